What follows belongs to an exercise in optimizing a design on an open flow for small area, a short achievable clock period and few clock cycles; a production flow would make more cautious choices.
At most, simulation tests tie the RTL to the original design; equivalence was not proved.
The runs stand in the order in which they began. Some may have run side by side, so a run need not build on the results above it, and the first need not be the original design.
The series may have gaps, and a smaller design here may also do less where the tests do not look.
Function not checked in runs 2, 4, 11, 19, 20 and 26: the RTL went through the layout flow alone.

<file path="flow/run.sh">
#!/bin/bash
# synth_recipe.tcl (not shown) runs the flow's synth.tcl, then flattens the netlist and writes it again
# the make line also repeats each setting of config.mk as NAME=value (left out here)
make -C /OpenROAD-flow-scripts/flow DESIGN_CONFIG=/design/flow/config.mk WORK_HOME=/design/flow/orfs CLKGATE_MAP_FILE= SYNTH_SCRIPT=/design/flow/synth_recipe.tcl finish
</file>
<file path="flow/config.mk">
export PLATFORM = sky130hd
export DESIGN_NAME = Mips_Top
export DESIGN_NICKNAME = Mips_Top
export VERILOG_FILES = /design/flow/design.v
export SDC_FILE = /design/flow/constraint.sdc
export NUM_CORES = 8
export LEC_CHECK = 0
export CAP_MARGIN = 20
export CORE_MARGIN = 2
export CORE_UTILIZATION = 40
export SLEW_MARGIN = 20
</file>
<file path="flow/constraint.sdc">
create_clock -name core_clock -period 24.0 [get_ports {CLK}]
set_input_delay 4.8000 -clock core_clock [delete_from_list [all_inputs] [get_ports {CLK}]]
set_output_delay 4.8000 -clock core_clock [all_outputs]
set_load 0.01 [all_outputs]
</file>
<file path="flow/design.v">
module MUX #(parameter WIDTH = 32) (
  input    wire    [WIDTH-1:0]    MUX_IN1,
  input    wire    [WIDTH-1:0]    MUX_IN2,
  input    wire                   MUX_SelectionBit,
  output   reg     [WIDTH-1:0]    MUX_OUT);
  always@(*)
  begin
    case(MUX_SelectionBit)
      1'b0    : begin
                 MUX_OUT = MUX_IN1;
                end
      1'b1    : begin
                 MUX_OUT = MUX_IN2;
                end
      default : begin
                 MUX_OUT = MUX_IN1;
                end
    endcase
  end
endmodule
module Adder #( parameter WIDTH = 32) (
  input    wire    [WIDTH-1:0]    Adder_IN1,
  input    wire    [WIDTH-1:0]    Adder_IN2,
  output   wire    [WIDTH-1:0]    Adder_OUT);
  assign Adder_OUT = Adder_IN1 + Adder_IN2;
endmodule
module Shift_LeftTwice #(parameter WIDTH =25)(
  input      wire     [WIDTH-1:0]                           SLT_in,
  output     wire     [((WIDTH+2)>32?32:(WIDTH+2))-1:0]     SLT_out);
  assign SLT_out = SLT_in<<2;
endmodule
module Sign_Extend (
  input      wire     [15:0]     SignExtend_in,
  output     wire     [31:0]     SignExtend_out);
  assign SignExtend_out = { {16{SignExtend_in[15]}} , SignExtend_in };
endmodule
module ProgramCounter (
  input    wire    [31:0]    PC_IN,
  input    wire              PC_RST,
  input    wire              PC_CLK,
  output   reg     [31:0]    PC_OUT);
  always@(posedge PC_CLK or negedge PC_RST)
  begin
    if(!PC_RST)
      begin
        PC_OUT <= 32'b0 ;
      end
    else
      begin
        PC_OUT <= PC_IN ;
      end
  end
endmodule
module Register_File #( parameter ADDR_Nbits =5 , parameter DEPTH = 100  ) (
  input    wire    [ADDR_Nbits-1:0]          RegisterFile_A1,
  input    wire    [ADDR_Nbits-1:0]          RegisterFile_A2,
  input    wire    [ADDR_Nbits-1:0]          RegisterFile_A3,
  input    wire    [2**(ADDR_Nbits)-1:0]     RegisterFile_WD3,
  input    wire                              RegisterFile_WE3,
  input    wire                              RegisterFile_CLK,
  input    wire                              RegisterFile_RST,
  output   wire    [2**(ADDR_Nbits)-1:0]     RegisterFile_RD1,
  output   wire    [2**(ADDR_Nbits)-1:0]     RegisterFile_RD2);
  reg    [2**(ADDR_Nbits)-1:0]    Rmem    [DEPTH-1:0];
  integer                       i;
  always@(posedge RegisterFile_CLK or negedge RegisterFile_RST)
  begin
    if(!RegisterFile_RST)
      begin
        for(i=0;i<DEPTH;i=i+1)
        begin
          Rmem[i] <= 'b0;
        end
      end
    else if(RegisterFile_WE3)
      Rmem[RegisterFile_A3] <= RegisterFile_WD3;
  end
  assign RegisterFile_RD1 = Rmem[RegisterFile_A1];
  assign RegisterFile_RD2 = Rmem[RegisterFile_A2];
endmodule
module ALU #( parameter WIDTH = 32)(
  input    wire    [WIDTH-1:0]    ALU_srca,
  input    wire    [WIDTH-1:0]    ALU_srcb,
  input    wire    [2:0]          Control,
  output   reg     [WIDTH-1:0]    ALU_out,
  output   wire                   ALU_Zero);
  always@(*)
  begin
    case(Control)
        3'b000: begin
                 ALU_out = ALU_srca & ALU_srcb;
                end
        3'b001: begin
                 ALU_out = ALU_srca | ALU_srcb;
                end
        3'b010: begin
                 ALU_out = ALU_srca + ALU_srcb;
                end
        3'b100: begin
                 ALU_out = ALU_srca - ALU_srcb;
                end
        3'b101: begin
                 ALU_out = ALU_srca * ALU_srcb;
                end
        3'b110: begin
                 if(ALU_srca < ALU_srcb)
                   begin
                     ALU_out = 'b1;
                   end
                 else
                     ALU_out = 'b0;
                end
        default: begin
                  ALU_out = 'b0;
                end
      endcase
  end
assign ALU_Zero = ~(|ALU_out);
endmodule
module Main_Decoder (
  input     wire     [5:0]     MainDecoder_Opcode,
  output    reg                MainDecoder_MemtoReg,
  output    reg                MainDecoder_MemWrite,
  output    reg                MainDecoder_Branch,
  output    reg                MainDecoder_ALUSrc,
  output    reg                MainDecoder_RegDst,
  output    reg                MainDecoder_RegWrite,
  output    reg                MainDecoder_Jump,
  output    reg      [1:0]     MainDecoder_ALUOp);
  always@(*)
  begin
    case(MainDecoder_Opcode)
      6'b100011 : begin 
                  MainDecoder_MemtoReg = 1'b1;
                  MainDecoder_MemWrite = 1'b0;
                  MainDecoder_Branch   = 1'b0;
                  MainDecoder_ALUSrc   = 1'b1;
                  MainDecoder_RegDst   = 1'b0;
                  MainDecoder_RegWrite = 1'b1;
                  MainDecoder_Jump     = 1'b0;
                  MainDecoder_ALUOp    = 2'b00;
                  end
      6'b101011 : begin 
                  MainDecoder_MemtoReg = 1'b1;
                  MainDecoder_MemWrite = 1'b1;
                  MainDecoder_Branch   = 1'b0;
                  MainDecoder_ALUSrc   = 1'b1;
                  MainDecoder_RegDst   = 1'b0;
                  MainDecoder_RegWrite = 1'b0;
                  MainDecoder_Jump     = 1'b0;
                  MainDecoder_ALUOp    = 2'b00;
                  end
      6'b000000 : begin 
                  MainDecoder_MemtoReg = 1'b0;
                  MainDecoder_MemWrite = 1'b0;
                  MainDecoder_Branch   = 1'b0;
                  MainDecoder_ALUSrc   = 1'b0;
                  MainDecoder_RegDst   = 1'b1;
                  MainDecoder_RegWrite = 1'b1;
                  MainDecoder_Jump     = 1'b0;
                  MainDecoder_ALUOp    = 2'b10;
                  end
      6'b001000 : begin 
                  MainDecoder_MemtoReg = 1'b0;
                  MainDecoder_MemWrite = 1'b0;
                  MainDecoder_Branch   = 1'b0;
                  MainDecoder_ALUSrc   = 1'b1;
                  MainDecoder_RegDst   = 1'b0;
                  MainDecoder_RegWrite = 1'b1;
                  MainDecoder_Jump     = 1'b0;
                  MainDecoder_ALUOp    = 2'b00;
                  end
      6'b000100 : begin 
                  MainDecoder_MemtoReg = 1'b0;
                  MainDecoder_MemWrite = 1'b0;
                  MainDecoder_Branch   = 1'b1;
                  MainDecoder_ALUSrc   = 1'b0;
                  MainDecoder_RegDst   = 1'b0;
                  MainDecoder_RegWrite = 1'b0;
                  MainDecoder_Jump     = 1'b0;
                  MainDecoder_ALUOp    = 2'b01;
                  end
      6'b000010 : begin 
                  MainDecoder_MemtoReg = 1'b0;
                  MainDecoder_MemWrite = 1'b0;
                  MainDecoder_Branch   = 1'b0;
                  MainDecoder_ALUSrc   = 1'b0;
                  MainDecoder_RegDst   = 1'b0;
                  MainDecoder_RegWrite = 1'b0;
                  MainDecoder_Jump     = 1'b1;
                  MainDecoder_ALUOp    = 2'b00;
                  end
      default   : begin
                  MainDecoder_MemtoReg = 1'b0;
                  MainDecoder_MemWrite = 1'b0;
                  MainDecoder_Branch   = 1'b0;
                  MainDecoder_ALUSrc   = 1'b0;
                  MainDecoder_RegDst   = 1'b0;
                  MainDecoder_RegWrite = 1'b0;
                  MainDecoder_Jump     = 1'b0;
                  MainDecoder_ALUOp    = 2'b00;
                  end
    endcase
  end
endmodule
module ALU_Decoder (
  input     wire     [1:0]     Decoder_ALUOp,
  input     wire     [5:0]     Decoder_Funct,
  output    reg      [2:0]     Decoder_Control);
  always@(*)
  begin
    case(Decoder_ALUOp)
      2'b00            : begin
                          Decoder_Control = 3'b010;
                         end
      2'b01            : begin
                          Decoder_Control = 3'b100;
                         end
      2'b10            : begin
                          case(Decoder_Funct)
                            6'b100000 : begin
                                         Decoder_Control = 3'b010;
                                        end
                            6'b100010 : begin
                                         Decoder_Control = 3'b100;
                                        end
                            6'b100100 : begin
                                         Decoder_Control = 3'b000;
                                        end
                            6'b100101 : begin
                                         Decoder_Control = 3'b001;
                                        end
                            6'b101010 : begin
                                         Decoder_Control = 3'b110;
                                        end
                            6'b011100 : begin
                                         Decoder_Control = 3'b101;
                                        end
                            default   : begin
                                         Decoder_Control = 3'b010;
                                        end
                          endcase
                         end
      default          : begin
                          Decoder_Control = 3'b010;
                         end
    endcase
  end
endmodule
module Control_Unit (
  input     wire     [5:0]      ControlUnit_Opcode,
  input     wire     [5:0]      ControlUnit_Funct,
  output    wire                ControlUnit_MemtoReg,
  output    wire                ControlUnit_MemWrite,
  output    wire                ControlUnit_Branch,
  output    wire                ControlUnit_ALUSrc,
  output    wire                ControlUnit_RegDst,
  output    wire                ControlUnit_RegWrite,
  output    wire                ControlUnit_Jump,
  output    wire     [2:0]      ControlUnit_ALUControl);
  wire    [1:0]    ALUOp;
  Main_Decoder U_Main_Decoder (
  .MainDecoder_Opcode(ControlUnit_Opcode),
  .MainDecoder_MemtoReg(ControlUnit_MemtoReg),
  .MainDecoder_MemWrite(ControlUnit_MemWrite),
  .MainDecoder_Branch(ControlUnit_Branch),
  .MainDecoder_ALUSrc(ControlUnit_ALUSrc),
  .MainDecoder_RegDst(ControlUnit_RegDst),
  .MainDecoder_RegWrite(ControlUnit_RegWrite),
  .MainDecoder_Jump(ControlUnit_Jump),
  .MainDecoder_ALUOp(ALUOp));
  ALU_Decoder U_ALU_Decoder (
  .Decoder_ALUOp(ALUOp),
  .Decoder_Funct(ControlUnit_Funct),
  .Decoder_Control(ControlUnit_ALUControl));
endmodule
module Data_Path (
  input    wire    [31:0]    DataPath_Instr,
  input    wire    [31:0]    DataPath_ReadData,
  input    wire    [2:0]     DataPath_ALUControl,
  input    wire              DataPath_MemtoReg,
  input    wire              DataPath_MemWrite,
  input    wire              DataPath_PCSrc,
  input    wire              DataPath_ALUSrc,
  input    wire              DataPath_RegDst,
  input    wire              DataPath_RegWrite,
  input    wire              DataPath_Jump,
  input    wire              DataPath_CLK,
  input    wire              DataPath_RST,
  output   wire    [31:0]    DataPath_ALUOUT,
  output   wire    [31:0]    DataPath_WriteData,
  output   wire              DataPath_Zero,
  output   wire    [31:0]    DataPath_PC);
  wire    [31:0]    srca;
  wire    [31:0]    srcb;
  wire    [31:0]    SignImm;
  wire    [31:0]    RESULT;
  wire    [31:0]    PCDASH;
  wire    [31:0]    PCDASH2;
  wire    [31:0]    PCPLUS4;
  wire    [31:0]    PCBRANCH;
  wire    [31:0]    SignImmSLT;
  wire    [27:0]    InstrSLT;
  wire    [4:0]     WriteReg;
  Register_File #(.ADDR_Nbits(5) , .DEPTH(32)) U0_Register_File ( 
  .RegisterFile_A1(DataPath_Instr[25:21]),
  .RegisterFile_A2(DataPath_Instr[20:16]),
  .RegisterFile_A3(WriteReg),
  .RegisterFile_WD3(RESULT),
  .RegisterFile_WE3(DataPath_RegWrite),
  .RegisterFile_CLK(DataPath_CLK),
  .RegisterFile_RST(DataPath_RST),
  .RegisterFile_RD1(srca),
  .RegisterFile_RD2(DataPath_WriteData));
  Sign_Extend U0_Sign_Extend (
  .SignExtend_in(DataPath_Instr[15:0]),
  .SignExtend_out(SignImm));
  ALU #(.WIDTH(32)) U0_ALU (
  .ALU_srca(srca),
  .ALU_srcb(srcb),
  .Control(DataPath_ALUControl),
  .ALU_out(DataPath_ALUOUT),
  .ALU_Zero(DataPath_Zero));
  ProgramCounter U0_ProgramCounter (
  .PC_IN(PCDASH),
  .PC_RST(DataPath_RST),
  .PC_CLK(DataPath_CLK),
  .PC_OUT(DataPath_PC));
  Adder #(.WIDTH(32)) U0_ADDER (
  .Adder_IN1(DataPath_PC),
  .Adder_IN2(32'd4),
  .Adder_OUT(PCPLUS4));
  Adder #(.WIDTH(32)) U1_ADDER (
  .Adder_IN1(SignImmSLT),
  .Adder_IN2(PCPLUS4),
  .Adder_OUT(PCBRANCH));
  MUX #(.WIDTH(32)) U0_MUX ( 
  .MUX_IN1(DataPath_WriteData),
  .MUX_IN2(SignImm),
  .MUX_SelectionBit(DataPath_ALUSrc),
  .MUX_OUT(srcb));
  MUX #(.WIDTH(5)) U1_MUX ( 
  .MUX_IN1(DataPath_Instr[20:16]),
  .MUX_IN2(DataPath_Instr[15:11]),
  .MUX_SelectionBit(DataPath_RegDst),
  .MUX_OUT(WriteReg));
  MUX #(.WIDTH(32)) U2_MUX ( 
  .MUX_IN1(DataPath_ALUOUT),
  .MUX_IN2(DataPath_ReadData),
  .MUX_SelectionBit(DataPath_MemtoReg),
  .MUX_OUT(RESULT));
  MUX #(.WIDTH(32)) U3_MUX ( 
  .MUX_IN1(PCPLUS4),
  .MUX_IN2(PCBRANCH),
  .MUX_SelectionBit(DataPath_PCSrc),
  .MUX_OUT(PCDASH2));
  MUX #(.WIDTH(32)) U4_MUX ( 
  .MUX_IN1(PCDASH2),
  .MUX_IN2({ PCPLUS4[31:28] , InstrSLT }),
  .MUX_SelectionBit(DataPath_Jump),
  .MUX_OUT(PCDASH));
  Shift_LeftTwice #(.WIDTH(32)) U0_Shift_LeftTwice (
  .SLT_in(SignImm),
  .SLT_out(SignImmSLT));
  Shift_LeftTwice #(.WIDTH(26)) U1_Shift_LeftTwice (
  .SLT_in(DataPath_Instr[25:0]),
  .SLT_out(InstrSLT));
endmodule
module Mips_Top (
  input     wire              CLK,
  input     wire              RST,
  output    wire    [31:0]    PC,
  input     wire    [31:0]    Instr,
  output    wire    [31:0]    DataAddr,
  output    wire    [31:0]    WriteData,
  output    wire              MemWrite,
  input     wire    [31:0]    ReadData);
  wire    [31:0]    ALUOUT;
  wire    [2:0]     ALUControl;
  wire              MemtoReg;
  wire              Branch;
  wire              ALUSrc;
  wire              RegDst;
  wire              RegWrite;
  wire              Jump;
  wire              Zero;
  Data_Path U0_Data_Path (
  .DataPath_Instr(Instr),
  .DataPath_ReadData(ReadData),
  .DataPath_ALUControl(ALUControl),
  .DataPath_MemtoReg(MemtoReg),
  .DataPath_MemWrite(MemWrite),
  .DataPath_PCSrc(Zero & Branch),
  .DataPath_ALUSrc(ALUSrc),
  .DataPath_RegDst(RegDst),
  .DataPath_RegWrite(RegWrite),
  .DataPath_Jump(Jump),
  .DataPath_CLK(CLK),
  .DataPath_RST(RST),
  .DataPath_ALUOUT(ALUOUT),
  .DataPath_WriteData(WriteData),
  .DataPath_Zero(Zero),
  .DataPath_PC(PC));
  Control_Unit U0_Control_Unit (
  .ControlUnit_Opcode(Instr[31:26]),
  .ControlUnit_Funct(Instr[5:0]),
  .ControlUnit_MemtoReg(MemtoReg),
  .ControlUnit_MemWrite(MemWrite),
  .ControlUnit_Branch(Branch),
  .ControlUnit_ALUSrc(ALUSrc),
  .ControlUnit_RegDst(RegDst),
  .ControlUnit_RegWrite(RegWrite),
  .ControlUnit_Jump(Jump),
  .ControlUnit_ALUControl(ALUControl));
  assign DataAddr = ALUOUT;
endmodule
</file>
==> run notes, run 1 <==
The flow ran to the end and the layout has no timing, DRC or antenna violations. The relative slew slack is 0.130. The minimum period implied by the final worst setup slack is roughly 23 ns. The final RePlAce weighted congestion came out at around 1.1. The number of antenna violations at the first check in global routing came to 33.

Together, buffers and inverters on the worst path number 9. The clock sink total is 1054. Counting every instance in the synthesized netlist gives between 8k and 9k. The class of the most critical setup path is in2out.

The warning count from the yosys run is 8. The number of buffers inserted to repair setup after CTS came out at 0. The share of synthesized area spent on multiplexers is 0.0146. The maximum clock insertion buffer count is 3. The share of Yosys cell area claimed by the top area cell type is 0.351. The vias after detailed routing is approximately 76k.

The final hold violation count is 0. The slowest cell on the critical path is sky130_fd_sc_hd__clkdlybuf4s50_1. Entering global routing, the biggest net connects roughly 120 pins.

The clock transition at the registers of the reported paths is ~0.060 ns. The count of nets left with antenna violations once routing finished came out at 0. The net count of the finished layout is 9451.

Detailed placement ended at an HPWL of between 200000 and 300000 um. The share of the clock period used by the worst path after layout came out at 0.948. The register-to-register setup slack came out at 9.98 ns.

The achievable clock frequency is roughly 44 MHz. The aggregate global routing overflow is 0. The number of cells traversed by the worst register-to-register path is 37.

The die covers roughly 0.19 mm2. The overall global routing resource usage is 0.421. After detailed routing, the number of remaining DRC violations is 0. The die height came out at 437 um.

The post-synthesis to final-layout area growth is 12.0%. The buffer cell driving the clock tree root is sky130_fd_sc_hd__clkbuf_16. Setup total negative slack on the finished layout was measured at 0 ns. The die span in x came out at between 400 and 500 um. The mean instance size in the synthesized netlist came out at about 8.5 um2.

After synthesis, the largest family of logic cells by area is simple AND/OR/NAND/NOR gates. The simple-gate share of the synthesized area came out at 0.197. The compound-gate portion of the synthesized area is 0.194. The number of cells on the worst hold path is 2. The final-report setup violation count is 0. The worst setup path is launched from an input port. The post-route clock skew came out at around 0.12 ns. The critical path crosses 36 cells after its start point. Across the run, the number of max-cap violations was 0. The dominant register cell in the synthesized netlist is sky130_fd_sc_hd__dfrtp_1. For this design the top-level I/O count stands at 163.

Among all cell types in the netlist, the one instantiated most often is sky130_fd_sc_hd__nand2_1. The most prevalent standard cell on the critical path is sky130_fd_sc_hd__fa_1. The number of synthesized register bits is approximately 1.1k. Data on the critical path is required at its endpoint by approximately 19 ns.

The length of the first detailed-routing pass in iterations is 8. The cell area after synthesis came out at roughly 0.075 mm2. The distinct cell type count after synthesis is between 100 and 150. On the critical path the largest part of the delay comes from adder cells. The commonest cells after synthesis are 1450 x sky130_fd_sc_hd__nand2_1, 1103 x sky130_fd_sc_hd__o21ai_0, 1054 x sky130_fd_sc_hd__dfrtp_1. The post-cts gate resize count came out at 0. At the worst endpoint, the arrival time is ~18 ns. The clock latency at the later pin of the worst-skew pair came out at 0.84 ns. The final max-slew violation count is 0. TritonCTS built the clock tree.

Of the total synthesized cell area, the portion taken by XOR and XNOR cells is 0.0167. The kind of path behind the tightest hold check is reg2reg. The transition at the pin with the smallest max-transition slack is approximately 1.3 ns. The starting density of the core came out at 0.401.

Summed over all instances, the cell type with the most area after synthesis is sky130_fd_sc_hd__dfrtp_1. The count of port buffers added during placement is 160. The number of CTS-inserted buffers is between 100 and 150.

The stage delay of the slowest cell on the critical path is around 1.1 ns. The number of H-tree levels came out at 3. The endpoint class of the critical path is an output port. The post-synthesis sequential area ratio came out at 0.351. The count of routing violations after the opening detailed-route iteration came out at between 10k and 15k. The number of filler instances in the final layout is ~18k. The number of enable flip-flop cells after synthesis is 0. After synthesis, the share of flip-flops with an asynchronous set or reset is 1.00.

After synthesis, the cell types taking the most area are sky130_fd_sc_hd__dfrtp_1 35%, sky130_fd_sc_hd__fa_1 11%, sky130_fd_sc_hd__o21ai_0 7.4%. Of the total synthesized cell area, the portion taken by full adders, half adders and majority gates is 0.151. The overall routed net length came out at between 400000 and 500000 um.

The first global-routing pass estimated 571000 um of wire. The worst hold margin is about 0.5 ns. After detailed routing, the average wire length per cell comes to roughly 36 um. The floorplan has ~160 rows. In the routed layout, each cell is associated on average with a via count of ~6.7.

The via count of the first global-routing pass is 72.6k. Setup repair after global routing left no endpoint under its margin. The ratio of cells with drive above 1 in the final layout came out at 0.0864. The core region area came out at roughly 0.19 mm2.

The maximum fanout along the worst path is 24. The hold-fix buffer count after cts is 0.
[routing by layer]
| metal | vias to the layer above | global-route usage | wire length, um |
|---|---|---|---|
| li1 | 30400 | - | - |
| met1 | 36800 | 0.531 | 151000 |
| met2 | 6360 | 0.583 | 163000 |
| met3 | 1951 | 0.165 | 57300 |
| met4 | 28 | 0.300 | 37400 |
| met5 | - | 0.00680 | 319 |
[logic make-up after synthesis]
logic type,count (synthesis)
XOR/XNOR,135
adder cells (fa/ha/maj),662
flip-flops,1054
other,1
buffers and inverters,1369
AO/OA/AOI/OAI,2309
AND/OR/NAND/NOR,3225
multiplexers,104
[worst min-delay path, stage by stage (launching register included)]
cell	delay (ns)
sky130_fd_sc_hd__dfrtp_1	0.36
sky130_fd_sc_hd__nand2_1	0.05
sky130_fd_sc_hd__o21ai_0	0.06
[registers in the layout, summed over array words and instances (netlist names)]
| name | count |
|---|---|
| U0_Data_Path.U0_ProgramCounter.PC_OUT | 30 |
| U0_Data_Path.U0_Register_File.Rmem | 1024 |
[placed cells by master, fill, tap and decap left out, types with 23 or more instances in the layout]
| master | count |
|---|---|
| sky130_fd_sc_hd__a2111oi_0 | 58 |
| sky130_fd_sc_hd__a21o_1 | 42 |
| sky130_fd_sc_hd__a21oi_1 | 185 |
| sky130_fd_sc_hd__a221oi_1 | 49 |
| sky130_fd_sc_hd__a22oi_1 | 559 |
| sky130_fd_sc_hd__a31oi_1 | 25 |
| sky130_fd_sc_hd__and3_1 | 214 |
| sky130_fd_sc_hd__buf_4 | 293 |
| sky130_fd_sc_hd__clkbuf_1 | 23 |
| sky130_fd_sc_hd__clkbuf_16 | 115 |
| sky130_fd_sc_hd__clkbuf_8 | 25 |
| sky130_fd_sc_hd__clkdlybuf4s50_1 | 154 |
| sky130_fd_sc_hd__dfrtp_1 | 1054 |
| sky130_fd_sc_hd__diode_2 | 34 |
| sky130_fd_sc_hd__fa_1 | 411 |
| sky130_fd_sc_hd__ha_1 | 251 |
| sky130_fd_sc_hd__inv_1 | 635 |
| sky130_fd_sc_hd__mux2_2 | 43 |
| sky130_fd_sc_hd__mux2i_1 | 33 |
| sky130_fd_sc_hd__nand2_1 | 1435 |
| sky130_fd_sc_hd__nand2b_1 | 42 |
| sky130_fd_sc_hd__nand3_1 | 464 |
| sky130_fd_sc_hd__nand4_1 | 193 |
| sky130_fd_sc_hd__nor2_1 | 510 |
| sky130_fd_sc_hd__nor2_4 | 24 |
| sky130_fd_sc_hd__nor2b_1 | 29 |
| sky130_fd_sc_hd__nor3_1 | 56 |
| sky130_fd_sc_hd__nor4_1 | 54 |
| sky130_fd_sc_hd__o21a_1 | 24 |
| sky130_fd_sc_hd__o21ai_0 | 1091 |
| sky130_fd_sc_hd__xnor2_1 | 98 |
| sky130_fd_sc_hd__xor2_1 | 32 |
[cell type report]
cell class                      instances  area [um2]  share of cell area
Antenna cell                           34        85.1             0.00101
Clock buffer                          163        3310              0.0394
Clock inverter                         51         808             0.00962
Inverter                              651        2440              0.0291
Multi-Input combinational cell       6437       43900               0.522
Sequential cell                      1054       26400               0.314
Tap cell                             2495        3120              0.0371
Timing Repair Buffer                  465        4010              0.0477
[path summary, 6_finish.rpt]
path                                                                  end                                       start
worst max register to register  U0_Data_Path.U0_ProgramCounter.PC_OUT[13]  U0_Data_Path.U0_Register_File.Rmem[14][13]
worst min-delay path            U0_Data_Path.U0_Register_File.Rmem[25][9]   U0_Data_Path.U0_Register_File.Rmem[25][9]
worst max-delay path                                         DataAddr[30]                                   Instr[21]
worst min register to register  U0_Data_Path.U0_Register_File.Rmem[25][9]   U0_Data_Path.U0_Register_File.Rmem[25][9]
max in group asynchronous       U0_Data_Path.U0_Register_File.Rmem[13][3]                                         RST
min in group asynchronous       U0_Data_Path.U0_Register_File.Rmem[0][24]                                         RST
[through the flow]
| step | cell area (um2) | worst slack [ns] | utilization | instances |
|---|---|---|---|---|
| 6_report | 84100 | 1.24 | 0.449 | 11400 |
| 5_1_grt | 84000 | 1.02 | 0.449 | 11300 |
| 4_1_cts | 83800 | 1.73 | 0.448 | 11300 |
| 3_5_place_dp | 79700 | 1.76 | 0.426 | 11100 |
| 3_3_place_gp | 79700 | 1.88 | 0.426 | 11100 |
| 2_1_floorplan | 75100 | 4.95 | - | 8860 |
Testbench counts, summed over its fixed seeds: cycles 33,680.
Power of run 1 is not shown: the default activity estimate is doubtful for this run.
==> inputs of run 2 (changes only) <==
--- a/flow/design.v
+++ b/flow/design.v
@@ -375,42 +375,147 @@
   output    wire    [31:0]    WriteData,
   output    wire              MemWrite,
   input     wire    [31:0]    ReadData);
-  wire    [31:0]    ALUOUT;
-  wire    [2:0]     ALUControl;
-  wire              MemtoReg;
-  wire              Branch;
-  wire              ALUSrc;
-  wire              RegDst;
-  wire              RegWrite;
-  wire              Jump;
-  wire              Zero;
-  Data_Path U0_Data_Path (
-  .DataPath_Instr(Instr),
-  .DataPath_ReadData(ReadData),
-  .DataPath_ALUControl(ALUControl),
-  .DataPath_MemtoReg(MemtoReg),
-  .DataPath_MemWrite(MemWrite),
-  .DataPath_PCSrc(Zero & Branch),
-  .DataPath_ALUSrc(ALUSrc),
-  .DataPath_RegDst(RegDst),
-  .DataPath_RegWrite(RegWrite),
-  .DataPath_Jump(Jump),
-  .DataPath_CLK(CLK),
-  .DataPath_RST(RST),
-  .DataPath_ALUOUT(ALUOUT),
-  .DataPath_WriteData(WriteData),
-  .DataPath_Zero(Zero),
-  .DataPath_PC(PC));
-  Control_Unit U0_Control_Unit (
-  .ControlUnit_Opcode(Instr[31:26]),
-  .ControlUnit_Funct(Instr[5:0]),
-  .ControlUnit_MemtoReg(MemtoReg),
-  .ControlUnit_MemWrite(MemWrite),
-  .ControlUnit_Branch(Branch),
-  .ControlUnit_ALUSrc(ALUSrc),
-  .ControlUnit_RegDst(RegDst),
-  .ControlUnit_RegWrite(RegWrite),
-  .ControlUnit_Jump(Jump),
-  .ControlUnit_ALUControl(ALUControl));
-  assign DataAddr = ALUOUT;
+  localparam [5:0] OP_R    = 6'b000000;
+  localparam [5:0] OP_ADDI = 6'b001000;
+  localparam [5:0] OP_LW   = 6'b100011;
+  localparam [5:0] OP_SW   = 6'b101011;
+  localparam [5:0] OP_BEQ  = 6'b000100;
+  localparam [5:0] OP_J    = 6'b000010;
+  localparam [2:0] ALU_ADD = 3'd0;
+  localparam [2:0] ALU_SUB = 3'd1;
+  localparam [2:0] ALU_AND = 3'd2;
+  localparam [2:0] ALU_OR  = 3'd3;
+  localparam [2:0] ALU_SLT = 3'd4;
+  localparam [2:0] ALU_MUL = 3'd5;
+  reg  [31:0] pc_q;
+  reg         e_valid;
+  reg         e_we, e_lw, e_sw, e_beq, e_mul, e_imm;
+  reg  [2:0]  e_op;
+  reg  [4:0]  e_rs, e_rt, e_dst;
+  reg  [15:0] e_immv;
+  reg  [29:0] e_pc;
+  reg  [31:0] e_A, e_B;
+  reg         e_av, e_bv;
+  reg         m_valid;
+  reg         m_we, m_lw, m_sw, m_mul;
+  reg  [4:0]  m_dst;
+  reg  [31:0] m_alu, m_B;
+  reg  [15:0] m_a16;
+  reg         w_valid;
+  reg  [4:0]  w_dst;
+  reg  [31:0] w_data;
+  reg  [31:0] rf [0:31];
+  reg  [31:0] rfv;
+  wire [5:0]  f_op  = Instr[31:26];
+  wire [4:0]  f_rs  = Instr[25:21];
+  wire [4:0]  f_rt  = Instr[20:16];
+  wire [4:0]  f_rd  = Instr[15:11];
+  wire [5:0]  f_fn  = Instr[5:0];
+  wire f_isr    = (f_op == OP_R);
+  wire f_isaddi = (f_op == OP_ADDI);
+  wire f_islw   = (f_op == OP_LW);
+  wire f_issw   = (f_op == OP_SW);
+  wire f_isbeq  = (f_op == OP_BEQ);
+  wire f_isj    = (f_op == OP_J);
+  wire f_use_rs = f_isr | f_isaddi | f_islw | f_issw | f_isbeq;
+  wire f_use_rt = f_isr | f_issw | f_isbeq;
+  reg  [2:0] f_aluop;
+  always @(*) begin
+    f_aluop = ALU_ADD;
+    if (f_isr) begin
+      case (f_fn)
+        6'b100010: f_aluop = ALU_SUB;
+        6'b100100: f_aluop = ALU_AND;
+        6'b100101: f_aluop = ALU_OR;
+        6'b101010: f_aluop = ALU_SLT;
+        6'b011100: f_aluop = ALU_MUL;
+        default:   f_aluop = ALU_ADD;
+      endcase
+    end
+  end
+  wire e_late  = e_valid & (e_lw | e_mul);
+  wire f_stall = e_late & ((f_use_rs & (f_rs == e_dst)) | (f_use_rt & (f_rt == e_dst)));
+  wire        m_fwd_ok = m_valid & m_we & ~m_lw & ~m_mul;
+  wire [31:0] e_Ar = e_av ? e_A : 32'd0;
+  wire [31:0] e_Br = e_bv ? e_B : 32'd0;
+  wire [31:0] srcA = (m_fwd_ok & (m_dst == e_rs)) ? m_alu :
+                     (w_valid  & (w_dst == e_rs)) ? w_data : e_Ar;
+  wire [31:0] rtv  = (m_fwd_ok & (m_dst == e_rt)) ? m_alu :
+                     (w_valid  & (w_dst == e_rt)) ? w_data : e_Br;
+  wire [31:0] sext = {{16{e_immv[15]}}, e_immv};
+  wire [31:0] srcB = e_imm ? sext : rtv;
+  wire        is_sub = (e_op == ALU_SUB) | (e_op == ALU_SLT);
+  wire [32:0] sum    = {1'b0, srcA} + {1'b0, is_sub ? ~srcB : srcB} + {32'd0, is_sub};
+  wire        ltu    = ~sum[32];
+  wire [31:0] p_lo   = srcA * {16'd0, srcB[15:0]};
+  reg  [31:0] alu;
+  always @(*) begin
+    case (e_op)
+      ALU_AND: alu = srcA & srcB;
+      ALU_OR:  alu = srcA | srcB;
+      ALU_SLT: alu = {31'd0, ltu};
+      ALU_MUL: alu = p_lo;
+      default: alu = sum[31:0];
+    endcase
+  end
+  wire        e_taken = e_valid & e_beq & (srcA == rtv);
+  wire [29:0] e_tgt   = e_pc + {{14{e_immv[15]}}, e_immv} + 30'd1;
+  wire [15:0] mul_hi = m_a16 * m_B[31:16];
+  wire [31:0] mulres = {m_alu[31:16] + mul_hi, m_alu[15:0]};
+  wire [31:0] m_res  = m_lw ? ReadData : (m_mul ? mulres : m_alu);
+  wire        m_wen  = m_valid & m_we;
+  assign PC        = pc_q;
+  assign DataAddr  = m_alu;
+  assign WriteData = m_B;
+  assign MemWrite  = m_valid & m_sw;
+  wire [31:0] pc4  = pc_q + 32'd4;
+  wire [31:0] pc_n = e_taken ? {e_tgt, 2'b00} :
+                     f_stall ? pc_q :
+                     f_isj   ? {pc4[31:28], Instr[25:0], 2'b00} : pc4;
+  always @(posedge CLK or negedge RST) begin
+    if (!RST) pc_q <= 32'd0;
+    else      pc_q <= pc_n;
+  end
+  always @(posedge CLK or negedge RST) begin
+    if (!RST) begin
+      e_valid <= 1'b0;
+      m_valid <= 1'b0;
+      w_valid <= 1'b0;
+      rfv     <= 32'd0;
+    end else begin
+      e_valid <= ~e_taken & ~f_stall & f_use_rs;
+      m_valid <= e_valid;
+      w_valid <= m_wen;
+      if (m_wen) rfv[m_dst] <= 1'b1;
+    end
+  end
+  always @(posedge CLK) begin
+    e_we   <= f_isr | f_isaddi | f_islw;
+    e_lw   <= f_islw;
+    e_sw   <= f_issw;
+    e_beq  <= f_isbeq;
+    e_mul  <= f_isr & (f_fn == 6'b011100);
+    e_imm  <= f_isaddi | f_islw | f_issw;
+    e_op   <= f_aluop;
+    e_rs   <= f_rs;
+    e_rt   <= f_rt;
+    e_dst  <= f_isr ? f_rd : f_rt;
+    e_immv <= Instr[15:0];
+    e_pc   <= pc_q[31:2];
+    e_A    <= rf[f_rs];
+    e_B    <= rf[f_rt];
+    e_av   <= rfv[f_rs];
+    e_bv   <= rfv[f_rt];
+    m_we   <= e_we;
+    m_lw   <= e_lw;
+    m_sw   <= e_sw;
+    m_mul  <= e_mul;
+    m_dst  <= e_dst;
+    m_alu  <= alu;
+    m_B    <= rtv;
+    m_a16  <= srcA[15:0];
+    w_dst  <= m_dst;
+    w_data <= m_res;
+    if (m_wen) rf[m_dst] <= m_res;
+  end
 endmodule
==> flow/flow/run.sh (new file) <==
#!/bin/bash
# Standard ORFS layout, run through standard.sh.
cd "$(dirname "$0")/.."
bash standard.sh > standard.log 2>&1
==> flow/standard.sh (new file) <==
#!/bin/bash
# synth_recipe.tcl (not shown) runs the flow's synth.tcl, then flattens the netlist and writes it again
# the make line also repeats each setting of config.mk as NAME=value (left out here)
make -C /OpenROAD-flow-scripts/flow DESIGN_CONFIG=/design/flow/config.mk WORK_HOME=/design/flow/orfs CLKGATE_MAP_FILE= SYNTH_SCRIPT=/design/flow/synth_recipe.tcl "${@:-finish}"
removed: flow/run.sh
==> run notes, run 2 <==
The register-to-register setup slack came out at 14.36 ns (+4.38 ns). The worst register-to-register path begins at m_lw. The maximum fanout along the worst path is 54 (+130%). The footprint of the multi-input gates is 0.0384 mm2 (-12%). The number of filler instances in the final layout is 17.3k (-5.7%). The most common cell in the synthesized netlist is sky130_fd_sc_hd__edfxtp_1.

The dominant register cell in the synthesized netlist is sky130_fd_sc_hd__edfxtp_1. The clock transition at the registers of the reported paths is 0.06 ns (about the same). The mean instance size in the synthesized netlist was 14.0 um2 (+65%). The post-synthesis to final-layout area growth came out at 12.6%. TritonCTS built the clock tree.

The overall global routing resource usage came out at 0.253 (-0.168). The ratio of cells with drive above 1 in the final layout is 0.207 (+0.121). The final RePlAce weighted congestion is 0.925 (-12%). The vias after detailed routing came out at 50.7k (-33%).

The number of max-cap violations is 0 (unchanged). The residual antenna-violating net count after detailed routing came out at 0 (unchanged). The minimum period implied by the final worst setup slack is 9.64 ns (-13.12 ns).

The launch point of the worst path is m_lw. Ranked by flip-flop count, first place goes to rf. The floorplan die area came out at 0.201 mm2 (+5.1%). Setup repair after global routing left no endpoint under its margin. The final max-slew violation count was 0 (unchanged). The maximum clock insertion buffer count is 3 (unchanged). The routed length per instance came to 29.8 um (-18%). The relative slew slack came out at 0.235 (+0.105). The global-route wire length before repair is 365000 um (-36%). The number of synthesized register bits is 1351 (+28%).

The count of port buffers added during placement is 160 (unchanged). The overall routed net length was 253000 um (-38%). The distinct cell type count after synthesis came out at 89 (-15%).

The end point of the most critical hold path is m_we. The count of routing violations after the opening detailed-route iteration was 6039 (-53%). The endpoint identified for the worst register-to-register timing path is m_alu[31]. The hold-fix buffer count after cts is 0 (unchanged). The hold path startpoint is e_we. The number of flip-flops in the largest register is 1024 (unchanged). The post-route clock skew came out at 0.0311 ns (-0.0844 ns). The clock latency at the later pin of the worst-skew pair came to 0.81 ns (-0.03 ns). The path class of the tightest hold or removal check is reg2reg. The maximum number of pins on one net before global-route repair was 121 (+2.5%). The largest individual stage delay along the critical path comes from the cell sky130_fd_sc_hd__mux2_2. The number of core rows is 163 (+2.5%). The critical path is of the reg2reg type.

The share of Yosys cell area claimed by the top area cell type came out at 0.389 (+0.0381). The half-perimeter wire length after detailed placement came to 162000 um (-41%). The endpoint required time on the critical path is 24.69 ns (+5.49 ns). The post-synthesis sequential area ratio came out at 0.476 (+0.125).

The top cell types in the final layout, fill and taps aside, are 1024 x sky130_fd_sc_hd__edfxtp_1, 660 x sky130_fd_sc_hd__mux4_2, 532 x sky130_fd_sc_hd__inv_1. Counting instances in the post-synthesis netlist gives the leading cell types as 1024 x sky130_fd_sc_hd__edfxtp_1, 660 x sky130_fd_sc_hd__mux4_2, 532 x sky130_fd_sc_hd__inv_1. The number of antenna violations at the first check in global routing is 14 (-58%). The boundary pin count is 163 (unchanged). The most common library cell in the layout ignoring fill and taps is sky130_fd_sc_hd__edfxtp_1. The average vias per placed instance came out at 5.96 (-10%). The post-cts gate resize count is 0 (unchanged). The endpoint class of the critical path is a flop.

The achievable clock frequency is 104 MHz (+140%). Yosys attributes the largest share of cell area to sky130_fd_sc_hd__edfxtp_1 39%, sky130_fd_sc_hd__mux4_2 19%, sky130_fd_sc_hd__fa_1 10%. The synthesized design spends more area on one cell type than any other, namely sky130_fd_sc_hd__edfxtp_1. The data arrival time of the worst path came to 10.34 ns (-7.62 ns). The cell area after synthesis is 0.0790 mm2 (+5.2%). The stage delay of the slowest cell on the critical path came to 0.65 ns (-0.48 ns). The number of cells traversed by the worst register-to-register path was 30 (-19%). The number of nets in the finished design is 6381 (-32%). The number of cells on the worst hold path came out at 0 (-2). The number of enable flip-flop cells after synthesis came out at 1024 (+1024). The number of buffers inserted to repair setup after CTS came out at 0 (unchanged). The number of H-tree levels is 4 (+1). The transition at the pin with the smallest max-transition slack came out at 1.15 ns (-0.153 ns). The number of CTS-inserted buffers is 144 (+26%). The starting density of the core came out at 0.401 (about the same). The share of the clock period used by the worst path after layout is 0.402 (-0.546). The die height came out at 448 um (+2.5%). The core region area came out at 0.197 mm2 (+5.1%). The final hold violation count came to 0 (unchanged). The warning count from the yosys run is 1 (-7). The length of the first detailed-routing pass in iterations is 5 (-3). The root buffer cell chosen for the clock tree is sky130_fd_sc_hd__clkbuf_16. The flow ran to the end and the layout has no timing, DRC or antenna violations. The async set or reset register ratio after synthesis came to 0.0481 (-0.952). The number of remaining DRC errors came out at 0 (unchanged). The summed negative setup slack over all endpoints is 0 ns (unchanged). The sort of element at the start of the critical path is a flop. The via count of the first global-routing pass came out at 51.6k (-29%). The clock sink total was 1351 (+28%).

The area used by sequential logic in the layout came out at 0.0376 mm2 (+43%). The post-synthesis instance total came out at 5632 (-36%). The final-report setup violation count came out at 0 (unchanged). The aggregate global routing overflow came out at 0 (unchanged). The die span in x was 448 um (+2.5%). The most numerous cell type found on the critical path is sky130_fd_sc_hd__fa_1.
-- run 2: cell count changes in the layout (fill, tap and decap cells not counted), moves of 388 or more --
cell,delta
sky130_fd_sc_hd__dfrtp_1,-989
sky130_fd_sc_hd__nand3_1,-388
sky130_fd_sc_hd__nand2_1,-918
sky130_fd_sc_hd__mux4_2,+660
sky130_fd_sc_hd__a22oi_1,-553
sky130_fd_sc_hd__o21ai_0,-989
sky130_fd_sc_hd__edfxtp_1,+1024
-- run 2: metrics by stage --
| step | setup slack, ns | cell area [um2] | util | hold slack [ns] | cells |
|---|---|---|---|---|---|
| floorplan | 15.85 | 79000 | - | 0.310 | 5633 |
| global placement | 14.53 | 83900 | 0.426 | 0.312 | 8226 |
| detailed placement | 14.36 | 83900 | 0.426 | 0.318 | 8227 |
| CTS | 14.36 | 88800 | 0.451 | 0.334 | 8495 |
| global route | 13.73 | 88900 | 0.452 | 0.338 | 8498 |
| finish | 14.36 | 88900 | 0.452 | 0.331 | 8505 |
-- run 2: kinds of logic (layout without fill, tap and decap cells) --
family	Yosys count	in the layout	synth area share
other	1	12	0.0000475
DFF	1351	1351	0.476
adders and majority gates	599	599	0.132
buffers and inverters	876	1098	0.0424
muxes	783	783	0.205
AOI/OAI and AO/OA	606	606	0.0503
and+or+nand+nor	1176	1176	0.0659
xor gates and xnor gates	240	240	0.0271
-- run 2: worst max path at each step --
stage / cells after the start / slack (ns) / end
finish: 30 / 14.36 / m_alu[31]
floorplan: 34 / 15.85 / m_alu[31]
detailed placement: 30 / 14.36 / m_alu[31]
global placement: 30 / 14.53 / m_alu[31]
CTS: 30 / 14.36 / m_alu[31]
global route: 30 / 13.73 / m_alu[31]
-- run 2: area by class of cell --
| class | instances | share of cell area |
|---|---|---|
| clock inverter | 73 | 0.0102 |
| clock buffer | 195 | 0.0449 |
| timing repair buffer | 288 | 0.0292 |
| sequential | 1351 | 0.423 |
| multi-input combinational | 3406 | 0.432 |
| inverter | 542 | 0.0229 |
| antenna | 10 | 0.000282 |
| tap | 2640 | 0.0372 |
-- run 2: layer usage --
layer | vias to the layer above | global-route usage | wire (um)
met1 | 26600 | 0.332 | 97800
met4 | 2 | 0.132 | 15400
met3 | 592 | 0.0396 | 20100
li1 | 20900 | - | -
met2 | 2609 | 0.406 | 120000
met5 | - | 0 | 13
-- run 2: critical path: cells and delay by family (launching register included) --
family                   cells  cell delay (ns)
AND/OR/NAND/NOR              8             1.41
AO/OA/AOI/OAI                8             2.86
flip-flops                   1             0.31
XOR/XNOR                     1             0.15
multiplexers                 1             0.65
buffers and inverters        5             1.26
adder cells (fa/ha/maj)      7             2.86
Power of run 2 is not shown: the default activity estimate is doubtful for this run.
==> inputs of run 3 (changes only) <==
--- a/flow/design.v
+++ b/flow/design.v
@@ -78,44 +78,1057 @@
   assign RegisterFile_RD1 = Rmem[RegisterFile_A1];
   assign RegisterFile_RD2 = Rmem[RegisterFile_A2];
 endmodule
-module ALU #( parameter WIDTH = 32)(
-  input    wire    [WIDTH-1:0]    ALU_srca,
-  input    wire    [WIDTH-1:0]    ALU_srcb,
-  input    wire    [2:0]          Control,
-  output   reg     [WIDTH-1:0]    ALU_out,
-  output   wire                   ALU_Zero);
-  always@(*)
-  begin
-    case(Control)
-        3'b000: begin
-                 ALU_out = ALU_srca & ALU_srcb;
-                end
-        3'b001: begin
-                 ALU_out = ALU_srca | ALU_srcb;
-                end
-        3'b010: begin
-                 ALU_out = ALU_srca + ALU_srcb;
-                end
-        3'b100: begin
-                 ALU_out = ALU_srca - ALU_srcb;
-                end
-        3'b101: begin
-                 ALU_out = ALU_srca * ALU_srcb;
-                end
-        3'b110: begin
-                 if(ALU_srca < ALU_srcb)
-                   begin
-                     ALU_out = 'b1;
-                   end
-                 else
-                     ALU_out = 'b0;
-                end
-        default: begin
-                  ALU_out = 'b0;
-                end
-      endcase
-  end
-assign ALU_Zero = ~(|ALU_out);
+module Mul_CSA (
+  input  wire [31:0] A,
+  input  wire [18:0] B,
+  output wire [31:0] S,
+  output wire [31:0] C);
+  wire [31:0] pp [0:18];
+  genvar j;
+  generate for (j = 0; j < 19; j = j + 1) begin : g_pp
+    assign pp[j] = A & {32{B[j]}};
+  end endgenerate
+  wire xs1 = pp[0][13] ^ pp[1][12];
+  wire xc2 = pp[0][13] & pp[1][12];
+  wire xs3 = pp[0][14] ^ pp[1][13] ^ pp[2][12];
+  wire xc4 = (pp[0][14] & pp[1][13]) | (pp[0][14] & pp[2][12]) | (pp[1][13] & pp[2][12]);
+  wire xs5 = pp[3][11] ^ pp[4][10];
+  wire xc6 = pp[3][11] & pp[4][10];
+  wire xs7 = pp[0][15] ^ pp[1][14] ^ pp[2][13];
+  wire xc8 = (pp[0][15] & pp[1][14]) | (pp[0][15] & pp[2][13]) | (pp[1][14] & pp[2][13]);
+  wire xs9 = pp[3][12] ^ pp[4][11] ^ pp[5][10];
+  wire xc10 = (pp[3][12] & pp[4][11]) | (pp[3][12] & pp[5][10]) | (pp[4][11] & pp[5][10]);
+  wire xs11 = pp[6][9] ^ pp[7][8];
+  wire xc12 = pp[6][9] & pp[7][8];
+  wire xs13 = pp[0][16] ^ pp[1][15] ^ pp[2][14];
+  wire xc14 = (pp[0][16] & pp[1][15]) | (pp[0][16] & pp[2][14]) | (pp[1][15] & pp[2][14]);
+  wire xs15 = pp[3][13] ^ pp[4][12] ^ pp[5][11];
+  wire xc16 = (pp[3][13] & pp[4][12]) | (pp[3][13] & pp[5][11]) | (pp[4][12] & pp[5][11]);
+  wire xs17 = pp[6][10] ^ pp[7][9] ^ pp[8][8];
+  wire xc18 = (pp[6][10] & pp[7][9]) | (pp[6][10] & pp[8][8]) | (pp[7][9] & pp[8][8]);
+  wire xs19 = pp[9][7] ^ pp[10][6];
+  wire xc20 = pp[9][7] & pp[10][6];
+  wire xs21 = pp[0][17] ^ pp[1][16] ^ pp[2][15];
+  wire xc22 = (pp[0][17] & pp[1][16]) | (pp[0][17] & pp[2][15]) | (pp[1][16] & pp[2][15]);
+  wire xs23 = pp[3][14] ^ pp[4][13] ^ pp[5][12];
+  wire xc24 = (pp[3][14] & pp[4][13]) | (pp[3][14] & pp[5][12]) | (pp[4][13] & pp[5][12]);
+  wire xs25 = pp[6][11] ^ pp[7][10] ^ pp[8][9];
+  wire xc26 = (pp[6][11] & pp[7][10]) | (pp[6][11] & pp[8][9]) | (pp[7][10] & pp[8][9]);
+  wire xs27 = pp[9][8] ^ pp[10][7] ^ pp[11][6];
+  wire xc28 = (pp[9][8] & pp[10][7]) | (pp[9][8] & pp[11][6]) | (pp[10][7] & pp[11][6]);
+  wire xs29 = pp[12][5] ^ pp[13][4];
+  wire xc30 = pp[12][5] & pp[13][4];
+  wire xs31 = pp[0][18] ^ pp[1][17] ^ pp[2][16];
+  wire xc32 = (pp[0][18] & pp[1][17]) | (pp[0][18] & pp[2][16]) | (pp[1][17] & pp[2][16]);
+  wire xs33 = pp[3][15] ^ pp[4][14] ^ pp[5][13];
+  wire xc34 = (pp[3][15] & pp[4][14]) | (pp[3][15] & pp[5][13]) | (pp[4][14] & pp[5][13]);
+  wire xs35 = pp[6][12] ^ pp[7][11] ^ pp[8][10];
+  wire xc36 = (pp[6][12] & pp[7][11]) | (pp[6][12] & pp[8][10]) | (pp[7][11] & pp[8][10]);
+  wire xs37 = pp[9][9] ^ pp[10][8] ^ pp[11][7];
+  wire xc38 = (pp[9][9] & pp[10][8]) | (pp[9][9] & pp[11][7]) | (pp[10][8] & pp[11][7]);
+  wire xs39 = pp[12][6] ^ pp[13][5] ^ pp[14][4];
+  wire xc40 = (pp[12][6] & pp[13][5]) | (pp[12][6] & pp[14][4]) | (pp[13][5] & pp[14][4]);
+  wire xs41 = pp[15][3] ^ pp[16][2];
+  wire xc42 = pp[15][3] & pp[16][2];
+  wire xs43 = pp[0][19] ^ pp[1][18] ^ pp[2][17];
+  wire xc44 = (pp[0][19] & pp[1][18]) | (pp[0][19] & pp[2][17]) | (pp[1][18] & pp[2][17]);
+  wire xs45 = pp[3][16] ^ pp[4][15] ^ pp[5][14];
+  wire xc46 = (pp[3][16] & pp[4][15]) | (pp[3][16] & pp[5][14]) | (pp[4][15] & pp[5][14]);
+  wire xs47 = pp[6][13] ^ pp[7][12] ^ pp[8][11];
+  wire xc48 = (pp[6][13] & pp[7][12]) | (pp[6][13] & pp[8][11]) | (pp[7][12] & pp[8][11]);
+  wire xs49 = pp[9][10] ^ pp[10][9] ^ pp[11][8];
+  wire xc50 = (pp[9][10] & pp[10][9]) | (pp[9][10] & pp[11][8]) | (pp[10][9] & pp[11][8]);
+  wire xs51 = pp[12][7] ^ pp[13][6] ^ pp[14][5];
+  wire xc52 = (pp[12][7] & pp[13][6]) | (pp[12][7] & pp[14][5]) | (pp[13][6] & pp[14][5]);
+  wire xs53 = pp[15][4] ^ pp[16][3] ^ pp[17][2];
+  wire xc54 = (pp[15][4] & pp[16][3]) | (pp[15][4] & pp[17][2]) | (pp[16][3] & pp[17][2]);
+  wire xs55 = pp[0][20] ^ pp[1][19] ^ pp[2][18];
+  wire xc56 = (pp[0][20] & pp[1][19]) | (pp[0][20] & pp[2][18]) | (pp[1][19] & pp[2][18]);
+  wire xs57 = pp[3][17] ^ pp[4][16] ^ pp[5][15];
+  wire xc58 = (pp[3][17] & pp[4][16]) | (pp[3][17] & pp[5][15]) | (pp[4][16] & pp[5][15]);
+  wire xs59 = pp[6][14] ^ pp[7][13] ^ pp[8][12];
+  wire xc60 = (pp[6][14] & pp[7][13]) | (pp[6][14] & pp[8][12]) | (pp[7][13] & pp[8][12]);
+  wire xs61 = pp[9][11] ^ pp[10][10] ^ pp[11][9];
+  wire xc62 = (pp[9][11] & pp[10][10]) | (pp[9][11] & pp[11][9]) | (pp[10][10] & pp[11][9]);
+  wire xs63 = pp[12][8] ^ pp[13][7] ^ pp[14][6];
+  wire xc64 = (pp[12][8] & pp[13][7]) | (pp[12][8] & pp[14][6]) | (pp[13][7] & pp[14][6]);
+  wire xs65 = pp[15][5] ^ pp[16][4] ^ pp[17][3];
+  wire xc66 = (pp[15][5] & pp[16][4]) | (pp[15][5] & pp[17][3]) | (pp[16][4] & pp[17][3]);
+  wire xs67 = pp[0][21] ^ pp[1][20] ^ pp[2][19];
+  wire xc68 = (pp[0][21] & pp[1][20]) | (pp[0][21] & pp[2][19]) | (pp[1][20] & pp[2][19]);
+  wire xs69 = pp[3][18] ^ pp[4][17] ^ pp[5][16];
+  wire xc70 = (pp[3][18] & pp[4][17]) | (pp[3][18] & pp[5][16]) | (pp[4][17] & pp[5][16]);
+  wire xs71 = pp[6][15] ^ pp[7][14] ^ pp[8][13];
+  wire xc72 = (pp[6][15] & pp[7][14]) | (pp[6][15] & pp[8][13]) | (pp[7][14] & pp[8][13]);
+  wire xs73 = pp[9][12] ^ pp[10][11] ^ pp[11][10];
+  wire xc74 = (pp[9][12] & pp[10][11]) | (pp[9][12] & pp[11][10]) | (pp[10][11] & pp[11][10]);
+  wire xs75 = pp[12][9] ^ pp[13][8] ^ pp[14][7];
+  wire xc76 = (pp[12][9] & pp[13][8]) | (pp[12][9] & pp[14][7]) | (pp[13][8] & pp[14][7]);
+  wire xs77 = pp[15][6] ^ pp[16][5] ^ pp[17][4];
+  wire xc78 = (pp[15][6] & pp[16][5]) | (pp[15][6] & pp[17][4]) | (pp[16][5] & pp[17][4]);
+  wire xs79 = pp[0][22] ^ pp[1][21] ^ pp[2][20];
+  wire xc80 = (pp[0][22] & pp[1][21]) | (pp[0][22] & pp[2][20]) | (pp[1][21] & pp[2][20]);
+  wire xs81 = pp[3][19] ^ pp[4][18] ^ pp[5][17];
+  wire xc82 = (pp[3][19] & pp[4][18]) | (pp[3][19] & pp[5][17]) | (pp[4][18] & pp[5][17]);
+  wire xs83 = pp[6][16] ^ pp[7][15] ^ pp[8][14];
+  wire xc84 = (pp[6][16] & pp[7][15]) | (pp[6][16] & pp[8][14]) | (pp[7][15] & pp[8][14]);
+  wire xs85 = pp[9][13] ^ pp[10][12] ^ pp[11][11];
+  wire xc86 = (pp[9][13] & pp[10][12]) | (pp[9][13] & pp[11][11]) | (pp[10][12] & pp[11][11]);
+  wire xs87 = pp[12][10] ^ pp[13][9] ^ pp[14][8];
+  wire xc88 = (pp[12][10] & pp[13][9]) | (pp[12][10] & pp[14][8]) | (pp[13][9] & pp[14][8]);
+  wire xs89 = pp[15][7] ^ pp[16][6] ^ pp[17][5];
+  wire xc90 = (pp[15][7] & pp[16][6]) | (pp[15][7] & pp[17][5]) | (pp[16][6] & pp[17][5]);
+  wire xs91 = pp[0][23] ^ pp[1][22] ^ pp[2][21];
+  wire xc92 = (pp[0][23] & pp[1][22]) | (pp[0][23] & pp[2][21]) | (pp[1][22] & pp[2][21]);
+  wire xs93 = pp[3][20] ^ pp[4][19] ^ pp[5][18];
+  wire xc94 = (pp[3][20] & pp[4][19]) | (pp[3][20] & pp[5][18]) | (pp[4][19] & pp[5][18]);
+  wire xs95 = pp[6][17] ^ pp[7][16] ^ pp[8][15];
+  wire xc96 = (pp[6][17] & pp[7][16]) | (pp[6][17] & pp[8][15]) | (pp[7][16] & pp[8][15]);
+  wire xs97 = pp[9][14] ^ pp[10][13] ^ pp[11][12];
+  wire xc98 = (pp[9][14] & pp[10][13]) | (pp[9][14] & pp[11][12]) | (pp[10][13] & pp[11][12]);
+  wire xs99 = pp[12][11] ^ pp[13][10] ^ pp[14][9];
+  wire xc100 = (pp[12][11] & pp[13][10]) | (pp[12][11] & pp[14][9]) | (pp[13][10] & pp[14][9]);
+  wire xs101 = pp[15][8] ^ pp[16][7] ^ pp[17][6];
+  wire xc102 = (pp[15][8] & pp[16][7]) | (pp[15][8] & pp[17][6]) | (pp[16][7] & pp[17][6]);
+  wire xs103 = pp[0][24] ^ pp[1][23] ^ pp[2][22];
+  wire xc104 = (pp[0][24] & pp[1][23]) | (pp[0][24] & pp[2][22]) | (pp[1][23] & pp[2][22]);
+  wire xs105 = pp[3][21] ^ pp[4][20] ^ pp[5][19];
+  wire xc106 = (pp[3][21] & pp[4][20]) | (pp[3][21] & pp[5][19]) | (pp[4][20] & pp[5][19]);
+  wire xs107 = pp[6][18] ^ pp[7][17] ^ pp[8][16];
+  wire xc108 = (pp[6][18] & pp[7][17]) | (pp[6][18] & pp[8][16]) | (pp[7][17] & pp[8][16]);
+  wire xs109 = pp[9][15] ^ pp[10][14] ^ pp[11][13];
+  wire xc110 = (pp[9][15] & pp[10][14]) | (pp[9][15] & pp[11][13]) | (pp[10][14] & pp[11][13]);
+  wire xs111 = pp[12][12] ^ pp[13][11] ^ pp[14][10];
+  wire xc112 = (pp[12][12] & pp[13][11]) | (pp[12][12] & pp[14][10]) | (pp[13][11] & pp[14][10]);
+  wire xs113 = pp[15][9] ^ pp[16][8] ^ pp[17][7];
+  wire xc114 = (pp[15][9] & pp[16][8]) | (pp[15][9] & pp[17][7]) | (pp[16][8] & pp[17][7]);
+  wire xs115 = pp[0][25] ^ pp[1][24] ^ pp[2][23];
+  wire xc116 = (pp[0][25] & pp[1][24]) | (pp[0][25] & pp[2][23]) | (pp[1][24] & pp[2][23]);
+  wire xs117 = pp[3][22] ^ pp[4][21] ^ pp[5][20];
+  wire xc118 = (pp[3][22] & pp[4][21]) | (pp[3][22] & pp[5][20]) | (pp[4][21] & pp[5][20]);
+  wire xs119 = pp[6][19] ^ pp[7][18] ^ pp[8][17];
+  wire xc120 = (pp[6][19] & pp[7][18]) | (pp[6][19] & pp[8][17]) | (pp[7][18] & pp[8][17]);
+  wire xs121 = pp[9][16] ^ pp[10][15] ^ pp[11][14];
+  wire xc122 = (pp[9][16] & pp[10][15]) | (pp[9][16] & pp[11][14]) | (pp[10][15] & pp[11][14]);
+  wire xs123 = pp[12][13] ^ pp[13][12] ^ pp[14][11];
+  wire xc124 = (pp[12][13] & pp[13][12]) | (pp[12][13] & pp[14][11]) | (pp[13][12] & pp[14][11]);
+  wire xs125 = pp[15][10] ^ pp[16][9] ^ pp[17][8];
+  wire xc126 = (pp[15][10] & pp[16][9]) | (pp[15][10] & pp[17][8]) | (pp[16][9] & pp[17][8]);
+  wire xs127 = pp[0][26] ^ pp[1][25] ^ pp[2][24];
+  wire xc128 = (pp[0][26] & pp[1][25]) | (pp[0][26] & pp[2][24]) | (pp[1][25] & pp[2][24]);
+  wire xs129 = pp[3][23] ^ pp[4][22] ^ pp[5][21];
+  wire xc130 = (pp[3][23] & pp[4][22]) | (pp[3][23] & pp[5][21]) | (pp[4][22] & pp[5][21]);
+  wire xs131 = pp[6][20] ^ pp[7][19] ^ pp[8][18];
+  wire xc132 = (pp[6][20] & pp[7][19]) | (pp[6][20] & pp[8][18]) | (pp[7][19] & pp[8][18]);
+  wire xs133 = pp[9][17] ^ pp[10][16] ^ pp[11][15];
+  wire xc134 = (pp[9][17] & pp[10][16]) | (pp[9][17] & pp[11][15]) | (pp[10][16] & pp[11][15]);
+  wire xs135 = pp[12][14] ^ pp[13][13] ^ pp[14][12];
+  wire xc136 = (pp[12][14] & pp[13][13]) | (pp[12][14] & pp[14][12]) | (pp[13][13] & pp[14][12]);
+  wire xs137 = pp[15][11] ^ pp[16][10] ^ pp[17][9];
+  wire xc138 = (pp[15][11] & pp[16][10]) | (pp[15][11] & pp[17][9]) | (pp[16][10] & pp[17][9]);
+  wire xs139 = pp[0][27] ^ pp[1][26] ^ pp[2][25];
+  wire xc140 = (pp[0][27] & pp[1][26]) | (pp[0][27] & pp[2][25]) | (pp[1][26] & pp[2][25]);
+  wire xs141 = pp[3][24] ^ pp[4][23] ^ pp[5][22];
+  wire xc142 = (pp[3][24] & pp[4][23]) | (pp[3][24] & pp[5][22]) | (pp[4][23] & pp[5][22]);
+  wire xs143 = pp[6][21] ^ pp[7][20] ^ pp[8][19];
+  wire xc144 = (pp[6][21] & pp[7][20]) | (pp[6][21] & pp[8][19]) | (pp[7][20] & pp[8][19]);
+  wire xs145 = pp[9][18] ^ pp[10][17] ^ pp[11][16];
+  wire xc146 = (pp[9][18] & pp[10][17]) | (pp[9][18] & pp[11][16]) | (pp[10][17] & pp[11][16]);
+  wire xs147 = pp[12][15] ^ pp[13][14] ^ pp[14][13];
+  wire xc148 = (pp[12][15] & pp[13][14]) | (pp[12][15] & pp[14][13]) | (pp[13][14] & pp[14][13]);
+  wire xs149 = pp[15][12] ^ pp[16][11] ^ pp[17][10];
+  wire xc150 = (pp[15][12] & pp[16][11]) | (pp[15][12] & pp[17][10]) | (pp[16][11] & pp[17][10]);
+  wire xs151 = pp[0][28] ^ pp[1][27] ^ pp[2][26];
+  wire xc152 = (pp[0][28] & pp[1][27]) | (pp[0][28] & pp[2][26]) | (pp[1][27] & pp[2][26]);
+  wire xs153 = pp[3][25] ^ pp[4][24] ^ pp[5][23];
+  wire xc154 = (pp[3][25] & pp[4][24]) | (pp[3][25] & pp[5][23]) | (pp[4][24] & pp[5][23]);
+  wire xs155 = pp[6][22] ^ pp[7][21] ^ pp[8][20];
+  wire xc156 = (pp[6][22] & pp[7][21]) | (pp[6][22] & pp[8][20]) | (pp[7][21] & pp[8][20]);
+  wire xs157 = pp[9][19] ^ pp[10][18] ^ pp[11][17];
+  wire xc158 = (pp[9][19] & pp[10][18]) | (pp[9][19] & pp[11][17]) | (pp[10][18] & pp[11][17]);
+  wire xs159 = pp[12][16] ^ pp[13][15] ^ pp[14][14];
+  wire xc160 = (pp[12][16] & pp[13][15]) | (pp[12][16] & pp[14][14]) | (pp[13][15] & pp[14][14]);
+  wire xs161 = pp[15][13] ^ pp[16][12] ^ pp[17][11];
+  wire xc162 = (pp[15][13] & pp[16][12]) | (pp[15][13] & pp[17][11]) | (pp[16][12] & pp[17][11]);
+  wire xs163 = pp[0][29] ^ pp[1][28] ^ pp[2][27];
+  wire xc164 = (pp[0][29] & pp[1][28]) | (pp[0][29] & pp[2][27]) | (pp[1][28] & pp[2][27]);
+  wire xs165 = pp[3][26] ^ pp[4][25] ^ pp[5][24];
+  wire xc166 = (pp[3][26] & pp[4][25]) | (pp[3][26] & pp[5][24]) | (pp[4][25] & pp[5][24]);
+  wire xs167 = pp[6][23] ^ pp[7][22] ^ pp[8][21];
+  wire xc168 = (pp[6][23] & pp[7][22]) | (pp[6][23] & pp[8][21]) | (pp[7][22] & pp[8][21]);
+  wire xs169 = pp[9][20] ^ pp[10][19] ^ pp[11][18];
+  wire xc170 = (pp[9][20] & pp[10][19]) | (pp[9][20] & pp[11][18]) | (pp[10][19] & pp[11][18]);
+  wire xs171 = pp[12][17] ^ pp[13][16] ^ pp[14][15];
+  wire xc172 = (pp[12][17] & pp[13][16]) | (pp[12][17] & pp[14][15]) | (pp[13][16] & pp[14][15]);
+  wire xs173 = pp[15][14] ^ pp[16][13] ^ pp[17][12];
+  wire xc174 = (pp[15][14] & pp[16][13]) | (pp[15][14] & pp[17][12]) | (pp[16][13] & pp[17][12]);
+  wire xs175 = pp[0][30] ^ pp[1][29] ^ pp[2][28];
+  wire xc176 = (pp[0][30] & pp[1][29]) | (pp[0][30] & pp[2][28]) | (pp[1][29] & pp[2][28]);
+  wire xs177 = pp[3][27] ^ pp[4][26] ^ pp[5][25];
+  wire xc178 = (pp[3][27] & pp[4][26]) | (pp[3][27] & pp[5][25]) | (pp[4][26] & pp[5][25]);
+  wire xs179 = pp[6][24] ^ pp[7][23] ^ pp[8][22];
+  wire xc180 = (pp[6][24] & pp[7][23]) | (pp[6][24] & pp[8][22]) | (pp[7][23] & pp[8][22]);
+  wire xs181 = pp[9][21] ^ pp[10][20] ^ pp[11][19];
+  wire xc182 = (pp[9][21] & pp[10][20]) | (pp[9][21] & pp[11][19]) | (pp[10][20] & pp[11][19]);
+  wire xs183 = pp[12][18] ^ pp[13][17] ^ pp[14][16];
+  wire xc184 = (pp[12][18] & pp[13][17]) | (pp[12][18] & pp[14][16]) | (pp[13][17] & pp[14][16]);
+  wire xs185 = pp[15][15] ^ pp[16][14] ^ pp[17][13];
+  wire xc186 = (pp[15][15] & pp[16][14]) | (pp[15][15] & pp[17][13]) | (pp[16][14] & pp[17][13]);
+  wire xs187 = pp[0][31] ^ pp[1][30] ^ pp[2][29];
+  wire xs188 = pp[3][28] ^ pp[4][27] ^ pp[5][26];
+  wire xs189 = pp[6][25] ^ pp[7][24] ^ pp[8][23];
+  wire xs190 = pp[9][22] ^ pp[10][21] ^ pp[11][20];
+  wire xs191 = pp[12][19] ^ pp[13][18] ^ pp[14][17];
+  wire xs192 = pp[15][16] ^ pp[16][15] ^ pp[17][14];
+  wire xs193 = pp[0][9] ^ pp[1][8];
+  wire xc194 = pp[0][9] & pp[1][8];
+  wire xs195 = pp[0][10] ^ pp[1][9] ^ pp[2][8];
+  wire xc196 = (pp[0][10] & pp[1][9]) | (pp[0][10] & pp[2][8]) | (pp[1][9] & pp[2][8]);
+  wire xs197 = pp[3][7] ^ pp[4][6];
+  wire xc198 = pp[3][7] & pp[4][6];
+  wire xs199 = pp[0][11] ^ pp[1][10] ^ pp[2][9];
+  wire xc200 = (pp[0][11] & pp[1][10]) | (pp[0][11] & pp[2][9]) | (pp[1][10] & pp[2][9]);
+  wire xs201 = pp[3][8] ^ pp[4][7] ^ pp[5][6];
+  wire xc202 = (pp[3][8] & pp[4][7]) | (pp[3][8] & pp[5][6]) | (pp[4][7] & pp[5][6]);
+  wire xs203 = pp[6][5] ^ pp[7][4];
+  wire xc204 = pp[6][5] & pp[7][4];
+  wire xs205 = pp[0][12] ^ pp[1][11] ^ pp[2][10];
+  wire xc206 = (pp[0][12] & pp[1][11]) | (pp[0][12] & pp[2][10]) | (pp[1][11] & pp[2][10]);
+  wire xs207 = pp[3][9] ^ pp[4][8] ^ pp[5][7];
+  wire xc208 = (pp[3][9] & pp[4][8]) | (pp[3][9] & pp[5][7]) | (pp[4][8] & pp[5][7]);
+  wire xs209 = pp[6][6] ^ pp[7][5] ^ pp[8][4];
+  wire xc210 = (pp[6][6] & pp[7][5]) | (pp[6][6] & pp[8][4]) | (pp[7][5] & pp[8][4]);
+  wire xs211 = pp[9][3] ^ pp[10][2];
+  wire xc212 = pp[9][3] & pp[10][2];
+  wire xs213 = xs1 ^ pp[2][11] ^ pp[3][10];
+  wire xc214 = (xs1 & pp[2][11]) | (xs1 & pp[3][10]) | (pp[2][11] & pp[3][10]);
+  wire xs215 = pp[4][9] ^ pp[5][8] ^ pp[6][7];
+  wire xc216 = (pp[4][9] & pp[5][8]) | (pp[4][9] & pp[6][7]) | (pp[5][8] & pp[6][7]);
+  wire xs217 = pp[7][6] ^ pp[8][5] ^ pp[9][4];
+  wire xc218 = (pp[7][6] & pp[8][5]) | (pp[7][6] & pp[9][4]) | (pp[8][5] & pp[9][4]);
+  wire xs219 = pp[10][3] ^ pp[11][2] ^ pp[12][1];
+  wire xc220 = (pp[10][3] & pp[11][2]) | (pp[10][3] & pp[12][1]) | (pp[11][2] & pp[12][1]);
+  wire xs221 = xc2 ^ xs3 ^ xs5;
+  wire xc222 = (xc2 & xs3) | (xc2 & xs5) | (xs3 & xs5);
+  wire xs223 = pp[5][9] ^ pp[6][8] ^ pp[7][7];
+  wire xc224 = (pp[5][9] & pp[6][8]) | (pp[5][9] & pp[7][7]) | (pp[6][8] & pp[7][7]);
+  wire xs225 = pp[8][6] ^ pp[9][5] ^ pp[10][4];
+  wire xc226 = (pp[8][6] & pp[9][5]) | (pp[8][6] & pp[10][4]) | (pp[9][5] & pp[10][4]);
+  wire xs227 = pp[11][3] ^ pp[12][2] ^ pp[13][1];
+  wire xc228 = (pp[11][3] & pp[12][2]) | (pp[11][3] & pp[13][1]) | (pp[12][2] & pp[13][1]);
+  wire xs229 = xc4 ^ xc6 ^ xs7;
+  wire xc230 = (xc4 & xc6) | (xc4 & xs7) | (xc6 & xs7);
+  wire xs231 = xs9 ^ xs11 ^ pp[8][7];
+  wire xc232 = (xs9 & xs11) | (xs9 & pp[8][7]) | (xs11 & pp[8][7]);
+  wire xs233 = pp[9][6] ^ pp[10][5] ^ pp[11][4];
+  wire xc234 = (pp[9][6] & pp[10][5]) | (pp[9][6] & pp[11][4]) | (pp[10][5] & pp[11][4]);
+  wire xs235 = pp[12][3] ^ pp[13][2] ^ pp[14][1];
+  wire xc236 = (pp[12][3] & pp[13][2]) | (pp[12][3] & pp[14][1]) | (pp[13][2] & pp[14][1]);
+  wire xs237 = xc8 ^ xc10 ^ xc12;
+  wire xc238 = (xc8 & xc10) | (xc8 & xc12) | (xc10 & xc12);
+  wire xs239 = xs13 ^ xs15 ^ xs17;
+  wire xc240 = (xs13 & xs15) | (xs13 & xs17) | (xs15 & xs17);
+  wire xs241 = xs19 ^ pp[11][5] ^ pp[12][4];
+  wire xc242 = (xs19 & pp[11][5]) | (xs19 & pp[12][4]) | (pp[11][5] & pp[12][4]);
+  wire xs243 = pp[13][3] ^ pp[14][2] ^ pp[15][1];
+  wire xc244 = (pp[13][3] & pp[14][2]) | (pp[13][3] & pp[15][1]) | (pp[14][2] & pp[15][1]);
+  wire xs245 = xc14 ^ xc16 ^ xc18;
+  wire xc246 = (xc14 & xc16) | (xc14 & xc18) | (xc16 & xc18);
+  wire xs247 = xc20 ^ xs21 ^ xs23;
+  wire xc248 = (xc20 & xs21) | (xc20 & xs23) | (xs21 & xs23);
+  wire xs249 = xs25 ^ xs27 ^ xs29;
+  wire xc250 = (xs25 & xs27) | (xs25 & xs29) | (xs27 & xs29);
+  wire xs251 = pp[14][3] ^ pp[15][2] ^ pp[16][1];
+  wire xc252 = (pp[14][3] & pp[15][2]) | (pp[14][3] & pp[16][1]) | (pp[15][2] & pp[16][1]);
+  wire xs253 = xc22 ^ xc24 ^ xc26;
+  wire xc254 = (xc22 & xc24) | (xc22 & xc26) | (xc24 & xc26);
+  wire xs255 = xc28 ^ xc30 ^ xs31;
+  wire xc256 = (xc28 & xc30) | (xc28 & xs31) | (xc30 & xs31);
+  wire xs257 = xs33 ^ xs35 ^ xs37;
+  wire xc258 = (xs33 & xs35) | (xs33 & xs37) | (xs35 & xs37);
+  wire xs259 = xs39 ^ xs41 ^ pp[17][1];
+  wire xc260 = (xs39 & xs41) | (xs39 & pp[17][1]) | (xs41 & pp[17][1]);
+  wire xs261 = xc32 ^ xc34 ^ xc36;
+  wire xc262 = (xc32 & xc34) | (xc32 & xc36) | (xc34 & xc36);
+  wire xs263 = xc38 ^ xc40 ^ xc42;
+  wire xc264 = (xc38 & xc40) | (xc38 & xc42) | (xc40 & xc42);
+  wire xs265 = xs43 ^ xs45 ^ xs47;
+  wire xc266 = (xs43 & xs45) | (xs43 & xs47) | (xs45 & xs47);
+  wire xs267 = xs49 ^ xs51 ^ xs53;
+  wire xc268 = (xs49 & xs51) | (xs49 & xs53) | (xs51 & xs53);
+  wire xs269 = xc44 ^ xc46 ^ xc48;
+  wire xc270 = (xc44 & xc46) | (xc44 & xc48) | (xc46 & xc48);
+  wire xs271 = xc50 ^ xc52 ^ xc54;
+  wire xc272 = (xc50 & xc52) | (xc50 & xc54) | (xc52 & xc54);
+  wire xs273 = xs55 ^ xs57 ^ xs59;
+  wire xc274 = (xs55 & xs57) | (xs55 & xs59) | (xs57 & xs59);
+  wire xs275 = xs61 ^ xs63 ^ xs65;
+  wire xc276 = (xs61 & xs63) | (xs61 & xs65) | (xs63 & xs65);
+  wire xs277 = xc56 ^ xc58 ^ xc60;
+  wire xc278 = (xc56 & xc58) | (xc56 & xc60) | (xc58 & xc60);
+  wire xs279 = xc62 ^ xc64 ^ xc66;
+  wire xc280 = (xc62 & xc64) | (xc62 & xc66) | (xc64 & xc66);
+  wire xs281 = xs67 ^ xs69 ^ xs71;
+  wire xc282 = (xs67 & xs69) | (xs67 & xs71) | (xs69 & xs71);
+  wire xs283 = xs73 ^ xs75 ^ xs77;
+  wire xc284 = (xs73 & xs75) | (xs73 & xs77) | (xs75 & xs77);
+  wire xs285 = xc68 ^ xc70 ^ xc72;
+  wire xc286 = (xc68 & xc70) | (xc68 & xc72) | (xc70 & xc72);
+  wire xs287 = xc74 ^ xc76 ^ xc78;
+  wire xc288 = (xc74 & xc76) | (xc74 & xc78) | (xc76 & xc78);
+  wire xs289 = xs79 ^ xs81 ^ xs83;
+  wire xc290 = (xs79 & xs81) | (xs79 & xs83) | (xs81 & xs83);
+  wire xs291 = xs85 ^ xs87 ^ xs89;
+  wire xc292 = (xs85 & xs87) | (xs85 & xs89) | (xs87 & xs89);
+  wire xs293 = xc80 ^ xc82 ^ xc84;
+  wire xc294 = (xc80 & xc82) | (xc80 & xc84) | (xc82 & xc84);
+  wire xs295 = xc86 ^ xc88 ^ xc90;
+  wire xc296 = (xc86 & xc88) | (xc86 & xc90) | (xc88 & xc90);
+  wire xs297 = xs91 ^ xs93 ^ xs95;
+  wire xc298 = (xs91 & xs93) | (xs91 & xs95) | (xs93 & xs95);
+  wire xs299 = xs97 ^ xs99 ^ xs101;
+  wire xc300 = (xs97 & xs99) | (xs97 & xs101) | (xs99 & xs101);
+  wire xs301 = xc92 ^ xc94 ^ xc96;
+  wire xc302 = (xc92 & xc94) | (xc92 & xc96) | (xc94 & xc96);
+  wire xs303 = xc98 ^ xc100 ^ xc102;
+  wire xc304 = (xc98 & xc100) | (xc98 & xc102) | (xc100 & xc102);
+  wire xs305 = xs103 ^ xs105 ^ xs107;
+  wire xc306 = (xs103 & xs105) | (xs103 & xs107) | (xs105 & xs107);
+  wire xs307 = xs109 ^ xs111 ^ xs113;
+  wire xc308 = (xs109 & xs111) | (xs109 & xs113) | (xs111 & xs113);
+  wire xs309 = xc104 ^ xc106 ^ xc108;
+  wire xc310 = (xc104 & xc106) | (xc104 & xc108) | (xc106 & xc108);
+  wire xs311 = xc110 ^ xc112 ^ xc114;
+  wire xc312 = (xc110 & xc112) | (xc110 & xc114) | (xc112 & xc114);
+  wire xs313 = xs115 ^ xs117 ^ xs119;
+  wire xc314 = (xs115 & xs117) | (xs115 & xs119) | (xs117 & xs119);
+  wire xs315 = xs121 ^ xs123 ^ xs125;
+  wire xc316 = (xs121 & xs123) | (xs121 & xs125) | (xs123 & xs125);
+  wire xs317 = xc116 ^ xc118 ^ xc120;
+  wire xc318 = (xc116 & xc118) | (xc116 & xc120) | (xc118 & xc120);
+  wire xs319 = xc122 ^ xc124 ^ xc126;
+  wire xc320 = (xc122 & xc124) | (xc122 & xc126) | (xc124 & xc126);
+  wire xs321 = xs127 ^ xs129 ^ xs131;
+  wire xc322 = (xs127 & xs129) | (xs127 & xs131) | (xs129 & xs131);
+  wire xs323 = xs133 ^ xs135 ^ xs137;
+  wire xc324 = (xs133 & xs135) | (xs133 & xs137) | (xs135 & xs137);
+  wire xs325 = xc128 ^ xc130 ^ xc132;
+  wire xc326 = (xc128 & xc130) | (xc128 & xc132) | (xc130 & xc132);
+  wire xs327 = xc134 ^ xc136 ^ xc138;
+  wire xc328 = (xc134 & xc136) | (xc134 & xc138) | (xc136 & xc138);
+  wire xs329 = xs139 ^ xs141 ^ xs143;
+  wire xc330 = (xs139 & xs141) | (xs139 & xs143) | (xs141 & xs143);
+  wire xs331 = xs145 ^ xs147 ^ xs149;
+  wire xc332 = (xs145 & xs147) | (xs145 & xs149) | (xs147 & xs149);
+  wire xs333 = xc140 ^ xc142 ^ xc144;
+  wire xc334 = (xc140 & xc142) | (xc140 & xc144) | (xc142 & xc144);
+  wire xs335 = xc146 ^ xc148 ^ xc150;
+  wire xc336 = (xc146 & xc148) | (xc146 & xc150) | (xc148 & xc150);
+  wire xs337 = xs151 ^ xs153 ^ xs155;
+  wire xc338 = (xs151 & xs153) | (xs151 & xs155) | (xs153 & xs155);
+  wire xs339 = xs157 ^ xs159 ^ xs161;
+  wire xc340 = (xs157 & xs159) | (xs157 & xs161) | (xs159 & xs161);
+  wire xs341 = xc152 ^ xc154 ^ xc156;
+  wire xc342 = (xc152 & xc154) | (xc152 & xc156) | (xc154 & xc156);
+  wire xs343 = xc158 ^ xc160 ^ xc162;
+  wire xc344 = (xc158 & xc160) | (xc158 & xc162) | (xc160 & xc162);
+  wire xs345 = xs163 ^ xs165 ^ xs167;
+  wire xc346 = (xs163 & xs165) | (xs163 & xs167) | (xs165 & xs167);
+  wire xs347 = xs169 ^ xs171 ^ xs173;
+  wire xc348 = (xs169 & xs171) | (xs169 & xs173) | (xs171 & xs173);
+  wire xs349 = xc164 ^ xc166 ^ xc168;
+  wire xc350 = (xc164 & xc166) | (xc164 & xc168) | (xc166 & xc168);
+  wire xs351 = xc170 ^ xc172 ^ xc174;
+  wire xc352 = (xc170 & xc172) | (xc170 & xc174) | (xc172 & xc174);
+  wire xs353 = xs175 ^ xs177 ^ xs179;
+  wire xc354 = (xs175 & xs177) | (xs175 & xs179) | (xs177 & xs179);
+  wire xs355 = xs181 ^ xs183 ^ xs185;
+  wire xc356 = (xs181 & xs183) | (xs181 & xs185) | (xs183 & xs185);
+  wire xs357 = xc176 ^ xc178 ^ xc180;
+  wire xs358 = xc182 ^ xc184 ^ xc186;
+  wire xs359 = xs187 ^ xs188 ^ xs189;
+  wire xs360 = xs190 ^ xs191 ^ xs192;
+  wire xs361 = pp[0][6] ^ pp[1][5];
+  wire xc362 = pp[0][6] & pp[1][5];
+  wire xs363 = pp[0][7] ^ pp[1][6] ^ pp[2][5];
+  wire xc364 = (pp[0][7] & pp[1][6]) | (pp[0][7] & pp[2][5]) | (pp[1][6] & pp[2][5]);
+  wire xs365 = pp[3][4] ^ pp[4][3];
+  wire xc366 = pp[3][4] & pp[4][3];
+  wire xs367 = pp[0][8] ^ pp[1][7] ^ pp[2][6];
+  wire xc368 = (pp[0][8] & pp[1][7]) | (pp[0][8] & pp[2][6]) | (pp[1][7] & pp[2][6]);
+  wire xs369 = pp[3][5] ^ pp[4][4] ^ pp[5][3];
+  wire xc370 = (pp[3][5] & pp[4][4]) | (pp[3][5] & pp[5][3]) | (pp[4][4] & pp[5][3]);
+  wire xs371 = pp[6][2] ^ pp[7][1];
+  wire xc372 = pp[6][2] & pp[7][1];
+  wire xs373 = xs193 ^ pp[2][7] ^ pp[3][6];
+  wire xc374 = (xs193 & pp[2][7]) | (xs193 & pp[3][6]) | (pp[2][7] & pp[3][6]);
+  wire xs375 = pp[4][5] ^ pp[5][4] ^ pp[6][3];
+  wire xc376 = (pp[4][5] & pp[5][4]) | (pp[4][5] & pp[6][3]) | (pp[5][4] & pp[6][3]);
+  wire xs377 = pp[7][2] ^ pp[8][1] ^ pp[9][0];
+  wire xc378 = (pp[7][2] & pp[8][1]) | (pp[7][2] & pp[9][0]) | (pp[8][1] & pp[9][0]);
+  wire xs379 = xc194 ^ xs195 ^ xs197;
+  wire xc380 = (xc194 & xs195) | (xc194 & xs197) | (xs195 & xs197);
+  wire xs381 = pp[5][5] ^ pp[6][4] ^ pp[7][3];
+  wire xc382 = (pp[5][5] & pp[6][4]) | (pp[5][5] & pp[7][3]) | (pp[6][4] & pp[7][3]);
+  wire xs383 = pp[8][2] ^ pp[9][1] ^ pp[10][0];
+  wire xc384 = (pp[8][2] & pp[9][1]) | (pp[8][2] & pp[10][0]) | (pp[9][1] & pp[10][0]);
+  wire xs385 = xc196 ^ xc198 ^ xs199;
+  wire xc386 = (xc196 & xc198) | (xc196 & xs199) | (xc198 & xs199);
+  wire xs387 = xs201 ^ xs203 ^ pp[8][3];
+  wire xc388 = (xs201 & xs203) | (xs201 & pp[8][3]) | (xs203 & pp[8][3]);
+  wire xs389 = pp[9][2] ^ pp[10][1] ^ pp[11][0];
+  wire xc390 = (pp[9][2] & pp[10][1]) | (pp[9][2] & pp[11][0]) | (pp[10][1] & pp[11][0]);
+  wire xs391 = xc200 ^ xc202 ^ xc204;
+  wire xc392 = (xc200 & xc202) | (xc200 & xc204) | (xc202 & xc204);
+  wire xs393 = xs205 ^ xs207 ^ xs209;
+  wire xc394 = (xs205 & xs207) | (xs205 & xs209) | (xs207 & xs209);
+  wire xs395 = xs211 ^ pp[11][1] ^ pp[12][0];
+  wire xc396 = (xs211 & pp[11][1]) | (xs211 & pp[12][0]) | (pp[11][1] & pp[12][0]);
+  wire xs397 = xc206 ^ xc208 ^ xc210;
+  wire xc398 = (xc206 & xc208) | (xc206 & xc210) | (xc208 & xc210);
+  wire xs399 = xc212 ^ xs213 ^ xs215;
+  wire xc400 = (xc212 & xs213) | (xc212 & xs215) | (xs213 & xs215);
+  wire xs401 = xs217 ^ xs219 ^ pp[13][0];
+  wire xc402 = (xs217 & xs219) | (xs217 & pp[13][0]) | (xs219 & pp[13][0]);
+  wire xs403 = xc214 ^ xc216 ^ xc218;
+  wire xc404 = (xc214 & xc216) | (xc214 & xc218) | (xc216 & xc218);
+  wire xs405 = xc220 ^ xs221 ^ xs223;
+  wire xc406 = (xc220 & xs221) | (xc220 & xs223) | (xs221 & xs223);
+  wire xs407 = xs225 ^ xs227 ^ pp[14][0];
+  wire xc408 = (xs225 & xs227) | (xs225 & pp[14][0]) | (xs227 & pp[14][0]);
+  wire xs409 = xc222 ^ xc224 ^ xc226;
+  wire xc410 = (xc222 & xc224) | (xc222 & xc226) | (xc224 & xc226);
+  wire xs411 = xc228 ^ xs229 ^ xs231;
+  wire xc412 = (xc228 & xs229) | (xc228 & xs231) | (xs229 & xs231);
+  wire xs413 = xs233 ^ xs235 ^ pp[15][0];
+  wire xc414 = (xs233 & xs235) | (xs233 & pp[15][0]) | (xs235 & pp[15][0]);
+  wire xs415 = xc230 ^ xc232 ^ xc234;
+  wire xc416 = (xc230 & xc232) | (xc230 & xc234) | (xc232 & xc234);
+  wire xs417 = xc236 ^ xs237 ^ xs239;
+  wire xc418 = (xc236 & xs237) | (xc236 & xs239) | (xs237 & xs239);
+  wire xs419 = xs241 ^ xs243 ^ pp[16][0];
+  wire xc420 = (xs241 & xs243) | (xs241 & pp[16][0]) | (xs243 & pp[16][0]);
+  wire xs421 = xc238 ^ xc240 ^ xc242;
+  wire xc422 = (xc238 & xc240) | (xc238 & xc242) | (xc240 & xc242);
+  wire xs423 = xc244 ^ xs245 ^ xs247;
+  wire xc424 = (xc244 & xs245) | (xc244 & xs247) | (xs245 & xs247);
+  wire xs425 = xs249 ^ xs251 ^ pp[17][0];
+  wire xc426 = (xs249 & xs251) | (xs249 & pp[17][0]) | (xs251 & pp[17][0]);
+  wire xs427 = xc246 ^ xc248 ^ xc250;
+  wire xc428 = (xc246 & xc248) | (xc246 & xc250) | (xc248 & xc250);
+  wire xs429 = xc252 ^ xs253 ^ xs255;
+  wire xc430 = (xc252 & xs253) | (xc252 & xs255) | (xs253 & xs255);
+  wire xs431 = xs257 ^ xs259 ^ pp[18][0];
+  wire xc432 = (xs257 & xs259) | (xs257 & pp[18][0]) | (xs259 & pp[18][0]);
+  wire xs433 = xc254 ^ xc256 ^ xc258;
+  wire xc434 = (xc254 & xc256) | (xc254 & xc258) | (xc256 & xc258);
+  wire xs435 = xc260 ^ xs261 ^ xs263;
+  wire xc436 = (xc260 & xs261) | (xc260 & xs263) | (xs261 & xs263);
+  wire xs437 = xs265 ^ xs267 ^ pp[18][1];
+  wire xc438 = (xs265 & xs267) | (xs265 & pp[18][1]) | (xs267 & pp[18][1]);
+  wire xs439 = xc262 ^ xc264 ^ xc266;
+  wire xc440 = (xc262 & xc264) | (xc262 & xc266) | (xc264 & xc266);
+  wire xs441 = xc268 ^ xs269 ^ xs271;
+  wire xc442 = (xc268 & xs269) | (xc268 & xs271) | (xs269 & xs271);
+  wire xs443 = xs273 ^ xs275 ^ pp[18][2];
+  wire xc444 = (xs273 & xs275) | (xs273 & pp[18][2]) | (xs275 & pp[18][2]);
+  wire xs445 = xc270 ^ xc272 ^ xc274;
+  wire xc446 = (xc270 & xc272) | (xc270 & xc274) | (xc272 & xc274);
+  wire xs447 = xc276 ^ xs277 ^ xs279;
+  wire xc448 = (xc276 & xs277) | (xc276 & xs279) | (xs277 & xs279);
+  wire xs449 = xs281 ^ xs283 ^ pp[18][3];
+  wire xc450 = (xs281 & xs283) | (xs281 & pp[18][3]) | (xs283 & pp[18][3]);
+  wire xs451 = xc278 ^ xc280 ^ xc282;
+  wire xc452 = (xc278 & xc280) | (xc278 & xc282) | (xc280 & xc282);
+  wire xs453 = xc284 ^ xs285 ^ xs287;
+  wire xc454 = (xc284 & xs285) | (xc284 & xs287) | (xs285 & xs287);
+  wire xs455 = xs289 ^ xs291 ^ pp[18][4];
+  wire xc456 = (xs289 & xs291) | (xs289 & pp[18][4]) | (xs291 & pp[18][4]);
+  wire xs457 = xc286 ^ xc288 ^ xc290;
+  wire xc458 = (xc286 & xc288) | (xc286 & xc290) | (xc288 & xc290);
+  wire xs459 = xc292 ^ xs293 ^ xs295;
+  wire xc460 = (xc292 & xs293) | (xc292 & xs295) | (xs293 & xs295);
+  wire xs461 = xs297 ^ xs299 ^ pp[18][5];
+  wire xc462 = (xs297 & xs299) | (xs297 & pp[18][5]) | (xs299 & pp[18][5]);
+  wire xs463 = xc294 ^ xc296 ^ xc298;
+  wire xc464 = (xc294 & xc296) | (xc294 & xc298) | (xc296 & xc298);
+  wire xs465 = xc300 ^ xs301 ^ xs303;
+  wire xc466 = (xc300 & xs301) | (xc300 & xs303) | (xs301 & xs303);
+  wire xs467 = xs305 ^ xs307 ^ pp[18][6];
+  wire xc468 = (xs305 & xs307) | (xs305 & pp[18][6]) | (xs307 & pp[18][6]);
+  wire xs469 = xc302 ^ xc304 ^ xc306;
+  wire xc470 = (xc302 & xc304) | (xc302 & xc306) | (xc304 & xc306);
+  wire xs471 = xc308 ^ xs309 ^ xs311;
+  wire xc472 = (xc308 & xs309) | (xc308 & xs311) | (xs309 & xs311);
+  wire xs473 = xs313 ^ xs315 ^ pp[18][7];
+  wire xc474 = (xs313 & xs315) | (xs313 & pp[18][7]) | (xs315 & pp[18][7]);
+  wire xs475 = xc310 ^ xc312 ^ xc314;
+  wire xc476 = (xc310 & xc312) | (xc310 & xc314) | (xc312 & xc314);
+  wire xs477 = xc316 ^ xs317 ^ xs319;
+  wire xc478 = (xc316 & xs317) | (xc316 & xs319) | (xs317 & xs319);
+  wire xs479 = xs321 ^ xs323 ^ pp[18][8];
+  wire xc480 = (xs321 & xs323) | (xs321 & pp[18][8]) | (xs323 & pp[18][8]);
+  wire xs481 = xc318 ^ xc320 ^ xc322;
+  wire xc482 = (xc318 & xc320) | (xc318 & xc322) | (xc320 & xc322);
+  wire xs483 = xc324 ^ xs325 ^ xs327;
+  wire xc484 = (xc324 & xs325) | (xc324 & xs327) | (xs325 & xs327);
+  wire xs485 = xs329 ^ xs331 ^ pp[18][9];
+  wire xc486 = (xs329 & xs331) | (xs329 & pp[18][9]) | (xs331 & pp[18][9]);
+  wire xs487 = xc326 ^ xc328 ^ xc330;
+  wire xc488 = (xc326 & xc328) | (xc326 & xc330) | (xc328 & xc330);
+  wire xs489 = xc332 ^ xs333 ^ xs335;
+  wire xc490 = (xc332 & xs333) | (xc332 & xs335) | (xs333 & xs335);
+  wire xs491 = xs337 ^ xs339 ^ pp[18][10];
+  wire xc492 = (xs337 & xs339) | (xs337 & pp[18][10]) | (xs339 & pp[18][10]);
+  wire xs493 = xc334 ^ xc336 ^ xc338;
+  wire xc494 = (xc334 & xc336) | (xc334 & xc338) | (xc336 & xc338);
+  wire xs495 = xc340 ^ xs341 ^ xs343;
+  wire xc496 = (xc340 & xs341) | (xc340 & xs343) | (xs341 & xs343);
+  wire xs497 = xs345 ^ xs347 ^ pp[18][11];
+  wire xc498 = (xs345 & xs347) | (xs345 & pp[18][11]) | (xs347 & pp[18][11]);
+  wire xs499 = xc342 ^ xc344 ^ xc346;
+  wire xc500 = (xc342 & xc344) | (xc342 & xc346) | (xc344 & xc346);
+  wire xs501 = xc348 ^ xs349 ^ xs351;
+  wire xc502 = (xc348 & xs349) | (xc348 & xs351) | (xs349 & xs351);
+  wire xs503 = xs353 ^ xs355 ^ pp[18][12];
+  wire xc504 = (xs353 & xs355) | (xs353 & pp[18][12]) | (xs355 & pp[18][12]);
+  wire xs505 = xc350 ^ xc352 ^ xc354;
+  wire xs506 = xc356 ^ xs357 ^ xs358;
+  wire xs507 = xs359 ^ xs360 ^ pp[18][13];
+  wire xs508 = pp[0][4] ^ pp[1][3];
+  wire xc509 = pp[0][4] & pp[1][3];
+  wire xs510 = pp[0][5] ^ pp[1][4] ^ pp[2][3];
+  wire xc511 = (pp[0][5] & pp[1][4]) | (pp[0][5] & pp[2][3]) | (pp[1][4] & pp[2][3]);
+  wire xs512 = pp[3][2] ^ pp[4][1];
+  wire xc513 = pp[3][2] & pp[4][1];
+  wire xs514 = xs361 ^ pp[2][4] ^ pp[3][3];
+  wire xc515 = (xs361 & pp[2][4]) | (xs361 & pp[3][3]) | (pp[2][4] & pp[3][3]);
+  wire xs516 = pp[4][2] ^ pp[5][1] ^ pp[6][0];
+  wire xc517 = (pp[4][2] & pp[5][1]) | (pp[4][2] & pp[6][0]) | (pp[5][1] & pp[6][0]);
+  wire xs518 = xc362 ^ xs363 ^ xs365;
+  wire xc519 = (xc362 & xs363) | (xc362 & xs365) | (xs363 & xs365);
+  wire xs520 = pp[5][2] ^ pp[6][1] ^ pp[7][0];
+  wire xc521 = (pp[5][2] & pp[6][1]) | (pp[5][2] & pp[7][0]) | (pp[6][1] & pp[7][0]);
+  wire xs522 = xc364 ^ xc366 ^ xs367;
+  wire xc523 = (xc364 & xc366) | (xc364 & xs367) | (xc366 & xs367);
+  wire xs524 = xs369 ^ xs371 ^ pp[8][0];
+  wire xc525 = (xs369 & xs371) | (xs369 & pp[8][0]) | (xs371 & pp[8][0]);
+  wire xs526 = xc368 ^ xc370 ^ xc372;
+  wire xc527 = (xc368 & xc370) | (xc368 & xc372) | (xc370 & xc372);
+  wire xs528 = xs373 ^ xs375 ^ xs377;
+  wire xc529 = (xs373 & xs375) | (xs373 & xs377) | (xs375 & xs377);
+  wire xs530 = xc374 ^ xc376 ^ xc378;
+  wire xc531 = (xc374 & xc376) | (xc374 & xc378) | (xc376 & xc378);
+  wire xs532 = xs379 ^ xs381 ^ xs383;
+  wire xc533 = (xs379 & xs381) | (xs379 & xs383) | (xs381 & xs383);
+  wire xs534 = xc380 ^ xc382 ^ xc384;
+  wire xc535 = (xc380 & xc382) | (xc380 & xc384) | (xc382 & xc384);
+  wire xs536 = xs385 ^ xs387 ^ xs389;
+  wire xc537 = (xs385 & xs387) | (xs385 & xs389) | (xs387 & xs389);
+  wire xs538 = xc386 ^ xc388 ^ xc390;
+  wire xc539 = (xc386 & xc388) | (xc386 & xc390) | (xc388 & xc390);
+  wire xs540 = xs391 ^ xs393 ^ xs395;
+  wire xc541 = (xs391 & xs393) | (xs391 & xs395) | (xs393 & xs395);
+  wire xs542 = xc392 ^ xc394 ^ xc396;
+  wire xc543 = (xc392 & xc394) | (xc392 & xc396) | (xc394 & xc396);
+  wire xs544 = xs397 ^ xs399 ^ xs401;
+  wire xc545 = (xs397 & xs399) | (xs397 & xs401) | (xs399 & xs401);
+  wire xs546 = xc398 ^ xc400 ^ xc402;
+  wire xc547 = (xc398 & xc400) | (xc398 & xc402) | (xc400 & xc402);
+  wire xs548 = xs403 ^ xs405 ^ xs407;
+  wire xc549 = (xs403 & xs405) | (xs403 & xs407) | (xs405 & xs407);
+  wire xs550 = xc404 ^ xc406 ^ xc408;
+  wire xc551 = (xc404 & xc406) | (xc404 & xc408) | (xc406 & xc408);
+  wire xs552 = xs409 ^ xs411 ^ xs413;
+  wire xc553 = (xs409 & xs411) | (xs409 & xs413) | (xs411 & xs413);
+  wire xs554 = xc410 ^ xc412 ^ xc414;
+  wire xc555 = (xc410 & xc412) | (xc410 & xc414) | (xc412 & xc414);
+  wire xs556 = xs415 ^ xs417 ^ xs419;
+  wire xc557 = (xs415 & xs417) | (xs415 & xs419) | (xs417 & xs419);
+  wire xs558 = xc416 ^ xc418 ^ xc420;
+  wire xc559 = (xc416 & xc418) | (xc416 & xc420) | (xc418 & xc420);
+  wire xs560 = xs421 ^ xs423 ^ xs425;
+  wire xc561 = (xs421 & xs423) | (xs421 & xs425) | (xs423 & xs425);
+  wire xs562 = xc422 ^ xc424 ^ xc426;
+  wire xc563 = (xc422 & xc424) | (xc422 & xc426) | (xc424 & xc426);
+  wire xs564 = xs427 ^ xs429 ^ xs431;
+  wire xc565 = (xs427 & xs429) | (xs427 & xs431) | (xs429 & xs431);
+  wire xs566 = xc428 ^ xc430 ^ xc432;
+  wire xc567 = (xc428 & xc430) | (xc428 & xc432) | (xc430 & xc432);
+  wire xs568 = xs433 ^ xs435 ^ xs437;
+  wire xc569 = (xs433 & xs435) | (xs433 & xs437) | (xs435 & xs437);
+  wire xs570 = xc434 ^ xc436 ^ xc438;
+  wire xc571 = (xc434 & xc436) | (xc434 & xc438) | (xc436 & xc438);
+  wire xs572 = xs439 ^ xs441 ^ xs443;
+  wire xc573 = (xs439 & xs441) | (xs439 & xs443) | (xs441 & xs443);
+  wire xs574 = xc440 ^ xc442 ^ xc444;
+  wire xc575 = (xc440 & xc442) | (xc440 & xc444) | (xc442 & xc444);
+  wire xs576 = xs445 ^ xs447 ^ xs449;
+  wire xc577 = (xs445 & xs447) | (xs445 & xs449) | (xs447 & xs449);
+  wire xs578 = xc446 ^ xc448 ^ xc450;
+  wire xc579 = (xc446 & xc448) | (xc446 & xc450) | (xc448 & xc450);
+  wire xs580 = xs451 ^ xs453 ^ xs455;
+  wire xc581 = (xs451 & xs453) | (xs451 & xs455) | (xs453 & xs455);
+  wire xs582 = xc452 ^ xc454 ^ xc456;
+  wire xc583 = (xc452 & xc454) | (xc452 & xc456) | (xc454 & xc456);
+  wire xs584 = xs457 ^ xs459 ^ xs461;
+  wire xc585 = (xs457 & xs459) | (xs457 & xs461) | (xs459 & xs461);
+  wire xs586 = xc458 ^ xc460 ^ xc462;
+  wire xc587 = (xc458 & xc460) | (xc458 & xc462) | (xc460 & xc462);
+  wire xs588 = xs463 ^ xs465 ^ xs467;
+  wire xc589 = (xs463 & xs465) | (xs463 & xs467) | (xs465 & xs467);
+  wire xs590 = xc464 ^ xc466 ^ xc468;
+  wire xc591 = (xc464 & xc466) | (xc464 & xc468) | (xc466 & xc468);
+  wire xs592 = xs469 ^ xs471 ^ xs473;
+  wire xc593 = (xs469 & xs471) | (xs469 & xs473) | (xs471 & xs473);
+  wire xs594 = xc470 ^ xc472 ^ xc474;
+  wire xc595 = (xc470 & xc472) | (xc470 & xc474) | (xc472 & xc474);
+  wire xs596 = xs475 ^ xs477 ^ xs479;
+  wire xc597 = (xs475 & xs477) | (xs475 & xs479) | (xs477 & xs479);
+  wire xs598 = xc476 ^ xc478 ^ xc480;
+  wire xc599 = (xc476 & xc478) | (xc476 & xc480) | (xc478 & xc480);
+  wire xs600 = xs481 ^ xs483 ^ xs485;
+  wire xc601 = (xs481 & xs483) | (xs481 & xs485) | (xs483 & xs485);
+  wire xs602 = xc482 ^ xc484 ^ xc486;
+  wire xc603 = (xc482 & xc484) | (xc482 & xc486) | (xc484 & xc486);
+  wire xs604 = xs487 ^ xs489 ^ xs491;
+  wire xc605 = (xs487 & xs489) | (xs487 & xs491) | (xs489 & xs491);
+  wire xs606 = xc488 ^ xc490 ^ xc492;
+  wire xc607 = (xc488 & xc490) | (xc488 & xc492) | (xc490 & xc492);
+  wire xs608 = xs493 ^ xs495 ^ xs497;
+  wire xc609 = (xs493 & xs495) | (xs493 & xs497) | (xs495 & xs497);
+  wire xs610 = xc494 ^ xc496 ^ xc498;
+  wire xc611 = (xc494 & xc496) | (xc494 & xc498) | (xc496 & xc498);
+  wire xs612 = xs499 ^ xs501 ^ xs503;
+  wire xc613 = (xs499 & xs501) | (xs499 & xs503) | (xs501 & xs503);
+  wire xs614 = xc500 ^ xc502 ^ xc504;
+  wire xs615 = xs505 ^ xs506 ^ xs507;
+  wire xs616 = pp[0][3] ^ pp[1][2];
+  wire xc617 = pp[0][3] & pp[1][2];
+  wire xs618 = xs508 ^ pp[2][2] ^ pp[3][1];
+  wire xc619 = (xs508 & pp[2][2]) | (xs508 & pp[3][1]) | (pp[2][2] & pp[3][1]);
+  wire xs620 = xc509 ^ xs510 ^ xs512;
+  wire xc621 = (xc509 & xs510) | (xc509 & xs512) | (xs510 & xs512);
+  wire xs622 = xc511 ^ xc513 ^ xs514;
+  wire xc623 = (xc511 & xc513) | (xc511 & xs514) | (xc513 & xs514);
+  wire xs624 = xc515 ^ xc517 ^ xs518;
+  wire xc625 = (xc515 & xc517) | (xc515 & xs518) | (xc517 & xs518);
+  wire xs626 = xc519 ^ xc521 ^ xs522;
+  wire xc627 = (xc519 & xc521) | (xc519 & xs522) | (xc521 & xs522);
+  wire xs628 = xc523 ^ xc525 ^ xs526;
+  wire xc629 = (xc523 & xc525) | (xc523 & xs526) | (xc525 & xs526);
+  wire xs630 = xc527 ^ xc529 ^ xs530;
+  wire xc631 = (xc527 & xc529) | (xc527 & xs530) | (xc529 & xs530);
+  wire xs632 = xc531 ^ xc533 ^ xs534;
+  wire xc633 = (xc531 & xc533) | (xc531 & xs534) | (xc533 & xs534);
+  wire xs634 = xc535 ^ xc537 ^ xs538;
+  wire xc635 = (xc535 & xc537) | (xc535 & xs538) | (xc537 & xs538);
+  wire xs636 = xc539 ^ xc541 ^ xs542;
+  wire xc637 = (xc539 & xc541) | (xc539 & xs542) | (xc541 & xs542);
+  wire xs638 = xc543 ^ xc545 ^ xs546;
+  wire xc639 = (xc543 & xc545) | (xc543 & xs546) | (xc545 & xs546);
+  wire xs640 = xc547 ^ xc549 ^ xs550;
+  wire xc641 = (xc547 & xc549) | (xc547 & xs550) | (xc549 & xs550);
+  wire xs642 = xc551 ^ xc553 ^ xs554;
+  wire xc643 = (xc551 & xc553) | (xc551 & xs554) | (xc553 & xs554);
+  wire xs644 = xc555 ^ xc557 ^ xs558;
+  wire xc645 = (xc555 & xc557) | (xc555 & xs558) | (xc557 & xs558);
+  wire xs646 = xc559 ^ xc561 ^ xs562;
+  wire xc647 = (xc559 & xc561) | (xc559 & xs562) | (xc561 & xs562);
+  wire xs648 = xc563 ^ xc565 ^ xs566;
+  wire xc649 = (xc563 & xc565) | (xc563 & xs566) | (xc565 & xs566);
+  wire xs650 = xc567 ^ xc569 ^ xs570;
+  wire xc651 = (xc567 & xc569) | (xc567 & xs570) | (xc569 & xs570);
+  wire xs652 = xc571 ^ xc573 ^ xs574;
+  wire xc653 = (xc571 & xc573) | (xc571 & xs574) | (xc573 & xs574);
+  wire xs654 = xc575 ^ xc577 ^ xs578;
+  wire xc655 = (xc575 & xc577) | (xc575 & xs578) | (xc577 & xs578);
+  wire xs656 = xc579 ^ xc581 ^ xs582;
+  wire xc657 = (xc579 & xc581) | (xc579 & xs582) | (xc581 & xs582);
+  wire xs658 = xc583 ^ xc585 ^ xs586;
+  wire xc659 = (xc583 & xc585) | (xc583 & xs586) | (xc585 & xs586);
+  wire xs660 = xc587 ^ xc589 ^ xs590;
+  wire xc661 = (xc587 & xc589) | (xc587 & xs590) | (xc589 & xs590);
+  wire xs662 = xc591 ^ xc593 ^ xs594;
+  wire xc663 = (xc591 & xc593) | (xc591 & xs594) | (xc593 & xs594);
+  wire xs664 = xc595 ^ xc597 ^ xs598;
+  wire xc665 = (xc595 & xc597) | (xc595 & xs598) | (xc597 & xs598);
+  wire xs666 = xc599 ^ xc601 ^ xs602;
+  wire xc667 = (xc599 & xc601) | (xc599 & xs602) | (xc601 & xs602);
+  wire xs668 = xc603 ^ xc605 ^ xs606;
+  wire xc669 = (xc603 & xc605) | (xc603 & xs606) | (xc605 & xs606);
+  wire xs670 = xc607 ^ xc609 ^ xs610;
+  wire xc671 = (xc607 & xc609) | (xc607 & xs610) | (xc609 & xs610);
+  wire xs672 = xc611 ^ xc613 ^ xs614;
+  wire xs673 = pp[0][2] ^ pp[1][1];
+  wire xc674 = pp[0][2] & pp[1][1];
+  wire xs675 = xs616 ^ pp[2][1] ^ pp[3][0];
+  wire xc676 = (xs616 & pp[2][1]) | (xs616 & pp[3][0]) | (pp[2][1] & pp[3][0]);
+  wire xs677 = xc617 ^ xs618 ^ pp[4][0];
+  wire xc678 = (xc617 & xs618) | (xc617 & pp[4][0]) | (xs618 & pp[4][0]);
+  wire xs679 = xc619 ^ xs620 ^ pp[5][0];
+  wire xc680 = (xc619 & xs620) | (xc619 & pp[5][0]) | (xs620 & pp[5][0]);
+  wire xs681 = xc621 ^ xs622 ^ xs516;
+  wire xc682 = (xc621 & xs622) | (xc621 & xs516) | (xs622 & xs516);
+  wire xs683 = xc623 ^ xs624 ^ xs520;
+  wire xc684 = (xc623 & xs624) | (xc623 & xs520) | (xs624 & xs520);
+  wire xs685 = xc625 ^ xs626 ^ xs524;
+  wire xc686 = (xc625 & xs626) | (xc625 & xs524) | (xs626 & xs524);
+  wire xs687 = xc627 ^ xs628 ^ xs528;
+  wire xc688 = (xc627 & xs628) | (xc627 & xs528) | (xs628 & xs528);
+  wire xs689 = xc629 ^ xs630 ^ xs532;
+  wire xc690 = (xc629 & xs630) | (xc629 & xs532) | (xs630 & xs532);
+  wire xs691 = xc631 ^ xs632 ^ xs536;
+  wire xc692 = (xc631 & xs632) | (xc631 & xs536) | (xs632 & xs536);
+  wire xs693 = xc633 ^ xs634 ^ xs540;
+  wire xc694 = (xc633 & xs634) | (xc633 & xs540) | (xs634 & xs540);
+  wire xs695 = xc635 ^ xs636 ^ xs544;
+  wire xc696 = (xc635 & xs636) | (xc635 & xs544) | (xs636 & xs544);
+  wire xs697 = xc637 ^ xs638 ^ xs548;
+  wire xc698 = (xc637 & xs638) | (xc637 & xs548) | (xs638 & xs548);
+  wire xs699 = xc639 ^ xs640 ^ xs552;
+  wire xc700 = (xc639 & xs640) | (xc639 & xs552) | (xs640 & xs552);
+  wire xs701 = xc641 ^ xs642 ^ xs556;
+  wire xc702 = (xc641 & xs642) | (xc641 & xs556) | (xs642 & xs556);
+  wire xs703 = xc643 ^ xs644 ^ xs560;
+  wire xc704 = (xc643 & xs644) | (xc643 & xs560) | (xs644 & xs560);
+  wire xs705 = xc645 ^ xs646 ^ xs564;
+  wire xc706 = (xc645 & xs646) | (xc645 & xs564) | (xs646 & xs564);
+  wire xs707 = xc647 ^ xs648 ^ xs568;
+  wire xc708 = (xc647 & xs648) | (xc647 & xs568) | (xs648 & xs568);
+  wire xs709 = xc649 ^ xs650 ^ xs572;
+  wire xc710 = (xc649 & xs650) | (xc649 & xs572) | (xs650 & xs572);
+  wire xs711 = xc651 ^ xs652 ^ xs576;
+  wire xc712 = (xc651 & xs652) | (xc651 & xs576) | (xs652 & xs576);
+  wire xs713 = xc653 ^ xs654 ^ xs580;
+  wire xc714 = (xc653 & xs654) | (xc653 & xs580) | (xs654 & xs580);
+  wire xs715 = xc655 ^ xs656 ^ xs584;
+  wire xc716 = (xc655 & xs656) | (xc655 & xs584) | (xs656 & xs584);
+  wire xs717 = xc657 ^ xs658 ^ xs588;
+  wire xc718 = (xc657 & xs658) | (xc657 & xs588) | (xs658 & xs588);
+  wire xs719 = xc659 ^ xs660 ^ xs592;
+  wire xc720 = (xc659 & xs660) | (xc659 & xs592) | (xs660 & xs592);
+  wire xs721 = xc661 ^ xs662 ^ xs596;
+  wire xc722 = (xc661 & xs662) | (xc661 & xs596) | (xs662 & xs596);
+  wire xs723 = xc663 ^ xs664 ^ xs600;
+  wire xc724 = (xc663 & xs664) | (xc663 & xs600) | (xs664 & xs600);
+  wire xs725 = xc665 ^ xs666 ^ xs604;
+  wire xc726 = (xc665 & xs666) | (xc665 & xs604) | (xs666 & xs604);
+  wire xs727 = xc667 ^ xs668 ^ xs608;
+  wire xc728 = (xc667 & xs668) | (xc667 & xs608) | (xs668 & xs608);
+  wire xs729 = xc669 ^ xs670 ^ xs612;
+  wire xc730 = (xc669 & xs670) | (xc669 & xs612) | (xs670 & xs612);
+  wire xs731 = xc671 ^ xs672 ^ xs615;
+  assign S[0] = pp[0][0];
+  assign C[0] = 1'b0;
+  assign S[1] = pp[0][1];
+  assign C[1] = pp[1][0];
+  assign S[2] = xs673;
+  assign C[2] = pp[2][0];
+  assign S[3] = xc674;
+  assign C[3] = xs675;
+  assign S[4] = xc676;
+  assign C[4] = xs677;
+  assign S[5] = xc678;
+  assign C[5] = xs679;
+  assign S[6] = xc680;
+  assign C[6] = xs681;
+  assign S[7] = xc682;
+  assign C[7] = xs683;
+  assign S[8] = xc684;
+  assign C[8] = xs685;
+  assign S[9] = xc686;
+  assign C[9] = xs687;
+  assign S[10] = xc688;
+  assign C[10] = xs689;
+  assign S[11] = xc690;
+  assign C[11] = xs691;
+  assign S[12] = xc692;
+  assign C[12] = xs693;
+  assign S[13] = xc694;
+  assign C[13] = xs695;
+  assign S[14] = xc696;
+  assign C[14] = xs697;
+  assign S[15] = xc698;
+  assign C[15] = xs699;
+  assign S[16] = xc700;
+  assign C[16] = xs701;
+  assign S[17] = xc702;
+  assign C[17] = xs703;
+  assign S[18] = xc704;
+  assign C[18] = xs705;
+  assign S[19] = xc706;
+  assign C[19] = xs707;
+  assign S[20] = xc708;
+  assign C[20] = xs709;
+  assign S[21] = xc710;
+  assign C[21] = xs711;
+  assign S[22] = xc712;
+  assign C[22] = xs713;
+  assign S[23] = xc714;
+  assign C[23] = xs715;
+  assign S[24] = xc716;
+  assign C[24] = xs717;
+  assign S[25] = xc718;
+  assign C[25] = xs719;
+  assign S[26] = xc720;
+  assign C[26] = xs721;
+  assign S[27] = xc722;
+  assign C[27] = xs723;
+  assign S[28] = xc724;
+  assign C[28] = xs725;
+  assign S[29] = xc726;
+  assign C[29] = xs727;
+  assign S[30] = xc728;
+  assign C[30] = xs729;
+  assign S[31] = xc730;
+  assign C[31] = xs731;
+endmodule
+module Mul_CSA2 (
+  input  wire [31:0] S,
+  input  wire [31:0] C,
+  input  wire [12:0] A,
+  input  wire [12:0] B,
+  output wire [31:0] S2,
+  output wire [31:0] C2);
+  wire [12:0] pp [0:12];
+  genvar j;
+  generate for (j = 0; j < 13; j = j + 1) begin : g_pp
+    assign pp[j] = A & {13{B[j]}};
+  end endgenerate
+  wire ys1 = S[30] ^ C[30];
+  wire yc2 = S[30] & C[30];
+  wire ys3 = S[31] ^ C[31] ^ pp[0][12];
+  wire ys4 = pp[1][11] ^ pp[2][10];
+  wire ys5 = S[26] ^ C[26];
+  wire yc6 = S[26] & C[26];
+  wire ys7 = S[27] ^ C[27] ^ pp[0][8];
+  wire yc8 = (S[27] & C[27]) | (S[27] & pp[0][8]) | (C[27] & pp[0][8]);
+  wire ys9 = pp[1][7] ^ pp[2][6];
+  wire yc10 = pp[1][7] & pp[2][6];
+  wire ys11 = S[28] ^ C[28] ^ pp[0][9];
+  wire yc12 = (S[28] & C[28]) | (S[28] & pp[0][9]) | (C[28] & pp[0][9]);
+  wire ys13 = pp[1][8] ^ pp[2][7] ^ pp[3][6];
+  wire yc14 = (pp[1][8] & pp[2][7]) | (pp[1][8] & pp[3][6]) | (pp[2][7] & pp[3][6]);
+  wire ys15 = pp[4][5] ^ pp[5][4];
+  wire yc16 = pp[4][5] & pp[5][4];
+  wire ys17 = S[29] ^ C[29] ^ pp[0][10];
+  wire yc18 = (S[29] & C[29]) | (S[29] & pp[0][10]) | (C[29] & pp[0][10]);
+  wire ys19 = pp[1][9] ^ pp[2][8] ^ pp[3][7];
+  wire yc20 = (pp[1][9] & pp[2][8]) | (pp[1][9] & pp[3][7]) | (pp[2][8] & pp[3][7]);
+  wire ys21 = pp[4][6] ^ pp[5][5] ^ pp[6][4];
+  wire yc22 = (pp[4][6] & pp[5][5]) | (pp[4][6] & pp[6][4]) | (pp[5][5] & pp[6][4]);
+  wire ys23 = pp[7][3] ^ pp[8][2];
+  wire yc24 = pp[7][3] & pp[8][2];
+  wire ys25 = ys1 ^ pp[0][11] ^ pp[1][10];
+  wire yc26 = (ys1 & pp[0][11]) | (ys1 & pp[1][10]) | (pp[0][11] & pp[1][10]);
+  wire ys27 = pp[2][9] ^ pp[3][8] ^ pp[4][7];
+  wire yc28 = (pp[2][9] & pp[3][8]) | (pp[2][9] & pp[4][7]) | (pp[3][8] & pp[4][7]);
+  wire ys29 = pp[5][6] ^ pp[6][5] ^ pp[7][4];
+  wire yc30 = (pp[5][6] & pp[6][5]) | (pp[5][6] & pp[7][4]) | (pp[6][5] & pp[7][4]);
+  wire ys31 = pp[8][3] ^ pp[9][2] ^ pp[10][1];
+  wire yc32 = (pp[8][3] & pp[9][2]) | (pp[8][3] & pp[10][1]) | (pp[9][2] & pp[10][1]);
+  wire ys33 = yc2 ^ ys3 ^ ys4;
+  wire ys34 = pp[3][9] ^ pp[4][8] ^ pp[5][7];
+  wire ys35 = pp[6][6] ^ pp[7][5] ^ pp[8][4];
+  wire ys36 = pp[9][3] ^ pp[10][2] ^ pp[11][1];
+  wire ys37 = S[23] ^ C[23];
+  wire yc38 = S[23] & C[23];
+  wire ys39 = S[24] ^ C[24] ^ pp[0][5];
+  wire yc40 = (S[24] & C[24]) | (S[24] & pp[0][5]) | (C[24] & pp[0][5]);
+  wire ys41 = pp[1][4] ^ pp[2][3];
+  wire yc42 = pp[1][4] & pp[2][3];
+  wire ys43 = S[25] ^ C[25] ^ pp[0][6];
+  wire yc44 = (S[25] & C[25]) | (S[25] & pp[0][6]) | (C[25] & pp[0][6]);
+  wire ys45 = pp[1][5] ^ pp[2][4] ^ pp[3][3];
+  wire yc46 = (pp[1][5] & pp[2][4]) | (pp[1][5] & pp[3][3]) | (pp[2][4] & pp[3][3]);
+  wire ys47 = pp[4][2] ^ pp[5][1];
+  wire yc48 = pp[4][2] & pp[5][1];
+  wire ys49 = ys5 ^ pp[0][7] ^ pp[1][6];
+  wire yc50 = (ys5 & pp[0][7]) | (ys5 & pp[1][6]) | (pp[0][7] & pp[1][6]);
+  wire ys51 = pp[2][5] ^ pp[3][4] ^ pp[4][3];
+  wire yc52 = (pp[2][5] & pp[3][4]) | (pp[2][5] & pp[4][3]) | (pp[3][4] & pp[4][3]);
+  wire ys53 = pp[5][2] ^ pp[6][1] ^ pp[7][0];
+  wire yc54 = (pp[5][2] & pp[6][1]) | (pp[5][2] & pp[7][0]) | (pp[6][1] & pp[7][0]);
+  wire ys55 = yc6 ^ ys7 ^ ys9;
+  wire yc56 = (yc6 & ys7) | (yc6 & ys9) | (ys7 & ys9);
+  wire ys57 = pp[3][5] ^ pp[4][4] ^ pp[5][3];
+  wire yc58 = (pp[3][5] & pp[4][4]) | (pp[3][5] & pp[5][3]) | (pp[4][4] & pp[5][3]);
+  wire ys59 = pp[6][2] ^ pp[7][1] ^ pp[8][0];
+  wire yc60 = (pp[6][2] & pp[7][1]) | (pp[6][2] & pp[8][0]) | (pp[7][1] & pp[8][0]);
+  wire ys61 = yc8 ^ yc10 ^ ys11;
+  wire yc62 = (yc8 & yc10) | (yc8 & ys11) | (yc10 & ys11);
+  wire ys63 = ys13 ^ ys15 ^ pp[6][3];
+  wire yc64 = (ys13 & ys15) | (ys13 & pp[6][3]) | (ys15 & pp[6][3]);
+  wire ys65 = pp[7][2] ^ pp[8][1] ^ pp[9][0];
+  wire yc66 = (pp[7][2] & pp[8][1]) | (pp[7][2] & pp[9][0]) | (pp[8][1] & pp[9][0]);
+  wire ys67 = yc12 ^ yc14 ^ yc16;
+  wire yc68 = (yc12 & yc14) | (yc12 & yc16) | (yc14 & yc16);
+  wire ys69 = ys17 ^ ys19 ^ ys21;
+  wire yc70 = (ys17 & ys19) | (ys17 & ys21) | (ys19 & ys21);
+  wire ys71 = ys23 ^ pp[9][1] ^ pp[10][0];
+  wire yc72 = (ys23 & pp[9][1]) | (ys23 & pp[10][0]) | (pp[9][1] & pp[10][0]);
+  wire ys73 = yc18 ^ yc20 ^ yc22;
+  wire yc74 = (yc18 & yc20) | (yc18 & yc22) | (yc20 & yc22);
+  wire ys75 = yc24 ^ ys25 ^ ys27;
+  wire yc76 = (yc24 & ys25) | (yc24 & ys27) | (ys25 & ys27);
+  wire ys77 = ys29 ^ ys31 ^ pp[11][0];
+  wire yc78 = (ys29 & ys31) | (ys29 & pp[11][0]) | (ys31 & pp[11][0]);
+  wire ys79 = yc26 ^ yc28 ^ yc30;
+  wire ys80 = yc32 ^ ys33 ^ ys34;
+  wire ys81 = ys35 ^ ys36 ^ pp[12][0];
+  wire ys82 = S[21] ^ C[21];
+  wire yc83 = S[21] & C[21];
+  wire ys84 = S[22] ^ C[22] ^ pp[0][3];
+  wire yc85 = (S[22] & C[22]) | (S[22] & pp[0][3]) | (C[22] & pp[0][3]);
+  wire ys86 = pp[1][2] ^ pp[2][1];
+  wire yc87 = pp[1][2] & pp[2][1];
+  wire ys88 = ys37 ^ pp[0][4] ^ pp[1][3];
+  wire yc89 = (ys37 & pp[0][4]) | (ys37 & pp[1][3]) | (pp[0][4] & pp[1][3]);
+  wire ys90 = pp[2][2] ^ pp[3][1] ^ pp[4][0];
+  wire yc91 = (pp[2][2] & pp[3][1]) | (pp[2][2] & pp[4][0]) | (pp[3][1] & pp[4][0]);
+  wire ys92 = yc38 ^ ys39 ^ ys41;
+  wire yc93 = (yc38 & ys39) | (yc38 & ys41) | (ys39 & ys41);
+  wire ys94 = pp[3][2] ^ pp[4][1] ^ pp[5][0];
+  wire yc95 = (pp[3][2] & pp[4][1]) | (pp[3][2] & pp[5][0]) | (pp[4][1] & pp[5][0]);
+  wire ys96 = yc40 ^ yc42 ^ ys43;
+  wire yc97 = (yc40 & yc42) | (yc40 & ys43) | (yc42 & ys43);
+  wire ys98 = ys45 ^ ys47 ^ pp[6][0];
+  wire yc99 = (ys45 & ys47) | (ys45 & pp[6][0]) | (ys47 & pp[6][0]);
+  wire ys100 = yc44 ^ yc46 ^ yc48;
+  wire yc101 = (yc44 & yc46) | (yc44 & yc48) | (yc46 & yc48);
+  wire ys102 = ys49 ^ ys51 ^ ys53;
+  wire yc103 = (ys49 & ys51) | (ys49 & ys53) | (ys51 & ys53);
+  wire ys104 = yc50 ^ yc52 ^ yc54;
+  wire yc105 = (yc50 & yc52) | (yc50 & yc54) | (yc52 & yc54);
+  wire ys106 = ys55 ^ ys57 ^ ys59;
+  wire yc107 = (ys55 & ys57) | (ys55 & ys59) | (ys57 & ys59);
+  wire ys108 = yc56 ^ yc58 ^ yc60;
+  wire yc109 = (yc56 & yc58) | (yc56 & yc60) | (yc58 & yc60);
+  wire ys110 = ys61 ^ ys63 ^ ys65;
+  wire yc111 = (ys61 & ys63) | (ys61 & ys65) | (ys63 & ys65);
+  wire ys112 = yc62 ^ yc64 ^ yc66;
+  wire yc113 = (yc62 & yc64) | (yc62 & yc66) | (yc64 & yc66);
+  wire ys114 = ys67 ^ ys69 ^ ys71;
+  wire yc115 = (ys67 & ys69) | (ys67 & ys71) | (ys69 & ys71);
+  wire ys116 = yc68 ^ yc70 ^ yc72;
+  wire yc117 = (yc68 & yc70) | (yc68 & yc72) | (yc70 & yc72);
+  wire ys118 = ys73 ^ ys75 ^ ys77;
+  wire yc119 = (ys73 & ys75) | (ys73 & ys77) | (ys75 & ys77);
+  wire ys120 = yc74 ^ yc76 ^ yc78;
+  wire ys121 = ys79 ^ ys80 ^ ys81;
+  wire ys122 = S[20] ^ C[20];
+  wire yc123 = S[20] & C[20];
+  wire ys124 = ys82 ^ pp[0][2] ^ pp[1][1];
+  wire yc125 = (ys82 & pp[0][2]) | (ys82 & pp[1][1]) | (pp[0][2] & pp[1][1]);
+  wire ys126 = yc83 ^ ys84 ^ ys86;
+  wire yc127 = (yc83 & ys84) | (yc83 & ys86) | (ys84 & ys86);
+  wire ys128 = yc85 ^ yc87 ^ ys88;
+  wire yc129 = (yc85 & yc87) | (yc85 & ys88) | (yc87 & ys88);
+  wire ys130 = yc89 ^ yc91 ^ ys92;
+  wire yc131 = (yc89 & yc91) | (yc89 & ys92) | (yc91 & ys92);
+  wire ys132 = yc93 ^ yc95 ^ ys96;
+  wire yc133 = (yc93 & yc95) | (yc93 & ys96) | (yc95 & ys96);
+  wire ys134 = yc97 ^ yc99 ^ ys100;
+  wire yc135 = (yc97 & yc99) | (yc97 & ys100) | (yc99 & ys100);
+  wire ys136 = yc101 ^ yc103 ^ ys104;
+  wire yc137 = (yc101 & yc103) | (yc101 & ys104) | (yc103 & ys104);
+  wire ys138 = yc105 ^ yc107 ^ ys108;
+  wire yc139 = (yc105 & yc107) | (yc105 & ys108) | (yc107 & ys108);
+  wire ys140 = yc109 ^ yc111 ^ ys112;
+  wire yc141 = (yc109 & yc111) | (yc109 & ys112) | (yc111 & ys112);
+  wire ys142 = yc113 ^ yc115 ^ ys116;
+  wire yc143 = (yc113 & yc115) | (yc113 & ys116) | (yc115 & ys116);
+  wire ys144 = yc117 ^ yc119 ^ ys120;
+  wire ys145 = S[19] ^ C[19];
+  wire yc146 = S[19] & C[19];
+  wire ys147 = ys122 ^ pp[0][1] ^ pp[1][0];
+  wire yc148 = (ys122 & pp[0][1]) | (ys122 & pp[1][0]) | (pp[0][1] & pp[1][0]);
+  wire ys149 = yc123 ^ ys124 ^ pp[2][0];
+  wire yc150 = (yc123 & ys124) | (yc123 & pp[2][0]) | (ys124 & pp[2][0]);
+  wire ys151 = yc125 ^ ys126 ^ pp[3][0];
+  wire yc152 = (yc125 & ys126) | (yc125 & pp[3][0]) | (ys126 & pp[3][0]);
+  wire ys153 = yc127 ^ ys128 ^ ys90;
+  wire yc154 = (yc127 & ys128) | (yc127 & ys90) | (ys128 & ys90);
+  wire ys155 = yc129 ^ ys130 ^ ys94;
+  wire yc156 = (yc129 & ys130) | (yc129 & ys94) | (ys130 & ys94);
+  wire ys157 = yc131 ^ ys132 ^ ys98;
+  wire yc158 = (yc131 & ys132) | (yc131 & ys98) | (ys132 & ys98);
+  wire ys159 = yc133 ^ ys134 ^ ys102;
+  wire yc160 = (yc133 & ys134) | (yc133 & ys102) | (ys134 & ys102);
+  wire ys161 = yc135 ^ ys136 ^ ys106;
+  wire yc162 = (yc135 & ys136) | (yc135 & ys106) | (ys136 & ys106);
+  wire ys163 = yc137 ^ ys138 ^ ys110;
+  wire yc164 = (yc137 & ys138) | (yc137 & ys110) | (ys138 & ys110);
+  wire ys165 = yc139 ^ ys140 ^ ys114;
+  wire yc166 = (yc139 & ys140) | (yc139 & ys114) | (ys140 & ys114);
+  wire ys167 = yc141 ^ ys142 ^ ys118;
+  wire yc168 = (yc141 & ys142) | (yc141 & ys118) | (ys142 & ys118);
+  wire ys169 = yc143 ^ ys144 ^ ys121;
+  assign S2[0] = S[0];
+  assign C2[0] = C[0];
+  assign S2[1] = S[1];
+  assign C2[1] = C[1];
+  assign S2[2] = S[2];
+  assign C2[2] = C[2];
+  assign S2[3] = S[3];
+  assign C2[3] = C[3];
+  assign S2[4] = S[4];
+  assign C2[4] = C[4];
+  assign S2[5] = S[5];
+  assign C2[5] = C[5];
+  assign S2[6] = S[6];
+  assign C2[6] = C[6];
+  assign S2[7] = S[7];
+  assign C2[7] = C[7];
+  assign S2[8] = S[8];
+  assign C2[8] = C[8];
+  assign S2[9] = S[9];
+  assign C2[9] = C[9];
+  assign S2[10] = S[10];
+  assign C2[10] = C[10];
+  assign S2[11] = S[11];
+  assign C2[11] = C[11];
+  assign S2[12] = S[12];
+  assign C2[12] = C[12];
+  assign S2[13] = S[13];
+  assign C2[13] = C[13];
+  assign S2[14] = S[14];
+  assign C2[14] = C[14];
+  assign S2[15] = S[15];
+  assign C2[15] = C[15];
+  assign S2[16] = S[16];
+  assign C2[16] = C[16];
+  assign S2[17] = S[17];
+  assign C2[17] = C[17];
+  assign S2[18] = S[18];
+  assign C2[18] = C[18];
+  assign S2[19] = ys145;
+  assign C2[19] = pp[0][0];
+  assign S2[20] = yc146;
+  assign C2[20] = ys147;
+  assign S2[21] = yc148;
+  assign C2[21] = ys149;
+  assign S2[22] = yc150;
+  assign C2[22] = ys151;
+  assign S2[23] = yc152;
+  assign C2[23] = ys153;
+  assign S2[24] = yc154;
+  assign C2[24] = ys155;
+  assign S2[25] = yc156;
+  assign C2[25] = ys157;
+  assign S2[26] = yc158;
+  assign C2[26] = ys159;
+  assign S2[27] = yc160;
+  assign C2[27] = ys161;
+  assign S2[28] = yc162;
+  assign C2[28] = ys163;
+  assign S2[29] = yc164;
+  assign C2[29] = ys165;
+  assign S2[30] = yc166;
+  assign C2[30] = ys167;
+  assign S2[31] = yc168;
+  assign C2[31] = ys169;
 endmodule
 module Main_Decoder (
   input     wire     [5:0]     MainDecoder_Opcode,
@@ -391,16 +1404,19 @@
   reg         e_valid;
   reg         e_we, e_lw, e_sw, e_beq, e_mul, e_imm;
   reg  [2:0]  e_op;
-  reg  [4:0]  e_rs, e_rt, e_dst;
+  reg  [4:0]  e_dst;
   reg  [15:0] e_immv;
   reg  [29:0] e_pc;
   reg  [31:0] e_A, e_B;
   reg         e_av, e_bv;
+  reg         e_fam, e_faw, e_fbm, e_fbw;    
   reg         m_valid;
-  reg         m_we, m_lw, m_sw, m_mul;
+  reg         m_we, m_lw, m_mul;
   reg  [4:0]  m_dst;
-  reg  [31:0] m_alu, m_B;
-  reg  [15:0] m_a16;
+  reg  [31:0] m_alu, m_c;
+  reg  [12:0] m_ah, m_bh;
+  reg  [31:0] da_q, wd_q;
+  reg         mw_q;
   reg         w_valid;
   reg  [4:0]  w_dst;
   reg  [31:0] w_data;
@@ -435,39 +1451,38 @@
   end
   wire e_late  = e_valid & (e_lw | e_mul);
   wire f_stall = e_late & ((f_use_rs & (f_rs == e_dst)) | (f_use_rt & (f_rt == e_dst)));
-  wire        m_fwd_ok = m_valid & m_we & ~m_lw & ~m_mul;
   wire [31:0] e_Ar = e_av ? e_A : 32'd0;
   wire [31:0] e_Br = e_bv ? e_B : 32'd0;
-  wire [31:0] srcA = (m_fwd_ok & (m_dst == e_rs)) ? m_alu :
-                     (w_valid  & (w_dst == e_rs)) ? w_data : e_Ar;
-  wire [31:0] rtv  = (m_fwd_ok & (m_dst == e_rt)) ? m_alu :
-                     (w_valid  & (w_dst == e_rt)) ? w_data : e_Br;
+  wire [31:0] srcA = e_fam ? m_alu : e_faw ? w_data : e_Ar;
+  wire [31:0] rtv  = e_fbm ? m_alu : e_fbw ? w_data : e_Br;
   wire [31:0] sext = {{16{e_immv[15]}}, e_immv};
   wire [31:0] srcB = e_imm ? sext : rtv;
   wire        is_sub = (e_op == ALU_SUB) | (e_op == ALU_SLT);
   wire [32:0] sum    = {1'b0, srcA} + {1'b0, is_sub ? ~srcB : srcB} + {32'd0, is_sub};
   wire        ltu    = ~sum[32];
-  wire [31:0] p_lo   = srcA * {16'd0, srcB[15:0]};
+  wire [31:0] mul_s, mul_c;
+  Mul_CSA U_Mul_CSA (.A(srcA), .B(rtv[18:0]), .S(mul_s), .C(mul_c));
   reg  [31:0] alu;
   always @(*) begin
     case (e_op)
       ALU_AND: alu = srcA & srcB;
       ALU_OR:  alu = srcA | srcB;
       ALU_SLT: alu = {31'd0, ltu};
-      ALU_MUL: alu = p_lo;
+      ALU_MUL: alu = mul_s;
       default: alu = sum[31:0];
     endcase
   end
   wire        e_taken = e_valid & e_beq & (srcA == rtv);
   wire [29:0] e_tgt   = e_pc + {{14{e_immv[15]}}, e_immv} + 30'd1;
-  wire [15:0] mul_hi = m_a16 * m_B[31:16];
-  wire [31:0] mulres = {m_alu[31:16] + mul_hi, m_alu[15:0]};
+  wire [31:0] mul_s2, mul_c2;
+  Mul_CSA2 U_Mul_CSA2 (.S(m_alu), .C(m_c), .A(m_ah), .B(m_bh), .S2(mul_s2), .C2(mul_c2));
+  wire [31:0] mulres = mul_s2 + mul_c2;
   wire [31:0] m_res  = m_lw ? ReadData : (m_mul ? mulres : m_alu);
   wire        m_wen  = m_valid & m_we;
   assign PC        = pc_q;
-  assign DataAddr  = m_alu;
-  assign WriteData = m_B;
-  assign MemWrite  = m_valid & m_sw;
+  assign DataAddr  = da_q;
+  assign WriteData = wd_q;
+  assign MemWrite  = mw_q;
   wire [31:0] pc4  = pc_q + 32'd4;
   wire [31:0] pc_n = e_taken ? {e_tgt, 2'b00} :
                      f_stall ? pc_q :
@@ -481,11 +1496,13 @@
       e_valid <= 1'b0;
       m_valid <= 1'b0;
       w_valid <= 1'b0;
+      mw_q    <= 1'b0;
       rfv     <= 32'd0;
     end else begin
       e_valid <= ~e_taken & ~f_stall & f_use_rs;
       m_valid <= e_valid;
       w_valid <= m_wen;
+      mw_q    <= e_valid & e_sw;
       if (m_wen) rfv[m_dst] <= 1'b1;
     end
   end
@@ -497,8 +1514,6 @@
     e_mul  <= f_isr & (f_fn == 6'b011100);
     e_imm  <= f_isaddi | f_islw | f_issw;
     e_op   <= f_aluop;
-    e_rs   <= f_rs;
-    e_rt   <= f_rt;
     e_dst  <= f_isr ? f_rd : f_rt;
     e_immv <= Instr[15:0];
     e_pc   <= pc_q[31:2];
@@ -506,14 +1521,20 @@
     e_B    <= rf[f_rt];
     e_av   <= rfv[f_rs];
     e_bv   <= rfv[f_rt];
+    e_fam  <= e_valid & e_we & ~e_lw & ~e_mul & (f_rs == e_dst);
+    e_fbm  <= e_valid & e_we & ~e_lw & ~e_mul & (f_rt == e_dst);
+    e_faw  <= m_wen & (f_rs == m_dst);
+    e_fbw  <= m_wen & (f_rt == m_dst);
     m_we   <= e_we;
     m_lw   <= e_lw;
-    m_sw   <= e_sw;
     m_mul  <= e_mul;
     m_dst  <= e_dst;
     m_alu  <= alu;
-    m_B    <= rtv;
-    m_a16  <= srcA[15:0];
+    m_c    <= mul_c;
+    m_ah   <= srcA[12:0];
+    m_bh   <= rtv[31:19];
+    da_q   <= sum[31:0];
+    wd_q   <= rtv;
     w_dst  <= m_dst;
     w_data <= m_res;
     if (m_wen) rf[m_dst] <= m_res;
==> flow/run.sh (new file) <==
#!/bin/bash
# synth_recipe.tcl (not shown) runs the flow's synth.tcl, then flattens the netlist and writes it again
# the make line also repeats each setting of config.mk as NAME=value (left out here)
make -C /OpenROAD-flow-scripts/flow DESIGN_CONFIG=/design/flow/config.mk WORK_HOME=/design/flow/orfs CLKGATE_MAP_FILE= SYNTH_SCRIPT=/design/flow/synth_recipe.tcl finish
removed: flow/flow/run.sh
removed: flow/standard.sh
==> run notes, run 3 <==
The final RePlAce weighted congestion is 1.01 (+9.5%). The number of CTS-inserted buffers is 153 (+6.3%). The number of buffers inserted to repair setup after CTS came out at 0 (unchanged).

The async set or reset register ratio after synthesis came out at 0.0465 (-0.00165). The clock latency at the later pin of the worst-skew pair came out at 0.83 ns (+0.02 ns). The average vias per placed instance is 6.09 (+2.1%).

TritonCTS built the clock tree. The cell sitting at the root of the clock tree is a sky130_fd_sc_hd__clkbuf_16. The post-synthesis to final-layout area growth is 13.7%.

The overall routed net length came to 270000 um (+6.7%). The final hold violation count is 0 (unchanged). The half-perimeter wire length after detailed placement came out at 170000 um (+4.6%). The mean instance size in the synthesized netlist is 14.4 um2 (+2.5%).

Setup repair after global routing left no endpoint under its margin. The setup path with the least slack is of type in2reg. The cell area after synthesis is 0.0788 mm2 (-0.25%). The number of H-tree levels was 4 (unchanged). The core region area is 0.195 mm2 (-0.72%). The library cell used most frequently in the layout, excluding fill and tap cells, is sky130_fd_sc_hd__edfxtp_1.

The count of port buffers added during placement came to 160 (unchanged). The post-cts gate resize count came out at 0 (unchanged). The final-report setup violation count came out at 0 (unchanged). The floorplan die area is 0.200 mm2 (-0.24%).

Ranked by flip-flop count, first place goes to rf. The length of the first detailed-routing pass in iterations came out at 5 (unchanged). The cell type with the highest aggregate area in the netlist is sky130_fd_sc_hd__edfxtp_1. The register-to-register setup slack is 16.23 ns (+1.87 ns).

The achievable clock frequency is 122 MHz (+18%). The post-synthesis sequential area ratio came out at 0.490 (+0.0134). STA classifies the critical path startpoint as an input port. The data arrival time of the worst path is 8.92 ns (-1.42 ns). The global-route wire length before repair was 383000 um (+4.9%). Sorting the synthesized cells by how often they occur yields 1024 x sky130_fd_sc_hd__edfxtp_1, 660 x sky130_fd_sc_hd__mux4_2, 435 x sky130_fd_sc_hd__nor2_1. The post-layout worst setup margin came out at 15.79 ns (+1.44 ns). By area the synthesized netlist is led by sky130_fd_sc_hd__edfxtp_1 39%, sky130_fd_sc_hd__mux4_2 19%, sky130_fd_sc_hd__fa_1 10%.

The number of enable flip-flop cells after synthesis is 1024 (unchanged). The final max-slew violation count came out at 0 (unchanged). The clock transition at the registers of the reported paths came to 0.06 ns (about the same). The number of filler instances in the final layout is 17.2k (-0.71%). The endpoint required time on the critical path came out at 24.71 ns (+0.02 ns). The flow ran to the end and the layout has no timing, DRC or antenna violations. The transition at the pin with the smallest max-transition slack came to 1.15 ns (-0.00121 ns). The dominant register cell in the synthesized netlist is sky130_fd_sc_hd__edfxtp_1. The library cells used most frequently in the layout, excluding fill and tap cells, are 1024 x sky130_fd_sc_hd__edfxtp_1, 660 x sky130_fd_sc_hd__mux4_2, 433 x sky130_fd_sc_hd__inv_1. The number of max-cap violations came out at 0 (unchanged). The number of flip-flops in the largest register is 1024 (unchanged).

The post-synthesis instance total is 5479 (-2.7%). The relative slew slack was 0.227 (-0.00727). The vias after detailed routing came out at 51.1k (+0.73%). The worst slack at placement is 14.96 ns (+0.600 ns). The number of core rows is 162 (-0.61%).

The number of remaining DRC errors is 0 (unchanged). The via count of the first global-routing pass is 51.4k (-0.33%). The worst hold margin came out at 0.360 ns (+0.0291 ns).

The routed length per instance is 32.2 um (+8.2%). The footprint of the multi-input gates came out at 0.0377 mm2 (-2.0%). The maximum fanout along the worst path came out at 65 (+20%). The area used by sequential logic in the layout came out at 0.0386 mm2 (+2.6%).

The distinct cell type count after synthesis came to 100 (+12%). The post-route clock skew is 0.0438 ns (+0.0127 ns). The boundary pin count is 163 (unchanged). The share of Yosys cell area claimed by the top area cell type is 0.390 (+0.000965).

The hold-fix buffer count after cts came out at 0 (unchanged). The most common cell in the synthesized netlist is sky130_fd_sc_hd__edfxtp_1. The post-detailed-placement cell area came out at 0.0839 mm2 (about the same). The minimum period implied by the final worst setup slack came out at 8.21 ns (-1.44 ns). The ratio of cells with drive above 1 in the final layout was 0.219 (+0.0119). The aggregate global routing overflow is 0 (unchanged). The residual antenna-violating net count after detailed routing came out at 0 (unchanged). The number of antenna violations at the first check in global routing is 9 (-5). The kind of path behind the tightest hold check is reg2reg. The share of the clock period used by the worst path after layout is 0.342 (-0.0599).

The number of nets in the finished design is 6231 (-2.4%). The maximum clock insertion buffer count came out at 3 (unchanged). The count of routing violations after the opening detailed-route iteration came out at 6228 (+3.1%). The maximum number of pins on one net before global-route repair is 135 (+12%).

The die span in x came out at 448 um (-0.12%). The endpoint class of the critical path is a flop. The warning count from the yosys run was 3 (+2). The starting density of the core came out at 0.403 (+0.00190). The summed negative setup slack over all endpoints is 0 ns (unchanged). The overall global routing resource usage is 0.270 (+0.0175). The clock sink total came out at 1399 (+3.6%).

The die height is 448 um (-0.12%). The number of synthesized register bits came out at 1399 (+3.6%). The final design instance area without fill is 0.0895 mm2 (+0.72%).
run 3: area by class of cell:
cell class / count / area share
well taps: 2624 / 0.0367
clock buffers: 196 / 0.0472
flip-flops and latches: 1399 / 0.431
inverters: 457 / 0.0192
clock inverters: 91 / 0.0142
diodes: 15 / 0.000419
repair buffers: 308 / 0.0308
multi-input cells: 3297 / 0.421
run 3: final timing paths:
check,cells after the start,from,endpoint
setup / recovery,7,Instr[17],e_B[23]
hold / removal,0,e_lw,m_lw
setup reg to reg,16,e_av,m_alu[26]
hold reg to reg,0,e_lw,m_lw
max in group asynchronous,2,RST,rfv[25]
min in group asynchronous,2,RST,pc_q[20]
run 3: cells by family after synthesis:
family | synth area share
AOI/OAI and AO/OA | 0.0565
muxes | 0.203
and+or+nand+nor | 0.0594
buffers and inverters | 0.0381
xor gates and xnor gates | 0.0237
adders and majority gates | 0.130
DFF | 0.490
other | 0.0000476
run 3: per-layer routing:
metal | GRT usage | share of wire | vias up
li1 | - | - | 20600
met1 | 0.348 | 0.37 | 26800
met2 | 0.421 | 0.47 | 2952
met3 | 0.0507 | 0.089 | 713
met4 | 0.173 | 0.073 | 0
met5 | 0 | 0 | -
run 3: worst max-delay path, stage by stage:
cell	delay, ns
sky130_fd_sc_hd__buf_8	0.35
sky130_fd_sc_hd__buf_4	0.61
sky130_fd_sc_hd__buf_4	0.90
sky130_fd_sc_hd__buf_4	0.88
sky130_fd_sc_hd__mux4_2	0.42
sky130_fd_sc_hd__mux4_2	0.49
sky130_fd_sc_hd__mux2_2	0.28
run 3: per-stage QoR:
step / instances / util
floorplan: 5480 / -
global placement: 8084 / 0.429
detailed placement: 8084 / 0.430
CTS: 8371 / 0.458
global route: 8385 / 0.458
finish: 8387 / 0.458
Testbench counts for the RTL of run 3, summed over its fixed seeds: cycles 36,835.
Power of run 3 is not shown: the default activity estimate is doubtful for this run.
==> inputs of run 4 (changes only) <==
--- a/flow/design.v
+++ b/flow/design.v
@@ -1,82 +1,45 @@
-module MUX #(parameter WIDTH = 32) (
-  input    wire    [WIDTH-1:0]    MUX_IN1,
-  input    wire    [WIDTH-1:0]    MUX_IN2,
-  input    wire                   MUX_SelectionBit,
-  output   reg     [WIDTH-1:0]    MUX_OUT);
-  always@(*)
-  begin
-    case(MUX_SelectionBit)
-      1'b0    : begin
-                 MUX_OUT = MUX_IN1;
-                end
-      1'b1    : begin
-                 MUX_OUT = MUX_IN2;
-                end
-      default : begin
-                 MUX_OUT = MUX_IN1;
-                end
-    endcase
-  end
-endmodule
-module Adder #( parameter WIDTH = 32) (
-  input    wire    [WIDTH-1:0]    Adder_IN1,
-  input    wire    [WIDTH-1:0]    Adder_IN2,
-  output   wire    [WIDTH-1:0]    Adder_OUT);
-  assign Adder_OUT = Adder_IN1 + Adder_IN2;
-endmodule
-module Shift_LeftTwice #(parameter WIDTH =25)(
-  input      wire     [WIDTH-1:0]                           SLT_in,
-  output     wire     [((WIDTH+2)>32?32:(WIDTH+2))-1:0]     SLT_out);
-  assign SLT_out = SLT_in<<2;
-endmodule
-module Sign_Extend (
-  input      wire     [15:0]     SignExtend_in,
-  output     wire     [31:0]     SignExtend_out);
-  assign SignExtend_out = { {16{SignExtend_in[15]}} , SignExtend_in };
-endmodule
-module ProgramCounter (
-  input    wire    [31:0]    PC_IN,
-  input    wire              PC_RST,
-  input    wire              PC_CLK,
-  output   reg     [31:0]    PC_OUT);
-  always@(posedge PC_CLK or negedge PC_RST)
-  begin
-    if(!PC_RST)
-      begin
-        PC_OUT <= 32'b0 ;
-      end
-    else
-      begin
-        PC_OUT <= PC_IN ;
-      end
+module Register_File (
+  input  wire        CLK,
+  input  wire        RST,
+  input  wire [4:0]  RA1,
+  input  wire [4:0]  RA2,
+  input  wire        WE,
+  input  wire [4:0]  WA,
+  input  wire [31:0] WD,
+  output wire [31:0] RD1,
+  output wire [31:0] RD2,
+  output wire        V1,
+  output wire        V2);
+  reg  [31:0] rf [0:31];
+  reg  [31:0] rfv;
+  wire [31:0] wsel;
+  wire [31:0] sel1, sel2;
+  reg  [31:0] rd1, rd2;
+  integer k;
+  genvar i;
+  generate for (i = 0; i < 32; i = i + 1) begin : g_r
+    assign wsel[i] = WE & (WA == i);
+    assign sel1[i] = (RA1 == i);
+    assign sel2[i] = (RA2 == i);
+    always @(posedge CLK)
+      rf[i] <= (rf[i] & ~{32{wsel[i]}}) | (WD & {32{wsel[i]}});
+  end endgenerate
+  always @(posedge CLK or negedge RST) begin
+    if (!RST) rfv <= 32'd0;
+    else      rfv <= rfv | wsel;
   end
-endmodule
-module Register_File #( parameter ADDR_Nbits =5 , parameter DEPTH = 100  ) (
-  input    wire    [ADDR_Nbits-1:0]          RegisterFile_A1,
-  input    wire    [ADDR_Nbits-1:0]          RegisterFile_A2,
-  input    wire    [ADDR_Nbits-1:0]          RegisterFile_A3,
-  input    wire    [2**(ADDR_Nbits)-1:0]     RegisterFile_WD3,
-  input    wire                              RegisterFile_WE3,
-  input    wire                              RegisterFile_CLK,
-  input    wire                              RegisterFile_RST,
-  output   wire    [2**(ADDR_Nbits)-1:0]     RegisterFile_RD1,
-  output   wire    [2**(ADDR_Nbits)-1:0]     RegisterFile_RD2);
-  reg    [2**(ADDR_Nbits)-1:0]    Rmem    [DEPTH-1:0];
-  integer                       i;
-  always@(posedge RegisterFile_CLK or negedge RegisterFile_RST)
-  begin
-    if(!RegisterFile_RST)
-      begin
-        for(i=0;i<DEPTH;i=i+1)
-        begin
-          Rmem[i] <= 'b0;
-        end
-      end
-    else if(RegisterFile_WE3)
-      Rmem[RegisterFile_A3] <= RegisterFile_WD3;
+  always @(*) begin
+    rd1 = 32'd0;
+    rd2 = 32'd0;
+    for (k = 0; k < 32; k = k + 1) begin
+      rd1 = rd1 | (rf[k] & {32{sel1[k]}});
+      rd2 = rd2 | (rf[k] & {32{sel2[k]}});
+    end
   end
-  assign RegisterFile_RD1 = Rmem[RegisterFile_A1];
-  assign RegisterFile_RD2 = Rmem[RegisterFile_A2];
+  assign RD1 = rd1;
+  assign RD2 = rd2;
+  assign V1  = |(rfv & sel1);
+  assign V2  = |(rfv & sel2);
 endmodule
 module Mul_CSA (
   input  wire [31:0] A,
@@ -1130,255 +1093,6 @@
   assign S2[31] = yc168;
   assign C2[31] = ys169;
 endmodule
-module Main_Decoder (
-  input     wire     [5:0]     MainDecoder_Opcode,
-  output    reg                MainDecoder_MemtoReg,
-  output    reg                MainDecoder_MemWrite,
-  output    reg                MainDecoder_Branch,
-  output    reg                MainDecoder_ALUSrc,
-  output    reg                MainDecoder_RegDst,
-  output    reg                MainDecoder_RegWrite,
-  output    reg                MainDecoder_Jump,
-  output    reg      [1:0]     MainDecoder_ALUOp);
-  always@(*)
-  begin
-    case(MainDecoder_Opcode)
-      6'b100011 : begin 
-                  MainDecoder_MemtoReg = 1'b1;
-                  MainDecoder_MemWrite = 1'b0;
-                  MainDecoder_Branch   = 1'b0;
-                  MainDecoder_ALUSrc   = 1'b1;
-                  MainDecoder_RegDst   = 1'b0;
-                  MainDecoder_RegWrite = 1'b1;
-                  MainDecoder_Jump     = 1'b0;
-                  MainDecoder_ALUOp    = 2'b00;
-                  end
-      6'b101011 : begin 
-                  MainDecoder_MemtoReg = 1'b1;
-                  MainDecoder_MemWrite = 1'b1;
-                  MainDecoder_Branch   = 1'b0;
-                  MainDecoder_ALUSrc   = 1'b1;
-                  MainDecoder_RegDst   = 1'b0;
-                  MainDecoder_RegWrite = 1'b0;
-                  MainDecoder_Jump     = 1'b0;
-                  MainDecoder_ALUOp    = 2'b00;
-                  end
-      6'b000000 : begin 
-                  MainDecoder_MemtoReg = 1'b0;
-                  MainDecoder_MemWrite = 1'b0;
-                  MainDecoder_Branch   = 1'b0;
-                  MainDecoder_ALUSrc   = 1'b0;
-                  MainDecoder_RegDst   = 1'b1;
-                  MainDecoder_RegWrite = 1'b1;
-                  MainDecoder_Jump     = 1'b0;
-                  MainDecoder_ALUOp    = 2'b10;
-                  end
-      6'b001000 : begin 
-                  MainDecoder_MemtoReg = 1'b0;
-                  MainDecoder_MemWrite = 1'b0;
-                  MainDecoder_Branch   = 1'b0;
-                  MainDecoder_ALUSrc   = 1'b1;
-                  MainDecoder_RegDst   = 1'b0;
-                  MainDecoder_RegWrite = 1'b1;
-                  MainDecoder_Jump     = 1'b0;
-                  MainDecoder_ALUOp    = 2'b00;
-                  end
-      6'b000100 : begin 
-                  MainDecoder_MemtoReg = 1'b0;
-                  MainDecoder_MemWrite = 1'b0;
-                  MainDecoder_Branch   = 1'b1;
-                  MainDecoder_ALUSrc   = 1'b0;
-                  MainDecoder_RegDst   = 1'b0;
-                  MainDecoder_RegWrite = 1'b0;
-                  MainDecoder_Jump     = 1'b0;
-                  MainDecoder_ALUOp    = 2'b01;
-                  end
-      6'b000010 : begin 
-                  MainDecoder_MemtoReg = 1'b0;
-                  MainDecoder_MemWrite = 1'b0;
-                  MainDecoder_Branch   = 1'b0;
-                  MainDecoder_ALUSrc   = 1'b0;
-                  MainDecoder_RegDst   = 1'b0;
-                  MainDecoder_RegWrite = 1'b0;
-                  MainDecoder_Jump     = 1'b1;
-                  MainDecoder_ALUOp    = 2'b00;
-                  end
-      default   : begin
-                  MainDecoder_MemtoReg = 1'b0;
-                  MainDecoder_MemWrite = 1'b0;
-                  MainDecoder_Branch   = 1'b0;
-                  MainDecoder_ALUSrc   = 1'b0;
-                  MainDecoder_RegDst   = 1'b0;
-                  MainDecoder_RegWrite = 1'b0;
-                  MainDecoder_Jump     = 1'b0;
-                  MainDecoder_ALUOp    = 2'b00;
-                  end
-    endcase
-  end
-endmodule
-module ALU_Decoder (
-  input     wire     [1:0]     Decoder_ALUOp,
-  input     wire     [5:0]     Decoder_Funct,
-  output    reg      [2:0]     Decoder_Control);
-  always@(*)
-  begin
-    case(Decoder_ALUOp)
-      2'b00            : begin
-                          Decoder_Control = 3'b010;
-                         end
-      2'b01            : begin
-                          Decoder_Control = 3'b100;
-                         end
-      2'b10            : begin
-                          case(Decoder_Funct)
-                            6'b100000 : begin
-                                         Decoder_Control = 3'b010;
-                                        end
-                            6'b100010 : begin
-                                         Decoder_Control = 3'b100;
-                                        end
-                            6'b100100 : begin
-                                         Decoder_Control = 3'b000;
-                                        end
-                            6'b100101 : begin
-                                         Decoder_Control = 3'b001;
-                                        end
-                            6'b101010 : begin
-                                         Decoder_Control = 3'b110;
-                                        end
-                            6'b011100 : begin
-                                         Decoder_Control = 3'b101;
-                                        end
-                            default   : begin
-                                         Decoder_Control = 3'b010;
-                                        end
-                          endcase
-                         end
-      default          : begin
-                          Decoder_Control = 3'b010;
-                         end
-    endcase
-  end
-endmodule
-module Control_Unit (
-  input     wire     [5:0]      ControlUnit_Opcode,
-  input     wire     [5:0]      ControlUnit_Funct,
-  output    wire                ControlUnit_MemtoReg,
-  output    wire                ControlUnit_MemWrite,
-  output    wire                ControlUnit_Branch,
-  output    wire                ControlUnit_ALUSrc,
-  output    wire                ControlUnit_RegDst,
-  output    wire                ControlUnit_RegWrite,
-  output    wire                ControlUnit_Jump,
-  output    wire     [2:0]      ControlUnit_ALUControl);
-  wire    [1:0]    ALUOp;
-  Main_Decoder U_Main_Decoder (
-  .MainDecoder_Opcode(ControlUnit_Opcode),
-  .MainDecoder_MemtoReg(ControlUnit_MemtoReg),
-  .MainDecoder_MemWrite(ControlUnit_MemWrite),
-  .MainDecoder_Branch(ControlUnit_Branch),
-  .MainDecoder_ALUSrc(ControlUnit_ALUSrc),
-  .MainDecoder_RegDst(ControlUnit_RegDst),
-  .MainDecoder_RegWrite(ControlUnit_RegWrite),
-  .MainDecoder_Jump(ControlUnit_Jump),
-  .MainDecoder_ALUOp(ALUOp));
-  ALU_Decoder U_ALU_Decoder (
-  .Decoder_ALUOp(ALUOp),
-  .Decoder_Funct(ControlUnit_Funct),
-  .Decoder_Control(ControlUnit_ALUControl));
-endmodule
-module Data_Path (
-  input    wire    [31:0]    DataPath_Instr,
-  input    wire    [31:0]    DataPath_ReadData,
-  input    wire    [2:0]     DataPath_ALUControl,
-  input    wire              DataPath_MemtoReg,
-  input    wire              DataPath_MemWrite,
-  input    wire              DataPath_PCSrc,
-  input    wire              DataPath_ALUSrc,
-  input    wire              DataPath_RegDst,
-  input    wire              DataPath_RegWrite,
-  input    wire              DataPath_Jump,
-  input    wire              DataPath_CLK,
-  input    wire              DataPath_RST,
-  output   wire    [31:0]    DataPath_ALUOUT,
-  output   wire    [31:0]    DataPath_WriteData,
-  output   wire              DataPath_Zero,
-  output   wire    [31:0]    DataPath_PC);
-  wire    [31:0]    srca;
-  wire    [31:0]    srcb;
-  wire    [31:0]    SignImm;
-  wire    [31:0]    RESULT;
-  wire    [31:0]    PCDASH;
-  wire    [31:0]    PCDASH2;
-  wire    [31:0]    PCPLUS4;
-  wire    [31:0]    PCBRANCH;
-  wire    [31:0]    SignImmSLT;
-  wire    [27:0]    InstrSLT;
-  wire    [4:0]     WriteReg;
-  Register_File #(.ADDR_Nbits(5) , .DEPTH(32)) U0_Register_File ( 
-  .RegisterFile_A1(DataPath_Instr[25:21]),
-  .RegisterFile_A2(DataPath_Instr[20:16]),
-  .RegisterFile_A3(WriteReg),
-  .RegisterFile_WD3(RESULT),
-  .RegisterFile_WE3(DataPath_RegWrite),
-  .RegisterFile_CLK(DataPath_CLK),
-  .RegisterFile_RST(DataPath_RST),
-  .RegisterFile_RD1(srca),
-  .RegisterFile_RD2(DataPath_WriteData));
-  Sign_Extend U0_Sign_Extend (
-  .SignExtend_in(DataPath_Instr[15:0]),
-  .SignExtend_out(SignImm));
-  ALU #(.WIDTH(32)) U0_ALU (
-  .ALU_srca(srca),
-  .ALU_srcb(srcb),
-  .Control(DataPath_ALUControl),
-  .ALU_out(DataPath_ALUOUT),
-  .ALU_Zero(DataPath_Zero));
-  ProgramCounter U0_ProgramCounter (
-  .PC_IN(PCDASH),
-  .PC_RST(DataPath_RST),
-  .PC_CLK(DataPath_CLK),
-  .PC_OUT(DataPath_PC));
-  Adder #(.WIDTH(32)) U0_ADDER (
-  .Adder_IN1(DataPath_PC),
-  .Adder_IN2(32'd4),
-  .Adder_OUT(PCPLUS4));
-  Adder #(.WIDTH(32)) U1_ADDER (
-  .Adder_IN1(SignImmSLT),
-  .Adder_IN2(PCPLUS4),
-  .Adder_OUT(PCBRANCH));
-  MUX #(.WIDTH(32)) U0_MUX ( 
-  .MUX_IN1(DataPath_WriteData),
-  .MUX_IN2(SignImm),
-  .MUX_SelectionBit(DataPath_ALUSrc),
-  .MUX_OUT(srcb));
-  MUX #(.WIDTH(5)) U1_MUX ( 
-  .MUX_IN1(DataPath_Instr[20:16]),
-  .MUX_IN2(DataPath_Instr[15:11]),
-  .MUX_SelectionBit(DataPath_RegDst),
-  .MUX_OUT(WriteReg));
-  MUX #(.WIDTH(32)) U2_MUX ( 
-  .MUX_IN1(DataPath_ALUOUT),
-  .MUX_IN2(DataPath_ReadData),
-  .MUX_SelectionBit(DataPath_MemtoReg),
-  .MUX_OUT(RESULT));
-  MUX #(.WIDTH(32)) U3_MUX ( 
-  .MUX_IN1(PCPLUS4),
-  .MUX_IN2(PCBRANCH),
-  .MUX_SelectionBit(DataPath_PCSrc),
-  .MUX_OUT(PCDASH2));
-  MUX #(.WIDTH(32)) U4_MUX ( 
-  .MUX_IN1(PCDASH2),
-  .MUX_IN2({ PCPLUS4[31:28] , InstrSLT }),
-  .MUX_SelectionBit(DataPath_Jump),
-  .MUX_OUT(PCDASH));
-  Shift_LeftTwice #(.WIDTH(32)) U0_Shift_LeftTwice (
-  .SLT_in(SignImm),
-  .SLT_out(SignImmSLT));
-  Shift_LeftTwice #(.WIDTH(26)) U1_Shift_LeftTwice (
-  .SLT_in(DataPath_Instr[25:0]),
-  .SLT_out(InstrSLT));
-endmodule
 module Mips_Top (
   input     wire              CLK,
   input     wire              RST,
@@ -1406,7 +1120,6 @@
   reg  [2:0]  e_op;
   reg  [4:0]  e_dst;
   reg  [15:0] e_immv;
-  reg  [29:0] e_pc;
   reg  [31:0] e_A, e_B;
   reg         e_av, e_bv;
   reg         e_fam, e_faw, e_fbm, e_fbw;    
@@ -1420,8 +1133,13 @@
   reg         w_valid;
   reg  [4:0]  w_dst;
   reg  [31:0] w_data;
-  reg  [31:0] rf [0:31];
-  reg  [31:0] rfv;
+  wire [31:0] rf_rd1, rf_rd2;
+  wire        rf_v1, rf_v2;
+  Register_File U_Register_File (
+    .CLK(CLK), .RST(RST),
+    .RA1(Instr[25:21]), .RA2(Instr[20:16]),
+    .WE(m_wen), .WA(m_dst), .WD(m_res),
+    .RD1(rf_rd1), .RD2(rf_rd2), .V1(rf_v1), .V2(rf_v2));
   wire [5:0]  f_op  = Instr[31:26];
   wire [4:0]  f_rs  = Instr[25:21];
   wire [4:0]  f_rt  = Instr[20:16];
@@ -1473,7 +1191,7 @@
     endcase
   end
   wire        e_taken = e_valid & e_beq & (srcA == rtv);
-  wire [29:0] e_tgt   = e_pc + {{14{e_immv[15]}}, e_immv} + 30'd1;
+  wire [29:0] e_tgt   = pc_q[31:2] + {{14{e_immv[15]}}, e_immv};
   wire [31:0] mul_s2, mul_c2;
   Mul_CSA2 U_Mul_CSA2 (.S(m_alu), .C(m_c), .A(m_ah), .B(m_bh), .S2(mul_s2), .C2(mul_c2));
   wire [31:0] mulres = mul_s2 + mul_c2;
@@ -1497,13 +1215,11 @@
       m_valid <= 1'b0;
       w_valid <= 1'b0;
       mw_q    <= 1'b0;
-      rfv     <= 32'd0;
     end else begin
       e_valid <= ~e_taken & ~f_stall & f_use_rs;
       m_valid <= e_valid;
       w_valid <= m_wen;
       mw_q    <= e_valid & e_sw;
-      if (m_wen) rfv[m_dst] <= 1'b1;
     end
   end
   always @(posedge CLK) begin
@@ -1516,11 +1232,10 @@
     e_op   <= f_aluop;
     e_dst  <= f_isr ? f_rd : f_rt;
     e_immv <= Instr[15:0];
-    e_pc   <= pc_q[31:2];
-    e_A    <= rf[f_rs];
-    e_B    <= rf[f_rt];
-    e_av   <= rfv[f_rs];
-    e_bv   <= rfv[f_rt];
+    e_A    <= rf_rd1;
+    e_B    <= rf_rd2;
+    e_av   <= rf_v1;
+    e_bv   <= rf_v2;
     e_fam  <= e_valid & e_we & ~e_lw & ~e_mul & (f_rs == e_dst);
     e_fbm  <= e_valid & e_we & ~e_lw & ~e_mul & (f_rt == e_dst);
     e_faw  <= m_wen & (f_rs == m_dst);
@@ -1537,6 +1252,5 @@
     wd_q   <= rtv;
     w_dst  <= m_dst;
     w_data <= m_res;
-    if (m_wen) rf[m_dst] <= m_res;
   end
 endmodule
==> flow/flow/run.sh (new file) <==
#!/bin/bash
# The standard ORFS layout, with repair_timing asked for setup slack
# margin: the design is laid out and signed off at the design's clock and
# constraints, and the repair steps aim at a shorter achieved period.
set -euo pipefail
bash standard.sh SETUP_SLACK_MARGIN=17.7 finish > standard.log 2>&1
==> flow/standard.sh (new file) <==
#!/bin/bash
# synth_recipe.tcl (not shown) runs the flow's synth.tcl, then flattens the netlist and writes it again
# the make line also repeats each setting of config.mk as NAME=value (left out here)
make -C /OpenROAD-flow-scripts/flow DESIGN_CONFIG=/design/flow/config.mk WORK_HOME=/design/flow/orfs CLKGATE_MAP_FILE= SYNTH_SCRIPT=/design/flow/synth_recipe.tcl "${@:-finish}"
removed: flow/run.sh
==> run notes, run 4 <==
CTS placed an instance of sky130_fd_sc_hd__clkbuf_16 at the clock tree root. The clock transition at the registers of the reported paths is 0.06 ns (about the same). The most used flip-flop cell after synthesis is sky130_fd_sc_hd__edfxtp_1.

The transition at the pin with the smallest max-transition slack is 1.23 ns (+0.0794 ns). The top register by number of flip-flops is U_Register_File.rf. The share of the clock period used by the worst path after layout came out at 0.265 (-0.0768).

The area used by sequential logic in the layout came out at 0.0381 mm2 (-1.4%). The maximum clock insertion buffer count came to 3 (unchanged). Setup repair after global routing could not meet its margin everywhere.

The routing usage on met3 came out at 0.137 (+0.0861). The number of H-tree levels came to 4 (unchanged). The aggregate global routing overflow came to 0 (unchanged).

The vias after detailed routing is 62.2k (+22%). The via count of the first global-routing pass is 60.3k (+17%). The half-perimeter wire length after detailed placement came out at 203000 um (+20%). Counting instances in the post-synthesis netlist gives the leading cell types as 1024 x sky130_fd_sc_hd__edfxtp_1, 726 x sky130_fd_sc_hd__a22oi_1, 560 x sky130_fd_sc_hd__nor2_1. The area growth from synthesis to layout is 17.8%. The number of standard cells in the final layout excluding fillers came to 9153 (+9.1%). The clock latency at the later pin of the worst-skew pair came out at 0.86 ns (+0.03 ns). The endpoint required time on the critical path came out at 24.79 ns (+0.08 ns).

For hold timing, the worst endpoint is m_we. The global-route wire length before repair came out at 483000 um (+26%). The number of CTS-inserted buffers came out at 150 (-2.0%).

The warning count from the yosys run came out at 5 (+2). The number of nets in the finished design is 7168 (+15%). The length of the first detailed-routing pass in iterations is 10 (+5). The number of placed instances, taps included came out at 8782 (+8.6%). The data arrival time of the worst path is 7.15 ns (-1.77 ns). The number of cells on the worst hold path is 0 (unchanged).

The met2 routing resource usage after global routing is 0.539 (+0.117). In this run the critical register-to-register path is captured at m_alu[28]. The sort of element at the start of the critical path is an input port.

Leaving out fill and tap cells, the most frequent cell in the layout is sky130_fd_sc_hd__edfxtp_1. sky130_fd_sc_hd__edfxtp_1 takes more of the synthesized area than any other cell. The number of flip-flops in the largest register came to 1024 (unchanged). The number of cells traversed by the worst register-to-register path is 18 (+2). The floorplan die area came out at 0.188 mm2 (-6.3%). The number of synthesized register bits came out at 1369 (-2.1%). The class of the most critical setup path is in2reg.

The die height came out at 433 um (-3.2%). The overall routed net length came out at 354000 um (+31%). The run finished with no timing, DRC or antenna violations. The core region area came out at 0.183 mm2 (-6.3%).

The post-synthesis instance total was 6336 (+16%). The async set or reset register ratio after synthesis came out at 0.0475 (+0.00102). The residual antenna-violating net count after detailed routing came out at 0 (unchanged). The mean instance size in the synthesized netlist is 11.6 um2 (-19%).

The worst slack at placement came out at 15.75 ns (+0.790 ns). The post-synthesis sequential area ratio is 0.515 (+0.0250). The maximum fanout along the worst path is 24 (-63%). The final hold violation count came out at 0 (unchanged). The tightest min-delay check is of the reg2reg type. The number of remaining DRC errors is 0 (unchanged).

The number of core rows came out at 157 (-3.1%). The number of max-cap violations is 0 (unchanged). The number of antenna violations at the first check in global routing is 17 (+8). The final RePlAce weighted congestion is 0.984 (-2.9%). The startpoint identified for the worst hold timing path is e_we. The stage delay of the slowest cell on the critical path is 0.53 ns (-0.37 ns). The worst setup path is captured at a flop. The share of Yosys cell area claimed by the top area cell type came out at 0.417 (+0.0264).

The post-layout worst setup margin was 17.64 ns (+1.84 ns). The final core utilization is 0.475 (+0.0166). In the layout the commonest cells are 1024 x sky130_fd_sc_hd__edfxtp_1, 633 x sky130_fd_sc_hd__a22oi_1, 544 x sky130_fd_sc_hd__inv_1. In this run the critical register-to-register path is launched from e_faw. The clock sink total came to 1369 (-2.1%). The global routing met1 resource utilization is 0.449 (+0.101). The relative slew slack came out at 0.182 (-0.0448).

The die span in x is 433 um (-3.2%). The summed negative setup slack over all endpoints is 0 ns (unchanged). The footprint of the multi-input gates is 0.0345 mm2 (-8.4%).

The achievable clock frequency came to 157 MHz (+29%). The number of filler instances in the final layout came out at 16.4k (-4.6%). The count of routing violations after the opening detailed-route iteration came to 11.1k (+79%). The count of port buffers added during placement came out at 160 (unchanged). The distinct cell type count after synthesis came out at 97 (-3.0%).

The maximum number of pins on one net before global-route repair came out at 66 (-51%). In this run the most used layer during global routing was met2. The most common cell in the synthesized netlist is sky130_fd_sc_hd__edfxtp_1. The minimum period implied by the final worst setup slack is 6.36 ns (-1.84 ns). The overall global routing resource usage came out at 0.371 (+0.101). The boundary pin count is 163 (unchanged).

The routed length per instance came to 38.7 um (+20%). The ratio of cells with drive above 1 in the final layout is 0.157 (-0.0616). The signal on the critical path passes through clkbuf_4, or3_4, nor2_4, buf_6, a22o_1, a221oi_1, nand4_1, or3_1. TritonCTS built the clock tree. The number of enable flip-flop cells after synthesis is 1024 (unchanged). The cell area after synthesis is 0.0738 mm2 (-6.3%). The register-to-register setup slack is 17.64 ns (+1.41 ns). The final-report setup violation count was 0 (unchanged).

The post-route clock skew is 0.0529 ns (+0.00904 ns). By area the synthesized netlist is led by sky130_fd_sc_hd__edfxtp_1 42%, sky130_fd_sc_hd__fa_1 11%, sky130_fd_sc_hd__dfxtp_1 7.6%. The starting density of the core is 0.403 (about the same). The largest individual stage delay along the critical path comes from the cell sky130_fd_sc_hd__nor2_4. The average vias per placed instance is 6.80 (+12%). The final max-slew violation count is 0 (unchanged).
## run 4: cell count changes after synthesis, moves of 36 or more
cell	before	now
sky130_fd_sc_hd__mux2_2	76	7
sky130_fd_sc_hd__clkbuf_1	232	320
sky130_fd_sc_hd__mux4_2	660	0
sky130_fd_sc_hd__nand2_1	390	301
sky130_fd_sc_hd__a221oi_1	10	196
sky130_fd_sc_hd__or2_2	4	40
sky130_fd_sc_hd__nand4_1	17	173
sky130_fd_sc_hd__nand3_1	47	106
sky130_fd_sc_hd__inv_1	433	549
sky130_fd_sc_hd__a22oi_1	59	726
sky130_fd_sc_hd__a22o_1	0	188
sky130_fd_sc_hd__or4_1	2	39
sky130_fd_sc_hd__nor2_1	435	560
## run 4: how the worst max path moves through the flow
stage	startpoint	endpoint	slack, ns	depth (start not counted)
5_1_grt	e_fbw	m_alu[28]	17.56	19
3_3_place_gp	Instr[23]	e_A[27]	15.81	8
2_1_floorplan	Instr[29]	pc_q[31]	17.24	11
3_5_place_dp	Instr[25]	e_av	15.75	8
4_1_cts	Instr[19]	e_B[26]	17.68	9
6_report	Instr[24]	e_A[26]	17.64	8
## run 4: through the flow
stage,hold slack (ns),area (um2)
floorplan,0.332,76700
global placement,0.346,80600
detailed placement,0.345,80700
CTS,0.356,86700
global route,0.364,86900
finish,0.358,86900
## run 4: metal layers
| metal | vias up | part of all wire |
|---|---|---|
| met3 | 1828 | 0.15 |
| met2 | 5722 | 0.42 |
| met4 | 14 | 0.096 |
| li1 | 24000 | - |
| met5 | - | 0.00084 |
| met1 | 30600 | 0.34 |
## run 4: cells by family (layout without fill, tap and decap cells)
group | count (synthesis) | after routing | synth area share
flops | 1369 | 1369 | 0.515
fa+ha+maj | 558 | 558 | 0.136
other cells | 1 | 10 | 0.0000508
simple gates | 1509 | 1509 | 0.0992
xor+xnor | 209 | 209 | 0.0248
buf+inv | 934 | 1278 | 0.0488
mux | 34 | 34 | 0.00473
compound gates | 1722 | 1722 | 0.172
## run 4: critical path, delay by kind of cell
family	cells	cell delay [ns]
simple gates	4	1.29
buf+inv	2	0.72
compound gates	2	0.28
## run 4: final cells by class
| class | count | share of cell area |
|---|---|---|
| Timing Repair Buffer | 445 | 0.0460 |
| Clock inverter | 87 | 0.0126 |
| Inverter | 557 | 0.0244 |
| Clock buffer | 189 | 0.0467 |
| Multi-Input combinational cell | 4034 | 0.397 |
| Tap cell | 2464 | 0.0355 |
| Antenna cell | 8 | 0.000230 |
| Sequential cell | 1369 | 0.438 |
## run 4: timing repair
| item | in CTS | in global routing |
|---|---|---|
| gates resized for setup | 327 | 55 |
| buffers inserted | 76 | 11 |
| pin swaps | 18 | 4 |
| hold buffers | 0 | 0 |
| endpoints found under the setup margin | 228 | 148 |
Power of run 4 is not shown: the default activity estimate is doubtful for this run.
==> inputs of run 5 (changes only) <==
--- a/flow/design.v
+++ b/flow/design.v
@@ -1151,8 +1151,10 @@
   wire f_issw   = (f_op == OP_SW);
   wire f_isbeq  = (f_op == OP_BEQ);
   wire f_isj    = (f_op == OP_J);
-  wire f_use_rs = f_isr | f_isaddi | f_islw | f_issw | f_isbeq;
-  wire f_use_rt = f_isr | f_issw | f_isbeq;
+  wire f_isbu   = f_isbeq & (f_rs == f_rt);
+  wire f_isbc   = f_isbeq & ~(f_rs == f_rt);
+  wire f_use_rs = f_isr | f_isaddi | f_islw | f_issw | f_isbc;
+  wire f_use_rt = f_isr | f_issw | f_isbc;
   reg  [2:0] f_aluop;
   always @(*) begin
     f_aluop = ALU_ADD;
@@ -1201,10 +1203,12 @@
   assign DataAddr  = da_q;
   assign WriteData = wd_q;
   assign MemWrite  = mw_q;
-  wire [31:0] pc4  = pc_q + 32'd4;
-  wire [31:0] pc_n = e_taken ? {e_tgt, 2'b00} :
-                     f_stall ? pc_q :
-                     f_isj   ? {pc4[31:28], Instr[25:0], 2'b00} : pc4;
+  wire [31:0] pc4   = pc_q + 32'd4;
+  wire [29:0] f_btg = pc4[31:2] + {{14{Instr[15]}}, Instr[15:0]};
+  wire [31:0] pc_n  = e_taken ? {e_tgt, 2'b00} :
+                      f_stall ? pc_q :
+                      f_isj   ? {pc4[31:28], Instr[25:0], 2'b00} :
+                      f_isbu  ? {f_btg, 2'b00} : pc4;
   always @(posedge CLK or negedge RST) begin
     if (!RST) pc_q <= 32'd0;
     else      pc_q <= pc_n;
@@ -1226,7 +1230,7 @@
     e_we   <= f_isr | f_isaddi | f_islw;
     e_lw   <= f_islw;
     e_sw   <= f_issw;
-    e_beq  <= f_isbeq;
+    e_beq  <= f_isbc;
     e_mul  <= f_isr & (f_fn == 6'b011100);
     e_imm  <= f_isaddi | f_islw | f_issw;
     e_op   <= f_aluop;
==> run notes, run 5 <==
The core region area is 0.187 mm2 (+2.3%). The post-synthesis instance total is 6554 (+3.4%). The maximum number of pins on one net before global-route repair came out at 66 (unchanged).

STA classifies the critical path endpoint as a flop. The average vias per placed instance came out at 6.84 (+0.60%). The async set or reset register ratio after synthesis came out at 0.0475 (unchanged). TritonCTS built the clock tree. The maximum clock insertion buffer count is 3 (unchanged). The number of synthesized register bits came to 1369 (unchanged).

The number of H-tree levels came out at 4 (unchanged). The ratio of cells with drive above 1 in the final layout is 0.183 (+0.0251). After synthesis, the largest family of logic cells by area is compound AO/OA/AOI/OAI gates. The number of remaining DRC errors is 0 (unchanged). The via count of the first global-routing pass came to 63.2k (+4.8%).

The register-to-register setup slack came out at 17.77 ns (+0.13 ns). The final max-slew violation count is 0 (unchanged). The final RePlAce weighted congestion came out at 0.993 (+0.98%). The startpoint identified for the worst register-to-register timing path is e_bv. The aggregate global routing overflow came out at 0 (unchanged). The count of routing violations after the opening detailed-route iteration is 10.8k (-2.5%). The post-route clock skew is 0.0686 ns (+0.0158 ns). The number of antenna violations at the first check in global routing is 19 (+2). The mean instance size in the synthesized netlist came to 11.5 um2 (-1.5%). In this run the worst setup path terminates at pc_q[28]. The overall global routing resource usage came out at 0.371 (-0.000500). In this run the critical register-to-register path is captured at m_alu[24]. By count the netlist is led by 1024 x sky130_fd_sc_hd__edfxtp_1, 761 x sky130_fd_sc_hd__a22oi_1, 585 x sky130_fd_sc_hd__nor2_1. The die span in x is 438 um (+0.94%). The number of core rows is 159 (+1.3%). The data arrival time of the worst path came out at 7.41 ns (+0.26 ns).

The relative slew slack is 0.170 (-0.0123). The final-report setup violation count is 0 (unchanged). The clock transition at the registers of the reported paths is 0.07 ns (about the same). The critical path starts at Instr[0]. The endpoint required time on the critical path came out at 24.68 ns (-0.11 ns). The residual antenna-violating net count after detailed routing is 0 (unchanged). The most common cell in the synthesized netlist is sky130_fd_sc_hd__edfxtp_1. Sorting the synthesized cells by area gives the leading types as sky130_fd_sc_hd__edfxtp_1 41%, sky130_fd_sc_hd__fa_1 11%, sky130_fd_sc_hd__a22oi_1 7.6%. The most common library cell in the layout ignoring fill and taps is sky130_fd_sc_hd__edfxtp_1. The share of synthesized area spent on multiplexers is 0.00434 (-0.000388). The post-synthesis sequential area ratio came out at 0.505 (-0.00959). The length of the first detailed-routing pass in iterations was 10 (unchanged). The overall routed net length is 363000 um (+2.7%). The global-route wire length before repair came to 497000 um (+2.9%). The die height is 438 um (+0.94%).

The hold path startpoint is e_lw. The boundary pin count is 163 (unchanged). Of all cell types, the one taking the most synthesized area is sky130_fd_sc_hd__edfxtp_1. The summed negative setup slack over all endpoints came out at 0 ns (unchanged). The post-synthesis to final-layout area growth came out at 19.8%. The achievable clock frequency came out at 149 MHz (-5.5%). The warning count from the yosys run is 5 (unchanged). The count of port buffers added during placement came out at 160 (unchanged). The cell area after synthesis is 0.0752 mm2 (+1.9%).

The clock sink total came out at 1369 (unchanged). The distinct cell type count after synthesis came to 94 (-3.1%). The minimum period implied by the final worst setup slack came out at 6.73 ns (+0.372 ns).

The share of the clock period used by the worst path after layout is 0.281 (+0.0155). The compound-gate portion of the synthesized area is 0.175 (+0.00369). The final hold violation count is 0 (unchanged). The routed length per instance came out at 38.3 um (-0.99%).

Setup repair after global routing could not meet its margin everywhere. The number of cells traversed by the worst register-to-register path is 18 (unchanged). The worst setup path is of the in2reg kind. The hold-fix buffer count after cts came out at 0 (unchanged). The flow ran to the end and the layout has no timing, DRC or antenna violations.

The top cell types in the final layout, fill and taps aside, are 1024 x sky130_fd_sc_hd__edfxtp_1, 659 x sky130_fd_sc_hd__a22oi_1, 554 x sky130_fd_sc_hd__inv_1. The maximum fanout along the worst path was 3 (-88%). The simple-gate share of the synthesized area is 0.0989 (-0.000283). The buffer cell driving the clock tree root is sky130_fd_sc_hd__clkbuf_16.

The sort of element at the start of the critical path is an input port. The half-perimeter wire length after detailed placement came to 207000 um (+2.2%). The transition at the pin with the smallest max-transition slack was 1.24 ns (+0.0102 ns). The share of synthesized cell area in full adder, half adder and majority cells is 0.138 (+0.00216). The xor/xnor share of the synthesized area is 0.0297 (+0.00490). The kind of path behind the tightest hold check is reg2reg. The number of CTS-inserted buffers came out at 148 (-1.3%). The share of Yosys cell area claimed by the top area cell type came out at 0.409 (-0.00776).

The floorplan die area was 0.191 mm2 (+1.9%). The vias after detailed routing is 64.9k (+4.3%). The number of flip-flops in the largest register came to 1024 (unchanged). The clock latency at the later pin of the worst-skew pair came out at 0.85 ns (about the same). The most used flip-flop cell after synthesis is sky130_fd_sc_hd__edfxtp_1. The number of enable flip-flop cells after synthesis is 1024 (unchanged).

The final core utilization is 0.481 (+0.00632). The starting density of the core was 0.402 (-0.00140). The number of max-cap violations came to 0 (unchanged). Ranked by flip-flop count, first place goes to U_Register_File.rf. The number of nets in the finished design is 7505 (+4.7%).
-- run 5: cell count changes after synthesis, moves of 15 or more --
cell,before,now
sky130_fd_sc_hd__a22oi_1,726,761
sky130_fd_sc_hd__ha_1,136,165
sky130_fd_sc_hd__nand3_1,106,124
sky130_fd_sc_hd__xnor2_1,138,195
sky130_fd_sc_hd__a21oi_1,172,205
sky130_fd_sc_hd__nand3b_1,23,8
sky130_fd_sc_hd__a21o_1,40,59
sky130_fd_sc_hd__nor2_1,560,585
-- run 5: per-stage QoR --
step / worst slack [ns] / hold WS [ns] / std cells / instance area, um2
after floorplan: 16.65 / 0.331 / 6555 / 78200
after global placement: 15.52 / 0.337 / 9024 / 82300
after detailed placement: 15.47 / 0.352 / 9024 / 82300
after CTS: 17.34 / 0.362 / 9449 / 89400
after global routing: 17.17 / 0.366 / 9483 / 90100
final: 17.27 / 0.358 / 9491 / 90100
-- run 5: cell families (layout without fill, tap and decap cells) --
family                   Yosys count  count (layout)
AO/OA/AOI/OAI                   1807            1807
XOR/XNOR                         255             255
adder cells (fa/ha/maj)          585             585
buffers and inverters            950            1382
flip-flops                      1369            1369
multiplexers                      32              32
other                              1              10
AND/OR/NAND/NOR                 1555            1556
-- run 5: routing by layer --
layer,share of wire,vias up,track usage
li1,-,24900,-
met1,0.33,31700,0.442
met2,0.41,6221,0.537
met3,0.15,2032,0.147
met4,0.10,20,0.280
met5,0.00057,-,0.00101
-- run 5: worst min path at each step --
| stage | to | slack (ns) | cells past startpoint |
|---|---|---|---|
| 3_3_place_gp | m_lw | 0.34 | 0 |
| 5_1_grt | m_lw | 0.37 | 0 |
| 2_1_floorplan | m_mul | 0.33 | 0 |
| 6_report | m_lw | 0.36 | 0 |
| 3_5_place_dp | m_lw | 0.35 | 0 |
| 4_1_cts | m_lw | 0.36 | 0 |
-- run 5: repair_timing --
| item | 4_1_cts | 5_1_grt |
|---|---|---|
| setup buffers | 142 | 32 |
| pin swaps | 71 | 41 |
| setup endpoints to repair | 196 | 93 |
| hold endpoints to repair | 0 | 0 |
| resized for setup | 561 | 108 |
| gates cloned | 9 | 1 |
-- run 5: critical path, stage by stage --
cell,delay [ns]
sky130_fd_sc_hd__buf_12,0.10
sky130_fd_sc_hd__ha_4,0.15
sky130_fd_sc_hd__fa_2,0.34
sky130_fd_sc_hd__a21oi_2,0.14
sky130_fd_sc_hd__nor2b_1,0.07
sky130_fd_sc_hd__a311o_1,0.33
sky130_fd_sc_hd__a31oi_4,0.24
sky130_fd_sc_hd__o21ai_2,0.12
sky130_fd_sc_hd__a41o_1,0.22
sky130_fd_sc_hd__a21o_1,0.17
sky130_fd_sc_hd__a211o_1,0.26
sky130_fd_sc_hd__a311o_1,0.31
sky130_fd_sc_hd__nand3_1,0.08
sky130_fd_sc_hd__o21ai_1,0.07
-- run 5: area by class of cell --
cell class | count | area, um2
fill | 16500 | 97100
clock buffer | 181 | 3970
inverter | 571 | 2180
multi-input combinational | 4237 | 36700
sequential | 1369 | 38100
antenna | 8 | 20.0
timing repair buffer | 537 | 4910
clock inverter | 93 | 1120
tap | 2495 | 3120
Testbench counts for the RTL of run 5, summed over its fixed seeds: cycles 35,865.
Power of run 5 is not shown: the default activity estimate is doubtful for this run.
==> inputs of run 6 (changes only) <==
--- a/flow/design.v
+++ b/flow/design.v
@@ -1151,8 +1151,9 @@
   wire f_issw   = (f_op == OP_SW);
   wire f_isbeq  = (f_op == OP_BEQ);
   wire f_isj    = (f_op == OP_J);
-  wire f_isbu   = f_isbeq & (f_rs == f_rt);
-  wire f_isbc   = f_isbeq & ~(f_rs == f_rt);
+  wire [5:0] f_blo = {1'b0, pc_q[6:2]} + 6'd1 + {1'b0, Instr[4:0]};
+  wire f_isbu   = f_isbeq & (f_rs == f_rt) & (Instr[15:5] == 11'd0) & ~f_blo[5];
+  wire f_isbc   = f_isbeq & ~f_isbu;
   wire f_use_rs = f_isr | f_isaddi | f_islw | f_issw | f_isbc;
   wire f_use_rt = f_isr | f_issw | f_isbc;
   reg  [2:0] f_aluop;
@@ -1170,7 +1171,8 @@
     end
   end
   wire e_late  = e_valid & (e_lw | e_mul);
-  wire f_stall = e_late & ((f_use_rs & (f_rs == e_dst)) | (f_use_rt & (f_rt == e_dst)));
+  wire f_may_rt = (f_op[5] & f_op[3]) | (~f_op[5] & ~f_op[3] & ~f_op[1]);
+  wire f_stall  = e_late & ((f_rs == e_dst) | (f_may_rt & (f_rt == e_dst)));
   wire [31:0] e_Ar = e_av ? e_A : 32'd0;
   wire [31:0] e_Br = e_bv ? e_B : 32'd0;
   wire [31:0] srcA = e_fam ? m_alu : e_faw ? w_data : e_Ar;
@@ -1204,11 +1206,17 @@
   assign WriteData = wd_q;
   assign MemWrite  = mw_q;
   wire [31:0] pc4   = pc_q + 32'd4;
-  wire [29:0] f_btg = pc4[31:2] + {{14{Instr[15]}}, Instr[15:0]};
-  wire [31:0] pc_n  = e_taken ? {e_tgt, 2'b00} :
-                      f_stall ? pc_q :
-                      f_isj   ? {pc4[31:28], Instr[25:0], 2'b00} :
-                      f_isbu  ? {f_btg, 2'b00} : pc4;
+  wire [29:0] f_btg   = {pc4[31:7], f_blo[4:0]};
+  wire        s_e  = e_taken;
+  wire        s_h  = ~e_taken & f_stall;
+  wire        s_j  = ~e_taken & ~f_stall & f_isj;
+  wire        s_b  = ~e_taken & ~f_stall & f_isbu;
+  wire        s_s  = ~e_taken & ~f_stall & ~f_isj & ~f_isbu;
+  wire [31:0] pc_n = ({32{s_e}} & {e_tgt, 2'b00}) |
+                     ({32{s_h}} & pc_q) |
+                     ({32{s_j}} & {pc4[31:28], Instr[25:0], 2'b00}) |
+                     ({32{s_b}} & {f_btg, 2'b00}) |
+                     ({32{s_s}} & pc4);
   always @(posedge CLK or negedge RST) begin
     if (!RST) pc_q <= 32'd0;
     else      pc_q <= pc_n;
==> run notes, run 6 <==
The run finished with no timing, DRC or antenna violations. The signal on the critical path passes through clkbuf_4, or2_4, buf_12, nor2_4, buf_6, a22o_1, a221oi_1, nand4_1, or3_1. The maximum clock insertion buffer count came out at 3 (unchanged).

The relative slew slack is 0.178 (+0.00807). The post-route clock skew came out at 0.0682 ns (-0.000410 ns). After synthesis, the most frequently instantiated cells are 1024 x sky130_fd_sc_hd__edfxtp_1, 698 x sky130_fd_sc_hd__a22oi_1, 560 x sky130_fd_sc_hd__inv_1.

The async set or reset register ratio after synthesis is 0.0489 (+0.00139). In this run the worst hold path is classified as reg2reg. The final core utilization came out at 0.474 (-0.00729). The warning count from the yosys run is 5 (unchanged). The sort of element at the start of the critical path is an input port. The buffer cell driving the clock tree root is sky130_fd_sc_hd__clkbuf_16. The transition at the pin with the smallest max-transition slack was 1.23 ns (-0.00380 ns). TritonCTS built the clock tree. The hold-fix buffer count after cts is 0 (unchanged). The clock sink total was 1371 (+0.15%). The number of filler instances in the final layout was 16.4k (-0.57%). The overall global routing resource usage came out at 0.367 (-0.00340). The post-synthesis sequential area ratio is 0.514 (+0.00895). The number of CTS-inserted buffers came out at 146 (-1.4%). The number of antenna violations at the first check in global routing was 30 (+11). The mean instance size in the synthesized netlist is 11.6 um2 (+1.0%). The number of remaining DRC errors is 0 (unchanged).

The worst setup path is captured at a flop. Setup repair after global routing left no endpoint under its margin. The clock transition at the registers of the reported paths came out at 0.06 ns (about the same). The share of synthesized area spent on multiplexers is 0.00558 (+0.00124). The stage delay of the slowest cell on the critical path came out at 0.40 ns (+0.06 ns). The setup path with the least slack is of type in2reg. The post-synthesis to final-layout area growth is 17.5%. The achievable clock frequency came to 158 MHz (+6.3%). The vias after detailed routing came out at 63.9k (-1.5%). The number of enable flip-flop cells after synthesis was 1024 (unchanged). The share of Yosys cell area claimed by the top area cell type came out at 0.416 (+0.00670).

The die height is 434 um (-0.80%). The share of the clock period used by the worst path after layout is 0.264 (-0.0167). The summed negative setup slack over all endpoints came out at 0 ns (unchanged). The largest total area in the synthesized netlist belongs to sky130_fd_sc_hd__edfxtp_1. The ratio of cells with drive above 1 in the final layout came to 0.151 (-0.0321). In the layout the commonest cells are 1024 x sky130_fd_sc_hd__edfxtp_1, 660 x sky130_fd_sc_hd__a22oi_1, 551 x sky130_fd_sc_hd__inv_1. The overall routed net length came out at 353000 um (-2.7%). The number of nets in the finished design is 7248 (-3.4%). The minimum period implied by the final worst setup slack came out at 6.33 ns (-0.400 ns). The maximum fanout along the worst path came out at 33 (+30).

The starting density of the core is 0.403 (+0.00156). Yosys attributes the largest share of cell area to sky130_fd_sc_hd__edfxtp_1 42%, sky130_fd_sc_hd__fa_1 11%, sky130_fd_sc_hd__dfxtp_1 7.6%. The final RePlAce weighted congestion came out at 1.01 (+2.0%).

The clock latency at the later pin of the worst-skew pair is 0.83 ns (-0.02 ns). After synthesis, the largest family of logic cells by area is compound AO/OA/AOI/OAI gates. The maximum number of pins on one net before global-route repair is 68 (+3.0%).

The worst hold margin is 0.360 ns (+0.00211 ns). The number of H-tree levels is 4 (unchanged). The count of routing violations after the opening detailed-route iteration came out at 12.3k (+13%). The xor/xnor share of the synthesized area is 0.0253 (-0.00437).

The routed length per instance came to 38.3 um (about the same). The simple-gate share of the synthesized area is 0.0984 (-0.000495). The number of max-cap violations was 0 (unchanged).

The post-synthesis instance total came out at 6383 (-2.6%). The compound-gate portion of the synthesized area is 0.172 (-0.00332). Grouping stages by cell kind, the critical path spends the most delay in simple AND/OR/NAND/NOR gates. The slowest stage of the critical path belongs to the cell sky130_fd_sc_hd__or3_1. Leaving out fill and tap cells, the most frequent cell in the layout is sky130_fd_sc_hd__edfxtp_1.

The global-route wire length before repair is 481000 um (-3.2%). The final max-slew violation count was 0 (unchanged). The number of buffer and inverter stages on the critical path came to 3 (+2). The number of synthesized register bits is 1371 (+0.15%).

The aggregate global routing overflow came out at 0 (unchanged). The data arrival time of the worst path is 7.01 ns (-0.40 ns). The distinct cell type count after synthesis is 86 (-8.5%).

The final hold violation count is 0 (unchanged). The number of core rows is 157 (-1.3%). The endpoint required time on the critical path came to 24.67 ns (about the same). The cell area after synthesis came out at 0.0740 mm2 (-1.6%). The boundary pin count came out at 163 (unchanged). Among all flip-flop cells after synthesis, the most frequent one is sky130_fd_sc_hd__edfxtp_1. The half-perimeter wire length after detailed placement came out at 201000 um (-2.9%).

The count of port buffers added during placement came out at 162 (+1.3%). The floorplan die area came out at 0.188 mm2 (-1.6%). The via count of the first global-routing pass is 60.7k (-4.0%).

The length of the first detailed-routing pass in iterations came out at 13 (+3). The residual antenna-violating net count after detailed routing came to 0 (unchanged). The share of synthesized cell area in full adder, half adder and majority cells is 0.136 (-0.00221). The die span in x came out at 434 um (-0.80%).

The final-report setup violation count is 0 (unchanged). The core region area is 0.183 mm2 (-2.0%). The average vias per placed instance came to 6.92 (+1.3%). The most common cell in the synthesized netlist is sky130_fd_sc_hd__edfxtp_1.
-- run 6: changes by cell type in the layout (fill, tap and decap cells not counted), sizes merged, moves of 22 or more --
cell,change
nor2,-43
a22o,+22
a21oi,-25
o21ai,+24
xnor2,-50
a22oi,-63
buf,-83
ha,-24
-- run 6: final cells by class --
type	count	area [um2]	share of cell area
diodes	16	40.0	0.000461
flip-flops and latches	1371	38100	0.438
repair buffers	475	4340	0.0499
multi-input cells	4068	34100	0.392
clock buffers	184	4000	0.0460
inverters	569	2170	0.0250
clock inverters	89	1070	0.0123
well taps	2464	3080	0.0355
-- run 6: per-stage QoR --
step	instances	area, um2	setup WS (ns)
after floorplan	6383	75600	17.39
after global placement	8831	80300	15.82
after detailed placement	8831	80300	15.80
after CTS	9196	86400	17.70
after global routing	9225	86900	17.65
final	9236	86900	17.67
-- run 6: cells by family after synthesis --
| kind of cell | Yosys count |
|---|---|
| AOI/OAI and AO/OA | 1737 |
| xor gates and xnor gates | 214 |
| adders and majority gates | 558 |
| buffers and inverters | 945 |
| DFF | 1371 |
| muxes | 40 |
| and+or+nand+nor | 1518 |
-- run 6: path summary, 6_finish.rpt --
path	cells past startpoint	slack, ns	endpoint	from
min in group asynchronous	1	4.11	U_Register_File.rfv[8]	RST
worst max register to register	17	17.74	m_alu[31]	e_av
worst min register to register	0	0.36	m_lw	e_lw
worst max-delay path	9	17.67	e_B[17]	Instr[16]
max in group asynchronous	1	19.13	pc_q[4]	RST
worst min-delay path	0	0.36	m_lw	e_lw
-- run 6: per-layer routing --
layer	share of wire	global-route usage	up-vias
met3	0.16	0.154	1928
met1	0.34	0.453	31300
met5	0.00084	0.000520	-
met2	0.40	0.521	6527
li1	-	-	24200
met4	0.090	0.250	26
-- run 6: what timing repair did --
action,in CTS,in global routing
pin swaps,18,10
gates cloned,2,2
setup buffers,90,20
setup endpoints to repair,204,136
resized for setup,404,82
Testbench counts for the RTL of run 6, summed over its fixed seeds: cycles 35,985.
Power of run 6 is not shown: the default activity estimate is doubtful for this run.
==> inputs of run 7 (changes only) <==
--- a/flow/config.mk
+++ b/flow/config.mk
@@ -8,4 +8,6 @@
 export CAP_MARGIN = 20
 export CORE_MARGIN = 2
 export CORE_UTILIZATION = 40
+export CTS_CLUSTER_DIAMETER = 100
+export CTS_CLUSTER_SIZE = 25
 export SLEW_MARGIN = 20
==> run notes, run 7 <==
The flow ran to the end and the layout has no timing, DRC or antenna violations. The distinct cell type count after synthesis came out at 86 (unchanged). The final-report setup violation count came out at 0 (unchanged). The post-synthesis instance total is 6383 (unchanged).

The data arrival time of the worst path came out at 7.03 ns (+0.02 ns). The biggest area contributor in the post-synthesis netlist is sky130_fd_sc_hd__edfxtp_1. The share of Yosys cell area claimed by the top area cell type is 0.416 (unchanged). The average vias per placed instance was 6.95 (+0.32%). The number of antenna violations at the first check in global routing is 29 (-3.3%).

The ratio of cells with drive above 1 in the final layout is 0.129 (-0.0217). The warning count from the yosys run is 5 (unchanged). The starting density of the core came to 0.403 (unchanged). The final hold violation count came out at 0 (unchanged). The residual antenna-violating net count after detailed routing is 0 (unchanged). The worst hold margin is 0.368 ns (+0.00862 ns). Ranked by instance count, the synthesized netlist is headed by 1024 x sky130_fd_sc_hd__edfxtp_1, 698 x sky130_fd_sc_hd__a22oi_1, 560 x sky130_fd_sc_hd__inv_1. The overall global routing resource usage came out at 0.364 (-0.00374). The length of the first detailed-routing pass in iterations came out at 11 (-2). The post-route clock skew came out at 0.0583 ns (-0.00990 ns). The area used by sequential logic in the layout came out at 0.0381 mm2 (about the same). The count of port buffers added during placement came out at 162 (unchanged). The number of nets in the finished design came out at 7175 (-1.0%). The maximum fanout along the worst path was 33 (unchanged).

The achievable clock frequency is 157 MHz (-0.70%). The summed negative setup slack over all endpoints was 0 ns (unchanged). The library cells used most frequently in the layout, excluding fill and tap cells, are 1024 x sky130_fd_sc_hd__edfxtp_1, 661 x sky130_fd_sc_hd__a22oi_1, 552 x sky130_fd_sc_hd__inv_1. The final RePlAce weighted congestion is 1.01 (unchanged).

The number of H-tree levels was 3 (-1). The relative slew slack is 0.196 (+0.0177). The number of synthesized register bits came to 1371 (unchanged).

The routed length per instance is 38.5 um (+0.56%). The clock latency at the later pin of the worst-skew pair is 0.77 ns (-0.06 ns). The die height is 434 um (unchanged). Leaving out fill and tap cells, the most frequent cell in the layout is sky130_fd_sc_hd__edfxtp_1. The final max-slew violation count is 0 (unchanged). The endpoint required time on the critical path was 24.65 ns (-0.02 ns). The maximum clock insertion buffer count is 3 (unchanged). The maximum number of pins on one net before global-route repair came out at 68 (unchanged). The sort of element at the start of the critical path is an input port. The boundary pin count came out at 163 (unchanged). After synthesis, the cell types taking the most area are sky130_fd_sc_hd__edfxtp_1 42%, sky130_fd_sc_hd__fa_1 11%, sky130_fd_sc_hd__dfxtp_1 7.6%.

The half-perimeter wire length after detailed placement was 201000 um (unchanged). The cell area after synthesis came out at 0.0740 mm2 (unchanged). The floorplan die area came out at 0.188 mm2 (unchanged).

The final core utilization is 0.459 (-0.0149). The critical path is of the in2reg type. The post-layout worst setup margin is 17.62 ns (-0.0448 ns). STA classifies the critical path endpoint as a flop. The share of the clock period used by the worst path after layout came out at 0.266 (+0.00187). The die span in x is 434 um (unchanged). The clock sink total is 1371 (unchanged).

The post-synthesis to final-layout area growth came out at 13.8%. The number of core rows came out at 157 (unchanged). The post-synthesis sequential area ratio was 0.514 (unchanged). The global-route wire length before repair is 476000 um (-0.91%). The worst slack at placement is 15.80 ns (unchanged).

The number of max-cap violations is 0 (unchanged). The CTS tree is yes. The dominant register cell in the synthesized netlist is sky130_fd_sc_hd__edfxtp_1.

The tightest min-delay check is of the reg2reg type. The aggregate global routing overflow is 0 (unchanged). The async set or reset register ratio after synthesis is 0.0489 (unchanged). The footprint of the multi-input gates was 0.0341 mm2 (about the same). The number of remaining DRC errors came out at 0 (unchanged).

The clock transition at the registers of the reported paths is 0.10 ns (+0.04 ns). The core region area came out at 0.183 mm2 (unchanged). The tree is rooted in a sky130_fd_sc_hd__clkbuf_16. The via count of the first global-routing pass is 59.8k (-1.4%). The number of CTS-inserted buffers came out at 70 (-52%). The number of enable flip-flop cells after synthesis came out at 1024 (unchanged). The overall routed net length came to 350000 um (-0.98%). The transition at the pin with the smallest max-transition slack was 1.21 ns (-0.0265 ns). The vias after detailed routing is 63.2k (-1.2%). Among all cell types in the netlist, the one instantiated most often is sky130_fd_sc_hd__edfxtp_1. Setup repair after global routing could not meet its margin everywhere. The number of filler instances in the final layout is 16.7k (+1.7%). The count of routing violations after the opening detailed-route iteration was 12.0k (-2.1%).

The minimum period implied by the final worst setup slack is 6.38 ns (+0.0448 ns). The mean instance size in the synthesized netlist was 11.6 um2 (unchanged).
run 7: cell types whose count changed in the layout (fill, tap and decap cells not counted), moves of 5 or more:
cell                              before  now
sky130_fd_sc_hd__clkbuf_16           151   71
sky130_fd_sc_hd__dlygate4sd2_1        55   81
sky130_fd_sc_hd__buf_2                25    2
sky130_fd_sc_hd__clkinv_2             23    3
sky130_fd_sc_hd__clkinv_1             21    3
sky130_fd_sc_hd__bufinv_16            14    0
sky130_fd_sc_hd__clkbuf_1             22   34
sky130_fd_sc_hd__clkbuf_8             12    0
sky130_fd_sc_hd__clkinvlp_4           19    8
sky130_fd_sc_hd__buf_4               232  241
sky130_fd_sc_hd__clkinv_4              9    1
sky130_fd_sc_hd__clkdlybuf4s15_1      12   19
sky130_fd_sc_hd__clkdlybuf4s15_2       9    4
sky130_fd_sc_hd__clkinv_8              1    6
run 7: layer usage:
| metal | wire length, um | GRT usage | vias up |
|---|---|---|---|
| met4 | 30800 | 0.244 | 24 |
| met5 | 292 | 0 | - |
| met3 | 56100 | 0.144 | 1807 |
| met1 | 121000 | 0.455 | 31200 |
| li1 | - | - | 24000 |
| met2 | 142000 | 0.516 | 6195 |
run 7: final cells by class:
cell class / count / area share
clock inverter: 22 / 0.00398
sequential: 1371 / 0.453
multi-input combinational: 4068 / 0.406
inverter: 569 / 0.0257
tap: 2464 / 0.0366
clock buffer: 105 / 0.0226
antenna: 18 / 0.000535
timing repair buffer: 478 / 0.0522
run 7: metrics by stage:
stage | std cells | cell area [um2]
final | 9095 | 84200
after floorplan | 6383 | 75600
after CTS | 9048 | 83600
after detailed placement | 8831 | 80300
after global placement | 8831 | 80300
after global routing | 9083 | 84200
run 7: logic make-up after synthesis:
family,synth area share
AOI/OAI and AO/OA,0.172
muxes,0.00558
DFF,0.514
xor gates and xnor gates,0.0253
adders and majority gates,0.136
and+or+nand+nor,0.0984
buffers and inverters,0.0485
run 7: path summary, 6_finish.rpt:
kind | depth (start not counted) | slack [ns] | start | end
worst min register to register | 0 | 0.37 | e_mul | m_mul
worst max register to register | 19 | 17.78 | e_faw | m_alu[19]
max in group asynchronous | 1 | 19.07 | RST | pc_q[14]
worst max-delay path | 8 | 17.62 | Instr[21] | e_A[6]
worst min-delay path | 0 | 0.37 | e_mul | m_mul
min in group asynchronous | 1 | 4.17 | RST | U_Register_File.rfv[8]
run 7: timing repair:
item	CTS	global route
pin swaps	19	14
gates resized for setup	346	83
setup buffers	88	27
cloned	2	1
hold buffers	0	0
endpoints found under the setup margin	204	118
run 7: critical path, stage by stage:
cell	delay, ns
sky130_fd_sc_hd__buf_4	0.18
sky130_fd_sc_hd__nand2b_4	0.29
sky130_fd_sc_hd__nor2_4	0.06
sky130_fd_sc_hd__buf_6	0.32
sky130_fd_sc_hd__a22o_1	0.35
sky130_fd_sc_hd__a221oi_1	0.32
sky130_fd_sc_hd__nand3_1	0.13
sky130_fd_sc_hd__or4_1	0.52
Power of run 7 is not shown: the default activity estimate is doubtful for this run.
==> inputs of run 8 (changes only) <==
--- a/flow/config.mk
+++ b/flow/config.mk
@@ -7,7 +7,7 @@
 export LEC_CHECK = 0
 export CAP_MARGIN = 20
 export CORE_MARGIN = 2
-export CORE_UTILIZATION = 40
+export CORE_UTILIZATION = 55
 export CTS_CLUSTER_DIAMETER = 100
 export CTS_CLUSTER_SIZE = 25
 export SLEW_MARGIN = 20
==> run notes, run 8 <==
The run finished with no timing, DRC or antenna violations. The count of port buffers added during placement was 162 (unchanged). The relative slew slack came out at 0.168 (-0.0275). The cell area after synthesis is 0.0740 mm2 (unchanged).

The die height is 371 um (-15%). The number of max-cap violations came out at 0 (unchanged). The endpoint class of the critical path is a flop. The count of routing violations after the opening detailed-route iteration was 12.0k (-0.24%). The minimum period implied by the final worst setup slack came out at 6.42 ns (+0.0459 ns). The share of synthesized area spent on multiplexers came out at 0.00558 (unchanged).

The overall global routing resource usage came to 0.482 (+0.119). The compound-gate portion of the synthesized area came out at 0.172 (unchanged). The number of H-tree levels was 3 (unchanged).

The number of nets in the finished design came to 7152 (-0.32%). The floorplan die area is 0.137 mm2 (-27%). The residual antenna-violating net count after detailed routing is 0 (unchanged).

The setup path with the least slack is of type in2reg. The transition at the pin with the smallest max-transition slack is 1.25 ns (+0.0413 ns). The distinct cell type count after synthesis came out at 86 (unchanged).

The stage delay of the slowest cell on the critical path is 0.67 ns (+0.15 ns). The number of core rows came out at 134 (-15%). The number of standard cells in the final layout excluding fillers is 8364 (-8.0%).

The summed negative setup slack over all endpoints came out at 0 ns (unchanged). The post-synthesis sequential area ratio is 0.514 (unchanged). The via count of the first global-routing pass is 59.3k (-0.86%). The endpoint required time on the critical path came out at 24.68 ns (+0.03 ns).

The post-synthesis instance total came out at 6383 (unchanged). The ratio of cells with drive above 1 in the final layout came to 0.124 (-0.00505). The maximum number of pins on one net before global-route repair is 68 (unchanged).

The number of placed instances, taps included was 8126 (-8.0%). The core region area came out at 0.133 mm2 (-27%). The final RePlAce weighted congestion is 0.997 (-1.5%). The most common library cell in the layout ignoring fill and taps is sky130_fd_sc_hd__edfxtp_1. In the layout the commonest cells are 1024 x sky130_fd_sc_hd__edfxtp_1, 662 x sky130_fd_sc_hd__a22oi_1, 551 x sky130_fd_sc_hd__inv_1. The gate family responsible for the most delay along the worst path is simple AND/OR/NAND/NOR gates. The data arrival time of the worst path came out at 7.10 ns (+0.07 ns). The number of antenna violations at the first check in global routing came out at 20 (-31%). The share of the clock period used by the worst path after layout came out at 0.268 (+0.00191). The xor/xnor share of the synthesized area is 0.0253 (unchanged). The routed length per instance is 40.0 um (+4.0%). The worst slack at placement was 15.69 ns (-0.110 ns).

The clock latency at the later pin of the worst-skew pair is 0.74 ns (-0.03 ns). The min-delay analysis places its worst path in the category reg2reg. The number of enable flip-flop cells after synthesis is 1024 (unchanged).

The warning count from the yosys run came out at 5 (unchanged). The final max-slew violation count was 0 (unchanged). The share of Yosys cell area claimed by the top area cell type came to 0.416 (unchanged). The post-route clock skew is 0.0357 ns (-0.0226 ns). The boundary pin count came out at 163 (unchanged). STA classifies the critical path startpoint as an input port.

Of all cell types, the one taking the most synthesized area is sky130_fd_sc_hd__edfxtp_1. The async set or reset register ratio after synthesis is 0.0489 (unchanged). The number of buffer and inverter stages on the critical path came to 2 (unchanged).

The overall routed net length was 335000 um (-4.3%). The global-route wire length before repair came out at 460000 um (-3.5%). The clock sink total is 1371 (unchanged). The mean instance size in the synthesized netlist came out at 11.6 um2 (unchanged). In the synthesized netlist the dominant register cell turns out to be sky130_fd_sc_hd__edfxtp_1. The simple-gate share of the synthesized area was 0.0984 (unchanged). The number of synthesized register bits is 1371 (unchanged).

Sorting the synthesized cells by area gives the leading types as sky130_fd_sc_hd__edfxtp_1 42%, sky130_fd_sc_hd__fa_1 11%, sky130_fd_sc_hd__dfxtp_1 7.6%. The slowest stage of the critical path is the sky130_fd_sc_hd__buf_4 cell. The vias after detailed routing came out at 62.4k (-1.3%). The number of CTS-inserted buffers is 69 (-1.4%). The starting density of the core came out at 0.554 (+0.151). The post-synthesis to final-layout area growth came out at 12.4%.

The post-layout worst setup margin came to 17.58 ns (-0.0459 ns). The critical path goes through clkbuf_4, nand3_4, nor2_4, buf_4, a22o_1, a221oi_1, nand4_1, or3_1. The aggregate global routing overflow came to 0 (unchanged). The length of the first detailed-routing pass in iterations came out at 11 (unchanged). The number of remaining DRC errors was 0 (unchanged). The half-perimeter wire length after detailed placement is 189000 um (-6.0%). Ranked by instance count, the synthesized netlist is headed by 1024 x sky130_fd_sc_hd__edfxtp_1, 698 x sky130_fd_sc_hd__a22oi_1, 560 x sky130_fd_sc_hd__inv_1.

The average vias per placed instance was 7.46 (+7.3%). The maximum fanout along the worst path was 23 (-30%). The die span in x came out at 371 um (-15%).

The share of synthesized cell area in full adder, half adder and majority cells came out at 0.136 (unchanged). The final-report setup violation count is 0 (unchanged). The clock transition at the registers of the reported paths was 0.10 ns (about the same).

TritonCTS built the clock tree. In the post-synthesis netlist, the cell with the most instances is sky130_fd_sc_hd__edfxtp_1. The root buffer cell chosen for the clock tree is sky130_fd_sc_hd__clkbuf_16.

Setup repair after global routing could not meet its margin everywhere. The achievable clock frequency came out at 156 MHz (-0.71%). After synthesis, the largest family of logic cells by area is compound AO/OA/AOI/OAI gates.

The final hold violation count is 0 (unchanged). The maximum clock insertion buffer count came out at 3 (unchanged).
==> run 8: cell counts after synthesis <==
No cell type changed its count.
==> run 8: what timing repair did <==
| action | CTS | global route |
|---|---|---|
| cloned | 2 | 3 |
| endpoints found under the setup margin | 211 | 89 |
| buffers inserted | 78 | 23 |
| hold buffers | 0 | 0 |
| pin swaps | 15 | 6 |
| gates resized for setup | 317 | 110 |
==> run 8: per-layer routing <==
| layer | global-route usage | part of all wire | wire, um | vias to the layer above |
|---|---|---|---|---|
| met5 | 0.00874 | 0.0015 | 489 | - |
| met1 | 0.616 | 0.34 | 113000 | 30200 |
| met2 | 0.688 | 0.41 | 137000 | 6222 |
| met4 | 0.306 | 0.092 | 30700 | 24 |
| li1 | - | - | - | 23900 |
| met3 | 0.184 | 0.16 | 54300 | 1939 |
==> run 8: through the flow <==
stage / util / area [um2] / hold slack [ns]
after floorplan: - / 75600 / 0.332
after global placement: 0.594 / 79300 / 0.363
after detailed placement: 0.594 / 79300 / 0.356
after CTS: 0.618 / 82500 / 0.374
after global routing: 0.623 / 83100 / 0.376
final: 0.623 / 83100 / 0.372
==> run 8: final timing paths <==
path                            from                      end  slack (ns)  depth (start not counted)
max                        Instr[24]                  e_A[10]       17.58                          8
min reg2reg                     e_lw                     m_lw        0.37                          0
min                             e_lw                     m_lw        0.37                          0
min in group asynchronous        RST  U_Register_File.rfv[27]        4.20                          1
max reg2reg                     e_bv                m_alu[22]       17.68                         18
max in group asynchronous        RST                 pc_q[13]       19.10                          1
==> run 8: cell type report <==
| cell class | instances | area, um2 |
|---|---|---|
| diodes | 4 | 10.0 |
| clock buffers | 109 | 1900 |
| clock inverters | 19 | 269 |
| fillers | 10800 | 50400 |
| inverters | 569 | 2170 |
| multi-input cells | 4069 | 34100 |
| flip-flops and latches | 1371 | 38100 |
| well taps | 1768 | 2210 |
| repair buffers | 455 | 4290 |
==> run 8: cell families after synthesis <==
kind of cell,after synthesis
flops,1371
xor+xnor,214
buf+inv,945
mux,40
compound gates,1737
fa+ha+maj,558
simple gates,1518
Power of run 8 is not shown: the default activity estimate is doubtful for this run.
==> inputs of run 9 (changes only) <==
==> flow/run.sh (new file) <==
#!/bin/bash
# synth_recipe.tcl (not shown) runs the flow's synth.tcl, then flattens the netlist and writes it again
# the make line also repeats each setting of config.mk as NAME=value (left out here)
make -C /OpenROAD-flow-scripts/flow DESIGN_CONFIG=/design/flow/config.mk WORK_HOME=/design/flow/orfs CLKGATE_MAP_FILE= SYNTH_SCRIPT=/design/flow/synth_recipe.tcl finish
--- a/flow/config.mk
+++ b/flow/config.mk
@@ -7,7 +7,7 @@
 export LEC_CHECK = 0
 export CAP_MARGIN = 20
 export CORE_MARGIN = 2
-export CORE_UTILIZATION = 55
+export CORE_UTILIZATION = 40
 export CTS_CLUSTER_DIAMETER = 100
 export CTS_CLUSTER_SIZE = 25
 export SLEW_MARGIN = 20
removed: flow/flow/run.sh
removed: flow/standard.sh
==> run notes, run 9 <==
The number of enable flip-flop cells after synthesis came out at 1024 (unchanged). The number of synthesized register bits came out at 1371 (unchanged). The count of routing violations after the opening detailed-route iteration is 12.8k (+6.6%).

The via count of the first global-routing pass is 59.9k (+1.1%). The number of standard cells in the final layout excluding fillers was 8969 (+7.2%). The flow ran to the end and the layout has no timing, DRC or antenna violations.

The cell type with the highest aggregate area in the netlist is sky130_fd_sc_hd__edfxtp_1. The post-synthesis sequential area ratio came out at 0.514 (unchanged). The number of H-tree levels came to 3 (unchanged).

The number of filler instances in the final layout is 16.8k (+56%). The routed length per instance is 38.8 um (-3.0%). The clock transition at the registers of the reported paths came out at 0.10 ns (about the same). The residual antenna-violating net count after detailed routing came to 0 (unchanged). The endpoint class of the critical path is a flop. The final hold violation count came out at 0 (unchanged). The number of core rows came out at 157 (+17%). The share of the clock period used by the worst path after layout came out at 0.330 (+0.0619). In this run the critical register-to-register path is launched from e_fbw. The number of nets in the finished design is 7054 (-1.4%). The length of the first detailed-routing pass in iterations came out at 13 (+2).

The number of remaining DRC errors came out at 0 (unchanged). The half-perimeter wire length after detailed placement is 207000 um (+9.3%). The maximum number of pins on one net before global-route repair is 68 (unchanged). The post-layout worst setup margin was 16.09 ns (-1.49 ns). The endpoint required time on the critical path was 24.70 ns (+0.02 ns). The maximum fanout along the worst path came out at 19 (-17%).

The boundary pin count is 163 (unchanged). The warning count from the yosys run is 5 (unchanged). The share of Yosys cell area claimed by the top area cell type is 0.416 (unchanged).

For this run, the leading register cell type out of synthesis is sky130_fd_sc_hd__edfxtp_1. The mean instance size in the synthesized netlist came out at 11.6 um2 (unchanged). Setup repair after global routing left no endpoint under its margin. The ratio of cells with drive above 1 in the final layout was 0.0791 (-0.0446).

The number of placed instances, taps included came out at 8827 (+8.6%). TritonCTS built the clock tree. The hold-fix buffer count after cts is 0 (unchanged). The aggregate global routing overflow is 0 (unchanged). The cell sitting at the root of the clock tree is a sky130_fd_sc_hd__clkbuf_16. The clock sink total came out at 1371 (unchanged). The number of buffers inserted to repair setup after CTS came out at 0 (-100%). The starting density of the core came out at 0.403 (-0.151). The relative slew slack is 0.126 (-0.0420). The floorplan die area came out at 0.188 mm2 (+37%). The vias after detailed routing is 62.2k (-0.24%). The post-cts gate resize count was 0 (-100%). The worst register-to-register path ends at m_alu[28]. The data arrival time of the worst path was 8.61 ns (+1.51 ns). The number of antenna violations at the first check in global routing is 25 (+25%). The async set or reset register ratio after synthesis came out at 0.0489 (unchanged). The overall routed net length is 348000 um (+4.0%).

The overall global routing resource usage came out at 0.363 (-0.119). The number of cells traversed by the worst register-to-register path came out at 18 (unchanged). The number of max-cap violations came out at 0 (unchanged).

In this run the worst setup path terminates at e_A[24]. The min-delay analysis places its worst path in the category reg2reg. The post-synthesis to final-layout area growth came out at 10.7%. The final-report setup violation count is 0 (unchanged).

The global-route wire length before repair came out at 474000 um (+3.2%). Ranked by instance count, the synthesized netlist is headed by 1024 x sky130_fd_sc_hd__edfxtp_1, 698 x sky130_fd_sc_hd__a22oi_1, 560 x sky130_fd_sc_hd__inv_1. The transition at the pin with the smallest max-transition slack is 1.31 ns (+0.0599 ns).

The number of CTS-inserted buffers came out at 72 (+4.3%). The final RePlAce weighted congestion came out at 1.02 (+2.6%). In the layout the commonest cells are 1024 x sky130_fd_sc_hd__edfxtp_1, 698 x sky130_fd_sc_hd__a22oi_1, 560 x sky130_fd_sc_hd__inv_1. The post-route clock skew was 0.107 ns (+0.0708 ns). The average vias per placed instance came out at 6.94 (-7.0%).

The worst slack at placement is 15.56 ns (-0.132 ns). The worst setup path is of the in2reg kind. The post-synthesis instance total came out at 6383 (unchanged). The core region area came out at 0.183 mm2 (+37%).

The summed negative setup slack over all endpoints is 0 ns (unchanged). The final max-slew violation count came to 0 (unchanged). The sort of element at the start of the critical path is an input port. The most common library cell in the layout ignoring fill and taps is sky130_fd_sc_hd__edfxtp_1. After synthesis, the cell types taking the most area are sky130_fd_sc_hd__edfxtp_1 42%, sky130_fd_sc_hd__fa_1 11%, sky130_fd_sc_hd__dfxtp_1 7.6%. The cell area after synthesis came out at 0.0740 mm2 (unchanged). The die height was 434 um (+17%). The maximum clock insertion buffer count came out at 3 (unchanged). The distinct cell type count after synthesis was 86 (unchanged). The most critical setup path has its startpoint at Instr[23]. The die span in x is 434 um (+17%). The register-to-register setup slack came out at 16.87 ns (-0.81 ns). The count of port buffers added during placement was 162 (unchanged). sky130_fd_sc_hd__edfxtp_1 is the most common cell in the netlist. The achievable clock frequency came out at 126 MHz (-19%).

The clock latency at the later pin of the worst-skew pair came out at 0.78 ns (+0.04 ns). The minimum period implied by the final worst setup slack is 7.91 ns (+1.49 ns).
[run 9: cell count changes in the layout (fill, tap and decap cells not counted), moves of 16 or more]
cell                              change
sky130_fd_sc_hd__a221oi_2            -66
sky130_fd_sc_hd__buf_6               -38
sky130_fd_sc_hd__clkdlybuf4s50_1    +122
sky130_fd_sc_hd__dfrtp_1             +26
sky130_fd_sc_hd__a221oi_1            +67
sky130_fd_sc_hd__a22oi_1             +36
sky130_fd_sc_hd__buf_8               -23
sky130_fd_sc_hd__dlygate4sd2_1       -99
sky130_fd_sc_hd__dfrtp_2             -26
sky130_fd_sc_hd__o21ai_0             +16
sky130_fd_sc_hd__a22oi_2             -36
sky130_fd_sc_hd__buf_4               -23
sky130_fd_sc_hd__buf_12              -20
[run 9: cell families after synthesis]
family | Yosys count | share of synthesized area
AOI/OAI and AO/OA | 1737 | 0.172
adders and majority gates | 558 | 0.136
xor gates and xnor gates | 214 | 0.0253
muxes | 40 | 0.00558
DFF | 1371 | 0.514
buffers and inverters | 945 | 0.0485
and+or+nand+nor | 1518 | 0.0984
[run 9: worst min path at each step]
stage	from	endpoint	slack, ns	cells after the start
finish	e_we	m_we	0.36	0
detailed placement	e_we	m_we	0.34	0
floorplan	e_we	m_we	0.33	0
global route	e_we	m_we	0.36	0
CTS	e_we	m_we	0.36	0
global placement	e_we	m_we	0.35	0
[run 9: area by class of cell]
class / instances / area (um2) / area share
sequential: 1371 / 38000 / 0.464
multi-input combinational: 4067 / 33300 / 0.406
tap: 2464 / 3080 / 0.0376
timing repair buffer: 356 / 3080 / 0.0375
inverter: 569 / 2140 / 0.0261
clock buffer: 108 / 1950 / 0.0238
clock inverter: 23 / 320 / 0.00391
antenna: 11 / 27.5 / 0.000336
[run 9: per-stage QoR]
step | cell area, um2 | hold WS [ns] | utilization
after global placement | 79600 | 0.348 | 0.434
after CTS | 81900 | 0.364 | 0.446
after detailed placement | 79600 | 0.344 | 0.434
after global routing | 81900 | 0.364 | 0.446
after floorplan | 74000 | 0.332 | -
final | 81900 | 0.363 | 0.446
[run 9: critical path, cell delays in order]
cell,delay (ns)
sky130_fd_sc_hd__clkdlybuf4s50_1,0.90
sky130_fd_sc_hd__or3_1,0.75
sky130_fd_sc_hd__nor2_4,0.81
sky130_fd_sc_hd__buf_4,0.67
sky130_fd_sc_hd__a22o_1,0.26
sky130_fd_sc_hd__a221oi_1,0.06
sky130_fd_sc_hd__nand3_1,0.13
sky130_fd_sc_hd__or4_1,0.14
[run 9: metal layers]
layer | wire length [um] | vias up | global-route usage
met5 | 153 | - | 0.00312
met4 | 30400 | 16 | 0.231
met3 | 55900 | 1851 | 0.146
met2 | 142000 | 6210 | 0.524
met1 | 120000 | 30400 | 0.449
li1 | - | 23700 | -
Power of run 9 is not shown: the default activity estimate is doubtful for this run.
==> inputs of run 10 (changes only) <==
==> flow/flow/run.sh (new file) <==
#!/bin/bash
# The standard ORFS layout, with repair_timing asked for setup slack
# margin: the design is laid out and signed off at the design's clock and
# constraints, and the repair steps aim at a shorter achieved period.
set -euo pipefail
bash standard.sh SETUP_SLACK_MARGIN=17.9 finish > standard.log 2>&1
==> flow/standard.sh (new file) <==
#!/bin/bash
# synth_recipe.tcl (not shown) runs the flow's synth.tcl, then flattens the netlist and writes it again
# the make line also repeats each setting of config.mk as NAME=value (left out here)
make -C /OpenROAD-flow-scripts/flow DESIGN_CONFIG=/design/flow/config.mk WORK_HOME=/design/flow/orfs CLKGATE_MAP_FILE= SYNTH_SCRIPT=/design/flow/synth_recipe.tcl "${@:-finish}"
removed: flow/run.sh
==> run notes, run 10 <==
The flow ran to the end and the layout has no timing, DRC or antenna violations. The clock transition at the registers of the reported paths is 0.10 ns (about the same). The global-route wire length before repair is 474000 um (about the same). The async set or reset register ratio after synthesis came to 0.0489 (unchanged). The clock latency at the later pin of the worst-skew pair is 0.76 ns (-0.02 ns). In this run the critical register-to-register path is launched from e_faw. Leaving out fill and tap cells, the most frequent cell in the layout is sky130_fd_sc_hd__edfxtp_1. The maximum number of pins on one net before global-route repair came out at 68 (unchanged). The achievable clock frequency came to 161 MHz (+28%). The hold-fix buffer count after cts is 0 (unchanged).

The path class of the tightest hold or removal check is reg2reg. The count of port buffers added during placement was 162 (unchanged). The register-to-register setup slack is 17.98 ns (+1.11 ns). The aggregate global routing overflow came out at 0 (unchanged). The residual antenna-violating net count after detailed routing came to 0 (unchanged). sky130_fd_sc_hd__edfxtp_1 is the most common cell in the netlist. The final-report setup violation count came out at 0 (unchanged). The share of Yosys cell area claimed by the top area cell type was 0.416 (unchanged).

The starting density of the core is 0.403 (unchanged). The cell area after synthesis was 0.0740 mm2 (unchanged). The warning count from the yosys run came out at 5 (unchanged).

TritonCTS built the clock tree. The ratio of cells with drive above 1 in the final layout is 0.160 (+0.0805). The core region area came out at 0.183 mm2 (unchanged). The worst setup path is of the in2reg kind. The minimum period implied by the final worst setup slack is 6.20 ns (-1.71 ns). The number of antenna violations at the first check in global routing was 24 (-4.0%). The maximum fanout along the worst path is 33 (+14). The length of the first detailed-routing pass in iterations came out at 11 (-2). The number of nets in the finished design came out at 7243 (+2.7%). The clock sink total is 1371 (unchanged). The distinct cell type count after synthesis is 86 (unchanged).

In this run the most critical hold path is launched from e_we. The final RePlAce weighted congestion came to 0.976 (-4.6%). The post-synthesis to final-layout area growth came out at 16.1%. The post-synthesis instance total came to 6383 (unchanged). The number of CTS-inserted buffers is 69 (-4.2%). In this run the critical register-to-register path is captured at m_alu[22].

The overall routed net length is 355000 um (+2.0%). The average vias per placed instance is 6.94 (about the same). The number of synthesized register bits came out at 1371 (unchanged). The number of cells traversed by the worst register-to-register path came to 17 (-1).

The overall global routing resource usage came out at 0.361 (-0.00190). Setup repair after global routing could not meet its margin everywhere. The die span in x came out at 434 um (unchanged). The data arrival time of the worst path came to 6.82 ns (-1.79 ns). The top cell types in the final layout, fill and taps aside, are 1024 x sky130_fd_sc_hd__edfxtp_1, 655 x sky130_fd_sc_hd__a22oi_1, 548 x sky130_fd_sc_hd__inv_1. The final hold violation count is 0 (unchanged). The cell type with the highest aggregate area in the netlist is sky130_fd_sc_hd__edfxtp_1. The routed length per instance came out at 38.8 um (-0.12%). The worst hold path terminates at m_we. The transition at the pin with the smallest max-transition slack is 1.27 ns (-0.0404 ns).

The post-synthesis sequential area ratio came out at 0.514 (unchanged). The floorplan die area is 0.188 mm2 (unchanged). The relative slew slack is 0.146 (+0.0201). The count of routing violations after the opening detailed-route iteration is 12.0k (-5.9%). The half-perimeter wire length after detailed placement is 198000 um (-4.1%). Counting instances in the post-synthesis netlist gives the leading cell types as 1024 x sky130_fd_sc_hd__edfxtp_1, 698 x sky130_fd_sc_hd__a22oi_1, 560 x sky130_fd_sc_hd__inv_1. By area the synthesized netlist is led by sky130_fd_sc_hd__edfxtp_1 42%, sky130_fd_sc_hd__fa_1 11%, sky130_fd_sc_hd__dfxtp_1 7.6%. The number of cells on the worst hold path came out at 0 (unchanged).

The summed negative setup slack over all endpoints was 0 ns (unchanged). The number of enable flip-flop cells after synthesis came out at 1024 (unchanged). The boundary pin count is 163 (unchanged). The number of max-cap violations came out at 0 (unchanged).

The sort of element at the start of the critical path is an input port. In the synthesized netlist the dominant register cell turns out to be sky130_fd_sc_hd__edfxtp_1. The vias after detailed routing is 63.6k (+2.2%). The endpoint required time on the critical path is 24.62 ns (-0.08 ns). The number of remaining DRC errors is 0 (unchanged). The via count of the first global-routing pass is 59.8k (-0.23%).

The number of H-tree levels is 3 (unchanged). The final max-slew violation count came out at 0 (unchanged). The buffer cell driving the clock tree root is sky130_fd_sc_hd__clkbuf_16. The share of the clock period used by the worst path after layout is 0.258 (-0.0711). The mean instance size in the synthesized netlist is 11.6 um2 (unchanged).

The number of core rows came out at 157 (unchanged). The post-route clock skew came to 0.0581 ns (-0.0485 ns). The maximum clock insertion buffer count is 3 (unchanged). The worst setup path is captured at a flop. The die height is 434 um (unchanged).
==> run 10: cell count changes in the layout (fill, tap and decap cells not counted), moves of 43 or more <==
cell                              delta
sky130_fd_sc_hd__buf_4              +64
sky130_fd_sc_hd__a221oi_2           +85
sky130_fd_sc_hd__a221oi_1           -86
sky130_fd_sc_hd__a22oi_1            -43
sky130_fd_sc_hd__a22oi_2            +43
sky130_fd_sc_hd__buf_12             +72
sky130_fd_sc_hd__clkdlybuf4s50_1   -127
sky130_fd_sc_hd__buf_6              +68
sky130_fd_sc_hd__buf_2              +52
==> run 10: how the worst max path moves through the flow <==
stage,startpoint,endpoint
2_1_floorplan,Instr[16],pc_q[31]
3_3_place_gp,Instr[17],e_B[7]
3_5_place_dp,Instr[17],e_B[11]
4_1_cts,pc_q[29],PC[29]
5_1_grt,Instr[31],pc_q[31]
6_report,Instr[18],e_B[9]
==> run 10: cell type report <==
cell class                 count  area, um2
clock buffer                 103       1860
timing repair buffer         548       5780
clock inverter                20        347
inverter                     569       2180
tap                         2464       3080
sequential                  1371      38100
multi-input combinational   4067      34400
antenna                       16       40.0
fill                       16600      97600
==> run 10: per-stage QoR <==
stage | utilization | cells | worst slack [ns] | hold slack [ns] | cell area (um2)
final | 0.468 | 9158 | 17.80 | 0.355 | 85900
after global routing | 0.468 | 9143 | 17.82 | 0.375 | 85800
after CTS | 0.458 | 9058 | 17.82 | 0.359 | 84000
after detailed placement | 0.437 | 8829 | 15.77 | 0.348 | 80200
after global placement | 0.437 | 8829 | 15.84 | 0.345 | 80200
after floorplan | - | 6383 | 17.39 | 0.332 | 75600
==> run 10: kinds of logic after synthesis <==
kind of cell	Yosys count	share of synthesized area
mux	40	0.00558
buf+inv	945	0.0485
xor+xnor	214	0.0253
compound gates	1737	0.172
fa+ha+maj	558	0.136
simple gates	1518	0.0984
flops	1371	0.514
==> run 10: repair_timing <==
item / in CTS / in global routing
setup buffers: 102 / 70
cloned: 4 / 14
endpoints found under the setup margin: 220 / 170
gates resized for setup: 774 / 209
pin swaps: 23 / 24
==> run 10: layer usage <==
layer  GRT usage  vias up  routed length [um]
met3       0.136     1953               57800
met1       0.449    31100              120000
met5    0.000781        -                 287
li1            -    24100                   -
met4       0.242       25               34000
met2       0.521     6303              143000
==> run 10: critical path: stages <==
cell,delay (ns)
sky130_fd_sc_hd__buf_8,0.14
sky130_fd_sc_hd__or3b_4,0.33
sky130_fd_sc_hd__nor2_4,0.06
sky130_fd_sc_hd__buf_12,0.21
sky130_fd_sc_hd__a22o_1,0.32
sky130_fd_sc_hd__a221oi_1,0.29
sky130_fd_sc_hd__nand4_1,0.17
sky130_fd_sc_hd__or3_1,0.38
Power of run 10 is not shown: the default activity estimate is doubtful for this run.
==> inputs of run 11 (changes only) <==
--- a/flow/design.v
+++ b/flow/design.v
@@ -7,12 +7,11 @@
   input  wire [4:0]  WA,
   input  wire [31:0] WD,
   output wire [31:0] RD1,
-  output wire [31:0] RD2,
-  output wire        V1,
-  output wire        V2);
+  output wire [31:0] RD2);
   reg  [31:0] rf [0:31];
-  reg  [31:0] rfv;
   wire [31:0] wsel;
+  wire [31:0] wen = wsel | {32{~RST}};    
+  wire [31:0] wd  = WD & {32{RST}};
   wire [31:0] sel1, sel2;
   reg  [31:0] rd1, rd2;
   integer k;
@@ -21,13 +20,10 @@
     assign wsel[i] = WE & (WA == i);
     assign sel1[i] = (RA1 == i);
     assign sel2[i] = (RA2 == i);
-    always @(posedge CLK)
-      rf[i] <= (rf[i] & ~{32{wsel[i]}}) | (WD & {32{wsel[i]}});
+    always @(posedge CLK) begin
+      if (wen[i]) rf[i] <= wd;
+    end
   end endgenerate
-  always @(posedge CLK or negedge RST) begin
-    if (!RST) rfv <= 32'd0;
-    else      rfv <= rfv | wsel;
-  end
   always @(*) begin
     rd1 = 32'd0;
     rd2 = 32'd0;
@@ -38,8 +34,6 @@
   end
   assign RD1 = rd1;
   assign RD2 = rd2;
-  assign V1  = |(rfv & sel1);
-  assign V2  = |(rfv & sel2);
 endmodule
 module Mul_CSA (
   input  wire [31:0] A,
@@ -1121,7 +1115,6 @@
   reg  [4:0]  e_dst;
   reg  [15:0] e_immv;
   reg  [31:0] e_A, e_B;
-  reg         e_av, e_bv;
   reg         e_fam, e_faw, e_fbm, e_fbw;    
   reg         m_valid;
   reg         m_we, m_lw, m_mul;
@@ -1134,12 +1127,11 @@
   reg  [4:0]  w_dst;
   reg  [31:0] w_data;
   wire [31:0] rf_rd1, rf_rd2;
-  wire        rf_v1, rf_v2;
   Register_File U_Register_File (
     .CLK(CLK), .RST(RST),
     .RA1(Instr[25:21]), .RA2(Instr[20:16]),
     .WE(m_wen), .WA(m_dst), .WD(m_res),
-    .RD1(rf_rd1), .RD2(rf_rd2), .V1(rf_v1), .V2(rf_v2));
+    .RD1(rf_rd1), .RD2(rf_rd2));
   wire [5:0]  f_op  = Instr[31:26];
   wire [4:0]  f_rs  = Instr[25:21];
   wire [4:0]  f_rt  = Instr[20:16];
@@ -1173,10 +1165,8 @@
   wire e_late  = e_valid & (e_lw | e_mul);
   wire f_may_rt = (f_op[5] & f_op[3]) | (~f_op[5] & ~f_op[3] & ~f_op[1]);
   wire f_stall  = e_late & ((f_rs == e_dst) | (f_may_rt & (f_rt == e_dst)));
-  wire [31:0] e_Ar = e_av ? e_A : 32'd0;
-  wire [31:0] e_Br = e_bv ? e_B : 32'd0;
-  wire [31:0] srcA = e_fam ? m_alu : e_faw ? w_data : e_Ar;
-  wire [31:0] rtv  = e_fbm ? m_alu : e_fbw ? w_data : e_Br;
+  wire [31:0] srcA = e_fam ? m_alu : e_faw ? w_data : e_A;
+  wire [31:0] rtv  = e_fbm ? m_alu : e_fbw ? w_data : e_B;
   wire [31:0] sext = {{16{e_immv[15]}}, e_immv};
   wire [31:0] srcB = e_imm ? sext : rtv;
   wire        is_sub = (e_op == ALU_SUB) | (e_op == ALU_SLT);
@@ -1246,8 +1236,6 @@
     e_immv <= Instr[15:0];
     e_A    <= rf_rd1;
     e_B    <= rf_rd2;
-    e_av   <= rf_v1;
-    e_bv   <= rf_v2;
     e_fam  <= e_valid & e_we & ~e_lw & ~e_mul & (f_rs == e_dst);
     e_fbm  <= e_valid & e_we & ~e_lw & ~e_mul & (f_rt == e_dst);
     e_faw  <= m_wen & (f_rs == m_dst);
==> run notes, run 11 <==
The most common library cell in the layout ignoring fill and taps is sky130_fd_sc_hd__edfxtp_1. The most common cell in the synthesized netlist is sky130_fd_sc_hd__edfxtp_1. The residual antenna-violating net count after detailed routing came out at 0 (unchanged). The floorplan die area came out at 0.187 mm2 (-0.87%).

The maximum clock insertion buffer count is 3 (unchanged). The hold-fix buffer count after cts is 0 (unchanged). The starting density of the core is 0.401 (-0.00181). The maximum fanout along the worst path is 2 (-94%). For this design, the slowest cell found on the critical path is sky130_fd_sc_hd__dfrtp_2.

The final RePlAce weighted congestion was 1.01 (+3.4%). The number of max-cap violations came to 0 (unchanged). The count of routing violations after the opening detailed-route iteration is 10.0k (-17%). The biggest area contributor in the post-synthesis netlist is sky130_fd_sc_hd__edfxtp_1. The dominant register cell in the synthesized netlist is sky130_fd_sc_hd__edfxtp_1. The average vias per placed instance is 6.87 (-1.0%). The number of nets in the finished design came out at 7091 (-2.1%). The die height came out at 432 um (-0.43%).

The number of synthesized register bits came to 1337 (-2.5%). The vias after detailed routing is 61.4k (-3.4%). The distinct cell type count after synthesis came to 87 (+1.2%). The number of CTS-inserted buffers is 72 (+4.3%). The maximum number of pins on one net before global-route repair is 68 (unchanged). Setup repair after global routing could not meet its margin everywhere. The overall routed net length came out at 351000 um (-1.2%). The post-synthesis to final-layout area growth is 16.1% (about the same). The post-synthesis sequential area ratio was 0.507 (-0.00693). Ranked by instance count, the synthesized netlist is headed by 1024 x sky130_fd_sc_hd__edfxtp_1, 612 x sky130_fd_sc_hd__a22oi_1, 560 x sky130_fd_sc_hd__inv_1.

The transition at the pin with the smallest max-transition slack is 1.17 ns (-0.0952 ns). The cell area after synthesis is 0.0733 mm2 (-0.87%). The core region area came out at 0.183 mm2 (-0.43%). The ratio of cells with drive above 1 in the final layout is 0.170 (+0.0106). The via count of the first global-routing pass is 58.3k (-2.5%). Yosys attributes the largest share of cell area to sky130_fd_sc_hd__edfxtp_1 42%, sky130_fd_sc_hd__fa_1 11%, sky130_fd_sc_hd__dfxtp_1 7.6%. The xor/xnor share of the synthesized area is 0.0270 (+0.00164). Walking the worst path, the cells encountered are buf_6.

The share of synthesized area spent on multiplexers came out at 0.0176 (+0.0120). The share of synthesized cell area in full adder, half adder and majority cells came out at 0.140 (+0.00461). The number of buffer and inverter stages on the critical path is 1 (-1). The final hold violation count is 0 (unchanged). The stage delay of the slowest cell on the critical path came out at 0.47 ns (+0.09 ns). The die span in x came out at 432 um (-0.43%). The achievable clock frequency is 162 MHz (+0.53%). TritonCTS built the clock tree.

The number of H-tree levels is 3 (unchanged). The number of enable flip-flop cells after synthesis came out at 1024 (unchanged). By area, the combinational part of the netlist is dominated by compound AO/OA/AOI/OAI gates. The mean instance size in the synthesized netlist came out at 11.7 um2 (+0.70%). The clock latency at the later pin of the worst-skew pair is 0.79 ns (+0.03 ns). The minimum period implied by the final worst setup slack is 6.17 ns (-0.0327 ns). The half-perimeter wire length after detailed placement came out at 201000 um (+1.3%). The overall global routing resource usage is 0.365 (+0.00369).

The post-synthesis instance total came out at 6283 (-1.6%). The worst setup path is captured at an output port. The final max-slew violation count came out at 0 (unchanged).

STA classifies the critical path startpoint as a flop. The clock transition at the registers of the reported paths is 0.10 ns (about the same). The warning count from the yosys run came out at 5 (unchanged).

The relative slew slack is 0.211 (+0.0642). Counting flops per register, the top entry is U_Register_File.rf. The global-route wire length before repair came out at 473000 um (-0.19%). The flow ran to the end and the layout has no timing, DRC or antenna violations.

The compound-gate portion of the synthesized area came out at 0.165 (-0.00746). The worst hold path belongs to the class reg2reg. The final core utilization is 0.466 (-0.00213).

The post-route clock skew is 0.0671 ns (+0.00905 ns). The count of port buffers added during placement was 162 (unchanged). The share of Yosys cell area claimed by the top area cell type came out at 0.419 (+0.00367). The simple-gate share of the synthesized area came out at 0.0938 (-0.00461). The routed length per instance came out at 39.3 um (+1.3%). The number of remaining DRC errors is 0 (unchanged). The number of filler instances in the final layout was 16.5k (-0.90%). The boundary pin count is 163 (unchanged). The class of the most critical setup path is reg2out. The endpoint required time on the critical path came out at 19.20 ns (-5.42 ns). The number of flip-flops in the largest register is between 1k and 1.5k. In the layout the commonest cells are 1024 x sky130_fd_sc_hd__edfxtp_1, 559 x sky130_fd_sc_hd__inv_1, 523 x sky130_fd_sc_hd__a22oi_1. The cell sitting at the root of the clock tree is a sky130_fd_sc_hd__clkbuf_16.

The final-report setup violation count came out at 0 (unchanged). The summed negative setup slack over all endpoints is 0 ns (unchanged). The share of the clock period used by the worst path after layout came to 0.257 (-0.00136). The length of the first detailed-routing pass in iterations came to 10 (-1). The async set or reset register ratio after synthesis came out at 0.0262 (-0.0227).

The aggregate global routing overflow came out at 0 (unchanged). The clock sink total is 1337 (-2.5%). The data arrival time of the worst path is 1.37 ns (-5.45 ns). The number of core rows is 157 (unchanged). The gate family responsible for the most delay along the worst path is flip-flops. The number of antenna violations at the first check in global routing is 25 (+4.2%).
-- run 11: changes by cell type in the layout (fill, tap and decap cells not counted), sizes merged, moves of 17 or more --
| cell | change |
|---|---|
| mux2 | +18 |
| dfrtp | -32 |
| maj3 | +25 |
| inv | +17 |
| or2 | -32 |
| o21ai | -29 |
| nand2 | -29 |
| a22oi | -87 |
| mux2i | +64 |
| buf | -67 |
| a21oi | -27 |
-- run 11: path summary, 6_finish.rpt --
kind | from | end | slack [ns] | depth (start not counted)
worst min register to register | e_we | m_we | 0.37 | 0
worst min-delay path | e_we | m_we | 0.37 | 0
max in group asynchronous | RST | pc_q[2] | 19.40 | 1
worst max register to register | e_fam | m_alu[22] | 17.97 | 18
worst max-delay path | pc_q[4] | PC[4] | 17.83 | 1
min in group asynchronous | RST | pc_q[30] | 4.07 | 1
-- run 11: logic make-up (layout without fill, tap and decap cells) --
group	count (synthesis)	in the layout
AO/OA/AOI/OAI	1632	1633
XOR/XNOR	225	225
adder cells (fa/ha/maj)	583	583
buffers and inverters	946	1193
flip-flops	1337	1337
multiplexers	122	122
other	0	18
AND/OR/NAND/NOR	1438	1438
-- run 11: cell type report --
type	instances	area, um2	share of cell area
sequential	1337	37300	0.438
multi-input combinational	4001	35400	0.416
timing repair buffer	494	4870	0.0572
tap	2385	2980	0.0351
inverter	568	2150	0.0252
clock buffer	106	1970	0.0232
clock inverter	25	375	0.00441
antenna	18	45.0	0.000529
-- run 11: stage by stage --
step | worst slack [ns] | cells | hold slack (ns) | instance area [um2]
floorplan | 17.32 | 6283 | 0.332 | 77000
global placement | 15.72 | 8621 | 0.357 | 80400
detailed placement | 15.60 | 8621 | 0.346 | 80400
CTS | 17.80 | 8865 | 0.373 | 84300
global route | 17.81 | 8925 | 0.375 | 85100
finish | 17.83 | 8934 | 0.373 | 85100
-- run 11: repair_timing --
item | 4_1_cts | 5_1_grt
resized for setup | 692 | 160
cloned | 3 | 9
pin swaps | 20 | 24
setup endpoints to repair | 1806 | 399
buffers inserted | 110 | 42
-- run 11: routing by layer --
layer / global-route usage / wire, um / vias to the layer above
met5: 0.00364 / 238 / -
met4: 0.233 / 31800 / 18
li1: - / - / 23700
met3: 0.140 / 52900 / 1673
met1: 0.449 / 120000 / 30300
met2: 0.534 / 146000 / 5698
Power of run 11 is not shown: the default activity estimate is doubtful for this run.
==> inputs of run 12 (changes only) <==
--- a/flow/design.v
+++ b/flow/design.v
@@ -11,7 +11,6 @@
   reg  [31:0] rf [0:31];
   wire [31:0] wsel;
   wire [31:0] wen = wsel | {32{~RST}};    
-  wire [31:0] wd  = WD & {32{RST}};
   wire [31:0] sel1, sel2;
   reg  [31:0] rd1, rd2;
   integer k;
@@ -21,7 +20,7 @@
     assign sel1[i] = (RA1 == i);
     assign sel2[i] = (RA2 == i);
     always @(posedge CLK) begin
-      if (wen[i]) rf[i] <= wd;
+      if (wen[i]) rf[i] <= WD;
     end
   end endgenerate
   always @(*) begin
@@ -1197,30 +1196,35 @@
   assign MemWrite  = mw_q;
   wire [31:0] pc4   = pc_q + 32'd4;
   wire [29:0] f_btg   = {pc4[31:7], f_blo[4:0]};
-  wire        s_e  = e_taken;
-  wire        s_h  = ~e_taken & f_stall;
-  wire        s_j  = ~e_taken & ~f_stall & f_isj;
-  wire        s_b  = ~e_taken & ~f_stall & f_isbu;
-  wire        s_s  = ~e_taken & ~f_stall & ~f_isj & ~f_isbu;
+  wire        s_e  = RST & e_taken;
+  wire        s_h  = RST & ~e_taken & f_stall;
+  wire        s_j  = RST & ~e_taken & ~f_stall & f_isj;
+  wire        s_b  = RST & ~e_taken & ~f_stall & f_isbu;
+  wire        s_s  = RST & ~e_taken & ~f_stall & ~f_isj & ~f_isbu;
   wire [31:0] pc_n = ({32{s_e}} & {e_tgt, 2'b00}) |
                      ({32{s_h}} & pc_q) |
                      ({32{s_j}} & {pc4[31:28], Instr[25:0], 2'b00}) |
                      ({32{s_b}} & {f_btg, 2'b00}) |
                      ({32{s_s}} & pc4);
-  always @(posedge CLK or negedge RST) begin
-    if (!RST) pc_q <= 32'd0;
-    else      pc_q <= pc_n;
+  always @(posedge CLK) begin
+    pc_q <= pc_n;
   end
   always @(posedge CLK or negedge RST) begin
     if (!RST) begin
       e_valid <= 1'b0;
       m_valid <= 1'b0;
       w_valid <= 1'b0;
+      m_lw    <= 1'b0;
+      m_mul   <= 1'b0;
+      m_alu   <= 32'd0;
       mw_q    <= 1'b0;
     end else begin
       e_valid <= ~e_taken & ~f_stall & f_use_rs;
       m_valid <= e_valid;
       w_valid <= m_wen;
+      m_lw    <= e_lw;
+      m_mul   <= e_mul;
+      m_alu   <= alu;
       mw_q    <= e_valid & e_sw;
     end
   end
@@ -1241,13 +1245,10 @@
     e_faw  <= m_wen & (f_rs == m_dst);
     e_fbw  <= m_wen & (f_rt == m_dst);
     m_we   <= e_we;
-    m_lw   <= e_lw;
-    m_mul  <= e_mul;
     m_dst  <= e_dst;
-    m_alu  <= alu;
     m_c    <= mul_c;
     m_ah   <= srcA[12:0];
-    m_bh   <= rtv[31:19];
+    m_bh   <= srcB[31:19];      
     da_q   <= sum[31:0];
     wd_q   <= rtv;
     w_dst  <= m_dst;
==> flow/flow/run.sh (replaced) <==
#!/bin/bash
# The standard ORFS layout, with repair_timing asked for setup slack
# margin: the design is laid out and signed off at the design's clock and
# constraints, and the repair steps aim at a shorter achieved period.
set -euo pipefail
bash standard.sh SETUP_SLACK_MARGIN=17.8 finish > standard.log 2>&1
==> run notes, run 12 <==
The post-route clock skew is 0.0660 ns (-0.00117 ns). Clock tree synthesis selected as its root buffer the cell sky130_fd_sc_hd__clkbuf_16. The endpoint required time on the critical path is 24.69 ns (+5.49 ns). The aggregate global routing overflow is 0 (unchanged).

The clock latency at the later pin of the worst-skew pair is 0.77 ns (-0.02 ns). The count of port buffers added during placement came out at 162 (unchanged). The share of the clock period used by the worst path after layout came to 0.262 (+0.00509). The clock transition at the registers of the reported paths came out at 0.11 ns (about the same). The wire length on met1 was 114000 um (-5.6%).

For this run, the leading register cell type out of synthesis is sky130_fd_sc_hd__edfxtp_1. The via count of the first global-routing pass came out at 58.3k (-0.024%). The hold-fix buffer count after cts came out at 0 (unchanged). The transition at the pin with the smallest max-transition slack is 1.17 ns (-0.00128 ns).

The summed negative setup slack over all endpoints is 0 ns (unchanged). The length of the first detailed-routing pass in iterations came to 12 (+2). The maximum fanout along the worst path is 23 (+21).

The min-delay analysis places its worst path in the category reg2reg. The half-perimeter wire length after detailed placement was 189000 um (-5.8%). The number of placed instances, taps included is 8629 (+0.093%). The floorplan die area is 0.186 mm2 (-0.14%). In the layout the commonest cells are 1024 x sky130_fd_sc_hd__edfxtp_1, 548 x sky130_fd_sc_hd__inv_1, 517 x sky130_fd_sc_hd__a22oi_1. The vias after detailed routing is 60.6k (-1.3%). The number of nets in the finished design is 7032 (-0.83%). The number of antenna violations at the first check in global routing came out at 14 (-44%). The async set or reset register ratio after synthesis is 0.0274 (+0.00123).

The minimum period implied by the final worst setup slack is 6.29 ns (+0.122 ns). The library cell used most frequently in the layout, excluding fill and tap cells, is sky130_fd_sc_hd__edfxtp_1. The wire length on met2 is 137000 um (-6.2%).

The global-route wire length before repair came out at 453000 um (-4.1%). The overall global routing resource usage is 0.347 (-0.0180). The maximum number of pins on one net before global-route repair is 67 (-1.5%).

The number of core rows is 157 (unchanged). The data arrival time of the worst path came out at 6.98 ns (+5.61 ns). The maximum clock insertion buffer count came out at 3 (unchanged). The post-synthesis instance total is 6267 (-0.25%).

The average vias per placed instance is 6.84 (-0.50%). Sorting the synthesized cells by area gives the leading types as sky130_fd_sc_hd__edfxtp_1 42%, sky130_fd_sc_hd__fa_1 11%, sky130_fd_sc_hd__dfxtp_1 7.9%. The residual antenna-violating net count after detailed routing is 0 (unchanged).

The number of H-tree levels is 3 (unchanged). The distinct cell type count after synthesis came out at 80 (-8.0%). The sort of element at the start of the critical path is an input port. The number of remaining DRC errors was 0 (unchanged). The cell type with the highest aggregate area in the netlist is sky130_fd_sc_hd__edfxtp_1. The warning count from the yosys run is 5 (unchanged).

The share of Yosys cell area claimed by the top area cell type is 0.420 (+0.000609). The clock sink total came out at 1350 (+0.97%). The post-synthesis sequential area ratio came out at 0.512 (+0.00443). The achievable clock frequency is 159 MHz (-1.9%). The cell area after synthesis came to 0.0732 mm2 (-0.15%). The number of standard cells in the final layout excluding fillers is 8865 (-0.77%). The starting density of the core came to 0.401 (about the same). The mean instance size in the synthesized netlist is 11.7 um2 (+0.11%). The die span in x was 432 um (about the same). The final max-slew violation count came out at 0 (unchanged).

The worst setup path is of the in2reg kind. The relative slew slack is 0.211 (+0.000863). Setup repair after global routing could not meet its margin everywhere.

The overall routed net length is 331000 um (-5.8%). The final RePlAce weighted congestion is 0.972 (-3.7%). Routed signal wires occupy layers up through met5. Counting instances in the post-synthesis netlist gives the leading cell types as 1024 x sky130_fd_sc_hd__edfxtp_1, 609 x sky130_fd_sc_hd__a22oi_1, 575 x sky130_fd_sc_hd__nor2_1.

The final-report setup violation count is 0 (unchanged). The number of flip-flops in the largest register is 1024 (unchanged). The number of CTS-inserted buffers is 68 (-5.6%). STA classifies the critical path endpoint as a flop. The number of enable flip-flop cells after synthesis was 1024 (unchanged). More flip-flops sit in one register than any other, and that register is U_Register_File.rf. The number of synthesized register bits came out at 1350 (+0.97%).

The final hold violation count is 0 (unchanged). By instance count, the leading cell after synthesis is sky130_fd_sc_hd__edfxtp_1. The core region area came to 0.182 mm2 (-0.11%). The count of routing violations after the opening detailed-route iteration is 10.5k (+5.2%). The number of max-cap violations is 0 (unchanged).

The run finished with no timing, DRC or antenna violations. The ratio of cells with drive above 1 in the final layout is 0.148 (-0.0225). The post-synthesis to final-layout area growth came out at 14.8%. The met3 routed wirelength came to 50500 um (-4.6%).

The routed length per instance is 37.3 um (-5.1%). TritonCTS built the clock tree. The boundary pin count came out at 163 (unchanged).

The die height is 432 um (about the same).
## run 12: changes by cell type in the layout (fill, tap and decap cells not counted), sizes merged, moves of 17 or more
| cell | previous run | this run |
|---|---|---|
| inv | 579 | 558 |
| a21oi | 158 | 179 |
| dlygate4sd2 | 7 | 50 |
| buf | 410 | 302 |
| mux2 | 28 | 10 |
| nor2 | 538 | 575 |
| and2 | 100 | 76 |
| clkdlybuf4s15 | 13 | 42 |
| clkbuf | 134 | 116 |
| o22ai | 6 | 23 |
## run 12: final cells by class
cell class / instances / area [um2]
Fill cell: 16400 / 98400
Sequential cell: 1350 / 37600
Multi-Input combinational cell: 3990 / 35000
Timing Repair Buffer: 450 / 4170
Tap cell: 2385 / 2980
Inverter: 555 / 2090
Clock buffer: 106 / 1890
Clock inverter: 19 / 337
Antenna cell: 10 / 25.0
## run 12: path summary, 6_finish.rpt
path | slack (ns) | startpoint | to | cells after the start
min in group asynchronous | 4.06 | RST | e_valid | 1
setup reg to reg | 17.93 | e_fbw | m_alu[18] | 17
max in group asynchronous | 18.93 | RST | m_lw | 2
hold / removal | 0.31 | e_we | m_we | 0
hold reg to reg | 0.31 | e_we | m_we | 0
setup / recovery | 17.71 | Instr[19] | e_B[29] | 9
## run 12: logic make-up (layout without fill, tap and decap cells)
group	after synthesis	count (layout)	synth area share
AOI/OAI and AO/OA	1660	1660	0.167
and+or+nand+nor	1441	1441	0.0934
DFF	1350	1350	0.512
buffers and inverters	927	1130	0.0488
adders and majority gates	582	582	0.140
xor gates and xnor gates	215	215	0.0257
muxes	92	92	0.0127
other	0	10	0
## run 12: timing repair
action | 4_1_cts | 5_1_grt
gates cloned | 2 | 0
endpoints found under the hold margin | 0 | 0
pin swaps | 27 | 10
buffers inserted | 79 | 20
resized for setup | 381 | 84
setup endpoints to repair | 1222 | 89
## run 12: through the flow
stage / instance area (um2) / utilization / hold slack (ns) / worst slack (ns)
floorplan: 76700 / - / 0.332 / 17.41
global placement: 80400 / 0.441 / 0.339 / 15.83
detailed placement: 80400 / 0.441 / 0.344 / 15.78
CTS: 83700 / 0.459 / 0.307 / 17.80
global route: 84100 / 0.461 / 0.318 / 17.76
finish: 84100 / 0.461 / 0.311 / 17.71
## run 12: metal layers
metal | track usage | up-vias
met1 | 0.429 | 29700
li1 | - | 23500
met5 | 0.00182 | -
met4 | 0.229 | 16
met2 | 0.502 | 5718
met3 | 0.134 | 1696
## run 12: critical path, cell delays in order
cell	delay, ns
sky130_fd_sc_hd__buf_4	0.18
sky130_fd_sc_hd__nand3b_1	0.18
sky130_fd_sc_hd__buf_4	0.18
sky130_fd_sc_hd__nor2_4	0.49
sky130_fd_sc_hd__buf_6	0.50
sky130_fd_sc_hd__a22o_1	0.24
sky130_fd_sc_hd__a221oi_1	0.05
sky130_fd_sc_hd__nand4_1	0.13
sky130_fd_sc_hd__or3_1	0.09
Testbench counts for the RTL of run 12, summed over its fixed seeds: cycles 35,985.
Power of run 12 is not shown: the default activity estimate is doubtful for this run.
==> inputs of run 13 (changes only) <==
==> flow/flow/run.sh (replaced) <==
#!/bin/bash
# The standard ORFS layout, with repair_timing asked for setup slack
# margin: the design is laid out and signed off at the design's clock and
# constraints, and the repair steps aim at a shorter achieved period.
set -euo pipefail
bash standard.sh SETUP_SLACK_MARGIN=17.9 finish > standard.log 2>&1
--- a/flow/config.mk
+++ b/flow/config.mk
@@ -9,5 +9,5 @@
 export CORE_MARGIN = 2
 export CORE_UTILIZATION = 40
 export CTS_CLUSTER_DIAMETER = 100
-export CTS_CLUSTER_SIZE = 25
+export CTS_CLUSTER_SIZE = 20
 export SLEW_MARGIN = 20
==> run notes, run 13 <==
The length of the first detailed-routing pass in iterations is 8 (-4). The top register by number of flip-flops is U_Register_File.rf. The number of nets in the finished design is 7091 (+0.84%). The number of flip-flops in the largest register came out at 1024 (unchanged). The number of cells traversed by the worst register-to-register path was 18 (+1). The number of core rows is 157 (unchanged).

STA classifies the critical path startpoint as an input port. The register-to-register setup slack is 18.01 ns (+0.08 ns). The maximum fanout along the worst path came out at 32 (+39%). The relative slew slack came out at 0.168 (-0.0435). The routed length per instance came to 38.3 um (+2.6%). The final-report setup violation count came out at 0 (unchanged). The data arrival time of the worst path is 6.79 ns (-0.19 ns).

The most common cell in the synthesized netlist is sky130_fd_sc_hd__edfxtp_1. The clock sink total is 1350 (unchanged). The ratio of cells with drive above 1 in the final layout came to 0.169 (+0.0211). The clock latency at the later pin of the worst-skew pair came to 0.81 ns (+0.04 ns). The launch point of the worst path is Instr[22].

The kind of path behind the tightest hold check is reg2reg. The capture instance of the worst register-to-register path is m_alu[17]. The warning count from the yosys run is 5 (unchanged). The final hold violation count came to 0 (unchanged). The starting density of the core was 0.401 (unchanged). The number of H-tree levels came out at 3 (unchanged). The minimum period implied by the final worst setup slack came to 6.18 ns (-0.108 ns). The library cell used most frequently in the layout, excluding fill and tap cells, is sky130_fd_sc_hd__edfxtp_1.

The number of enable flip-flop cells after synthesis is 1024 (unchanged). Ranked by total cell area, the synthesized netlist is headed by sky130_fd_sc_hd__edfxtp_1 42%, sky130_fd_sc_hd__fa_1 11%, sky130_fd_sc_hd__dfxtp_1 7.9%. The residual antenna-violating net count after detailed routing came to 0 (unchanged). The average vias per placed instance is 6.82 (-0.18%).

The summed negative setup slack over all endpoints came out at 0 ns (unchanged). The die height was 432 um (unchanged). The run finished with no timing, DRC or antenna violations. The vias after detailed routing is 60.9k (+0.54%). The count of routing violations after the opening detailed-route iteration was 10.1k (-3.9%).

The distinct cell type count after synthesis was 80 (unchanged). From synthesis to final layout, the design area changed by 16.3%. The buffer cell driving the clock tree root is sky130_fd_sc_hd__clkbuf_16. The number of antenna violations at the first check in global routing is 20 (+6). The share of the clock period used by the worst path after layout is 0.258 (-0.00449). The transition at the pin with the smallest max-transition slack came out at 1.24 ns (+0.0730 ns). The share of Yosys cell area claimed by the top area cell type was 0.420 (unchanged). The number of remaining DRC errors came to 0 (unchanged). The overall global routing resource usage was 0.356 (+0.00970). The half-perimeter wire length after detailed placement came to 192000 um (+1.7%). The post-synthesis sequential area ratio was 0.512 (unchanged). The global-route wire length before repair is 464000 um (+2.4%).

The clock transition at the registers of the reported paths is 0.09 ns (-0.02 ns). The via count of the first global-routing pass came out at 58.7k (+0.78%). The post-route clock skew is 0.0721 ns (+0.00609 ns). The launching point of the worst reg2reg path is e_fbw. The overall routed net length is 342000 um (+3.4%). The final max-slew violation count is 0 (unchanged). The count of port buffers added during placement came to 162 (unchanged). The final core utilization came out at 0.466 (+0.00576). By count the netlist is led by 1024 x sky130_fd_sc_hd__edfxtp_1, 609 x sky130_fd_sc_hd__a22oi_1, 575 x sky130_fd_sc_hd__nor2_1.

The maximum clock insertion buffer count is 3 (unchanged). The boundary pin count is 163 (unchanged). In the layout the commonest cells are 1024 x sky130_fd_sc_hd__edfxtp_1, 546 x sky130_fd_sc_hd__inv_1, 515 x sky130_fd_sc_hd__a22oi_1. The number of max-cap violations is 0 (unchanged). The endpoint required time on the critical path came out at 24.61 ns (-0.08 ns). The maximum number of pins on one net before global-route repair came to 65 (-3.0%). The post-synthesis instance total is 6267 (unchanged). The biggest area contributor in the post-synthesis netlist is sky130_fd_sc_hd__edfxtp_1. The number of synthesized register bits came to 1350 (unchanged). The final RePlAce weighted congestion came out at 1.00 (+2.8%).

The core region area came out at 0.182 mm2 (unchanged). The aggregate global routing overflow was 0 (unchanged). The endpoint class of the critical path is a flop.

Setup repair after global routing could not meet its margin everywhere. The cell area after synthesis came to 0.0732 mm2 (unchanged). The die span in x is 432 um (unchanged). The class of the most critical setup path is in2reg. The number of CTS-inserted buffers came out at 82 (+21%). Following the worst setup path forward leads to its endpoint at e_A[11]. The achievable clock frequency is 162 MHz (+1.7%). The mean instance size in the synthesized netlist is 11.7 um2 (unchanged).

The floorplan die area is 0.186 mm2 (unchanged). The most used flip-flop cell after synthesis is sky130_fd_sc_hd__edfxtp_1. The CTS tree is yes. The async set or reset register ratio after synthesis came out at 0.0274 (unchanged).
## run 13: cell type report
type / count / area, um2
clock buffers: 127 / 2240
flip-flops and latches: 1350 / 37600
repair inverters: 1 / 5.00
inverters: 555 / 2110
repair buffers: 494 / 4740
multi-input cells: 3990 / 35100
diodes: 10 / 25.0
well taps: 2385 / 2980
clock inverters: 17 / 302
fillers: 16300 / 97400
## run 13: kinds of logic (layout without fill, tap and decap cells)
group,Yosys count,in the layout,synth area share
buffers and inverters,927,1194,0.0488
multiplexers,92,92,0.0127
AND/OR/NAND/NOR,1441,1441,0.0934
XOR/XNOR,215,215,0.0257
other,0,10,0
adder cells (fa/ha/maj),582,582,0.140
AO/OA/AOI/OAI,1660,1660,0.167
flip-flops,1350,1350,0.512
## run 13: worst min path at each step
stage               start    to  slack [ns]  depth (start not counted)
finish               e_lw  m_lw        0.36                          0
global placement     e_lw  m_lw        0.35                          0
floorplan            e_we  m_we        0.33                          0
global route         e_lw  m_lw        0.38                          0
detailed placement   e_lw  m_lw        0.35                          0
CTS                  e_lw  m_lw        0.36                          0
## run 13: worst max-delay path, cell delays in order
cell,delay (ns)
sky130_fd_sc_hd__buf_6,0.15
sky130_fd_sc_hd__or2_4,0.22
sky130_fd_sc_hd__buf_12,0.15
sky130_fd_sc_hd__nor2_4,0.04
sky130_fd_sc_hd__buf_6,0.24
sky130_fd_sc_hd__a221oi_2,0.38
sky130_fd_sc_hd__nand3_1,0.11
sky130_fd_sc_hd__or4_1,0.54
## run 13: per-layer routing
layer	global-route usage	vias to the layer above	wire length [um]
met5	0.00130	-	414
met4	0.229	22	30100
li1	-	23600	-
met2	0.520	5469	142000
met3	0.136	1664	50500
met1	0.441	30200	118000
## run 13: repair_timing
action,CTS,global route
hold buffers,0,0
pin swaps,24,21
setup buffers,89,42
endpoints found under the setup margin,210,119
cloned,4,7
gates resized for setup,664,130
## run 13: through the flow
| step | hold WS (ns) | setup WS, ns | area, um2 | instances |
|---|---|---|---|---|
| 6_report | 0.360 | 17.82 | 85100 | 8929 |
| 5_1_grt | 0.381 | 17.86 | 85100 | 8924 |
| 2_1_floorplan | 0.332 | 17.41 | 76700 | 6267 |
| 4_1_cts | 0.362 | 17.90 | 84300 | 8870 |
| 3_3_place_gp | 0.351 | 15.88 | 80400 | 8631 |
| 3_5_place_dp | 0.349 | 15.86 | 80500 | 8633 |
Power of run 13 is not shown: the default activity estimate is doubtful for this run.
==> inputs of run 14 (changes only) <==
--- a/flow/config.mk
+++ b/flow/config.mk
@@ -9,5 +9,5 @@
 export CORE_MARGIN = 2
 export CORE_UTILIZATION = 40
 export CTS_CLUSTER_DIAMETER = 100
-export CTS_CLUSTER_SIZE = 20
+export CTS_CLUSTER_SIZE = 25
 export SLEW_MARGIN = 20
==> run notes, run 14 <==
The transition at the pin with the smallest max-transition slack came out at 1.18 ns (-0.0660 ns). After synthesis, the most frequently instantiated cells are 1024 x sky130_fd_sc_hd__edfxtp_1, 609 x sky130_fd_sc_hd__a22oi_1, 575 x sky130_fd_sc_hd__nor2_1. The run finished with no timing, DRC or antenna violations. The worst hold path begins at e_lw.

By area the synthesized netlist is led by sky130_fd_sc_hd__edfxtp_1 42%, sky130_fd_sc_hd__fa_1 11%, sky130_fd_sc_hd__dfxtp_1 7.9%. The share of synthesized cell area in full adder, half adder and majority cells came out at 0.140 (unchanged). The worst setup path is launched from an input port.

The count of routing violations after the opening detailed-route iteration came out at 9573 (-5.3%). The core region area is 0.182 mm2 (unchanged). The tree is rooted in a sky130_fd_sc_hd__clkbuf_16. The overall global routing resource usage is 0.356 (-0.000591). The maximum clock insertion buffer count came out at 3 (unchanged). The number of nets in the finished design is 7068 (-0.32%).

The final hold violation count came to 0 (unchanged). The maximum number of pins on one net before global-route repair is 65 (unchanged). The aggregate global routing overflow is 0 (unchanged).

The post-route clock skew was 0.0797 ns (+0.00762 ns). The global-route wire length before repair came out at 463000 um (-0.22%). The via count of the first global-routing pass came out at 58.7k (-0.027%).

The overall routed net length is 339000 um (-0.69%). The most used flip-flop cell after synthesis is sky130_fd_sc_hd__edfxtp_1. The final RePlAce weighted congestion was 1.00 (unchanged). TritonCTS built the clock tree. The biggest area contributor in the post-synthesis netlist is sky130_fd_sc_hd__edfxtp_1.

The number of synthesized register bits is 1350 (unchanged). The length of the first detailed-routing pass in iterations is 9 (+1). The starting density of the core is 0.401 (unchanged).

The async set or reset register ratio after synthesis is 0.0274 (unchanged). In the layout the commonest cells are 1024 x sky130_fd_sc_hd__edfxtp_1, 546 x sky130_fd_sc_hd__inv_1, 514 x sky130_fd_sc_hd__a22oi_1. The routed length per instance came out at 38.1 um (-0.38%). The final max-slew violation count came to 0 (unchanged).

The path class of the tightest hold or removal check is reg2reg. The minimum period implied by the final worst setup slack is 6.16 ns (-0.0223 ns). The share of synthesized area spent on multiplexers came to 0.0127 (unchanged). The achievable clock frequency is 162 MHz (+0.36%). The data arrival time of the worst path is 6.83 ns (+0.04 ns).

The ratio of cells with drive above 1 in the final layout is 0.167 (-0.00191). The share of the clock period used by the worst path after layout is 0.257 (-0.000929). The startpoint identified for the worst register-to-register timing path is e_fbw. The warning count from the yosys run is 5 (unchanged). The number of max-cap violations is 0 (unchanged). The number of core rows is 157 (unchanged). By instance count, the leading cell after synthesis is sky130_fd_sc_hd__edfxtp_1. The post-synthesis instance total came to 6267 (unchanged).

Counting flops per register, the top entry is U_Register_File.rf. The endpoint required time on the critical path is 24.67 ns (+0.06 ns). The number of H-tree levels came out at 3 (unchanged).

The share of Yosys cell area claimed by the top area cell type is 0.420 (unchanged). The hold-fix buffer count after cts came to 0 (unchanged). The post-synthesis sequential area ratio is 0.512 (unchanged). The register-to-register setup slack came out at 17.99 ns (-0.02 ns). The die height came out at 432 um (unchanged). The clock latency at the later pin of the worst-skew pair is 0.80 ns (about the same). The boundary pin count came to 163 (unchanged). The half-perimeter wire length after detailed placement is 192000 um (unchanged).

The number of antenna violations at the first check in global routing is 18 (-10%). The relative slew slack is 0.212 (+0.0442). The final-report setup violation count came to 0 (unchanged). The routing layer with the top usage in global route is met2. The residual antenna-violating net count after detailed routing is 0 (unchanged). The clock transition at the registers of the reported paths was 0.10 ns (about the same). The distinct cell type count after synthesis came out at 80 (unchanged). The cell area after synthesis is 0.0732 mm2 (unchanged). The die span in x is 432 um (unchanged). The mean instance size in the synthesized netlist is 11.7 um2 (unchanged). Compared with the post-synthesis result, the final layout area differs by 15.7%. By area, the combinational part of the netlist is dominated by compound AO/OA/AOI/OAI gates.

The clock sink total is 1350 (unchanged). The number of remaining DRC errors came to 0 (unchanged). The number of CTS-inserted buffers is 70 (-15%). The maximum fanout along the worst path is 32 (unchanged). The met2 routing resource usage after global routing came out at 0.517 (-0.00284). The routing usage on met3 is 0.134 (-0.00176). The average vias per placed instance came out at 6.83 (about the same).

The number of cells on the worst hold path came out at 0 (unchanged). The floorplan die area is 0.186 mm2 (unchanged). The worst setup path is captured at a flop. The xor/xnor share of the synthesized area is 0.0257 (unchanged). The number of enable flip-flop cells after synthesis is 1024 (unchanged). The compound-gate portion of the synthesized area came out at 0.167 (unchanged). The summed negative setup slack over all endpoints is 0 ns (unchanged). The global routing met1 resource utilization is 0.440 (-0.000841). The number of flip-flops in the largest register came to 1024 (unchanged).

The critical path is of the in2reg type. The vias after detailed routing came out at 60.8k (-0.29%). Leaving out fill and tap cells, the most frequent cell in the layout is sky130_fd_sc_hd__edfxtp_1. The count of port buffers added during placement came out at 162 (unchanged). Setup repair after global routing could not meet its margin everywhere. The worst register-to-register path ends at m_alu[22]. The worst hold path terminates at m_lw. The number of cells traversed by the worst register-to-register path came out at 19 (+1). The simple-gate share of the synthesized area came out at 0.0934 (unchanged).
run 14: cell counts after synthesis:
Identical to the previous run, type by type.
run 14: timing repair:
item / 4_1_cts / 5_1_grt
setup endpoints to repair: 216 / 117
pin swaps: 23 / 16
gates cloned: 4 / 2
buffers inserted: 106 / 18
resized for setup: 688 / 111
run 14: kinds of logic (layout without fill, tap and decap cells):
| group | count (synthesis) | after routing |
|---|---|---|
| xor+xnor | 215 | 215 |
| flops | 1350 | 1350 |
| other cells | 0 | 9 |
| buf+inv | 927 | 1167 |
| fa+ha+maj | 582 | 582 |
| mux | 92 | 92 |
| compound gates | 1660 | 1660 |
| simple gates | 1441 | 1441 |
run 14: worst max-delay path, stage by stage:
cell and delay [ns]:
sky130_fd_sc_hd__buf_6 0.15, sky130_fd_sc_hd__nand2b_4 0.21, sky130_fd_sc_hd__buf_4 0.14, sky130_fd_sc_hd__buf_4 0.11, sky130_fd_sc_hd__nor2_4 0.04, sky130_fd_sc_hd__buf_12 0.20
sky130_fd_sc_hd__a22o_1 0.33, sky130_fd_sc_hd__a221oi_2 0.19, sky130_fd_sc_hd__nand4_1 0.17, sky130_fd_sc_hd__or3_1 0.35
run 14: worst max path at each step:
stage | start | end | cells past startpoint
final | Instr[22] | e_A[30] | 10
after global routing | e_fbw | m_alu[19] | 19
after CTS | mw_q | MemWrite | 1
after detailed placement | Instr[17] | e_B[10] | 8
after global placement | Instr[17] | e_B[30] | 8
after floorplan | RST | U_Register_File.rf[0][0] | 3
run 14: per-layer routing:
metal / up-vias / part of all wire
met5: - / 0.0012
met4: 14 / 0.092
met3: 1738 / 0.15
met2: 5324 / 0.41
met1: 30100 / 0.35
li1: 23600 / -
run 14: cell type report:
cell class / count / area (um2)
fill: 16300 / 97800
clock buffer: 108 / 1930
sequential: 1350 / 37600
timing repair buffer: 484 / 4600
inverter: 555 / 2100
multi-input combinational: 3990 / 35100
antenna: 9 / 22.5
clock inverter: 20 / 332
tap: 2385 / 2980
run 14: through the flow:
stage                util  hold slack, ns  cell area (um2)  setup WS (ns)  instances
detailed placement  0.441           0.349            80500          15.86       8633
CTS                 0.461           0.364            84200          17.89       8871
floorplan               -           0.332            76700          17.41       6267
global route        0.464           0.384            84700          17.84       8897
finish              0.464           0.365            84700          17.84       8901
global placement    0.441           0.351            80400          15.88       8631
Power of run 14 is not shown: the default activity estimate is doubtful for this run.
==> inputs of run 15 (changes only) <==
--- a/flow/config.mk
+++ b/flow/config.mk
@@ -7,7 +7,7 @@
 export LEC_CHECK = 0
 export CAP_MARGIN = 20
 export CORE_MARGIN = 2
-export CORE_UTILIZATION = 40
+export CORE_UTILIZATION = 34
 export CTS_CLUSTER_DIAMETER = 100
 export CTS_CLUSTER_SIZE = 25
 export SLEW_MARGIN = 20
==> run notes, run 15 <==
The critical path goes through buf_6, nand2b_4, buf_12, buf_4, nor2_4, buf_8, a22o_1, a221oi_2, nand3_1, or4_1. The worst setup path is captured at a flop. The residual antenna-violating net count after detailed routing is 0 (unchanged).

The footprint of the multi-input gates came to 0.0352 mm2 (+0.18%). The warning count from the yosys run is 5 (unchanged). The length of the first detailed-routing pass in iterations came to 11 (+2). The count of port buffers added during placement is 162 (unchanged).

The die span in x came out at 468 um (+8.4%). The final hold violation count is 0 (unchanged). The number of core rows came out at 170 (+8.3%). The maximum number of pins on one net before global-route repair is 69 (+6.2%). The final max-slew violation count came out at 0 (unchanged). The clock sink total came out at 1350 (unchanged). The average vias per placed instance came out at 6.50 (-4.7%). The post-layout worst setup margin is 17.83 ns (-0.00570 ns). The number of H-tree levels is 3 (unchanged). Among all flip-flop cells after synthesis, the most frequent one is sky130_fd_sc_hd__edfxtp_1.

The core region area came out at 0.214 mm2 (+17%). The number of buffer and inverter stages on the critical path came out at 4 (unchanged). The post-route clock skew came out at 0.0726 ns (-0.00708 ns). The data arrival time of the worst path was 6.77 ns (-0.06 ns).

The number of max-cap violations came out at 0 (unchanged). The number of synthesized register bits is 1350 (unchanged). The maximum fanout along the worst path is 32 (unchanged). The boundary pin count is 163 (unchanged). The transition at the pin with the smallest max-transition slack is 1.15 ns (-0.0234 ns). The post-synthesis sequential area ratio is 0.512 (unchanged). The class of the most critical setup path is in2reg.

The aggregate global routing overflow came to 0 (unchanged). In this design, the largest share of critical-path delay is due to simple AND/OR/NAND/NOR gates. The half-perimeter wire length after detailed placement is 188000 um (-2.4%). The mean instance size in the synthesized netlist was 11.7 um2 (unchanged). The final core utilization came out at 0.399 (-0.0652). The most common library cell in the layout ignoring fill and taps is sky130_fd_sc_hd__edfxtp_1. The overall global routing resource usage is 0.294 (-0.0620). The cell area after synthesis is 0.0732 mm2 (unchanged). The endpoint required time on the critical path came to 24.61 ns (-0.06 ns). The biggest area contributor in the post-synthesis netlist is sky130_fd_sc_hd__edfxtp_1. The hold-fix buffer count after cts is 0 (unchanged).

The maximum clock insertion buffer count is 3 (unchanged). The number of enable flip-flop cells after synthesis came out at 1024 (unchanged). The number of flip-flops in the largest register is 1024 (unchanged). The number of CTS-inserted buffers came out at 68 (-2.9%). After synthesis, the cell types taking the most area are sky130_fd_sc_hd__edfxtp_1 42%, sky130_fd_sc_hd__fa_1 11%, sky130_fd_sc_hd__dfxtp_1 7.9%. The stage delay of the slowest cell on the critical path came out at 0.48 ns (+0.13 ns). The CTS tree is yes. The post-synthesis instance total came out at 6267 (unchanged). The worst hold path belongs to the class reg2reg. The clock transition at the registers of the reported paths came out at 0.09 ns (about the same). The share of the clock period used by the worst path after layout came to 0.257 (about the same). Sorting the synthesized cells by how often they occur yields 1024 x sky130_fd_sc_hd__edfxtp_1, 609 x sky130_fd_sc_hd__a22oi_1, 575 x sky130_fd_sc_hd__nor2_1.

Setup repair after global routing could not meet its margin everywhere. The number of remaining DRC errors is 0 (unchanged). The floorplan die area is 0.219 mm2 (+17%). The slowest cell on the critical path is sky130_fd_sc_hd__or4_1. CTS placed an instance of sky130_fd_sc_hd__clkbuf_16 at the clock tree root. The via count of the first global-routing pass came out at 58.4k (-0.53%). The vias after detailed routing is 61.0k (+0.35%). The register with the most flip-flops in the final layout is U_Register_File.rf. The flow ran to the end and the layout has no timing, DRC or antenna violations. The post-synthesis to final-layout area growth came out at 16.8%. The async set or reset register ratio after synthesis is 0.0274 (unchanged). The overall routed net length came out at 334000 um (-1.5%).

The distinct cell type count after synthesis is 80 (unchanged). The starting density of the core was 0.341 (-0.0597). The number of antenna violations at the first check in global routing is 15 (-3). The ratio of cells with drive above 1 in the final layout was 0.170 (+0.00350). In the post-synthesis netlist, the cell with the most instances is sky130_fd_sc_hd__edfxtp_1. The final-report setup violation count came out at 0 (unchanged).

The summed negative setup slack over all endpoints is 0 ns (unchanged). The relative slew slack came out at 0.228 (+0.0157). The die height came out at 468 um (+8.4%). The share of Yosys cell area claimed by the top area cell type is 0.420 (unchanged).

The minimum period implied by the final worst setup slack is 6.17 ns (+0.00570 ns). The final RePlAce weighted congestion is 0.964 (-3.6%). The worst slack at placement came out at 15.92 ns (+0.0624 ns). The number of filler instances in the final layout is 20.3k (+24%). The sort of element at the start of the critical path is an input port. The routed length per instance came out at 35.6 um (-6.5%).

The area used by sequential logic in the layout was 0.0376 mm2 (about the same). The global-route wire length before repair came out at 454000 um (-1.9%). In the layout the commonest cells are 1024 x sky130_fd_sc_hd__edfxtp_1, 547 x sky130_fd_sc_hd__inv_1, 514 x sky130_fd_sc_hd__a22oi_1.

The number of nets in the finished design came out at 7087 (+0.27%). The clock latency at the later pin of the worst-skew pair is 0.75 ns (-0.05 ns). The achievable clock frequency came out at 162 MHz (about the same). The count of routing violations after the opening detailed-route iteration came out at 11.1k (+16%).
-- run 15: kinds of logic (layout without fill, tap and decap cells) --
kind of cell	Yosys count	count (layout)	share of synthesized area
xor+xnor	215	215	0.0257
flops	1350	1350	0.512
fa+ha+maj	582	582	0.140
mux	92	92	0.0127
buf+inv	927	1186	0.0488
other cells	0	12	0
compound gates	1660	1660	0.167
simple gates	1441	1441	0.0934
-- run 15: metal layers --
layer	wire length, um	track usage
met2	138000	0.431
met5	487	0.00725
met1	114000	0.366
met3	54200	0.119
met4	27000	0.163
-- run 15: repair_timing --
action / CTS / global route
resized for setup: 641 / 186
gates cloned: 4 / 6
setup buffers: 85 / 62
endpoints found under the hold margin: 0 / 0
pin swaps: 20 / 22
setup endpoints to repair: 1233 / 295
-- run 15: worst paths after layout --
kind,startpoint,to,slack (ns),depth (start not counted)
min in group asynchronous,RST,m_alu[13],4.06,1
max in group asynchronous,RST,m_lw,19.42,1
hold reg to reg,e_we,m_we,0.36,0
setup / recovery,Instr[22],e_A[27],17.83,10
hold / removal,e_we,m_we,0.36,0
setup reg to reg,e_faw,m_alu[22],18.00,19
-- run 15: through the flow --
stage	instances	area, um2	hold slack, ns
5_1_grt	9365	85500	0.380
2_1_floorplan	6267	76700	0.332
3_5_place_dp	9081	81000	0.351
6_report	9376	85500	0.362
4_1_cts	9296	84500	0.364
3_3_place_gp	9080	81000	0.338
-- run 15: layout make-up --
type	count	area share
inverter	555	0.0246
timing repair buffer	505	0.0566
tap	2838	0.0415
clock inverter	17	0.00328
sequential	1350	0.440
clock buffer	109	0.0222
multi-input combinational	3990	0.411
antenna	12	0.000351
Power of run 15 is not shown: the default activity estimate is doubtful for this run.
==> inputs of run 16 (changes only) <==
--- a/flow/config.mk
+++ b/flow/config.mk
@@ -7,7 +7,7 @@
 export LEC_CHECK = 0
 export CAP_MARGIN = 20
 export CORE_MARGIN = 2
-export CORE_UTILIZATION = 34
+export CORE_UTILIZATION = 47
 export CTS_CLUSTER_DIAMETER = 100
 export CTS_CLUSTER_SIZE = 25
 export SLEW_MARGIN = 20
==> run notes, run 16 <==
The final-report setup violation count came to 0 (unchanged). After synthesis, the largest family of logic cells by area is compound AO/OA/AOI/OAI gates. The average vias per placed instance is 7.07 (+8.7%). The vias after detailed routing was 60.8k (-0.25%). The share of Yosys cell area claimed by the top area cell type is 0.420 (unchanged). The length of the first detailed-routing pass in iterations came to 8 (-3). The final max-slew violation count came out at 0 (unchanged). The number of synthesized register bits came out at 1350 (unchanged).

The xor/xnor share of the synthesized area is 0.0257 (unchanged). The distinct cell type count after synthesis is 80 (unchanged). For this design, the slowest cell found on the critical path is sky130_fd_sc_hd__a22o_1.

The number of core rows is 144 (-15%). The post-route clock skew came out at 0.0526 ns (-0.0201 ns). The aggregate global routing overflow was 0 (unchanged). The starting density of the core is 0.474 (+0.133). The number of remaining DRC errors is 0 (unchanged).

The register-to-register setup slack came out at 18.03 ns (+0.03 ns). The path class of the tightest hold or removal check is reg2reg. The top register by number of flip-flops is U_Register_File.rf. The global-route wire length before repair is 452000 um (-0.52%). The boundary pin count is 163 (unchanged). The simple-gate share of the synthesized area came out at 0.0934 (unchanged). The critical path in this run is classified as in2reg. The number of H-tree levels came to 3 (unchanged). The post-synthesis instance total came to 6267 (unchanged). The die height is 399 um (-15%).

The number of nets in the finished design came out at 7115 (+0.40%). The routed length per instance was 39.2 um (+10%). The most common cell in the synthesized netlist is sky130_fd_sc_hd__edfxtp_1. The transition at the pin with the smallest max-transition slack was 1.22 ns (+0.0611 ns).

The stage delay of the slowest cell on the critical path is 0.35 ns (-0.13 ns). The core region area was 0.154 mm2 (-28%). The residual antenna-violating net count after detailed routing came out at 0 (unchanged). Setup repair after global routing could not meet its margin everywhere. TritonCTS built the clock tree. The half-perimeter wire length after detailed placement came out at 186000 um (-0.74%). Tracing the worst setup path back leads to its startpoint at Instr[25]. The flow ran to the end and the layout has no timing, DRC or antenna violations. The number of flip-flops in the largest register is 1024 (unchanged). The compound-gate portion of the synthesized area is 0.167 (unchanged).

The number of cells on the worst hold path is 0 (unchanged). The maximum clock insertion buffer count is 3 (unchanged). The die span in x is 399 um (-15%). The share of synthesized area spent on multiplexers is 0.0127 (unchanged). The number of max-cap violations is 0 (unchanged).

The most prevalent standard cell on the critical path is sky130_fd_sc_hd__buf_6. The count of port buffers added during placement is 162 (unchanged). Sorting the synthesized cells by area gives the leading types as sky130_fd_sc_hd__edfxtp_1 42%, sky130_fd_sc_hd__fa_1 11%, sky130_fd_sc_hd__dfxtp_1 7.9%. The warning count from the yosys run came out at 5 (unchanged).

The mean instance size in the synthesized netlist is 11.7 um2 (unchanged). The final hold violation count is 0 (unchanged). The number of antenna violations at the first check in global routing is 15 (unchanged). The critical path ends at e_A[17]. STA classifies the critical path startpoint as an input port. The number of CTS-inserted buffers is 68 (unchanged). The number of cells traversed by the worst register-to-register path is 19 (unchanged). The maximum fanout along the worst path was 33 (+3.1%). The count of routing violations after the opening detailed-route iteration is 10.4k (-6.4%). The achievable clock frequency came out at 161 MHz (-0.57%). The overall routed net length came out at 337000 um (+0.96%). The launching point of the worst reg2reg path is e_faw. The number of enable flip-flop cells after synthesis came to 1024 (unchanged). The overall global routing resource usage is 0.409 (+0.115).

The post-synthesis to final-layout area growth came out at 16.0%. The async set or reset register ratio after synthesis is 0.0274 (unchanged). The commonest cells after synthesis are 1024 x sky130_fd_sc_hd__edfxtp_1, 609 x sky130_fd_sc_hd__a22oi_1, 575 x sky130_fd_sc_hd__nor2_1. The floorplan die area is 0.159 mm2 (-27%).

For this run, the leading register cell type out of synthesis is sky130_fd_sc_hd__edfxtp_1. Leaving out fill and tap cells, the most frequent cell in the layout is sky130_fd_sc_hd__edfxtp_1. The summed negative setup slack over all endpoints came out at 0 ns (unchanged). The clock latency at the later pin of the worst-skew pair came to 0.76 ns (about the same). The endpoint identified for the worst register-to-register timing path is m_alu[22]. The cell area after synthesis is 0.0732 mm2 (unchanged). Summed over all instances, the cell type with the most area after synthesis is sky130_fd_sc_hd__edfxtp_1. The post-synthesis sequential area ratio is 0.512 (unchanged). The data arrival time of the worst path is 6.82 ns (+0.05 ns).

The share of the clock period used by the worst path after layout came out at 0.258 (+0.00148). The minimum period implied by the final worst setup slack is 6.20 ns (+0.0354 ns). The final RePlAce weighted congestion is 0.985 (+2.2%). The worst setup path is captured at a flop.

The buffer cell driving the clock tree root is sky130_fd_sc_hd__clkbuf_16. The via count of the first global-routing pass is 57.7k (-1.2%). The endpoint required time on the critical path was 24.62 ns (about the same). The share of synthesized cell area in full adder, half adder and majority cells is 0.140 (unchanged). The ratio of cells with drive above 1 in the final layout is 0.173 (+0.00296). The clock sink total is 1350 (unchanged). The maximum number of pins on one net before global-route repair came out at 65 (-5.8%). The clock transition at the registers of the reported paths is 0.11 ns (+0.02 ns). The relative slew slack is 0.187 (-0.0409).

The number of filler instances in the final layout is 12.9k (-36%). The signal on the critical path passes through buf_6, or3_4, nor2_4, buf_6, a22o_1, a221oi_1, nand4_1, or3_1. The library cells used most frequently in the layout, excluding fill and tap cells, are 1024 x sky130_fd_sc_hd__edfxtp_1, 548 x sky130_fd_sc_hd__inv_1, 516 x sky130_fd_sc_hd__a22oi_1.
run 16: cell type report:
class	count	area, um2	area share
tap	2044	2560	0.0301
multi-input combinational	3990	35200	0.415
sequential	1350	37600	0.443
clock buffer	108	1890	0.0223
timing repair buffer	533	5270	0.0621
inverter	555	2100	0.0247
antenna	9	22.5	0.000265
clock inverter	17	263	0.00309
run 16: worst min path at each step:
stage,startpoint,to,slack [ns]
after detailed placement,e_mul,m_mul,0.35
after floorplan,e_we,m_we,0.33
after global routing,e_lw,m_lw,0.36
after global placement,e_lw,m_lw,0.35
final,e_lw,m_lw,0.36
after CTS,e_lw,m_lw,0.36
run 16: cell families after synthesis:
kind of cell	count (synthesis)
flip-flops	1350
XOR/XNOR	215
adder cells (fa/ha/maj)	582
AND/OR/NAND/NOR	1441
multiplexers	92
buffers and inverters	927
AO/OA/AOI/OAI	1660
run 16: through the flow:
step                hold slack (ns)  std cells  utilization  setup slack, ns  area, um2
floorplan                     0.332       6267            -            17.41      76700
global placement              0.354       8296        0.518            15.82      80100
detailed placement            0.352       8296        0.519            15.75      80100
CTS                           0.364       8530        0.543            17.87      83900
global route                  0.360       8598        0.550            17.85      84900
finish                        0.358       8606        0.550            17.80      84900
run 16: per-layer routing:
metal  vias to the layer above  track usage  wire length (um)
li1                      23700            -                 -
met1                     29800        0.522            117000
met2                      5646        0.597            139000
met3                      1647        0.142             51400
met4                        16        0.252             29900
met5                         -      0.00212               347
run 16: repair_timing:
item	in CTS	in global routing
hold buffers	0	0
gates resized for setup	680	155
setup buffers	107	56
endpoints found under the setup margin	200	104
pin swaps	29	31
gates cloned	2	11
run 16: critical path: cells and delay by family:
family / cells / cell delay, ns
buf+inv: 2 / 0.44
compound gates: 2 / 0.68
simple gates: 4 / 0.79
Power of run 16 is not shown: the default activity estimate is doubtful for this run.
==> inputs of run 17 (changes only) <==
==> flow/flow/run.sh (replaced) <==
#!/bin/bash
# The standard ORFS layout (standard.sh), in two calls:
#  1. synthesis and floorplan with no setup margin, so the floorplan's
#     timing repair (which sees no wires yet) leaves the netlist alone;
#  2. the rest, with repair_timing asked for a setup slack margin, so the
#     placed design is repaired towards a shorter achieved period.
# The design is laid out and signed off at the design's clock and
# constraints throughout.
set -euo pipefail
bash standard.sh SETUP_SLACK_MARGIN=0 floorplan > standard_floorplan.log 2>&1
bash standard.sh SETUP_SLACK_MARGIN=17.9 finish > standard.log 2>&1
--- a/flow/config.mk
+++ b/flow/config.mk
@@ -7,7 +7,7 @@
 export LEC_CHECK = 0
 export CAP_MARGIN = 20
 export CORE_MARGIN = 2
-export CORE_UTILIZATION = 47
+export CORE_UTILIZATION = 40
 export CTS_CLUSTER_DIAMETER = 100
 export CTS_CLUSTER_SIZE = 25
 export SLEW_MARGIN = 20
==> run notes, run 17 <==
The worst setup path is captured at a flop. The ratio of cells with drive above 1 in the final layout is 0.125 (-0.0485). The achievable clock frequency came out at 160 MHz (-0.96%).

The routed length per instance came out at 39.0 um (-0.54%). The detailed router used layers up to and including met5. The summed negative setup slack over all endpoints was 0 ns (unchanged). The data arrival time of the worst path is 6.91 ns (+0.09 ns). The aggregate global routing overflow came to 0 (unchanged). The number of enable flip-flop cells after synthesis came out at 1024 (unchanged). The number of CTS-inserted buffers is 70 (+2.9%). Traced cell by cell, the critical path runs through buf_6, nand3b_1, buf_12, nor2_4, buf_12, a22o_1, a221oi_1, nand3_1, or4_1. The share of synthesized cell area in full adder, half adder and majority cells came out at 0.140 (unchanged). The distinct cell type count after synthesis came out at 80 (unchanged). In this run the most critical hold path is launched from e_mul. The async set or reset register ratio after synthesis came to 0.0274 (unchanged). The boundary pin count came out at 163 (unchanged). The global-route wire length before repair came to 466000 um (+3.2%). The number of cells traversed by the worst register-to-register path is 18 (-1). The wire length on met2 is 142000 um (+2.6%). The final RePlAce weighted congestion came out at 0.983 (-0.17%). The residual antenna-violating net count after detailed routing came out at 0 (unchanged).

The flow ran to the end and the layout has no timing, DRC or antenna violations. The post-route clock skew came out at 0.0584 ns (+0.00582 ns). The simple-gate share of the synthesized area came to 0.0934 (unchanged).

The number of buffer and inverter stages on the critical path was 3 (+1). For this run, the leading register cell type out of synthesis is sky130_fd_sc_hd__edfxtp_1. The transition at the pin with the smallest max-transition slack came out at 1.17 ns (-0.0432 ns). The overall routed net length was 346000 um (+2.5%). The met3 routed wirelength is 53000 um (+3.0%). The kind of path behind the tightest hold check is reg2reg.

The maximum fanout along the worst path is 32 (-3.0%). By count the netlist is led by 1024 x sky130_fd_sc_hd__edfxtp_1, 609 x sky130_fd_sc_hd__a22oi_1, 575 x sky130_fd_sc_hd__nor2_1. The share of the clock period used by the worst path after layout came out at 0.261 (+0.00250). The total stage count of the critical path came out at 9 (+1). On the critical path, the stage with the largest delay is an instance of sky130_fd_sc_hd__or4_1. Setup repair after global routing could not meet its margin everywhere. The maximum number of pins on one net before global-route repair came out at 65 (unchanged). The largest total area in the synthesized netlist belongs to sky130_fd_sc_hd__edfxtp_1. The post-synthesis to final-layout area growth is 13.9%.

The class of the most critical setup path is in2reg. The mean instance size in the synthesized netlist came out at 11.7 um2 (unchanged). The sort of element at the start of the critical path is an input port. The clock transition at the registers of the reported paths is 0.11 ns (about the same). The die span in x is 432 um (+8.3%).

The number of synthesized register bits came out at 1350 (unchanged). The floorplan die area came out at 0.186 mm2 (+17%). The number of nets in the finished design is 7034 (-1.1%).

The via count of the first global-routing pass came out at 58.7k (+1.8%). The startpoint identified for the worst register-to-register timing path is e_faw. The starting density of the core came to 0.401 (-0.0730). The cell area after synthesis is 0.0732 mm2 (unchanged). The length of the first detailed-routing pass in iterations is 12 (+4).

The main combinational cell family by area after synthesis is compound AO/OA/AOI/OAI gates. TritonCTS built the clock tree. The clock sink total came out at 1350 (unchanged). The share of Yosys cell area claimed by the top area cell type is 0.420 (unchanged).

The post-synthesis instance total is 6267 (unchanged). The xor/xnor share of the synthesized area is 0.0257 (unchanged). The most common cell in the synthesized netlist is sky130_fd_sc_hd__edfxtp_1. The compound-gate portion of the synthesized area came to 0.167 (unchanged). By area the synthesized netlist is led by sky130_fd_sc_hd__edfxtp_1 42%, sky130_fd_sc_hd__fa_1 11%, sky130_fd_sc_hd__dfxtp_1 7.9%. The hold-fix buffer count after cts was 0 (unchanged). The clock latency at the later pin of the worst-skew pair is 0.76 ns (about the same). The minimum period implied by the final worst setup slack is 6.26 ns (+0.0601 ns).

The tree is rooted in a sky130_fd_sc_hd__clkbuf_16. The core region area came out at 0.182 mm2 (+18%). The number of cells on the worst hold path was 0 (unchanged). The most numerous cell type found on the critical path is sky130_fd_sc_hd__buf_12.

The share of synthesized area spent on multiplexers is 0.0127 (unchanged). The number of antenna violations at the first check in global routing was 16 (+1). The half-perimeter wire length after detailed placement came out at 196000 um (+5.0%).

The number of flip-flops in the largest register is 1024 (unchanged). The count of routing violations after the opening detailed-route iteration was 11.3k (+8.2%). The final hold violation count came to 0 (unchanged). The number of H-tree levels came out at 3 (unchanged). The endpoint required time on the critical path is 24.65 ns (+0.03 ns). The average vias per placed instance is 6.90 (-2.4%).

The die height is 432 um (+8.3%). The stage delay of the slowest cell on the critical path came to 0.52 ns (+0.17 ns). The wire length on met1 is 118000 um (+1.2%).

The count of port buffers added during placement came to 162 (unchanged). The number of standard cells in the final layout excluding fillers came to 8868 (+3.0%). The relative slew slack was 0.219 (+0.0318). The gate family responsible for the most delay along the worst path is simple AND/OR/NAND/NOR gates. The overall global routing resource usage came out at 0.358 (-0.0507).

The number of max-cap violations is 0 (unchanged). The maximum clock insertion buffer count came out at 3 (unchanged). The vias after detailed routing is 61.2k (+0.55%).

The final-report setup violation count is 0 (unchanged). The number of remaining DRC errors is 0 (unchanged). The final max-slew violation count is 0 (unchanged). The number of placed instances, taps included came out at 8633 (+4.1%). The post-synthesis sequential area ratio was 0.512 (unchanged). The launch point of the worst path is Instr[25].

The number of core rows is 157 (+9.0%). In the layout the commonest cells are 1024 x sky130_fd_sc_hd__edfxtp_1, 608 x sky130_fd_sc_hd__a22oi_1, 547 x sky130_fd_sc_hd__inv_1. Counting flops per register, the top entry is U_Register_File.rf. The library cell used most frequently in the layout, excluding fill and tap cells, is sky130_fd_sc_hd__edfxtp_1.

The warning count from the yosys run came out at 5 (unchanged).
-- run 17: worst register-to-register path: stages (launching register included) --
cell	delay (ns)
sky130_fd_sc_hd__dfxtp_2	0.36
sky130_fd_sc_hd__buf_12	0.23
sky130_fd_sc_hd__mux2i_1	0.19
sky130_fd_sc_hd__o21a_1	0.19
sky130_fd_sc_hd__buf_4	0.21
sky130_fd_sc_hd__inv_1	0.35
sky130_fd_sc_hd__nand2_1	0.14
sky130_fd_sc_hd__fa_1	0.57
sky130_fd_sc_hd__inv_1	0.06
sky130_fd_sc_hd__fa_1	0.52
sky130_fd_sc_hd__inv_1	0.07
sky130_fd_sc_hd__fa_1	0.44
sky130_fd_sc_hd__fa_1	0.49
sky130_fd_sc_hd__fa_1	0.53
sky130_fd_sc_hd__fa_1	0.44
sky130_fd_sc_hd__or3_1	0.40
sky130_fd_sc_hd__o21ai_0	0.09
sky130_fd_sc_hd__o21ai_0	0.13
sky130_fd_sc_hd__a21oi_2	0.39
-- run 17: kinds of logic (layout without fill, tap and decap cells) --
kind of cell / Yosys count / after routing
AOI/OAI and AO/OA: 1660 / 1660
xor gates and xnor gates: 215 / 215
adders and majority gates: 582 / 582
buffers and inverters: 927 / 1134
DFF: 1350 / 1350
muxes: 92 / 92
other: 0 / 9
and+or+nand+nor: 1441 / 1441
-- run 17: final timing paths --
| check | slack, ns | endpoint |
|---|---|---|
| worst min register to register | 0.37 | m_mul |
| worst max register to register | 18.04 | m_alu[19] |
| min in group asynchronous | 3.95 | m_alu[4] |
| max in group asynchronous | 19.07 | m_alu[22] |
| worst min-delay path | 0.37 | m_mul |
| worst max-delay path | 17.74 | e_A[26] |
-- run 17: cell type report --
class / count / area, um2
Fill cell: 16400 / 99100
Inverter: 555 / 2110
Multi-Input combinational cell: 3990 / 33800
Tap cell: 2385 / 2980
Antenna cell: 9 / 22.5
Timing Repair Buffer: 450 / 4540
Sequential cell: 1350 / 37600
Clock buffer: 112 / 1980
Clock inverter: 17 / 305
-- run 17: routing by layer --
metal  vias to the layer above  GRT usage
met1                     30100      0.442
met5                         -     0.0117
met2                      5804      0.522
li1                      23500          -
met3                      1736      0.138
met4                        18      0.233
-- run 17: what timing repair did --
action | in CTS | in global routing
resized for setup | 656 | 227
pin swaps | 13 | 22
cloned | 2 | 7
setup buffers | 61 | 27
endpoints found under the setup margin | 458 | 158
-- run 17: stage by stage --
step	setup WS (ns)	util	instance area [um2]	hold WS, ns
final	17.74	0.457	83400	0.374
after global routing	17.84	0.457	83400	0.384
after CTS	17.90	0.452	82400	0.375
after detailed placement	15.56	0.432	78900	0.355
after global placement	15.55	0.432	78900	0.347
after floorplan	16.92	-	73200	0.332
Power of run 17 is not shown: the default activity estimate is doubtful for this run.
==> inputs of run 18 (changes only) <==
--- a/flow/flow/run.sh
+++ b/flow/flow/run.sh
@@ -8,4 +8,4 @@
 # constraints throughout.
 set -euo pipefail
 bash standard.sh SETUP_SLACK_MARGIN=0 floorplan > standard_floorplan.log 2>&1
-bash standard.sh SETUP_SLACK_MARGIN=17.9 finish > standard.log 2>&1
+bash standard.sh SETUP_SLACK_MARGIN=18.0 finish > standard.log 2>&1
==> run notes, run 18 <==
The sort of element at the start of the critical path is an input port. The run finished with no timing, DRC or antenna violations. STA classifies the critical path endpoint as a flop. The count of port buffers added during placement came out at 162 (unchanged). The number of H-tree levels is 3 (unchanged).

The boundary pin count came out at 163 (unchanged). The number of max-cap violations is 0 (unchanged). Setup repair after global routing could not meet its margin everywhere. The average vias per placed instance came to 7.13 (+3.4%). The mean instance size in the synthesized netlist is 11.7 um2 (unchanged). The floorplan die area came out at 0.186 mm2 (unchanged). The number of nets in the finished design is 7182 (+2.1%).

The tree is rooted in a sky130_fd_sc_hd__clkbuf_16. The share of the clock period used by the worst path after layout came out at 0.259 (-0.00197). The post-synthesis instance total was 6267 (unchanged). The biggest area contributor in the post-synthesis netlist is sky130_fd_sc_hd__edfxtp_1. The signal on the critical path passes through buf_8, or3b_4, buf_6, nor2_4, clkbuf_16, buf_16, a22oi_1, nand4_1, or3_1. The critical path is of the in2reg type. The transition at the pin with the smallest max-transition slack is 1.22 ns (+0.0500 ns). The most common cell in the synthesized netlist is sky130_fd_sc_hd__edfxtp_1. The vias after detailed routing is 64.5k (+5.5%). The clock latency at the later pin of the worst-skew pair came out at 0.79 ns (+0.03 ns). The count of routing violations after the opening detailed-route iteration came out at 13.2k (+17%). The number of buffer and inverter stages on the critical path came out at 4 (+1).

The maximum clock insertion buffer count came out at 3 (unchanged). The number of CTS-inserted buffers is 70 (unchanged). The core region area came out at 0.182 mm2 (unchanged). The warning count from the yosys run is 5 (unchanged). The minimum period implied by the final worst setup slack is 6.22 ns (-0.0472 ns).

The overall global routing resource usage is 0.370 (+0.0113). The maximum fanout along the worst path came to 13 (-59%). The global-route wire length before repair came out at 479000 um (+2.7%). The number of remaining DRC errors is 0 (unchanged). Ranked by total cell area, the synthesized netlist is headed by sky130_fd_sc_hd__edfxtp_1 42%, sky130_fd_sc_hd__fa_1 11%, sky130_fd_sc_hd__dfxtp_1 7.9%. The most common library cell in the layout ignoring fill and taps is sky130_fd_sc_hd__edfxtp_1. The stage delay of the slowest cell on the critical path is 0.49 ns (-0.03 ns). The final hold violation count came out at 0 (unchanged).

The via count of the first global-routing pass was 59.5k (+1.4%). The share of Yosys cell area claimed by the top area cell type came out at 0.420 (unchanged). The post-route clock skew is 0.0677 ns (+0.00931 ns). The largest individual stage delay along the critical path comes from the cell sky130_fd_sc_hd__or3b_4. On the critical path the largest part of the delay comes from simple AND/OR/NAND/NOR gates. Counting instances in the post-synthesis netlist gives the leading cell types as 1024 x sky130_fd_sc_hd__edfxtp_1, 609 x sky130_fd_sc_hd__a22oi_1, 575 x sky130_fd_sc_hd__nor2_1. The maximum number of pins on one net before global-route repair came out at 65 (unchanged). The die height came out at 432 um (unchanged).

The achievable clock frequency came to 161 MHz (+0.76%). The relative slew slack was 0.178 (-0.0408). The ratio of cells with drive above 1 in the final layout is 0.159 (+0.0347). The final-report setup violation count is 0 (unchanged). The number of antenna violations at the first check in global routing came out at 39 (+23). The post-synthesis sequential area ratio came to 0.512 (unchanged). The endpoint required time on the critical path is 24.74 ns (+0.09 ns). The half-perimeter wire length after detailed placement is 196000 um (unchanged).

In the layout the commonest cells are 1024 x sky130_fd_sc_hd__edfxtp_1, 603 x sky130_fd_sc_hd__a22oi_1, 545 x sky130_fd_sc_hd__inv_1. The worst hold margin came out at 0.373 ns (-0.00109 ns). The starting density of the core came out at 0.401 (unchanged). The number of flip-flops in the largest register is 1024 (unchanged). The length of the first detailed-routing pass in iterations came out at 9 (-3). The hold-fix buffer count after cts came to 0 (unchanged). The clock transition at the registers of the reported paths came out at 0.11 ns (about the same). The final max-slew violation count came out at 0 (unchanged). From synthesis to final layout, the design area changed by 18.4%. The number of core rows came out at 157 (unchanged).

The final RePlAce weighted congestion came to 0.983 (unchanged). The worst hold path belongs to the class reg2reg. The summed negative setup slack over all endpoints came out at 0 ns (unchanged). The die span in x came to 432 um (unchanged).

The number of enable flip-flop cells after synthesis is 1024 (unchanged). The async set or reset register ratio after synthesis is 0.0274 (unchanged). The overall routed net length is 374000 um (+8.3%). The residual antenna-violating net count after detailed routing came to 0 (unchanged). The most used flip-flop cell after synthesis is sky130_fd_sc_hd__edfxtp_1. The cell area after synthesis was 0.0732 mm2 (unchanged). TritonCTS built the clock tree.

The final core utilization is 0.475 (+0.0183). The aggregate global routing overflow is 0 (unchanged). The routed length per instance is 41.4 um (+6.2%). The data arrival time of the worst path is 6.95 ns (+0.04 ns). The distinct cell type count after synthesis is 80 (unchanged).

The clock sink total came out at 1350 (unchanged). The number of synthesized register bits came out at 1350 (unchanged). The top register by number of flip-flops is U_Register_File.rf.
==> run 18: cell count changes in the layout (fill, tap and decap cells not counted), sizes merged <==
cell,delta
and4b,+1
buf,+134
bufbuf,+11
clkbuf,+21
clkdlybuf4s15,-16
clkdlybuf4s50,-4
clkinvlp,+1
diode,+28
inv,-1
o21ai,+1
==> run 18: final cells by class <==
class	count	area, um2
multi-input combinational	3992	34400
fill	16100	95800
inverter	555	2110
clock inverter	17	305
sequential	1350	37600
antenna	37	92.6
timing repair buffer	596	7250
tap	2385	2980
clock buffer	112	1980
==> run 18: worst paths after layout <==
kind / end / slack, ns / from / depth (start not counted)
max in group asynchronous: m_alu[22] / 19.06 / RST / 2
min reg2reg: m_mul / 0.37 / e_mul / 0
max: e_B[22] / 17.78 / Instr[19] / 9
max reg2reg: m_alu[19] / 18.02 / e_B[2] / 17
min in group asynchronous: m_alu[4] / 3.93 / RST / 1
min: m_mul / 0.37 / e_mul / 0
==> run 18: worst reg2reg max path: stages, from the launching register on <==
cell	delay, ns
sky130_fd_sc_hd__dfxtp_1	0.69
sky130_fd_sc_hd__mux2i_1	0.19
sky130_fd_sc_hd__o21a_1	0.21
sky130_fd_sc_hd__buf_4	0.24
sky130_fd_sc_hd__clkinv_4	0.26
sky130_fd_sc_hd__nand2_1	0.12
sky130_fd_sc_hd__fa_1	0.56
sky130_fd_sc_hd__inv_1	0.06
sky130_fd_sc_hd__fa_1	0.52
sky130_fd_sc_hd__inv_1	0.07
sky130_fd_sc_hd__fa_1	0.44
sky130_fd_sc_hd__fa_1	0.49
sky130_fd_sc_hd__fa_1	0.53
sky130_fd_sc_hd__fa_1	0.44
sky130_fd_sc_hd__or3_1	0.41
sky130_fd_sc_hd__o21ai_0	0.09
sky130_fd_sc_hd__o21ai_0	0.13
sky130_fd_sc_hd__a21oi_2	0.36
==> run 18: cells by family after synthesis <==
| family | count (synthesis) | share of synthesized area |
|---|---|---|
| compound gates | 1660 | 0.167 |
| simple gates | 1441 | 0.0934 |
| flops | 1350 | 0.512 |
| buf+inv | 927 | 0.0488 |
| fa+ha+maj | 582 | 0.140 |
| xor+xnor | 215 | 0.0257 |
| mux | 92 | 0.0127 |
==> run 18: what timing repair did <==
| item | in CTS | in global routing |
|---|---|---|
| gates resized for setup | 890 | 266 |
| setup endpoints to repair | 1246 | 213 |
| pin swaps | 22 | 63 |
| gates cloned | 17 | 39 |
| buffers inserted | 108 | 81 |
==> run 18: per-layer routing <==
layer	up-vias	global-route usage	share of wire
li1	23900	-	-
met3	2287	0.154	0.16
met1	31500	0.447	0.33
met2	6847	0.531	0.40
met5	-	0.00390	0.0032
met4	50	0.261	0.11
==> run 18: through the flow <==
stage               area [um2]  cells  setup slack (ns)
floorplan                73200   6267             16.92
global placement         78900   8631             15.55
detailed placement       78900   8633             15.56
CTS                      83800   8887             17.91
global route             86600   9009             17.87
finish                   86700   9044             17.78
Power of run 18 is not shown: the default activity estimate is doubtful for this run.
==> run 19: too many edits to list; what changed since run 18 <==
flow/design.v: 1257 -> 1176 lines; modules unchanged: 1
  Mul_CSA: edited, 806 -> 682 lines, shown in part
  Mul_CSA2: edited, 246 -> 288 lines
  Mips_Top: edited, 169 -> 170 lines
==> module Mul_CSA as of run 19, first 40 of 682 lines <==
module Mul_CSA (
  input  wire [31:0] A,
  input  wire [17:0] B,
  output wire [31:0] S,
  output wire [31:0] C);
  wire one0 = B[0] ^ 1'b0;
  wire two0 = (B[1] & ~B[0] & ~1'b0) | (~B[1] & B[0] & 1'b0);
  wire neg0 = B[1] & ~(B[0] & 1'b0);
  wire [31:0] x0 = A[31:0] ^ {32{neg0}};
  wire p0_0 = (one0 & x0[0]) | (two0 & neg0);
  wire p0_1 = (one0 & x0[1]) | (two0 & x0[0]);
  wire p0_2 = (one0 & x0[2]) | (two0 & x0[1]);
  wire p0_3 = (one0 & x0[3]) | (two0 & x0[2]);
  wire p0_4 = (one0 & x0[4]) | (two0 & x0[3]);
  wire p0_5 = (one0 & x0[5]) | (two0 & x0[4]);
  wire p0_6 = (one0 & x0[6]) | (two0 & x0[5]);
  wire p0_7 = (one0 & x0[7]) | (two0 & x0[6]);
  wire p0_8 = (one0 & x0[8]) | (two0 & x0[7]);
  wire p0_9 = (one0 & x0[9]) | (two0 & x0[8]);
  wire p0_10 = (one0 & x0[10]) | (two0 & x0[9]);
  wire p0_11 = (one0 & x0[11]) | (two0 & x0[10]);
  wire p0_12 = (one0 & x0[12]) | (two0 & x0[11]);
  wire p0_13 = (one0 & x0[13]) | (two0 & x0[12]);
  wire p0_14 = (one0 & x0[14]) | (two0 & x0[13]);
  wire p0_15 = (one0 & x0[15]) | (two0 & x0[14]);
  wire p0_16 = (one0 & x0[16]) | (two0 & x0[15]);
  wire p0_17 = (one0 & x0[17]) | (two0 & x0[16]);
  wire p0_18 = (one0 & x0[18]) | (two0 & x0[17]);
  wire p0_19 = (one0 & x0[19]) | (two0 & x0[18]);
  wire p0_20 = (one0 & x0[20]) | (two0 & x0[19]);
  wire p0_21 = (one0 & x0[21]) | (two0 & x0[20]);
  wire p0_22 = (one0 & x0[22]) | (two0 & x0[21]);
  wire p0_23 = (one0 & x0[23]) | (two0 & x0[22]);
  wire p0_24 = (one0 & x0[24]) | (two0 & x0[23]);
  wire p0_25 = (one0 & x0[25]) | (two0 & x0[24]);
  wire p0_26 = (one0 & x0[26]) | (two0 & x0[25]);
  wire p0_27 = (one0 & x0[27]) | (two0 & x0[26]);
  wire p0_28 = (one0 & x0[28]) | (two0 & x0[27]);
  wire p0_29 = (one0 & x0[29]) | (two0 & x0[28]);
  wire p0_30 = (one0 & x0[30]) | (two0 & x0[29]);
==> module Mul_CSA2 as of run 19 <==
module Mul_CSA2 (
  input  wire [31:0] S,
  input  wire [31:0] C,
  input  wire [13:0] A,
  input  wire [14:0] B,
  output wire [31:0] S2,
  output wire [31:0] C2);
  wire one9 = B[1] ^ B[0];
  wire two9 = (B[2] & ~B[1] & ~B[0]) | (~B[2] & B[1] & B[0]);
  wire neg9 = B[2] & ~(B[1] & B[0]);
  wire [13:0] x9 = A[13:0] ^ {14{neg9}};
  wire p9_0 = (one9 & x9[0]) | (two9 & neg9);
  wire p9_1 = (one9 & x9[1]) | (two9 & x9[0]);
  wire p9_2 = (one9 & x9[2]) | (two9 & x9[1]);
  wire p9_3 = (one9 & x9[3]) | (two9 & x9[2]);
  wire p9_4 = (one9 & x9[4]) | (two9 & x9[3]);
  wire p9_5 = (one9 & x9[5]) | (two9 & x9[4]);
  wire p9_6 = (one9 & x9[6]) | (two9 & x9[5]);
  wire p9_7 = (one9 & x9[7]) | (two9 & x9[6]);
  wire p9_8 = (one9 & x9[8]) | (two9 & x9[7]);
  wire p9_9 = (one9 & x9[9]) | (two9 & x9[8]);
  wire p9_10 = (one9 & x9[10]) | (two9 & x9[9]);
  wire p9_11 = (one9 & x9[11]) | (two9 & x9[10]);
  wire p9_12 = (one9 & x9[12]) | (two9 & x9[11]);
  wire p9_13 = (one9 & x9[13]) | (two9 & x9[12]);
  wire one10 = B[3] ^ B[2];
  wire two10 = (B[4] & ~B[3] & ~B[2]) | (~B[4] & B[3] & B[2]);
  wire neg10 = B[4] & ~(B[3] & B[2]);
  wire [11:0] x10 = A[11:0] ^ {12{neg10}};
  wire p10_0 = (one10 & x10[0]) | (two10 & neg10);
  wire p10_1 = (one10 & x10[1]) | (two10 & x10[0]);
  wire p10_2 = (one10 & x10[2]) | (two10 & x10[1]);
  wire p10_3 = (one10 & x10[3]) | (two10 & x10[2]);
  wire p10_4 = (one10 & x10[4]) | (two10 & x10[3]);
  wire p10_5 = (one10 & x10[5]) | (two10 & x10[4]);
  wire p10_6 = (one10 & x10[6]) | (two10 & x10[5]);
  wire p10_7 = (one10 & x10[7]) | (two10 & x10[6]);
  wire p10_8 = (one10 & x10[8]) | (two10 & x10[7]);
  wire p10_9 = (one10 & x10[9]) | (two10 & x10[8]);
  wire p10_10 = (one10 & x10[10]) | (two10 & x10[9]);
  wire p10_11 = (one10 & x10[11]) | (two10 & x10[10]);
  wire one11 = B[5] ^ B[4];
  wire two11 = (B[6] & ~B[5] & ~B[4]) | (~B[6] & B[5] & B[4]);
  wire neg11 = B[6] & ~(B[5] & B[4]);
  wire [9:0] x11 = A[9:0] ^ {10{neg11}};
  wire p11_0 = (one11 & x11[0]) | (two11 & neg11);
  wire p11_1 = (one11 & x11[1]) | (two11 & x11[0]);
  wire p11_2 = (one11 & x11[2]) | (two11 & x11[1]);
  wire p11_3 = (one11 & x11[3]) | (two11 & x11[2]);
  wire p11_4 = (one11 & x11[4]) | (two11 & x11[3]);
  wire p11_5 = (one11 & x11[5]) | (two11 & x11[4]);
  wire p11_6 = (one11 & x11[6]) | (two11 & x11[5]);
  wire p11_7 = (one11 & x11[7]) | (two11 & x11[6]);
  wire p11_8 = (one11 & x11[8]) | (two11 & x11[7]);
  wire p11_9 = (one11 & x11[9]) | (two11 & x11[8]);
  wire one12 = B[7] ^ B[6];
  wire two12 = (B[8] & ~B[7] & ~B[6]) | (~B[8] & B[7] & B[6]);
  wire neg12 = B[8] & ~(B[7] & B[6]);
  wire [7:0] x12 = A[7:0] ^ {8{neg12}};
  wire p12_0 = (one12 & x12[0]) | (two12 & neg12);
  wire p12_1 = (one12 & x12[1]) | (two12 & x12[0]);
  wire p12_2 = (one12 & x12[2]) | (two12 & x12[1]);
  wire p12_3 = (one12 & x12[3]) | (two12 & x12[2]);
  wire p12_4 = (one12 & x12[4]) | (two12 & x12[3]);
  wire p12_5 = (one12 & x12[5]) | (two12 & x12[4]);
  wire p12_6 = (one12 & x12[6]) | (two12 & x12[5]);
  wire p12_7 = (one12 & x12[7]) | (two12 & x12[6]);
  wire one13 = B[9] ^ B[8];
  wire two13 = (B[10] & ~B[9] & ~B[8]) | (~B[10] & B[9] & B[8]);
  wire neg13 = B[10] & ~(B[9] & B[8]);
  wire [5:0] x13 = A[5:0] ^ {6{neg13}};
  wire p13_0 = (one13 & x13[0]) | (two13 & neg13);
  wire p13_1 = (one13 & x13[1]) | (two13 & x13[0]);
  wire p13_2 = (one13 & x13[2]) | (two13 & x13[1]);
  wire p13_3 = (one13 & x13[3]) | (two13 & x13[2]);
  wire p13_4 = (one13 & x13[4]) | (two13 & x13[3]);
  wire p13_5 = (one13 & x13[5]) | (two13 & x13[4]);
  wire one14 = B[11] ^ B[10];
  wire two14 = (B[12] & ~B[11] & ~B[10]) | (~B[12] & B[11] & B[10]);
  wire neg14 = B[12] & ~(B[11] & B[10]);
  wire [3:0] x14 = A[3:0] ^ {4{neg14}};
  wire p14_0 = (one14 & x14[0]) | (two14 & neg14);
  wire p14_1 = (one14 & x14[1]) | (two14 & x14[0]);
  wire p14_2 = (one14 & x14[2]) | (two14 & x14[1]);
  wire p14_3 = (one14 & x14[3]) | (two14 & x14[2]);
  wire one15 = B[13] ^ B[12];
  wire two15 = (B[14] & ~B[13] & ~B[12]) | (~B[14] & B[13] & B[12]);
  wire neg15 = B[14] & ~(B[13] & B[12]);
  wire [1:0] x15 = A[1:0] ^ {2{neg15}};
  wire p15_0 = (one15 & x15[0]) | (two15 & neg15);
  wire p15_1 = (one15 & x15[1]) | (two15 & x15[0]);
  wire ys1 = S[30] ^ C[30];
  wire yc2 = S[30] & C[30];
  wire ys3 = S[31] ^ C[31];
  wire ys4 = S[24] ^ C[24];
  wire yc5 = S[24] & C[24];
  wire ys6 = S[25] ^ C[25];
  wire yc7 = S[25] & C[25];
  wire ys8 = S[26] ^ C[26] ^ p9_8;
  wire yc9 = (S[26] & C[26]) | (S[26] & p9_8) | (C[26] & p9_8);
  wire ys10 = p10_6 ^ p11_4;
  wire yc11 = p10_6 & p11_4;
  wire ys12 = S[27] ^ C[27] ^ p9_9;
  wire yc13 = (S[27] & C[27]) | (S[27] & p9_9) | (C[27] & p9_9);
  wire ys14 = p10_7 ^ p11_5;
  wire yc15 = p10_7 & p11_5;
  wire ys16 = S[28] ^ C[28] ^ p9_10;
  wire yc17 = (S[28] & C[28]) | (S[28] & p9_10) | (C[28] & p9_10);
  wire ys18 = p10_8 ^ p11_6 ^ p12_4;
  wire yc19 = (p10_8 & p11_6) | (p10_8 & p12_4) | (p11_6 & p12_4);
  wire ys20 = p13_2 ^ p14_0;
  wire yc21 = p13_2 & p14_0;
  wire ys22 = S[29] ^ C[29] ^ p9_11;
  wire yc23 = (S[29] & C[29]) | (S[29] & p9_11) | (C[29] & p9_11);
  wire ys24 = p10_9 ^ p11_7 ^ p12_5;
  wire yc25 = (p10_9 & p11_7) | (p10_9 & p12_5) | (p11_7 & p12_5);
  wire ys26 = p13_3 ^ p14_1;
  wire yc27 = p13_3 & p14_1;
  wire ys28 = ys1 ^ p9_12 ^ p10_10;
  wire yc29 = (ys1 & p9_12) | (ys1 & p10_10) | (p9_12 & p10_10);
  wire ys30 = p11_8 ^ p12_6 ^ p13_4;
  wire yc31 = (p11_8 & p12_6) | (p11_8 & p13_4) | (p12_6 & p13_4);
  wire ys32 = p14_2 ^ p15_0 ^ neg15;
  wire yc33 = (p14_2 & p15_0) | (p14_2 & neg15) | (p15_0 & neg15);
  wire ys34 = yc2 ^ ys3 ^ p9_13;
  wire ys35 = p10_11 ^ p11_9 ^ p12_7;
  wire ys36 = p13_5 ^ p14_3 ^ p15_1;
  wire ys37 = S[20] ^ C[20];
  wire yc38 = S[20] & C[20];
  wire ys39 = S[21] ^ C[21];
  wire yc40 = S[21] & C[21];
  wire ys41 = S[22] ^ C[22] ^ p9_4;
  wire yc42 = (S[22] & C[22]) | (S[22] & p9_4) | (C[22] & p9_4);
  wire ys43 = p10_2 ^ p11_0;
  wire yc44 = p10_2 & p11_0;
  wire ys45 = S[23] ^ C[23] ^ p9_5;
  wire yc46 = (S[23] & C[23]) | (S[23] & p9_5) | (C[23] & p9_5);
  wire ys47 = p10_3 ^ p11_1;
  wire yc48 = p10_3 & p11_1;
  wire ys49 = ys4 ^ p9_6 ^ p10_4;
  wire yc50 = (ys4 & p9_6) | (ys4 & p10_4) | (p9_6 & p10_4);
  wire ys51 = p11_2 ^ p12_0 ^ neg12;
  wire yc52 = (p11_2 & p12_0) | (p11_2 & neg12) | (p12_0 & neg12);
  wire ys53 = yc5 ^ ys6 ^ p9_7;
  wire yc54 = (yc5 & ys6) | (yc5 & p9_7) | (ys6 & p9_7);
  wire ys55 = p10_5 ^ p11_3 ^ p12_1;
  wire yc56 = (p10_5 & p11_3) | (p10_5 & p12_1) | (p11_3 & p12_1);
  wire ys57 = yc7 ^ ys8 ^ ys10;
  wire yc58 = (yc7 & ys8) | (yc7 & ys10) | (ys8 & ys10);
  wire ys59 = p12_2 ^ p13_0 ^ neg13;
  wire yc60 = (p12_2 & p13_0) | (p12_2 & neg13) | (p13_0 & neg13);
  wire ys61 = yc9 ^ yc11 ^ ys12;
  wire yc62 = (yc9 & yc11) | (yc9 & ys12) | (yc11 & ys12);
  wire ys63 = ys14 ^ p12_3 ^ p13_1;
  wire yc64 = (ys14 & p12_3) | (ys14 & p13_1) | (p12_3 & p13_1);
  wire ys65 = yc13 ^ yc15 ^ ys16;
  wire yc66 = (yc13 & yc15) | (yc13 & ys16) | (yc15 & ys16);
  wire ys67 = ys18 ^ ys20 ^ neg14;
  wire yc68 = (ys18 & ys20) | (ys18 & neg14) | (ys20 & neg14);
  wire ys69 = yc17 ^ yc19 ^ yc21;
  wire yc70 = (yc17 & yc19) | (yc17 & yc21) | (yc19 & yc21);
  wire ys71 = ys22 ^ ys24 ^ ys26;
  wire yc72 = (ys22 & ys24) | (ys22 & ys26) | (ys24 & ys26);
  wire ys73 = yc23 ^ yc25 ^ yc27;
  wire yc74 = (yc23 & yc25) | (yc23 & yc27) | (yc25 & yc27);
  wire ys75 = ys28 ^ ys30 ^ ys32;
  wire yc76 = (ys28 & ys30) | (ys28 & ys32) | (ys30 & ys32);
  wire ys77 = yc29 ^ yc31 ^ yc33;
  wire ys78 = ys34 ^ ys35 ^ ys36;
  wire ys79 = S[18] ^ C[18];
  wire yc80 = S[18] & C[18];
  wire ys81 = S[19] ^ C[19];
  wire yc82 = S[19] & C[19];
  wire ys83 = ys37 ^ p9_2 ^ p10_0;
  wire yc84 = (ys37 & p9_2) | (ys37 & p10_0) | (p9_2 & p10_0);
  wire ys85 = yc38 ^ ys39 ^ p9_3;
  wire yc86 = (yc38 & ys39) | (yc38 & p9_3) | (ys39 & p9_3);
  wire ys87 = yc40 ^ ys41 ^ ys43;
  wire yc88 = (yc40 & ys41) | (yc40 & ys43) | (ys41 & ys43);
  wire ys89 = yc42 ^ yc44 ^ ys45;
  wire yc90 = (yc42 & yc44) | (yc42 & ys45) | (yc44 & ys45);
  wire ys91 = yc46 ^ yc48 ^ ys49;
  wire yc92 = (yc46 & yc48) | (yc46 & ys49) | (yc48 & ys49);
  wire ys93 = yc50 ^ yc52 ^ ys53;
  wire yc94 = (yc50 & yc52) | (yc50 & ys53) | (yc52 & ys53);
  wire ys95 = yc54 ^ yc56 ^ ys57;
  wire yc96 = (yc54 & yc56) | (yc54 & ys57) | (yc56 & ys57);
  wire ys97 = yc58 ^ yc60 ^ ys61;
  wire yc98 = (yc58 & yc60) | (yc58 & ys61) | (yc60 & ys61);
  wire ys99 = yc62 ^ yc64 ^ ys65;
  wire yc100 = (yc62 & yc64) | (yc62 & ys65) | (yc64 & ys65);
  wire ys101 = yc66 ^ yc68 ^ ys69;
  wire yc102 = (yc66 & yc68) | (yc66 & ys69) | (yc68 & ys69);
  wire ys103 = yc70 ^ yc72 ^ ys73;
  wire yc104 = (yc70 & yc72) | (yc70 & ys73) | (yc72 & ys73);
  wire ys105 = yc74 ^ yc76 ^ ys77;
  wire ys106 = ys79 ^ p9_0;
  wire yc107 = ys79 & p9_0;
  wire ys108 = yc80 ^ ys81 ^ p9_1;
  wire yc109 = (yc80 & ys81) | (yc80 & p9_1) | (ys81 & p9_1);
  wire ys110 = yc82 ^ ys83 ^ neg10;
  wire yc111 = (yc82 & ys83) | (yc82 & neg10) | (ys83 & neg10);
  wire ys112 = yc84 ^ ys85 ^ p10_1;
  wire yc113 = (yc84 & ys85) | (yc84 & p10_1) | (ys85 & p10_1);
  wire ys114 = yc86 ^ ys87 ^ neg11;
  wire yc115 = (yc86 & ys87) | (yc86 & neg11) | (ys87 & neg11);
  wire ys116 = yc88 ^ ys89 ^ ys47;
  wire yc117 = (yc88 & ys89) | (yc88 & ys47) | (ys89 & ys47);
  wire ys118 = yc90 ^ ys91 ^ ys51;
  wire yc119 = (yc90 & ys91) | (yc90 & ys51) | (ys91 & ys51);
  wire ys120 = yc92 ^ ys93 ^ ys55;
  wire yc121 = (yc92 & ys93) | (yc92 & ys55) | (ys93 & ys55);
  wire ys122 = yc94 ^ ys95 ^ ys59;
  wire yc123 = (yc94 & ys95) | (yc94 & ys59) | (ys95 & ys59);
  wire ys124 = yc96 ^ ys97 ^ ys63;
  wire yc125 = (yc96 & ys97) | (yc96 & ys63) | (ys97 & ys63);
  wire ys126 = yc98 ^ ys99 ^ ys67;
  wire yc127 = (yc98 & ys99) | (yc98 & ys67) | (ys99 & ys67);
  wire ys128 = yc100 ^ ys101 ^ ys71;
  wire yc129 = (yc100 & ys101) | (yc100 & ys71) | (ys101 & ys71);
  wire ys130 = yc102 ^ ys103 ^ ys75;
  wire yc131 = (yc102 & ys103) | (yc102 & ys75) | (ys103 & ys75);
  wire ys132 = yc104 ^ ys105 ^ ys78;
  assign S2[0] = S[0];
  assign C2[0] = C[0];
  assign S2[1] = S[1];
  assign C2[1] = C[1];
  assign S2[2] = S[2];
  assign C2[2] = C[2];
  assign S2[3] = S[3];
  assign C2[3] = C[3];
  assign S2[4] = S[4];
  assign C2[4] = C[4];
  assign S2[5] = S[5];
  assign C2[5] = C[5];
  assign S2[6] = S[6];
  assign C2[6] = C[6];
  assign S2[7] = S[7];
  assign C2[7] = C[7];
  assign S2[8] = S[8];
  assign C2[8] = C[8];
  assign S2[9] = S[9];
  assign C2[9] = C[9];
  assign S2[10] = S[10];
  assign C2[10] = C[10];
  assign S2[11] = S[11];
  assign C2[11] = C[11];
  assign S2[12] = S[12];
  assign C2[12] = C[12];
  assign S2[13] = S[13];
  assign C2[13] = C[13];
  assign S2[14] = S[14];
  assign C2[14] = C[14];
  assign S2[15] = S[15];
  assign C2[15] = C[15];
  assign S2[16] = S[16];
  assign C2[16] = C[16];
  assign S2[17] = S[17];
  assign C2[17] = C[17];
  assign S2[18] = ys106;
  assign C2[18] = neg9;
  assign S2[19] = yc107;
  assign C2[19] = ys108;
  assign S2[20] = yc109;
  assign C2[20] = ys110;
  assign S2[21] = yc111;
  assign C2[21] = ys112;
  assign S2[22] = yc113;
  assign C2[22] = ys114;
  assign S2[23] = yc115;
  assign C2[23] = ys116;
  assign S2[24] = yc117;
  assign C2[24] = ys118;
  assign S2[25] = yc119;
  assign C2[25] = ys120;
  assign S2[26] = yc121;
  assign C2[26] = ys122;
  assign S2[27] = yc123;
  assign C2[27] = ys124;
  assign S2[28] = yc125;
  assign C2[28] = ys126;
  assign S2[29] = yc127;
  assign C2[29] = ys128;
  assign S2[30] = yc129;
  assign C2[30] = ys130;
  assign S2[31] = yc131;
  assign C2[31] = ys132;
endmodule
==> module Mips_Top, changes in run 19 <==
@@ -31,7 +31,8 @@
   reg         m_we, m_lw, m_mul;
   reg  [4:0]  m_dst;
   reg  [31:0] m_alu, m_c;
-  reg  [12:0] m_ah, m_bh;
+  reg  [13:0] m_ah;
+  reg  [14:0] m_bh;
   reg  [31:0] da_q, wd_q;
   reg         mw_q;
   reg         w_valid;
@@ -84,7 +85,7 @@
   wire [32:0] sum    = {1'b0, srcA} + {1'b0, is_sub ? ~srcB : srcB} + {32'd0, is_sub};
   wire        ltu    = ~sum[32];
   wire [31:0] mul_s, mul_c;
-  Mul_CSA U_Mul_CSA (.A(srcA), .B(rtv[18:0]), .S(mul_s), .C(mul_c));
+  Mul_CSA U_Mul_CSA (.A(srcA), .B(rtv[17:0]), .S(mul_s), .C(mul_c));
   reg  [31:0] alu;
   always @(*) begin
     case (e_op)
@@ -159,8 +160,8 @@
     m_we   <= e_we;
     m_dst  <= e_dst;
     m_c    <= mul_c;
-    m_ah   <= srcA[12:0];
-    m_bh   <= srcB[31:19];      
+    m_ah   <= srcA[13:0];
+    m_bh   <= srcB[31:17];      
     da_q   <= sum[31:0];
     wd_q   <= rtv;
     w_dst  <= m_dst;
--- a/flow/flow/run.sh
+++ b/flow/flow/run.sh
@@ -8,4 +8,4 @@
 # constraints throughout.
 set -euo pipefail
 bash standard.sh SETUP_SLACK_MARGIN=0 floorplan > standard_floorplan.log 2>&1
-bash standard.sh SETUP_SLACK_MARGIN=18.0 finish > standard.log 2>&1
+bash standard.sh SETUP_SLACK_MARGIN=17.9 finish > standard.log 2>&1
==> run notes, run 19 <==
After synthesis, the largest family of logic cells by area is compound AO/OA/AOI/OAI gates. The tree is rooted in a sky130_fd_sc_hd__clkbuf_16. The number of core rows came to 154 (-1.9%).

The average vias per placed instance came out at 7.23 (+1.3%). The die height is 425 um (-1.6%). The register-to-register setup slack came to 18.03 ns (about the same). The number of synthesized register bits is 1352 (+0.15%).

The overall routed net length came out at 344000 um (-8.0%). The residual antenna-violating net count after detailed routing came out at 0 (unchanged). The clock transition at the registers of the reported paths is 0.11 ns (about the same).

The simple-gate share of the synthesized area was 0.0695 (-0.0239). The run finished with no timing, DRC or antenna violations. The clock latency at the later pin of the worst-skew pair is 0.78 ns (about the same). The distinct cell type count after synthesis came out at 88 (+10%). The vias after detailed routing is 61.6k (-4.5%). The clock sink total was 1352 (+0.15%). In the post-synthesis netlist, the biggest area contributors are sky130_fd_sc_hd__edfxtp_1 43%, sky130_fd_sc_hd__dfxtp_1 8.2%, sky130_fd_sc_hd__a22oi_1 7.1%. The overall global routing resource usage is 0.358 (-0.0113). The number of antenna violations at the first check in global routing was 26 (-33%). The final hold violation count came out at 0 (unchanged). The starting density of the core came out at 0.402 (+0.00132).

STA classifies the critical path startpoint as an input port. The number of cells on the worst hold path is 0 (unchanged). The routed length per instance came out at 40.4 um (-2.5%).

The summed negative setup slack over all endpoints came out at 0 ns (unchanged). The count of routing violations after the opening detailed-route iteration was 11.9k (-9.6%). The post-synthesis instance total came out at 5886 (-6.1%). The maximum fanout along the worst path came out at 32 (+19). The post-synthesis sequential area ratio is 0.529 (+0.0174). The share of synthesized area spent on multiplexers came to 0.0198 (+0.00704). The final max-slew violation count came out at 0 (unchanged). The via count of the first global-routing pass came out at 56.7k (-4.7%). The number of nets in the finished design came out at 6518 (-9.2%). The number of H-tree levels is 3 (unchanged). The number of enable flip-flop cells after synthesis is 1024 (unchanged).

The CTS tree is yes. The top cell types in the final layout, fill and taps aside, are 1024 x sky130_fd_sc_hd__edfxtp_1, 670 x sky130_fd_sc_hd__a22oi_1, 361 x sky130_fd_sc_hd__xnor2_1. The share of synthesized cell area in full adder, half adder and majority cells is 0.0877 (-0.0528). The xor/xnor share of the synthesized area came to 0.0581 (+0.0324). The async set or reset register ratio after synthesis is 0.0274 (-0.0000405). The final RePlAce weighted congestion came out at 0.969 (-1.5%). The ratio of cells with drive above 1 in the final layout is 0.157 (-0.00266). The endpoint identified for the worst register-to-register timing path is m_alu[27].

The maximum clock insertion buffer count is 3 (unchanged). The kind of path behind the tightest hold check is reg2reg. The transition at the pin with the smallest max-transition slack came out at 1.12 ns (-0.0972 ns). After synthesis, the most frequently instantiated cells are 1024 x sky130_fd_sc_hd__edfxtp_1, 673 x sky130_fd_sc_hd__a22oi_1, 361 x sky130_fd_sc_hd__xnor2_1. The final-report setup violation count is 0 (unchanged). The cell area after synthesis is 0.0709 mm2 (-3.2%). The endpoint required time on the critical path is 24.63 ns (-0.11 ns). The achievable clock frequency is 160 MHz (-0.64%). The floorplan die area came to 0.181 mm2 (-3.2%).

Among all cell types in the netlist, the one instantiated most often is sky130_fd_sc_hd__edfxtp_1. The warning count from the yosys run is 3 (-2). The share of the clock period used by the worst path after layout is 0.261 (+0.00167). The half-perimeter wire length after detailed placement came out at 189000 um (-3.6%). The data arrival time of the worst path is 6.89 ns (-0.06 ns). The aggregate global routing overflow is 0 (unchanged).

The final core utilization came to 0.467 (-0.00854). The number of filler instances in the final layout came out at 15.8k (-1.5%). The startpoint identified for the worst register-to-register timing path is e_fbw. The length of the first detailed-routing pass in iterations is 9 (unchanged). The global-route wire length before repair came out at 452000 um (-5.5%). Summed over all instances, the cell type with the most area after synthesis is sky130_fd_sc_hd__edfxtp_1. The compound-gate portion of the synthesized area came out at 0.197 (+0.0293). The minimum period implied by the final worst setup slack came out at 6.26 ns (+0.0400 ns). The number of remaining DRC errors came to 0 (unchanged).

The critical path is of the in2reg type. The most used flip-flop cell after synthesis is sky130_fd_sc_hd__edfxtp_1. The top register by number of flip-flops is U_Register_File.rf.

The startpoint identified for the worst hold timing path is e_we. The number of max-cap violations is 0 (unchanged). The boundary pin count came out at 163 (unchanged). The count of port buffers added during placement is 162 (unchanged). The maximum number of pins on one net before global-route repair came out at 60 (-7.7%).

The number of flip-flops in the largest register came out at 1024 (unchanged). The mean instance size in the synthesized netlist came to 12.0 um2 (+3.1%). The library cell used most frequently in the layout, excluding fill and tap cells, is sky130_fd_sc_hd__edfxtp_1. Compared with the post-synthesis result, the final layout area differs by 15.9%. The die span in x is 425 um (-1.6%). The share of Yosys cell area claimed by the top area cell type is 0.434 (+0.0138). The endpoint class of the critical path is a flop. The number of CTS-inserted buffers is 71 (+1.4%).

The number of cells traversed by the worst register-to-register path is 16 (-1). The post-route clock skew was 0.0655 ns (-0.00222 ns). The worst hold path terminates at m_we. The core region area came to 0.176 mm2 (-3.5%). Setup repair after global routing could not meet its margin everywhere.

The relative slew slack was 0.250 (+0.0723).
-- run 19: repair_timing --
item                       in CTS  in global routing
hold buffers                    0                  0
buffers inserted               98                 62
pin swaps                      20                 34
resized for setup             733                168
gates cloned                    5                 16
setup endpoints to repair    1342                416
-- run 19: how the worst max path moves through the flow --
stage,start,to,slack (ns),cells past startpoint
after floorplan,Instr[22],pc_q[6],17.00,10
after global placement,Instr[18],pc_q[6],15.69,11
after detailed placement,Instr[20],pc_q[6],15.64,11
after CTS,e_fbw,m_alu[22],17.82,17
after global routing,Instr[13],pc_q[1],17.80,8
final,Instr[21],e_A[0],17.74,8
-- run 19: cell families after synthesis --
kind of cell    count (synthesis)
fa+ha+maj                     384
compound gates               1871
mux                           132
flops                        1352
simple gates                  956
buf+inv                       721
xor+xnor                      470
-- run 19: layer usage --
| metal | GRT usage | vias to the layer above | wire length (um) |
|---|---|---|---|
| li1 | - | 23400 | - |
| met2 | 0.516 | 6343 | 139000 |
| met1 | 0.438 | 29900 | 116000 |
| met4 | 0.243 | 20 | 33600 |
| met5 | 0.00582 | - | 339 |
| met3 | 0.146 | 2006 | 55700 |
-- run 19: final cells by class --
| class | count | area, um2 | area share |
|---|---|---|---|
| repair buffers | 537 | 5470 | 0.0666 |
| well taps | 2340 | 2930 | 0.0356 |
| inverters | 319 | 1200 | 0.0146 |
| diodes | 33 | 82.6 | 0.00100 |
| multi-input cells | 3818 | 32600 | 0.396 |
| clock inverters | 22 | 375 | 0.00457 |
| clock buffers | 106 | 1930 | 0.0235 |
| flip-flops and latches | 1352 | 37600 | 0.458 |
-- run 19: worst max-delay path, cell delays in order --
cell and delay [ns]:
sky130_fd_sc_hd__buf_6 0.15, sky130_fd_sc_hd__nand2b_4 0.26, sky130_fd_sc_hd__buf_4 0.16, sky130_fd_sc_hd__nor2_4 0.04, sky130_fd_sc_hd__buf_6 0.21, sky130_fd_sc_hd__a221oi_2 0.43
sky130_fd_sc_hd__nand3_1 0.09, sky130_fd_sc_hd__or4_1 0.50
-- run 19: per-stage QoR --
step	instance area [um2]	instances	hold slack, ns	setup slack, ns
4_1_cts	80600	8416	0.369	17.82
3_3_place_gp	76500	8185	0.347	15.69
6_report	82200	8527	0.372	17.74
2_1_floorplan	70900	5886	0.332	17.00
3_5_place_dp	76500	8185	0.352	15.64
5_1_grt	82100	8496	0.389	17.80
Power of run 19 is not shown: the default activity estimate is doubtful for this run.
==> inputs of run 20 (changes only) <==
==> flow/design.v (replaced) <==
module Register_File (
  input  wire        CLK,
  input  wire        RST,
  input  wire [4:0]  RA1,
  input  wire [4:0]  RA2,
  input  wire        WE,
  input  wire [4:0]  WA,
  input  wire [31:0] WD,
  output wire [31:0] RD1,
  output wire [31:0] RD2);
  reg  [31:0] rf [0:31];
  wire [31:0] wsel;
  wire [31:0] wen = wsel | {32{~RST}};    
  wire [31:0] sel1, sel2;
  reg  [31:0] rd1, rd2;
  integer k;
  genvar i;
  generate for (i = 0; i < 32; i = i + 1) begin : g_r
    assign wsel[i] = WE & (WA == i);
    assign sel1[i] = (RA1 == i);
    assign sel2[i] = (RA2 == i);
    always @(posedge CLK) begin
      if (wen[i]) rf[i] <= WD;
    end
  end endgenerate
  always @(*) begin
    rd1 = 32'd0;
    rd2 = 32'd0;
    for (k = 0; k < 32; k = k + 1) begin
      rd1 = rd1 | (rf[k] & {32{sel1[k]}});
      rd2 = rd2 | (rf[k] & {32{sel2[k]}});
    end
  end
  assign RD1 = rd1;
  assign RD2 = rd2;
endmodule
module Mul_CSA (
  input  wire [31:0] A,
  input  wire [15:0] B,
  output wire [31:0] S,
  output wire [31:0] C);
  wire one0 = B[0] ^ 1'b0;
  wire two0 = (B[1] & ~B[0] & ~1'b0) | (~B[1] & B[0] & 1'b0);
  wire neg0 = B[1] & ~(B[0] & 1'b0);
  wire [31:0] x0 = A[31:0] ^ {32{neg0}};
  wire p0_0 = (one0 & x0[0]) | (two0 & neg0);
  wire p0_1 = (one0 & x0[1]) | (two0 & x0[0]);
  wire p0_2 = (one0 & x0[2]) | (two0 & x0[1]);
  wire p0_3 = (one0 & x0[3]) | (two0 & x0[2]);
  wire p0_4 = (one0 & x0[4]) | (two0 & x0[3]);
  wire p0_5 = (one0 & x0[5]) | (two0 & x0[4]);
  wire p0_6 = (one0 & x0[6]) | (two0 & x0[5]);
  wire p0_7 = (one0 & x0[7]) | (two0 & x0[6]);
  wire p0_8 = (one0 & x0[8]) | (two0 & x0[7]);
  wire p0_9 = (one0 & x0[9]) | (two0 & x0[8]);
  wire p0_10 = (one0 & x0[10]) | (two0 & x0[9]);
  wire p0_11 = (one0 & x0[11]) | (two0 & x0[10]);
  wire p0_12 = (one0 & x0[12]) | (two0 & x0[11]);
  wire p0_13 = (one0 & x0[13]) | (two0 & x0[12]);
  wire p0_14 = (one0 & x0[14]) | (two0 & x0[13]);
  wire p0_15 = (one0 & x0[15]) | (two0 & x0[14]);
  wire p0_16 = (one0 & x0[16]) | (two0 & x0[15]);
  wire p0_17 = (one0 & x0[17]) | (two0 & x0[16]);
  wire p0_18 = (one0 & x0[18]) | (two0 & x0[17]);
  wire p0_19 = (one0 & x0[19]) | (two0 & x0[18]);
  wire p0_20 = (one0 & x0[20]) | (two0 & x0[19]);
  wire p0_21 = (one0 & x0[21]) | (two0 & x0[20]);
  wire p0_22 = (one0 & x0[22]) | (two0 & x0[21]);
  wire p0_23 = (one0 & x0[23]) | (two0 & x0[22]);
  wire p0_24 = (one0 & x0[24]) | (two0 & x0[23]);
  wire p0_25 = (one0 & x0[25]) | (two0 & x0[24]);
  wire p0_26 = (one0 & x0[26]) | (two0 & x0[25]);
  wire p0_27 = (one0 & x0[27]) | (two0 & x0[26]);
  wire p0_28 = (one0 & x0[28]) | (two0 & x0[27]);
  wire p0_29 = (one0 & x0[29]) | (two0 & x0[28]);
  wire p0_30 = (one0 & x0[30]) | (two0 & x0[29]);
  wire p0_31 = (one0 & x0[31]) | (two0 & x0[30]);
  wire one1 = B[2] ^ B[1];
  wire two1 = (B[3] & ~B[2] & ~B[1]) | (~B[3] & B[2] & B[1]);
  wire neg1 = B[3] & ~(B[2] & B[1]);
  wire [29:0] x1 = A[29:0] ^ {30{neg1}};
  wire p1_0 = (one1 & x1[0]) | (two1 & neg1);
  wire p1_1 = (one1 & x1[1]) | (two1 & x1[0]);
  wire p1_2 = (one1 & x1[2]) | (two1 & x1[1]);
  wire p1_3 = (one1 & x1[3]) | (two1 & x1[2]);
  wire p1_4 = (one1 & x1[4]) | (two1 & x1[3]);
  wire p1_5 = (one1 & x1[5]) | (two1 & x1[4]);
  wire p1_6 = (one1 & x1[6]) | (two1 & x1[5]);
  wire p1_7 = (one1 & x1[7]) | (two1 & x1[6]);
  wire p1_8 = (one1 & x1[8]) | (two1 & x1[7]);
  wire p1_9 = (one1 & x1[9]) | (two1 & x1[8]);
  wire p1_10 = (one1 & x1[10]) | (two1 & x1[9]);
  wire p1_11 = (one1 & x1[11]) | (two1 & x1[10]);
  wire p1_12 = (one1 & x1[12]) | (two1 & x1[11]);
  wire p1_13 = (one1 & x1[13]) | (two1 & x1[12]);
  wire p1_14 = (one1 & x1[14]) | (two1 & x1[13]);
  wire p1_15 = (one1 & x1[15]) | (two1 & x1[14]);
  wire p1_16 = (one1 & x1[16]) | (two1 & x1[15]);
  wire p1_17 = (one1 & x1[17]) | (two1 & x1[16]);
  wire p1_18 = (one1 & x1[18]) | (two1 & x1[17]);
  wire p1_19 = (one1 & x1[19]) | (two1 & x1[18]);
  wire p1_20 = (one1 & x1[20]) | (two1 & x1[19]);
  wire p1_21 = (one1 & x1[21]) | (two1 & x1[20]);
  wire p1_22 = (one1 & x1[22]) | (two1 & x1[21]);
  wire p1_23 = (one1 & x1[23]) | (two1 & x1[22]);
  wire p1_24 = (one1 & x1[24]) | (two1 & x1[23]);
  wire p1_25 = (one1 & x1[25]) | (two1 & x1[24]);
  wire p1_26 = (one1 & x1[26]) | (two1 & x1[25]);
  wire p1_27 = (one1 & x1[27]) | (two1 & x1[26]);
  wire p1_28 = (one1 & x1[28]) | (two1 & x1[27]);
  wire p1_29 = (one1 & x1[29]) | (two1 & x1[28]);
  wire one2 = B[4] ^ B[3];
  wire two2 = (B[5] & ~B[4] & ~B[3]) | (~B[5] & B[4] & B[3]);
  wire neg2 = B[5] & ~(B[4] & B[3]);
  wire [27:0] x2 = A[27:0] ^ {28{neg2}};
  wire p2_0 = (one2 & x2[0]) | (two2 & neg2);
  wire p2_1 = (one2 & x2[1]) | (two2 & x2[0]);
  wire p2_2 = (one2 & x2[2]) | (two2 & x2[1]);
  wire p2_3 = (one2 & x2[3]) | (two2 & x2[2]);
  wire p2_4 = (one2 & x2[4]) | (two2 & x2[3]);
  wire p2_5 = (one2 & x2[5]) | (two2 & x2[4]);
  wire p2_6 = (one2 & x2[6]) | (two2 & x2[5]);
  wire p2_7 = (one2 & x2[7]) | (two2 & x2[6]);
  wire p2_8 = (one2 & x2[8]) | (two2 & x2[7]);
  wire p2_9 = (one2 & x2[9]) | (two2 & x2[8]);
  wire p2_10 = (one2 & x2[10]) | (two2 & x2[9]);
  wire p2_11 = (one2 & x2[11]) | (two2 & x2[10]);
  wire p2_12 = (one2 & x2[12]) | (two2 & x2[11]);
  wire p2_13 = (one2 & x2[13]) | (two2 & x2[12]);
  wire p2_14 = (one2 & x2[14]) | (two2 & x2[13]);
  wire p2_15 = (one2 & x2[15]) | (two2 & x2[14]);
  wire p2_16 = (one2 & x2[16]) | (two2 & x2[15]);
  wire p2_17 = (one2 & x2[17]) | (two2 & x2[16]);
  wire p2_18 = (one2 & x2[18]) | (two2 & x2[17]);
  wire p2_19 = (one2 & x2[19]) | (two2 & x2[18]);
  wire p2_20 = (one2 & x2[20]) | (two2 & x2[19]);
  wire p2_21 = (one2 & x2[21]) | (two2 & x2[20]);
  wire p2_22 = (one2 & x2[22]) | (two2 & x2[21]);
  wire p2_23 = (one2 & x2[23]) | (two2 & x2[22]);
  wire p2_24 = (one2 & x2[24]) | (two2 & x2[23]);
  wire p2_25 = (one2 & x2[25]) | (two2 & x2[24]);
  wire p2_26 = (one2 & x2[26]) | (two2 & x2[25]);
  wire p2_27 = (one2 & x2[27]) | (two2 & x2[26]);
  wire one3 = B[6] ^ B[5];
  wire two3 = (B[7] & ~B[6] & ~B[5]) | (~B[7] & B[6] & B[5]);
  wire neg3 = B[7] & ~(B[6] & B[5]);
  wire [25:0] x3 = A[25:0] ^ {26{neg3}};
  wire p3_0 = (one3 & x3[0]) | (two3 & neg3);
  wire p3_1 = (one3 & x3[1]) | (two3 & x3[0]);
  wire p3_2 = (one3 & x3[2]) | (two3 & x3[1]);
  wire p3_3 = (one3 & x3[3]) | (two3 & x3[2]);
  wire p3_4 = (one3 & x3[4]) | (two3 & x3[3]);
  wire p3_5 = (one3 & x3[5]) | (two3 & x3[4]);
  wire p3_6 = (one3 & x3[6]) | (two3 & x3[5]);
  wire p3_7 = (one3 & x3[7]) | (two3 & x3[6]);
  wire p3_8 = (one3 & x3[8]) | (two3 & x3[7]);
  wire p3_9 = (one3 & x3[9]) | (two3 & x3[8]);
  wire p3_10 = (one3 & x3[10]) | (two3 & x3[9]);
  wire p3_11 = (one3 & x3[11]) | (two3 & x3[10]);
  wire p3_12 = (one3 & x3[12]) | (two3 & x3[11]);
  wire p3_13 = (one3 & x3[13]) | (two3 & x3[12]);
  wire p3_14 = (one3 & x3[14]) | (two3 & x3[13]);
  wire p3_15 = (one3 & x3[15]) | (two3 & x3[14]);
  wire p3_16 = (one3 & x3[16]) | (two3 & x3[15]);
  wire p3_17 = (one3 & x3[17]) | (two3 & x3[16]);
  wire p3_18 = (one3 & x3[18]) | (two3 & x3[17]);
  wire p3_19 = (one3 & x3[19]) | (two3 & x3[18]);
  wire p3_20 = (one3 & x3[20]) | (two3 & x3[19]);
  wire p3_21 = (one3 & x3[21]) | (two3 & x3[20]);
  wire p3_22 = (one3 & x3[22]) | (two3 & x3[21]);
  wire p3_23 = (one3 & x3[23]) | (two3 & x3[22]);
  wire p3_24 = (one3 & x3[24]) | (two3 & x3[23]);
  wire p3_25 = (one3 & x3[25]) | (two3 & x3[24]);
  wire one4 = B[8] ^ B[7];
  wire two4 = (B[9] & ~B[8] & ~B[7]) | (~B[9] & B[8] & B[7]);
  wire neg4 = B[9] & ~(B[8] & B[7]);
  wire [23:0] x4 = A[23:0] ^ {24{neg4}};
  wire p4_0 = (one4 & x4[0]) | (two4 & neg4);
  wire p4_1 = (one4 & x4[1]) | (two4 & x4[0]);
  wire p4_2 = (one4 & x4[2]) | (two4 & x4[1]);
  wire p4_3 = (one4 & x4[3]) | (two4 & x4[2]);
  wire p4_4 = (one4 & x4[4]) | (two4 & x4[3]);
  wire p4_5 = (one4 & x4[5]) | (two4 & x4[4]);
  wire p4_6 = (one4 & x4[6]) | (two4 & x4[5]);
  wire p4_7 = (one4 & x4[7]) | (two4 & x4[6]);
  wire p4_8 = (one4 & x4[8]) | (two4 & x4[7]);
  wire p4_9 = (one4 & x4[9]) | (two4 & x4[8]);
  wire p4_10 = (one4 & x4[10]) | (two4 & x4[9]);
  wire p4_11 = (one4 & x4[11]) | (two4 & x4[10]);
  wire p4_12 = (one4 & x4[12]) | (two4 & x4[11]);
  wire p4_13 = (one4 & x4[13]) | (two4 & x4[12]);
  wire p4_14 = (one4 & x4[14]) | (two4 & x4[13]);
  wire p4_15 = (one4 & x4[15]) | (two4 & x4[14]);
  wire p4_16 = (one4 & x4[16]) | (two4 & x4[15]);
  wire p4_17 = (one4 & x4[17]) | (two4 & x4[16]);
  wire p4_18 = (one4 & x4[18]) | (two4 & x4[17]);
  wire p4_19 = (one4 & x4[19]) | (two4 & x4[18]);
  wire p4_20 = (one4 & x4[20]) | (two4 & x4[19]);
  wire p4_21 = (one4 & x4[21]) | (two4 & x4[20]);
  wire p4_22 = (one4 & x4[22]) | (two4 & x4[21]);
  wire p4_23 = (one4 & x4[23]) | (two4 & x4[22]);
  wire one5 = B[10] ^ B[9];
  wire two5 = (B[11] & ~B[10] & ~B[9]) | (~B[11] & B[10] & B[9]);
  wire neg5 = B[11] & ~(B[10] & B[9]);
  wire [21:0] x5 = A[21:0] ^ {22{neg5}};
  wire p5_0 = (one5 & x5[0]) | (two5 & neg5);
  wire p5_1 = (one5 & x5[1]) | (two5 & x5[0]);
  wire p5_2 = (one5 & x5[2]) | (two5 & x5[1]);
  wire p5_3 = (one5 & x5[3]) | (two5 & x5[2]);
  wire p5_4 = (one5 & x5[4]) | (two5 & x5[3]);
  wire p5_5 = (one5 & x5[5]) | (two5 & x5[4]);
  wire p5_6 = (one5 & x5[6]) | (two5 & x5[5]);
  wire p5_7 = (one5 & x5[7]) | (two5 & x5[6]);
  wire p5_8 = (one5 & x5[8]) | (two5 & x5[7]);
  wire p5_9 = (one5 & x5[9]) | (two5 & x5[8]);
  wire p5_10 = (one5 & x5[10]) | (two5 & x5[9]);
  wire p5_11 = (one5 & x5[11]) | (two5 & x5[10]);
  wire p5_12 = (one5 & x5[12]) | (two5 & x5[11]);
  wire p5_13 = (one5 & x5[13]) | (two5 & x5[12]);
  wire p5_14 = (one5 & x5[14]) | (two5 & x5[13]);
  wire p5_15 = (one5 & x5[15]) | (two5 & x5[14]);
  wire p5_16 = (one5 & x5[16]) | (two5 & x5[15]);
  wire p5_17 = (one5 & x5[17]) | (two5 & x5[16]);
  wire p5_18 = (one5 & x5[18]) | (two5 & x5[17]);
  wire p5_19 = (one5 & x5[19]) | (two5 & x5[18]);
  wire p5_20 = (one5 & x5[20]) | (two5 & x5[19]);
  wire p5_21 = (one5 & x5[21]) | (two5 & x5[20]);
  wire one6 = B[12] ^ B[11];
  wire two6 = (B[13] & ~B[12] & ~B[11]) | (~B[13] & B[12] & B[11]);
  wire neg6 = B[13] & ~(B[12] & B[11]);
  wire [19:0] x6 = A[19:0] ^ {20{neg6}};
  wire p6_0 = (one6 & x6[0]) | (two6 & neg6);
  wire p6_1 = (one6 & x6[1]) | (two6 & x6[0]);
  wire p6_2 = (one6 & x6[2]) | (two6 & x6[1]);
  wire p6_3 = (one6 & x6[3]) | (two6 & x6[2]);
  wire p6_4 = (one6 & x6[4]) | (two6 & x6[3]);
  wire p6_5 = (one6 & x6[5]) | (two6 & x6[4]);
  wire p6_6 = (one6 & x6[6]) | (two6 & x6[5]);
  wire p6_7 = (one6 & x6[7]) | (two6 & x6[6]);
  wire p6_8 = (one6 & x6[8]) | (two6 & x6[7]);
  wire p6_9 = (one6 & x6[9]) | (two6 & x6[8]);
  wire p6_10 = (one6 & x6[10]) | (two6 & x6[9]);
  wire p6_11 = (one6 & x6[11]) | (two6 & x6[10]);
  wire p6_12 = (one6 & x6[12]) | (two6 & x6[11]);
  wire p6_13 = (one6 & x6[13]) | (two6 & x6[12]);
  wire p6_14 = (one6 & x6[14]) | (two6 & x6[13]);
  wire p6_15 = (one6 & x6[15]) | (two6 & x6[14]);
  wire p6_16 = (one6 & x6[16]) | (two6 & x6[15]);
  wire p6_17 = (one6 & x6[17]) | (two6 & x6[16]);
  wire p6_18 = (one6 & x6[18]) | (two6 & x6[17]);
  wire p6_19 = (one6 & x6[19]) | (two6 & x6[18]);
  wire one7 = B[14] ^ B[13];
  wire two7 = (B[15] & ~B[14] & ~B[13]) | (~B[15] & B[14] & B[13]);
  wire neg7 = B[15] & ~(B[14] & B[13]);
  wire [17:0] x7 = A[17:0] ^ {18{neg7}};
  wire p7_0 = (one7 & x7[0]) | (two7 & neg7);
  wire p7_1 = (one7 & x7[1]) | (two7 & x7[0]);
  wire p7_2 = (one7 & x7[2]) | (two7 & x7[1]);
  wire p7_3 = (one7 & x7[3]) | (two7 & x7[2]);
  wire p7_4 = (one7 & x7[4]) | (two7 & x7[3]);
  wire p7_5 = (one7 & x7[5]) | (two7 & x7[4]);
  wire p7_6 = (one7 & x7[6]) | (two7 & x7[5]);
  wire p7_7 = (one7 & x7[7]) | (two7 & x7[6]);
  wire p7_8 = (one7 & x7[8]) | (two7 & x7[7]);
  wire p7_9 = (one7 & x7[9]) | (two7 & x7[8]);
  wire p7_10 = (one7 & x7[10]) | (two7 & x7[9]);
  wire p7_11 = (one7 & x7[11]) | (two7 & x7[10]);
  wire p7_12 = (one7 & x7[12]) | (two7 & x7[11]);
  wire p7_13 = (one7 & x7[13]) | (two7 & x7[12]);
  wire p7_14 = (one7 & x7[14]) | (two7 & x7[13]);
  wire p7_15 = (one7 & x7[15]) | (two7 & x7[14]);
  wire p7_16 = (one7 & x7[16]) | (two7 & x7[15]);
  wire p7_17 = (one7 & x7[17]) | (two7 & x7[16]);
  wire xs1 = p0_10 ^ p1_8;
  wire xc2 = p0_10 & p1_8;
  wire xs3 = p0_11 ^ p1_9;
  wire xc4 = p0_11 & p1_9;
  wire xs5 = p0_12 ^ p1_10 ^ p2_8;
  wire xc6 = (p0_12 & p1_10) | (p0_12 & p2_8) | (p1_10 & p2_8);
  wire xs7 = p3_6 ^ p4_4;
  wire xc8 = p3_6 & p4_4;
  wire xs9 = p0_13 ^ p1_11 ^ p2_9;
  wire xc10 = (p0_13 & p1_11) | (p0_13 & p2_9) | (p1_11 & p2_9);
  wire xs11 = p3_7 ^ p4_5;
  wire xc12 = p3_7 & p4_5;
  wire xs13 = p0_14 ^ p1_12 ^ p2_10;
  wire xc14 = (p0_14 & p1_12) | (p0_14 & p2_10) | (p1_12 & p2_10);
  wire xs15 = p3_8 ^ p4_6 ^ p5_4;
  wire xc16 = (p3_8 & p4_6) | (p3_8 & p5_4) | (p4_6 & p5_4);
  wire xs17 = p6_2 ^ p7_0;
  wire xc18 = p6_2 & p7_0;
  wire xs19 = p0_15 ^ p1_13 ^ p2_11;
  wire xc20 = (p0_15 & p1_13) | (p0_15 & p2_11) | (p1_13 & p2_11);
  wire xs21 = p3_9 ^ p4_7 ^ p5_5;
  wire xc22 = (p3_9 & p4_7) | (p3_9 & p5_5) | (p4_7 & p5_5);
  wire xs23 = p6_3 ^ p7_1;
  wire xc24 = p6_3 & p7_1;
  wire xs25 = p0_16 ^ p1_14 ^ p2_12;
  wire xc26 = (p0_16 & p1_14) | (p0_16 & p2_12) | (p1_14 & p2_12);
  wire xs27 = p3_10 ^ p4_8 ^ p5_6;
  wire xc28 = (p3_10 & p4_8) | (p3_10 & p5_6) | (p4_8 & p5_6);
  wire xs29 = p6_4 ^ p7_2;
  wire xc30 = p6_4 & p7_2;
  wire xs31 = p0_17 ^ p1_15 ^ p2_13;
  wire xc32 = (p0_17 & p1_15) | (p0_17 & p2_13) | (p1_15 & p2_13);
  wire xs33 = p3_11 ^ p4_9 ^ p5_7;
  wire xc34 = (p3_11 & p4_9) | (p3_11 & p5_7) | (p4_9 & p5_7);
  wire xs35 = p6_5 ^ p7_3;
  wire xc36 = p6_5 & p7_3;
  wire xs37 = p0_18 ^ p1_16 ^ p2_14;
  wire xc38 = (p0_18 & p1_16) | (p0_18 & p2_14) | (p1_16 & p2_14);
  wire xs39 = p3_12 ^ p4_10 ^ p5_8;
  wire xc40 = (p3_12 & p4_10) | (p3_12 & p5_8) | (p4_10 & p5_8);
  wire xs41 = p6_6 ^ p7_4;
  wire xc42 = p6_6 & p7_4;
  wire xs43 = p0_19 ^ p1_17 ^ p2_15;
  wire xc44 = (p0_19 & p1_17) | (p0_19 & p2_15) | (p1_17 & p2_15);
  wire xs45 = p3_13 ^ p4_11 ^ p5_9;
  wire xc46 = (p3_13 & p4_11) | (p3_13 & p5_9) | (p4_11 & p5_9);
  wire xs47 = p6_7 ^ p7_5;
  wire xc48 = p6_7 & p7_5;
  wire xs49 = p0_20 ^ p1_18 ^ p2_16;
  wire xc50 = (p0_20 & p1_18) | (p0_20 & p2_16) | (p1_18 & p2_16);
  wire xs51 = p3_14 ^ p4_12 ^ p5_10;
  wire xc52 = (p3_14 & p4_12) | (p3_14 & p5_10) | (p4_12 & p5_10);
  wire xs53 = p6_8 ^ p7_6;
  wire xc54 = p6_8 & p7_6;
  wire xs55 = p0_21 ^ p1_19 ^ p2_17;
  wire xc56 = (p0_21 & p1_19) | (p0_21 & p2_17) | (p1_19 & p2_17);
  wire xs57 = p3_15 ^ p4_13 ^ p5_11;
  wire xc58 = (p3_15 & p4_13) | (p3_15 & p5_11) | (p4_13 & p5_11);
  wire xs59 = p6_9 ^ p7_7;
  wire xc60 = p6_9 & p7_7;
  wire xs61 = p0_22 ^ p1_20 ^ p2_18;
  wire xc62 = (p0_22 & p1_20) | (p0_22 & p2_18) | (p1_20 & p2_18);
  wire xs63 = p3_16 ^ p4_14 ^ p5_12;
  wire xc64 = (p3_16 & p4_14) | (p3_16 & p5_12) | (p4_14 & p5_12);
  wire xs65 = p6_10 ^ p7_8;
  wire xc66 = p6_10 & p7_8;
  wire xs67 = p0_23 ^ p1_21 ^ p2_19;
  wire xc68 = (p0_23 & p1_21) | (p0_23 & p2_19) | (p1_21 & p2_19);
  wire xs69 = p3_17 ^ p4_15 ^ p5_13;
  wire xc70 = (p3_17 & p4_15) | (p3_17 & p5_13) | (p4_15 & p5_13);
  wire xs71 = p6_11 ^ p7_9;
  wire xc72 = p6_11 & p7_9;
  wire xs73 = p0_24 ^ p1_22 ^ p2_20;
  wire xc74 = (p0_24 & p1_22) | (p0_24 & p2_20) | (p1_22 & p2_20);
  wire xs75 = p3_18 ^ p4_16 ^ p5_14;
  wire xc76 = (p3_18 & p4_16) | (p3_18 & p5_14) | (p4_16 & p5_14);
  wire xs77 = p6_12 ^ p7_10;
  wire xc78 = p6_12 & p7_10;
  wire xs79 = p0_25 ^ p1_23 ^ p2_21;
  wire xc80 = (p0_25 & p1_23) | (p0_25 & p2_21) | (p1_23 & p2_21);
  wire xs81 = p3_19 ^ p4_17 ^ p5_15;
  wire xc82 = (p3_19 & p4_17) | (p3_19 & p5_15) | (p4_17 & p5_15);
  wire xs83 = p6_13 ^ p7_11;
  wire xc84 = p6_13 & p7_11;
  wire xs85 = p0_26 ^ p1_24 ^ p2_22;
  wire xc86 = (p0_26 & p1_24) | (p0_26 & p2_22) | (p1_24 & p2_22);
  wire xs87 = p3_20 ^ p4_18 ^ p5_16;
  wire xc88 = (p3_20 & p4_18) | (p3_20 & p5_16) | (p4_18 & p5_16);
  wire xs89 = p6_14 ^ p7_12;
  wire xc90 = p6_14 & p7_12;
  wire xs91 = p0_27 ^ p1_25 ^ p2_23;
  wire xc92 = (p0_27 & p1_25) | (p0_27 & p2_23) | (p1_25 & p2_23);
  wire xs93 = p3_21 ^ p4_19 ^ p5_17;
  wire xc94 = (p3_21 & p4_19) | (p3_21 & p5_17) | (p4_19 & p5_17);
  wire xs95 = p6_15 ^ p7_13;
  wire xc96 = p6_15 & p7_13;
  wire xs97 = p0_28 ^ p1_26 ^ p2_24;
  wire xc98 = (p0_28 & p1_26) | (p0_28 & p2_24) | (p1_26 & p2_24);
  wire xs99 = p3_22 ^ p4_20 ^ p5_18;
  wire xc100 = (p3_22 & p4_20) | (p3_22 & p5_18) | (p4_20 & p5_18);
  wire xs101 = p6_16 ^ p7_14;
  wire xc102 = p6_16 & p7_14;
  wire xs103 = p0_29 ^ p1_27 ^ p2_25;
  wire xc104 = (p0_29 & p1_27) | (p0_29 & p2_25) | (p1_27 & p2_25);
  wire xs105 = p3_23 ^ p4_21 ^ p5_19;
  wire xc106 = (p3_23 & p4_21) | (p3_23 & p5_19) | (p4_21 & p5_19);
  wire xs107 = p6_17 ^ p7_15;
  wire xc108 = p6_17 & p7_15;
  wire xs109 = p0_30 ^ p1_28 ^ p2_26;
  wire xc110 = (p0_30 & p1_28) | (p0_30 & p2_26) | (p1_28 & p2_26);
  wire xs111 = p3_24 ^ p4_22 ^ p5_20;
  wire xc112 = (p3_24 & p4_22) | (p3_24 & p5_20) | (p4_22 & p5_20);
  wire xs113 = p6_18 ^ p7_16;
  wire xc114 = p6_18 & p7_16;
  wire xs115 = p0_31 ^ p1_29 ^ p2_27;
  wire xs116 = p3_25 ^ p4_23 ^ p5_21;
  wire xs117 = p6_19 ^ p7_17;
  wire xs118 = p0_6 ^ p1_4;
  wire xc119 = p0_6 & p1_4;
  wire xs120 = p0_7 ^ p1_5;
  wire xc121 = p0_7 & p1_5;
  wire xs122 = p0_8 ^ p1_6 ^ p2_4;
  wire xc123 = (p0_8 & p1_6) | (p0_8 & p2_4) | (p1_6 & p2_4);
  wire xs124 = p3_2 ^ p4_0;
  wire xc125 = p3_2 & p4_0;
  wire xs126 = p0_9 ^ p1_7 ^ p2_5;
  wire xc127 = (p0_9 & p1_7) | (p0_9 & p2_5) | (p1_7 & p2_5);
  wire xs128 = p3_3 ^ p4_1;
  wire xc129 = p3_3 & p4_1;
  wire xs130 = xs1 ^ p2_6 ^ p3_4;
  wire xc131 = (xs1 & p2_6) | (xs1 & p3_4) | (p2_6 & p3_4);
  wire xs132 = p4_2 ^ p5_0 ^ neg5;
  wire xc133 = (p4_2 & p5_0) | (p4_2 & neg5) | (p5_0 & neg5);
  wire xs134 = xc2 ^ xs3 ^ p2_7;
  wire xc135 = (xc2 & xs3) | (xc2 & p2_7) | (xs3 & p2_7);
  wire xs136 = p3_5 ^ p4_3 ^ p5_1;
  wire xc137 = (p3_5 & p4_3) | (p3_5 & p5_1) | (p4_3 & p5_1);
  wire xs138 = xc4 ^ xs5 ^ xs7;
  wire xc139 = (xc4 & xs5) | (xc4 & xs7) | (xs5 & xs7);
  wire xs140 = p5_2 ^ p6_0 ^ neg6;
  wire xc141 = (p5_2 & p6_0) | (p5_2 & neg6) | (p6_0 & neg6);
  wire xs142 = xc6 ^ xc8 ^ xs9;
  wire xc143 = (xc6 & xc8) | (xc6 & xs9) | (xc8 & xs9);
  wire xs144 = xs11 ^ p5_3 ^ p6_1;
  wire xc145 = (xs11 & p5_3) | (xs11 & p6_1) | (p5_3 & p6_1);
  wire xs146 = xc10 ^ xc12 ^ xs13;
  wire xc147 = (xc10 & xc12) | (xc10 & xs13) | (xc12 & xs13);
  wire xs148 = xs15 ^ xs17 ^ neg7;
  wire xc149 = (xs15 & xs17) | (xs15 & neg7) | (xs17 & neg7);
  wire xs150 = xc14 ^ xc16 ^ xc18;
  wire xc151 = (xc14 & xc16) | (xc14 & xc18) | (xc16 & xc18);
  wire xs152 = xs19 ^ xs21 ^ xs23;
  wire xc153 = (xs19 & xs21) | (xs19 & xs23) | (xs21 & xs23);
  wire xs154 = xc20 ^ xc22 ^ xc24;
  wire xc155 = (xc20 & xc22) | (xc20 & xc24) | (xc22 & xc24);
  wire xs156 = xs25 ^ xs27 ^ xs29;
  wire xc157 = (xs25 & xs27) | (xs25 & xs29) | (xs27 & xs29);
  wire xs158 = xc26 ^ xc28 ^ xc30;
  wire xc159 = (xc26 & xc28) | (xc26 & xc30) | (xc28 & xc30);
  wire xs160 = xs31 ^ xs33 ^ xs35;
  wire xc161 = (xs31 & xs33) | (xs31 & xs35) | (xs33 & xs35);
  wire xs162 = xc32 ^ xc34 ^ xc36;
  wire xc163 = (xc32 & xc34) | (xc32 & xc36) | (xc34 & xc36);
  wire xs164 = xs37 ^ xs39 ^ xs41;
  wire xc165 = (xs37 & xs39) | (xs37 & xs41) | (xs39 & xs41);
  wire xs166 = xc38 ^ xc40 ^ xc42;
  wire xc167 = (xc38 & xc40) | (xc38 & xc42) | (xc40 & xc42);
  wire xs168 = xs43 ^ xs45 ^ xs47;
  wire xc169 = (xs43 & xs45) | (xs43 & xs47) | (xs45 & xs47);
  wire xs170 = xc44 ^ xc46 ^ xc48;
  wire xc171 = (xc44 & xc46) | (xc44 & xc48) | (xc46 & xc48);
  wire xs172 = xs49 ^ xs51 ^ xs53;
  wire xc173 = (xs49 & xs51) | (xs49 & xs53) | (xs51 & xs53);
  wire xs174 = xc50 ^ xc52 ^ xc54;
  wire xc175 = (xc50 & xc52) | (xc50 & xc54) | (xc52 & xc54);
  wire xs176 = xs55 ^ xs57 ^ xs59;
  wire xc177 = (xs55 & xs57) | (xs55 & xs59) | (xs57 & xs59);
  wire xs178 = xc56 ^ xc58 ^ xc60;
  wire xc179 = (xc56 & xc58) | (xc56 & xc60) | (xc58 & xc60);
  wire xs180 = xs61 ^ xs63 ^ xs65;
  wire xc181 = (xs61 & xs63) | (xs61 & xs65) | (xs63 & xs65);
  wire xs182 = xc62 ^ xc64 ^ xc66;
  wire xc183 = (xc62 & xc64) | (xc62 & xc66) | (xc64 & xc66);
  wire xs184 = xs67 ^ xs69 ^ xs71;
  wire xc185 = (xs67 & xs69) | (xs67 & xs71) | (xs69 & xs71);
  wire xs186 = xc68 ^ xc70 ^ xc72;
  wire xc187 = (xc68 & xc70) | (xc68 & xc72) | (xc70 & xc72);
  wire xs188 = xs73 ^ xs75 ^ xs77;
  wire xc189 = (xs73 & xs75) | (xs73 & xs77) | (xs75 & xs77);
  wire xs190 = xc74 ^ xc76 ^ xc78;
  wire xc191 = (xc74 & xc76) | (xc74 & xc78) | (xc76 & xc78);
  wire xs192 = xs79 ^ xs81 ^ xs83;
  wire xc193 = (xs79 & xs81) | (xs79 & xs83) | (xs81 & xs83);
  wire xs194 = xc80 ^ xc82 ^ xc84;
  wire xc195 = (xc80 & xc82) | (xc80 & xc84) | (xc82 & xc84);
  wire xs196 = xs85 ^ xs87 ^ xs89;
  wire xc197 = (xs85 & xs87) | (xs85 & xs89) | (xs87 & xs89);
  wire xs198 = xc86 ^ xc88 ^ xc90;
  wire xc199 = (xc86 & xc88) | (xc86 & xc90) | (xc88 & xc90);
  wire xs200 = xs91 ^ xs93 ^ xs95;
  wire xc201 = (xs91 & xs93) | (xs91 & xs95) | (xs93 & xs95);
  wire xs202 = xc92 ^ xc94 ^ xc96;
  wire xc203 = (xc92 & xc94) | (xc92 & xc96) | (xc94 & xc96);
  wire xs204 = xs97 ^ xs99 ^ xs101;
  wire xc205 = (xs97 & xs99) | (xs97 & xs101) | (xs99 & xs101);
  wire xs206 = xc98 ^ xc100 ^ xc102;
  wire xc207 = (xc98 & xc100) | (xc98 & xc102) | (xc100 & xc102);
  wire xs208 = xs103 ^ xs105 ^ xs107;
  wire xc209 = (xs103 & xs105) | (xs103 & xs107) | (xs105 & xs107);
  wire xs210 = xc104 ^ xc106 ^ xc108;
  wire xc211 = (xc104 & xc106) | (xc104 & xc108) | (xc106 & xc108);
  wire xs212 = xs109 ^ xs111 ^ xs113;
  wire xc213 = (xs109 & xs111) | (xs109 & xs113) | (xs111 & xs113);
  wire xs214 = xc110 ^ xc112 ^ xc114;
  wire xs215 = xs115 ^ xs116 ^ xs117;
  wire xs216 = p0_4 ^ p1_2;
  wire xc217 = p0_4 & p1_2;
  wire xs218 = p0_5 ^ p1_3;
  wire xc219 = p0_5 & p1_3;
  wire xs220 = xs118 ^ p2_2 ^ p3_0;
  wire xc221 = (xs118 & p2_2) | (xs118 & p3_0) | (p2_2 & p3_0);
  wire xs222 = xc119 ^ xs120 ^ p2_3;
  wire xc223 = (xc119 & xs120) | (xc119 & p2_3) | (xs120 & p2_3);
  wire xs224 = xc121 ^ xs122 ^ xs124;
  wire xc225 = (xc121 & xs122) | (xc121 & xs124) | (xs122 & xs124);
  wire xs226 = xc123 ^ xc125 ^ xs126;
  wire xc227 = (xc123 & xc125) | (xc123 & xs126) | (xc125 & xs126);
  wire xs228 = xc127 ^ xc129 ^ xs130;
  wire xc229 = (xc127 & xc129) | (xc127 & xs130) | (xc129 & xs130);
  wire xs230 = xc131 ^ xc133 ^ xs134;
  wire xc231 = (xc131 & xc133) | (xc131 & xs134) | (xc133 & xs134);
  wire xs232 = xc135 ^ xc137 ^ xs138;
  wire xc233 = (xc135 & xc137) | (xc135 & xs138) | (xc137 & xs138);
  wire xs234 = xc139 ^ xc141 ^ xs142;
  wire xc235 = (xc139 & xc141) | (xc139 & xs142) | (xc141 & xs142);
  wire xs236 = xc143 ^ xc145 ^ xs146;
  wire xc237 = (xc143 & xc145) | (xc143 & xs146) | (xc145 & xs146);
  wire xs238 = xc147 ^ xc149 ^ xs150;
  wire xc239 = (xc147 & xc149) | (xc147 & xs150) | (xc149 & xs150);
  wire xs240 = xc151 ^ xc153 ^ xs154;
  wire xc241 = (xc151 & xc153) | (xc151 & xs154) | (xc153 & xs154);
  wire xs242 = xc155 ^ xc157 ^ xs158;
  wire xc243 = (xc155 & xc157) | (xc155 & xs158) | (xc157 & xs158);
  wire xs244 = xc159 ^ xc161 ^ xs162;
  wire xc245 = (xc159 & xc161) | (xc159 & xs162) | (xc161 & xs162);
  wire xs246 = xc163 ^ xc165 ^ xs166;
  wire xc247 = (xc163 & xc165) | (xc163 & xs166) | (xc165 & xs166);
  wire xs248 = xc167 ^ xc169 ^ xs170;
  wire xc249 = (xc167 & xc169) | (xc167 & xs170) | (xc169 & xs170);
  wire xs250 = xc171 ^ xc173 ^ xs174;
  wire xc251 = (xc171 & xc173) | (xc171 & xs174) | (xc173 & xs174);
  wire xs252 = xc175 ^ xc177 ^ xs178;
  wire xc253 = (xc175 & xc177) | (xc175 & xs178) | (xc177 & xs178);
  wire xs254 = xc179 ^ xc181 ^ xs182;
  wire xc255 = (xc179 & xc181) | (xc179 & xs182) | (xc181 & xs182);
  wire xs256 = xc183 ^ xc185 ^ xs186;
  wire xc257 = (xc183 & xc185) | (xc183 & xs186) | (xc185 & xs186);
  wire xs258 = xc187 ^ xc189 ^ xs190;
  wire xc259 = (xc187 & xc189) | (xc187 & xs190) | (xc189 & xs190);
  wire xs260 = xc191 ^ xc193 ^ xs194;
  wire xc261 = (xc191 & xc193) | (xc191 & xs194) | (xc193 & xs194);
  wire xs262 = xc195 ^ xc197 ^ xs198;
  wire xc263 = (xc195 & xc197) | (xc195 & xs198) | (xc197 & xs198);
  wire xs264 = xc199 ^ xc201 ^ xs202;
  wire xc265 = (xc199 & xc201) | (xc199 & xs202) | (xc201 & xs202);
  wire xs266 = xc203 ^ xc205 ^ xs206;
  wire xc267 = (xc203 & xc205) | (xc203 & xs206) | (xc205 & xs206);
  wire xs268 = xc207 ^ xc209 ^ xs210;
  wire xc269 = (xc207 & xc209) | (xc207 & xs210) | (xc209 & xs210);
  wire xs270 = xc211 ^ xc213 ^ xs214;
  wire xs271 = p0_2 ^ p1_0;
  wire xc272 = p0_2 & p1_0;
  wire xs273 = p0_3 ^ p1_1;
  wire xc274 = p0_3 & p1_1;
  wire xs275 = xs216 ^ p2_0 ^ neg2;
  wire xc276 = (xs216 & p2_0) | (xs216 & neg2) | (p2_0 & neg2);
  wire xs277 = xc217 ^ xs218 ^ p2_1;
  wire xc278 = (xc217 & xs218) | (xc217 & p2_1) | (xs218 & p2_1);
  wire xs279 = xc219 ^ xs220 ^ neg3;
  wire xc280 = (xc219 & xs220) | (xc219 & neg3) | (xs220 & neg3);
  wire xs281 = xc221 ^ xs222 ^ p3_1;
  wire xc282 = (xc221 & xs222) | (xc221 & p3_1) | (xs222 & p3_1);
  wire xs283 = xc223 ^ xs224 ^ neg4;
  wire xc284 = (xc223 & xs224) | (xc223 & neg4) | (xs224 & neg4);
  wire xs285 = xc225 ^ xs226 ^ xs128;
  wire xc286 = (xc225 & xs226) | (xc225 & xs128) | (xs226 & xs128);
  wire xs287 = xc227 ^ xs228 ^ xs132;
  wire xc288 = (xc227 & xs228) | (xc227 & xs132) | (xs228 & xs132);
  wire xs289 = xc229 ^ xs230 ^ xs136;
  wire xc290 = (xc229 & xs230) | (xc229 & xs136) | (xs230 & xs136);
  wire xs291 = xc231 ^ xs232 ^ xs140;
  wire xc292 = (xc231 & xs232) | (xc231 & xs140) | (xs232 & xs140);
  wire xs293 = xc233 ^ xs234 ^ xs144;
  wire xc294 = (xc233 & xs234) | (xc233 & xs144) | (xs234 & xs144);
  wire xs295 = xc235 ^ xs236 ^ xs148;
  wire xc296 = (xc235 & xs236) | (xc235 & xs148) | (xs236 & xs148);
  wire xs297 = xc237 ^ xs238 ^ xs152;
  wire xc298 = (xc237 & xs238) | (xc237 & xs152) | (xs238 & xs152);
  wire xs299 = xc239 ^ xs240 ^ xs156;
  wire xc300 = (xc239 & xs240) | (xc239 & xs156) | (xs240 & xs156);
  wire xs301 = xc241 ^ xs242 ^ xs160;
  wire xc302 = (xc241 & xs242) | (xc241 & xs160) | (xs242 & xs160);
  wire xs303 = xc243 ^ xs244 ^ xs164;
  wire xc304 = (xc243 & xs244) | (xc243 & xs164) | (xs244 & xs164);
  wire xs305 = xc245 ^ xs246 ^ xs168;
  wire xc306 = (xc245 & xs246) | (xc245 & xs168) | (xs246 & xs168);
  wire xs307 = xc247 ^ xs248 ^ xs172;
  wire xc308 = (xc247 & xs248) | (xc247 & xs172) | (xs248 & xs172);
  wire xs309 = xc249 ^ xs250 ^ xs176;
  wire xc310 = (xc249 & xs250) | (xc249 & xs176) | (xs250 & xs176);
  wire xs311 = xc251 ^ xs252 ^ xs180;
  wire xc312 = (xc251 & xs252) | (xc251 & xs180) | (xs252 & xs180);
  wire xs313 = xc253 ^ xs254 ^ xs184;
  wire xc314 = (xc253 & xs254) | (xc253 & xs184) | (xs254 & xs184);
  wire xs315 = xc255 ^ xs256 ^ xs188;
  wire xc316 = (xc255 & xs256) | (xc255 & xs188) | (xs256 & xs188);
  wire xs317 = xc257 ^ xs258 ^ xs192;
  wire xc318 = (xc257 & xs258) | (xc257 & xs192) | (xs258 & xs192);
  wire xs319 = xc259 ^ xs260 ^ xs196;
  wire xc320 = (xc259 & xs260) | (xc259 & xs196) | (xs260 & xs196);
  wire xs321 = xc261 ^ xs262 ^ xs200;
  wire xc322 = (xc261 & xs262) | (xc261 & xs200) | (xs262 & xs200);
  wire xs323 = xc263 ^ xs264 ^ xs204;
  wire xc324 = (xc263 & xs264) | (xc263 & xs204) | (xs264 & xs204);
  wire xs325 = xc265 ^ xs266 ^ xs208;
  wire xc326 = (xc265 & xs266) | (xc265 & xs208) | (xs266 & xs208);
  wire xs327 = xc267 ^ xs268 ^ xs212;
  wire xc328 = (xc267 & xs268) | (xc267 & xs212) | (xs268 & xs212);
  wire xs329 = xc269 ^ xs270 ^ xs215;
  assign S[0] = p0_0;
  assign C[0] = neg0;
  assign S[1] = p0_1;
  assign C[1] = 1'b0;
  assign S[2] = xs271;
  assign C[2] = neg1;
  assign S[3] = xc272;
  assign C[3] = xs273;
  assign S[4] = xc274;
  assign C[4] = xs275;
  assign S[5] = xc276;
  assign C[5] = xs277;
  assign S[6] = xc278;
  assign C[6] = xs279;
  assign S[7] = xc280;
  assign C[7] = xs281;
  assign S[8] = xc282;
  assign C[8] = xs283;
  assign S[9] = xc284;
  assign C[9] = xs285;
  assign S[10] = xc286;
  assign C[10] = xs287;
  assign S[11] = xc288;
  assign C[11] = xs289;
  assign S[12] = xc290;
  assign C[12] = xs291;
  assign S[13] = xc292;
  assign C[13] = xs293;
  assign S[14] = xc294;
  assign C[14] = xs295;
  assign S[15] = xc296;
  assign C[15] = xs297;
  assign S[16] = xc298;
  assign C[16] = xs299;
  assign S[17] = xc300;
  assign C[17] = xs301;
  assign S[18] = xc302;
  assign C[18] = xs303;
  assign S[19] = xc304;
  assign C[19] = xs305;
  assign S[20] = xc306;
  assign C[20] = xs307;
  assign S[21] = xc308;
  assign C[21] = xs309;
  assign S[22] = xc310;
  assign C[22] = xs311;
  assign S[23] = xc312;
  assign C[23] = xs313;
  assign S[24] = xc314;
  assign C[24] = xs315;
  assign S[25] = xc316;
  assign C[25] = xs317;
  assign S[26] = xc318;
  assign C[26] = xs319;
  assign S[27] = xc320;
  assign C[27] = xs321;
  assign S[28] = xc322;
  assign C[28] = xs323;
  assign S[29] = xc324;
  assign C[29] = xs325;
  assign S[30] = xc326;
  assign C[30] = xs327;
  assign S[31] = xc328;
  assign C[31] = xs329;
endmodule
module Mul_CSA2 (
  input  wire [31:0] S,
  input  wire [31:0] C,
  input  wire [15:0] A,
  input  wire [16:0] B,
  output wire [31:0] S2,
  output wire [31:0] C2);
  wire one8 = B[1] ^ B[0];
  wire two8 = (B[2] & ~B[1] & ~B[0]) | (~B[2] & B[1] & B[0]);
  wire neg8 = B[2] & ~(B[1] & B[0]);
  wire [15:0] x8 = A[15:0] ^ {16{neg8}};
  wire p8_0 = (one8 & x8[0]) | (two8 & neg8);
  wire p8_1 = (one8 & x8[1]) | (two8 & x8[0]);
  wire p8_2 = (one8 & x8[2]) | (two8 & x8[1]);
  wire p8_3 = (one8 & x8[3]) | (two8 & x8[2]);
  wire p8_4 = (one8 & x8[4]) | (two8 & x8[3]);
  wire p8_5 = (one8 & x8[5]) | (two8 & x8[4]);
  wire p8_6 = (one8 & x8[6]) | (two8 & x8[5]);
  wire p8_7 = (one8 & x8[7]) | (two8 & x8[6]);
  wire p8_8 = (one8 & x8[8]) | (two8 & x8[7]);
  wire p8_9 = (one8 & x8[9]) | (two8 & x8[8]);
  wire p8_10 = (one8 & x8[10]) | (two8 & x8[9]);
  wire p8_11 = (one8 & x8[11]) | (two8 & x8[10]);
  wire p8_12 = (one8 & x8[12]) | (two8 & x8[11]);
  wire p8_13 = (one8 & x8[13]) | (two8 & x8[12]);
  wire p8_14 = (one8 & x8[14]) | (two8 & x8[13]);
  wire p8_15 = (one8 & x8[15]) | (two8 & x8[14]);
  wire one9 = B[3] ^ B[2];
  wire two9 = (B[4] & ~B[3] & ~B[2]) | (~B[4] & B[3] & B[2]);
  wire neg9 = B[4] & ~(B[3] & B[2]);
  wire [13:0] x9 = A[13:0] ^ {14{neg9}};
  wire p9_0 = (one9 & x9[0]) | (two9 & neg9);
  wire p9_1 = (one9 & x9[1]) | (two9 & x9[0]);
  wire p9_2 = (one9 & x9[2]) | (two9 & x9[1]);
  wire p9_3 = (one9 & x9[3]) | (two9 & x9[2]);
  wire p9_4 = (one9 & x9[4]) | (two9 & x9[3]);
  wire p9_5 = (one9 & x9[5]) | (two9 & x9[4]);
  wire p9_6 = (one9 & x9[6]) | (two9 & x9[5]);
  wire p9_7 = (one9 & x9[7]) | (two9 & x9[6]);
  wire p9_8 = (one9 & x9[8]) | (two9 & x9[7]);
  wire p9_9 = (one9 & x9[9]) | (two9 & x9[8]);
  wire p9_10 = (one9 & x9[10]) | (two9 & x9[9]);
  wire p9_11 = (one9 & x9[11]) | (two9 & x9[10]);
  wire p9_12 = (one9 & x9[12]) | (two9 & x9[11]);
  wire p9_13 = (one9 & x9[13]) | (two9 & x9[12]);
  wire one10 = B[5] ^ B[4];
  wire two10 = (B[6] & ~B[5] & ~B[4]) | (~B[6] & B[5] & B[4]);
  wire neg10 = B[6] & ~(B[5] & B[4]);
  wire [11:0] x10 = A[11:0] ^ {12{neg10}};
  wire p10_0 = (one10 & x10[0]) | (two10 & neg10);
  wire p10_1 = (one10 & x10[1]) | (two10 & x10[0]);
  wire p10_2 = (one10 & x10[2]) | (two10 & x10[1]);
  wire p10_3 = (one10 & x10[3]) | (two10 & x10[2]);
  wire p10_4 = (one10 & x10[4]) | (two10 & x10[3]);
  wire p10_5 = (one10 & x10[5]) | (two10 & x10[4]);
  wire p10_6 = (one10 & x10[6]) | (two10 & x10[5]);
  wire p10_7 = (one10 & x10[7]) | (two10 & x10[6]);
  wire p10_8 = (one10 & x10[8]) | (two10 & x10[7]);
  wire p10_9 = (one10 & x10[9]) | (two10 & x10[8]);
  wire p10_10 = (one10 & x10[10]) | (two10 & x10[9]);
  wire p10_11 = (one10 & x10[11]) | (two10 & x10[10]);
  wire one11 = B[7] ^ B[6];
  wire two11 = (B[8] & ~B[7] & ~B[6]) | (~B[8] & B[7] & B[6]);
  wire neg11 = B[8] & ~(B[7] & B[6]);
  wire [9:0] x11 = A[9:0] ^ {10{neg11}};
  wire p11_0 = (one11 & x11[0]) | (two11 & neg11);
  wire p11_1 = (one11 & x11[1]) | (two11 & x11[0]);
  wire p11_2 = (one11 & x11[2]) | (two11 & x11[1]);
  wire p11_3 = (one11 & x11[3]) | (two11 & x11[2]);
  wire p11_4 = (one11 & x11[4]) | (two11 & x11[3]);
  wire p11_5 = (one11 & x11[5]) | (two11 & x11[4]);
  wire p11_6 = (one11 & x11[6]) | (two11 & x11[5]);
  wire p11_7 = (one11 & x11[7]) | (two11 & x11[6]);
  wire p11_8 = (one11 & x11[8]) | (two11 & x11[7]);
  wire p11_9 = (one11 & x11[9]) | (two11 & x11[8]);
  wire one12 = B[9] ^ B[8];
  wire two12 = (B[10] & ~B[9] & ~B[8]) | (~B[10] & B[9] & B[8]);
  wire neg12 = B[10] & ~(B[9] & B[8]);
  wire [7:0] x12 = A[7:0] ^ {8{neg12}};
  wire p12_0 = (one12 & x12[0]) | (two12 & neg12);
  wire p12_1 = (one12 & x12[1]) | (two12 & x12[0]);
  wire p12_2 = (one12 & x12[2]) | (two12 & x12[1]);
  wire p12_3 = (one12 & x12[3]) | (two12 & x12[2]);
  wire p12_4 = (one12 & x12[4]) | (two12 & x12[3]);
  wire p12_5 = (one12 & x12[5]) | (two12 & x12[4]);
  wire p12_6 = (one12 & x12[6]) | (two12 & x12[5]);
  wire p12_7 = (one12 & x12[7]) | (two12 & x12[6]);
  wire one13 = B[11] ^ B[10];
  wire two13 = (B[12] & ~B[11] & ~B[10]) | (~B[12] & B[11] & B[10]);
  wire neg13 = B[12] & ~(B[11] & B[10]);
  wire [5:0] x13 = A[5:0] ^ {6{neg13}};
  wire p13_0 = (one13 & x13[0]) | (two13 & neg13);
  wire p13_1 = (one13 & x13[1]) | (two13 & x13[0]);
  wire p13_2 = (one13 & x13[2]) | (two13 & x13[1]);
  wire p13_3 = (one13 & x13[3]) | (two13 & x13[2]);
  wire p13_4 = (one13 & x13[4]) | (two13 & x13[3]);
  wire p13_5 = (one13 & x13[5]) | (two13 & x13[4]);
  wire one14 = B[13] ^ B[12];
  wire two14 = (B[14] & ~B[13] & ~B[12]) | (~B[14] & B[13] & B[12]);
  wire neg14 = B[14] & ~(B[13] & B[12]);
  wire [3:0] x14 = A[3:0] ^ {4{neg14}};
  wire p14_0 = (one14 & x14[0]) | (two14 & neg14);
  wire p14_1 = (one14 & x14[1]) | (two14 & x14[0]);
  wire p14_2 = (one14 & x14[2]) | (two14 & x14[1]);
  wire p14_3 = (one14 & x14[3]) | (two14 & x14[2]);
  wire one15 = B[15] ^ B[14];
  wire two15 = (B[16] & ~B[15] & ~B[14]) | (~B[16] & B[15] & B[14]);
  wire neg15 = B[16] & ~(B[15] & B[14]);
  wire [1:0] x15 = A[1:0] ^ {2{neg15}};
  wire p15_0 = (one15 & x15[0]) | (two15 & neg15);
  wire p15_1 = (one15 & x15[1]) | (two15 & x15[0]);
  wire ys1 = S[28] ^ C[28];
  wire yc2 = S[28] & C[28];
  wire ys3 = S[29] ^ C[29];
  wire yc4 = S[29] & C[29];
  wire ys5 = S[30] ^ C[30] ^ p8_14;
  wire yc6 = (S[30] & C[30]) | (S[30] & p8_14) | (C[30] & p8_14);
  wire ys7 = p9_12 ^ p10_10;
  wire yc8 = p9_12 & p10_10;
  wire ys9 = S[31] ^ C[31] ^ p8_15;
  wire ys10 = p9_13 ^ p10_11;
  wire ys11 = S[22] ^ C[22];
  wire yc12 = S[22] & C[22];
  wire ys13 = S[23] ^ C[23];
  wire yc14 = S[23] & C[23];
  wire ys15 = S[24] ^ C[24] ^ p8_8;
  wire yc16 = (S[24] & C[24]) | (S[24] & p8_8) | (C[24] & p8_8);
  wire ys17 = p9_6 ^ p10_4;
  wire yc18 = p9_6 & p10_4;
  wire ys19 = S[25] ^ C[25] ^ p8_9;
  wire yc20 = (S[25] & C[25]) | (S[25] & p8_9) | (C[25] & p8_9);
  wire ys21 = p9_7 ^ p10_5;
  wire yc22 = p9_7 & p10_5;
  wire ys23 = S[26] ^ C[26] ^ p8_10;
  wire yc24 = (S[26] & C[26]) | (S[26] & p8_10) | (C[26] & p8_10);
  wire ys25 = p9_8 ^ p10_6 ^ p11_4;
  wire yc26 = (p9_8 & p10_6) | (p9_8 & p11_4) | (p10_6 & p11_4);
  wire ys27 = p12_2 ^ p13_0;
  wire yc28 = p12_2 & p13_0;
  wire ys29 = S[27] ^ C[27] ^ p8_11;
  wire yc30 = (S[27] & C[27]) | (S[27] & p8_11) | (C[27] & p8_11);
  wire ys31 = p9_9 ^ p10_7 ^ p11_5;
  wire yc32 = (p9_9 & p10_7) | (p9_9 & p11_5) | (p10_7 & p11_5);
  wire ys33 = p12_3 ^ p13_1;
  wire yc34 = p12_3 & p13_1;
  wire ys35 = ys1 ^ p8_12 ^ p9_10;
  wire yc36 = (ys1 & p8_12) | (ys1 & p9_10) | (p8_12 & p9_10);
  wire ys37 = p10_8 ^ p11_6 ^ p12_4;
  wire yc38 = (p10_8 & p11_6) | (p10_8 & p12_4) | (p11_6 & p12_4);
  wire ys39 = p13_2 ^ p14_0 ^ neg14;
  wire yc40 = (p13_2 & p14_0) | (p13_2 & neg14) | (p14_0 & neg14);
  wire ys41 = yc2 ^ ys3 ^ p8_13;
  wire yc42 = (yc2 & ys3) | (yc2 & p8_13) | (ys3 & p8_13);
  wire ys43 = p9_11 ^ p10_9 ^ p11_7;
  wire yc44 = (p9_11 & p10_9) | (p9_11 & p11_7) | (p10_9 & p11_7);
  wire ys45 = p12_5 ^ p13_3 ^ p14_1;
  wire yc46 = (p12_5 & p13_3) | (p12_5 & p14_1) | (p13_3 & p14_1);
  wire ys47 = yc4 ^ ys5 ^ ys7;
  wire yc48 = (yc4 & ys5) | (yc4 & ys7) | (ys5 & ys7);
  wire ys49 = p11_8 ^ p12_6 ^ p13_4;
  wire yc50 = (p11_8 & p12_6) | (p11_8 & p13_4) | (p12_6 & p13_4);
  wire ys51 = p14_2 ^ p15_0 ^ neg15;
  wire yc52 = (p14_2 & p15_0) | (p14_2 & neg15) | (p15_0 & neg15);
  wire ys53 = yc6 ^ yc8 ^ ys9;
  wire ys54 = ys10 ^ p11_9 ^ p12_7;
  wire ys55 = p13_5 ^ p14_3 ^ p15_1;
  wire ys56 = S[18] ^ C[18];
  wire yc57 = S[18] & C[18];
  wire ys58 = S[19] ^ C[19];
  wire yc59 = S[19] & C[19];
  wire ys60 = S[20] ^ C[20] ^ p8_4;
  wire yc61 = (S[20] & C[20]) | (S[20] & p8_4) | (C[20] & p8_4);
  wire ys62 = p9_2 ^ p10_0;
  wire yc63 = p9_2 & p10_0;
  wire ys64 = S[21] ^ C[21] ^ p8_5;
  wire yc65 = (S[21] & C[21]) | (S[21] & p8_5) | (C[21] & p8_5);
  wire ys66 = p9_3 ^ p10_1;
  wire yc67 = p9_3 & p10_1;
  wire ys68 = ys11 ^ p8_6 ^ p9_4;
  wire yc69 = (ys11 & p8_6) | (ys11 & p9_4) | (p8_6 & p9_4);
  wire ys70 = p10_2 ^ p11_0 ^ neg11;
  wire yc71 = (p10_2 & p11_0) | (p10_2 & neg11) | (p11_0 & neg11);
  wire ys72 = yc12 ^ ys13 ^ p8_7;
  wire yc73 = (yc12 & ys13) | (yc12 & p8_7) | (ys13 & p8_7);
  wire ys74 = p9_5 ^ p10_3 ^ p11_1;
  wire yc75 = (p9_5 & p10_3) | (p9_5 & p11_1) | (p10_3 & p11_1);
  wire ys76 = yc14 ^ ys15 ^ ys17;
  wire yc77 = (yc14 & ys15) | (yc14 & ys17) | (ys15 & ys17);
  wire ys78 = p11_2 ^ p12_0 ^ neg12;
  wire yc79 = (p11_2 & p12_0) | (p11_2 & neg12) | (p12_0 & neg12);
  wire ys80 = yc16 ^ yc18 ^ ys19;
  wire yc81 = (yc16 & yc18) | (yc16 & ys19) | (yc18 & ys19);
  wire ys82 = ys21 ^ p11_3 ^ p12_1;
  wire yc83 = (ys21 & p11_3) | (ys21 & p12_1) | (p11_3 & p12_1);
  wire ys84 = yc20 ^ yc22 ^ ys23;
  wire yc85 = (yc20 & yc22) | (yc20 & ys23) | (yc22 & ys23);
  wire ys86 = ys25 ^ ys27 ^ neg13;
  wire yc87 = (ys25 & ys27) | (ys25 & neg13) | (ys27 & neg13);
  wire ys88 = yc24 ^ yc26 ^ yc28;
  wire yc89 = (yc24 & yc26) | (yc24 & yc28) | (yc26 & yc28);
  wire ys90 = ys29 ^ ys31 ^ ys33;
  wire yc91 = (ys29 & ys31) | (ys29 & ys33) | (ys31 & ys33);
  wire ys92 = yc30 ^ yc32 ^ yc34;
  wire yc93 = (yc30 & yc32) | (yc30 & yc34) | (yc32 & yc34);
  wire ys94 = ys35 ^ ys37 ^ ys39;
  wire yc95 = (ys35 & ys37) | (ys35 & ys39) | (ys37 & ys39);
  wire ys96 = yc36 ^ yc38 ^ yc40;
  wire yc97 = (yc36 & yc38) | (yc36 & yc40) | (yc38 & yc40);
  wire ys98 = ys41 ^ ys43 ^ ys45;
  wire yc99 = (ys41 & ys43) | (ys41 & ys45) | (ys43 & ys45);
  wire ys100 = yc42 ^ yc44 ^ yc46;
  wire yc101 = (yc42 & yc44) | (yc42 & yc46) | (yc44 & yc46);
  wire ys102 = ys47 ^ ys49 ^ ys51;
  wire yc103 = (ys47 & ys49) | (ys47 & ys51) | (ys49 & ys51);
  wire ys104 = yc48 ^ yc50 ^ yc52;
  wire ys105 = ys53 ^ ys54 ^ ys55;
  wire ys106 = S[16] ^ C[16];
  wire yc107 = S[16] & C[16];
  wire ys108 = S[17] ^ C[17];
  wire yc109 = S[17] & C[17];
  wire ys110 = ys56 ^ p8_2 ^ p9_0;
  wire yc111 = (ys56 & p8_2) | (ys56 & p9_0) | (p8_2 & p9_0);
  wire ys112 = yc57 ^ ys58 ^ p8_3;
  wire yc113 = (yc57 & ys58) | (yc57 & p8_3) | (ys58 & p8_3);
  wire ys114 = yc59 ^ ys60 ^ ys62;
  wire yc115 = (yc59 & ys60) | (yc59 & ys62) | (ys60 & ys62);
  wire ys116 = yc61 ^ yc63 ^ ys64;
  wire yc117 = (yc61 & yc63) | (yc61 & ys64) | (yc63 & ys64);
  wire ys118 = yc65 ^ yc67 ^ ys68;
  wire yc119 = (yc65 & yc67) | (yc65 & ys68) | (yc67 & ys68);
  wire ys120 = yc69 ^ yc71 ^ ys72;
  wire yc121 = (yc69 & yc71) | (yc69 & ys72) | (yc71 & ys72);
  wire ys122 = yc73 ^ yc75 ^ ys76;
  wire yc123 = (yc73 & yc75) | (yc73 & ys76) | (yc75 & ys76);
  wire ys124 = yc77 ^ yc79 ^ ys80;
  wire yc125 = (yc77 & yc79) | (yc77 & ys80) | (yc79 & ys80);
  wire ys126 = yc81 ^ yc83 ^ ys84;
  wire yc127 = (yc81 & yc83) | (yc81 & ys84) | (yc83 & ys84);
  wire ys128 = yc85 ^ yc87 ^ ys88;
  wire yc129 = (yc85 & yc87) | (yc85 & ys88) | (yc87 & ys88);
  wire ys130 = yc89 ^ yc91 ^ ys92;
  wire yc131 = (yc89 & yc91) | (yc89 & ys92) | (yc91 & ys92);
  wire ys132 = yc93 ^ yc95 ^ ys96;
  wire yc133 = (yc93 & yc95) | (yc93 & ys96) | (yc95 & ys96);
  wire ys134 = yc97 ^ yc99 ^ ys100;
  wire yc135 = (yc97 & yc99) | (yc97 & ys100) | (yc99 & ys100);
  wire ys136 = yc101 ^ yc103 ^ ys104;
  wire ys137 = ys106 ^ p8_0;
  wire yc138 = ys106 & p8_0;
  wire ys139 = yc107 ^ ys108 ^ p8_1;
  wire yc140 = (yc107 & ys108) | (yc107 & p8_1) | (ys108 & p8_1);
  wire ys141 = yc109 ^ ys110 ^ neg9;
  wire yc142 = (yc109 & ys110) | (yc109 & neg9) | (ys110 & neg9);
  wire ys143 = yc111 ^ ys112 ^ p9_1;
  wire yc144 = (yc111 & ys112) | (yc111 & p9_1) | (ys112 & p9_1);
  wire ys145 = yc113 ^ ys114 ^ neg10;
  wire yc146 = (yc113 & ys114) | (yc113 & neg10) | (ys114 & neg10);
  wire ys147 = yc115 ^ ys116 ^ ys66;
  wire yc148 = (yc115 & ys116) | (yc115 & ys66) | (ys116 & ys66);
  wire ys149 = yc117 ^ ys118 ^ ys70;
  wire yc150 = (yc117 & ys118) | (yc117 & ys70) | (ys118 & ys70);
  wire ys151 = yc119 ^ ys120 ^ ys74;
  wire yc152 = (yc119 & ys120) | (yc119 & ys74) | (ys120 & ys74);
  wire ys153 = yc121 ^ ys122 ^ ys78;
  wire yc154 = (yc121 & ys122) | (yc121 & ys78) | (ys122 & ys78);
  wire ys155 = yc123 ^ ys124 ^ ys82;
  wire yc156 = (yc123 & ys124) | (yc123 & ys82) | (ys124 & ys82);
  wire ys157 = yc125 ^ ys126 ^ ys86;
  wire yc158 = (yc125 & ys126) | (yc125 & ys86) | (ys126 & ys86);
  wire ys159 = yc127 ^ ys128 ^ ys90;
  wire yc160 = (yc127 & ys128) | (yc127 & ys90) | (ys128 & ys90);
  wire ys161 = yc129 ^ ys130 ^ ys94;
  wire yc162 = (yc129 & ys130) | (yc129 & ys94) | (ys130 & ys94);
  wire ys163 = yc131 ^ ys132 ^ ys98;
  wire yc164 = (yc131 & ys132) | (yc131 & ys98) | (ys132 & ys98);
  wire ys165 = yc133 ^ ys134 ^ ys102;
  wire yc166 = (yc133 & ys134) | (yc133 & ys102) | (ys134 & ys102);
  wire ys167 = yc135 ^ ys136 ^ ys105;
  assign S2[0] = S[0];
  assign C2[0] = C[0];
  assign S2[1] = S[1];
  assign C2[1] = C[1];
  assign S2[2] = S[2];
  assign C2[2] = C[2];
  assign S2[3] = S[3];
  assign C2[3] = C[3];
  assign S2[4] = S[4];
  assign C2[4] = C[4];
  assign S2[5] = S[5];
  assign C2[5] = C[5];
  assign S2[6] = S[6];
  assign C2[6] = C[6];
  assign S2[7] = S[7];
  assign C2[7] = C[7];
  assign S2[8] = S[8];
  assign C2[8] = C[8];
  assign S2[9] = S[9];
  assign C2[9] = C[9];
  assign S2[10] = S[10];
  assign C2[10] = C[10];
  assign S2[11] = S[11];
  assign C2[11] = C[11];
  assign S2[12] = S[12];
  assign C2[12] = C[12];
  assign S2[13] = S[13];
  assign C2[13] = C[13];
  assign S2[14] = S[14];
  assign C2[14] = C[14];
  assign S2[15] = S[15];
  assign C2[15] = C[15];
  assign S2[16] = ys137;
  assign C2[16] = neg8;
  assign S2[17] = yc138;
  assign C2[17] = ys139;
  assign S2[18] = yc140;
  assign C2[18] = ys141;
  assign S2[19] = yc142;
  assign C2[19] = ys143;
  assign S2[20] = yc144;
  assign C2[20] = ys145;
  assign S2[21] = yc146;
  assign C2[21] = ys147;
  assign S2[22] = yc148;
  assign C2[22] = ys149;
  assign S2[23] = yc150;
  assign C2[23] = ys151;
  assign S2[24] = yc152;
  assign C2[24] = ys153;
  assign S2[25] = yc154;
  assign C2[25] = ys155;
  assign S2[26] = yc156;
  assign C2[26] = ys157;
  assign S2[27] = yc158;
  assign C2[27] = ys159;
  assign S2[28] = yc160;
  assign C2[28] = ys161;
  assign S2[29] = yc162;
  assign C2[29] = ys163;
  assign S2[30] = yc164;
  assign C2[30] = ys165;
  assign S2[31] = yc166;
  assign C2[31] = ys167;
endmodule
module Mips_Top (
  input     wire              CLK,
  input     wire              RST,
  output    wire    [31:0]    PC,
  input     wire    [31:0]    Instr,
  output    wire    [31:0]    DataAddr,
  output    wire    [31:0]    WriteData,
  output    wire              MemWrite,
  input     wire    [31:0]    ReadData);
  localparam [5:0] OP_R    = 6'b000000;
  localparam [5:0] OP_ADDI = 6'b001000;
  localparam [5:0] OP_LW   = 6'b100011;
  localparam [5:0] OP_SW   = 6'b101011;
  localparam [5:0] OP_BEQ  = 6'b000100;
  localparam [5:0] OP_J    = 6'b000010;
  localparam [2:0] ALU_ADD = 3'd0;
  localparam [2:0] ALU_SUB = 3'd1;
  localparam [2:0] ALU_AND = 3'd2;
  localparam [2:0] ALU_OR  = 3'd3;
  localparam [2:0] ALU_SLT = 3'd4;
  localparam [2:0] ALU_MUL = 3'd5;
  reg  [31:0] pc_q;
  reg         e_valid;
  reg         e_we, e_lw, e_sw, e_beq, e_mul, e_imm;
  reg  [2:0]  e_op;
  reg  [4:0]  e_dst;
  reg  [15:0] e_immv;
  reg  [31:0] e_A, e_B;
  reg         e_fam, e_faw, e_fbm, e_fbw;    
  reg         m_valid;
  reg         m_we, m_lw, m_mul;
  reg  [4:0]  m_dst;
  reg  [31:0] m_alu, m_c;
  reg  [15:0] m_ah;
  reg  [16:0] m_bh;
  reg  [31:0] da_q, wd_q;
  reg         mw_q;
  reg         w_valid;
  reg  [4:0]  w_dst;
  reg  [31:0] w_data;
  wire [31:0] rf_rd1, rf_rd2;
  Register_File U_Register_File (
    .CLK(CLK), .RST(RST),
    .RA1(Instr[25:21]), .RA2(Instr[20:16]),
    .WE(m_wen), .WA(m_dst), .WD(m_res),
    .RD1(rf_rd1), .RD2(rf_rd2));
  wire [5:0]  f_op  = Instr[31:26];
  wire [4:0]  f_rs  = Instr[25:21];
  wire [4:0]  f_rt  = Instr[20:16];
  wire [4:0]  f_rd  = Instr[15:11];
  wire [5:0]  f_fn  = Instr[5:0];
  wire f_isr    = (f_op == OP_R);
  wire f_isaddi = (f_op == OP_ADDI);
  wire f_islw   = (f_op == OP_LW);
  wire f_issw   = (f_op == OP_SW);
  wire f_isbeq  = (f_op == OP_BEQ);
  wire f_isj    = (f_op == OP_J);
  wire [5:0] f_blo = {1'b0, pc_q[6:2]} + 6'd1 + {1'b0, Instr[4:0]};
  wire f_isbu   = f_isbeq & (f_rs == f_rt) & (Instr[15:5] == 11'd0) & ~f_blo[5];
  wire f_isbc   = f_isbeq & ~f_isbu;
  wire f_use_rs = f_isr | f_isaddi | f_islw | f_issw | f_isbc;
  wire f_use_rt = f_isr | f_issw | f_isbc;
  reg  [2:0] f_aluop;
  always @(*) begin
    f_aluop = ALU_ADD;
    if (f_isr) begin
      case (f_fn)
        6'b100010: f_aluop = ALU_SUB;
        6'b100100: f_aluop = ALU_AND;
        6'b100101: f_aluop = ALU_OR;
        6'b101010: f_aluop = ALU_SLT;
        6'b011100: f_aluop = ALU_MUL;
        default:   f_aluop = ALU_ADD;
      endcase
    end
  end
  wire e_late  = e_valid & (e_lw | e_mul);
  wire f_may_rt = (f_op[5] & f_op[3]) | (~f_op[5] & ~f_op[3] & ~f_op[1]);
  wire f_stall  = e_late & ((f_rs == e_dst) | (f_may_rt & (f_rt == e_dst)));
  wire [31:0] srcA = e_fam ? m_alu : e_faw ? w_data : e_A;
  wire [31:0] rtv  = e_fbm ? m_alu : e_fbw ? w_data : e_B;
  wire [31:0] sext = {{16{e_immv[15]}}, e_immv};
  wire [31:0] srcB = e_imm ? sext : rtv;
  wire        is_sub = (e_op == ALU_SUB) | (e_op == ALU_SLT);
  wire [32:0] sum    = {1'b0, srcA} + {1'b0, is_sub ? ~srcB : srcB} + {32'd0, is_sub};
  wire        ltu    = ~sum[32];
  wire [31:0] mul_s, mul_c;
  Mul_CSA U_Mul_CSA (.A(srcA), .B(rtv[15:0]), .S(mul_s), .C(mul_c));
  reg  [31:0] alu;
  always @(*) begin
    case (e_op)
      ALU_AND: alu = srcA & srcB;
      ALU_OR:  alu = srcA | srcB;
      ALU_SLT: alu = {31'd0, ltu};
      ALU_MUL: alu = mul_s;
      default: alu = sum[31:0];
    endcase
  end
  wire        e_taken = e_valid & e_beq & (srcA == rtv);
  wire [29:0] e_tgt   = pc_q[31:2] + {{14{e_immv[15]}}, e_immv};
  wire [31:0] mul_s2, mul_c2;
  Mul_CSA2 U_Mul_CSA2 (.S(m_alu), .C(m_c), .A(m_ah), .B(m_bh), .S2(mul_s2), .C2(mul_c2));
  wire [31:0] mulres = mul_s2 + mul_c2;
  wire [31:0] m_res  = m_lw ? ReadData : (m_mul ? mulres : m_alu);
  wire        m_wen  = m_valid & m_we;
  assign PC        = pc_q;
  assign DataAddr  = da_q;
  assign WriteData = wd_q;
  assign MemWrite  = mw_q;
  wire [31:0] pc4   = pc_q + 32'd4;
  wire [29:0] f_btg   = {pc4[31:7], f_blo[4:0]};
  wire        s_e  = RST & e_taken;
  wire        s_h  = RST & ~e_taken & f_stall;
  wire        s_j  = RST & ~e_taken & ~f_stall & f_isj;
  wire        s_b  = RST & ~e_taken & ~f_stall & f_isbu;
  wire        s_s  = RST & ~e_taken & ~f_stall & ~f_isj & ~f_isbu;
  wire [31:0] pc_n = ({32{s_e}} & {e_tgt, 2'b00}) |
                     ({32{s_h}} & pc_q) |
                     ({32{s_j}} & {pc4[31:28], Instr[25:0], 2'b00}) |
                     ({32{s_b}} & {f_btg, 2'b00}) |
                     ({32{s_s}} & pc4);
  always @(posedge CLK) begin
    pc_q <= pc_n;
  end
  always @(posedge CLK or negedge RST) begin
    if (!RST) begin
      e_valid <= 1'b0;
      m_valid <= 1'b0;
      w_valid <= 1'b0;
      m_lw    <= 1'b0;
      m_mul   <= 1'b0;
      m_alu   <= 32'd0;
      mw_q    <= 1'b0;
    end else begin
      e_valid <= ~e_taken & ~f_stall & f_use_rs;
      m_valid <= e_valid;
      w_valid <= m_wen;
      m_lw    <= e_lw;
      m_mul   <= e_mul;
      m_alu   <= alu;
      mw_q    <= e_valid & e_sw;
    end
  end
  always @(posedge CLK) begin
    e_we   <= f_isr | f_isaddi | f_islw;
    e_lw   <= f_islw;
    e_sw   <= f_issw;
    e_beq  <= f_isbc;
    e_mul  <= f_isr & (f_fn == 6'b011100);
    e_imm  <= f_isaddi | f_islw | f_issw;
    e_op   <= f_aluop;
    e_dst  <= f_isr ? f_rd : f_rt;
    e_immv <= Instr[15:0];
    e_A    <= rf_rd1;
    e_B    <= rf_rd2;
    e_fam  <= e_valid & e_we & ~e_lw & ~e_mul & (f_rs == e_dst);
    e_fbm  <= e_valid & e_we & ~e_lw & ~e_mul & (f_rt == e_dst);
    e_faw  <= m_wen & (f_rs == m_dst);
    e_fbw  <= m_wen & (f_rt == m_dst);
    m_we   <= e_we;
    m_dst  <= e_dst;
    m_c    <= mul_c;
    m_ah   <= srcA[15:0];
    m_bh   <= srcB[31:15];      
    da_q   <= sum[31:0];
    wd_q   <= rtv;
    w_dst  <= m_dst;
    w_data <= m_res;
  end
endmodule
==> run notes, run 20 <==
The launch point of the worst path is Instr[22]. Following the worst setup path forward leads to its endpoint at e_A[27]. The clock transition at the registers of the reported paths came out at 0.11 ns (about the same).

The relative slew slack is 0.201 (-0.0489). The via count of the first global-routing pass came out at 56.8k (+0.29%). The library cell used most frequently in the layout, excluding fill and tap cells, is sky130_fd_sc_hd__edfxtp_1. The hold path startpoint is e_lw.

The starting density of the core is 0.404 (+0.00118). The clock latency at the later pin of the worst-skew pair is 0.79 ns (about the same). The vias after detailed routing is 60.6k (-1.6%). The warning count from the yosys run is 3 (unchanged). The top cell types in the final layout, fill and taps aside, are 1024 x sky130_fd_sc_hd__edfxtp_1, 695 x sky130_fd_sc_hd__a22oi_1, 371 x sky130_fd_sc_hd__xnor2_1.

Setup repair after global routing could not meet its margin everywhere. The simple-gate share of the synthesized area came out at 0.0703 (+0.000821). The floorplan die area is 0.182 mm2 (+0.51%). The sort of element at the start of the critical path is an input port. The number of enable flip-flop cells after synthesis is 1024 (unchanged). The core region area is 0.176 mm2 (+0.22%). The mean instance size in the synthesized netlist is 12.0 um2 (-0.16%). The xor/xnor share of the synthesized area came to 0.0549 (-0.00312). The achievable clock frequency came out at 162 MHz (+1.1%). The number of antenna violations at the first check in global routing was 23 (-12%).

The stage delay of the slowest cell on the critical path is 0.53 ns (+0.03 ns). The number of CTS-inserted buffers came out at 69 (-2.8%). The aggregate global routing overflow came out at 0 (unchanged).

The overall routed net length was 344000 um (-0.20%). The number of cells traversed by the worst register-to-register path came out at 19 (+3). The final RePlAce weighted congestion is 0.980 (+1.2%). The number of synthesized register bits was 1356 (+0.30%).

The share of the clock period used by the worst path after layout is 0.258 (-0.00294). The die height came to 426 um (+0.25%). The post-route clock skew is 0.0619 ns (-0.00355 ns). The maximum clock insertion buffer count is 3 (unchanged).

The critical path goes through buf_12, clkinvlp_4, nand2_8, nor2_4, buf_8, a22o_1, a221oi_1, nand3_1, or4_1. The cell area after synthesis came out at 0.0712 mm2 (+0.51%). The capture instance of the worst register-to-register path is m_alu[30]. The number of cells on the worst hold path came to 0 (unchanged). The global-route wire length before repair came out at 459000 um (+1.4%). The most used flip-flop cell after synthesis is sky130_fd_sc_hd__edfxtp_1. The maximum number of pins on one net before global-route repair came out at 67 (+12%). The share of Yosys cell area claimed by the top area cell type was 0.432 (-0.00222). The count of port buffers added during placement came to 162 (unchanged). The transition at the pin with the smallest max-transition slack is 1.16 ns (+0.0401 ns).

The register-to-register setup slack came to 18.09 ns (+0.06 ns). The length of the first detailed-routing pass in iterations is 9 (unchanged). The minimum period implied by the final worst setup slack is 6.19 ns (-0.0705 ns). The routed length per instance came out at 40.2 um (-0.48%).

The number of H-tree levels came out at 3 (unchanged). The number of remaining DRC errors came out at 0 (unchanged). The slowest stage of the critical path belongs to the cell sky130_fd_sc_hd__or4_1.

The half-perimeter wire length after detailed placement is 193000 um (+2.3%). The final max-slew violation count is 0 (unchanged). The share of synthesized area spent on multiplexers came out at 0.0221 (+0.00229). The average vias per placed instance came to 7.09 (-1.9%). The residual antenna-violating net count after detailed routing is 0 (unchanged). After synthesis, the largest family of logic cells by area is compound AO/OA/AOI/OAI gates. The async set or reset register ratio after synthesis came out at 0.0273 (-0.0000807).

The count of routing violations after the opening detailed-route iteration is 11.8k (-1.5%). The post-synthesis instance total came out at 5926 (+0.68%). The endpoint required time on the critical path was 24.63 ns (about the same). Ranked by total cell area, the synthesized netlist is headed by sky130_fd_sc_hd__edfxtp_1 43%, sky130_fd_sc_hd__dfxtp_1 8.3%, sky130_fd_sc_hd__a22oi_1 7.4%. The maximum fanout along the worst path came to 32 (unchanged). The number of nets in the finished design came out at 6558 (+0.61%). The number of buffer and inverter stages on the critical path came to 3 (unchanged). The tree is rooted in a sky130_fd_sc_hd__clkbuf_16. The number of flip-flops in the largest register was 1024 (unchanged).

The distinct cell type count after synthesis came to 92 (+4.5%). The synthesized design spends more area on one cell type than any other, namely sky130_fd_sc_hd__edfxtp_1. The summed negative setup slack over all endpoints is 0 ns (unchanged).

The final hold violation count is 0 (unchanged). The run finished with no timing, DRC or antenna violations. TritonCTS built the clock tree. The gate family responsible for the most delay along the worst path is simple AND/OR/NAND/NOR gates. sky130_fd_sc_hd__edfxtp_1 is the most common cell in the netlist. The clock sink total was 1356 (+0.30%). The class of the most critical setup path is in2reg.

The post-synthesis sequential area ratio was 0.527 (-0.00158). The worst register-to-register path begins at e_fbw. The post-synthesis to final-layout area growth is 15.7%. The total stage count of the critical path is 9 (+1). The commonest cells after synthesis are 1024 x sky130_fd_sc_hd__edfxtp_1, 699 x sky130_fd_sc_hd__a22oi_1, 373 x sky130_fd_sc_hd__xnor2_1. The overall global routing resource usage is 0.362 (+0.00403). The compound-gate portion of the synthesized area is 0.198 (+0.00114). The path class of the tightest hold or removal check is reg2reg.

The boundary pin count was 163 (unchanged). The number of filler instances in the final layout came out at 16.0k (+0.95%). The data arrival time of the worst path is 6.82 ns (-0.07 ns). The number of max-cap violations was 0 (unchanged). The number of core rows is 154 (unchanged).

The final-report setup violation count came out at 0 (unchanged). The share of synthesized cell area in full adder, half adder and majority cells came out at 0.0874 (-0.000237). The ratio of cells with drive above 1 in the final layout is 0.159 (+0.00243). The worst setup path is captured at a flop. Counting flops per register, the top entry is U_Register_File.rf. The die span in x came to 426 um (+0.25%). The worst hold margin is 0.351 ns (-0.0206 ns).
[run 20: how the worst min path moves through the flow]
| stage | endpoint | slack, ns |
|---|---|---|
| final | m_lw | 0.35 |
| after global routing | m_mul | 0.37 |
| after CTS | m_lw | 0.35 |
| after detailed placement | m_mul | 0.34 |
| after global placement | m_lw | 0.33 |
| after floorplan | m_we | 0.33 |
[run 20: cells by family after synthesis]
kind of cell | Yosys count
buffers and inverters | 732
AO/OA/AOI/OAI | 1903
XOR/XNOR | 447
multiplexers | 141
AND/OR/NAND/NOR | 962
flip-flops | 1356
adder cells (fa/ha/maj) | 385
[run 20: area by class of cell]
cell class	count	area, um2	share of cell area
Antenna cell	19	47.5	0.000577
Clock buffer	108	1890	0.0229
Clock inverter	18	320	0.00388
Inverter	341	1290	0.0156
Multi-Input combinational cell	3843	32900	0.399
Sequential cell	1356	37700	0.458
Tap cell	2340	2930	0.0355
Timing Repair Buffer	526	5390	0.0654
[run 20: metal layers]
layer | GRT usage | wire (um) | vias up
li1 | - | - | 23500
met1 | 0.441 | 117000 | 29600
met2 | 0.529 | 141000 | 5816
met5 | 0 | 109 | -
met4 | 0.253 | 33200 | 16
met3 | 0.137 | 51500 | 1716
[run 20: per-stage QoR]
step            util  cells  area [um2]  worst slack, ns
2_1_floorplan      -   5926       71200            17.06
4_1_cts        0.457   8468       80700            17.84
5_1_grt        0.467   8539       82400            17.80
3_5_place_dp   0.435   8231       76800            15.72
3_3_place_gp   0.435   8231       76800            15.73
6_report       0.467   8551       82400            17.81
[run 20: timing repair]
action | CTS | global route
resized for setup | 739 | 224
pin swaps | 28 | 46
hold buffers | 0 | 0
hold endpoints to repair | 0 | 0
setup buffers | 104 | 48
endpoints found under the setup margin | 1358 | 298
gates cloned | 7 | 15
Power of run 20 is not shown: the default activity estimate is doubtful for this run.
==> inputs of run 21 (changes only) <==
--- a/flow/design.v
+++ b/flow/design.v
@@ -1048,6 +1048,8 @@
   reg         w_valid;
   reg  [4:0]  w_dst;
   reg  [31:0] w_data;
+  wire        m_wen;           
+  wire [31:0] m_res;           
   wire [31:0] rf_rd1, rf_rd2;
   Register_File U_Register_File (
     .CLK(CLK), .RST(RST),
@@ -1069,7 +1071,6 @@
   wire f_isbu   = f_isbeq & (f_rs == f_rt) & (Instr[15:5] == 11'd0) & ~f_blo[5];
   wire f_isbc   = f_isbeq & ~f_isbu;
   wire f_use_rs = f_isr | f_isaddi | f_islw | f_issw | f_isbc;
-  wire f_use_rt = f_isr | f_issw | f_isbc;
   reg  [2:0] f_aluop;
   always @(*) begin
     f_aluop = ALU_ADD;
@@ -1111,8 +1112,8 @@
   wire [31:0] mul_s2, mul_c2;
   Mul_CSA2 U_Mul_CSA2 (.S(m_alu), .C(m_c), .A(m_ah), .B(m_bh), .S2(mul_s2), .C2(mul_c2));
   wire [31:0] mulres = mul_s2 + mul_c2;
-  wire [31:0] m_res  = m_lw ? ReadData : (m_mul ? mulres : m_alu);
-  wire        m_wen  = m_valid & m_we;
+  assign m_res = m_lw ? ReadData : (m_mul ? mulres : m_alu);
+  assign m_wen = m_valid & m_we;
   assign PC        = pc_q;
   assign DataAddr  = da_q;
   assign WriteData = wd_q;
==> run notes, run 21 <==
The average vias per placed instance came out at 7.09 (unchanged). The kind of path behind the tightest hold check is reg2reg. Among all cell types in the netlist, the one instantiated most often is sky130_fd_sc_hd__edfxtp_1. The endpoint required time on the critical path is 24.63 ns (about the same). The hold-fix buffer count after cts is 0 (unchanged). The cell area after synthesis is 0.0712 mm2 (unchanged). The post-detailed-placement cell area came out at 0.0768 mm2 (unchanged). U_Register_File.rf holds more flip-flops than any other register. In the layout the commonest cells are 1024 x sky130_fd_sc_hd__edfxtp_1, 695 x sky130_fd_sc_hd__a22oi_1, 371 x sky130_fd_sc_hd__xnor2_1. The number of enable flip-flop cells after synthesis is 1024 (unchanged). The post-synthesis sequential area ratio is 0.527 (unchanged). The critical path goes through buf_12, clkinvlp_4, nand2_8, nor2_4, buf_8, a22o_1, a221oi_1, nand3_1, or4_1. The maximum clock insertion buffer count is 3 (unchanged). The number of H-tree levels was 3 (unchanged). The number of remaining DRC errors came out at 0 (unchanged). The share of the clock period used by the worst path after layout is 0.258 (unchanged). The final hold violation count is 0 (unchanged). The starting density of the core came out at 0.404 (unchanged). The core region area came out at 0.176 mm2 (unchanged).

The post-route clock skew is 0.0619 ns (unchanged). The number of nets in the finished design came to 6558 (unchanged). The ratio of cells with drive above 1 in the final layout is 0.159 (unchanged). The class of the most critical setup path is in2reg. The length of the first detailed-routing pass in iterations is 9 (unchanged).

The summed negative setup slack over all endpoints is 0 ns (unchanged). Setup repair after global routing could not meet its margin everywhere. The maximum fanout along the worst path is 32 (unchanged). The final-report setup violation count came to 0 (unchanged). The endpoint class of the critical path is a flop. The minimum period implied by the final worst setup slack came out at 6.19 ns (unchanged). The number of flip-flops in the largest register came out at 1024 (unchanged). The flow ran to the end and the layout has no timing, DRC or antenna violations.

The number of synthesized register bits is 1356 (unchanged). The final RePlAce weighted congestion came out at 0.980 (unchanged). The number of antenna violations at the first check in global routing came to 23 (unchanged). The routed length per instance is 40.2 um (unchanged).

The dominant register cell in the synthesized netlist is sky130_fd_sc_hd__edfxtp_1. The achievable clock frequency came to 162 MHz (unchanged). The number of max-cap violations is 0 (unchanged). In the post-synthesis netlist, the biggest area contributors are sky130_fd_sc_hd__edfxtp_1 43%, sky130_fd_sc_hd__dfxtp_1 8.3%, sky130_fd_sc_hd__a22oi_1 7.4%. The overall routed net length is 344000 um (unchanged). Leaving out fill and tap cells, the most frequent cell in the layout is sky130_fd_sc_hd__edfxtp_1. The mean instance size in the synthesized netlist is 12.0 um2 (unchanged). The clock sink total came out at 1356 (unchanged). The tree is rooted in a sky130_fd_sc_hd__clkbuf_16.

The die height came to 426 um (unchanged). The count of routing violations after the opening detailed-route iteration came out at 11.8k (unchanged). The maximum number of pins on one net before global-route repair is 67 (unchanged). The final max-slew violation count is 0 (unchanged). TritonCTS built the clock tree.

The warning count from the yosys run came out at 3 (unchanged). The half-perimeter wire length after detailed placement is 193000 um (unchanged). The register-to-register setup slack is 18.09 ns (about the same). The via count of the first global-routing pass is 56.8k (unchanged). The vias after detailed routing came out at 60.6k (unchanged). The overall global routing resource usage is 0.362 (unchanged).

The number of CTS-inserted buffers is 69 (unchanged). The boundary pin count is 163 (unchanged). The global-route wire length before repair came out at 459000 um (unchanged). The sort of element at the start of the critical path is an input port.

The final design instance area without fill is 0.0824 mm2 (unchanged). The clock latency at the later pin of the worst-skew pair came to 0.79 ns (about the same). The clock transition at the registers of the reported paths is 0.11 ns (about the same). The stage delay of the slowest cell on the critical path came out at 0.53 ns (about the same). The slowest cell on the critical path is sky130_fd_sc_hd__or4_1. The transition at the pin with the smallest max-transition slack was 1.16 ns (unchanged). The post-synthesis to final-layout area growth came to 15.7% (unchanged). The count of port buffers added during placement came to 162 (unchanged). The residual antenna-violating net count after detailed routing is 0 (unchanged). The die span in x came out at 426 um (unchanged). Ranked by instance count, the synthesized netlist is headed by 1024 x sky130_fd_sc_hd__edfxtp_1, 699 x sky130_fd_sc_hd__a22oi_1, 373 x sky130_fd_sc_hd__xnor2_1.

The aggregate global routing overflow came out at 0 (unchanged). The share of Yosys cell area claimed by the top area cell type came out at 0.432 (unchanged). The data arrival time of the worst path is 6.82 ns (about the same). The cell type with the highest aggregate area in the netlist is sky130_fd_sc_hd__edfxtp_1.

The distinct cell type count after synthesis was 92 (unchanged). The post-synthesis instance total is 5926 (unchanged). The number of core rows came to 154 (unchanged). The floorplan die area was 0.182 mm2 (unchanged).

The relative slew slack is 0.201 (unchanged). The async set or reset register ratio after synthesis came to 0.0273 (unchanged).
run 21: cell counts in the layout (fill, tap and decap cells not counted):
No cell type changed its count.
run 21: metrics by stage:
step	worst slack (ns)	instances	util	hold WS, ns
2_1_floorplan	17.06	5926	-	0.332
3_3_place_gp	15.73	8231	0.435	0.330
3_5_place_dp	15.72	8231	0.435	0.337
4_1_cts	17.84	8468	0.457	0.352
5_1_grt	17.80	8539	0.467	0.371
6_report	17.81	8551	0.467	0.351
run 21: final cells by class:
class,count,area (um2)
Sequential cell,1356,37700
Clock inverter,18,320
Multi-Input combinational cell,3843,32900
Antenna cell,19,47.5
Tap cell,2340,2930
Fill cell,16000,94100
Inverter,341,1290
Clock buffer,108,1890
Timing Repair Buffer,526,5390
run 21: cells by family after synthesis:
group                      share of synthesized area
DFF                                            0.527
xor gates and xnor gates                      0.0549
buffers and inverters                         0.0401
and+or+nand+nor                               0.0703
muxes                                         0.0221
adders and majority gates                     0.0874
AOI/OAI and AO/OA                              0.198
run 21: path summary, 6_finish.rpt:
kind / from / endpoint / depth (start not counted)
min: e_lw / m_lw / 0
min reg2reg: e_lw / m_lw / 0
max in group asynchronous: RST / m_lw / 2
max reg2reg: e_fbw / m_alu[30] / 19
max: Instr[22] / e_A[27] / 9
min in group asynchronous: RST / mw_q / 1
run 21: worst max-delay path: cells and delay by family:
family | cells | cell delay [ns]
buffers and inverters | 3 | 0.55
AO/OA/AOI/OAI | 2 | 0.54
AND/OR/NAND/NOR | 4 | 0.89
run 21: repair_timing:
action                                 in CTS  in global routing
gates resized for setup                   739                224
pin swaps                                  28                 46
setup endpoints to repair                1358                298
cloned                                      7                 15
buffers inserted                          104                 48
endpoints found under the hold margin       0                  0
run 21: per-layer routing:
layer | GRT usage | up-vias | wire length, um
met3 | 0.137 | 1716 | 51500
met1 | 0.441 | 29600 | 117000
met2 | 0.529 | 5816 | 141000
met4 | 0.253 | 16 | 33200
li1 | - | 23500 | -
met5 | 0 | - | 109
Testbench counts for the RTL of run 21, summed over its fixed seeds: cycles 35,985.
Power of run 21 is not shown: the default activity estimate is doubtful for this run.
==> inputs of run 22 (changes only) <==
==> flow/run.sh (new file) <==
#!/bin/bash
# synth_recipe.tcl (not shown) runs the flow's synth.tcl, then flattens the netlist and writes it again
# the make line also repeats each setting of config.mk as NAME=value (left out here)
make -C /OpenROAD-flow-scripts/flow DESIGN_CONFIG=/design/flow/config.mk WORK_HOME=/design/flow/orfs CLKGATE_MAP_FILE= SYNTH_SCRIPT=/design/flow/synth_recipe.tcl finish
removed: flow/flow/run.sh
removed: flow/standard.sh
==> run notes, run 22 <==
The xor/xnor share of the synthesized area is 0.0549 (unchanged). The starting density of the core came out at 0.404 (unchanged). The post-cts gate resize count was 0 (-100%). The area used by sequential logic in the layout came out at 0.0376 mm2 (-0.34%).

The relative slew slack came out at 0.210 (+0.00877). The footprint of the multi-input gates is 0.0320 mm2 (-2.7%). The clock latency at the later pin of the worst-skew pair is 0.78 ns (about the same). The post-synthesis sequential area ratio is 0.527 (unchanged). The post-route clock skew is 0.0632 ns (+0.00124 ns). The worst setup path is of the in2reg kind. The final RePlAce weighted congestion is 0.980 (unchanged). The global-route wire length before repair was 449000 um (-2.1%). Leaving out fill and tap cells, the most frequent cell in the layout is sky130_fd_sc_hd__edfxtp_1. The final hold violation count was 0 (unchanged).

The half-perimeter wire length after detailed placement came out at 193000 um (unchanged). The overall global routing resource usage is 0.354 (-0.00827). The distinct cell type count after synthesis is 92 (unchanged). The summed negative setup slack over all endpoints came out at 0 ns (unchanged). The run finished with no timing, DRC or antenna violations. The simple-gate share of the synthesized area is 0.0703 (unchanged). The number of buffers inserted to repair setup after CTS is 0 (-100%). The cell area after synthesis came out at 0.0712 mm2 (unchanged). STA classifies the critical path startpoint as an input port.

The die height came out at 426 um (unchanged). The aggregate global routing overflow came out at 0 (unchanged). The mean instance size in the synthesized netlist is 12.0 um2 (unchanged).

More flip-flops sit in one register than any other, and that register is U_Register_File.rf. The via count of the first global-routing pass came to 55.9k (-1.6%). The kind of path behind the tightest hold check is reg2reg. The transition at the pin with the smallest max-transition slack is 1.18 ns (+0.0117 ns). The number of nets in the finished design was 6383 (-2.7%). The synthesized design spends more area on one cell type than any other, namely sky130_fd_sc_hd__edfxtp_1. The achievable clock frequency came out at 131 MHz (-19%). The residual antenna-violating net count after detailed routing came out at 0 (unchanged). Setup repair after global routing left no endpoint under its margin. The number of remaining DRC errors came out at 0 (unchanged). The post-synthesis instance total came out at 5926 (unchanged). The endpoint required time on the critical path came out at 24.71 ns (+0.08 ns). The share of Yosys cell area claimed by the top area cell type came out at 0.432 (unchanged).

The clock transition at the registers of the reported paths came out at 0.11 ns (about the same). The number of antenna violations at the first check in global routing is 21 (-8.7%). The number of max-cap violations is 0 (unchanged). The number of CTS-inserted buffers was 69 (unchanged).

The count of routing violations after the opening detailed-route iteration was 11.4k (-3.1%). The floorplan die area is 0.182 mm2 (unchanged). TritonCTS built the clock tree. The average vias per placed instance came out at 7.06 (-0.40%). sky130_fd_sc_hd__edfxtp_1 is the most common cell in the netlist. The die span in x is 426 um (unchanged). The number of core rows is 154 (unchanged).

The hold-fix buffer count after cts came out at 0 (unchanged). The maximum fanout along the worst path came out at 18 (-44%). The endpoint class of the critical path is a flop. The number of flip-flops in the largest register came to 1024 (unchanged). The number of enable flip-flop cells after synthesis came out at 1024 (unchanged).

By count the netlist is led by 1024 x sky130_fd_sc_hd__edfxtp_1, 699 x sky130_fd_sc_hd__a22oi_1, 373 x sky130_fd_sc_hd__xnor2_1. The share of synthesized area spent on multiplexers is 0.0221 (unchanged). The post-synthesis to final-layout area growth is 11.0%. After synthesis, the cell types taking the most area are sky130_fd_sc_hd__edfxtp_1 43%, sky130_fd_sc_hd__dfxtp_1 8.3%, sky130_fd_sc_hd__a22oi_1 7.4%. The share of the clock period used by the worst path after layout came out at 0.318 (+0.0603). In the layout the commonest cells are 1024 x sky130_fd_sc_hd__edfxtp_1, 699 x sky130_fd_sc_hd__a22oi_1, 373 x sky130_fd_sc_hd__xnor2_1. The number of synthesized register bits came out at 1356 (unchanged). The clock sink total was 1356 (unchanged). The buffer cell driving the clock tree root is sky130_fd_sc_hd__clkbuf_16. For this run, the leading register cell type out of synthesis is sky130_fd_sc_hd__edfxtp_1. The count of port buffers added during placement is 162 (unchanged). The routed length per instance came out at 39.3 um (-2.1%). The maximum clock insertion buffer count is 3 (unchanged).

The data arrival time of the worst path came out at 8.34 ns (+1.52 ns). The number of placed instances, taps included was 8231 (unchanged). The final-report setup violation count came out at 0 (unchanged). The compound-gate portion of the synthesized area is 0.198 (unchanged). The overall routed net length is 329000 um (-4.2%).

The async set or reset register ratio after synthesis came out at 0.0273 (unchanged). The boundary pin count is 163 (unchanged). The length of the first detailed-routing pass in iterations came to 14 (+5). The vias after detailed routing came out at 59.1k (-2.5%).

The minimum period implied by the final worst setup slack came out at 7.63 ns (+1.45 ns). The number of filler instances in the final layout came out at 16.3k (+2.0%). The number of H-tree levels came out at 3 (unchanged).

The share of synthesized cell area in full adder, half adder and majority cells is 0.0874 (unchanged). The ratio of cells with drive above 1 in the final layout came out at 0.0882 (-0.0710). The maximum number of pins on one net before global-route repair is 67 (unchanged). The main combinational cell family by area after synthesis is compound AO/OA/AOI/OAI gates. The warning count from the yosys run came out at 3 (unchanged).

The number of standard cells in the final layout excluding fillers is 8368 (-2.1%). The core region area is 0.176 mm2 (unchanged). The final max-slew violation count is 0 (unchanged).
-- run 22: cell counts after synthesis --
Identical to the previous run, type by type.
-- run 22: critical path: stages --
cell	delay, ns
sky130_fd_sc_hd__clkdlybuf4s50_1	0.96
sky130_fd_sc_hd__nand3b_1	0.47
sky130_fd_sc_hd__nor2_4	0.95
sky130_fd_sc_hd__buf_4	0.56
sky130_fd_sc_hd__a22o_1	0.22
sky130_fd_sc_hd__a221oi_1	0.05
sky130_fd_sc_hd__nand4_1	0.17
sky130_fd_sc_hd__or3_1	0.11
-- run 22: logic make-up (layout without fill, tap and decap cells) --
family / Yosys count / after routing
muxes: 141 / 141
and+or+nand+nor: 962 / 962
AOI/OAI and AO/OA: 1903 / 1903
DFF: 1356 / 1356
adders and majority gates: 385 / 385
other: 0 / 11
buffers and inverters: 732 / 823
xor gates and xnor gates: 447 / 447
-- run 22: path summary, 6_finish.rpt --
check	start	to	slack [ns]	cells past startpoint
worst max-delay path	Instr[25]	e_A[15]	16.37	8
worst min-delay path	e_lw	m_lw	0.35	0
worst max register to register	m_bh[6]	U_Register_File.rf[28][27]	17.63	19
worst min register to register	e_lw	m_lw	0.35	0
max in group asynchronous	RST	m_lw	18.32	2
min in group asynchronous	RST	mw_q	4.09	1
-- run 22: per-layer routing --
layer / share of wire / vias up / global-route usage
met5: 0.00022 / - / 0
met4: 0.093 / 8 / 0.237
met3: 0.15 / 1621 / 0.125
met2: 0.41 / 5561 / 0.520
met1: 0.35 / 28800 / 0.439
li1: - / 23100 / -
-- run 22: area by class of cell --
type                            count  share of cell area
Inverter                          341              0.0162
Clock buffer                      108              0.0238
Timing Repair Buffer              356              0.0389
Multi-Input combinational cell   3838               0.404
Clock inverter                     18             0.00405
Antenna cell                       11            0.000348
Tap cell                         2340              0.0370
Sequential cell                  1356               0.475
-- run 22: through the flow --
| stage | setup slack (ns) | area [um2] | hold WS [ns] | util |
|---|---|---|---|---|
| after floorplan | 17.06 | 71200 | 0.332 | - |
| after global placement | 15.73 | 76800 | 0.330 | 0.435 |
| after detailed placement | 15.72 | 76800 | 0.337 | 0.435 |
| after CTS | 16.50 | 79000 | 0.352 | 0.448 |
| after global routing | 16.31 | 79100 | 0.370 | 0.448 |
| final | 16.37 | 79100 | 0.355 | 0.448 |
Power of run 22 is not shown: the default activity estimate is doubtful for this run.
==> inputs of run 23 (changes only) <==
==> flow/flow/run.sh (new file) <==
#!/bin/bash
# The standard ORFS layout (standard.sh), in two calls:
#  1. synthesis and floorplan with no setup margin, so the floorplan's
#     timing repair (which sees no wires yet) leaves the netlist alone;
#  2. the rest, with repair_timing asked for a setup slack margin, so the
#     placed design is repaired towards a shorter achieved period.
# The design is laid out and signed off at the design's clock and
# constraints throughout.
set -euo pipefail
bash standard.sh SETUP_SLACK_MARGIN=0 floorplan > standard_floorplan.log 2>&1
bash standard.sh SETUP_SLACK_MARGIN=17.85 finish > standard.log 2>&1
==> flow/standard.sh (new file) <==
#!/bin/bash
# synth_recipe.tcl (not shown) runs the flow's synth.tcl, then flattens the netlist and writes it again
# the make line also repeats each setting of config.mk as NAME=value (left out here)
make -C /OpenROAD-flow-scripts/flow DESIGN_CONFIG=/design/flow/config.mk WORK_HOME=/design/flow/orfs CLKGATE_MAP_FILE= SYNTH_SCRIPT=/design/flow/synth_recipe.tcl "${@:-finish}"
removed: flow/run.sh
==> run notes, run 23 <==
The final RePlAce weighted congestion came out at 0.980 (unchanged). The async set or reset register ratio after synthesis came out at 0.0273 (unchanged). The buffer cell driving the clock tree root is sky130_fd_sc_hd__clkbuf_16. The hold-fix buffer count after cts came out at 0 (unchanged). The number of max-cap violations is 0 (unchanged). The number of remaining DRC errors is 0 (unchanged). The final-report setup violation count is 0 (unchanged).

The post-synthesis sequential area ratio was 0.527 (unchanged). The average vias per placed instance came out at 7.07 (+0.11%). The number of filler instances in the final layout came out at 16.1k (-1.3%).

The half-perimeter wire length after detailed placement came out at 193000 um (unchanged). The number of nets in the finished design came to 6516 (+2.1%). The global-route wire length before repair came to 457000 um (+1.8%). Counting instances in the post-synthesis netlist gives the leading cell types as 1024 x sky130_fd_sc_hd__edfxtp_1, 699 x sky130_fd_sc_hd__a22oi_1, 373 x sky130_fd_sc_hd__xnor2_1.

The routed length per instance is 40.0 um (+1.7%). The startpoint identified for the worst register-to-register timing path is m_bh[1]. The number of H-tree levels is 3 (unchanged). In the synthesized netlist the dominant register cell turns out to be sky130_fd_sc_hd__edfxtp_1.

The die span in x was 426 um (unchanged). Sorting the synthesized cells by area gives the leading types as sky130_fd_sc_hd__edfxtp_1 43%, sky130_fd_sc_hd__dfxtp_1 8.3%, sky130_fd_sc_hd__a22oi_1 7.4%. The class of the most critical setup path is in2reg. By instance count, the leading cell after synthesis is sky130_fd_sc_hd__edfxtp_1. The number of enable flip-flop cells after synthesis came out at 1024 (unchanged). The synthesized design spends more area on one cell type than any other, namely sky130_fd_sc_hd__edfxtp_1.

The maximum clock insertion buffer count came to 3 (unchanged). Leaving out fill and tap cells, the most frequent cells in the layout are 1024 x sky130_fd_sc_hd__edfxtp_1, 699 x sky130_fd_sc_hd__a22oi_1, 371 x sky130_fd_sc_hd__xnor2_1. The worst slack at placement is 15.72 ns (unchanged). The share of Yosys cell area claimed by the top area cell type is 0.432 (unchanged). The mean instance size in the synthesized netlist came to 12.0 um2 (unchanged). The data arrival time of the worst path came to 6.93 ns (-1.41 ns). The relative slew slack is 0.200 (-0.0101). TritonCTS built the clock tree.

The core region area came to 0.176 mm2 (unchanged). The flow ran to the end and the layout has no timing, DRC or antenna violations. The achievable clock frequency is 160 MHz (+22%). The area growth from synthesis to layout is 14.6%. The vias after detailed routing was 60.1k (+1.8%). The number of cells on the worst hold path came out at 0 (unchanged). The post-synthesis instance total is 5926 (unchanged).

The overall global routing resource usage came out at 0.361 (+0.00697). The ratio of cells with drive above 1 in the final layout is 0.146 (+0.0576). The endpoint required time on the critical path came out at 24.66 ns (-0.05 ns). The number of core rows is 154 (unchanged). The clock sink total is 1356 (unchanged). The summed negative setup slack over all endpoints came out at 0 ns (unchanged). The length of the first detailed-routing pass in iterations came out at 10 (-4). The final hold violation count is 0 (unchanged). In this run the most critical hold path is launched from e_lw.

The transition at the pin with the smallest max-transition slack is 1.19 ns (+0.0150 ns). The share of the clock period used by the worst path after layout is 0.261 (-0.0571). The aggregate global routing overflow came to 0 (unchanged). The number of antenna violations at the first check in global routing came out at 25 (+19%). The maximum number of pins on one net before global-route repair came out at 67 (unchanged).

The number of cells traversed by the worst register-to-register path came to 17 (-2). The end point of the most critical hold path is m_lw. The number of flip-flops in the largest register is 1024 (unchanged). Counting flops per register, the top entry is U_Register_File.rf.

The sort of element at the start of the critical path is an input port. The distinct cell type count after synthesis came out at 92 (unchanged). The via count of the first global-routing pass was 56.8k (+1.5%). The warning count from the yosys run is 3 (unchanged). The cell area after synthesis is 0.0712 mm2 (unchanged). The count of routing violations after the opening detailed-route iteration is 11.5k (+0.82%). The kind of path behind the tightest hold check is reg2reg. The boundary pin count came out at 163 (unchanged). The worst setup path is captured at a flop. The capture instance of the worst register-to-register path is U_Register_File.rf[17][31].

The residual antenna-violating net count after detailed routing came out at 0 (unchanged). The overall routed net length is 340000 um (+3.4%). The minimum period implied by the final worst setup slack came out at 6.26 ns (-1.37 ns). The clock latency at the later pin of the worst-skew pair was 0.79 ns (about the same).

The final max-slew violation count came out at 0 (unchanged). The starting density of the core came to 0.404 (unchanged). Setup repair after global routing could not meet its margin everywhere. Leaving out fill and tap cells, the most frequent cell in the layout is sky130_fd_sc_hd__edfxtp_1.

The clock transition at the registers of the reported paths is 0.11 ns (about the same). The count of port buffers added during placement is 162 (unchanged). The number of synthesized register bits is 1356 (unchanged). The register-to-register setup slack is 18.02 ns (+0.39 ns).

The post-route clock skew came out at 0.0623 ns (-0.000845 ns). The floorplan die area came out at 0.182 mm2 (unchanged). The number of CTS-inserted buffers is 69 (unchanged). The maximum fanout along the worst path is 32 (+14). The post-layout worst setup margin came out at 17.74 ns (+1.37 ns).

The die height is 426 um (unchanged).
==> run 23: metrics by stage <==
step                utilization  cells  hold WS [ns]  area (um2)
floorplan                     -   5926         0.332       71200
global placement          0.435   8231         0.330       76800
detailed placement        0.435   8231         0.337       76800
CTS                       0.457   8460         0.352       80600
global route              0.463   8498         0.371       81600
finish                    0.463   8508         0.352       81700
==> run 23: logic make-up after synthesis <==
| kind of cell | Yosys count | synth area share |
|---|---|---|
| buffers and inverters | 732 | 0.0401 |
| AND/OR/NAND/NOR | 962 | 0.0703 |
| XOR/XNOR | 447 | 0.0549 |
| adder cells (fa/ha/maj) | 385 | 0.0874 |
| AO/OA/AOI/OAI | 1903 | 0.198 |
| multiplexers | 141 | 0.0221 |
| flip-flops | 1356 | 0.527 |
==> run 23: per-layer routing <==
layer  global-route usage  part of all wire  vias up
met4                0.252             0.096       12
li1                     -                 -    23400
met5             0.000794           0.00025        -
met1                0.440              0.34    29300
met3                0.136              0.15     1768
met2                0.527              0.41     5649
==> run 23: cell type report <==
| class | count | area (um2) | area share |
|---|---|---|---|
| Antenna cell | 18 | 45.0 | 0.000552 |
| Clock buffer | 108 | 1890 | 0.0231 |
| Clock inverter | 18 | 320 | 0.00392 |
| Inverter | 341 | 1290 | 0.0158 |
| Multi-Input combinational cell | 3842 | 32600 | 0.399 |
| Sequential cell | 1356 | 37700 | 0.462 |
| Tap cell | 2340 | 2930 | 0.0359 |
| Timing Repair Buffer | 485 | 4850 | 0.0595 |
==> run 23: worst max-delay path by stage <==
stage | from | end | slack (ns) | depth (start not counted)
floorplan | RST | U_Register_File.rf[16][0] | 17.06 | 3
global placement | Instr[16] | e_B[6] | 15.73 | 8
detailed placement | Instr[21] | e_A[13] | 15.72 | 9
CTS | Instr[21] | e_A[13] | 17.81 | 9
global route | Instr[18] | e_B[10] | 17.79 | 9
finish | Instr[20] | e_B[26] | 17.74 | 9
==> run 23: worst max-delay path, stage by stage <==
cell	delay, ns
sky130_fd_sc_hd__buf_6	0.16
sky130_fd_sc_hd__nor2_1	0.07
sky130_fd_sc_hd__nand2_2	0.21
sky130_fd_sc_hd__nor2_4	0.06
sky130_fd_sc_hd__buf_6	0.23
sky130_fd_sc_hd__a22o_1	0.36
sky130_fd_sc_hd__a221oi_1	0.35
sky130_fd_sc_hd__nand4_1	0.13
sky130_fd_sc_hd__or3_1	0.37
==> run 23: what timing repair did <==
action                      CTS  global route
buffers inserted             97            19
gates resized for setup     612           201
cloned                        6            10
pin swaps                    24            27
setup endpoints to repair  1353           289
Power of run 23 is not shown: the default activity estimate is doubtful for this run.
==> inputs of run 24 (changes only) <==
--- a/flow/flow/run.sh
+++ b/flow/flow/run.sh
@@ -8,4 +8,4 @@
 # constraints throughout.
 set -euo pipefail
 bash standard.sh SETUP_SLACK_MARGIN=0 floorplan > standard_floorplan.log 2>&1
-bash standard.sh SETUP_SLACK_MARGIN=17.85 finish > standard.log 2>&1
+bash standard.sh SETUP_SLACK_MARGIN=17.95 finish > standard.log 2>&1
==> run notes, run 24 <==
The run finished, with violations left. The reasons given for failing layout checks are antenna violations. The starting density of the core is 0.404 (unchanged). The post-route clock skew is 0.0638 ns (+0.00146 ns).

The clock latency at the later pin of the worst-skew pair is 0.79 ns (about the same). The number of nets in the finished design came out at 6624 (+1.7%). The final core utilization is 0.475 (+0.0127). The minimum period implied by the final worst setup slack is 6.16 ns (-0.0990 ns). The relative slew slack is 0.186 (-0.0143). The share of the clock period used by the worst path after layout came to 0.257 (-0.00412).

The die span in x is 426 um (unchanged). For this design, the slowest cell found on the critical path is sky130_fd_sc_hd__or3_1. The warning count from the yosys run is 3 (unchanged).

The most critical setup path has its startpoint at Instr[19]. The overall routed net length came to 355000 um (+4.3%). The largest total area in the synthesized netlist belongs to sky130_fd_sc_hd__edfxtp_1.

The summed negative setup slack over all endpoints is 0 ns (unchanged). Setup repair after global routing could not meet its margin everywhere. The residual antenna-violating net count after detailed routing came out at 1 (+1). The register-to-register setup slack came out at 18.15 ns (+0.13 ns). The library cell used most frequently in the layout, excluding fill and tap cells, is sky130_fd_sc_hd__edfxtp_1. The class of the most critical setup path is in2reg. The number of buffer and inverter stages on the critical path is 2 (unchanged). The number of flip-flops in the largest register was 1024 (unchanged). In this run the most critical hold path is launched from e_lw. The routing usage on met3 came out at 0.142 (+0.00603). The number of CTS-inserted buffers came out at 69 (unchanged). The floorplan die area is 0.182 mm2 (unchanged). The endpoint required time on the critical path came to 24.64 ns (-0.02 ns). The maximum number of pins on one net before global-route repair is 68 (+1.5%). The number of max-cap violations was 0 (unchanged). The share of Yosys cell area claimed by the top area cell type is 0.432 (unchanged). The number of synthesized register bits is 1356 (unchanged).

The cell sitting at the root of the clock tree is a sky130_fd_sc_hd__clkbuf_16. The count of port buffers added during placement is 162 (unchanged). The post-synthesis to final-layout area growth is 17.8%. The half-perimeter wire length after detailed placement is 193000 um (unchanged). The number of antenna violations at the first check in global routing came out at 33 (+32%). The average vias per placed instance came out at 7.22 (+2.2%).

The top register by number of flip-flops is U_Register_File.rf. The CTS tree is yes. The final RePlAce weighted congestion is 0.980 (unchanged). After synthesis, the most frequently instantiated cells are 1024 x sky130_fd_sc_hd__edfxtp_1, 699 x sky130_fd_sc_hd__a22oi_1, 373 x sky130_fd_sc_hd__xnor2_1. The count of routing violations after the opening detailed-route iteration came to 12.3k (+7.3%). In the synthesized netlist the dominant register cell turns out to be sky130_fd_sc_hd__edfxtp_1.

The number of H-tree levels came out at 3 (unchanged). The async set or reset register ratio after synthesis is 0.0273 (unchanged). The ratio of cells with drive above 1 in the final layout was 0.176 (+0.0298). The core region area is 0.176 mm2 (unchanged).

The length of the first detailed-routing pass in iterations came out at 10 (unchanged). The maximum fanout along the worst path is 32 (unchanged). The clock sink total is 1356 (unchanged). The capture instance of the worst register-to-register path is U_Register_File.rf[9][31]. The post-synthesis sequential area ratio is 0.527 (unchanged). The worst register-to-register path begins at m_bh[1]. The worst setup path is launched from an input port. The transition at the pin with the smallest max-transition slack is 1.22 ns (+0.0300 ns). The final max-slew violation count came out at 0 (unchanged).

The global-route wire length before repair is 463000 um (+1.2%). In the post-synthesis netlist, the cell with the most instances is sky130_fd_sc_hd__edfxtp_1. The boundary pin count came out at 163 (unchanged). The distinct cell type count after synthesis is 92 (unchanged). The via count of the first global-routing pass is 57.0k (+0.32%).

The global routing met1 resource utilization came to 0.446 (+0.00573). The number of remaining DRC errors came to 0 (unchanged). The met2 routing resource usage after global routing is 0.528 (+0.000676).

After synthesis, the cell types taking the most area are sky130_fd_sc_hd__edfxtp_1 43%, sky130_fd_sc_hd__dfxtp_1 8.3%, sky130_fd_sc_hd__a22oi_1 7.4%. The overall global routing resource usage is 0.366 (+0.00529). The number of cells traversed by the worst register-to-register path was 17 (unchanged). The clock transition at the registers of the reported paths came out at 0.11 ns (about the same).

The final hold violation count was 0 (unchanged). The routed length per instance is 41.1 um (+2.7%). Leaving out fill and tap cells, the most frequent cells in the layout are 1024 x sky130_fd_sc_hd__edfxtp_1, 688 x sky130_fd_sc_hd__a22oi_1, 371 x sky130_fd_sc_hd__xnor2_1. The post-synthesis instance total is 5926 (unchanged). The worst setup path is captured at a flop. Traced cell by cell, the critical path runs through buf_8, or3b_4, nor2_4, buf_12, a22o_1, a221oi_1, nand4_1, or3_1. The maximum clock insertion buffer count came out at 3 (unchanged). The data arrival time of the worst path is 6.80 ns (-0.13 ns). The mean instance size in the synthesized netlist came out at 12.0 um2 (unchanged). The total stage count of the critical path is 8 (-1).

The vias after detailed routing is 62.4k (+3.7%). The cell family contributing the most delay on the critical path is simple AND/OR/NAND/NOR gates. The most critical setup path has its endpoint at e_B[13]. The number of core rows came out at 154 (unchanged). The global routing stage identified its most utilized layer as met2. The die height came to 426 um (unchanged). The achievable clock frequency is 162 MHz (+1.6%).

The cell area after synthesis is 0.0712 mm2 (unchanged). The stage delay of the slowest cell on the critical path is 0.41 ns (+0.04 ns). The final-report setup violation count is 0 (unchanged). The number of enable flip-flop cells after synthesis came out at 1024 (unchanged). The path class of the tightest hold or removal check is reg2reg. The number of filler instances in the final layout is 15.8k (-1.7%). The aggregate global routing overflow came out at 0 (unchanged).
-- run 24: cell counts after synthesis --
Identical to the previous run, type by type.
-- run 24: cells by family (layout without fill, tap and decap cells) --
kind of cell	after synthesis	count (layout)	share of synthesized area
flops	1356	1356	0.527
fa+ha+maj	385	385	0.0874
compound gates	1903	1907	0.198
xor+xnor	447	447	0.0549
other cells	0	41	0
simple gates	962	962	0.0703
buf+inv	732	1060	0.0401
mux	141	141	0.0221
-- run 24: stage by stage --
| step | std cells | setup WS, ns | hold WS, ns | area [um2] |
|---|---|---|---|---|
| 6_report | 8639 | 17.84 | 0.351 | 83900 |
| 3_5_place_dp | 8231 | 15.72 | 0.337 | 76800 |
| 5_1_grt | 8604 | 17.84 | 0.370 | 83800 |
| 3_3_place_gp | 8231 | 15.73 | 0.330 | 76800 |
| 4_1_cts | 8484 | 17.88 | 0.352 | 81400 |
| 2_1_floorplan | 5926 | 17.06 | 0.332 | 71200 |
-- run 24: worst min-delay path by stage --
| stage | endpoint | slack (ns) | cells past startpoint |
|---|---|---|---|
| final | m_lw | 0.35 | 0 |
| after global routing | m_mul | 0.37 | 0 |
| after CTS | m_lw | 0.35 | 0 |
| after detailed placement | m_mul | 0.34 | 0 |
| after global placement | m_lw | 0.33 | 0 |
| after floorplan | m_we | 0.33 | 0 |
-- run 24: what timing repair did --
action	CTS	global route
setup buffers	115	88
pin swaps	30	94
gates cloned	12	25
gates resized for setup	864	240
hold buffers	0	0
endpoints found under the setup margin	1394	333
-- run 24: per-layer routing --
metal / up-vias / wire length, um
li1: 23600 / -
met1: 30400 / 119000
met2: 6325 / 144000
met3: 1976 / 55400
met4: 16 / 36300
met5: - / 186
-- run 24: area by class of cell --
class	count	area, um2	share of cell area
Antenna cell	41	103	0.00122
Clock buffer	108	1890	0.0225
Clock inverter	18	320	0.00382
Inverter	341	1290	0.0154
Multi-Input combinational cell	3842	33000	0.394
Sequential cell	1356	37700	0.450
Tap cell	2340	2930	0.0349
Timing Repair Buffer	593	6600	0.0786
Power of run 24 is not shown: the default activity estimate is doubtful for this run.
==> inputs of run 25 (changes only) <==
--- a/flow/design.v
+++ b/flow/design.v
@@ -1172,7 +1172,7 @@
     m_dst  <= e_dst;
     m_c    <= mul_c;
     m_ah   <= srcA[15:0];
-    m_bh   <= srcB[31:15];      
+    m_bh   <= rtv[31:15];
     da_q   <= sum[31:0];
     wd_q   <= rtv;
     w_dst  <= m_dst;
--- a/flow/flow/run.sh
+++ b/flow/flow/run.sh
@@ -8,4 +8,4 @@
 # constraints throughout.
 set -euo pipefail
 bash standard.sh SETUP_SLACK_MARGIN=0 floorplan > standard_floorplan.log 2>&1
-bash standard.sh SETUP_SLACK_MARGIN=17.95 finish > standard.log 2>&1
+bash standard.sh SETUP_SLACK_MARGIN=17.9 finish > standard.log 2>&1
==> run notes, run 25 <==
The flow ran to the end and the layout has no timing, DRC or antenna violations. The aggregate global routing overflow is 0 (unchanged). The count of routing violations after the opening detailed-route iteration came out at 11.3k (-8.6%). STA classifies the critical path startpoint as an input port. The final max-slew violation count is 0 (unchanged).

The number of CTS-inserted buffers came out at 69 (unchanged). The half-perimeter wire length after detailed placement came out at 187000 um (-3.1%). The clock latency at the later pin of the worst-skew pair is 0.76 ns (-0.03 ns). The summed negative setup slack over all endpoints is 0 ns (unchanged). The final RePlAce weighted congestion came out at 0.992 (+1.2%). The mean instance size in the synthesized netlist came out at 12.0 um2 (about the same). The ratio of cells with drive above 1 in the final layout is 0.148 (-0.0275).

The length of the first detailed-routing pass in iterations was 11 (+1). The share of the clock period used by the worst path after layout is 0.260 (+0.00273). The data arrival time of the worst path is 6.85 ns (+0.05 ns). The global-route wire length before repair came out at 447000 um (-3.4%). The hold-fix buffer count after cts is 0 (unchanged). The post-detailed-placement cell area was 0.0763 mm2 (-0.67%). The average vias per placed instance came out at 7.12 (-1.4%). The relative slew slack came out at 0.239 (+0.0537).

The boundary pin count came to 163 (unchanged). The number of enable flip-flop cells after synthesis came out at 1024 (unchanged). The final core utilization came to 0.461 (-0.0144).

The number of nets in the finished design came out at 6478 (-2.2%). The starting density of the core is 0.402 (-0.00144). The core region area was 0.176 mm2 (-0.33%). Yosys attributes the largest share of cell area to sky130_fd_sc_hd__edfxtp_1 43%, sky130_fd_sc_hd__dfxtp_1 7.9%, sky130_fd_sc_hd__a22oi_1 7.3%. The async set or reset register ratio after synthesis came out at 0.0276 (+0.000346). Leaving out fill and tap cells, the most frequent cell in the layout is sky130_fd_sc_hd__edfxtp_1. By instance count, the leading cell after synthesis is sky130_fd_sc_hd__edfxtp_1. The clock transition at the registers of the reported paths is 0.11 ns (about the same). The kind of path behind the tightest hold check is reg2reg. STA classifies the critical path endpoint as a flop. Summed over all instances, the cell type with the most area after synthesis is sky130_fd_sc_hd__edfxtp_1.

The tree is rooted in a sky130_fd_sc_hd__clkbuf_16. The post-synthesis sequential area ratio is 0.526 (-0.00118). The top register by number of flip-flops is U_Register_File.rf. Setup repair after global routing could not meet its margin everywhere. The maximum clock insertion buffer count is 3 (unchanged). The number of core rows came to 154 (unchanged). The maximum fanout along the worst path came out at 32 (unchanged). The routed length per instance came out at 39.5 um (-3.8%). The via count of the first global-routing pass came out at 56.0k (-1.6%).

The number of flip-flops in the largest register came out at 1024 (unchanged). The endpoint required time on the critical path is 24.62 ns (-0.02 ns). The final design instance area without fill is 0.0811 mm2 (-3.3%). In the synthesized netlist, the cells that appear most often are 1024 x sky130_fd_sc_hd__edfxtp_1, 691 x sky130_fd_sc_hd__a22oi_1, 360 x sky130_fd_sc_hd__xnor2_1.

The warning count from the yosys run was 3 (unchanged). The die span in x is 425 um (-0.34%). The post-route clock skew is 0.0542 ns (-0.00962 ns). The post-synthesis instance total came out at 5888 (-0.64%).

The number of max-cap violations came out at 0 (unchanged). The distinct cell type count after synthesis came out at 84 (-8.7%). The clock sink total is 1339 (-1.3%). The final-report setup violation count came out at 0 (unchanged). The dominant register cell in the synthesized netlist is sky130_fd_sc_hd__edfxtp_1. The floorplan die area is 0.180 mm2 (-0.67%).

The share of Yosys cell area claimed by the top area cell type is 0.435 (+0.00297). The vias after detailed routing came out at 60.2k (-3.5%). The area growth from synthesis to layout is 14.6%. The final hold violation count came out at 0 (unchanged). The critical path is of the in2reg type. The overall global routing resource usage is 0.353 (-0.0134). The top cell types in the final layout, fill and taps aside, are 1024 x sky130_fd_sc_hd__edfxtp_1, 688 x sky130_fd_sc_hd__a22oi_1, 360 x sky130_fd_sc_hd__xnor2_1. The cell area after synthesis is 0.0708 mm2 (-0.68%). The overall routed net length is 334000 um (-5.9%). The transition at the pin with the smallest max-transition slack is 1.14 ns (-0.0805 ns). The number of synthesized register bits came out at 1339 (-1.3%). The achievable clock frequency came out at 161 MHz (-1.1%). TritonCTS built the clock tree. The number of antenna violations at the first check in global routing came out at 18 (-45%). The die height came out at 425 um (-0.34%). The number of remaining DRC errors came out at 0 (unchanged). The maximum number of pins on one net before global-route repair came to 67 (-1.5%). The count of port buffers added during placement was 162 (unchanged). The number of H-tree levels is 3 (unchanged).

The minimum period implied by the final worst setup slack came out at 6.23 ns (+0.0655 ns). The residual antenna-violating net count after detailed routing was 0 (-1).
==> run 25: changes by cell type in the layout (fill, tap and decap cells not counted), sizes merged, moves of 17 or more <==
cell           before  now
buf               512  405
diode              41    6
nand2             188  161
xor2               74   94
clkdlybuf4s15       0   17
dfxtp             295  278
==> run 25: cell type report <==
| cell class | count | area, um2 |
|---|---|---|
| Tap cell | 2340 | 2930 |
| Clock buffer | 110 | 1880 |
| Timing Repair Buffer | 491 | 4850 |
| Antenna cell | 6 | 15.0 |
| Sequential cell | 1339 | 37400 |
| Multi-Input combinational cell | 3810 | 32400 |
| Inverter | 346 | 1300 |
| Clock inverter | 15 | 259 |
| Fill cell | 15700 | 94800 |
==> run 25: metrics by stage <==
stage	setup slack (ns)	std cells	hold WS (ns)
after CTS	17.85	8409	0.390
final	17.77	8457	0.400
after global placement	15.91	8187	0.355
after detailed placement	15.82	8187	0.361
after global routing	17.83	8452	0.403
after floorplan	17.05	5888	0.332
==> run 25: cells by family after synthesis <==
family	synth area share
adder cells (fa/ha/maj)	0.0882
buffers and inverters	0.0410
XOR/XNOR	0.0562
AND/OR/NAND/NOR	0.0679
AO/OA/AOI/OAI	0.200
multiplexers	0.0207
flip-flops	0.526
==> run 25: path summary, 6_finish.rpt <==
path	from	to	slack (ns)	cells after the start
setup / recovery	Instr[23]	e_A[23]	17.77	8
hold / removal	e_we	m_we	0.40	0
setup reg to reg	e_fbw	m_alu[18]	18.02	16
hold reg to reg	e_we	m_we	0.40	0
max in group asynchronous	RST	m_lw	19.19	2
min in group asynchronous	RST	mw_q	3.97	1
==> run 25: worst max-delay path: stages <==
cell	delay, ns
sky130_fd_sc_hd__buf_6	0.14
sky130_fd_sc_hd__or3b_4	0.35
sky130_fd_sc_hd__nor2_4	0.07
sky130_fd_sc_hd__buf_8	0.23
sky130_fd_sc_hd__a22o_1	0.28
sky130_fd_sc_hd__a221oi_2	0.28
sky130_fd_sc_hd__nand3_1	0.14
sky130_fd_sc_hd__or4_4	0.50
==> run 25: per-layer routing <==
layer,share of wire,global-route usage
met1,0.34,0.430
met2,0.41,0.513
met5,0.00083,0.00661
met3,0.16,0.143
met4,0.096,0.235
==> run 25: what timing repair did <==
action                                  in CTS  in global routing
gates resized for setup                    730                155
pin swaps                                   24                 22
endpoints found under the setup margin    1456                574
setup buffers                               91                 34
cloned                                       6                  8
Testbench counts for the RTL of run 25, summed over its fixed seeds: cycles 35,985.
Power of run 25 is not shown: the default activity estimate is doubtful for this run.
==> inputs of run 26 (changes only) <==
--- a/flow/design.v
+++ b/flow/design.v
@@ -1043,7 +1043,7 @@
   reg  [31:0] m_alu, m_c;
   reg  [15:0] m_ah;
   reg  [16:0] m_bh;
-  reg  [31:0] da_q, wd_q;
+  reg  [31:0] wd_q;
   reg         mw_q;
   reg         w_valid;
   reg  [4:0]  w_dst;
@@ -1115,7 +1115,7 @@
   assign m_res = m_lw ? ReadData : (m_mul ? mulres : m_alu);
   assign m_wen = m_valid & m_we;
   assign PC        = pc_q;
-  assign DataAddr  = da_q;
+  assign DataAddr  = m_alu;      
   assign WriteData = wd_q;
   assign MemWrite  = mw_q;
   wire [31:0] pc4   = pc_q + 32'd4;
@@ -1173,7 +1173,6 @@
     m_c    <= mul_c;
     m_ah   <= srcA[15:0];
     m_bh   <= rtv[31:15];
-    da_q   <= sum[31:0];
     wd_q   <= rtv;
     w_dst  <= m_dst;
     w_data <= m_res;
==> run notes, run 26 <==
The flow ran to the end and the layout has no timing, DRC or antenna violations. The hold-fix buffer count after cts is 0 (unchanged). The vias after detailed routing came out at 61.3k (+1.8%).

The achievable clock frequency was 161 MHz (+0.14%). The post-synthesis to final-layout area growth is 18.3%. The worst setup path is launched from a flop. The final-report setup violation count came to 0 (unchanged). The half-perimeter wire length after detailed placement came out at 188000 um (+0.61%). The top cell types in the final layout, fill and taps aside, are 1024 x sky130_fd_sc_hd__edfxtp_1, 707 x sky130_fd_sc_hd__a22oi_1, 371 x sky130_fd_sc_hd__xnor2_1.

The die span in x is 423 um (-0.42%). Walking the worst path, the cells encountered are buf_6. The summed negative setup slack over all endpoints came out at 0 ns (unchanged). The number of placed instances, taps included is 8158 (-0.35%). The distinct cell type count after synthesis came to 93 (+11%). The clock sink total is 1307 (-2.4%). Among all stages on the critical path, the largest delay is contributed by sky130_fd_sc_hd__dfrtp_2. The mean instance size in the synthesized netlist came out at 12.0 um2 (-0.52%).

The ratio of cells with drive above 1 in the final layout came out at 0.185 (+0.0369). The floorplan die area came out at 0.179 mm2 (-0.83%). On the critical path the largest part of the delay comes from flip-flops.

The tree is rooted in a sky130_fd_sc_hd__clkbuf_16. The transition at the pin with the smallest max-transition slack is 1.17 ns (+0.0279 ns). The routed length per instance was 40.1 um (+1.6%). The via count of the first global-routing pass came out at 56.9k (+1.5%). U_Register_File.rf holds more flip-flops than any other register. In this run the worst setup path begins at m_alu[4]. Sorting the synthesized cells by area gives the leading types as sky130_fd_sc_hd__edfxtp_1 44%, sky130_fd_sc_hd__a22oi_1 7.6%, sky130_fd_sc_hd__dfxtp_1 7.0%. The share of the clock period used by the worst path after layout is 0.259 (-0.000354). The cell area after synthesis is 0.0702 mm2 (-0.84%).

The boundary pin count came out at 163 (unchanged). The number of H-tree levels came out at 3 (unchanged). The number of antenna violations at the first check in global routing came out at 23 (+5).

The maximum clock insertion buffer count is 3 (unchanged). The die height came out at 423 um (-0.42%). The dominant register cell in the synthesized netlist is sky130_fd_sc_hd__edfxtp_1.

The post-synthesis instance total is 5869 (-0.32%). The number of filler instances in the final layout came out at 15.2k (-3.3%). The overall global routing resource usage is 0.357 (+0.00419).

The data arrival time of the worst path is 1.42 ns (-5.43 ns). The global-route wire length before repair came out at 450000 um (+0.65%). The cell type with the highest aggregate area in the netlist is sky130_fd_sc_hd__edfxtp_1. The post-route clock skew is 0.0666 ns (+0.0124 ns). The overall routed net length is 345000 um (+3.2%). The count of port buffers added during placement was 162 (unchanged). The kind of path behind the tightest hold check is reg2reg. The residual antenna-violating net count after detailed routing is 0 (unchanged). The library cell used most frequently in the layout, excluding fill and tap cells, is sky130_fd_sc_hd__edfxtp_1. The number of synthesized register bits came out at 1307 (-2.4%). The number of standard cells in the final layout excluding fillers was 8591 (+1.6%). The warning count from the yosys run came to 3 (unchanged). The count of routing violations after the opening detailed-route iteration is 11.5k (+2.1%).

The final RePlAce weighted congestion came to 0.975 (-1.7%). The number of core rows came out at 153 (-0.65%). TritonCTS built the clock tree. The endpoint required time on the critical path came out at 19.20 ns (-5.42 ns). The final max-slew violation count came out at 0 (unchanged). The clock transition at the registers of the reported paths came out at 0.10 ns (about the same).

Setup repair after global routing could not meet its margin everywhere. The number of enable flip-flop cells after synthesis came out at 1024 (unchanged). The number of cells traversed by the worst register-to-register path came out at 24 (+8). The share of Yosys cell area claimed by the top area cell type is 0.438 (+0.00369). The commonest cells after synthesis are 1024 x sky130_fd_sc_hd__edfxtp_1, 715 x sky130_fd_sc_hd__a22oi_1, 371 x sky130_fd_sc_hd__xnor2_1. The maximum fanout along the worst path came out at 2 (-94%).

The number of max-cap violations was 0 (unchanged). The worst setup path is of the reg2out kind. The top metal layer carrying routed signals is met5. The number of buffer and inverter stages on the critical path is 1 (-1). The met3 routed wirelength came out at 53000 um (+0.77%). The starting density of the core is 0.403 (+0.000988). Yosys instantiated no cell more often than sky130_fd_sc_hd__edfxtp_1. The number of remaining DRC errors is 0 (unchanged). The register-to-register setup slack came out at 17.97 ns (-0.05 ns).

The maximum number of pins on one net before global-route repair is 66 (-1.5%). The number of CTS-inserted buffers is 67 (-2.9%). In this run the most critical hold path is launched from e_lw. The core region area came out at 0.174 mm2 (-1.1%). The clock latency at the later pin of the worst-skew pair came to 0.75 ns (about the same).

The number of nets in the finished design is 6597 (+1.8%). The stage delay of the slowest cell on the critical path is 0.53 ns (+0.03 ns). The endpoint identified for the worst register-to-register timing path is U_Register_File.rf[21][31]. The number of flip-flops in the largest register came out at 1024 (unchanged). The aggregate global routing overflow came out at 0 (unchanged). The post-synthesis sequential area ratio is 0.522 (-0.00466). The length of the first detailed-routing pass in iterations is 12 (+1). The minimum period implied by the final worst setup slack came out at 6.22 ns (-0.00850 ns). The wire length on met1 came out at 113000 um (-0.25%). The total stage count of the critical path was 1 (-7). The relative slew slack is 0.221 (-0.0186). The endpoint class of the critical path is an output port. The startpoint identified for the worst register-to-register timing path is wd_q[16].

The average vias per placed instance is 7.13 (+0.25%). The final hold violation count came out at 0 (unchanged). The most critical setup path has its endpoint at DataAddr[4]. The wire length on met2 was 144000 um (+5.8%). The async set or reset register ratio after synthesis came out at 0.0283 (+0.000677).
## run 26: cell types whose count changed after synthesis, moves of 14 or more
cell	change
sky130_fd_sc_hd__a22oi_1	+24
sky130_fd_sc_hd__nand3_1	+20
sky130_fd_sc_hd__dfxtp_1	-32
sky130_fd_sc_hd__nand2_1	+14
sky130_fd_sc_hd__a221oi_1	-27
sky130_fd_sc_hd__a211oi_1	-20
## run 26: repair_timing
action / in CTS / in global routing
cloned: 10 / 33
setup endpoints to repair: 1230 / 728
pin swaps: 31 / 64
setup buffers: 152 / 79
gates resized for setup: 854 / 241
## run 26: metal layers
layer / up-vias / GRT usage
li1: 23500 / -
met1: 29700 / 0.423
met2: 6107 / 0.533
met3: 2005 / 0.137
met4: 14 / 0.253
met5: - / 0.00457
## run 26: worst min path at each step
stage	end	slack, ns	cells past startpoint
floorplan	m_we	0.33	0
global placement	m_lw	0.34	0
detailed placement	m_lw	0.34	0
CTS	m_lw	0.34	0
global route	m_lw	0.34	0
finish	m_lw	0.35	0
## run 26: kinds of logic after synthesis
kind of cell,synth area share
compound gates,0.197
xor+xnor,0.0582
fa+ha+maj,0.0886
buf+inv,0.0403
flops,0.522
mux,0.0225
simple gates,0.0717
## run 26: area by class of cell
cell class                 count  area (um2)  share of cell area
antenna                       39        97.6             0.00118
clock buffer                 103        1840              0.0222
clock inverter                17         268             0.00323
inverter                     338        1270              0.0153
multi-input combinational   3831       33000               0.397
sequential                  1307       36800               0.444
tap                         2325        2910              0.0350
timing repair buffer         631        6810              0.0821
## run 26: per-stage QoR
stage | worst slack (ns) | hold slack (ns) | utilization | cell area (um2)
after floorplan | 16.97 | 0.332 | - | 70200
after global placement | 15.76 | 0.336 | 0.435 | 75800
after detailed placement | 15.70 | 0.337 | 0.436 | 75800
after CTS | 17.76 | 0.343 | 0.462 | 80400
after global routing | 17.77 | 0.338 | 0.477 | 82900
final | 17.78 | 0.348 | 0.477 | 83000
Power of run 26 is not shown: the default activity estimate is doubtful for this run.
==> inputs of run 27 (changes only) <==
--- a/flow/design.v
+++ b/flow/design.v
@@ -1043,7 +1043,7 @@
   reg  [31:0] m_alu, m_c;
   reg  [15:0] m_ah;
   reg  [16:0] m_bh;
-  reg  [31:0] wd_q;
+  reg  [31:0] da_q, wd_q;
   reg         mw_q;
   reg         w_valid;
   reg  [4:0]  w_dst;
@@ -1115,7 +1115,7 @@
   assign m_res = m_lw ? ReadData : (m_mul ? mulres : m_alu);
   assign m_wen = m_valid & m_we;
   assign PC        = pc_q;
-  assign DataAddr  = m_alu;      
+  assign DataAddr  = da_q;
   assign WriteData = wd_q;
   assign MemWrite  = mw_q;
   wire [31:0] pc4   = pc_q + 32'd4;
@@ -1173,6 +1173,7 @@
     m_c    <= mul_c;
     m_ah   <= srcA[15:0];
     m_bh   <= rtv[31:15];
+    da_q   <= sum[31:0];
     wd_q   <= rtv;
     w_dst  <= m_dst;
     w_data <= m_res;
==> flow/run.sh (new file) <==
#!/bin/bash
# synth_recipe.tcl (not shown) runs the flow's synth.tcl, then flattens the netlist and writes it again
# the make line also repeats each setting of config.mk as NAME=value (left out here)
make -C /OpenROAD-flow-scripts/flow DESIGN_CONFIG=/design/flow/config.mk WORK_HOME=/design/flow/orfs CLKGATE_MAP_FILE= SYNTH_SCRIPT=/design/flow/synth_recipe.tcl finish
removed: flow/flow/run.sh
removed: flow/standard.sh
==> run notes, run 27 <==
The transition at the pin with the smallest max-transition slack is 1.25 ns (+0.0779 ns). The endpoint class of the critical path is a flop. The clock sink total came out at 1339 (+2.4%). The xor/xnor share of the synthesized area is 0.0562 (-0.00197). The relative slew slack is 0.145 (-0.0757).

The floorplan die area is 0.180 mm2 (+0.84%). The length of the first detailed-routing pass in iterations came out at 13 (+1). The distinct cell type count after synthesis was 84 (-9.7%). The async set or reset register ratio after synthesis was 0.0276 (-0.000677).

The half-perimeter wire length after detailed placement was 187000 um (-0.60%). The hold-fix buffer count after cts is 0 (unchanged). The footprint of the multi-input gates is 0.0318 mm2 (-3.7%). The number of flip-flops in the largest register came out at 1024 (unchanged).

sky130_fd_sc_hd__edfxtp_1 takes more of the synthesized area than any other cell. The final hold violation count came out at 0 (unchanged). The final max-slew violation count is 0 (unchanged).

The number of filler instances in the final layout is 16.0k (+4.9%). The share of synthesized cell area in full adder, half adder and majority cells was 0.0882 (-0.000463). The post-synthesis sequential area ratio is 0.526 (+0.00466). In the post-synthesis netlist, the biggest area contributors are sky130_fd_sc_hd__edfxtp_1 43%, sky130_fd_sc_hd__dfxtp_1 7.9%, sky130_fd_sc_hd__a22oi_1 7.3%. The final RePlAce weighted congestion came out at 0.992 (+1.8%). The number of remaining DRC errors was 0 (unchanged). The share of the clock period used by the worst path after layout is 0.316 (+0.0571).

The count of routing violations after the opening detailed-route iteration is 10.7k (-7.4%). The number of max-cap violations is 0 (unchanged). The ratio of cells with drive above 1 in the final layout is 0.0864 (-0.0986). The die span in x came out at 425 um (+0.42%). The overall routed net length is 322000 um (-6.5%). The simple-gate share of the synthesized area came out at 0.0679 (-0.00380).

The slowest stage of the critical path is the sky130_fd_sc_hd__clkdlybuf4s50_1 cell. The die height is 425 um (+0.42%). The stage delay of the slowest cell on the critical path came out at 0.84 ns (+0.31 ns). The post-detailed-placement cell area is 0.0763 mm2 (+0.65%). The number of synthesized register bits is 1339 (+2.4%).

The number of placed instances, taps included is 8187 (+0.36%). The routed length per instance came out at 38.7 um (-3.5%). The overall global routing resource usage was 0.346 (-0.0107). The post-synthesis instance total came out at 5888 (+0.32%).

By area, the combinational part of the netlist is dominated by compound AO/OA/AOI/OAI gates. The aggregate global routing overflow is 0 (unchanged). The core region area is 0.176 mm2 (+1.1%).

The boundary pin count was 163 (unchanged). The clock latency at the later pin of the worst-skew pair came out at 0.76 ns (about the same). The post-synthesis to final-layout area growth came out at 11.0%. By instance count, the leading cell after synthesis is sky130_fd_sc_hd__edfxtp_1.

The share of synthesized area spent on multiplexers is 0.0207 (-0.00189). The data arrival time of the worst path came out at 8.29 ns (+6.87 ns). The via count of the first global-routing pass is 55.2k (-3.0%). The share of Yosys cell area claimed by the top area cell type came out at 0.435 (-0.00369). Setup repair after global routing left no endpoint under its margin. The starting density of the core is 0.402 (-0.000988). The clock transition at the registers of the reported paths came out at 0.10 ns (about the same). The path class of the tightest hold or removal check is reg2reg. The number of nets in the finished design is 6340 (-3.9%).

The worst setup path is launched from an input port. The count of port buffers added during placement came out at 162 (unchanged). The mean instance size in the synthesized netlist is 12.0 um2 (+0.52%). Leaving out fill and tap cells, the most frequent cell in the layout is sky130_fd_sc_hd__edfxtp_1. The final core utilization came out at 0.446 (-0.0307). The summed negative setup slack over all endpoints is 0 ns (unchanged). The setup path with the least slack is of type in2reg.

The maximum clock insertion buffer count is 3 (unchanged). The global-route wire length before repair came out at 439000 um (-2.4%). The maximum number of pins on one net before global-route repair was 66 (unchanged). The final-report setup violation count came to 0 (unchanged). The number of buffers inserted to repair setup after CTS was 0 (-100%). The number of antenna violations at the first check in global routing came out at 11 (-52%). The minimum period implied by the final worst setup slack came out at 7.59 ns (+1.37 ns). The commonest cells after synthesis are 1024 x sky130_fd_sc_hd__edfxtp_1, 691 x sky130_fd_sc_hd__a22oi_1, 360 x sky130_fd_sc_hd__xnor2_1. The cell sitting at the root of the clock tree is a sky130_fd_sc_hd__clkbuf_16. The final design instance area without fill is 0.0785 mm2 (-5.4%). The number of enable flip-flop cells after synthesis is 1024 (unchanged). The post-route clock skew is 0.0530 ns (-0.0136 ns). The vias after detailed routing is 58.8k (-4.0%). The warning count from the yosys run came out at 3 (unchanged). The endpoint required time on the critical path is 24.70 ns (+5.50 ns). The achievable clock frequency is 132 MHz (-18%).

The number of H-tree levels is 3 (unchanged). Among all flip-flop cells after synthesis, the most frequent one is sky130_fd_sc_hd__edfxtp_1. The compound-gate portion of the synthesized area came to 0.200 (+0.00280). U_Register_File.rf holds more flip-flops than any other register. The number of CTS-inserted buffers is 69 (+3.0%). The cell area after synthesis came out at 0.0708 mm2 (+0.85%). The number of standard cells in the final layout excluding fillers came out at 8322 (-3.1%). The signal on the critical path passes through clkdlybuf4s50_1, nand2b_1, nor2_4, buf_4, a22o_1, a221oi_1, nand4_1, or3_1.

The post-cts gate resize count came out at 0 (-100%). The residual antenna-violating net count after detailed routing is 0 (unchanged). The library cells used most frequently in the layout, excluding fill and tap cells, are 1024 x sky130_fd_sc_hd__edfxtp_1, 691 x sky130_fd_sc_hd__a22oi_1, 360 x sky130_fd_sc_hd__xnor2_1. The maximum fanout along the worst path was 21 (+19). The flow ran to the end and the layout has no timing, DRC or antenna violations. The area used by sequential logic in the layout was 0.0373 mm2 (+1.2%). The average vias per placed instance came out at 7.07 (-0.91%). TritonCTS built the clock tree. The number of core rows is 154 (+0.65%).
## run 27: cell count changes in the layout (fill, tap and decap cells not counted), moves of 41 or more
cell / before / now
sky130_fd_sc_hd__buf_12: 75 / 0
sky130_fd_sc_hd__dfxtp_4: 41 / 0
sky130_fd_sc_hd__buf_2: 61 / 0
sky130_fd_sc_hd__buf_6: 68 / 0
sky130_fd_sc_hd__buf_4: 304 / 196
sky130_fd_sc_hd__a221oi_1: 127 / 226
sky130_fd_sc_hd__a221oi_2: 70 / 6
sky130_fd_sc_hd__dfxtp_1: 185 / 273
sky130_fd_sc_hd__clkdlybuf4s50_1: 32 / 161
## run 27: area by class of cell
cell class,instances,area share
timing repair buffer,358,0.0396
multi-input combinational,3805,0.405
clock inverter,15,0.00330
clock buffer,110,0.0239
tap,2340,0.0373
inverter,346,0.0165
antenna,9,0.000287
sequential,1339,0.474
## run 27: final timing paths
check,slack (ns),depth (start not counted),endpoint,from
min reg2reg,0.37,0,m_lw,e_lw
min in group asynchronous,4.06,1,mw_q,RST
max in group asynchronous,18.34,2,m_lw,RST
max reg2reg,17.22,16,U_Register_File.rf[27][29],wd_q[16]
min,0.37,0,m_lw,e_lw
max,16.41,8,e_B[18],Instr[16]
## run 27: logic make-up (layout without fill, tap and decap cells)
logic type               Yosys count  count (layout)
adder cells (fa/ha/maj)          386             386
AO/OA/AOI/OAI                   1902            1902
AND/OR/NAND/NOR                  928             928
XOR/XNOR                         454             454
other                              0               9
buffers and inverters            744             829
flip-flops                      1339            1339
multiplexers                     135             135
## run 27: per-layer routing
metal / GRT usage / vias to the layer above / share of wire
met2: 0.504 / 5485 / 0.41
met4: 0.225 / 10 / 0.089
met5: 0.00106 / - / 0.00028
met1: 0.431 / 28800 / 0.35
met3: 0.129 / 1613 / 0.15
li1: - / 23000 / -
## run 27: through the flow
step	setup slack (ns)	hold slack [ns]
5_1_grt	16.41	0.388
3_5_place_dp	15.82	0.361
2_1_floorplan	17.05	0.332
4_1_cts	16.60	0.373
3_3_place_gp	15.91	0.355
6_report	16.41	0.373
## run 27: worst max-delay path: cells and delay by family
kind | cells | cell delay, ns
AND/OR/NAND/NOR | 4 | 1.67
buffers and inverters | 2 | 1.47
AO/OA/AOI/OAI | 2 | 0.29
Testbench counts for the RTL of run 27, summed over its fixed seeds: cycles 35,985.
Power of run 27 is not shown: the default activity estimate is doubtful for this run.

## port drivers added, routing unchanged
The results above use ideal ports. As a check the final layouts listed here were re-extracted and re-timed, cells and wires unchanged.
Step 1 (the two cells are an assumption about what drives the block):
set clk [get_ports {CLK}]
set_driving_cell -lib_cell sky130_fd_sc_hd__clkbuf_16 $clk
set_driving_cell -lib_cell sky130_fd_sc_hd__buf_2 [delete_from_list [all_inputs] $clk]
Step 2, shift: input delay + t, output delay - t, t = (earliest + latest rising clock arrival at the registers) / 2. This alone moves slack from input paths to output paths.
Slacks: ideal / step 1 / step 2; pairs: ideal / step 1.
run	shift t [ns]	setup slack, ns	worst setup path at the end	worst slew at a driven data input, ns	cell pins on the clock port's net
run 1	0.867	1.241 / 1.217 / 1.217	input to output	0.19	1
run 2	0.875	14.356 / 14.356 / 14.356	register to register	0.12	1
run 3	0.901	15.794 / 15.819 / 14.918	input to register	0.11	1
run 4	0.907	17.638 / 17.627 / 16.779	input to register	0.08	1
run 5	0.901	17.266 / 17.300 / 16.399	input to register	0.06	1
run 6	0.881	17.666 / 17.643 / 16.839	input to register	0.08	1
run 7	0.815	17.621 / 17.643 / 16.834	input to register	0.07	1
run 8	0.803	17.575 / 17.628 / 16.825	input to register	0.05	1
run 9	0.814	16.090 / 16.131 / 15.317	input to register	0.12	1
run 10	0.816	17.797 / 17.771 / 17.020	input to register	0.08	1
run 11	0.837	17.830 / 17.744 / 17.021	input to register	0.12	1
run 12	0.822	17.707 / 17.753 / 16.947	input to register	0.11	1
run 13	0.855	17.815 / 17.843 / 17.007	input to register	0.13	1
run 14	0.844	17.837 / 17.814 / 17.036	input to register	0.14	1
run 15	0.799	17.832 / 17.792 / 17.031	input to register	0.11	1
run 16	0.816	17.796 / 17.834 / 17.018	input to register	0.08	1
run 17	0.808	17.736 / 17.729 / 16.921	input to register	0.17	1
run 18	0.838	17.784 / 17.779 / 16.941	input to register	0.18	1
run 19	0.824	17.743 / 17.790 / 16.966	input to register	0.10	1
run 20	0.837	17.814 / 17.831 / 16.995	input to register	0.11	1
run 21	0.837	17.814 / 17.831 / 16.995	input to register	0.11	1
run 22	0.831	16.367 / 16.420 / 15.590	input to register	0.10	1
run 23	0.843	17.738 / 17.773 / 16.931	input to register	0.11	1
run 24	0.836	17.837 / 17.845 / 17.020	input to register	0.12	1
run 25	0.810	17.772 / 17.816 / 17.006	input to register	0.07	1
run 26	0.807	17.780 / 17.689 / 16.950	input to register	0.19	1
run 27	0.808	16.409 / 16.464 / 15.656	input to register	0.08	1
For run 3, which loses most, drivers alone change the setup slack by +0.025 ns; drivers and shift together by -0.876 ns.
